Context: an optimization exercise on an open-source flow, tuned for small area and a short achievable clock period. The choices shown serve that exercise and are no tape-out recipe.
Where RTL was checked, it was by simulation tests only, not by an equivalence proof against the original.
Order is by start time. A run may have started before the one above it ended, and the first run may already hold edits.
The series may have gaps, and a smaller design here may also do less where the tests do not look.
No functional check of the RTL was part of runs 2 to 10, 17 to 19, 21, 25 to 27, 29, 30, 33, 36 and 37.
Power figures rest on the tool's default switching activity, not on a simulated workload.

## flow/config.mk

```make
export PLATFORM = sky130hd
export DESIGN_NAME = systolictop
export DESIGN_NICKNAME = systolictop
export VERILOG_FILES = /design/flow/design.v
export SDC_FILE = /design/flow/constraint.sdc
export NUM_CORES = 4
export LEC_CHECK = 0
export CAP_MARGIN = 20
export CORE_MARGIN = 2
export CORE_UTILIZATION = 40
export SLEW_MARGIN = 20
```

## flow/constraint.sdc

```tcl
create_clock -name core_clock -period 6.6 [get_ports {clk}]
set_input_delay 1.3200 -clock core_clock [delete_from_list [all_inputs] [get_ports {clk}]]
set_output_delay 1.3200 -clock core_clock [all_outputs]
set_load 0.01 [all_outputs]
```

## flow/design.v

```verilog
module processelement
(
  input  wire clk,
  input  wire [8-1:0] MUL_A_in,
  input  wire [8-1:0] MUL_B_in,
  input  wire reset,
  input  wire clear,
  output reg [2*8-1:0] MUL_C_out,
  output reg [2*8-1:0] MUL_A_out,
  output reg [2*8-1:0] MUL_B_out
);
  wire [63:0] RESULT;
  wire [63:0] NEXT_RESULT;
  assign RESULT = MUL_A_in * MUL_B_in;
  assign NEXT_RESULT = clear ? RESULT : RESULT + MUL_C_out;
  always @( posedge clk ) begin
    if ( reset ) begin
      MUL_C_out <= 64'b0;
      MUL_A_out <= 64'b0;
      MUL_B_out <= 64'b0;
	 end
    else begin
      MUL_C_out <= NEXT_RESULT;
      MUL_A_out <= MUL_A_in;
      MUL_B_out <= MUL_B_in;
	 end
   end
endmodule
module systolicCU
(
 input wire clk,reset,
 input wire [8-1:0] a1,a2,b1,b2,
 output reg clear1,clear2,clear3,clear4
);
localparam
	s0 = 0,
	s1 = 1,
	s2 = 2,
	s3 = 3,
	s4 = 4,
	s5 = 5,
	s6 = 6,
	s7 = 7,
	s8 = 8,
	s9 = 9,
	s10= 10;
	reg [4:0] state_reg,state_next;
always @(posedge clk) begin
    if (reset) begin
        state_reg <= s0;
    end
    else begin
        state_reg <= state_next;
    end
end 
always @(state_reg or a1) begin 
    state_next = s0;
    case (state_reg)
        s0 : begin
            if ( a1 != 0) begin   
                state_next = s1; 
            end
            else begin  
                state_next = s0; 
            end
        end
        s1 : begin
                state_next = s2; 
            end
        s2 : begin
                state_next = s3; 
            end
        s3 : begin
                state_next = s4; 
            end
        s4 : begin
                state_next = s5; 
            end
        s5 : begin
                state_next = s6; 
            end
        s6 : begin
                state_next = s7; 
            end
		  s7 : begin
                state_next = s8; 
            end
		  s8 : begin
                state_next = s9; 
            end
		  s9 : begin
                state_next = s10; 
            end
		  s10 : begin
                state_next = s3; 
            end
    endcase
end 
always @(state_reg) begin
    case (state_reg)  
        s0 : begin
				clear1 = 0;
				clear2 = 0;
				clear3 = 0;
				clear4 = 0;
        end
        s3 : begin
				clear1 = 0;
				clear2 = 0;
				clear3 = 0;
				clear4 = 0;
        end
        s8 : begin
				clear1 = 1;
				clear2 = 0;
				clear3 = 0;
				clear4 = 0;
        end
		  s9 : begin
				clear1 = 0;
				clear2 = 1;
				clear3 = 1;
				clear4 = 0;
        end
		  s10 : begin
				clear1 = 0;
				clear2 = 0;
				clear3 = 0;
				clear4 = 1;
        end
		  default: begin
				clear1 = 0;
				clear2 = 0;
				clear3 = 0;
				clear4 = 0;
		   end
    endcase
end 
endmodule
module systolictop
(
 input wire clk,reset,
 input wire [8-1:0] a1,a2,b1,b2,
 input wire [3-1:0] i,j,
 output wire [2*8-1:0] c1,c2,c3,c4
);
 wire [8-1:0] a12,a34,b13,b24;
 wire clear1,clear2,clear3,clear4;
 systolicCU ctrl1(.clk(clk), .reset(reset), .clear1(clear1), .clear2(clear2), .clear3(clear3), .clear4(clear4), .a1(a1), .a2(a2), .b1(b1), .b2(b2));
 processelement pe1 (.clk(clk), .reset(reset), .MUL_A_in(a1),  .MUL_B_in(b1),  .MUL_A_out(a12), .MUL_B_out(b13), .MUL_C_out(c1), .clear(clear1));
 processelement pe2 (.clk(clk), .reset(reset), .MUL_A_in(a12), .MUL_B_in(b2),  .MUL_A_out(),    .MUL_B_out(b24), .MUL_C_out(c2), .clear(clear2));
 processelement pe3 (.clk(clk), .reset(reset), .MUL_A_in(a2),  .MUL_B_in(b13), .MUL_A_out(a34), .MUL_B_out(),    .MUL_C_out(c3), .clear(clear3));
 processelement pe4 (.clk(clk), .reset(reset), .MUL_A_in(a34), .MUL_B_in(b24), .MUL_A_out(),    .MUL_B_out(),    .MUL_C_out(c4), .clear(clear4));
endmodule
```

## flow/run.sh

```bash
#!/bin/bash
# synth_recipe.tcl (not shown) runs the flow's synth.tcl, then flattens the netlist and writes it again
# the make line also repeats each setting of config.mk as NAME=value (left out here)
make -C /OpenROAD-flow-scripts/flow DESIGN_CONFIG=/design/flow/config.mk WORK_HOME=/design/flow/orfs CLKGATE_MAP_FILE= SYNTH_SCRIPT=/design/flow/synth_recipe.tcl finish
```

==> impl_metrics.ini, run 1 <==
[status]
outcome = timing/DRC/antenna clean

[sta]
worstMarginPinSlew_ns = 0.832
setup_violations = 0
fin_setup_tns_ns = 0
hold_ws_ns = 0.596
fin_crit_sh_pct = 96.7
finalClockSkew_ns = 0.0143
period_needed_ns = 6.38
maxSlewViolCount = 0
max_freq_ghz = 0.157
hold_viol_final = 0
max_slew_margin_pct = 44.3

[power]
power_density_nw_per_um2 = 325
p_leak_nw = 9.01
ir_worst_vdd_v = 0.000459

[placement]
dpl_cell_area_um2 = 17200
place.detailed.hpwl_um = 29100
gp_congestion = 0.902
place_inst = 2396
numPortBuffers = 97

[final_layout]
syn2layout_area_growth_pct = 22.2
postLayoutCellArea_um2 = 17600
fin_util_pct = 49.6
nets = 2344
diodes = 0
multiInputGateArea_um2 = 11700
drive_gt1_share_pct = 12.5
seq_area_um2 = 2000
fillerInstances = 3481
fin_cells = 2414

[synth]
synthCells = 1692
synthArstFlopShare_pct = 0
yosysWarnings = 6
synth-seq-cells = 100
synth-main-ff-cell = dfxtp_1
synth.distinct_cells = 65
ys_seq_area_share_pct = 13.9
syn_area_per_cell_um2 = 8.53
synth_edf_count = 0
synthesis.area_um2 = 14400
synth_fp_nets = 2088

[clocking]
cts_sinks = 100
clk_pin_slew_worst_paths_ns = 0.07
cts_root_buf = clkbuf_16
htreeDepth = 3
cts_tree = yes
clock_path_buffers = 2
holdBufCountCts = 0
numCtsBuffers = 9
clkLatencyLatePin_ns = 0.38

[global_route]
antenna_found_initial = 0
grt_pass1_wl_um = 60400
grt_use_total_pct = 19.3
overflow = 0
grt_pass1_vias = 12600
grt_start_max_net_pins = 69

[route]
first_iter_violations = 401
post_drt_via_cell_ratio = 5.13
drtAntennaViolNets = 0
routed-via-count = 12400
firstDrtPassIters = 5
wl_per_cell_um = 14.6
routed_wl_um = 35400
drc = 0

[setup_path]
criticalPathCategory = in2reg
endpoint_kind = register
required_ns = 6.92
worstSetupStartpointType = input pin
cp_max_fo = 8
crit_arrival_ns = 6.70

[die]
fp.dieH_um = 194
coreArea_um2 = 35600
start_util_pct = 40.6
placementRows = 69
fp.dieArea_um2 = 37600
die_w_um = 194
num_io_pins = 104

[run]
cap_violations = 0

[worst_hold_path]
hold_path.class = reg2reg
==> layout by cell type, fill, tap and decap left out, types with 5 or more instances in the layout <==
cell type          n
and2_1           226
inv_1            214
ha_1             205
buf_4            174
fa_1             148
nand2_1          141
a21oi_1          108
dfxtp_1          100
nor2_1            72
clkdlybuf4s50_1   71
xnor2_1           46
o21ai_0           45
nor2b_1           41
xor2_1            30
a21o_1            29
a211oi_1          25
nand3_1           22
nor3_1            21
o21a_1            17
o21bai_1          15
dlymetal6s2s_1    14
clkbuf_16          9
nor4_1             8
nand4_1            7
clkbuf_2           7
or2_2              6
nand2b_1           6
o21ai_1            6
and3_1             6
a22o_1             6
a31oi_1            5
a21oi_2            5
o211ai_1           5
mux2i_1            5
==> area by class of cell <==
type / count / share of cell area, %
repair buffers: 272 / 13.0
clock buffers: 11 / 1.38
well taps: 461 / 3.27
inverters: 216 / 4.60
clock inverters: 5 / 0.425
multi-input cells: 1349 / 66.0
flip-flops and latches: 100 / 11.3
==> report_power, final <==
group | switching (W) | internal (W)
sequential | 0.000123 | 0.000756
combinational | 0.00204 | 0.00220
clock | 0.000265 | 0.000342
==> worst max-delay path: stages <==
cell and delay (ns):
clkdlybuf4s50_1 0.46, buf_4 0.17, nand2_1 0.09, fa_1 0.49
fa_1 0.50, inv_1 0.05, fa_1 0.47, inv_1 0.05
fa_1 0.47, inv_1 0.04, ha_1 0.33, nand2_1 0.11
o21ai_2 0.06, buf_4 0.14, o21a_1 0.15, nor2_1 0.11
xnor2_1 0.12, ha_1 0.36, o21ai_0 0.13, a21oi_2 0.17
a21oi_1 0.10, a311o_1 0.34, or4_1 0.41, nand3_1 0.08
==> layer usage <==
layer / part of all wire (%) / vias to the layer above / GRT usage [%]
met3: 2.9 / 39 / 2.52
li1: - / 6170 / -
met2: 49 / 174 / 33.7
met5: 0 / - / 0
met1: 47 / 5991 / 25.3
met4: 1.8 / 0 / 4.57
==> synthesized netlist by cell type (all sizes together) (7+ instances only) <==
| library cell | number | share of area [%] |
|---|---|---|
| and2 | 226 | 9.8 |
| inv | 216 | 5.6 |
| ha | 208 | 18 |
| fa | 148 | 21 |
| nand2 | 141 | 3.7 |
| a21oi | 113 | 3.9 |
| dfxtp | 100 | 14 |
| nor2 | 76 | 2.0 |
| o21ai | 54 | 1.9 |
| xnor2 | 48 | 2.9 |
| nor2b | 41 | 1.8 |
| a21o | 30 | 1.6 |
| xor2 | 30 | 1.8 |
| a211oi | 28 | 1.5 |
| clkbuf | 25 | 0.65 |
| nand3 | 22 | 0.76 |
| nor3 | 21 | 0.73 |
| o21a | 17 | 0.88 |
| o21bai | 15 | 0.78 |
| nor4 | 9 | 0.39 |
| nand4 | 7 | 0.30 |
==> metrics by stage <==
| step | total power (W) | setup slack (ns) |
|---|---|---|
| 3_5_place_dp | 0.00500 | -0.707 |
| 6_report | 0.00573 | 0.215 |
| 5_1_grt | 0.00631 | -0.00854 |
| 3_3_place_gp | 0.00494 | -0.707 |
| 4_1_cts | 0.00567 | -0.00170 |
| 2_1_floorplan | 0.00342 | 0.0180 |
==> repair_timing <==
action / CTS / global route
setup buffers: 0 / 2
gates resized for setup: 17 / 63
setup endpoints to repair: 6 / 13
pin swaps: 2 / 15
==> cells by family after synthesis <==
logic type / after synthesis / share of synthesized area, %
DFF: 100 / 13.9
adders and majority gates: 356 / 38.6
buffers and inverters: 243 / 6.32
muxes: 8 / 0.581
AOI/OAI and AO/OA: 321 / 14.4
xor gates and xnor gates: 78 / 4.73
and+or+nand+nor: 586 / 21.6
==> final timing paths <==
check	end	startpoint	depth (start not counted)	slack, ns
worst min-delay path	ctrl1.state_reg[3]	ctrl1.state_reg[1]	2	0.60
worst max-delay path	pe3.MUL_C_out[14]	a2[1]	24	0.22
worst min register to register	ctrl1.state_reg[3]	ctrl1.state_reg[1]	2	0.60
worst max register to register	pe4.MUL_C_out[15]	pe3.MUL_A_out[5]	21	0.88
==> inputs of run 2 (changes only) <==
--- a/flow/design.v
+++ b/flow/design.v
@@ -1,30 +1,17 @@
 module processelement
 (
-  input  wire clk,
-  input  wire [8-1:0] MUL_A_in,
-  input  wire [8-1:0] MUL_B_in,
-  input  wire reset,
-  input  wire clear,
-  output reg [2*8-1:0] MUL_C_out,
-  output reg [2*8-1:0] MUL_A_out,
-  output reg [2*8-1:0] MUL_B_out
+  input  wire        clk,
+  input  wire        reset,
+  input  wire        clear,
+  input  wire [7:0]  a,
+  input  wire [7:0]  b,
+  output reg  [15:0] c
 );
-  wire [63:0] RESULT;
-  wire [63:0] NEXT_RESULT;
-  assign RESULT = MUL_A_in * MUL_B_in;
-  assign NEXT_RESULT = clear ? RESULT : RESULT + MUL_C_out;
-  always @( posedge clk ) begin
-    if ( reset ) begin
-      MUL_C_out <= 64'b0;
-      MUL_A_out <= 64'b0;
-      MUL_B_out <= 64'b0;
-	 end
-    else begin
-      MUL_C_out <= NEXT_RESULT;
-      MUL_A_out <= MUL_A_in;
-      MUL_B_out <= MUL_B_in;
-	 end
-   end
+  wire [15:0] acc = clear ? 16'd0 : c;
+  always @(posedge clk) begin
+    if (reset) c <= 16'd0;
+    else       c <= acc + a * b;
+  end
 endmodule
 module systolicCU
 (
@@ -139,16 +126,24 @@
 endmodule
 module systolictop
 (
- input wire clk,reset,
- input wire [8-1:0] a1,a2,b1,b2,
- input wire [3-1:0] i,j,
- output wire [2*8-1:0] c1,c2,c3,c4
+ input  wire clk, reset,
+ input  wire [7:0] a1, a2, b1, b2,
+ input  wire [2:0] i, j,
+ output wire [15:0] c1, c2, c3, c4
 );
- wire [8-1:0] a12,a34,b13,b24;
- wire clear1,clear2,clear3,clear4;
- systolicCU ctrl1(.clk(clk), .reset(reset), .clear1(clear1), .clear2(clear2), .clear3(clear3), .clear4(clear4), .a1(a1), .a2(a2), .b1(b1), .b2(b2));
- processelement pe1 (.clk(clk), .reset(reset), .MUL_A_in(a1),  .MUL_B_in(b1),  .MUL_A_out(a12), .MUL_B_out(b13), .MUL_C_out(c1), .clear(clear1));
- processelement pe2 (.clk(clk), .reset(reset), .MUL_A_in(a12), .MUL_B_in(b2),  .MUL_A_out(),    .MUL_B_out(b24), .MUL_C_out(c2), .clear(clear2));
- processelement pe3 (.clk(clk), .reset(reset), .MUL_A_in(a2),  .MUL_B_in(b13), .MUL_A_out(a34), .MUL_B_out(),    .MUL_C_out(c3), .clear(clear3));
- processelement pe4 (.clk(clk), .reset(reset), .MUL_A_in(a34), .MUL_B_in(b24), .MUL_A_out(),    .MUL_B_out(),    .MUL_C_out(c4), .clear(clear4));
+  reg [7:0] a12, b13, a34, b24;
+  wire clear1, clear2, clear3, clear4;
+  always @(posedge clk) begin
+    if (reset) begin
+      a12 <= 8'd0; b13 <= 8'd0; a34 <= 8'd0; b24 <= 8'd0;
+    end else begin
+      a12 <= a1; b13 <= b1; a34 <= a2; b24 <= b2;
+    end
+  end
+  systolicCU ctrl1(.clk(clk), .reset(reset), .a1(a1), .a2(a2), .b1(b1), .b2(b2),
+                   .clear1(clear1), .clear2(clear2), .clear3(clear3), .clear4(clear4));
+  processelement pe1 (.clk(clk), .reset(reset), .clear(clear1), .a(a1),  .b(b1),  .c(c1));
+  processelement pe2 (.clk(clk), .reset(reset), .clear(clear2), .a(a12), .b(b2),  .c(c2));
+  processelement pe3 (.clk(clk), .reset(reset), .clear(clear3), .a(a2),  .b(b13), .c(c3));
+  processelement pe4 (.clk(clk), .reset(reset), .clear(clear4), .a(a34), .b(b24), .c(c4));
 endmodule
==> run 2 against run 1 <==
Effect of this change: routed wire length is 20% lower; critical path depth is 10 lower; cell area is 18% lower; count of clock-buffer cells in the layout is 2 higher; combinational power is about 20% lower; first-iteration DRC count is 18% lower; clock skew is 0.0031 ns lower; die area is 11% lower; via count is 24% lower; power is 16% lower; critical endpoint is now pe1.c[13]; highest routed layer unchanged.
==> impl_metrics.ini, run 2 <==
[global_route]
grt_start_max_net_pins = 67
grt_pass1_wl_um = 49400
grt_pass1_vias = 10100
grt_use_total_pct = 18.4
overflow = 0
antenna_found_initial = 0

[worst_hold_path]
hold_path.class = reg2reg
whs_path_depth = 1

[route]
drtAntennaViolNets = 0
drc = 0
routed-via-count = 9370
firstDrtPassIters = 5
first_iter_violations = 330
wl_per_cell_um = 14.5
routed_wl_um = 28200
post_drt_via_cell_ratio = 4.82

[synth]
synth-main-ff-cell = dfxtp_1
synthTopCellsByArea = fa_1, dfxtp_1, ha_1
synth.distinct_cells = 52
synth_area_leader_cell = fa_1
synth_fp_nets = 1838
synthCells = 1458
yosysTopAreaCellShare_pct = 31.1
synthAdderAreaFrac_pct = 44.7
synth_commonest_cells = inv_1, fa_1, and2_1
synth-simple-area-share_pct = 20.6
syn_area_per_cell_um2 = 8.82
synth_top_family_by_area = adder cells
synth-seq-cells = 100
synth_edf_count = 0
yosysWarnings = 3
synth_xor_area_share_pct = 2.52
ys_seq_area_share_pct = 15.6
synth_compound_area_share_pct = 5.89
synthArstFlopShare_pct = 0
synthesis.area_um2 = 12900
synth.most_common_cell = inv_1
synth.mux.area_fraction_pct = 0.175

[placement]
place_inst = 1928
place.detailed.hpwl_um = 23100
pre_cts_ws_ns = 0.556
gp_congestion = 0.860
numPortBuffers = 97

[final_layout]
final_common_cell = inv_1
diodes = 0
layout_common_cells = inv_1, fa_1, and2_1, nand2_1, ha_1
syn2layout_area_growth_pct = 12.8
nets = 1917
drive_gt1_share_pct = 1.69
fillerInstances = 3067
fin_cells = 1944

[setup_path]
cp_max_fo = 10
endpoint_kind = register
criticalPathCategory = in2reg
critPathMaxStageDelay_ns = 0.69
path_depth = 14
required_ns = 6.86
cp_top_family = adder cells
worstPathCellList = clkdlybuf4s50_1, and2_1, fa_1, fa_1, fa_1, inv_1, fa_1, inv_1, ha_1, a21o_1, a21oi_1, o21ai_1, a31oi_1, mux2_1
reg2reg_depth = 19
crit_path_top_delay_cell = clkdlybuf4s50_1
r2r_slack_ns = 1.35
crit_arrival_ns = 5.95
path_common_cell = fa_1
crit_buf_inv = 3
worstSetupStartpointType = input pin

[sta]
period_needed_ns = 5.69
setup_ws_ns = 0.911
worstMarginPinSlew_ns = 0.880
max_slew_margin_pct = 41.0
fin_setup_tns_ns = 0
fin_crit_sh_pct = 86.2
hold_ws_ns = 0.551
hold_viol_final = 0
finalClockSkew_ns = 0.0112
maxSlewViolCount = 0
setup_violations = 0
grt_setup_unrepaired = no
max_freq_ghz = 0.176

[die]
start_util_pct = 40.7
fp.dieH_um = 183
coreArea_um2 = 31600
die_w_um = 183
num_io_pins = 104
placementRows = 65
fp.dieArea_um2 = 33600

[clocking]
numCtsBuffers = 9
holdBufCountCts = 0
postCtsSetupRepairBufs = 0
htreeDepth = 3
cts_root_buf = clkbuf_16
cts_tree = yes
clkLatencyLatePin_ns = 0.37
clk_pin_slew_worst_paths_ns = 0.08
cts_resized = 0
clock_path_buffers = 2
cts_sinks = 100

[status]
outcome = timing/DRC/antenna clean

[run]
cap_violations = 0

[power]
power_density_nw_per_um2 = 331
p_leak_nw = 7.30
ir_worst_vdd_v = 0.000235
==> run 2: changes by cell type in the layout (fill, tap and decap cells not counted), sizes merged, moves of 22 or more <==
cell           delta
fa               +52
nor2             -22
clkdlybuf4s50    +25
buf             -172
ha               -68
a21oi            -86
xor2             -23
o21ai            -28
and2             -44
inv             +112
==> run 2: worst register-to-register path, cell delays in order, from the launching register on <==
cell	delay [ns]
dfxtp_1	0.36
nor3b_2	0.19
nand2_1	0.49
buf_4	0.36
nand2_1	0.14
fa_1	0.54
inv_1	0.04
ha_1	0.27
ha_1	0.28
inv_1	0.04
fa_1	0.49
inv_1	0.05
ha_1	0.22
fa_1	0.50
a211oi_1	0.34
nor2_1	0.12
o31ai_1	0.33
a31oi_1	0.16
xnor2_1	0.17
nor2_1	0.05
==> run 2: cell type report <==
cell class | instances | area, µm² | area share, %
Multi-Input combinational cell | 998 | 9510 | 65.5
Sequential cell | 100 | 2000 | 13.8
Inverter | 328 | 1230 | 8.49
Timing Repair Buffer | 100 | 991 | 6.83
Tap cell | 402 | 503 | 3.47
Clock buffer | 13 | 250 | 1.73
Clock inverter | 3 | 22.5 | 0.155
==> run 2: path summary, 6_finish.rpt <==
path / start / endpoint
max: a1[7] / pe1.c[13]
min: ctrl1.state_reg[3] / ctrl1.state_reg[2]
min reg2reg: ctrl1.state_reg[3] / ctrl1.state_reg[2]
max reg2reg: ctrl1.state_reg[3] / pe3.c[15]
==> run 2: per-layer routing <==
metal | track usage [%] | share of wire (%) | vias up
li1 | - | - | 4565
met4 | 5.15 | 1.3 | 0
met5 | 0 | 0 | -
met2 | 31.8 | 49 | 142
met3 | 1.85 | 3.0 | 18
met1 | 24.5 | 47 | 4645
==> run 2: kinds of logic after synthesis <==
| group | count (synthesis) |
|---|---|
| buffers and inverters | 360 |
| adders and majority gates | 340 |
| and+or+nand+nor | 505 |
| DFF | 100 |
| xor gates and xnor gates | 37 |
| muxes | 2 |
| AOI/OAI and AO/OA | 114 |
==> run 2: power breakdown <==
part / leakage [nW] / switching [W] / internal [W]
clock: 0.134 / 0.000260 / 0.000268
combinational: 6.34 / 0.00186 / 0.00155
sequential: 0.830 / 0.000103 / 0.000764
total: 7.30 / 0.00222 / 0.00259
==> run 2: metrics by stage <==
step | utilization, % | power, W | area (µm²)
after floorplan | - | 0.00341 | 12900
after global placement | 45.0 | 0.00423 | 14200
after detailed placement | 45.0 | 0.00428 | 14200
after CTS | 45.8 | 0.00486 | 14500
after global routing | 45.8 | 0.00541 | 14500
final | 45.8 | 0.00480 | 14500
==> inputs of run 3 (changes only) <==
--- a/flow/design.v
+++ b/flow/design.v
@@ -7,10 +7,132 @@
   input  wire [7:0]  b,
   output reg  [15:0] c
 );
+  wire [63:0] pp;
+  genvar gi, gj;
+  generate for (gi = 0; gi < 8; gi = gi + 1) begin : g_pp_a
+    for (gj = 0; gj < 8; gj = gj + 1) begin : g_pp_b
+      assign pp[gi*8+gj] = a[gi] & b[gj];
+    end
+  end endgenerate
   wire [15:0] acc = clear ? 16'd0 : c;
+  wire s1 = acc[1] ^ pp[1] ^ pp[8];
+  wire k2 = (acc[1] & pp[1]) | (acc[1] & pp[8]) | (pp[1] & pp[8]);
+  wire s3 = acc[2] ^ pp[2] ^ pp[9];
+  wire k4 = (acc[2] & pp[2]) | (acc[2] & pp[9]) | (pp[2] & pp[9]);
+  wire s5 = pp[16] ^ k2 ^ s3;
+  wire k6 = (pp[16] & k2) | (pp[16] & s3) | (k2 & s3);
+  wire s7 = acc[3] ^ pp[3] ^ pp[10];
+  wire k8 = (acc[3] & pp[3]) | (acc[3] & pp[10]) | (pp[3] & pp[10]);
+  wire s9 = pp[17] ^ pp[24] ^ k4;
+  wire k10 = (pp[17] & pp[24]) | (pp[17] & k4) | (pp[24] & k4);
+  wire s11 = s7 ^ k6 ^ s9;
+  wire k12 = (s7 & k6) | (s7 & s9) | (k6 & s9);
+  wire s13 = acc[4] ^ pp[4] ^ pp[11];
+  wire k14 = (acc[4] & pp[4]) | (acc[4] & pp[11]) | (pp[4] & pp[11]);
+  wire s15 = pp[18] ^ pp[25] ^ pp[32];
+  wire k16 = (pp[18] & pp[25]) | (pp[18] & pp[32]) | (pp[25] & pp[32]);
+  wire s17 = k8 ^ s13 ^ s15;
+  wire k18 = (k8 & s13) | (k8 & s15) | (s13 & s15);
+  wire s19 = k10 ^ s17 ^ k12;
+  wire k20 = (k10 & s17) | (k10 & k12) | (s17 & k12);
+  wire s21 = acc[5] ^ pp[5] ^ pp[12];
+  wire k22 = (acc[5] & pp[5]) | (acc[5] & pp[12]) | (pp[5] & pp[12]);
+  wire s23 = pp[19] ^ pp[26] ^ pp[33];
+  wire k24 = (pp[19] & pp[26]) | (pp[19] & pp[33]) | (pp[26] & pp[33]);
+  wire s25 = pp[40] ^ k14 ^ k16;
+  wire k26 = (pp[40] & k14) | (pp[40] & k16) | (k14 & k16);
+  wire s27 = s21 ^ s23 ^ k18;
+  wire k28 = (s21 & s23) | (s21 & k18) | (s23 & k18);
+  wire s29 = s25 ^ s27 ^ k20;
+  wire k30 = (s25 & s27) | (s25 & k20) | (s27 & k20);
+  wire s31 = acc[6] ^ pp[6] ^ pp[13];
+  wire k32 = (acc[6] & pp[6]) | (acc[6] & pp[13]) | (pp[6] & pp[13]);
+  wire s33 = pp[20] ^ pp[27] ^ pp[34];
+  wire k34 = (pp[20] & pp[27]) | (pp[20] & pp[34]) | (pp[27] & pp[34]);
+  wire s35 = pp[41] ^ pp[48] ^ k22;
+  wire k36 = (pp[41] & pp[48]) | (pp[41] & k22) | (pp[48] & k22);
+  wire s37 = k24 ^ s31 ^ s33;
+  wire k38 = (k24 & s31) | (k24 & s33) | (s31 & s33);
+  wire s39 = k26 ^ s35 ^ s37;
+  wire k40 = (k26 & s35) | (k26 & s37) | (s35 & s37);
+  wire s41 = k28 ^ s39 ^ k30;
+  wire k42 = (k28 & s39) | (k28 & k30) | (s39 & k30);
+  wire s43 = acc[7] ^ pp[7] ^ pp[14];
+  wire k44 = (acc[7] & pp[7]) | (acc[7] & pp[14]) | (pp[7] & pp[14]);
+  wire s45 = pp[21] ^ pp[28] ^ pp[35];
+  wire k46 = (pp[21] & pp[28]) | (pp[21] & pp[35]) | (pp[28] & pp[35]);
+  wire s47 = pp[42] ^ pp[49] ^ pp[56];
+  wire k48 = (pp[42] & pp[49]) | (pp[42] & pp[56]) | (pp[49] & pp[56]);
+  wire s49 = k32 ^ k34 ^ s43;
+  wire k50 = (k32 & k34) | (k32 & s43) | (k34 & s43);
+  wire s51 = s45 ^ s47 ^ k36;
+  wire k52 = (s45 & s47) | (s45 & k36) | (s47 & k36);
+  wire s53 = k38 ^ s49 ^ s51;
+  wire k54 = (k38 & s49) | (k38 & s51) | (s49 & s51);
+  wire s55 = k40 ^ s53 ^ k42;
+  wire k56 = (k40 & s53) | (k40 & k42) | (s53 & k42);
+  wire s57 = acc[8] ^ pp[15] ^ pp[22];
+  wire k58 = (acc[8] & pp[15]) | (acc[8] & pp[22]) | (pp[15] & pp[22]);
+  wire s59 = pp[29] ^ pp[36] ^ pp[43];
+  wire k60 = (pp[29] & pp[36]) | (pp[29] & pp[43]) | (pp[36] & pp[43]);
+  wire s61 = pp[50] ^ pp[57] ^ k44;
+  wire k62 = (pp[50] & pp[57]) | (pp[50] & k44) | (pp[57] & k44);
+  wire s63 = k46 ^ k48 ^ s57;
+  wire k64 = (k46 & k48) | (k46 & s57) | (k48 & s57);
+  wire s65 = s59 ^ k50 ^ s61;
+  wire k66 = (s59 & k50) | (s59 & s61) | (k50 & s61);
+  wire s67 = s63 ^ k52 ^ s65;
+  wire k68 = (s63 & k52) | (s63 & s65) | (k52 & s65);
+  wire s69 = k54 ^ s67 ^ k56;
+  wire k70 = (k54 & s67) | (k54 & k56) | (s67 & k56);
+  wire s71 = acc[9] ^ pp[23] ^ pp[30];
+  wire k72 = (acc[9] & pp[23]) | (acc[9] & pp[30]) | (pp[23] & pp[30]);
+  wire s73 = pp[37] ^ pp[44] ^ pp[51];
+  wire k74 = (pp[37] & pp[44]) | (pp[37] & pp[51]) | (pp[44] & pp[51]);
+  wire s75 = pp[58] ^ k58 ^ k60;
+  wire k76 = (pp[58] & k58) | (pp[58] & k60) | (k58 & k60);
+  wire s77 = s71 ^ s73 ^ k62;
+  wire k78 = (s71 & s73) | (s71 & k62) | (s73 & k62);
+  wire s79 = k64 ^ s75 ^ k66;
+  wire k80 = (k64 & s75) | (k64 & k66) | (s75 & k66);
+  wire s81 = s77 ^ k68 ^ s79;
+  wire k82 = (s77 & k68) | (s77 & s79) | (k68 & s79);
+  wire s83 = acc[10] ^ pp[31] ^ pp[38];
+  wire k84 = (acc[10] & pp[31]) | (acc[10] & pp[38]) | (pp[31] & pp[38]);
+  wire s85 = pp[45] ^ pp[52] ^ pp[59];
+  wire k86 = (pp[45] & pp[52]) | (pp[45] & pp[59]) | (pp[52] & pp[59]);
+  wire s87 = k72 ^ k74 ^ s83;
+  wire k88 = (k72 & k74) | (k72 & s83) | (k74 & s83);
+  wire s89 = s85 ^ k76 ^ s87;
+  wire k90 = (s85 & k76) | (s85 & s87) | (k76 & s87);
+  wire s91 = k78 ^ s89 ^ k80;
+  wire k92 = (k78 & s89) | (k78 & k80) | (s89 & k80);
+  wire s93 = acc[11] ^ pp[39] ^ pp[46];
+  wire k94 = (acc[11] & pp[39]) | (acc[11] & pp[46]) | (pp[39] & pp[46]);
+  wire s95 = pp[53] ^ pp[60] ^ k84;
+  wire k96 = (pp[53] & pp[60]) | (pp[53] & k84) | (pp[60] & k84);
+  wire s97 = k86 ^ s93 ^ k88;
+  wire k98 = (k86 & s93) | (k86 & k88) | (s93 & k88);
+  wire s99 = s95 ^ k90 ^ s97;
+  wire k100 = (s95 & k90) | (s95 & s97) | (k90 & s97);
+  wire s101 = acc[12] ^ pp[47] ^ pp[54];
+  wire k102 = (acc[12] & pp[47]) | (acc[12] & pp[54]) | (pp[47] & pp[54]);
+  wire s103 = pp[61] ^ k94 ^ s101;
+  wire k104 = (pp[61] & k94) | (pp[61] & s101) | (k94 & s101);
+  wire s105 = k96 ^ s103 ^ k98;
+  wire k106 = (k96 & s103) | (k96 & k98) | (s103 & k98);
+  wire s107 = acc[13] ^ pp[55] ^ pp[62];
+  wire k108 = (acc[13] & pp[55]) | (acc[13] & pp[62]) | (pp[55] & pp[62]);
+  wire s109 = k102 ^ s107 ^ k104;
+  wire k110 = (k102 & s107) | (k102 & k104) | (s107 & k104);
+  wire s111 = acc[14] ^ pp[63] ^ k108;
+  wire k112 = (acc[14] & pp[63]) | (acc[14] & k108) | (pp[63] & k108);
+  wire [15:0] r0 = {acc[15], s111, s109, k100, s99, s91, s81, s69, s55, s41, s29, s19, s11, s5, s1, acc[0]};
+  wire [15:0] r1 = {k112, k110, k106, s105, k92, k82, k70, 1'b0, 1'b0, 1'b0, 1'b0, 1'b0, 1'b0, 1'b0, 1'b0, pp[0]};
+  wire [15:0] sum = r0 + r1;
   always @(posedge clk) begin
     if (reset) c <= 16'd0;
-    else       c <= acc + a * b;
+    else       c <= sum;
   end
 endmodule
 module systolicCU
==> run 3 against run 2 <==
Effect of this change: flip-flop and latch count stayed put; critical path depth is 4 higher; clock skew is 0.0046 ns lower; count of clock-buffer cells in the layout is 1 lower; non-clock buffer count is 42 higher; global-route usage is 0.70 points higher; setup slack worse by 0.63 ns; sequential power hardly changed; register-to-register slack worse by 0.78 ns; die area is 12% lower; hold slack better by 0.016 ns.
==> impl_metrics.ini, run 3 <==
[die]
start_util_pct = 40.7
coreArea_um2 = 27800
die_w_um = 172
placementRows = 61
num_io_pins = 104
fp.dieArea_um2 = 29600
fp.dieH_um = 172

[synth]
synthAdderAreaFrac_pct = 43.2
yosysWarnings = 3
synth.distinct_cells = 52
synth_xor_area_share_pct = 3.87
synthCells = 1169
ys_seq_area_share_pct = 17.7
synth_fp_nets = 1465
synth_compound_area_share_pct = 3.63
synth_commonest_cells = and2_1, fa_1, inv_1
synthArstFlopShare_pct = 0
synth_edf_count = 0
yosysTopAreaCellShare_pct = 39.7
syn_area_per_cell_um2 = 9.67
synth.mux.area_fraction_pct = 0.387
synth.most_common_cell = and2_1
synthesis.area_um2 = 11300
synth_top_family_by_area = adder cells
synth_area_leader_cell = fa_1
synth-simple-area-share_pct = 24.9
synth-seq-cells = 100
synth-main-ff-cell = dfxtp_1
synthTopCellsByArea = fa_1, dfxtp_1, and2_1

[worst_hold_path]
min_from = ctrl1.state_reg[0]
hold_path.class = reg2reg

[final_layout]
seq_area_um2 = 2000
diodes = 0
fin_util_pct = 47.8
postLayoutCellArea_um2 = 13300
fillerInstances = 2733
nets = 1594
drive_gt1_share_pct = 5.22
layout_common_cells = and2_1, fa_1, inv_1, nand2_1, dfxtp_1
syn2layout_area_growth_pct = 17.3
final_common_cell = and2_1
multiInputGateArea_um2 = 8590

[placement]
place.detailed.hpwl_um = 21100
numPortBuffers = 97
dpl_cell_area_um2 = 13000
gp_congestion = 0.800

[setup_path]
required_ns = 6.85
r2r_slack_ns = 0.57
startpoint = a2[0]
worstSetupStartpointType = input pin
crit_path_top_delay_cell = fa_1
crit_buf_inv = 4
critPathMaxStageDelay_ns = 0.52
r2r-start = ctrl1.state_reg[2]
cp_top_family = adder cells
crit_arrival_ns = 6.57
worstPathCellList = clkdlybuf4s50_1, and2_1, fa_1, fa_1, fa_1, fa_1, inv_1, fa_1, inv_1, fa_1, fa_1, inv_1, fa_1, nand4b_1, o311ai_1, o211ai_1, mux2i_1, nand2_1
path_common_cell = fa_1
cp_max_fo = 4
endpoint_kind = register
criticalPathCategory = in2reg

[power]
power.switching_w = 0.00206
seqPwrFrac_pct = 18.2
p_sw_share_pct = 43.6
p_total_w = 0.00474
power_density_nw_per_um2 = 357
p_leak_nw = 5.97
p_comb_share_pct = 70.8
ir_worst_vdd_v = 0.000486
power.internal_w = 0.00267
clkPwrFrac_pct = 11.0

[clocking]
cts_resized = 0
postCtsSetupRepairBufs = 0
clock_path_buffers = 2
clkLatencyLatePin_ns = 0.36
cts_tree = yes
htreeDepth = 3
clk_pin_slew_worst_paths_ns = 0.07
cts_sinks = 100
numCtsBuffers = 9
cts_root_buf = clkbuf_16

[route]
routed-via-count = 7983
first_iter_violations = 363
routed_wl_um = 26200
firstDrtPassIters = 4
post_drt_via_cell_ratio = 4.75
drc = 0
drtAntennaViolNets = 0
wl_per_cell_um = 15.6

[global_route]
grt_pass1_wl_um = 43800
overflow = 0
antenna_found_initial = 0
grt_pass1_vias = 8316
grt_start_max_net_pins = 55
grt_use_total_pct = 19.1

[status]
outcome = timing/DRC/antenna clean

[sta]
grt_setup_unrepaired = yes
worstMarginPinSlew_ns = 0.643
period_needed_ns = 6.32
maxSlewViolCount = 0
setup_violations = 0
hold_viol_final = 0
max_slew_margin_pct = 57.1
max_freq_ghz = 0.158
fin_crit_sh_pct = 95.7
finalClockSkew_ns = 0.00655
fin_setup_tns_ns = 0

[run]
cap_violations = 0
[run 3: cell count changes in the layout (fill, tap and decap cells not counted), moves of 19 or more]
cell	previous run	this run
inv_1	328	165
ha_1	140	32
and2_1	182	228
buf_4	4	46
nand2_1	152	116
fa_1	200	224
xor2_1	7	26
[run 3: worst paths after layout]
kind | end | cells past startpoint
worst min register to register | ctrl1.state_reg[0] | 1
worst min-delay path | ctrl1.state_reg[0] | 1
worst max register to register | pe3.c[14] | 18
worst max-delay path | pe3.c[14] | 18
[run 3: power by group through the flow]
stage	Clock, W	Sequential, W	Combinational [W]
after global placement	0	0.000877	0.00333
after detailed placement	0	0.000876	0.00334
after global routing	0.000556	0.000884	0.00382
after CTS	0.000540	0.000866	0.00338
after floorplan	0	0.000906	0.00230
final	0.000519	0.000864	0.00335
[run 3: through the flow]
step,setup WS (ns),std cells,hold slack (ns)
final,0.283,1681,0.567
after global routing,-0.0169,1681,0.626
after CTS,0.299,1681,0.569
after detailed placement,-0.107,1665,0.559
after global placement,-0.0593,1665,0.542
after floorplan,0.483,1169,0.500
[run 3: final cells by class]
class | instances | area share (%)
multi-input cells | 880 | 64.8
inverters | 165 | 4.67
repair buffers | 142 | 9.85
flip-flops and latches | 100 | 15.1
well taps | 378 | 3.57
clock inverters | 4 | 0.189
clock buffers | 12 | 1.86
[run 3: cells by family (layout without fill, tap and decap cells)]
logic type	after synthesis	in the layout
flops	100	100
xor+xnor	50	50
compound gates	61	61
fa+ha+maj	256	256
simple gates	509	509
mux	4	4
buf+inv	189	323
[run 3: worst reg2reg max path, cell delays in order, from the launching register on]
cell and delay [ns]:
dfxtp_1 0.38, nand4bb_1 0.60, and2_1 0.40, fa_1 0.40
fa_1 0.52, fa_1 0.46, fa_1 0.42, inv_1 0.08
fa_1 0.17, inv_1 0.05, fa_1 0.45, fa_1 0.42
inv_1 0.08, fa_1 0.45, nand4b_1 0.29, o311ai_1 0.33
o211ai_1 0.19, mux2i_1 0.18, nand2_1 0.07
[run 3: what timing repair did]
item,CTS,global route
endpoints found under the hold margin,0,0
hold buffers,0,0
setup endpoints to repair,0,2
[run 3: routing by layer]
layer,wire (µm),vias to the layer above,share of wire (%),GRT usage (%)
li1,-,3815,-,-
met1,12500,4032,48,27.5
met2,12500,118,48,31.4
met3,854,18,3.3,1.79
met4,296,0,1.1,4.13
met5,0,-,0,0
==> inputs of run 4 (changes only) <==
==> flow/design.v (replaced) <==
module processelement
(
  input  wire        clk,
  input  wire        reset,
  input  wire        clear,
  input  wire [7:0]  a,
  input  wire [7:0]  b,
  output reg  [15:0] c
);
  wire [63:0] pp;
  genvar gi, gj;
  generate for (gi = 0; gi < 8; gi = gi + 1) begin : g_pp_a
    for (gj = 0; gj < 8; gj = gj + 1) begin : g_pp_b
      assign pp[gi*8+gj] = a[gi] & b[gj];
    end
  end endgenerate
  wire [15:0] acc = clear ? 16'd0 : c;
  wire s1 = acc[5] ^ pp[5];
  wire k2 = acc[5] & pp[5];
  wire s3 = acc[6] ^ pp[6] ^ pp[13];
  wire k4 = (acc[6] & pp[6]) | (acc[6] & pp[13]) | (pp[6] & pp[13]);
  wire s5 = pp[20] ^ pp[27];
  wire k6 = pp[20] & pp[27];
  wire s7 = acc[7] ^ pp[7] ^ pp[14];
  wire k8 = (acc[7] & pp[7]) | (acc[7] & pp[14]) | (pp[7] & pp[14]);
  wire s9 = pp[21] ^ pp[28] ^ pp[35];
  wire k10 = (pp[21] & pp[28]) | (pp[21] & pp[35]) | (pp[28] & pp[35]);
  wire s11 = pp[42] ^ pp[49];
  wire k12 = pp[42] & pp[49];
  wire s13 = acc[8] ^ pp[15] ^ pp[22];
  wire k14 = (acc[8] & pp[15]) | (acc[8] & pp[22]) | (pp[15] & pp[22]);
  wire s15 = pp[29] ^ pp[36] ^ pp[43];
  wire k16 = (pp[29] & pp[36]) | (pp[29] & pp[43]) | (pp[36] & pp[43]);
  wire s17 = pp[50] ^ pp[57];
  wire k18 = pp[50] & pp[57];
  wire s19 = acc[9] ^ pp[23] ^ pp[30];
  wire k20 = (acc[9] & pp[23]) | (acc[9] & pp[30]) | (pp[23] & pp[30]);
  wire s21 = pp[37] ^ pp[44] ^ pp[51];
  wire k22 = (pp[37] & pp[44]) | (pp[37] & pp[51]) | (pp[44] & pp[51]);
  wire s23 = acc[10] ^ pp[31] ^ pp[38];
  wire k24 = (acc[10] & pp[31]) | (acc[10] & pp[38]) | (pp[31] & pp[38]);
  wire s25 = acc[3] ^ pp[3];
  wire k26 = acc[3] & pp[3];
  wire s27 = acc[4] ^ pp[4] ^ pp[11];
  wire k28 = (acc[4] & pp[4]) | (acc[4] & pp[11]) | (pp[4] & pp[11]);
  wire s29 = pp[18] ^ pp[25];
  wire k30 = pp[18] & pp[25];
  wire s31 = pp[12] ^ pp[19] ^ pp[26];
  wire k32 = (pp[12] & pp[19]) | (pp[12] & pp[26]) | (pp[19] & pp[26]);
  wire s33 = pp[33] ^ pp[40] ^ s1;
  wire k34 = (pp[33] & pp[40]) | (pp[33] & s1) | (pp[40] & s1);
  wire s35 = pp[34] ^ pp[41] ^ pp[48];
  wire k36 = (pp[34] & pp[41]) | (pp[34] & pp[48]) | (pp[41] & pp[48]);
  wire s37 = k2 ^ s5 ^ s3;
  wire k38 = (k2 & s5) | (k2 & s3) | (s5 & s3);
  wire s39 = pp[56] ^ k6 ^ s11;
  wire k40 = (pp[56] & k6) | (pp[56] & s11) | (k6 & s11);
  wire s41 = k4 ^ s7 ^ s9;
  wire k42 = (k4 & s7) | (k4 & s9) | (s7 & s9);
  wire s43 = k12 ^ s17 ^ k8;
  wire k44 = (k12 & s17) | (k12 & k8) | (s17 & k8);
  wire s45 = k10 ^ s13 ^ s15;
  wire k46 = (k10 & s13) | (k10 & s15) | (s13 & s15);
  wire s47 = pp[58] ^ k18 ^ k14;
  wire k48 = (pp[58] & k18) | (pp[58] & k14) | (k18 & k14);
  wire s49 = k16 ^ s19 ^ s21;
  wire k50 = (k16 & s19) | (k16 & s21) | (s19 & s21);
  wire s51 = pp[45] ^ pp[52] ^ pp[59];
  wire k52 = (pp[45] & pp[52]) | (pp[45] & pp[59]) | (pp[52] & pp[59]);
  wire s53 = k20 ^ k22 ^ s23;
  wire k54 = (k20 & k22) | (k20 & s23) | (k22 & s23);
  wire s55 = acc[11] ^ pp[39] ^ pp[46];
  wire k56 = (acc[11] & pp[39]) | (acc[11] & pp[46]) | (pp[39] & pp[46]);
  wire s57 = pp[53] ^ pp[60] ^ k24;
  wire k58 = (pp[53] & pp[60]) | (pp[53] & k24) | (pp[60] & k24);
  wire s59 = acc[12] ^ pp[47] ^ pp[54];
  wire k60 = (acc[12] & pp[47]) | (acc[12] & pp[54]) | (pp[47] & pp[54]);
  wire s61 = acc[2] ^ pp[2];
  wire k62 = acc[2] & pp[2];
  wire s63 = pp[10] ^ pp[17] ^ pp[24];
  wire k64 = (pp[10] & pp[17]) | (pp[10] & pp[24]) | (pp[17] & pp[24]);
  wire s65 = pp[32] ^ k26 ^ s29;
  wire k66 = (pp[32] & k26) | (pp[32] & s29) | (k26 & s29);
  wire s67 = k30 ^ k28 ^ s31;
  wire k68 = (k30 & k28) | (k30 & s31) | (k28 & s31);
  wire s69 = k32 ^ s35 ^ k34;
  wire k70 = (k32 & s35) | (k32 & k34) | (s35 & k34);
  wire s71 = k36 ^ s39 ^ k38;
  wire k72 = (k36 & s39) | (k36 & k38) | (s39 & k38);
  wire s73 = k40 ^ k42 ^ s43;
  wire k74 = (k40 & k42) | (k40 & s43) | (k42 & s43);
  wire s75 = k44 ^ k46 ^ s47;
  wire k76 = (k44 & k46) | (k44 & s47) | (k46 & s47);
  wire s77 = s51 ^ k48 ^ k50;
  wire k78 = (s51 & k48) | (s51 & k50) | (k48 & k50);
  wire s79 = k52 ^ s55 ^ k54;
  wire k80 = (k52 & s55) | (k52 & k54) | (s55 & k54);
  wire s81 = pp[61] ^ k56 ^ s59;
  wire k82 = (pp[61] & k56) | (pp[61] & s59) | (k56 & s59);
  wire s83 = acc[13] ^ pp[55] ^ pp[62];
  wire k84 = (acc[13] & pp[55]) | (acc[13] & pp[62]) | (pp[55] & pp[62]);
  wire s85 = acc[1] ^ pp[1];
  wire k86 = acc[1] & pp[1];
  wire s87 = pp[9] ^ pp[16] ^ s61;
  wire k88 = (pp[9] & pp[16]) | (pp[9] & s61) | (pp[16] & s61);
  wire s89 = k62 ^ s25 ^ s63;
  wire k90 = (k62 & s25) | (k62 & s63) | (s25 & s63);
  wire s91 = k64 ^ s27 ^ s65;
  wire k92 = (k64 & s27) | (k64 & s65) | (s27 & s65);
  wire s93 = k66 ^ s33 ^ s67;
  wire k94 = (k66 & s33) | (k66 & s67) | (s33 & s67);
  wire s95 = k68 ^ s37 ^ s69;
  wire k96 = (k68 & s37) | (k68 & s69) | (s37 & s69);
  wire s97 = s41 ^ k70 ^ s71;
  wire k98 = (s41 & k70) | (s41 & s71) | (k70 & s71);
  wire s99 = s45 ^ k72 ^ s73;
  wire k100 = (s45 & k72) | (s45 & s73) | (k72 & s73);
  wire s101 = s49 ^ k74 ^ s75;
  wire k102 = (s49 & k74) | (s49 & s75) | (k74 & s75);
  wire s103 = s53 ^ k76 ^ s77;
  wire k104 = (s53 & k76) | (s53 & s77) | (k76 & s77);
  wire s105 = s57 ^ k78 ^ s79;
  wire k106 = (s57 & k78) | (s57 & s79) | (k78 & s79);
  wire s107 = k58 ^ s81 ^ k80;
  wire k108 = (k58 & s81) | (k58 & k80) | (s81 & k80);
  wire s109 = k60 ^ s83 ^ k82;
  wire k110 = (k60 & s83) | (k60 & k82) | (s83 & k82);
  wire s111 = acc[14] ^ pp[63] ^ k84;
  wire k112 = (acc[14] & pp[63]) | (acc[14] & k84) | (pp[63] & k84);
  wire [15:0] r0 = {acc[15], s111, s109, k106, k104, k102, k100, k98, k96, k94, k92, k90, k88, k86, pp[8], acc[0]};
  wire [15:0] r1 = {k112, k110, k108, s107, s105, s103, s101, s99, s97, s95, s93, s91, s89, s87, s85, pp[0]};
  wire [15:0] sum = r0 + r1;
  always @(posedge clk) begin
    if (reset) c <= 16'd0;
    else       c <= sum;
  end
endmodule
module systolicCU
(
 input wire clk,reset,
 input wire [8-1:0] a1,a2,b1,b2,
 output reg clear1,clear2,clear3,clear4
);
localparam
	s0 = 0,
	s1 = 1,
	s2 = 2,
	s3 = 3,
	s4 = 4,
	s5 = 5,
	s6 = 6,
	s7 = 7,
	s8 = 8,
	s9 = 9,
	s10= 10;
	reg [4:0] state_reg,state_next;
always @(posedge clk) begin
    if (reset) begin
        state_reg <= s0;
    end
    else begin
        state_reg <= state_next;
    end
end 
always @(state_reg or a1) begin 
    state_next = s0;
    case (state_reg)
        s0 : begin
            if ( a1 != 0) begin   
                state_next = s1; 
            end
            else begin  
                state_next = s0; 
            end
        end
        s1 : begin
                state_next = s2; 
            end
        s2 : begin
                state_next = s3; 
            end
        s3 : begin
                state_next = s4; 
            end
        s4 : begin
                state_next = s5; 
            end
        s5 : begin
                state_next = s6; 
            end
        s6 : begin
                state_next = s7; 
            end
		  s7 : begin
                state_next = s8; 
            end
		  s8 : begin
                state_next = s9; 
            end
		  s9 : begin
                state_next = s10; 
            end
		  s10 : begin
                state_next = s3; 
            end
    endcase
end 
always @(state_reg) begin
    case (state_reg)  
        s0 : begin
				clear1 = 0;
				clear2 = 0;
				clear3 = 0;
				clear4 = 0;
        end
        s3 : begin
				clear1 = 0;
				clear2 = 0;
				clear3 = 0;
				clear4 = 0;
        end
        s8 : begin
				clear1 = 1;
				clear2 = 0;
				clear3 = 0;
				clear4 = 0;
        end
		  s9 : begin
				clear1 = 0;
				clear2 = 1;
				clear3 = 1;
				clear4 = 0;
        end
		  s10 : begin
				clear1 = 0;
				clear2 = 0;
				clear3 = 0;
				clear4 = 1;
        end
		  default: begin
				clear1 = 0;
				clear2 = 0;
				clear3 = 0;
				clear4 = 0;
		   end
    endcase
end 
endmodule
module systolictop
(
 input  wire clk, reset,
 input  wire [7:0] a1, a2, b1, b2,
 input  wire [2:0] i, j,
 output wire [15:0] c1, c2, c3, c4
);
  reg [7:0] a12, b13, a34, b24;
  wire clear1, clear2, clear3, clear4;
  always @(posedge clk) begin
    if (reset) begin
      a12 <= 8'd0; b13 <= 8'd0; a34 <= 8'd0; b24 <= 8'd0;
    end else begin
      a12 <= a1; b13 <= b1; a34 <= a2; b24 <= b2;
    end
  end
  systolicCU ctrl1(.clk(clk), .reset(reset), .a1(a1), .a2(a2), .b1(b1), .b2(b2),
                   .clear1(clear1), .clear2(clear2), .clear3(clear3), .clear4(clear4));
  processelement pe1 (.clk(clk), .reset(reset), .clear(clear1), .a(a1),  .b(b1),  .c(c1));
  processelement pe2 (.clk(clk), .reset(reset), .clear(clear2), .a(a12), .b(b2),  .c(c2));
  processelement pe3 (.clk(clk), .reset(reset), .clear(clear3), .a(a2),  .b(b13), .c(c3));
  processelement pe4 (.clk(clk), .reset(reset), .clear(clear4), .a(a34), .b(b24), .c(c4));
endmodule
==> run 4 against run 3 <==
Effect of this change: register-to-register slack better by 0.42 ns; critical path depth down 4; routed wire length up 18%; critical path type unchanged; sequential power up 2.4%.
==> impl_metrics.ini, run 4 <==
[synth]
yosysTopAreaCellShare_pct = 31.1
synth.most_common_cell = inv_1
synthCells = 1428
syn_area_per_cell_um2 = 8.83
synth-main-ff-cell = dfxtp_1
synthesis.area_um2 = 12600
ys_seq_area_share_pct = 15.9
synth_commonest_cells = inv_1, and2_1, fa_1
synth_fp_nets = 1756
synth_edf_count = 0
synth-seq-cells = 100
synthTopCellsByArea = fa_1, dfxtp_1, and2_1
synthArstFlopShare_pct = 0
synth.distinct_cells = 68
synth_area_leader_cell = fa_1
yosysWarnings = 3

[setup_path]
endpoint_kind = register
worstPathCellList = clkdlybuf4s50_1, and2_1, fa_1, fa_1, fa_1, inv_1, fa_1, inv_1, ha_1, a21oi_1, o21ai_0, o211a_1, a311oi_1, mux2_2
cp_max_fo = 9
path_common_cell = fa_1
criticalPathCategory = in2reg
crit_path_top_delay_cell = clkdlybuf4s50_1
crit_arrival_ns = 6.08
r2r_slack_ns = 0.99
critPathMaxStageDelay_ns = 0.64
required_ns = 6.84
cp_top_family = adder cells
worstSetupStartpointType = input pin
crit_buf_inv = 3

[sta]
grt_setup_unrepaired = no
fin_setup_tns_ns = 0
finalClockSkew_ns = 0.00713
worstMarginPinSlew_ns = 0.914
max_freq_ghz = 0.171
setup_violations = 0
hold_viol_final = 0
max_slew_margin_pct = 38.7
maxSlewViolCount = 0
fin_crit_sh_pct = 88.4
period_needed_ns = 5.84

[die]
placementRows = 64
start_util_pct = 40.9
fp.dieArea_um2 = 32900
coreArea_um2 = 30800
fp.dieH_um = 182
num_io_pins = 104
die_w_um = 182

[clocking]
postCtsSetupRepairBufs = 0
cts_root_buf = clkbuf_16
numCtsBuffers = 9
clock_path_buffers = 2
cts_resized = 0
cts_tree = yes
cts_sinks = 100
holdBufCountCts = 0
htreeDepth = 3
clk_pin_slew_worst_paths_ns = 0.08
clkLatencyLatePin_ns = 0.36

[global_route]
grt_start_max_net_pins = 64
overflow = 0
grt_pass1_vias = 10300
grt_use_total_pct = 19.7
grt_pass1_wl_um = 52500
antenna_found_initial = 0

[final_layout]
syn2layout_area_growth_pct = 13.5
final_common_cell = inv_1
seq_area_um2 = 2000
nets = 1840
multiInputGateArea_um2 = 9520
fillerInstances = 2987
layout_common_cells = inv_1, and2_1, fa_1, nand2_1, dfxtp_1
drive_gt1_share_pct = 3.23
postLayoutCellArea_um2 = 14300

[route]
wl_per_cell_um = 16.1
first_iter_violations = 426
routed-via-count = 9725
drc = 0
firstDrtPassIters = 5
post_drt_via_cell_ratio = 5.08
routed_wl_um = 30800
drtAntennaViolNets = 0

[power]
ir_worst_vdd_v = 0.000282
p_sw_share_pct = 47.7
power.internal_w = 0.00267
p_comb_share_pct = 72.3
seqPwrFrac_pct = 17.4
clkPwrFrac_pct = 10.3
p_total_w = 0.00510
p_leak_nw = 6.77
power_density_nw_per_um2 = 356
power.switching_w = 0.00243

[placement]
place.detailed.hpwl_um = 24800
gp_congestion = 0.865
dpl_cell_area_um2 = 14000
numPortBuffers = 97

[worst_hold_path]
hold_path.class = reg2reg

[status]
outcome = timing/DRC/antenna clean

[run]
cap_violations = 0
[run 4: cell types whose count changed after synthesis, sizes merged, moves of 10 or more]
cell / delta
inv: +83
ha: +60
nand2: +44
and2: -30
fa: -28
a21oi: +27
a21o: +14
clkbuf: +13
nor3: +13
xor2: -10
[run 4: layout make-up]
type	count	area share, %
antenna	1	0.0175
sequential	100	14.0
tap	396	3.46
clock buffer	13	1.75
clock inverter	3	0.157
multi-input combinational	1041	66.5
timing repair buffer	112	7.56
inverter	248	6.51
[run 4: path summary, 6_finish.rpt]
| check | startpoint | endpoint | cells after the start |
|---|---|---|---|
| worst min register to register | ctrl1.state_reg[0] | ctrl1.state_reg[0] | 1 |
| worst max-delay path | a2[5] | pe3.c[13] | 14 |
| worst max register to register | ctrl1.state_reg[2] | pe4.c[14] | 14 |
| worst min-delay path | ctrl1.state_reg[0] | ctrl1.state_reg[0] | 1 |
[run 4: power groups by stage]
stage / registers (W) / logic (W) / clock network (W)
after global routing: 0.000904 / 0.00421 / 0.000568
after floorplan: 0.000920 / 0.00267 / 0
final: 0.000885 / 0.00369 / 0.000524
after global placement: 0.000898 / 0.00362 / 0
after CTS: 0.000887 / 0.00370 / 0.000546
after detailed placement: 0.000899 / 0.00367 / 0
[run 4: per-layer routing]
| metal | global-route usage (%) | up-vias | wire (µm) |
|---|---|---|---|
| met5 | 0 | - | 0 |
| met4 | 4.81 | 0 | 482 |
| met3 | 1.95 | 28 | 763 |
| met2 | 33.5 | 167 | 15000 |
| met1 | 27.2 | 4872 | 14600 |
| li1 | - | 4658 | - |
[run 4: cell families (layout without fill, tap and decap cells)]
family,after synthesis,after routing,share of synthesized area [%]
AOI/OAI and AO/OA,142,142,7.99
xor gates and xnor gates,32,32,2.28
adders and majority gates,288,288,40.3
buffers and inverters,287,376,8.63
DFF,100,100,15.9
muxes,12,12,1.02
other,0,1,0
and+or+nand+nor,567,567,23.9
[run 4: per-stage QoR]
step | std cells | hold WS, ns | worst slack (ns) | utilization, %
6_report | 1914 | 0.567 | 0.764 | 46.4
5_1_grt | 1913 | 0.606 | 0.547 | 46.4
4_1_cts | 1913 | 0.566 | 0.794 | 46.4
3_5_place_dp | 1897 | 0.556 | 0.405 | 45.5
3_3_place_gp | 1897 | 0.546 | 0.491 | 45.5
2_1_floorplan | 1428 | 0.500 | 1.26 | -
[run 4: worst reg2reg max path, cell delays in order, from the launching register on]
cell and delay [ns]:
dfxtp_1 0.39, nand4bb_1 0.83, and2_1 0.55, fa_1 0.42, fa_1 0.54, inv_1 0.05, fa_1 0.52, fa_1 0.55
inv_1 0.04, ha_1 0.37, a21o_1 0.24, a221oi_1 0.32, o21ai_0 0.16, o21ai_0 0.15, or3b_1 0.35
==> inputs of run 5 (changes only) <==
--- a/flow/config.mk
+++ b/flow/config.mk
@@ -8,4 +8,5 @@
 export CAP_MARGIN = 20
 export CORE_MARGIN = 2
 export CORE_UTILIZATION = 40
+export SETUP_SLACK_MARGIN = 1.5
 export SLEW_MARGIN = 20
==> run 5 against run 4 <==
Effect of this change: cell count up 0.16%; count of clock-buffer cells in the layout down 2; first-iteration DRC count down 4.5%; utilization up 0.59 points; clock power up 3%; non-clock buffer count up 4; combinational power up 9.8%; power up 7.3%; maximum frequency up 16%; sequential power down 0.7%; hold slack worse by 0.034 ns; critical endpoint unchanged; largest power group unchanged.
==> impl_metrics.ini, run 5 <==
[final_layout]
multiInputGateArea_um2 = 9750
layout_common_cells = inv_1, and2_1, fa_1, nand2_1, dfxtp_1
drive_gt1_share_pct = 7.76
final_common_cell = inv_1
diodes = 0
nets = 1844
seq_area_um2 = 2010
fillerInstances = 2999
syn2layout_area_growth_pct = 14.9
fin_cells = 1917

[sta]
setup_ws_ns = 1.58
fin_crit_sh_pct = 76.1
finalClockSkew_ns = 0.0109
hold_viol_final = 0
fin_setup_tns_ns = 0
max_freq_ghz = 0.199
max_slew_margin_pct = 48.9
worstMarginPinSlew_ns = 0.766
period_needed_ns = 5.02
maxSlewViolCount = 0
setup_violations = 0
grt_setup_unrepaired = no

[synth]
synthArstFlopShare_pct = 0
synthesis.area_um2 = 12600
syn_area_per_cell_um2 = 8.83
synth-seq-cells = 100
synthTopCellsByArea = fa_1, dfxtp_1, and2_1
synth_area_leader_cell = fa_1
ys_seq_area_share_pct = 15.9
synth.distinct_cells = 68
yosysWarnings = 3
yosysTopAreaCellShare_pct = 31.1
synth_edf_count = 0
synth-main-ff-cell = dfxtp_1
synth_commonest_cells = inv_1, and2_1, fa_1
synthCells = 1428
synth_fp_nets = 1756
synth.most_common_cell = inv_1

[die]
placementRows = 64
start_util_pct = 40.9
coreArea_um2 = 30800
fp.dieArea_um2 = 32900
die_w_um = 182
fp.dieH_um = 182
num_io_pins = 104

[route]
post_drt_via_cell_ratio = 5.05
first_iter_violations = 407
routed-via-count = 9688
routed_wl_um = 31000
wl_per_cell_um = 16.2
drtAntennaViolNets = 0
drc = 0
firstDrtPassIters = 5

[global_route]
grt_use_total_pct = 19.7
overflow = 0
grt_pass1_wl_um = 52200
grt_pass1_vias = 10100
antenna_found_initial = 0
grt_start_max_net_pins = 62

[clocking]
cts_root_buf = clkbuf_16
clkLatencyLatePin_ns = 0.36
htreeDepth = 3
cts_sinks = 100
numCtsBuffers = 9
cts_tree = yes
holdBufCountCts = 0
clk_pin_slew_worst_paths_ns = 0.08
clock_path_buffers = 2

[setup_path]
critPathMaxStageDelay_ns = 0.54
worstSetupStartpointType = input pin
r2r_slack_ns = 1.77
crit_arrival_ns = 5.26
reg2reg_depth = 15
required_ns = 6.84
path_depth = 16
crit_path_top_delay_cell = fa_1
worstPathCellList = dlygate4sd2_1, and2_1, ha_1, inv_1, fa_1, inv_1, fa_1, inv_1, fa_1, inv_1, ha_2, and4_4, nor2b_1, o211a_1, a311oi_2, mux2_2
crit_buf_inv = 5
path_common_cell = inv_1
endpoint_kind = register
cp_top_family = adder cells
criticalPathCategory = in2reg
cp_max_fo = 7

[placement]
place_inst = 1895
numPortBuffers = 97
place.detailed.hpwl_um = 24800
gp_congestion = 0.845
pre_cts_ws_ns = 0.551

[power]
power_density_nw_per_um2 = 378
ir_worst_vdd_v = 0.000302
p_leak_nw = 6.84

[worst_hold_path]
hold_path.class = reg2reg
whs_path_depth = 1

[run]
cap_violations = 0

[status]
outcome = timing/DRC/antenna clean
## run 5: cell counts after synthesis
No cell type changed its count.
## run 5: cells by family after synthesis
kind of cell | share of synthesized area [%]
flops | 15.9
buf+inv | 8.63
xor+xnor | 2.28
simple gates | 23.9
mux | 1.02
fa+ha+maj | 40.3
compound gates | 7.99
## run 5: report_power, final
group          total (W)  leakage (nW)  internal (W)  switching, W
sequential      0.000879         0.832      0.000772      0.000107
clock           0.000542         0.145      0.000278      0.000264
combinational    0.00405          5.86       0.00183       0.00222
total            0.00547          6.84       0.00288       0.00259
## run 5: path summary, 6_finish.rpt
check | end | startpoint
worst min register to register | ctrl1.state_reg[0] | ctrl1.state_reg[0]
worst min-delay path | ctrl1.state_reg[0] | ctrl1.state_reg[0]
worst max-delay path | pe3.c[13] | a2[7]
worst max register to register | pe4.c[14] | ctrl1.state_reg[0]
## run 5: layout make-up
| type | instances | share of cell area [%] |
|---|---|---|
| Clock buffer | 11 | 1.75 |
| Clock inverter | 5 | 0.251 |
| Inverter | 248 | 6.43 |
| Multi-Input combinational cell | 1041 | 67.3 |
| Sequential cell | 100 | 13.9 |
| Tap cell | 396 | 3.42 |
| Timing Repair Buffer | 116 | 6.95 |
## run 5: layer usage
layer	wire length (µm)	GRT usage [%]	vias to the layer above
li1	-	-	4664
met1	14700	27.4	4814
met2	15000	33.4	194
met3	1010	2.35	16
met4	294	3.54	0
met5	0	0	-
## run 5: stage by stage
stage	total power [W]	area, µm²	utilization, %	hold WS (ns)
finish	0.00547	14500	47.0	0.533
global route	0.00605	14500	47.0	0.557
CTS	0.00532	14400	46.7	0.604
detailed placement	0.00462	14000	45.5	0.564
global placement	0.00456	14000	45.5	0.546
floorplan	0.00363	12600	-	0.500
## run 5: repair_timing
action,CTS,global route
pin swaps,3,13
setup endpoints to repair,27,18
resized for setup,83,66
hold endpoints to repair,0,0
setup buffers,1,5
==> inputs of run 6 (changes only) <==
==> flow/design.v (replaced) <==
module processelement
(
  input  wire        clk,
  input  wire        reset,
  input  wire        clear,
  input  wire [7:0]  a,
  input  wire [7:0]  b,
  output reg  [15:0] c
);
  wire [63:0] pp;
  genvar gi, gj;
  generate for (gi = 0; gi < 8; gi = gi + 1) begin : g_pp_a
    for (gj = 0; gj < 8; gj = gj + 1) begin : g_pp_b
      assign pp[gi*8+gj] = a[gi] & b[gj];
    end
  end endgenerate
  wire [15:0] acc = clear ? 16'd0 : c;
  wire s1 = acc[5] ^ pp[5];
  wire k2 = acc[5] & pp[5];
  wire s3, k4;
  fa_cell u_s3 (.a(acc[6]), .b(pp[6]), .c(pp[13]), .s(s3), .co(k4));
  wire s5 = pp[20] ^ pp[27];
  wire k6 = pp[20] & pp[27];
  wire s7, k8;
  fa_cell u_s7 (.a(acc[7]), .b(pp[7]), .c(pp[14]), .s(s7), .co(k8));
  wire s9, k10;
  fa_cell u_s9 (.a(pp[21]), .b(pp[28]), .c(pp[35]), .s(s9), .co(k10));
  wire s11 = pp[42] ^ pp[49];
  wire k12 = pp[42] & pp[49];
  wire s13, k14;
  fa_cell u_s13 (.a(acc[8]), .b(pp[15]), .c(pp[22]), .s(s13), .co(k14));
  wire s15, k16;
  fa_cell u_s15 (.a(pp[29]), .b(pp[36]), .c(pp[43]), .s(s15), .co(k16));
  wire s17 = pp[50] ^ pp[57];
  wire k18 = pp[50] & pp[57];
  wire s19, k20;
  fa_cell u_s19 (.a(acc[9]), .b(pp[23]), .c(pp[30]), .s(s19), .co(k20));
  wire s21, k22;
  fa_cell u_s21 (.a(pp[37]), .b(pp[44]), .c(pp[51]), .s(s21), .co(k22));
  wire s23, k24;
  fa_cell u_s23 (.a(acc[10]), .b(pp[31]), .c(pp[38]), .s(s23), .co(k24));
  wire s25 = acc[3] ^ pp[3];
  wire k26 = acc[3] & pp[3];
  wire s27, k28;
  fa_cell u_s27 (.a(acc[4]), .b(pp[4]), .c(pp[11]), .s(s27), .co(k28));
  wire s29 = pp[18] ^ pp[25];
  wire k30 = pp[18] & pp[25];
  wire s31, k32;
  fa_cell u_s31 (.a(pp[12]), .b(pp[19]), .c(pp[26]), .s(s31), .co(k32));
  wire s33, k34;
  fa_cell u_s33 (.a(pp[33]), .b(pp[40]), .c(s1), .s(s33), .co(k34));
  wire s35, k36;
  fa_cell u_s35 (.a(pp[34]), .b(pp[41]), .c(pp[48]), .s(s35), .co(k36));
  wire s37, k38;
  fa_cell u_s37 (.a(k2), .b(s5), .c(s3), .s(s37), .co(k38));
  wire s39, k40;
  fa_cell u_s39 (.a(pp[56]), .b(k6), .c(s11), .s(s39), .co(k40));
  wire s41, k42;
  fa_cell u_s41 (.a(k4), .b(s7), .c(s9), .s(s41), .co(k42));
  wire s43, k44;
  fa_cell u_s43 (.a(k12), .b(s17), .c(k8), .s(s43), .co(k44));
  wire s45, k46;
  fa_cell u_s45 (.a(k10), .b(s13), .c(s15), .s(s45), .co(k46));
  wire s47, k48;
  fa_cell u_s47 (.a(pp[58]), .b(k18), .c(k14), .s(s47), .co(k48));
  wire s49, k50;
  fa_cell u_s49 (.a(k16), .b(s19), .c(s21), .s(s49), .co(k50));
  wire s51, k52;
  fa_cell u_s51 (.a(pp[45]), .b(pp[52]), .c(pp[59]), .s(s51), .co(k52));
  wire s53, k54;
  fa_cell u_s53 (.a(k20), .b(k22), .c(s23), .s(s53), .co(k54));
  wire s55, k56;
  fa_cell u_s55 (.a(acc[11]), .b(pp[39]), .c(pp[46]), .s(s55), .co(k56));
  wire s57, k58;
  fa_cell u_s57 (.a(pp[53]), .b(pp[60]), .c(k24), .s(s57), .co(k58));
  wire s59, k60;
  fa_cell u_s59 (.a(acc[12]), .b(pp[47]), .c(pp[54]), .s(s59), .co(k60));
  wire s61 = acc[2] ^ pp[2];
  wire k62 = acc[2] & pp[2];
  wire s63, k64;
  fa_cell u_s63 (.a(pp[10]), .b(pp[17]), .c(pp[24]), .s(s63), .co(k64));
  wire s65, k66;
  fa_cell u_s65 (.a(pp[32]), .b(k26), .c(s29), .s(s65), .co(k66));
  wire s67, k68;
  fa_cell u_s67 (.a(k30), .b(k28), .c(s31), .s(s67), .co(k68));
  wire s69, k70;
  fa_cell u_s69 (.a(k32), .b(s35), .c(k34), .s(s69), .co(k70));
  wire s71, k72;
  fa_cell u_s71 (.a(k36), .b(s39), .c(k38), .s(s71), .co(k72));
  wire s73, k74;
  fa_cell u_s73 (.a(k40), .b(k42), .c(s43), .s(s73), .co(k74));
  wire s75, k76;
  fa_cell u_s75 (.a(k44), .b(k46), .c(s47), .s(s75), .co(k76));
  wire s77, k78;
  fa_cell u_s77 (.a(s51), .b(k48), .c(k50), .s(s77), .co(k78));
  wire s79, k80;
  fa_cell u_s79 (.a(k52), .b(s55), .c(k54), .s(s79), .co(k80));
  wire s81, k82;
  fa_cell u_s81 (.a(pp[61]), .b(k56), .c(s59), .s(s81), .co(k82));
  wire s83, k84;
  fa_cell u_s83 (.a(acc[13]), .b(pp[55]), .c(pp[62]), .s(s83), .co(k84));
  wire s85 = acc[1] ^ pp[1];
  wire k86 = acc[1] & pp[1];
  wire s87, k88;
  fa_cell u_s87 (.a(pp[9]), .b(pp[16]), .c(s61), .s(s87), .co(k88));
  wire s89, k90;
  fa_cell u_s89 (.a(k62), .b(s25), .c(s63), .s(s89), .co(k90));
  wire s91, k92;
  fa_cell u_s91 (.a(k64), .b(s27), .c(s65), .s(s91), .co(k92));
  wire s93, k94;
  fa_cell u_s93 (.a(k66), .b(s33), .c(s67), .s(s93), .co(k94));
  wire s95, k96;
  fa_cell u_s95 (.a(k68), .b(s37), .c(s69), .s(s95), .co(k96));
  wire s97, k98;
  fa_cell u_s97 (.a(s41), .b(k70), .c(s71), .s(s97), .co(k98));
  wire s99, k100;
  fa_cell u_s99 (.a(s45), .b(k72), .c(s73), .s(s99), .co(k100));
  wire s101, k102;
  fa_cell u_s101 (.a(s49), .b(k74), .c(s75), .s(s101), .co(k102));
  wire s103, k104;
  fa_cell u_s103 (.a(s53), .b(k76), .c(s77), .s(s103), .co(k104));
  wire s105, k106;
  fa_cell u_s105 (.a(s57), .b(k78), .c(s79), .s(s105), .co(k106));
  wire s107, k108;
  fa_cell u_s107 (.a(k58), .b(s81), .c(k80), .s(s107), .co(k108));
  wire s109, k110;
  fa_cell u_s109 (.a(k60), .b(s83), .c(k82), .s(s109), .co(k110));
  wire s111, k112;
  fa_cell u_s111 (.a(acc[14]), .b(pp[63]), .c(k84), .s(s111), .co(k112));
  wire [15:0] r0 = {acc[15], s111, s109, k106, k104, k102, k100, k98, k96, k94, k92, k90, k88, k86, pp[8], acc[0]};
  wire [15:0] r1 = {k112, k110, k108, s107, s105, s103, s101, s99, s97, s95, s93, s91, s89, s87, s85, pp[0]};
  wire [15:0] sum = r0 + r1;
  always @(posedge clk) begin
    if (reset) c <= 16'd0;
    else       c <= sum;
  end
endmodule
module fa_cell (input wire a, input wire b, input wire c, output wire s, output wire co);
  assign s = a ^ b ^ c;
  assign co = (a & b) | (a & c) | (b & c);
endmodule
module systolicCU
(
 input wire clk,reset,
 input wire [8-1:0] a1,a2,b1,b2,
 output reg clear1,clear2,clear3,clear4
);
localparam
	s0 = 0,
	s1 = 1,
	s2 = 2,
	s3 = 3,
	s4 = 4,
	s5 = 5,
	s6 = 6,
	s7 = 7,
	s8 = 8,
	s9 = 9,
	s10= 10;
	reg [4:0] state_reg,state_next;
always @(posedge clk) begin
    if (reset) begin
        state_reg <= s0;
    end
    else begin
        state_reg <= state_next;
    end
end 
always @(state_reg or a1) begin 
    state_next = s0;
    case (state_reg)
        s0 : begin
            if ( a1 != 0) begin   
                state_next = s1; 
            end
            else begin  
                state_next = s0; 
            end
        end
        s1 : begin
                state_next = s2; 
            end
        s2 : begin
                state_next = s3; 
            end
        s3 : begin
                state_next = s4; 
            end
        s4 : begin
                state_next = s5; 
            end
        s5 : begin
                state_next = s6; 
            end
        s6 : begin
                state_next = s7; 
            end
		  s7 : begin
                state_next = s8; 
            end
		  s8 : begin
                state_next = s9; 
            end
		  s9 : begin
                state_next = s10; 
            end
		  s10 : begin
                state_next = s3; 
            end
    endcase
end 
always @(state_reg) begin
    case (state_reg)  
        s0 : begin
				clear1 = 0;
				clear2 = 0;
				clear3 = 0;
				clear4 = 0;
        end
        s3 : begin
				clear1 = 0;
				clear2 = 0;
				clear3 = 0;
				clear4 = 0;
        end
        s8 : begin
				clear1 = 1;
				clear2 = 0;
				clear3 = 0;
				clear4 = 0;
        end
		  s9 : begin
				clear1 = 0;
				clear2 = 1;
				clear3 = 1;
				clear4 = 0;
        end
		  s10 : begin
				clear1 = 0;
				clear2 = 0;
				clear3 = 0;
				clear4 = 1;
        end
		  default: begin
				clear1 = 0;
				clear2 = 0;
				clear3 = 0;
				clear4 = 0;
		   end
    endcase
end 
endmodule
module systolictop
(
 input  wire clk, reset,
 input  wire [7:0] a1, a2, b1, b2,
 input  wire [2:0] i, j,
 output wire [15:0] c1, c2, c3, c4
);
  reg [7:0] a12, b13, a34, b24;
  wire clear1, clear2, clear3, clear4;
  always @(posedge clk) begin
    if (reset) begin
      a12 <= 8'd0; b13 <= 8'd0; a34 <= 8'd0; b24 <= 8'd0;
    end else begin
      a12 <= a1; b13 <= b1; a34 <= a2; b24 <= b2;
    end
  end
  systolicCU ctrl1(.clk(clk), .reset(reset), .a1(a1), .a2(a2), .b1(b1), .b2(b2),
                   .clear1(clear1), .clear2(clear2), .clear3(clear3), .clear4(clear4));
  processelement pe1 (.clk(clk), .reset(reset), .clear(clear1), .a(a1),  .b(b1),  .c(c1));
  processelement pe2 (.clk(clk), .reset(reset), .clear(clear2), .a(a12), .b(b2),  .c(c2));
  processelement pe3 (.clk(clk), .reset(reset), .clear(clear3), .a(a2),  .b(b13), .c(c3));
  processelement pe4 (.clk(clk), .reset(reset), .clear(clear4), .a(a34), .b(b24), .c(c4));
endmodule
--- a/flow/config.mk
+++ b/flow/config.mk
@@ -8,5 +8,6 @@
 export CAP_MARGIN = 20
 export CORE_MARGIN = 2
 export CORE_UTILIZATION = 40
-export SETUP_SLACK_MARGIN = 1.5
 export SLEW_MARGIN = 20
+export SYNTH_HIERARCHICAL = 1
+export SYNTH_MINIMUM_KEEP_SIZE = 0
==> run 6 against run 5 <==
Effect of this change: sequential power down 1%; setup slack worse by 0.28 ns; utilization down 0.56 points; critical path type unchanged; critical endpoint is now pe2.c[14].
==> impl_metrics.ini, run 6 <==
[worst_hold_path]
min_from = ctrl1.state_reg[3]
whs_endpoint = ctrl1.state_reg[2]
whs_path_depth = 1
hold_path.class = reg2reg

[clocking]
numCtsBuffers = 9
clkLatencyLatePin_ns = 0.37
postCtsSetupRepairBufs = 0
clock_path_buffers = 2
holdBufCountCts = 0
htreeDepth = 3
cts_sinks = 100
cts_root_buf = clkbuf_16
clk_pin_slew_worst_paths_ns = 0.08
cts_resized = 0
cts_tree = yes

[synth]
synthArstFlopShare_pct = 0
synth_commonest_cells = and2_1, fa_1, nor2b_1
synth-seq-cells = 100
synth_fp_nets = 1534
synthCells = 1206
synth-main-ff-cell = dfxtp_1
yosysTopAreaCellShare_pct = 32.4
synth_area_leader_cell = fa_1
yosysWarnings = 9
synth.most_common_cell = and2_1
synth.distinct_cells = 47
synth_edf_count = 0
synthTopCellsByArea = fa_1, dfxtp_1, and2_1
ys_seq_area_share_pct = 16.5
syn_area_per_cell_um2 = 10.1
synthesis.area_um2 = 12100

[power]
power_density_nw_per_um2 = 365
p_leak_nw = 6.19
ir_worst_vdd_v = 0.000239
p_total_w = 0.00503

[sta]
fin_setup_tns_ns = 0
max_slew_margin_pct = 36.3
hold_viol_final = 0
fin_crit_sh_pct = 80.3
worstMarginPinSlew_ns = 0.951
finalClockSkew_ns = 0.0201
setup_violations = 0
max_freq_ghz = 0.189
period_needed_ns = 5.30
maxSlewViolCount = 0
grt_setup_unrepaired = no

[global_route]
grt_use_total_pct = 19.6
grt_util_met3_pct = 2.58
grt_pass1_wl_um = 49100
gr-usage-met1_pct = 26.7
grt_start_max_net_pins = 79
busiest_layer = met2
overflow = 0
grt_pass1_vias = 9456
antenna_found_initial = 0
grtUsageMet2_pct = 33.6

[route]
routed-via-count = 8808
drtAntennaViolNets = 0
firstDrtPassIters = 4
first_iter_violations = 343
wl_per_cell_um = 17.2
post_drt_via_cell_ratio = 5.21
drc = 0
routed_wl_um = 29100

[setup_path]
r2r-start = ctrl1.state_reg[3]
cp_max_fo = 9
criticalPathCategory = in2reg
endpoint_kind = register
r2r_slack_ns = 1.40
crit_arrival_ns = 5.56
reg2reg_depth = 14
r2r-end = pe3.c[14]
worstSetupStartpointType = input pin
required_ns = 6.86

[final_layout]
diodes = 0
layout_common_cells = and2_1, fa_1, nor2b_1, dfxtp_1, clkdlybuf4s50_1
syn2layout_area_growth_pct = 13.8
postLayoutCellArea_um2 = 13800
fin_util_pct = 46.4
nets = 1625
drive_gt1_share_pct = 3.46
final_common_cell = and2_1

[die]
coreArea_um2 = 29700
start_util_pct = 40.8
fp.dieArea_um2 = 31700
placementRows = 63
fp.dieH_um = 178
num_io_pins = 104
die_w_um = 178

[placement]
numPortBuffers = 97
place.detailed.hpwl_um = 22800
gp_congestion = 0.836
dpl_cell_area_um2 = 13500

[run]
cap_violations = 0

[status]
outcome = timing/DRC/antenna clean
run 6: cell types whose count changed after synthesis, sizes merged, moves of 9 or more:
cell | before | now
o21a | 3 | 12
nor2b | 51 | 124
nor2 | 53 | 63
and2 | 198 | 260
clkbuf | 31 | 8
nand2 | 160 | 44
nand4 | 10 | 0
inv | 248 | 5
o21ai | 15 | 24
a21oi | 42 | 61
run 6: final cells by class:
class	count	area [µm²]
multi-input combinational	1080	10000
sequential	100	2000
clock buffer	9	225
tap	390	488
inverter	5	18.8
timing repair buffer	101	998
clock inverter	5	53.8
fill	2818	15900
run 6: kinds of logic (layout without fill, tap and decap cells):
family,Yosys count,after routing,synth area share (%)
buf+inv,26,120,0.980
mux,16,16,1.44
simple gates,586,586,28.3
compound gates,161,161,8.78
fa+ha+maj,288,288,41.8
flops,100,100,16.5
xor+xnor,29,29,2.09
run 6: modules after synthesis (local to each module, per instance):
module          cells  flip-flops and latches  times used
fa_cell             1                       0         192
systolicCU         23                       4           1
systolictop        67                      32           1
processelement    231                      16           4
run 6: critical path, cell delays in order:
cell and delay [ns]:
clkdlybuf4s50_1 0.61, and2_1 0.27, fa_1 0.51, fa_1 0.40
fa_1 0.55, fa_1 0.42, ha_1 0.37, a21oi_1 0.14
o21ai_0 0.14, a31oi_1 0.20, a21boi_0 0.27, mux2_2 0.37
run 6: how the worst max path moves through the flow:
stage	startpoint	to	slack (ns)	depth (start not counted)
after floorplan	ctrl1.state_reg[3]	pe3.c[14]	1.75	15
after global placement	a1[3]	pe1.c[14]	0.93	12
after detailed placement	b2[5]	pe2.c[14]	0.92	12
after CTS	b2[5]	pe2.c[14]	1.32	12
after global routing	a1[3]	pe1.c[14]	1.06	12
final	b2[5]	pe2.c[14]	1.30	12
run 6: report_power, final:
part           internal, W  switching (W)
combinational      0.00167        0.00194
clock             0.000290       0.000260
sequential        0.000767       0.000102
run 6: per-stage QoR:
step / worst slack [ns] / hold WS, ns / std cells
global route: 1.06 / 0.589 / 1690
finish: 1.30 / 0.530 / 1690
floorplan: 1.75 / 0.457 / 1206
CTS: 1.32 / 0.533 / 1690
global placement: 0.934 / 0.501 / 1676
detailed placement: 0.917 / 0.517 / 1676
run 6: metal layers:
metal	part of all wire (%)	wire length, µm
met1	47	13600
met4	0.92	266
met2	49	14300
met5	0	0
met3	3.2	923
==> inputs of run 7 (changes only) <==
==> flow/design.v (replaced) <==
module processelement (
  input  wire [7:0]  a,
  input  wire [7:0]  b,
  input  wire        en,
  input  wire        keep,
  input  wire [15:0] c,
  output wire [15:0] d
);
  wire n1;
  g_nand3 u1 (.a(a[0]), .b(b[0]), .c(en), .y(n1));
  wire n2;
  g_nand3 u2 (.a(a[0]), .b(b[1]), .c(en), .y(n2));
  wire n3;
  g_nand3 u3 (.a(a[0]), .b(b[2]), .c(en), .y(n3));
  wire n4;
  g_nand3 u4 (.a(a[0]), .b(b[3]), .c(en), .y(n4));
  wire n5;
  g_nand3 u5 (.a(a[0]), .b(b[4]), .c(en), .y(n5));
  wire n6;
  g_nand3 u6 (.a(a[0]), .b(b[5]), .c(en), .y(n6));
  wire n7;
  g_nand3 u7 (.a(a[0]), .b(b[6]), .c(en), .y(n7));
  wire n8;
  g_nand3 u8 (.a(a[0]), .b(b[7]), .c(en), .y(n8));
  wire n9;
  g_nand3 u9 (.a(a[1]), .b(b[0]), .c(en), .y(n9));
  wire n10;
  g_nand3 u10 (.a(a[1]), .b(b[1]), .c(en), .y(n10));
  wire n11;
  g_nand3 u11 (.a(a[1]), .b(b[2]), .c(en), .y(n11));
  wire n12;
  g_nand3 u12 (.a(a[1]), .b(b[3]), .c(en), .y(n12));
  wire n13;
  g_nand3 u13 (.a(a[1]), .b(b[4]), .c(en), .y(n13));
  wire n14;
  g_nand3 u14 (.a(a[1]), .b(b[5]), .c(en), .y(n14));
  wire n15;
  g_nand3 u15 (.a(a[1]), .b(b[6]), .c(en), .y(n15));
  wire n16;
  g_nand3 u16 (.a(a[1]), .b(b[7]), .c(en), .y(n16));
  wire n17;
  g_nand3 u17 (.a(a[2]), .b(b[0]), .c(en), .y(n17));
  wire n18;
  g_nand3 u18 (.a(a[2]), .b(b[1]), .c(en), .y(n18));
  wire n19;
  g_nand3 u19 (.a(a[2]), .b(b[2]), .c(en), .y(n19));
  wire n20;
  g_nand3 u20 (.a(a[2]), .b(b[3]), .c(en), .y(n20));
  wire n21;
  g_nand3 u21 (.a(a[2]), .b(b[4]), .c(en), .y(n21));
  wire n22;
  g_nand3 u22 (.a(a[2]), .b(b[5]), .c(en), .y(n22));
  wire n23;
  g_nand3 u23 (.a(a[2]), .b(b[6]), .c(en), .y(n23));
  wire n24;
  g_nand3 u24 (.a(a[2]), .b(b[7]), .c(en), .y(n24));
  wire n25;
  g_nand3 u25 (.a(a[3]), .b(b[0]), .c(en), .y(n25));
  wire n26;
  g_nand3 u26 (.a(a[3]), .b(b[1]), .c(en), .y(n26));
  wire n27;
  g_nand3 u27 (.a(a[3]), .b(b[2]), .c(en), .y(n27));
  wire n28;
  g_nand3 u28 (.a(a[3]), .b(b[3]), .c(en), .y(n28));
  wire n29;
  g_nand3 u29 (.a(a[3]), .b(b[4]), .c(en), .y(n29));
  wire n30;
  g_nand3 u30 (.a(a[3]), .b(b[5]), .c(en), .y(n30));
  wire n31;
  g_nand3 u31 (.a(a[3]), .b(b[6]), .c(en), .y(n31));
  wire n32;
  g_nand3 u32 (.a(a[3]), .b(b[7]), .c(en), .y(n32));
  wire n33;
  g_nand3 u33 (.a(a[4]), .b(b[0]), .c(en), .y(n33));
  wire n34;
  g_nand3 u34 (.a(a[4]), .b(b[1]), .c(en), .y(n34));
  wire n35;
  g_nand3 u35 (.a(a[4]), .b(b[2]), .c(en), .y(n35));
  wire n36;
  g_nand3 u36 (.a(a[4]), .b(b[3]), .c(en), .y(n36));
  wire n37;
  g_nand3 u37 (.a(a[4]), .b(b[4]), .c(en), .y(n37));
  wire n38;
  g_nand3 u38 (.a(a[4]), .b(b[5]), .c(en), .y(n38));
  wire n39;
  g_nand3 u39 (.a(a[4]), .b(b[6]), .c(en), .y(n39));
  wire n40;
  g_nand3 u40 (.a(a[4]), .b(b[7]), .c(en), .y(n40));
  wire n41;
  g_nand3 u41 (.a(a[5]), .b(b[0]), .c(en), .y(n41));
  wire n42;
  g_nand3 u42 (.a(a[5]), .b(b[1]), .c(en), .y(n42));
  wire n43;
  g_nand3 u43 (.a(a[5]), .b(b[2]), .c(en), .y(n43));
  wire n44;
  g_nand3 u44 (.a(a[5]), .b(b[3]), .c(en), .y(n44));
  wire n45;
  g_nand3 u45 (.a(a[5]), .b(b[4]), .c(en), .y(n45));
  wire n46;
  g_nand3 u46 (.a(a[5]), .b(b[5]), .c(en), .y(n46));
  wire n47;
  g_nand3 u47 (.a(a[5]), .b(b[6]), .c(en), .y(n47));
  wire n48;
  g_nand3 u48 (.a(a[5]), .b(b[7]), .c(en), .y(n48));
  wire n49;
  g_nand3 u49 (.a(a[6]), .b(b[0]), .c(en), .y(n49));
  wire n50;
  g_nand3 u50 (.a(a[6]), .b(b[1]), .c(en), .y(n50));
  wire n51;
  g_nand3 u51 (.a(a[6]), .b(b[2]), .c(en), .y(n51));
  wire n52;
  g_nand3 u52 (.a(a[6]), .b(b[3]), .c(en), .y(n52));
  wire n53;
  g_nand3 u53 (.a(a[6]), .b(b[4]), .c(en), .y(n53));
  wire n54;
  g_nand3 u54 (.a(a[6]), .b(b[5]), .c(en), .y(n54));
  wire n55;
  g_nand3 u55 (.a(a[6]), .b(b[6]), .c(en), .y(n55));
  wire n56;
  g_nand3 u56 (.a(a[6]), .b(b[7]), .c(en), .y(n56));
  wire n57;
  g_nand3 u57 (.a(a[7]), .b(b[0]), .c(en), .y(n57));
  wire n58;
  g_nand3 u58 (.a(a[7]), .b(b[1]), .c(en), .y(n58));
  wire n59;
  g_nand3 u59 (.a(a[7]), .b(b[2]), .c(en), .y(n59));
  wire n60;
  g_nand3 u60 (.a(a[7]), .b(b[3]), .c(en), .y(n60));
  wire n61;
  g_nand3 u61 (.a(a[7]), .b(b[4]), .c(en), .y(n61));
  wire n62;
  g_nand3 u62 (.a(a[7]), .b(b[5]), .c(en), .y(n62));
  wire n63;
  g_nand3 u63 (.a(a[7]), .b(b[6]), .c(en), .y(n63));
  wire n64;
  g_nand3 u64 (.a(a[7]), .b(b[7]), .c(en), .y(n64));
  wire n65;
  g_nand2 u65 (.a(c[0]), .b(keep), .y(n65));
  wire n66;
  g_nand2 u66 (.a(c[1]), .b(keep), .y(n66));
  wire n67;
  g_nand2 u67 (.a(c[2]), .b(keep), .y(n67));
  wire n68;
  g_nand2 u68 (.a(c[3]), .b(keep), .y(n68));
  wire n69;
  g_nand2 u69 (.a(c[4]), .b(keep), .y(n69));
  wire n70;
  g_nand2 u70 (.a(c[5]), .b(keep), .y(n70));
  wire n71;
  g_nand2 u71 (.a(c[6]), .b(keep), .y(n71));
  wire n72;
  g_nand2 u72 (.a(c[7]), .b(keep), .y(n72));
  wire n73;
  g_nand2 u73 (.a(c[8]), .b(keep), .y(n73));
  wire n74;
  g_nand2 u74 (.a(c[9]), .b(keep), .y(n74));
  wire n75;
  g_nand2 u75 (.a(c[10]), .b(keep), .y(n75));
  wire n76;
  g_nand2 u76 (.a(c[11]), .b(keep), .y(n76));
  wire n77;
  g_nand2 u77 (.a(c[12]), .b(keep), .y(n77));
  wire n78;
  g_nand2 u78 (.a(c[13]), .b(keep), .y(n78));
  wire n79;
  g_nand2 u79 (.a(c[14]), .b(keep), .y(n79));
  wire n80;
  g_nand2 u80 (.a(c[15]), .b(keep), .y(n80));
  wire n81;
  g_xnor2 u81 (.a(n70), .b(n6), .y(n81));
  wire n82;
  g_or2 u82 (.a(n70), .b(n6), .y(n82));
  wire n83;
  wire n84;
  g_fa u84 (.a(n71), .b(n7), .c(n14), .s(n83), .co(n84));
  wire n85;
  g_xnor2 u85 (.a(n21), .b(n28), .y(n85));
  wire n86;
  g_or2 u86 (.a(n21), .b(n28), .y(n86));
  wire n87;
  wire n88;
  g_fa u88 (.a(n72), .b(n8), .c(n15), .s(n87), .co(n88));
  wire n89;
  wire n90;
  g_fa u90 (.a(n22), .b(n29), .c(n36), .s(n89), .co(n90));
  wire n91;
  g_xnor2 u91 (.a(n43), .b(n50), .y(n91));
  wire n92;
  g_or2 u92 (.a(n43), .b(n50), .y(n92));
  wire n93;
  wire n94;
  g_fa u94 (.a(n73), .b(n16), .c(n23), .s(n93), .co(n94));
  wire n95;
  wire n96;
  g_fa u96 (.a(n30), .b(n37), .c(n44), .s(n95), .co(n96));
  wire n97;
  g_xnor2 u97 (.a(n51), .b(n58), .y(n97));
  wire n98;
  g_or2 u98 (.a(n51), .b(n58), .y(n98));
  wire n99;
  wire n100;
  g_fa u100 (.a(n74), .b(n24), .c(n31), .s(n99), .co(n100));
  wire n101;
  wire n102;
  g_fa u102 (.a(n38), .b(n45), .c(n52), .s(n101), .co(n102));
  wire n103;
  wire n104;
  g_fa u104 (.a(n75), .b(n32), .c(n39), .s(n103), .co(n104));
  wire n105;
  g_xnor2 u105 (.a(n68), .b(n4), .y(n105));
  wire n106;
  g_or2 u106 (.a(n68), .b(n4), .y(n106));
  wire n107;
  wire n108;
  g_fa u108 (.a(n69), .b(n5), .c(n12), .s(n107), .co(n108));
  wire n109;
  g_xnor2 u109 (.a(n19), .b(n26), .y(n109));
  wire n110;
  g_or2 u110 (.a(n19), .b(n26), .y(n110));
  wire n111;
  wire n112;
  g_fa u112 (.a(n13), .b(n20), .c(n27), .s(n111), .co(n112));
  wire n113;
  wire n114;
  g_fa u114 (.a(n34), .b(n41), .c(n81), .s(n113), .co(n114));
  wire n115;
  wire n116;
  g_fa u116 (.a(n35), .b(n42), .c(n49), .s(n115), .co(n116));
  wire n117;
  wire n118;
  g_fa u118 (.a(n82), .b(n85), .c(n83), .s(n117), .co(n118));
  wire n119;
  wire n120;
  g_fa u120 (.a(n57), .b(n86), .c(n91), .s(n119), .co(n120));
  wire n121;
  wire n122;
  g_fa u122 (.a(n84), .b(n87), .c(n89), .s(n121), .co(n122));
  wire n123;
  wire n124;
  g_fa u124 (.a(n92), .b(n97), .c(n88), .s(n123), .co(n124));
  wire n125;
  wire n126;
  g_fa u126 (.a(n90), .b(n93), .c(n95), .s(n125), .co(n126));
  wire n127;
  wire n128;
  g_fa u128 (.a(n59), .b(n98), .c(n94), .s(n127), .co(n128));
  wire n129;
  wire n130;
  g_fa u130 (.a(n96), .b(n99), .c(n101), .s(n129), .co(n130));
  wire n131;
  wire n132;
  g_fa u132 (.a(n46), .b(n53), .c(n60), .s(n131), .co(n132));
  wire n133;
  wire n134;
  g_fa u134 (.a(n100), .b(n102), .c(n103), .s(n133), .co(n134));
  wire n135;
  wire n136;
  g_fa u136 (.a(n76), .b(n40), .c(n47), .s(n135), .co(n136));
  wire n137;
  wire n138;
  g_fa u138 (.a(n54), .b(n61), .c(n104), .s(n137), .co(n138));
  wire n139;
  wire n140;
  g_fa u140 (.a(n77), .b(n48), .c(n55), .s(n139), .co(n140));
  wire n141;
  g_xnor2 u141 (.a(n67), .b(n3), .y(n141));
  wire n142;
  g_or2 u142 (.a(n67), .b(n3), .y(n142));
  wire n143;
  wire n144;
  g_fa u144 (.a(n11), .b(n18), .c(n25), .s(n143), .co(n144));
  wire n145;
  wire n146;
  g_fa u146 (.a(n33), .b(n106), .c(n109), .s(n145), .co(n146));
  wire n147;
  wire n148;
  g_fa u148 (.a(n110), .b(n108), .c(n111), .s(n147), .co(n148));
  wire n149;
  wire n150;
  g_fa u150 (.a(n112), .b(n115), .c(n114), .s(n149), .co(n150));
  wire n151;
  wire n152;
  g_fa u152 (.a(n116), .b(n119), .c(n118), .s(n151), .co(n152));
  wire n153;
  wire n154;
  g_fa u154 (.a(n120), .b(n122), .c(n123), .s(n153), .co(n154));
  wire n155;
  wire n156;
  g_fa u156 (.a(n124), .b(n126), .c(n127), .s(n155), .co(n156));
  wire n157;
  wire n158;
  g_fa u158 (.a(n131), .b(n128), .c(n130), .s(n157), .co(n158));
  wire n159;
  wire n160;
  g_fa u160 (.a(n132), .b(n135), .c(n134), .s(n159), .co(n160));
  wire n161;
  wire n162;
  g_fa u162 (.a(n62), .b(n136), .c(n139), .s(n161), .co(n162));
  wire n163;
  wire n164;
  g_fa u164 (.a(n78), .b(n56), .c(n63), .s(n163), .co(n164));
  wire n165;
  g_xnor2 u165 (.a(n66), .b(n2), .y(n165));
  wire n166;
  g_or2 u166 (.a(n66), .b(n2), .y(n166));
  wire n167;
  wire n168;
  g_fa u168 (.a(n10), .b(n17), .c(n141), .s(n167), .co(n168));
  wire n169;
  wire n170;
  g_fa u170 (.a(n142), .b(n105), .c(n143), .s(n169), .co(n170));
  wire n171;
  wire n172;
  g_fa u172 (.a(n144), .b(n107), .c(n145), .s(n171), .co(n172));
  wire n173;
  wire n174;
  g_fa u174 (.a(n146), .b(n113), .c(n147), .s(n173), .co(n174));
  wire n175;
  wire n176;
  g_fa u176 (.a(n148), .b(n117), .c(n149), .s(n175), .co(n176));
  wire n177;
  wire n178;
  g_fa u178 (.a(n121), .b(n150), .c(n151), .s(n177), .co(n178));
  wire n179;
  wire n180;
  g_fa u180 (.a(n125), .b(n152), .c(n153), .s(n179), .co(n180));
  wire n181;
  wire n182;
  g_fa u182 (.a(n129), .b(n154), .c(n155), .s(n181), .co(n182));
  wire n183;
  wire n184;
  g_fa u184 (.a(n133), .b(n156), .c(n157), .s(n183), .co(n184));
  wire n185;
  wire n186;
  g_fa u186 (.a(n137), .b(n158), .c(n159), .s(n185), .co(n186));
  wire n187;
  wire n188;
  g_fa u188 (.a(n138), .b(n161), .c(n160), .s(n187), .co(n188));
  wire n189;
  wire n190;
  g_fa u190 (.a(n140), .b(n163), .c(n162), .s(n189), .co(n190));
  wire n191;
  wire n192;
  g_fa u192 (.a(n79), .b(n64), .c(n164), .s(n191), .co(n192));
  g_xor2 u193 (.a(n65), .b(n1), .y(d[0]));
  wire n194;
  g_nor2 u194 (.a(n65), .b(n1), .y(n194));
  wire n195;
  g_xor2 u195 (.a(n165), .b(n9), .y(n195));
  wire n196;
  g_nor2 u196 (.a(n165), .b(n9), .y(n196));
  wire n197;
  g_xor2 u197 (.a(n166), .b(n167), .y(n197));
  wire n198;
  g_nor2 u198 (.a(n166), .b(n167), .y(n198));
  wire n199;
  g_xor2 u199 (.a(n168), .b(n169), .y(n199));
  wire n200;
  g_nor2 u200 (.a(n168), .b(n169), .y(n200));
  wire n201;
  g_xor2 u201 (.a(n170), .b(n171), .y(n201));
  wire n202;
  g_nor2 u202 (.a(n170), .b(n171), .y(n202));
  wire n203;
  g_xor2 u203 (.a(n172), .b(n173), .y(n203));
  wire n204;
  g_nor2 u204 (.a(n172), .b(n173), .y(n204));
  wire n205;
  g_xor2 u205 (.a(n174), .b(n175), .y(n205));
  wire n206;
  g_nor2 u206 (.a(n174), .b(n175), .y(n206));
  wire n207;
  g_xor2 u207 (.a(n176), .b(n177), .y(n207));
  wire n208;
  g_nor2 u208 (.a(n176), .b(n177), .y(n208));
  wire n209;
  g_xor2 u209 (.a(n178), .b(n179), .y(n209));
  wire n210;
  g_nor2 u210 (.a(n178), .b(n179), .y(n210));
  wire n211;
  g_xor2 u211 (.a(n180), .b(n181), .y(n211));
  wire n212;
  g_nor2 u212 (.a(n180), .b(n181), .y(n212));
  wire n213;
  g_xor2 u213 (.a(n182), .b(n183), .y(n213));
  wire n214;
  g_nor2 u214 (.a(n182), .b(n183), .y(n214));
  wire n215;
  g_xor2 u215 (.a(n184), .b(n185), .y(n215));
  wire n216;
  g_nor2 u216 (.a(n184), .b(n185), .y(n216));
  wire n217;
  g_xor2 u217 (.a(n186), .b(n187), .y(n217));
  wire n218;
  g_nor2 u218 (.a(n186), .b(n187), .y(n218));
  wire n219;
  g_xor2 u219 (.a(n188), .b(n189), .y(n219));
  wire n220;
  g_nor2 u220 (.a(n188), .b(n189), .y(n220));
  wire n221;
  g_xor2 u221 (.a(n190), .b(n191), .y(n221));
  wire n222;
  g_nor2 u222 (.a(n190), .b(n191), .y(n222));
  wire n223;
  g_xor2 u223 (.a(n192), .b(n80), .y(n223));
  wire n224;
  g_nor2 u224 (.a(n192), .b(n80), .y(n224));
  wire n225;
  g_aoi21 u225 (.a1(n195), .a2(n194), .b1(n196), .y(n225));
  wire n226;
  g_inv u226 (.a(n225), .y(n226));
  wire n227;
  g_aoi21 u227 (.a1(n197), .a2(n226), .b1(n198), .y(n227));
  wire n228;
  g_inv u228 (.a(n227), .y(n228));
  wire n229;
  g_aoi21 u229 (.a1(n199), .a2(n228), .b1(n200), .y(n229));
  wire n230;
  g_inv u230 (.a(n229), .y(n230));
  wire n231;
  g_aoi21 u231 (.a1(n201), .a2(n230), .b1(n202), .y(n231));
  wire n232;
  g_inv u232 (.a(n231), .y(n232));
  wire n233;
  g_aoi21 u233 (.a1(n203), .a2(n232), .b1(n204), .y(n233));
  wire n234;
  g_inv u234 (.a(n233), .y(n234));
  wire n235;
  g_aoi21 u235 (.a1(n205), .a2(n234), .b1(n206), .y(n235));
  wire n236;
  g_inv u236 (.a(n235), .y(n236));
  wire n237;
  g_aoi21 u237 (.a1(n207), .a2(n236), .b1(n208), .y(n237));
  wire n238;
  g_inv u238 (.a(n237), .y(n238));
  wire n239;
  g_aoi21 u239 (.a1(n209), .a2(n238), .b1(n210), .y(n239));
  wire n240;
  g_inv u240 (.a(n239), .y(n240));
  wire n241;
  g_aoi21 u241 (.a1(n211), .a2(n240), .b1(n212), .y(n241));
  wire n242;
  g_inv u242 (.a(n241), .y(n242));
  wire n243;
  g_aoi21 u243 (.a1(n213), .a2(n242), .b1(n214), .y(n243));
  wire n244;
  g_inv u244 (.a(n243), .y(n244));
  wire n245;
  g_aoi21 u245 (.a1(n215), .a2(n244), .b1(n216), .y(n245));
  wire n246;
  g_inv u246 (.a(n245), .y(n246));
  wire n247;
  g_aoi21 u247 (.a1(n217), .a2(n246), .b1(n218), .y(n247));
  wire n248;
  g_inv u248 (.a(n247), .y(n248));
  wire n249;
  g_aoi21 u249 (.a1(n219), .a2(n248), .b1(n220), .y(n249));
  wire n250;
  g_inv u250 (.a(n249), .y(n250));
  wire n251;
  g_aoi21 u251 (.a1(n221), .a2(n250), .b1(n222), .y(n251));
  wire n252;
  g_inv u252 (.a(n251), .y(n252));
  wire n253;
  g_aoi21 u253 (.a1(n223), .a2(n252), .b1(n224), .y(n253));
  g_xor2 u254 (.a(n195), .b(n194), .y(d[1]));
  g_xnor2 u255 (.a(n197), .b(n225), .y(d[2]));
  g_xnor2 u256 (.a(n199), .b(n227), .y(d[3]));
  g_xnor2 u257 (.a(n201), .b(n229), .y(d[4]));
  g_xnor2 u258 (.a(n203), .b(n231), .y(d[5]));
  g_xnor2 u259 (.a(n205), .b(n233), .y(d[6]));
  g_xnor2 u260 (.a(n207), .b(n235), .y(d[7]));
  g_xnor2 u261 (.a(n209), .b(n237), .y(d[8]));
  g_xnor2 u262 (.a(n211), .b(n239), .y(d[9]));
  g_xnor2 u263 (.a(n213), .b(n241), .y(d[10]));
  g_xnor2 u264 (.a(n215), .b(n243), .y(d[11]));
  g_xnor2 u265 (.a(n217), .b(n245), .y(d[12]));
  g_xnor2 u266 (.a(n219), .b(n247), .y(d[13]));
  g_xnor2 u267 (.a(n221), .b(n249), .y(d[14]));
  g_xnor2 u268 (.a(n223), .b(n251), .y(d[15]));
endmodule
module g_aoi21 (input wire a1, a2, b1, output wire y);
  assign y = ~((a1 & a2) | b1);
endmodule
module g_fa (input wire a, b, c, output wire s, co);
  assign s = a ^ b ^ c;
  assign co = (a & b) | (a & c) | (b & c);
endmodule
module g_inv (input wire a, output wire y);
  assign y = ~a;
endmodule
module g_nand2 (input wire a, b, output wire y);
  assign y = ~(a & b);
endmodule
module g_nand3 (input wire a, b, c, output wire y);
  assign y = ~(a & b & c);
endmodule
module g_nor2 (input wire a, b, output wire y);
  assign y = ~(a | b);
endmodule
module g_or2 (input wire a, b, output wire y);
  assign y = a | b;
endmodule
module g_xnor2 (input wire a, b, output wire y);
  assign y = ~(a ^ b);
endmodule
module g_xor2 (input wire a, b, output wire y);
  assign y = a ^ b;
endmodule
module systolicCU
(
 input  wire clk, reset,
 input  wire [7:0] a1,
 output wire clear1, clear2, clear4
);
  localparam s0 = 4'd0, s1 = 4'd1, s2 = 4'd2, s3 = 4'd3, s4 = 4'd4, s5 = 4'd5,
             s6 = 4'd6, s7 = 4'd7, s8 = 4'd8, s9 = 4'd9, s10 = 4'd10;
  reg [3:0] state_reg;
  reg [3:0] state_next;
  always @(*) begin
    case (state_reg)
      s0:      state_next = (a1 != 8'd0) ? s1 : s0;
      s10:     state_next = s3;
      default: state_next = (state_reg > s10) ? s0 : state_reg + 4'd1;
    endcase
  end
  always @(posedge clk) begin
    if (reset) state_reg <= s0;
    else       state_reg <= state_next;
  end
  assign clear1 = (state_reg == s8);
  assign clear2 = (state_reg == s9);
  assign clear4 = (state_reg == s10);
endmodule
module systolictop
(
 input  wire clk, reset,
 input  wire [7:0] a1, a2, b1, b2,
 input  wire [2:0] i, j,
 output wire [15:0] c1, c2, c3, c4
);
  reg  [7:0]  a12, b13, a34, b24;
  reg  [15:0] acc1, acc2, acc3, acc4;
  wire [15:0] d1, d2, d3, d4;
  wire clear1, clear2, clear4;    
  wire en = ~reset;
  wire keep1 = ~(clear1 | reset);
  wire keep2 = ~(clear2 | reset);
  wire keep4 = ~(clear4 | reset);
  systolicCU ctrl1 (.clk(clk), .reset(reset), .a1(a1),
                    .clear1(clear1), .clear2(clear2), .clear4(clear4));
  always @(posedge clk) begin
    if (reset) begin
      a12 <= 8'd0; b13 <= 8'd0; a34 <= 8'd0; b24 <= 8'd0;
    end else begin
      a12 <= a1; b13 <= b1; a34 <= a2; b24 <= b2;
    end
  end
  processelement pe1 (.a(a1),  .b(b1),  .en(en), .keep(keep1), .c(acc1), .d(d1));
  processelement pe2 (.a(a12), .b(b2),  .en(en), .keep(keep2), .c(acc2), .d(d2));
  processelement pe3 (.a(a2),  .b(b13), .en(en), .keep(keep2), .c(acc3), .d(d3));
  processelement pe4 (.a(a34), .b(b24), .en(en), .keep(keep4), .c(acc4), .d(d4));
  always @(posedge clk) begin
    acc1 <= d1; acc2 <= d2; acc3 <= d3; acc4 <= d4;
  end
  assign c1 = acc1;
  assign c2 = acc2;
  assign c3 = acc3;
  assign c4 = acc4;
endmodule
==> run 7 against run 6 <==
Effect of this change: non-clock buffer count grew 72; largest power group unchanged; cell area shrank 8.6%; sequential power grew 4.8%; still clean on timing, DRC and antenna.
==> impl_metrics.ini, run 7 <==
[synth]
synth-main-ff-cell = dfxtp_1
synthTopCellsByArea = fa_1, dfxtp_1, nand3_1
yosysWarnings = 8
synth_fp_nets = 1271
synthCells = 1035
synth_area_leader_cell = fa_1
synth.most_common_cell = nand3_1
syn_area_per_cell_um2 = 9.97
synth-seq-cells = 100
synthArstFlopShare_pct = 0
ys_seq_area_share_pct = 19.4
synthesis.area_um2 = 10300
synth_edf_count = 0
synth_commonest_cells = nand3_1, fa_1, dfxtp_1
yosysTopAreaCellShare_pct = 37.3
synth.distinct_cells = 25

[clocking]
cts_sinks = 100
numCtsBuffers = 9
holdBufCountCts = 0
cts_tree = yes
clk_pin_slew_worst_paths_ns = 0.07
cts_resized = 0
clock_path_buffers = 2
cts_root_buf = clkbuf_16
postCtsSetupRepairBufs = 0
htreeDepth = 3
clkLatencyLatePin_ns = 0.35

[setup_path]
crit_path_top_delay_cell = clkdlybuf4s50_1
endpoint_kind = register
r2r-end = acc3[15]
reg2reg_depth = 32
startpoint = a1[1]
cp-endpoint = acc1[15]
worstSetupStartpointType = input pin
required_ns = 6.88
critPathMaxStageDelay_ns = 0.83
crit_arrival_ns = 6.25
criticalPathCategory = in2reg
path_common_cell = a21oi_2
path_depth = 26
cp_max_fo = 10
cp_top_family = adder cells
r2r-start = ctrl1.state_reg[1]
crit_buf_inv = 10
r2r_slack_ns = 1.38

[final_layout]
postLayoutCellArea_um2 = 12600
fin_cells = 1550
diodes = 0
layout_common_cells = nand3_1, fa_1, dfxtp_1, clkdlybuf4s50_1, xnor2_1
nets = 1452
drive_gt1_share_pct = 12.6
final_common_cell = nand3_1
syn2layout_area_growth_pct = 22.2

[sta]
max_slew_margin_pct = 61.7
max_freq_ghz = 0.168
finalClockSkew_ns = 0.00500
fin_crit_sh_pct = 90.4
setup_violations = 0
maxSlewViolCount = 0
hold_ws_ns = 0.515
hold_viol_final = 0
grt_setup_unrepaired = no
period_needed_ns = 5.97
worstMarginPinSlew_ns = 0.573

[power]
p_leak_nw = 3.91
power_density_nw_per_um2 = 256
ir_worst_vdd_v = 0.000142
p_total_w = 0.00323

[global_route]
antenna_found_initial = 0
overflow = 0
grt_pass1_vias = 8422
gr-usage-met1_pct = 27.2
grt_pass1_wl_um = 42300
grtUsageMet2_pct = 32.7
grt_use_total_pct = 19.7
grt_util_met3_pct = 2.66
busiest_layer = met2
grt_start_max_net_pins = 56

[die]
start_util_pct = 40.8
fp.dieH_um = 165
placementRows = 58
coreArea_um2 = 25300
num_io_pins = 104
die_w_um = 165
fp.dieArea_um2 = 27100

[route]
drc = 0
routed_wl_um = 25000
post_drt_via_cell_ratio = 5.14
drtAntennaViolNets = 0
wl_per_cell_um = 16.1
routed-via-count = 7960
first_iter_violations = 474
firstDrtPassIters = 5

[worst_hold_path]
hold_path.class = reg2reg

[placement]
dpl_cell_area_um2 = 12300
gp_congestion = 0.801
place.detailed.hpwl_um = 19400
numPortBuffers = 97
place_inst = 1535

[run]
cap_violations = 0

[status]
outcome = timing/DRC/antenna clean
[run 7: cell types whose count changed after synthesis, moves of 32 or more]
cell / delta
a21oi_1: -55
a21oi_2: +55
and2_1: -258
ha_1: -88
inv_1: +51
nand3_1: +238
nor2b_1: -94
or2_1: +32
xnor2_1: +73
xor2_1: +56
[run 7: cell type report]
cell class / instances / area, µm²
clock buffers: 13 / 250
multi-input cells: 876 / 8100
flip-flops and latches: 100 / 2000
repair buffers: 173 / 1590
inverters: 56 / 214
well taps: 330 / 413
fillers: 2379 / 12600
clock inverters: 2 / 35.0
[run 7: kinds of logic after synthesis]
kind of cell,Yosys count,synth area share [%]
adders and majority gates,196,37.7
DFF,100,19.4
buffers and inverters,59,2.37
and+or+nand+nor,461,21.8
AOI/OAI and AO/OA,61,5.24
xor gates and xnor gates,158,13.4
[run 7: power breakdown]
part / internal (W) / total (W) / switching, W
registers: 0.000780 / 0.000911 / 0.000131
logic: 0.000907 / 0.00178 / 0.000869
clock network: 0.000303 / 0.000544 / 0.000242
[run 7: tightest hold or removal path, cell delays in order (launching register included)]
cell and delay (ns):
dfxtp_1 0.31, nand2_1 0.09, xor2_1 0.07
[run 7: how the worst min path moves through the flow]
stage / slack [ns] / cells after the start / endpoint / start
2_1_floorplan: 0.53 / 2 / acc1[0] / acc1[0]
3_3_place_gp: 0.50 / 2 / acc2[0] / acc2[0]
3_5_place_dp: 0.49 / 2 / acc1[0] / acc1[0]
4_1_cts: 0.51 / 2 / acc2[0] / acc2[0]
5_1_grt: 0.55 / 2 / acc1[0] / acc1[0]
6_report: 0.51 / 2 / acc1[0] / acc1[0]
[run 7: per-module statistics from Yosys (local to each module, per instance), a selection]
module / copies in the design / area [µm²] / cells inside / flops+latches
g_fa: 192 / 20.0 / 1 / 0
g_or2: 32 / 6.26 / 1 / 0
g_xor2: 68 / 8.76 / 1 / 0
g_nor2: 60 / 3.75 / 1 / 0
systolicCU: 1 / 298 / 32 / 4
g_aoi21: 56 / 8.76 / 1 / 0
systolictop: 1 / 2170 / 135 / 96
g_nand2: 64 / 3.75 / 1 / 0
g_inv: 52 / 3.75 / 1 / 0
g_xnor2: 88 / 8.76 / 1 / 0
g_nand3: 256 / 5.00 / 1 / 0
[run 7: per-layer routing]
| metal | vias up | part of all wire [%] |
|---|---|---|
| met4 | 0 | 1.7 |
| li1 | 3753 | - |
| met2 | 213 | 48 |
| met5 | - | 0 |
| met1 | 3963 | 45 |
| met3 | 31 | 4.8 |
[run 7: metrics by stage]
stage	worst slack (ns)	util [%]	setup TNS [ns]
2_1_floorplan	-1.39	-	-22.12
3_3_place_gp	0.0475	48.8	0
3_5_place_dp	0.0337	48.8	0
4_1_cts	0.394	49.9	0
5_1_grt	0.141	49.9	0
6_report	0.633	49.9	0
==> inputs of run 8 (changes only) <==
--- a/flow/design.v
+++ b/flow/design.v
@@ -408,76 +408,138 @@
   wire n225;
   g_aoi21 u225 (.a1(n195), .a2(n194), .b1(n196), .y(n225));
   wire n226;
-  g_inv u226 (.a(n225), .y(n226));
+  g_aoi21 u226 (.a1(n199), .a2(n198), .b1(n200), .y(n226));
   wire n227;
-  g_aoi21 u227 (.a1(n197), .a2(n226), .b1(n198), .y(n227));
+  g_nand2 u227 (.a(n199), .b(n197), .y(n227));
   wire n228;
-  g_inv u228 (.a(n227), .y(n228));
+  g_aoi21 u228 (.a1(n203), .a2(n202), .b1(n204), .y(n228));
   wire n229;
-  g_aoi21 u229 (.a1(n199), .a2(n228), .b1(n200), .y(n229));
+  g_nand2 u229 (.a(n203), .b(n201), .y(n229));
   wire n230;
-  g_inv u230 (.a(n229), .y(n230));
+  g_aoi21 u230 (.a1(n207), .a2(n206), .b1(n208), .y(n230));
   wire n231;
-  g_aoi21 u231 (.a1(n201), .a2(n230), .b1(n202), .y(n231));
+  g_nand2 u231 (.a(n207), .b(n205), .y(n231));
   wire n232;
-  g_inv u232 (.a(n231), .y(n232));
+  g_aoi21 u232 (.a1(n211), .a2(n210), .b1(n212), .y(n232));
   wire n233;
-  g_aoi21 u233 (.a1(n203), .a2(n232), .b1(n204), .y(n233));
+  g_nand2 u233 (.a(n211), .b(n209), .y(n233));
   wire n234;
-  g_inv u234 (.a(n233), .y(n234));
+  g_aoi21 u234 (.a1(n215), .a2(n214), .b1(n216), .y(n234));
   wire n235;
-  g_aoi21 u235 (.a1(n205), .a2(n234), .b1(n206), .y(n235));
+  g_nand2 u235 (.a(n215), .b(n213), .y(n235));
   wire n236;
-  g_inv u236 (.a(n235), .y(n236));
+  g_aoi21 u236 (.a1(n219), .a2(n218), .b1(n220), .y(n236));
   wire n237;
-  g_aoi21 u237 (.a1(n207), .a2(n236), .b1(n208), .y(n237));
+  g_nand2 u237 (.a(n219), .b(n217), .y(n237));
   wire n238;
-  g_inv u238 (.a(n237), .y(n238));
+  g_aoi21 u238 (.a1(n223), .a2(n222), .b1(n224), .y(n238));
   wire n239;
-  g_aoi21 u239 (.a1(n209), .a2(n238), .b1(n210), .y(n239));
+  g_nand2 u239 (.a(n223), .b(n221), .y(n239));
   wire n240;
-  g_inv u240 (.a(n239), .y(n240));
+  g_inv u240 (.a(n225), .y(n240));
   wire n241;
-  g_aoi21 u241 (.a1(n211), .a2(n240), .b1(n212), .y(n241));
+  g_aoi21 u241 (.a1(n197), .a2(n240), .b1(n198), .y(n241));
   wire n242;
-  g_inv u242 (.a(n241), .y(n242));
+  g_oai21 u242 (.a1(n227), .a2(n225), .b1(n226), .y(n242));
   wire n243;
-  g_aoi21 u243 (.a1(n213), .a2(n242), .b1(n214), .y(n243));
+  g_inv u243 (.a(n228), .y(n243));
   wire n244;
-  g_inv u244 (.a(n243), .y(n244));
+  g_inv u244 (.a(n229), .y(n244));
   wire n245;
-  g_aoi21 u245 (.a1(n215), .a2(n244), .b1(n216), .y(n245));
+  g_aoi21 u245 (.a1(n205), .a2(n243), .b1(n206), .y(n245));
   wire n246;
-  g_inv u246 (.a(n245), .y(n246));
+  g_nand2 u246 (.a(n205), .b(n244), .y(n246));
   wire n247;
-  g_aoi21 u247 (.a1(n217), .a2(n246), .b1(n218), .y(n247));
+  g_oai21 u247 (.a1(n231), .a2(n228), .b1(n230), .y(n247));
   wire n248;
-  g_inv u248 (.a(n247), .y(n248));
+  g_nor2 u248 (.a(n231), .b(n229), .y(n248));
   wire n249;
-  g_aoi21 u249 (.a1(n219), .a2(n248), .b1(n220), .y(n249));
+  g_inv u249 (.a(n232), .y(n249));
   wire n250;
-  g_inv u250 (.a(n249), .y(n250));
+  g_inv u250 (.a(n233), .y(n250));
   wire n251;
-  g_aoi21 u251 (.a1(n221), .a2(n250), .b1(n222), .y(n251));
+  g_aoi21 u251 (.a1(n213), .a2(n249), .b1(n214), .y(n251));
   wire n252;
-  g_inv u252 (.a(n251), .y(n252));
+  g_nand2 u252 (.a(n213), .b(n250), .y(n252));
   wire n253;
-  g_aoi21 u253 (.a1(n223), .a2(n252), .b1(n224), .y(n253));
-  g_xor2 u254 (.a(n195), .b(n194), .y(d[1]));
-  g_xnor2 u255 (.a(n197), .b(n225), .y(d[2]));
-  g_xnor2 u256 (.a(n199), .b(n227), .y(d[3]));
-  g_xnor2 u257 (.a(n201), .b(n229), .y(d[4]));
-  g_xnor2 u258 (.a(n203), .b(n231), .y(d[5]));
-  g_xnor2 u259 (.a(n205), .b(n233), .y(d[6]));
-  g_xnor2 u260 (.a(n207), .b(n235), .y(d[7]));
-  g_xnor2 u261 (.a(n209), .b(n237), .y(d[8]));
-  g_xnor2 u262 (.a(n211), .b(n239), .y(d[9]));
-  g_xnor2 u263 (.a(n213), .b(n241), .y(d[10]));
-  g_xnor2 u264 (.a(n215), .b(n243), .y(d[11]));
-  g_xnor2 u265 (.a(n217), .b(n245), .y(d[12]));
-  g_xnor2 u266 (.a(n219), .b(n247), .y(d[13]));
-  g_xnor2 u267 (.a(n221), .b(n249), .y(d[14]));
-  g_xnor2 u268 (.a(n223), .b(n251), .y(d[15]));
+  g_oai21 u253 (.a1(n235), .a2(n232), .b1(n234), .y(n253));
+  wire n254;
+  g_nor2 u254 (.a(n235), .b(n233), .y(n254));
+  wire n255;
+  g_inv u255 (.a(n236), .y(n255));
+  wire n256;
+  g_inv u256 (.a(n237), .y(n256));
+  wire n257;
+  g_aoi21 u257 (.a1(n221), .a2(n255), .b1(n222), .y(n257));
+  wire n258;
+  g_nand2 u258 (.a(n221), .b(n256), .y(n258));
+  wire n259;
+  g_oai21 u259 (.a1(n239), .a2(n236), .b1(n238), .y(n259));
+  wire n260;
+  g_nor2 u260 (.a(n239), .b(n237), .y(n260));
+  wire n261;
+  g_aoi21 u261 (.a1(n201), .a2(n242), .b1(n202), .y(n261));
+  wire n262;
+  g_inv u262 (.a(n242), .y(n262));
+  wire n263;
+  g_oai21 u263 (.a1(n229), .a2(n262), .b1(n228), .y(n263));
+  wire n264;
+  g_oai21 u264 (.a1(n246), .a2(n262), .b1(n245), .y(n264));
+  wire n265;
+  g_aoi21 u265 (.a1(n248), .a2(n242), .b1(n247), .y(n265));
+  wire n266;
+  g_aoi21 u266 (.a1(n217), .a2(n253), .b1(n218), .y(n266));
+  wire n267;
+  g_nand2 u267 (.a(n217), .b(n254), .y(n267));
+  wire n268;
+  g_inv u268 (.a(n253), .y(n268));
+  wire n269;
+  g_inv u269 (.a(n254), .y(n269));
+  wire n270;
+  g_oai21 u270 (.a1(n237), .a2(n268), .b1(n236), .y(n270));
+  wire n271;
+  g_nor2 u271 (.a(n237), .b(n269), .y(n271));
+  wire n272;
+  g_oai21 u272 (.a1(n258), .a2(n268), .b1(n257), .y(n272));
+  wire n273;
+  g_nor2 u273 (.a(n258), .b(n269), .y(n273));
+  wire n274;
+  g_aoi21 u274 (.a1(n260), .a2(n253), .b1(n259), .y(n274));
+  wire n275;
+  g_nand2 u275 (.a(n260), .b(n254), .y(n275));
+  wire n276;
+  g_inv u276 (.a(n265), .y(n276));
+  wire n277;
+  g_aoi21 u277 (.a1(n209), .a2(n276), .b1(n210), .y(n277));
+  wire n278;
+  g_oai21 u278 (.a1(n233), .a2(n265), .b1(n232), .y(n278));
+  wire n279;
+  g_oai21 u279 (.a1(n252), .a2(n265), .b1(n251), .y(n279));
+  wire n280;
+  g_aoi21 u280 (.a1(n254), .a2(n276), .b1(n253), .y(n280));
+  wire n281;
+  g_oai21 u281 (.a1(n267), .a2(n265), .b1(n266), .y(n281));
+  wire n282;
+  g_aoi21 u282 (.a1(n271), .a2(n276), .b1(n270), .y(n282));
+  wire n283;
+  g_aoi21 u283 (.a1(n273), .a2(n276), .b1(n272), .y(n283));
+  wire n284;
+  g_oai21 u284 (.a1(n275), .a2(n265), .b1(n274), .y(n284));
+  g_xor2 u285 (.a(n195), .b(n194), .y(d[1]));
+  g_xnor2 u286 (.a(n197), .b(n225), .y(d[2]));
+  g_xnor2 u287 (.a(n199), .b(n241), .y(d[3]));
+  g_xor2 u288 (.a(n201), .b(n242), .y(d[4]));
+  g_xnor2 u289 (.a(n203), .b(n261), .y(d[5]));
+  g_xor2 u290 (.a(n205), .b(n263), .y(d[6]));
+  g_xor2 u291 (.a(n207), .b(n264), .y(d[7]));
+  g_xnor2 u292 (.a(n209), .b(n265), .y(d[8]));
+  g_xnor2 u293 (.a(n211), .b(n277), .y(d[9]));
+  g_xor2 u294 (.a(n213), .b(n278), .y(d[10]));
+  g_xor2 u295 (.a(n215), .b(n279), .y(d[11]));
+  g_xnor2 u296 (.a(n217), .b(n280), .y(d[12]));
+  g_xor2 u297 (.a(n219), .b(n281), .y(d[13]));
+  g_xnor2 u298 (.a(n221), .b(n282), .y(d[14]));
+  g_xnor2 u299 (.a(n223), .b(n283), .y(d[15]));
 endmodule
 module g_aoi21 (input wire a1, a2, b1, output wire y);
   assign y = ~((a1 & a2) | b1);
@@ -498,6 +560,9 @@
 module g_nor2 (input wire a, b, output wire y);
   assign y = ~(a | b);
 endmodule
+module g_oai21 (input wire a1, a2, b1, output wire y);
+  assign y = ~((a1 | a2) & b1);
+endmodule
 module g_or2 (input wire a, b, output wire y);
   assign y = a | b;
 endmodule
==> run 8 against run 7 <==
Effect of this change: flip-flop and latch count did not move; hold slack improved by 0.0042 ns; cell area rose by 1.2%; synthesized cell count rose by 10%; non-clock buffer count fell by 68; die area rose by 4.9%; setup slack improved by 0.50 ns; critical endpoint is now acc2[14].
==> impl_metrics.ini, run 8 <==
[setup_path]
path_common_cell = fa_1
criticalPathCategory = in2reg
crit_path_top_delay_cell = fa_1
worstSetupStartpointType = input pin
crit_arrival_ns = 5.71
endpoint_kind = register
required_ns = 6.85
critPathMaxStageDelay_ns = 0.55
cp_max_fo = 41
worstPathCellList = clkdlybuf4s50_1, buf_4, nor2_2, buf_4, nand2_1, fa_1, fa_1, fa_1, fa_1, xor2_2, nand2_1, o21ai_2, inv_1, o21ai_1, a21oi_2, xnor2_1

[die]
die_w_um = 169
fp.dieArea_um2 = 28400
num_io_pins = 104
fp.dieH_um = 169
placementRows = 60
start_util_pct = 40.4
coreArea_um2 = 26800

[sta]
fin_crit_sh_pct = 82.8
hold_viol_final = 0
grt_setup_unrepaired = no
worstMarginPinSlew_ns = 0.533
maxSlewViolCount = 0
finalClockSkew_ns = 0.0143
fin_setup_tns_ns = 0
period_needed_ns = 5.47
max_freq_ghz = 0.183
max_slew_margin_pct = 64.4
hold_ws_ns = 0.519
setup_violations = 0

[route]
drtAntennaViolNets = 0
first_iter_violations = 542
routed-via-count = 8433
drc = 0
firstDrtPassIters = 5
post_drt_via_cell_ratio = 5.28
routed_wl_um = 26000
wl_per_cell_um = 16.3

[global_route]
grt_pass1_vias = 8869
grt_pass1_wl_um = 44200
grt_start_max_net_pins = 119
antenna_found_initial = 0
overflow = 0
grt_use_total_pct = 19.3

[placement]
place_inst = 1582
place.detailed.hpwl_um = 19800
gp_congestion = 0.818
numPortBuffers = 97

[final_layout]
fin_cells = 1597
nets = 1488
seq_area_um2 = 2000
diodes = 0
multiInputGateArea_um2 = 8800
fillerInstances = 2547
layout_common_cells = nand3_1, fa_1, nand2_1, dfxtp_1, clkdlybuf4s50_1
final_common_cell = nand3_1
syn2layout_area_growth_pct = 17.7
drive_gt1_share_pct = 10.9

[synth]
synth-main-ff-cell = dfxtp_1
synth-seq-cells = 100
synth_fp_nets = 1375
ys_seq_area_share_pct = 18.5
synth.distinct_cells = 26
yosysTopAreaCellShare_pct = 35.5
synth_commonest_cells = nand3_1, fa_1, nand2_1
synthCells = 1139
synthesis.area_um2 = 10800
synth_area_leader_cell = fa_1
synthArstFlopShare_pct = 0
synth_edf_count = 0
synth.most_common_cell = nand3_1
syn_area_per_cell_um2 = 9.51
yosysWarnings = 8
synthTopCellsByArea = fa_1, dfxtp_1, nand3_1

[clocking]
numCtsBuffers = 9
postCtsSetupRepairBufs = 0
clk_pin_slew_worst_paths_ns = 0.08
cts_tree = yes
htreeDepth = 3
clkLatencyLatePin_ns = 0.36
clock_path_buffers = 2
holdBufCountCts = 0
cts_sinks = 100
cts_root_buf = clkbuf_16
cts_resized = 0

[power]
p_leak_nw = 3.62
ir_worst_vdd_v = 0.000164
power_density_nw_per_um2 = 261
p_total_w = 0.00333

[status]
outcome = timing/DRC/antenna clean

[worst_hold_path]
hold_path.class = reg2reg

[run]
cap_violations = 0
-- run 8: cell count changes in the layout (fill, tap and decap cells not counted), sizes merged --
cell,delta
dlymetal6s2s,-1
clkdlybuf4s50,+1
a21oi,+16
nor2,+16
o21ai,+40
buf,-68
inv,-8
nand2,+40
xor2,+24
xnor2,-24
-- run 8: power breakdown --
| group | internal (W) | leakage (nW) | switching, W |
|---|---|---|---|
| clock | 0.000303 | 0.140 | 0.000244 |
| sequential | 0.000780 | 0.833 | 0.000131 |
| combinational | 0.000848 | 2.65 | 0.00102 |
-- run 8: path summary, 6_finish.rpt --
check / startpoint / to / slack [ns] / depth (start not counted)
setup / recovery: reset / acc2[14] / 1.13 / 16
hold / removal: acc4[0] / acc4[0] / 0.52 / 2
setup reg to reg: ctrl1.state_reg[0] / acc4[15] / 2.04 / 17
hold reg to reg: acc4[0] / acc4[0] / 0.52 / 2
-- run 8: cells by family (layout without fill, tap and decap cells) --
logic type / after synthesis / after routing / share of synthesized area [%]
fa+ha+maj: 196 / 196 / 35.9
xor+xnor: 158 / 158 / 12.8
simple gates: 517 / 517 / 22.7
buf+inv: 51 / 168 / 1.97
compound gates: 117 / 117 / 8.13
flops: 100 / 100 / 18.5
-- run 8: cell type report --
type                            count  share of cell area (%)
Multi-Input combinational cell    988                    69.0
Sequential cell                   100                    15.7
Inverter                           48                    1.44
Tap cell                          341                    3.34
Clock inverter                      2                   0.275
Timing Repair Buffer              105                    8.28
Clock buffer                       13                    1.96
-- run 8: worst max-delay path, delay by kind of cell --
kind,cells,cell delay [ns]
AOI/OAI and AO/OA,3,0.43
buffers and inverters,4,1.23
xor gates and xnor gates,2,0.39
adders and majority gates,4,1.91
and+or+nand+nor,3,0.38
-- run 8: through the flow --
stage / setup slack [ns] / cell area [µm²] / utilization [%]
5_1_grt: 0.864 / 12800 / 47.6
3_5_place_dp: 0.741 / 12500 / 46.5
4_1_cts: 1.12 / 12800 / 47.6
2_1_floorplan: -0.575 / 11000 / -
6_report: 1.13 / 12800 / 47.6
3_3_place_gp: 0.801 / 12500 / 46.5
-- run 8: per-layer routing --
metal	track usage, %	wire, µm	up-vias
li1	-	-	3991
met1	26.3	11800	4240
met2	32.8	12800	184
met3	2.15	1060	18
met4	5.10	338	0
met5	0	0	-
-- run 8: Yosys stat by module (local to each module, per instance), excerpt --
module       cells  cell area, µm²  copies in the design
systolictop    135            2170                     1
systolicCU      32             298                     1
g_fa             1            20.0                   192
g_xnor2          1            8.76                    64
g_aoi21          1            8.76                    72
g_oai21          1            5.00                    40
g_nand3          1            5.00                   256
g_nand2          1            3.75                   104
g_nor2           1            3.75                    76
g_inv            1            3.75                    44
==> run 9: too many edits to list; what changed since run 8 <==
flow/design.v: 635 -> 629 lines; modules unchanged: 10
  processelement: edited, 543 -> 542 lines, not shown
  systolictop: edited, 36 -> 34 lines, not shown
  removed: g_nand3
==> run 9 against run 8 <==
Effect of this change: first-iteration DRC count decreased by 41%; critical path type unchanged; clock power fell by 6.6%; largest cell class unchanged; clock skew shrank 0.0044 ns; flip-flop and latch count up 1; critical path depth down 2; still clean; via count down 7.1%.
==> impl_metrics.ini, run 9 <==
[final_layout]
nets = 1495
final_common_cell = nand2_1
fin_cells = 1599
syn2layout_area_growth_pct = 15.9
fillerInstances = 2496
multiInputGateArea_um2 = 8450
layout_common_cells = nand2_1, fa_1, dfxtp_1, clkdlybuf4s50_1, xor2_1
drive_gt1_share_pct = 10.4
diodes = 0
seq_area_um2 = 2020

[clocking]
cts_tree = yes
postCtsSetupRepairBufs = 0
clk_pin_slew_worst_paths_ns = 0.07
htreeDepth = 3
clock_path_buffers = 2
clkLatencyLatePin_ns = 0.36
cts_root_buf = clkbuf_16
cts_resized = 0
holdBufCountCts = 0
cts_sinks = 101
numCtsBuffers = 9

[synth]
synthArstFlopShare_pct = 0
ys_seq_area_share_pct = 18.9
yosysWarnings = 8
syn_area_per_cell_um2 = 9.38
synth-seq-cells = 101
synthesis.area_um2 = 10700
synthTopCellsByArea = fa_1, dfxtp_1, nand2_1
synth.most_common_cell = nand2_1
synth_commonest_cells = nand2_1, fa_1, dfxtp_1
synthCells = 1142
synth_area_leader_cell = fa_1
synth_fp_nets = 1378
yosysTopAreaCellShare_pct = 35.9
synth-main-ff-cell = dfxtp_1
synth_edf_count = 0
synth.distinct_cells = 26

[setup_path]
path_common_cell = fa_1
critPathMaxStageDelay_ns = 0.72
crit_arrival_ns = 5.83
crit_path_top_delay_cell = nor3b_2
r2r-start = rst_q
criticalPathCategory = in2reg
required_ns = 6.84
worstPathCellList = buf_2, nor3b_2, nand2_1, fa_1, fa_1, fa_1, fa_1, xor2_1, nand2_1, o21ai_1, inv_1, o21ai_1, a21oi_2, xnor2_1
worstSetupStartpointType = input pin
r2r-end = acc4[14]
reg2reg_depth = 14
endpoint_kind = register
r2r_slack_ns = 1.78
cp_max_fo = 42

[status]
outcome = timing/DRC/antenna clean

[route]
drtAntennaViolNets = 0
routed-via-count = 7835
drc = 0
post_drt_via_cell_ratio = 4.90
firstDrtPassIters = 5
first_iter_violations = 322
wl_per_cell_um = 14.8
routed_wl_um = 23600

[sta]
setup_ws_ns = 1.01
max_slew_margin_pct = 34.2
finalClockSkew_ns = 0.00996
grt_setup_unrepaired = no
maxSlewViolCount = 0
fin_crit_sh_pct = 84.8
setup_violations = 0
fin_setup_tns_ns = 0
worstMarginPinSlew_ns = 0.986
hold_viol_final = 0
period_needed_ns = 5.59
max_freq_ghz = 0.179

[run]
cap_violations = 0

[die]
fp.dieArea_um2 = 28100
coreArea_um2 = 26200
placementRows = 59
start_util_pct = 40.9
num_io_pins = 104
fp.dieH_um = 168
die_w_um = 168

[power]
power_density_nw_per_um2 = 264
p_leak_nw = 3.72
ir_worst_vdd_v = 0.000184

[global_route]
grt_pass1_wl_um = 41500
antenna_found_initial = 0
grt_use_total_pct = 18.2
overflow = 0
grt_start_max_net_pins = 43
grt_pass1_vias = 8413

[worst_hold_path]
hold_path.class = reg2reg
whs_endpoint = acc4[0]
whs_path_depth = 2
min_from = acc4[0]

[placement]
place.detailed.hpwl_um = 19000
numPortBuffers = 97
place_inst = 1583
gp_congestion = 0.813
pre_cts_ws_ns = 0.652
==> run 9: routing by layer <==
layer / part of all wire (%) / vias up / wire, µm / track usage [%]
li1: - / 3791 / - / -
met1: 46 / 3878 / 10900 / 24.7
met2: 49 / 153 / 11500 / 31.0
met3: 4.0 / 13 / 940 / 2.86
met4: 1.2 / 0 / 274 / 4.01
met5: 0 / - / 0 / 0
==> run 9: how the worst max path moves through the flow <==
stage / to / cells after the start / from / slack (ns)
after CTS: acc4[14] / 14 / reset / 1.02
after detailed placement: acc4[14] / 14 / reset / 0.65
after global placement: acc4[14] / 14 / reset / 0.72
final: acc4[14] / 14 / reset / 1.01
after global routing: acc1[15] / 14 / reset / 0.68
after floorplan: acc2[14] / 15 / reset / 0.97
==> run 9: cell type report <==
type                            count  area share, %
Inverter                           47           1.42
Sequential cell                   101           16.3
Clock buffer                       10           1.84
Clock inverter                      6          0.323
Multi-Input combinational cell    988           68.1
Timing Repair Buffer              112           8.69
Tap cell                          335           3.38
==> run 9: per-module statistics from Yosys, one instance, submodules excluded, excerpt <==
module	cells	cell area, µm²	copies in the design
g_xor2	1	8.76	92
g_fa	1	20.0	192
systolicCU	32	298	1
g_nand2	1	3.75	360
systolictop	138	2370	1
g_or2	1	6.26	32
g_inv	1	3.75	44
g_oai21	1	5.00	40
g_aoi21	1	8.76	72
g_nor2	1	3.75	76
g_xnor2	1	8.76	64
==> run 9: worst max-delay path, delay by kind of cell <==
family | cells | cell delay, ns
compound gates | 3 | 0.52
buf+inv | 2 | 0.51
simple gates | 3 | 1.01
fa+ha+maj | 4 | 1.94
xor+xnor | 2 | 0.50
==> run 9: logic make-up after synthesis <==
group                    after synthesis  synth area share, %
AND/OR/NAND/NOR                      517                 21.4
adder cells (fa/ha/maj)              196                 36.4
XOR/XNOR                             158                 12.9
AO/OA/AOI/OAI                        117                 8.22
flip-flops                           101                 18.9
buffers and inverters                 53                 2.28
==> run 9: through the flow <==
step | hold WS [ns] | area, µm² | power (W) | util (%)
after floorplan | 0.530 | 10700 | 0.00217 | -
after global placement | 0.500 | 12100 | 0.00276 | 46.3
after detailed placement | 0.501 | 12100 | 0.00278 | 46.3
after CTS | 0.513 | 12400 | 0.00333 | 47.4
after global routing | 0.551 | 12400 | 0.00357 | 47.4
final | 0.512 | 12400 | 0.00328 | 47.4
==> run 9: where the power goes <==
part | internal [W] | switching, W | leakage, nW
logic | 0.000842 | 0.00102 | 2.74
registers | 0.000798 | 0.000110 | 0.846
clock network | 0.000256 | 0.000256 | 0.132
total | 0.00190 | 0.00138 | 3.72
==> inputs of run 10 (changes only) <==
--- a/flow/config.mk
+++ b/flow/config.mk
@@ -8,6 +8,7 @@
 export CAP_MARGIN = 20
 export CORE_MARGIN = 2
 export CORE_UTILIZATION = 40
+export SETUP_SLACK_MARGIN = 2.0
 export SLEW_MARGIN = 20
 export SYNTH_HIERARCHICAL = 1
 export SYNTH_MINIMUM_KEEP_SIZE = 0
==> run 10 against run 9 <==
Effect of this change: global-route usage grew 0.59 points; critical path depth grew 3; synthesized cell count is the same; die area is the same; largest power group unchanged; largest cell class unchanged.
==> impl_metrics.ini, run 10 <==
[status]
outcome = timing/DRC/antenna clean

[synth]
synth-seq-cells = 101
synth-main-ff-cell = dfxtp_1
ys_seq_area_share_pct = 18.9
synthCells = 1142
synth.most_common_cell = nand2_1
yosysTopAreaCellShare_pct = 35.9
yosysWarnings = 8
synthArstFlopShare_pct = 0
synth_fp_nets = 1378
synth_edf_count = 0
synth.distinct_cells = 26
synthTopCellsByArea = fa_1, dfxtp_1, nand2_1
synth_area_leader_cell = fa_1
syn_area_per_cell_um2 = 9.38
synthesis.area_um2 = 10700
synth_commonest_cells = nand2_1, fa_1, dfxtp_1

[final_layout]
postLayoutCellArea_um2 = 14700
syn2layout_area_growth_pct = 37.1
fillerInstances = 2251
diodes = 0
layout_common_cells = nand2_1, fa_1, buf_4, dfxtp_1, a21oi_2
final_common_cell = nand2_1
fin_cells = 1746
drive_gt1_share_pct = 32.5
nets = 1642

[sta]
max_slew_margin_pct = 54.2
grt_setup_unrepaired = yes
fin_crit_sh_pct = 71.6
period_needed_ns = 4.73
max_freq_ghz = 0.212
maxSlewViolCount = 0
worstMarginPinSlew_ns = 0.687
finalClockSkew_ns = 0.0104
setup_violations = 0
hold_viol_final = 0
fin_setup_tns_ns = 0

[route]
routed_wl_um = 26400
post_drt_via_cell_ratio = 4.88
routed-via-count = 8527
drtAntennaViolNets = 0
wl_per_cell_um = 15.1
drc = 0
first_iter_violations = 328
firstDrtPassIters = 6

[setup_path]
crit_path_top_delay_cell = fa_2
path_common_cell = fa_1
r2r-start = ctrl1.state_reg[0]
crit_arrival_ns = 4.97
worstPathCellList = buf_16, buf_12, nor3b_4, buf_6, buf_4, nand2_1, or2_1, fa_1, fa_1, fa_2, xor2_4, nand2_2, o21ai_2, a21oi_4, inv_4, a21oi_2, xnor2_1
cp_max_fo = 11
reg2reg_depth = 18
critPathMaxStageDelay_ns = 0.66
endpoint_kind = register
worstSetupStartpointType = input pin
criticalPathCategory = in2reg
r2r-end = acc1[14]
required_ns = 6.84
r2r_slack_ns = 2.40

[clocking]
numCtsBuffers = 9
cts_tree = yes
cts_sinks = 101
clock_path_buffers = 2
cts_root_buf = clkbuf_16
clkLatencyLatePin_ns = 0.36
clk_pin_slew_worst_paths_ns = 0.07
htreeDepth = 3

[placement]
dpl_cell_area_um2 = 12400
place.detailed.hpwl_um = 19400
place_inst = 1575
gp_congestion = 0.801
numPortBuffers = 97

[worst_hold_path]
whs_path_depth = 2
whs_endpoint = acc4[0]
min_from = acc4[0]
hold_path.class = reg2reg

[power]
p_leak_nw = 4.89
p_total_w = 0.00403
ir_worst_vdd_v = 0.000260
power_density_nw_per_um2 = 275

[die]
start_util_pct = 40.9
fp.dieH_um = 168
fp.dieArea_um2 = 28100
coreArea_um2 = 26200
num_io_pins = 104
placementRows = 59
die_w_um = 168

[global_route]
grt_use_total_pct = 18.8
antenna_found_initial = 0
grt_pass1_vias = 8971
grt_start_max_net_pins = 25
gr-usage-met1_pct = 24.9
grt_pass1_wl_um = 42800
overflow = 0
grt_util_met3_pct = 2.36
grtUsageMet2_pct = 32.3
busiest_layer = met2

[run]
cap_violations = 0
run 10: area by class of cell:
cell class | instances | area, µm² | area share [%]
clock inverters | 3 | 42.5 | 0.290
clock buffers | 13 | 270 | 1.84
inverters | 47 | 186 | 1.27
multi-input cells | 988 | 9390 | 64.0
flip-flops and latches | 101 | 2030 | 13.8
well taps | 335 | 419 | 2.85
repair buffers | 259 | 2340 | 16.0
run 10: cell families after synthesis:
logic type                 share of synthesized area [%]
DFF                                                 18.9
and+or+nand+nor                                     21.4
AOI/OAI and AO/OA                                   8.22
buffers and inverters                               2.28
xor gates and xnor gates                            12.9
adders and majority gates                           36.4
run 10: worst max-delay path by stage:
| stage | end | from | cells after the start | slack (ns) |
|---|---|---|---|---|
| after floorplan | acc4[14] | reset | 15 | 1.66 |
| after global placement | acc1[15] | b1[7] | 14 | 0.89 |
| after detailed placement | acc1[12] | reset | 15 | 0.88 |
| after CTS | acc3[14] | reset | 15 | 1.89 |
| after global routing | acc4[11] | reset | 16 | 1.74 |
| final | acc4[9] | reset | 17 | 1.87 |
run 10: per-layer routing:
metal  part of all wire (%)  routed length [µm]
met5                      0                   0
met4                    1.6                 427
met3                    3.4                 890
met2                     51               13500
met1                     44               11700
run 10: worst max-delay path: cells and delay by family:
kind            cells  cell delay (ns)
xor+xnor            2             0.32
fa+ha+maj           3             1.66
simple gates        4             0.65
compound gates      3             0.36
buf+inv             5             0.65
run 10: where the power goes:
part / internal (W) / switching (W)
logic: 0.00125 / 0.00128
registers: 0.000798 / 0.000116
clock network: 0.000326 / 0.000256
total: 0.00238 / 0.00166
run 10: per-module statistics from Yosys (local to each module, per instance), excerpt:
module	cells	cell area [µm²]	flip-flops and latches	copies in the design
systolictop	138	2370	97	1
systolicCU	32	298	4	1
g_fa	1	20.0	0	192
g_aoi21	1	8.76	0	72
g_xnor2	1	8.76	0	64
g_xor2	1	8.76	0	92
g_or2	1	6.26	0	32
g_oai21	1	5.00	0	40
g_inv	1	3.75	0	44
g_nand2	1	3.75	0	360
g_nor2	1	3.75	0	76
run 10: what timing repair did:
item / in CTS / in global routing
hold endpoints to repair: 0 / 0
buffers inserted: 94 / 58
setup endpoints to repair: 39 / 31
cloned: 3 / 0
gates resized for setup: 132 / 123
pin swaps: 101 / 119
hold buffers: 0 / 0
run 10: stage by stage:
stage               utilization [%]  hold WS, ns  setup WS, ns
floorplan                         -        0.529          1.66
global placement               47.4        0.501         0.894
detailed placement             47.4        0.507         0.883
CTS                            52.9        0.517          1.89
global route                   56.0        0.540          1.74
finish                         56.0        0.509          1.87
==> inputs of run 11 (changes only) <==
--- a/flow/design.v
+++ b/flow/design.v
@@ -605,25 +605,25 @@
   reg  [15:0] acc1, acc2, acc3, acc4;
   wire [15:0] d1, d2, d3, d4;
   wire clear1, clear2, clear4;    
-  wire z = ~(reset | rst_q);
-  wire keep1 = ~(clear1 | reset);
-  wire keep2 = ~(clear2 | reset);
-  wire keep4 = ~(clear4 | reset);
+  wire z = ~rst_q;
+  wire keep1 = ~(clear1 | rst_q);
+  wire keep2 = ~(clear2 | rst_q);
+  wire keep4 = ~(clear4 | rst_q);
   systolicCU ctrl1 (.clk(clk), .reset(reset), .a1(a1),
                     .clear1(clear1), .clear2(clear2), .clear4(clear4));
   always @(posedge clk) begin
     rst_q <= reset;
     a12 <= a1; b13 <= b1; a34 <= a2; b24 <= b2;
   end
-  processelement pe1 (.a(a1), .b(b1 & {8{~reset}}), .keep(keep1), .c(acc1), .d(d1));
-  processelement pe2 (.a(a12 & {8{z}}), .b(b2),  .keep(keep2), .c(acc2), .d(d2));
-  processelement pe3 (.a(a2),  .b(b13 & {8{z}}), .keep(keep2), .c(acc3), .d(d3));
+  processelement pe1 (.a(a1), .b(b1), .keep(keep1), .c(acc1), .d(d1));
+  processelement pe2 (.a(a12 & {8{z}}), .b(b2), .keep(keep2), .c(acc2), .d(d2));
+  processelement pe3 (.a(a2), .b(b13 & {8{z}}), .keep(keep2), .c(acc3), .d(d3));
   processelement pe4 (.a(a34 & {8{z}}), .b(b24), .keep(keep4), .c(acc4), .d(d4));
   always @(posedge clk) begin
     acc1 <= d1; acc2 <= d2; acc3 <= d3; acc4 <= d4;
   end
-  assign c1 = acc1;
-  assign c2 = acc2;
-  assign c3 = acc3;
-  assign c4 = acc4;
+  assign c1 = acc1 & {16{z}};
+  assign c2 = acc2 & {16{z}};
+  assign c3 = acc3 & {16{z}};
+  assign c4 = acc4 & {16{z}};
 endmodule
--- a/flow/config.mk
+++ b/flow/config.mk
@@ -8,7 +8,6 @@
 export CAP_MARGIN = 20
 export CORE_MARGIN = 2
 export CORE_UTILIZATION = 40
-export SETUP_SLACK_MARGIN = 2.0
 export SLEW_MARGIN = 20
 export SYNTH_HIERARCHICAL = 1
 export SYNTH_MINIMUM_KEEP_SIZE = 0
==> run 11 against run 10 <==
Effect of this change: still clean; synthesized cell count is 5.3% higher; first-iteration DRC count grew 19%; utilization down 9.2 points; setup slack got worse by 0.49 ns; critical path depth is 4 lower; global-route usage up 0.12 points; critical endpoint is now acc1[14].
==> impl_metrics.ini, run 11 <==
[status]
outcome = timing/DRC/antenna clean

[synth]
yosysWarnings = 8
synthesis.area_um2 = 10900
synth.distinct_cells = 26
ys_seq_area_share_pct = 18.6
yosysTopAreaCellShare_pct = 35.3
synth_fp_nets = 1438
synthTopCellsByArea = fa_1, dfxtp_1, nand2_1
synth_commonest_cells = nand2_1, fa_1, dfxtp_1
synth_area_leader_cell = fa_1
synthCells = 1202
synth-seq-cells = 101
synth_edf_count = 0
synth.most_common_cell = nand2_1
synth-main-ff-cell = dfxtp_1
syn_area_per_cell_um2 = 9.06
synthArstFlopShare_pct = 0

[setup_path]
critPathMaxStageDelay_ns = 0.78
r2r_slack_ns = 1.69
required_ns = 6.84
worstSetupStartpointType = input pin
crit_arrival_ns = 5.46
criticalPathCategory = in2reg
worstPathCellList = clkdlybuf4s50_1, nand2_1, fa_1, fa_1, fa_1, fa_1, xor2_1, nand2_1, o21ai_1, inv_1, o21ai_1, a21oi_2, xnor2_1
crit_buf_inv = 2
r2r-start = rst_q
cp_top_family = adder cells
crit_path_top_delay_cell = clkdlybuf4s50_1
r2r-end = acc2[14]
reg2reg_depth = 13
cp_max_fo = 10
path_common_cell = fa_1
endpoint_kind = register

[sta]
hold_ws_ns = 0.516
grt_setup_unrepaired = no
finalClockSkew_ns = 0.00857
fin_crit_sh_pct = 79.1
setup_violations = 0
worstMarginPinSlew_ns = 0.978
period_needed_ns = 5.22
fin_setup_tns_ns = 0
max_freq_ghz = 0.192
max_slew_margin_pct = 34.8
hold_viol_final = 0
maxSlewViolCount = 0

[die]
num_io_pins = 104
placementRows = 60
die_w_um = 169
fp.dieH_um = 169
fp.dieArea_um2 = 28600
coreArea_um2 = 26900
start_util_pct = 40.5

[clocking]
numCtsBuffers = 9
clk_pin_slew_worst_paths_ns = 0.07
htreeDepth = 3
cts_root_buf = clkbuf_16
cts_tree = yes
clock_path_buffers = 2
postCtsSetupRepairBufs = 0
cts_sinks = 101
clkLatencyLatePin_ns = 0.36
cts_resized = 0
holdBufCountCts = 0

[global_route]
grt_pass1_wl_um = 43300
grt_pass1_vias = 8923
grt_use_total_pct = 19.0
grt_start_max_net_pins = 92
overflow = 0
antenna_found_initial = 1

[final_layout]
postLayoutCellArea_um2 = 12600
nets = 1540
drive_gt1_share_pct = 7.49
layout_common_cells = nand2_1, fa_1, dfxtp_1, clkdlybuf4s50_1, xor2_1
diodes = 0
syn2layout_area_growth_pct = 15.4
final_common_cell = nand2_1

[power]
seqPwrFrac_pct = 22.2
p_total_w = 0.00440
clkPwrFrac_pct = 12.3
p_comb_share_pct = 65.5
p_sw_share_pct = 45.4
power.switching_w = 0.00200
power.internal_w = 0.00240
ir_worst_vdd_v = 0.000203
p_leak_nw = 4.18
power_density_nw_per_um2 = 350

[route]
firstDrtPassIters = 7
wl_per_cell_um = 15.3
post_drt_via_cell_ratio = 4.98
first_iter_violations = 389
drtAntennaViolNets = 0
drc = 0
routed-via-count = 8212
routed_wl_um = 25200

[worst_hold_path]
min_from = acc4[0]
whs_endpoint = acc4[0]
whs_path_depth = 2
hold_path.class = reg2reg

[placement]
numPortBuffers = 97
dpl_cell_area_um2 = 12300
gp_congestion = 0.853
place.detailed.hpwl_um = 19800

[run]
cap_violations = 0
run 11: logic make-up after synthesis:
kind of cell	synth area share, %
adder cells (fa/ha/maj)	35.7
AND/OR/NAND/NOR	22.8
flip-flops	18.6
XOR/XNOR	12.7
AO/OA/AOI/OAI	8.09
buffers and inverters	2.08
run 11: worst register-to-register path: cells and delay by family (launching register included):
family | cells | cell delay [ns]
AOI/OAI and AO/OA | 3 | 0.53
xor gates and xnor gates | 2 | 0.49
adders and majority gates | 4 | 1.99
buffers and inverters | 1 | 0.10
DFF | 1 | 0.64
and+or+nand+nor | 3 | 1.05
run 11: stage by stage:
stage          setup slack [ns]  std cells  util, %
2_1_floorplan              1.82       1202        -
3_3_place_gp               1.08       1634     45.7
3_5_place_dp               1.01       1634     45.7
4_1_cts                    1.39       1650     46.8
5_1_grt                    1.08       1650     46.8
6_report                   1.38       1650     46.8
run 11: Yosys stat by module (local to each module, per instance), excerpt:
module,cell area [µm²],copies in the design
g_xnor2,8.76,64
g_nor2,3.75,76
g_fa,20.0,192
systolicCU,298,1
g_nand2,3.75,360
g_oai21,5.00,40
g_or2,6.26,32
g_xor2,8.76,92
g_aoi21,8.76,72
g_inv,3.75,44
systolictop,2550,1
run 11: per-layer routing:
layer	part of all wire, %	vias to the layer above	GRT usage, %
met4	1.3	2	4.46
li1	-	3915	-
met3	4.6	27	3.13
met2	50	207	33.6
met1	44	4061	24.3
met5	0.051	-	0
run 11: layout make-up:
class                   instances  area, µm²
fillers                      2578      14300
well taps                     341        427
multi-input cells            1044       8650
clock buffers                  13        280
flip-flops and latches        101       2030
repair buffers                101       1000
clock inverters                 3       17.5
inverters                      47        176
run 11: worst max-delay path by stage:
stage / slack, ns / from / cells after the start / to
6_report: 1.38 / a1[2] / 13 / acc1[14]
5_1_grt: 1.08 / b2[7] / 13 / acc2[15]
4_1_cts: 1.39 / a1[3] / 13 / acc1[14]
3_5_place_dp: 1.01 / a1[4] / 13 / acc1[14]
3_3_place_gp: 1.08 / a1[3] / 13 / acc1[15]
2_1_floorplan: 1.82 / ctrl1.state_reg[1] / 16 / acc2[14]
run 11: power groups by stage:
| stage | clock network (W) | registers [W] | logic, W |
|---|---|---|---|
| final | 0.000542 | 0.000975 | 0.00288 |
| after global placement | 0 | 0.000992 | 0.00282 |
| after floorplan | 0 | 0.000929 | 0.00225 |
| after CTS | 0.000564 | 0.000981 | 0.00290 |
| after global routing | 0.000586 | 0.00101 | 0.00325 |
| after detailed placement | 0 | 0.000991 | 0.00287 |
## Run 12: large edit since run 11, in outline
flow/design.v: 629 -> 638 lines; modules unchanged: 9
  processelement: edited, 542 -> 542 lines, not shown
  g_and2: new, 3 lines
  systolicCU: edited, 25 -> 29 lines, not shown
  systolictop: edited, 34 -> 36 lines, not shown
==> module g_and2 as of run 12 <==
module g_and2 (input wire a, b, output wire y);
  assign y = a & b;
endmodule
removed: flow/run.sh
==> flow/flow/run.sh (new file) <==
#!/bin/bash
# Layout flow: the standard flow (standard.sh: ORFS synthesis to the final layout) with
#  - the port buffers made of buf_2 instead of the cell buffer_ports picks by default,
#  - clock tree synthesis without dummy load cells.
# ORFS writes each tool's log under orfs/logs; this script's own output goes to flow_run.log.
set -e
exec > flow_run.log 2>&1
export BUFFER_PORTS_ARGS="-buffer_cell sky130_fd_sc_hd__buf_2"
export CTS_ARGS="-sink_clustering_enable -repair_clock_nets -dont_use_dummy_load -buf_list {sky130_fd_sc_hd__clkbuf_4 sky130_fd_sc_hd__clkbuf_8}"
bash standard.sh
==> flow/standard.sh (new file) <==
#!/bin/bash
# synth_recipe.tcl (not shown) runs the flow's synth.tcl, then flattens the netlist and writes it again
# the make line also repeats each setting of config.mk as NAME=value (left out here)
make -C /OpenROAD-flow-scripts/flow DESIGN_CONFIG=/design/flow/config.mk WORK_HOME=/design/flow/orfs CLKGATE_MAP_FILE= SYNTH_SCRIPT=/design/flow/synth_recipe.tcl "${@:-finish}"
--- a/flow/config.mk
+++ b/flow/config.mk
@@ -8,6 +8,7 @@
 export CAP_MARGIN = 20
 export CORE_MARGIN = 2
 export CORE_UTILIZATION = 40
+export SETUP_SLACK_MARGIN = 2.8
 export SLEW_MARGIN = 20
 export SYNTH_HIERARCHICAL = 1
 export SYNTH_MINIMUM_KEEP_SIZE = 0
==> run 12 against run 11 <==
Effect of this change: critical path depth down 5; register-to-register slack better by 1.3 ns; count of clock-buffer cells in the layout is 4 higher; via count down 3.8%; routed wire length decreased by 0.63%; combinational power shrank 19%; cell count stayed put; utilization shrank 4.7 points.
==> impl_metrics.ini, run 12 <==
[status]
outcome = timing/DRC/antenna clean

[final_layout]
fillerInstances = 2927
syn2layout_area_growth_pct = 4.25
layout_common_cells = nand2_1, fa_1, dfxtp_1, buf_2, xor2_1
multiInputGateArea_um2 = 8370
final_common_cell = nand2_1
drive_gt1_share_pct = 13.9
nets = 1497
diodes = 0
seq_area_um2 = 2730

[sta]
maxSlewViolCount = 0
worstMarginPinSlew_ns = 0.741
fin_crit_sh_pct = 55.5
setup_violations = 0
period_needed_ns = 3.66
fin_setup_tns_ns = 0
hold_viol_final = 0
max_slew_margin_pct = 50.6
grt_setup_unrepaired = no
max_freq_ghz = 0.273
finalClockSkew_ns = 0.0191

[setup_path]
endpoint_kind = register
crit_arrival_ns = 4.03
criticalPathCategory = in2reg
r2r-start = ctrl1.keep2
r2r_slack_ns = 2.97
r2r-end = s3[7]
reg2reg_depth = 8
cp_max_fo = 10
worstSetupStartpointType = input pin
required_ns = 6.97

[global_route]
grt_pass1_wl_um = 42800
grt_pass1_vias = 8652
grt_use_total_pct = 17.3
overflow = 0
antenna_found_initial = 0
grt_start_max_net_pins = 65

[power]
ir_worst_vdd_v = 0.000215
power.internal_w = 0.00234
p_sw_share_pct = 43.5
power.switching_w = 0.00180
clkPwrFrac_pct = 12.3
seqPwrFrac_pct = 31.1
p_comb_share_pct = 56.6
power_density_nw_per_um2 = 333
p_total_w = 0.00413
p_leak_nw = 4.25

[route]
post_drt_via_cell_ratio = 4.79
drtAntennaViolNets = 0
routed-via-count = 7901
routed_wl_um = 25100
wl_per_cell_um = 15.2
drc = 0
firstDrtPassIters = 5
first_iter_violations = 271

[clocking]
clk_pin_slew_worst_paths_ns = 0.08
clkLatencyLatePin_ns = 0.43
cts_root_buf = clkbuf_8
clock_path_buffers = 2
numCtsBuffers = 17
cts_resized = 0
holdBufCountCts = 0
cts_sinks = 136
postCtsSetupRepairBufs = 0
htreeDepth = 4
cts_tree = yes

[placement]
numPortBuffers = 97
place.detailed.hpwl_um = 19400
gp_congestion = 0.817

[synth]
synthesis.area_um2 = 11900
yosysWarnings = 8
synth_fp_nets = 1479
synthCells = 1244
syn_area_per_cell_um2 = 9.57

[run]
cap_violations = 0

[worst_hold_path]
min_from = s1[0]
whs_path_depth = 2
whs_endpoint = s1[0]
hold_path.class = reg2reg

[die]
die_w_um = 177
coreArea_um2 = 29500
fp.dieH_um = 177
num_io_pins = 104
placementRows = 63
start_util_pct = 40.4
fp.dieArea_um2 = 31200
-- run 12: cell types whose count changed in the layout (fill, tap and decap cells not counted), sizes merged, moves of 12 or more --
cell           previous run  this run
clkdlybuf4s50            97         0
inv                      47        26
nor2b                    90        33
and2                      2        64
nand2                   360       336
a21oi                    73        53
dfxtp                   101       136
buf                       4        98
nor2                     81        56
or2                      32        44
o21ai                    41        29
-- run 12: layout make-up --
cell class	count	area share, %
inverter	26	0.786
timing repair buffer	98	3.97
sequential	136	22.0
clock buffer	17	1.89
multi-input combinational	983	67.5
tap	390	3.93
-- run 12: critical path, stage by stage --
cell	delay (ns)
buf_2	0.27
nand2_1	0.12
fa_1	0.48
fa_1	0.40
fa_1	0.46
fa_1	0.54
xor2_1	0.26
xor2_1	0.18
-- run 12: worst max-delay path by stage --
stage | start | end | slack (ns)
final | a1[0] | s1[7] | 2.94
after global placement | a1[1] | s1[7] | 2.47
after detailed placement | a1[1] | s1[7] | 2.51
after floorplan | a2[0] | s3[7] | 2.84
after global routing | s4[12] | c4[14] | 2.78
after CTS | s4[13] | c4[14] | 2.81
-- run 12: metrics by stage --
step	area (µm²)	hold WS [ns]	instances	setup WS, ns	util [%]
after floorplan	11900	0.582	1244	2.84	-
after global placement	12100	0.497	1633	2.47	41.2
after detailed placement	12100	0.500	1633	2.51	41.2
after CTS	12400	0.510	1650	2.81	42.0
after global routing	12400	0.552	1650	2.78	42.1
final	12400	0.509	1650	2.94	42.1
-- run 12: power groups by stage --
stage	sequential (W)	combinational (W)	clock [W]
finish	0.00129	0.00234	0.000508
global route	0.00132	0.00267	0.000564
CTS	0.00128	0.00235	0.000533
detailed placement	0.00130	0.00233	0
global placement	0.00130	0.00227	0
floorplan	0.00124	0.00241	0
-- run 12: metal layers --
metal  track usage, %  part of all wire [%]  up-vias
li1                 -                     -     3783
met1             22.2                    44     3942
met2             30.2                    50      152
met3             3.06                   4.0       24
met4             4.37                   1.3        0
met5                0                     0        -
==> inputs of run 13 (changes only) <==
--- a/flow/config.mk
+++ b/flow/config.mk
@@ -7,7 +7,8 @@
 export LEC_CHECK = 0
 export CAP_MARGIN = 20
 export CORE_MARGIN = 2
-export CORE_UTILIZATION = 40
+export CORE_UTILIZATION = 60
+export PLACE_DENSITY = 0.7
 export SETUP_SLACK_MARGIN = 2.8
 export SLEW_MARGIN = 20
 export SYNTH_HIERARCHICAL = 1
==> run 13 against run 12 <==
Effect of this change: still clean; clock skew up 0.0039 ns; clock power shrank 1%; critical path depth up 1; setup slack better by 0.021 ns; highest routed layer unchanged.
==> impl_metrics.ini, run 13 <==
[placement]
place_inst = 1508
dpl_cell_area_um2 = 12000
gp_congestion = 0.832
place.detailed.hpwl_um = 18200
numPortBuffers = 97

[power]
ir_worst_vdd_v = 0.000274
power.internal_w = 0.00233
power.switching_w = 0.00177
clkPwrFrac_pct = 12.2
power_density_nw_per_um2 = 335
p_comb_share_pct = 56.8
p_total_w = 0.00410
seqPwrFrac_pct = 31.0
p_leak_nw = 4.24
p_sw_share_pct = 43.1

[sta]
max_slew_margin_pct = 53.1
max_freq_ghz = 0.275
fin_setup_tns_ns = 0
period_needed_ns = 3.64
fin_crit_sh_pct = 55.2
grt_setup_unrepaired = yes
hold_viol_final = 0
worstMarginPinSlew_ns = 0.703
setup_violations = 0
finalClockSkew_ns = 0.0230
maxSlewViolCount = 0

[setup_path]
criticalPathCategory = in2reg
worstPathCellList = buf_2, nand2_1, fa_1, fa_1, fa_1, xor2_1, a21oi_2, o21ai_1, xor2_1
cp_top_family = adder cells
cp_max_fo = 10
critPathMaxStageDelay_ns = 0.56
endpoint_kind = register
crit_buf_inv = 1
required_ns = 6.97
crit_arrival_ns = 4.01
worstSetupStartpointType = input pin
r2r_slack_ns = 3.17
crit_path_top_delay_cell = fa_1
path_common_cell = fa_1

[die]
die_w_um = 145
fp.dieArea_um2 = 21000
placementRows = 51
fp.dieH_um = 145
start_util_pct = 61.2
num_io_pins = 104
coreArea_um2 = 19500

[clocking]
cts_root_buf = clkbuf_8
postCtsSetupRepairBufs = 0
numCtsBuffers = 17
clock_path_buffers = 2
cts_resized = 0
clk_pin_slew_worst_paths_ns = 0.07
htreeDepth = 4
cts_sinks = 136
clkLatencyLatePin_ns = 0.45
holdBufCountCts = 0
cts_tree = yes

[global_route]
grt_pass1_wl_um = 39900
grt_use_total_pct = 24.6
grt_start_max_net_pins = 65
grt_pass1_vias = 8420
antenna_found_initial = 0
overflow = 0

[final_layout]
fin_cells = 1525
fin_util_pct = 62.9
diodes = 0
syn2layout_area_growth_pct = 2.82
layout_common_cells = nand2_1, fa_1, dfxtp_1, buf_2, xor2_1
postLayoutCellArea_um2 = 12200
nets = 1497
final_common_cell = nand2_1
drive_gt1_share_pct = 13.8

[route]
drc = 0
routed_wl_um = 23700
firstDrtPassIters = 6
first_iter_violations = 327
post_drt_via_cell_ratio = 5.21
drtAntennaViolNets = 0
routed-via-count = 7950
wl_per_cell_um = 15.6

[synth]
synthesis.area_um2 = 11900
yosysWarnings = 8
synth_fp_nets = 1479
syn_area_per_cell_um2 = 9.57
synthCells = 1244

[status]
outcome = timing/DRC/antenna clean

[run]
cap_violations = 0

[worst_hold_path]
hold_path.class = reg2reg
run 13: cell count changes in the layout (fill, tap and decap cells not counted):
cell | before | now
xor2_1 | 90 | 92
dfxtp_2 | 0 | 1
dfxtp_1 | 135 | 134
xor2_2 | 2 | 0
run 13: final timing paths:
path,end,cells after the start,from
setup / recovery,s1[7],9,a1[1]
hold / removal,s3[0],2,s3[0]
setup reg to reg,s2[7],8,ctrl1.keep2
hold reg to reg,s3[0],2,s3[0]
run 13: final cells by class:
| cell class | count | area, µm² |
|---|---|---|
| Inverter | 26 | 97.6 |
| Clock buffer | 17 | 234 |
| Multi-Input combinational cell | 983 | 8360 |
| Tap cell | 265 | 332 |
| Sequential cell | 136 | 2730 |
| Fill cell | 1684 | 7220 |
| Timing Repair Buffer | 98 | 493 |
run 13: per-stage QoR:
| stage | hold slack [ns] | worst slack (ns) |
|---|---|---|
| 6_report | 0.508 | 2.96 |
| 5_1_grt | 0.536 | 2.72 |
| 4_1_cts | 0.507 | 2.85 |
| 3_5_place_dp | 0.497 | 2.53 |
| 3_3_place_gp | 0.493 | 2.52 |
| 2_1_floorplan | 0.582 | 2.84 |
run 13: power by group through the flow:
| stage | logic (W) | clock network [W] | registers (W) |
|---|---|---|---|
| after floorplan | 0.00241 | 0 | 0.00124 |
| after CTS | 0.00234 | 0.000515 | 0.00127 |
| after global placement | 0.00226 | 0 | 0.00127 |
| after global routing | 0.00265 | 0.000553 | 0.00130 |
| after detailed placement | 0.00232 | 0 | 0.00129 |
| final | 0.00233 | 0.000501 | 0.00127 |
run 13: worst reg2reg max path, delay by kind of cell, from the launching register on:
family	cells	cell delay, ns
flip-flops	1	0.59
adder cells (fa/ha/maj)	4	1.90
XOR/XNOR	2	0.45
buffers and inverters	1	0.31
AND/OR/NAND/NOR	1	0.11
run 13: routing by layer:
metal  GRT usage (%)  vias up  routed length [µm]
li1                -     3778                   -
met1            31.8     3955               10400
met2            42.3      195               12000
met3            4.38       22                1060
met4            7.41        0                 333
met5               0        -                   0
==> inputs of run 14 (changes only) <==
--- a/flow/config.mk
+++ b/flow/config.mk
@@ -7,9 +7,8 @@
 export LEC_CHECK = 0
 export CAP_MARGIN = 20
 export CORE_MARGIN = 2
-export CORE_UTILIZATION = 60
-export PLACE_DENSITY = 0.7
-export SETUP_SLACK_MARGIN = 2.8
+export CORE_UTILIZATION = 40
+export SETUP_SLACK_MARGIN = 3.0
 export SLEW_MARGIN = 20
 export SYNTH_HIERARCHICAL = 1
 export SYNTH_MINIMUM_KEEP_SIZE = 0
==> run 14 against run 13 <==
Effect of this change: non-clock buffer count grew 18; synthesized cell count is the same; first-iteration DRC count grew 3.7%; critical endpoint unchanged; cell area grew 4.3%; still clean; count of clock-buffer cells in the layout is the same; register-to-register slack gained 0.02 ns; maximum frequency grew 2.5%; setup slack gained 0.089 ns; via count grew 1.0%.
==> impl_metrics.ini, run 14 <==
[global_route]
antenna_found_initial = 0
grt_start_max_net_pins = 65
grt_use_total_pct = 17.4
grt_pass1_vias = 8640
grt_pass1_wl_um = 42900
overflow = 0

[setup_path]
worstPathCellList = clkbuf_4, nand2_1, fa_1, fa_2, fa_1, fa_1, xor2_2, xor2_1
endpoint_kind = register
crit_arrival_ns = 3.90
reg2reg_depth = 7
critPathMaxStageDelay_ns = 0.59
crit_path_top_delay_cell = fa_1
r2r_slack_ns = 3.19
cp_max_fo = 10
worstSetupStartpointType = input pin
r2r-end = s1[7]
r2r-start = ctrl1.keep1
criticalPathCategory = in2reg
path_common_cell = fa_1
required_ns = 6.95

[power]
p_total_w = 0.00434
power_density_nw_per_um2 = 340
ir_worst_vdd_v = 0.000229
p_leak_nw = 4.40

[worst_hold_path]
hold_path.class = reg2reg
whs_path_depth = 2
whs_endpoint = s1[0]
min_from = s1[0]

[synth]
synthCells = 1244
syn_area_per_cell_um2 = 9.57
synthesis.area_um2 = 11900
synth_fp_nets = 1479
yosysWarnings = 8

[route]
drtAntennaViolNets = 0
drc = 0
wl_per_cell_um = 15.3
first_iter_violations = 339
routed_wl_um = 25400
routed-via-count = 8032
post_drt_via_cell_ratio = 4.82
firstDrtPassIters = 5

[sta]
worstMarginPinSlew_ns = 0.740
finalClockSkew_ns = 0.0271
hold_viol_final = 0
grt_setup_unrepaired = yes
max_slew_margin_pct = 50.6
fin_setup_tns_ns = 0
period_needed_ns = 3.55
setup_violations = 0
hold_ws_ns = 0.512
max_freq_ghz = 0.281
fin_crit_sh_pct = 53.8
maxSlewViolCount = 0

[final_layout]
fin_util_pct = 43.3
diodes = 0
layout_common_cells = nand2_1, fa_1, dfxtp_1, buf_2, xor2_1
final_common_cell = nand2_1
nets = 1515
syn2layout_area_growth_pct = 7.27
drive_gt1_share_pct = 17.3
fin_cells = 1668

[die]
coreArea_um2 = 29500
start_util_pct = 40.4
placementRows = 63
fp.dieH_um = 177
fp.dieArea_um2 = 31200
num_io_pins = 104
die_w_um = 177

[clocking]
numCtsBuffers = 17
cts_sinks = 136
clkLatencyLatePin_ns = 0.44
cts_tree = yes
clk_pin_slew_worst_paths_ns = 0.06
htreeDepth = 4
clock_path_buffers = 2
cts_root_buf = clkbuf_8

[placement]
place_inst = 1633
place.detailed.hpwl_um = 19400
numPortBuffers = 97
gp_congestion = 0.808

[run]
cap_violations = 0

[status]
outcome = timing/DRC/antenna clean
## run 14: power breakdown
part / leakage, nW / internal, W / switching, W
Combinational: 3.15 / 0.00115 / 0.00138
Clock: 0.122 / 0.000227 / 0.000284
Sequential: 1.13 / 0.00109 / 0.000215
Total: 4.40 / 0.00247 / 0.00188
## run 14: layout make-up
class                           instances  area [µm²]
Clock buffer                           17         234
Fill cell                            2904       16700
Inverter                               26        97.6
Multi-Input combinational cell        983        8570
Sequential cell                       136        2730
Tap cell                              390         488
Timing Repair Buffer                  116         651
## run 14: worst max path at each step
stage / endpoint / slack (ns) / cells past startpoint / startpoint
floorplan: s3[7] / 2.90 / 8 / a2[0]
global placement: s1[7] / 2.58 / 9 / a1[1]
detailed placement: s1[7] / 2.55 / 8 / a1[0]
CTS: c3[13] / 3.00 / 8 / s3[11]
global route: c3[13] / 2.94 / 8 / s3[14]
finish: s1[7] / 3.05 / 8 / a1[1]
## run 14: repair_timing
item                       4_1_cts  5_1_grt
hold buffers                     0        0
resized for setup               14       18
pin swaps                        1       10
buffers inserted                 0       18
setup endpoints to repair       10       14
## run 14: stage by stage
stage | area (µm²) | setup slack, ns
2_1_floorplan | 12000 | 2.90
3_3_place_gp | 12200 | 2.58
3_5_place_dp | 12200 | 2.55
4_1_cts | 12500 | 3.00
5_1_grt | 12800 | 2.94
6_report | 12800 | 3.05
## run 14: worst max-delay path, delay by kind of cell
family / cells / cell delay (ns)
XOR/XNOR: 2 / 0.38
AND/OR/NAND/NOR: 1 / 0.10
adder cells (fa/ha/maj): 4 / 1.86
buffers and inverters: 1 / 0.22
## run 14: routing by layer
metal / vias to the layer above / GRT usage [%] / share of wire [%]
met5: - / 0 / 0
met2: 138 / 30.0 / 50
li1: 3795 / - / -
met3: 12 / 3.04 / 3.6
met4: 0 / 3.27 / 0.85
met1: 4087 / 23.0 / 45
==> inputs of run 15 (changes only) <==
--- a/flow/config.mk
+++ b/flow/config.mk
@@ -7,8 +7,9 @@
 export LEC_CHECK = 0
 export CAP_MARGIN = 20
 export CORE_MARGIN = 2
-export CORE_UTILIZATION = 40
-export SETUP_SLACK_MARGIN = 3.0
+export CORE_UTILIZATION = 70
+export PLACE_DENSITY = 0.8
+export SETUP_SLACK_MARGIN = 2.9
 export SLEW_MARGIN = 20
 export SYNTH_HIERARCHICAL = 1
 export SYNTH_MINIMUM_KEEP_SIZE = 0
==> run 15 against run 14 <==
Effect of this change: highest routed layer unchanged; count of clock-buffer cells in the layout unchanged; still clean; maximum frequency decreased by 1.7%; critical endpoint is now c1[13]; via count decreased by 0.14%.
==> impl_metrics.ini, run 15 <==
[die]
num_io_pins = 104
placementRows = 47
start_util_pct = 71.8
fp.dieArea_um2 = 18100
die_w_um = 134
coreArea_um2 = 16600
fp.dieH_um = 134

[route]
first_iter_violations = 442
routed-via-count = 8021
wl_per_cell_um = 15.8
drtAntennaViolNets = 0
firstDrtPassIters = 5
post_drt_via_cell_ratio = 5.42
drc = 0
routed_wl_um = 23400

[global_route]
antenna_found_initial = 0
grt_use_total_pct = 28.2
grt_pass1_wl_um = 40100
grt_pass1_vias = 8731
overflow = 0
grt_start_max_net_pins = 65

[synth]
yosysWarnings = 8
syn_area_per_cell_um2 = 9.57
synthesis.area_um2 = 11900
synthCells = 1244
synth_fp_nets = 1479

[clocking]
clk_pin_slew_worst_paths_ns = 0.07
cts_root_buf = clkbuf_8
clock_path_buffers = 2
holdBufCountCts = 0
cts_sinks = 136
postCtsSetupRepairBufs = 0
htreeDepth = 4
numCtsBuffers = 17
cts_tree = yes
clkLatencyLatePin_ns = 0.44

[setup_path]
worstSetupStartpointType = register
crit_path_top_delay_cell = dfxtp_1
worstPathCellList = xor2_2, nand2_1, o21ai_2, inv_1, o21ai_1, xor2_1, and2_1, buf_2
critPathMaxStageDelay_ns = 0.41
endpoint_kind = output pin
crit_arrival_ns = 2.29
criticalPathCategory = reg2out
required_ns = 5.28
cp_top_family = XOR/XNOR gates
crit_buf_inv = 2
cp_max_fo = 4

[final_layout]
final_common_cell = nand2_1
syn2layout_area_growth_pct = 3.52
fillerInstances = 1225
drive_gt1_share_pct = 15.3
diodes = 0
layout_common_cells = nand2_1, fa_1, dfxtp_1, buf_2, xor2_1
nets = 1497
fin_cells = 1480

[power]
ir_worst_vdd_v = 0.000291
power_density_nw_per_um2 = 341
p_leak_nw = 4.27

[sta]
finalClockSkew_ns = 0.0208
grt_setup_unrepaired = yes
maxSlewViolCount = 0
worstMarginPinSlew_ns = 1.03
fin_setup_tns_ns = 0
hold_viol_final = 0
setup_violations = 0
max_freq_ghz = 0.277
hold_ws_ns = 0.508
max_slew_margin_pct = 31.1
fin_crit_sh_pct = 54.7
period_needed_ns = 3.61

[placement]
gp_congestion = 0.864
place_inst = 1463
numPortBuffers = 97
place.detailed.hpwl_um = 18000

[run]
cap_violations = 0

[worst_hold_path]
hold_path.class = reg2reg

[status]
outcome = timing/DRC/antenna clean
-- run 15: tightest hold or removal path, stage by stage (launching register included) --
cell	delay, ns
dfxtp_1	0.31
nand2_1	0.09
xor2_1	0.06
-- run 15: repair_timing --
item,CTS,global route
endpoints found under the setup margin,7,11
gates resized for setup,4,14
pin swaps,0,0
-- run 15: final timing paths --
path | from | endpoint | slack (ns) | cells after the start
setup / recovery | s1[14] | c1[13] | 2.99 | 8
hold / removal | s3[0] | s3[0] | 0.51 | 2
setup reg to reg | ctrl1.keep4 | s4[7] | 3.20 | 7
hold reg to reg | s3[0] | s3[0] | 0.51 | 2
-- run 15: power by group --
part,total (W),internal (W),switching [W]
sequential,0.00128,0.00109,0.000187
combinational,0.00242,0.00105,0.00137
clock,0.000502,0.000227,0.000275
total,0.00420,0.00237,0.00183
-- run 15: per-stage QoR --
step | setup WS, ns | power (W) | cell area (µm²) | utilization (%)
2_1_floorplan | 2.88 | 0.00368 | 12000 | -
3_3_place_gp | 2.57 | 0.00354 | 12000 | 72.3
3_5_place_dp | 2.56 | 0.00365 | 12000 | 72.3
4_1_cts | 2.98 | 0.00417 | 12200 | 73.8
5_1_grt | 2.82 | 0.00458 | 12300 | 74.3
6_report | 2.99 | 0.00420 | 12300 | 74.3
-- run 15: cell type report --
type	count	area, µm²	share of cell area, %
clock buffers	17	234	1.90
inverters	26	97.6	0.792
multi-input cells	983	8500	69.0
flip-flops and latches	136	2730	22.1
well taps	220	275	2.23
repair buffers	98	493	4.00
-- run 15: routing by layer --
layer | part of all wire [%] | vias to the layer above | global-route usage, % | wire [µm]
li1 | - | 3763 | - | -
met1 | 42 | 3975 | 36.3 | 9940
met2 | 51 | 247 | 48.9 | 11900
met3 | 5.1 | 36 | 4.65 | 1190
met4 | 1.8 | 0 | 9.12 | 414
met5 | 0 | - | 0 | 0
==> inputs of run 16 (changes only) <==
--- a/flow/flow/run.sh
+++ b/flow/flow/run.sh
@@ -6,5 +6,5 @@
 set -e
 exec > flow_run.log 2>&1
 export BUFFER_PORTS_ARGS="-buffer_cell sky130_fd_sc_hd__buf_2"
-export CTS_ARGS="-sink_clustering_enable -repair_clock_nets -dont_use_dummy_load -buf_list {sky130_fd_sc_hd__clkbuf_4 sky130_fd_sc_hd__clkbuf_8}"
+export CTS_ARGS="-sink_clustering_enable -repair_clock_nets -dont_use_dummy_load -sink_clustering_size 30 -sink_clustering_max_diameter 80 -buf_list {sky130_fd_sc_hd__clkbuf_4 sky130_fd_sc_hd__clkbuf_8}"
 bash standard.sh
--- a/flow/config.mk
+++ b/flow/config.mk
@@ -7,9 +7,9 @@
 export LEC_CHECK = 0
 export CAP_MARGIN = 20
 export CORE_MARGIN = 2
-export CORE_UTILIZATION = 70
-export PLACE_DENSITY = 0.8
-export SETUP_SLACK_MARGIN = 2.9
+export CORE_UTILIZATION = 60
+export PLACE_DENSITY = 0.7
+export SETUP_SLACK_MARGIN = 2.8
 export SLEW_MARGIN = 20
 export SYNTH_HIERARCHICAL = 1
 export SYNTH_MINIMUM_KEEP_SIZE = 0
==> run 16 against run 15 <==
Effect of this change: first-iteration DRC count down 26%; via count down 0.89%; synthesized cell count unchanged; power down 2.5%; routed wire length up 1.3%; register-to-register slack worse by 0.03 ns; hold slack about the same; flip-flop and latch count unchanged; critical path type is now in2reg.
==> impl_metrics.ini, run 16 <==
[final_layout]
fin_util_pct = 62.9
seq_area_um2 = 2730
fin_cells = 1525
multiInputGateArea_um2 = 8360
drive_gt1_share_pct = 13.8
nets = 1497
syn2layout_area_growth_pct = 2.82
diodes = 0
fillerInstances = 1684
final_common_cell = nand2_1
layout_common_cells = nand2_1, fa_1, dfxtp_1, buf_2, xor2_1

[setup_path]
crit_arrival_ns = 4.01
r2r-end = s2[7]
path_common_cell = fa_1
reg2reg_depth = 8
r2r_slack_ns = 3.17
startpoint = a1[1]
cp-endpoint = s1[7]
crit_path_top_delay_cell = fa_1
path_depth = 9
r2r-start = ctrl1.keep2
cp_max_fo = 10
critPathMaxStageDelay_ns = 0.56
worstSetupStartpointType = input pin
worstPathCellList = buf_2, nand2_1, fa_1, fa_1, fa_1, xor2_1, a21oi_2, o21ai_1, xor2_1
crit_buf_inv = 1
required_ns = 6.97
endpoint_kind = register
cp_top_family = adder cells
criticalPathCategory = in2reg

[run]
cap_violations = 0

[placement]
place_inst = 1508
gp_congestion = 0.832
place.detailed.hpwl_um = 18200
numPortBuffers = 97

[route]
first_iter_violations = 327
routed.top_layer = met4
drc = 0
wl_met3_um = 1060
post_drt_via_cell_ratio = 5.21
firstDrtPassIters = 6
routed_wl_um = 23700
routed-via-count = 7950
met2_length_um = 12000
drtAntennaViolNets = 0
wl_per_cell_um = 15.6
m1WireLength_um = 10400

[status]
outcome = timing/DRC/antenna clean

[sta]
fin_crit_sh_pct = 55.2
hold_ws_ns = 0.508
finalClockSkew_ns = 0.0230
max_slew_margin_pct = 53.1
setup_violations = 0
period_needed_ns = 3.64
hold_viol_final = 0
fin_setup_tns_ns = 0
maxSlewViolCount = 0
max_freq_ghz = 0.275
worstMarginPinSlew_ns = 0.703
grt_setup_unrepaired = yes

[global_route]
grt_start_max_net_pins = 65
grt_use_total_pct = 24.6
overflow = 0
grt_pass1_wl_um = 39900
antenna_found_initial = 0
grt_pass1_vias = 8420

[clocking]
cts_sinks = 136
cts_root_buf = clkbuf_8
numCtsBuffers = 17
htreeDepth = 4
clk_pin_slew_worst_paths_ns = 0.07
cts_tree = yes
clkLatencyLatePin_ns = 0.45
clock_path_buffers = 2

[worst_hold_path]
hold_path.class = reg2reg
whs_path_depth = 2
min_from = s3[0]

[die]
start_util_pct = 61.2
placementRows = 51
fp.dieH_um = 145
fp.dieArea_um2 = 21000
num_io_pins = 104
coreArea_um2 = 19500
die_w_um = 145

[power]
ir_worst_vdd_v = 0.000274
power_density_nw_per_um2 = 335
p_leak_nw = 4.24
p_total_w = 0.00410

[synth]
synth_fp_nets = 1479
yosysWarnings = 8
syn_area_per_cell_um2 = 9.57
synthCells = 1244
synthesis.area_um2 = 11900
## run 16: cell type report
class	instances	share of cell area (%)
multi-input cells	983	68.3
clock buffers	17	1.91
well taps	265	2.71
inverters	26	0.797
flip-flops and latches	136	22.3
repair buffers	98	4.03
## run 16: layer usage
layer | up-vias | GRT usage [%]
met1 | 3955 | 31.8
met3 | 22 | 4.38
met4 | 0 | 7.41
met5 | - | 0
li1 | 3778 | -
met2 | 195 | 42.3
## run 16: worst min path at each step
stage                    endpoint  slack, ns
2_1_floorplan  ctrl1.state_reg[2]       0.58
5_1_grt                     s1[0]       0.54
3_5_place_dp                s3[0]       0.50
3_3_place_gp                s2[0]       0.49
4_1_cts                     s3[0]       0.51
6_report                    s3[0]       0.51
## run 16: where the power goes
part	internal [W]	leakage [nW]	switching, W	total (W)
Combinational	0.00101	2.99	0.00132	0.00233
Clock	0.000226	0.122	0.000275	0.000501
Sequential	0.00109	1.13	0.000176	0.00127
Total	0.00233	4.24	0.00177	0.00410
## run 16: through the flow
step,worst slack [ns],area (µm²)
2_1_floorplan,2.84,11900
3_3_place_gp,2.52,12000
3_5_place_dp,2.53,12000
4_1_cts,2.85,12200
5_1_grt,2.72,12200
6_report,2.96,12200
## run 16: worst register-to-register path, stage by stage (launching register included)
cell and delay [ns]:
dfxtp_2 0.59, buf_4 0.31, nand2_1 0.11, fa_1 0.51
fa_1 0.40, fa_1 0.45, fa_1 0.54, xor2_1 0.28
xor2_1 0.17
## run 16: repair_timing
| action | 4_1_cts | 5_1_grt |
|---|---|---|
| gates resized for setup | 0 | 5 |
| buffers inserted | 0 | 0 |
| endpoints found under the hold margin | 0 | 0 |
| setup endpoints to repair | 0 | 10 |
| hold buffers | 0 | 0 |
--- run 17: outline of the changes from run 16 ---
flow/design.v: 638 -> 654 lines; modules unchanged: 11
  processelement: edited, 542 -> 558 lines, shown in part
  systolictop: edited, 36 -> 36 lines, not shown
==> module processelement, changes in run 17, first 29 of 367 lines <==
@@ -5,8 +5,8 @@
   input  wire        clr,
   input  wire        rq,
   input  wire        rn,
-  input  wire [23:0] s,
-  output wire [23:0] ns,
+  input  wire [25:0] s,
+  output wire [25:0] ns,
   output wire [15:0] o
 );
   wire n1;
@@ -143,21 +143,21 @@
   g_or2 u66 (.a(fa5), .b(n6), .y(n66));
   wire n67;
   wire n68;
-  g_fa u68 (.a(fa6), .b(n7), .c(n14), .s(n67), .co(n68));
+  g_fa u68 (.a(n7), .b(n14), .c(n21), .s(n67), .co(n68));
   wire n69;
-  g_xnor2 u69 (.a(n21), .b(n28), .y(n69));
+  g_xnor2 u69 (.a(n28), .b(n35), .y(n69));
   wire n70;
-  g_or2 u70 (.a(n21), .b(n28), .y(n70));
+  g_or2 u70 (.a(n28), .b(n35), .y(n70));
   wire n71;
   wire n72;
-  g_fa u72 (.a(fa7), .b(n8), .c(n15), .s(n71), .co(n72));
+  g_fa u72 (.a(n8), .b(n15), .c(n22), .s(n71), .co(n72));
   wire n73;
   wire n74;
--- a/flow/flow/run.sh
+++ b/flow/flow/run.sh
@@ -6,5 +6,5 @@
 set -e
 exec > flow_run.log 2>&1
 export BUFFER_PORTS_ARGS="-buffer_cell sky130_fd_sc_hd__buf_2"
-export CTS_ARGS="-sink_clustering_enable -repair_clock_nets -dont_use_dummy_load -sink_clustering_size 30 -sink_clustering_max_diameter 80 -buf_list {sky130_fd_sc_hd__clkbuf_4 sky130_fd_sc_hd__clkbuf_8}"
+export CTS_ARGS="-sink_clustering_enable -repair_clock_nets -dont_use_dummy_load -buf_list {sky130_fd_sc_hd__clkbuf_4 sky130_fd_sc_hd__clkbuf_8}"
 bash standard.sh
==> run 17 against run 16 <==
Effect of this change: still clean on timing, DRC and antenna; first-iteration DRC count grew 16%; sequential share of layout area grew 0.84 points; register-to-register slack gained 0.37 ns; cell area grew 2.0%; maximum frequency grew 1.2%; setup slack gained 0.044 ns; largest cell class unchanged; highest routed layer unchanged.
==> impl_metrics.ini, run 17 <==
[sta]
grt_setup_unrepaired = no
fin_setup_tns_ns = 0
maxSlewViolCount = 0
max_slew_margin_pct = 49.6
fin_crit_sh_pct = 54.5
worstMarginPinSlew_ns = 0.755
setup_ws_ns = 3.00
hold_viol_final = 0
setup_violations = 0
max_freq_ghz = 0.278
finalClockSkew_ns = 0.0164
period_needed_ns = 3.60

[die]
fp.dieArea_um2 = 21500
fp.dieH_um = 146
die_w_um = 146
num_io_pins = 104
placementRows = 52
start_util_pct = 60.6
coreArea_um2 = 20100

[setup_path]
r2r-start = s2[7]
crit_path_top_delay_cell = dfxtp_1
path_common_cell = xor2_1
reg2reg_depth = 9
r2r_slack_ns = 3.54
worstSetupStartpointType = register
cp_max_fo = 4
criticalPathCategory = reg2out
r2r-end = s2[16]
worstPathCellList = xor2_1, nand2_1, o21ai_2, inv_1, o21ai_1, xor2_1, and2_1, buf_2
required_ns = 5.28
crit_arrival_ns = 2.28
endpoint_kind = output pin
critPathMaxStageDelay_ns = 0.34

[synth]
synth_fp_nets = 1507
yosysWarnings = 8
synthesis.area_um2 = 12200
syn_area_per_cell_um2 = 9.58
synthCells = 1272

[worst_hold_path]
min_from = s3[0]
whs_path_depth = 2
whs_endpoint = s3[0]
hold_path.class = reg2reg

[placement]
numPortBuffers = 97
place.detailed.hpwl_um = 18200
pre_cts_ws_ns = 2.86
gp_congestion = 0.840

[clocking]
htreeDepth = 4
clk_pin_slew_worst_paths_ns = 0.07
clkLatencyLatePin_ns = 0.45
clock_path_buffers = 2
cts_sinks = 144
cts_root_buf = clkbuf_8
cts_tree = yes
numCtsBuffers = 17
postCtsSetupRepairBufs = 0

[global_route]
grt_pass1_vias = 8474
grt_start_max_net_pins = 65
overflow = 0
antenna_found_initial = 0
grt_use_total_pct = 23.6
grt_pass1_wl_um = 40600

[route]
routed_wl_um = 23400
firstDrtPassIters = 5
first_iter_violations = 378
drc = 0
post_drt_via_cell_ratio = 5.21
wl_per_cell_um = 15.1
drtAntennaViolNets = 0
routed-via-count = 8083

[status]
outcome = timing/DRC/antenna clean

[power]
power_density_nw_per_um2 = 347
power.switching_w = 0.00188
clkPwrFrac_pct = 11.8
p_comb_share_pct = 57.1
p_sw_share_pct = 43.4
seqPwrFrac_pct = 31.2
ir_worst_vdd_v = 0.000244
power.internal_w = 0.00245
p_leak_nw = 4.38

[final_layout]
seq_area_um2 = 2890
nets = 1517
drive_gt1_share_pct = 14.0
fillerInstances = 1710
diodes = 0
final_common_cell = nand2_1
multiInputGateArea_um2 = 8420
layout_common_cells = nand2_1, fa_1, dfxtp_1, buf_2, xor2_1
syn2layout_area_growth_pct = 2.49
fin_util_pct = 62.1

[run]
cap_violations = 0
run 17: worst max-delay path by stage:
stage               startpoint     end  cells past startpoint
finish                  s4[12]  c4[11]                      8
detailed placement       a1[3]  s1[16]                      6
floorplan                a2[3]  s3[16]                      6
CTS                      s2[7]  c2[15]                      8
global placement         a1[3]  s1[16]                      6
global route            s4[11]  c4[15]                      8
run 17: per-stage QoR:
stage,total power [W],instance area (µm²),hold slack [ns],instances
2_1_floorplan,0.00384,12200,0.582,1272
5_1_grt,0.00477,12500,0.548,1550
3_5_place_dp,0.00384,12200,0.496,1533
6_report,0.00433,12500,0.513,1550
4_1_cts,0.00438,12400,0.509,1550
3_3_place_gp,0.00376,12200,0.490,1533
run 17: layer usage:
metal	up-vias	track usage (%)	share of wire, %
li1	3836	-	-
met1	4034	31.2	44
met2	184	40.4	50
met3	29	4.84	4.8
met4	0	5.73	1.3
met5	-	0	0
run 17: power by group through the flow:
stage          clock network [W]  logic (W)  registers [W]
3_3_place_gp                   0    0.00240        0.00136
3_5_place_dp                   0    0.00247        0.00137
2_1_floorplan                  0    0.00252        0.00132
4_1_cts                 0.000533    0.00250        0.00135
6_report                0.000510    0.00247        0.00135
5_1_grt                 0.000565    0.00283        0.00138
run 17: area by class of cell:
type,instances,share of cell area (%)
multi-input cells,991,67.4
well taps,270,2.71
inverters,30,0.902
repair buffers,98,3.95
flip-flops and latches,144,23.1
clock buffers,17,1.87
run 17: worst max-delay path, delay by kind of cell (launching register included):
family / cells / cell delay [ns]
AND/OR/NAND/NOR: 2 / 0.27
flip-flops: 1 / 0.34
buffers and inverters: 2 / 0.23
XOR/XNOR: 2 / 0.55
AO/OA/AOI/OAI: 2 / 0.45
run 17: repair_timing:
item	4_1_cts	5_1_grt
gates resized for setup	1	6
pin swaps	0	0
hold buffers	0	0
setup endpoints to repair	2	15
==> inputs of run 18 (changes only) <==
--- a/flow/design.v
+++ b/flow/design.v
@@ -5,8 +5,8 @@
   input  wire        clr,
   input  wire        rq,
   input  wire        rn,
-  input  wire [25:0] s,
-  output wire [25:0] ns,
+  input  wire [24:0] s,
+  output wire [24:0] ns,
   output wire [15:0] o
 );
   wire n1;
@@ -143,11 +143,11 @@
   g_or2 u66 (.a(fa5), .b(n6), .y(n66));
   wire n67;
   wire n68;
-  g_fa u68 (.a(n7), .b(n14), .c(n21), .s(n67), .co(n68));
+  g_fa u68 (.a(fa6), .b(n7), .c(n14), .s(n67), .co(n68));
   wire n69;
-  g_xnor2 u69 (.a(n28), .b(n35), .y(n69));
+  g_xnor2 u69 (.a(n21), .b(n28), .y(n69));
   wire n70;
-  g_or2 u70 (.a(n28), .b(n35), .y(n70));
+  g_or2 u70 (.a(n21), .b(n28), .y(n70));
   wire n71;
   wire n72;
   g_fa u72 (.a(n8), .b(n15), .c(n22), .s(n71), .co(n72));
@@ -196,10 +196,10 @@
   g_fa u98 (.a(n34), .b(n41), .c(n65), .s(n97), .co(n98));
   wire n99;
   wire n100;
-  g_fa u100 (.a(n42), .b(n49), .c(n66), .s(n99), .co(n100));
+  g_fa u100 (.a(n35), .b(n42), .c(n49), .s(n99), .co(n100));
   wire n101;
   wire n102;
-  g_fa u102 (.a(n69), .b(fa6), .c(n67), .s(n101), .co(n102));
+  g_fa u102 (.a(n66), .b(n69), .c(n67), .s(n101), .co(n102));
   wire n103;
   wire n104;
   g_fa u104 (.a(n70), .b(n75), .c(fa7), .s(n103), .co(n104));
@@ -248,7 +248,7 @@
   g_fa u132 (.a(n94), .b(n92), .c(n95), .s(n131), .co(n132));
   wire n133;
   wire n134;
-  g_fa u134 (.a(n96), .b(n98), .c(n99), .s(n133), .co(n134));
+  g_fa u134 (.a(n96), .b(n99), .c(n98), .s(n133), .co(n134));
   wire n135;
   wire n136;
   g_fa u136 (.a(n100), .b(n103), .c(n102), .s(n135), .co(n136));
@@ -358,203 +358,190 @@
   wire n198;
   g_aoi21 u198 (.a1(n195), .a2(n194), .b1(n196), .y(n198));
   wire n199;
-  g_xor2 u199 (.a(n176), .b(fa15), .y(n199));
+  g_xnor2 u199 (.a(n158), .b(n159), .y(n199));
   wire n200;
-  g_xor2 u200 (.a(s[7]), .b(s[8]), .y(n200));
+  g_or2 u200 (.a(n158), .b(n159), .y(n200));
   wire n201;
-  g_nor2 u201 (.a(s[7]), .b(s[8]), .y(n201));
+  g_xor2 u201 (.a(n199), .b(n198), .y(n201));
   wire n202;
-  g_xor2 u202 (.a(s[9]), .b(s[10]), .y(n202));
+  g_oai21 u202 (.a1(n199), .a2(n198), .b1(n200), .y(n202));
   wire n203;
-  g_nor2 u203 (.a(s[9]), .b(s[10]), .y(n203));
+  g_xor2 u203 (.a(n176), .b(fa15), .y(n203));
   wire n204;
-  g_xor2 u204 (.a(s[11]), .b(s[12]), .y(n204));
+  g_xor2 u204 (.a(s[8]), .b(s[9]), .y(n204));
   wire n205;
-  g_nor2 u205 (.a(s[11]), .b(s[12]), .y(n205));
+  g_nor2 u205 (.a(s[8]), .b(s[9]), .y(n205));
   wire n206;
-  g_xor2 u206 (.a(s[13]), .b(s[14]), .y(n206));
+  g_xor2 u206 (.a(s[10]), .b(s[11]), .y(n206));
   wire n207;
-  g_nor2 u207 (.a(s[13]), .b(s[14]), .y(n207));
+  g_nor2 u207 (.a(s[10]), .b(s[11]), .y(n207));
   wire n208;
-  g_xor2 u208 (.a(s[15]), .b(s[16]), .y(n208));
+  g_xor2 u208 (.a(s[12]), .b(s[13]), .y(n208));
   wire n209;
-  g_nor2 u209 (.a(s[15]), .b(s[16]), .y(n209));
+  g_nor2 u209 (.a(s[12]), .b(s[13]), .y(n209));
   wire n210;
-  g_xor2 u210 (.a(s[17]), .b(s[18]), .y(n210));
+  g_xor2 u210 (.a(s[14]), .b(s[15]), .y(n210));
   wire n211;
-  g_nor2 u211 (.a(s[17]), .b(s[18]), .y(n211));
+  g_nor2 u211 (.a(s[14]), .b(s[15]), .y(n211));
   wire n212;
-  g_xor2 u212 (.a(s[19]), .b(s[20]), .y(n212));
+  g_xor2 u212 (.a(s[16]), .b(s[17]), .y(n212));
   wire n213;
-  g_nor2 u213 (.a(s[19]), .b(s[20]), .y(n213));
+  g_nor2 u213 (.a(s[16]), .b(s[17]), .y(n213));
   wire n214;
-  g_xor2 u214 (.a(s[21]), .b(s[22]), .y(n214));
+  g_xor2 u214 (.a(s[18]), .b(s[19]), .y(n214));
   wire n215;
-  g_nor2 u215 (.a(s[21]), .b(s[22]), .y(n215));
+  g_nor2 u215 (.a(s[18]), .b(s[19]), .y(n215));
   wire n216;
-  g_xor2 u216 (.a(s[23]), .b(s[24]), .y(n216));
+  g_xor2 u216 (.a(s[20]), .b(s[21]), .y(n216));
   wire n217;
-  g_nor2 u217 (.a(s[23]), .b(s[24]), .y(n217));
+  g_nor2 u217 (.a(s[20]), .b(s[21]), .y(n217));
   wire n218;
-  g_inv u218 (.a(s[6]), .y(n218));
+  g_xor2 u218 (.a(s[22]), .b(s[23]), .y(n218));
   wire n219;
-  g_aoi21 u219 (.a1(n200), .a2(n218), .b1(n201), .y(n219));
+  g_nor2 u219 (.a(s[22]), .b(s[23]), .y(n219));
   wire n220;
-  g_aoi21 u220 (.a1(n204), .a2(n203), .b1(n205), .y(n220));
+  g_aoi21 u220 (.a1(n204), .a2(s[7]), .b1(n205), .y(n220));
   wire n221;
-  g_nand2 u221 (.a(n204), .b(n202), .y(n221));
+  g_aoi21 u221 (.a1(n208), .a2(n207), .b1(n209), .y(n221));
   wire n222;
-  g_aoi21 u222 (.a1(n208), .a2(n207), .b1(n209), .y(n222));
+  g_nand2 u222 (.a(n208), .b(n206), .y(n222));
   wire n223;
-  g_nand2 u223 (.a(n208), .b(n206), .y(n223));
+  g_aoi21 u223 (.a1(n212), .a2(n211), .b1(n213), .y(n223));
   wire n224;
-  g_aoi21 u224 (.a1(n212), .a2(n211), .b1(n213), .y(n224));
+  g_nand2 u224 (.a(n212), .b(n210), .y(n224));
   wire n225;
-  g_nand2 u225 (.a(n212), .b(n210), .y(n225));
+  g_aoi21 u225 (.a1(n216), .a2(n215), .b1(n217), .y(n225));
   wire n226;
-  g_aoi21 u226 (.a1(n216), .a2(n215), .b1(n217), .y(n226));
+  g_nand2 u226 (.a(n216), .b(n214), .y(n226));
   wire n227;
-  g_nand2 u227 (.a(n216), .b(n214), .y(n227));
+  g_nand2 u227 (.a(s[24]), .b(n219), .y(n227));
   wire n228;
-  g_inv u228 (.a(n219), .y(n228));
+  g_nand2 u228 (.a(s[24]), .b(n218), .y(n228));
   wire n229;
-  g_aoi21 u229 (.a1(n202), .a2(n228), .b1(n203), .y(n229));
+  g_inv u229 (.a(n220), .y(n229));
   wire n230;
-  g_oai21 u230 (.a1(n221), .a2(n219), .b1(n220), .y(n230));
+  g_aoi21 u230 (.a1(n206), .a2(n229), .b1(n207), .y(n230));
   wire n231;
-  g_inv u231 (.a(n222), .y(n231));
+  g_oai21 u231 (.a1(n222), .a2(n220), .b1(n221), .y(n231));
   wire n232;
-  g_aoi21 u232 (.a1(n210), .a2(n231), .b1(n211), .y(n232));
+  g_inv u232 (.a(n223), .y(n232));
   wire n233;
-  g_inv u233 (.a(n223), .y(n233));
+  g_aoi21 u233 (.a1(n214), .a2(n232), .b1(n215), .y(n233));
   wire n234;
-  g_nand2 u234 (.a(n210), .b(n233), .y(n234));
+  g_inv u234 (.a(n224), .y(n234));
   wire n235;
-  g_oai21 u235 (.a1(n225), .a2(n222), .b1(n224), .y(n235));
+  g_nand2 u235 (.a(n214), .b(n234), .y(n235));
   wire n236;
-  g_nor2 u236 (.a(n225), .b(n223), .y(n236));
+  g_oai21 u236 (.a1(n226), .a2(n223), .b1(n225), .y(n236));
   wire n237;
-  g_inv u237 (.a(s[25]), .y(n237));
+  g_nor2 u237 (.a(n226), .b(n224), .y(n237));
   wire n238;
-  g_nor2 u238 (.a(n237), .b(n226), .y(n238));
+  g_aoi21 u238 (.a1(n210), .a2(n231), .b1(n211), .y(n238));
   wire n239;
-  g_inv u239 (.a(n227), .y(n239));
+  g_inv u239 (.a(n231), .y(n239));
   wire n240;
-  g_nand2 u240 (.a(s[25]), .b(n239), .y(n240));
+  g_oai21 u240 (.a1(n224), .a2(n239), .b1(n223), .y(n240));
   wire n241;
-  g_aoi21 u241 (.a1(n206), .a2(n230), .b1(n207), .y(n241));
+  g_oai21 u241 (.a1(n235), .a2(n239), .b1(n233), .y(n241));
   wire n242;
-  g_inv u242 (.a(n230), .y(n242));
+  g_aoi21 u242 (.a1(n237), .a2(n231), .b1(n236), .y(n242));
   wire n243;
-  g_oai21 u243 (.a1(n223), .a2(n242), .b1(n222), .y(n243));
+  g_inv u243 (.a(n242), .y(n243));
   wire n244;
-  g_oai21 u244 (.a1(n234), .a2(n242), .b1(n232), .y(n244));
+  g_aoi21 u244 (.a1(n218), .a2(n243), .b1(n219), .y(n244));
   wire n245;
-  g_aoi21 u245 (.a1(n236), .a2(n230), .b1(n235), .y(n245));
+  g_oai21 u245 (.a1(n228), .a2(n242), .b1(n227), .y(n245));
   wire n246;
-  g_inv u246 (.a(n245), .y(n246));
+  g_xor2 u246 (.a(n204), .b(s[7]), .y(n246));
   wire n247;
-  g_aoi21 u247 (.a1(n214), .a2(n246), .b1(n215), .y(n247));
+  g_xnor2 u247 (.a(n206), .b(n220), .y(n247));
   wire n248;
-  g_oai21 u248 (.a1(n227), .a2(n245), .b1(n226), .y(n248));
+  g_xnor2 u248 (.a(n208), .b(n230), .y(n248));
   wire n249;
-  g_inv u249 (.a(n240), .y(n249));
+  g_xor2 u249 (.a(n210), .b(n231), .y(n249));
   wire n250;
-  g_aoi21 u250 (.a1(n249), .a2(n246), .b1(n238), .y(n250));
+  g_xnor2 u250 (.a(n212), .b(n238), .y(n250));
   wire n251;
-  g_xnor2 u251 (.a(n200), .b(s[6]), .y(n251));
+  g_xor2 u251 (.a(n214), .b(n240), .y(n251));
   wire n252;
-  g_xnor2 u252 (.a(n202), .b(n219), .y(n252));
+  g_xor2 u252 (.a(n216), .b(n241), .y(n252));
   wire n253;
-  g_xnor2 u253 (.a(n204), .b(n229), .y(n253));
+  g_xnor2 u253 (.a(n218), .b(n242), .y(n253));
   wire n254;
-  g_xor2 u254 (.a(n206), .b(n230), .y(n254));
-  wire n255;
-  g_xnor2 u255 (.a(n208), .b(n241), .y(n255));
-  wire n256;
-  g_xor2 u256 (.a(n210), .b(n243), .y(n256));
-  wire n257;
-  g_xor2 u257 (.a(n212), .b(n244), .y(n257));
-  wire n258;
-  g_xnor2 u258 (.a(n214), .b(n245), .y(n258));
-  wire n259;
-  g_xnor2 u259 (.a(n216), .b(n247), .y(n259));
-  wire n260;
-  g_xor2 u260 (.a(s[25]), .b(n248), .y(n260));
+  g_xnor2 u254 (.a(s[24]), .b(n244), .y(n254));
   wire fa0;
-  g_and2 u261 (.a(s[0]), .b(rn), .y(o[0]));
-  g_nand2 u262 (.a(s[0]), .b(keep), .y(fa0));
+  g_and2 u255 (.a(s[0]), .b(rn), .y(o[0]));
+  g_nand2 u256 (.a(s[0]), .b(keep), .y(fa0));
   wire fa1;
-  g_and2 u263 (.a(s[1]), .b(rn), .y(o[1]));
-  g_nand2 u264 (.a(s[1]), .b(keep), .y(fa1));
+  g_and2 u257 (.a(s[1]), .b(rn), .y(o[1]));
+  g_nand2 u258 (.a(s[1]), .b(keep), .y(fa1));
   wire fa2;
-  g_and2 u265 (.a(s[2]), .b(rn), .y(o[2]));
-  g_nand2 u266 (.a(s[2]), .b(keep), .y(fa2));
+  g_and2 u259 (.a(s[2]), .b(rn), .y(o[2]));
+  g_nand2 u260 (.a(s[2]), .b(keep), .y(fa2));
   wire fa3;
-  g_and2 u267 (.a(s[3]), .b(rn), .y(o[3]));
-  g_nand2 u268 (.a(s[3]), .b(keep), .y(fa3));
+  g_and2 u261 (.a(s[3]), .b(rn), .y(o[3]));
+  g_nand2 u262 (.a(s[3]), .b(keep), .y(fa3));
   wire fa4;
-  g_and2 u269 (.a(s[4]), .b(rn), .y(o[4]));
-  g_nand2 u270 (.a(s[4]), .b(keep), .y(fa4));
+  g_and2 u263 (.a(s[4]), .b(rn), .y(o[4]));
+  g_nand2 u264 (.a(s[4]), .b(keep), .y(fa4));
   wire fa5;
-  g_and2 u271 (.a(s[5]), .b(rn), .y(o[5]));
-  g_nand2 u272 (.a(s[5]), .b(keep), .y(fa5));
+  g_and2 u265 (.a(s[5]), .b(rn), .y(o[5]));
+  g_nand2 u266 (.a(s[5]), .b(keep), .y(fa5));
   wire fa6;
-  g_and2 u273 (.a(n251), .b(rn), .y(o[6]));
-  g_nand2 u274 (.a(n251), .b(keep), .y(fa6));
+  g_and2 u267 (.a(s[6]), .b(rn), .y(o[6]));
+  g_nand2 u268 (.a(s[6]), .b(keep), .y(fa6));
   wire fa7;
-  g_and2 u275 (.a(n252), .b(rn), .y(o[7]));
-  g_nand2 u276 (.a(n252), .b(keep), .y(fa7));
+  g_and2 u269 (.a(n246), .b(rn), .y(o[7]));
+  g_nand2 u270 (.a(n246), .b(keep), .y(fa7));
   wire fa8;
-  g_and2 u277 (.a(n253), .b(rn), .y(o[8]));
-  g_nand2 u278 (.a(n253), .b(keep), .y(fa8));
+  g_and2 u271 (.a(n247), .b(rn), .y(o[8]));
+  g_nand2 u272 (.a(n247), .b(keep), .y(fa8));
   wire fa9;
-  g_and2 u279 (.a(n254), .b(rn), .y(o[9]));
-  g_nand2 u280 (.a(n254), .b(keep), .y(fa9));
+  g_and2 u273 (.a(n248), .b(rn), .y(o[9]));
+  g_nand2 u274 (.a(n248), .b(keep), .y(fa9));
   wire fa10;
-  g_and2 u281 (.a(n255), .b(rn), .y(o[10]));
-  g_nand2 u282 (.a(n255), .b(keep), .y(fa10));
+  g_and2 u275 (.a(n249), .b(rn), .y(o[10]));
+  g_nand2 u276 (.a(n249), .b(keep), .y(fa10));
   wire fa11;
-  g_and2 u283 (.a(n256), .b(rn), .y(o[11]));
-  g_nand2 u284 (.a(n256), .b(keep), .y(fa11));
+  g_and2 u277 (.a(n250), .b(rn), .y(o[11]));
+  g_nand2 u278 (.a(n250), .b(keep), .y(fa11));
   wire fa12;
-  g_and2 u285 (.a(n257), .b(rn), .y(o[12]));
-  g_nand2 u286 (.a(n257), .b(keep), .y(fa12));
+  g_and2 u279 (.a(n251), .b(rn), .y(o[12]));
+  g_nand2 u280 (.a(n251), .b(keep), .y(fa12));
   wire fa13;
-  g_and2 u287 (.a(n258), .b(rn), .y(o[13]));
-  g_nand2 u288 (.a(n258), .b(keep), .y(fa13));
+  g_and2 u281 (.a(n252), .b(rn), .y(o[13]));
+  g_nand2 u282 (.a(n252), .b(keep), .y(fa13));
   wire fa14;
-  g_and2 u289 (.a(n259), .b(rn), .y(o[14]));
-  g_nand2 u290 (.a(n259), .b(keep), .y(fa14));
+  g_and2 u283 (.a(n253), .b(rn), .y(o[14]));
+  g_nand2 u284 (.a(n253), .b(keep), .y(fa14));
   wire fa15;
-  g_and2 u291 (.a(n260), .b(rn), .y(o[15]));
-  g_nand2 u292 (.a(n260), .b(keep), .y(fa15));
+  g_and2 u285 (.a(n254), .b(rn), .y(o[15]));
+  g_nand2 u286 (.a(n254), .b(keep), .y(fa15));
   assign ns[0] = n177;
   assign ns[1] = n181;
   assign ns[2] = n185;
   assign ns[3] = n189;
   assign ns[4] = n193;
   assign ns[5] = n197;
-  assign ns[6] = n198;
-  assign ns[7] = n158;
-  assign ns[8] = n159;
-  assign ns[9] = n160;
-  assign ns[10] = n161;
-  assign ns[11] = n162;
-  assign ns[12] = n163;
-  assign ns[13] = n164;
-  assign ns[14] = n165;
-  assign ns[15] = n166;
-  assign ns[16] = n167;
-  assign ns[17] = n168;
-  assign ns[18] = n169;
-  assign ns[19] = n170;
-  assign ns[20] = n171;
-  assign ns[21] = n172;
-  assign ns[22] = n173;
-  assign ns[23] = n174;
-  assign ns[24] = n175;
-  assign ns[25] = n199;
+  assign ns[6] = n201;
+  assign ns[7] = n202;
+  assign ns[8] = n160;
+  assign ns[9] = n161;
+  assign ns[10] = n162;
+  assign ns[11] = n163;
+  assign ns[12] = n164;
+  assign ns[13] = n165;
+  assign ns[14] = n166;
+  assign ns[15] = n167;
+  assign ns[16] = n168;
+  assign ns[17] = n169;
+  assign ns[18] = n170;
+  assign ns[19] = n171;
+  assign ns[20] = n172;
+  assign ns[21] = n173;
+  assign ns[22] = n174;
+  assign ns[23] = n175;
+  assign ns[24] = n203;
 endmodule
 module g_and2 (input wire a, b, output wire y);
   assign y = a & b;
@@ -626,8 +613,8 @@
   reg  [7:0]  a12, b13, a34, b24;
   reg         rst_q;       
   reg         rst_n;       
-  reg  [25:0] s1, s2, s3, s4;
-  wire [25:0] ns1, ns2, ns3, ns4;
+  reg  [24:0] s1, s2, s3, s4;
+  wire [24:0] ns1, ns2, ns3, ns4;
   wire clr1, clr2, clr4, keep1, keep2, keep4;    
   systolicCU ctrl1 (.clk(clk), .reset(reset), .a1(a1), .clr1(clr1), .clr2(clr2), .clr4(clr4),
                     .keep1(keep1), .keep2(keep2), .keep4(keep4));
==> run 18 against run 17 <==
Effect of this change: setup slack worse by 0.029 ns; count of clock-buffer cells in the layout stayed put; maximum frequency down 0.79%; cell area fell by 1.1%; synthesized area fell by 1.4%; cell count down 1.4%; routed wire length grew 2.0%; clock skew rose by 0.0023 ns; die area shrank 1.3%.
==> impl_metrics.ini, run 18 <==
[status]
outcome = timing/DRC/antenna clean

[sta]
grt_setup_unrepaired = yes
period_needed_ns = 3.63
finalClockSkew_ns = 0.0187
worstMarginPinSlew_ns = 0.711
maxSlewViolCount = 0
fin_crit_sh_pct = 54.9
max_slew_margin_pct = 52.6
max_freq_ghz = 0.276
setup_violations = 0
hold_viol_final = 0
fin_setup_tns_ns = 0

[global_route]
grt_pass1_wl_um = 41300
grt_use_total_pct = 24.2
grt_pass1_vias = 8616
overflow = 0
antenna_found_initial = 0
grt_start_max_net_pins = 65

[route]
first_iter_violations = 365
post_drt_via_cell_ratio = 5.24
wl_per_cell_um = 15.6
drtAntennaViolNets = 0
firstDrtPassIters = 5
routed_wl_um = 23900
drc = 0
routed-via-count = 8008

[setup_path]
endpoint_kind = output pin
cp_top_family = XOR/XNOR gates
worstSetupStartpointType = register
critPathMaxStageDelay_ns = 0.35
worstPathCellList = xor2_1, nand2_1, o21ai_2, inv_1, o21ai_1, xor2_1, and2_1, buf_2
path_depth = 8
required_ns = 5.28
crit_arrival_ns = 2.31
cp_max_fo = 4
path_common_cell = xor2_1
crit_buf_inv = 2
crit_path_top_delay_cell = dfxtp_1
criticalPathCategory = reg2out
reg2reg_depth = 8

[power]
p_leak_nw = 4.29
p_sw_share_pct = 43.6
ir_worst_vdd_v = 0.000288
power.internal_w = 0.00241
power_density_nw_per_um2 = 346
power.switching_w = 0.00186
clkPwrFrac_pct = 12.0
p_comb_share_pct = 57.1
seqPwrFrac_pct = 30.9

[die]
start_util_pct = 61.3
die_w_um = 146
coreArea_um2 = 19600
placementRows = 51
num_io_pins = 104
fp.dieArea_um2 = 21200
fp.dieH_um = 146

[final_layout]
final_common_cell = nand2_1
diodes = 0
layout_common_cells = nand2_1, fa_1, dfxtp_1, buf_2, xor2_1
drive_gt1_share_pct = 13.9
postLayoutCellArea_um2 = 12400
nets = 1501
syn2layout_area_growth_pct = 2.78

[synth]
syn_area_per_cell_um2 = 9.60
yosysWarnings = 8
synthesis.area_um2 = 12000
synth_fp_nets = 1487
synthCells = 1252

[clocking]
clkLatencyLatePin_ns = 0.45
clk_pin_slew_worst_paths_ns = 0.07
cts_sinks = 140
htreeDepth = 4
cts_root_buf = clkbuf_8
cts_tree = yes
clock_path_buffers = 2
numCtsBuffers = 17

[worst_hold_path]
hold_path.class = reg2reg
whs_path_depth = 2

[placement]
place.detailed.hpwl_um = 18500
gp_congestion = 0.837
numPortBuffers = 97
dpl_cell_area_um2 = 12100

[run]
cap_violations = 0
run 18: cell type report:
class | count | area [µm²]
Multi-Input combinational cell | 983 | 8390
Fill cell | 1668 | 7240
Sequential cell | 140 | 2810
Timing Repair Buffer | 98 | 493
Tap cell | 265 | 332
Clock buffer | 17 | 234
Inverter | 26 | 97.6
run 18: tightest hold or removal path, cell delays in order, from the launching register on:
cell and delay, ns:
dfxtp_1 0.31, nand2_1 0.09, xor2_1 0.06
run 18: metal layers:
metal / up-vias / GRT usage [%] / part of all wire (%)
li1: 3794 / - / -
met1: 3964 / 31.9 / 43
met2: 214 / 41.4 / 50
met3: 36 / 3.57 / 4.8
met4: 0 / 8.43 / 2.2
met5: - / 0 / 0
run 18: worst paths after layout:
check | from | endpoint | slack [ns]
worst min register to register | s3[0] | s3[0] | 0.50
worst max-delay path | s3[12] | c3[12] | 2.97
worst min-delay path | s3[0] | s3[0] | 0.50
worst max register to register | ctrl1.keep2 | s2[6] | 3.25
run 18: power by group through the flow:
stage / Sequential (W) / Clock [W] / Combinational [W]
after floorplan: 0.00128 / 0 / 0.00247
after global placement: 0.00132 / 0 / 0.00235
after detailed placement: 0.00133 / 0 / 0.00243
after CTS: 0.00132 / 0.000532 / 0.00246
after global routing: 0.00135 / 0.000563 / 0.00278
final: 0.00132 / 0.000512 / 0.00244
run 18: repair_timing:
| action | CTS | global route |
|---|---|---|
| endpoints found under the hold margin | 0 | 0 |
| setup buffers | 0 | 0 |
| setup endpoints to repair | 1 | 11 |
| gates resized for setup | 1 | 7 |
| hold buffers | 0 | 0 |
run 18: per-stage QoR:
| stage | total power (W) | hold slack (ns) | instances | utilization, % | worst slack (ns) |
|---|---|---|---|---|---|
| 2_1_floorplan | 0.00375 | 0.582 | 1252 | - | 3.01 |
| 4_1_cts | 0.00430 | 0.508 | 1529 | 62.8 | 2.82 |
| 5_1_grt | 0.00470 | 0.541 | 1529 | 63.0 | 2.78 |
| 6_report | 0.00428 | 0.504 | 1529 | 63.0 | 2.97 |
| 3_3_place_gp | 0.00367 | 0.491 | 1512 | 61.6 | 2.76 |
| 3_5_place_dp | 0.00376 | 0.496 | 1512 | 61.6 | 2.74 |
--- run 19: outline of the changes from run 18 ---
flow/design.v: 641 -> 677 lines; modules unchanged: 11
  processelement: edited, 545 -> 578 lines, shown in part
  g_mux2i: new, 3 lines
  systolictop: edited, 36 -> 36 lines, not shown
==> module processelement, changes in run 19, first 30 of 381 lines <==
@@ -5,8 +5,8 @@
   input  wire        clr,
   input  wire        rq,
   input  wire        rn,
-  input  wire [24:0] s,
-  output wire [24:0] ns,
+  input  wire [25:0] s,
+  output wire [25:0] ns,
   output wire [15:0] o
 );
   wire n1;
@@ -143,11 +143,11 @@
   g_or2 u66 (.a(fa5), .b(n6), .y(n66));
   wire n67;
   wire n68;
-  g_fa u68 (.a(fa6), .b(n7), .c(n14), .s(n67), .co(n68));
+  g_fa u68 (.a(n7), .b(n14), .c(n21), .s(n67), .co(n68));
   wire n69;
-  g_xnor2 u69 (.a(n21), .b(n28), .y(n69));
+  g_xnor2 u69 (.a(n28), .b(n35), .y(n69));
   wire n70;
-  g_or2 u70 (.a(n21), .b(n28), .y(n70));
+  g_or2 u70 (.a(n28), .b(n35), .y(n70));
   wire n71;
   wire n72;
   g_fa u72 (.a(n8), .b(n15), .c(n22), .s(n71), .co(n72));
@@ -196,10 +196,10 @@
   g_fa u98 (.a(n34), .b(n41), .c(n65), .s(n97), .co(n98));
   wire n99;
   wire n100;
==> module g_mux2i as of run 19 <==
module g_mux2i (input wire a0, a1, s, output wire y);
  assign y = ~(s ? a1 : a0);
endmodule
--- a/flow/config.mk
+++ b/flow/config.mk
@@ -9,7 +9,7 @@
 export CORE_MARGIN = 2
 export CORE_UTILIZATION = 60
 export PLACE_DENSITY = 0.7
-export SETUP_SLACK_MARGIN = 2.8
+export SETUP_SLACK_MARGIN = 2.9
 export SLEW_MARGIN = 20
 export SYNTH_HIERARCHICAL = 1
 export SYNTH_MINIMUM_KEEP_SIZE = 0
==> run 19 against run 18 <==
Effect of this change: non-clock buffer count is 3 higher; clock skew grew 0.0097 ns; power fell by 14%; cell count rose by 4.3%; combinational power fell by 23%; flip-flop and latch count grew 5; synthesized cell count up 4.9%; sequential share of layout area hardly changed; die area grew 3.1%; via count is 5.1% higher; critical path type unchanged.
==> impl_metrics.ini, run 19 <==
[sta]
hold_viol_final = 0
fin_crit_sh_pct = 54.6
setup_ws_ns = 3.00
max_freq_ghz = 0.278
fin_setup_tns_ns = 0
setup_violations = 0
max_slew_margin_pct = 51.6
finalClockSkew_ns = 0.0284
worstMarginPinSlew_ns = 0.725
maxSlewViolCount = 0
period_needed_ns = 3.60
grt_setup_unrepaired = yes

[route]
first_iter_violations = 451
drtAntennaViolNets = 0
firstDrtPassIters = 5
post_drt_via_cell_ratio = 5.28
routed_wl_um = 24900
routed-via-count = 8414
wl_per_cell_um = 15.6
drc = 0

[final_layout]
seq_area_um2 = 2900
layout_common_cells = nand2_1, fa_1, dfxtp_1, buf_2, or2_1
final_common_cell = nand2_1
diodes = 0
drive_gt1_share_pct = 14.0
syn2layout_area_growth_pct = 3.03
nets = 1561
fillerInstances = 1691
multiInputGateArea_um2 = 8670

[placement]
gp_congestion = 0.835
place.detailed.hpwl_um = 19100
pre_cts_ws_ns = 2.88
numPortBuffers = 97

[die]
placementRows = 52
coreArea_um2 = 20200
die_w_um = 148
fp.dieArea_um2 = 21800
start_util_pct = 61.3
num_io_pins = 104
fp.dieH_um = 148

[setup_path]
worstPathCellList = xor2_1, a21oi_2, o21ai_4, inv_1, o21ai_1, mux2i_1, buf_2
required_ns = 5.28
endpoint_kind = output pin
cp_max_fo = 4
cp_top_family = compound AO/OA/AOI/OAI gates
critPathMaxStageDelay_ns = 0.35
crit_path_top_delay_cell = dfxtp_1
crit_buf_inv = 2
crit_arrival_ns = 2.28
reg2reg_depth = 8
worstSetupStartpointType = register
criticalPathCategory = reg2out
path_depth = 7

[global_route]
grt_pass1_wl_um = 42700
gr-usage-met1_pct = 33.2
grt_start_max_net_pins = 44
antenna_found_initial = 0
busiest_layer = met2
grtUsageMet2_pct = 41.9
overflow = 0
grt_util_met3_pct = 3.67
grt_pass1_vias = 8873
grt_use_total_pct = 24.5

[power]
power_density_nw_per_um2 = 288
p_sw_share_pct = 42.2
p_leak_nw = 4.48
ir_worst_vdd_v = 0.000212
p_comb_share_pct = 50.8
power.switching_w = 0.00155
power.internal_w = 0.00213
clkPwrFrac_pct = 13.9
seqPwrFrac_pct = 35.3

[synth]
yosysWarnings = 8
syn_area_per_cell_um2 = 9.45
synthesis.area_um2 = 12400
synthCells = 1313
synth_fp_nets = 1548

[status]
outcome = timing/DRC/antenna clean

[clocking]
clkLatencyLatePin_ns = 0.45
cts_sinks = 145
cts_root_buf = clkbuf_8
clock_path_buffers = 2
htreeDepth = 4
holdBufCountCts = 0
clk_pin_slew_worst_paths_ns = 0.07
cts_tree = yes
numCtsBuffers = 17

[worst_hold_path]
whs_path_depth = 2
hold_path.class = reg2reg

[run]
cap_violations = 0
run 19: stage by stage:
step	util [%]	cell area [µm²]	power [W]	std cells	hold WS (ns)
global route	63.1	12800	0.00402	1594	0.532
detailed placement	61.5	12400	0.00314	1576	0.498
finish	63.1	12800	0.00368	1594	0.508
floorplan	-	12400	0.00306	1313	0.582
CTS	62.7	12700	0.00367	1593	0.513
global placement	61.5	12400	0.00307	1576	0.492
run 19: cell type report:
class / instances / area share (%)
multi-input combinational: 1031 / 67.9
tap: 270 / 2.64
inverter: 30 / 0.881
clock buffer: 17 / 1.83
timing repair buffer: 101 / 4.03
sequential: 145 / 22.7
run 19: layer usage:
metal | vias up | wire length [µm] | part of all wire [%]
met1 | 4208 | 11300 | 45
li1 | 4006 | - | -
met3 | 27 | 986 | 4.0
met2 | 173 | 12300 | 49
met5 | - | 0 | 0
met4 | 0 | 358 | 1.4
run 19: worst reg2reg max path, delay by kind of cell, from the launching register on:
kind	cells	cell delay (ns)
muxes	1	0.28
buffers and inverters	1	0.53
adders and majority gates	3	1.31
xor gates and xnor gates	1	0.20
and+or+nand+nor	2	0.26
DFF	1	0.59
run 19: repair_timing:
| action | in CTS | in global routing |
|---|---|---|
| setup endpoints to repair | 6 | 12 |
| setup buffers | 0 | 1 |
| resized for setup | 4 | 10 |
| pin swaps | 0 | 1 |
run 19: final timing paths:
check	startpoint	end	slack, ns
setup / recovery	s1[7]	c1[12]	3.00
hold / removal	s1[0]	s1[0]	0.51
setup reg to reg	rst_n	s1[14]	3.31
hold reg to reg	s1[0]	s1[0]	0.51
run 19: power groups by stage:
stage / Sequential (W) / Combinational, W / Clock, W
finish: 0.00130 / 0.00187 / 0.000511
global route: 0.00133 / 0.00213 / 0.000563
CTS: 0.00129 / 0.00185 / 0.000530
detailed placement: 0.00131 / 0.00184 / 0
global placement: 0.00130 / 0.00177 / 0
floorplan: 0.00126 / 0.00179 / 0
==> inputs of run 20 (changes only) <==
==> flow/design.v: back to that of run 12 <==
==> flow/flow/run.sh (replaced) <==
#!/bin/bash
# Layout flow: the standard flow (standard.sh: ORFS synthesis to the final layout) with
#  - the port buffers made of buf_2 instead of the cell buffer_ports picks by default,
#  - clock tree synthesis without dummy load cells,
#  - before floorplanning, combinational cells set to drive strength 1 (flow/downsize.tcl);
#    the flow's timing repair sizes up the ones that need it.
# ORFS writes each tool's log under orfs/logs; this script's own output goes to flow_run.log.
set -e
exec > flow_run.log 2>&1
export BUFFER_PORTS_ARGS="-buffer_cell sky130_fd_sc_hd__buf_2"
export CTS_ARGS="-sink_clustering_enable -repair_clock_nets -dont_use_dummy_load -buf_list {sky130_fd_sc_hd__clkbuf_4 sky130_fd_sc_hd__clkbuf_8}"
export PRE_FLOORPLAN_TCL="$(pwd)/flow/downsize.tcl"
bash standard.sh
==> flow/flow/downsize.tcl (new file) <==
# Before floorplanning: set the combinational cells that synthesis mapped at a drive strength
# above 1 back to strength 1. The timing repair steps of the flow size up the ones that need it.
set n 0
foreach inst [[ord::get_db_block] getInsts] {
  set m [[$inst getMaster] getName]
  if {[regexp {^sky130_fd_sc_hd__(a21oi|o21ai|nand2|nor2|xor2|xnor2|and2|or2|nor2b|nand3|inv|a21o|o21a|nand2b|and3|or3|nor3)_([2-9]|1[0-9])$} $m -> base sz]} {
    set target sky130_fd_sc_hd__${base}_1
    if {[get_lib_cells -quiet */$target] ne ""} {
      replace_cell [$inst getName] $target
      incr n
    }
  }
}
puts "downsize.tcl: $n cells set to drive strength 1"
--- a/flow/config.mk
+++ b/flow/config.mk
@@ -9,7 +9,7 @@
 export CORE_MARGIN = 2
 export CORE_UTILIZATION = 60
 export PLACE_DENSITY = 0.7
-export SETUP_SLACK_MARGIN = 2.9
+export SETUP_SLACK_MARGIN = 2.8
 export SLEW_MARGIN = 20
 export SYNTH_HIERARCHICAL = 1
 export SYNTH_MINIMUM_KEEP_SIZE = 0
==> run 20 against run 19 <==
Effect of this change: synthesized cell count fell by 5.3%; power rose by 8.7%; die area fell by 5.4%; via count fell by 5.8%; maximum frequency fell by 1.7%; clock power barely moved; count of clock-buffer cells in the layout did not move; hold slack got worse by 0.0021 ns; sequential power fell by 3%; flip-flop and latch count fell by 9; critical endpoint is now c3[13]; highest routed layer is now met5.
==> impl_metrics.ini, run 20 <==
[status]
outcome = timing/DRC/antenna clean

[setup_path]
crit_path_top_delay_cell = o21ai_1
crit_arrival_ns = 2.35
critPathMaxStageDelay_ns = 0.38
cp_max_fo = 4
worstSetupStartpointType = register
required_ns = 5.28
endpoint_kind = output pin
worstPathCellList = xor2_1, a21oi_1, o21ai_1, inv_1, o21ai_1, xor2_1, and2_1, buf_2
reg2reg_depth = 7
criticalPathCategory = reg2out

[sta]
fin_crit_sh_pct = 55.6
maxSlewViolCount = 0
finalClockSkew_ns = 0.0249
grt_setup_unrepaired = no
fin_setup_tns_ns = 0
max_slew_margin_pct = 31.3
hold_viol_final = 0
worstMarginPinSlew_ns = 1.03
period_needed_ns = 3.67
max_freq_ghz = 0.273
setup_ws_ns = 2.93
setup_violations = 0

[final_layout]
syn2layout_area_growth_pct = 2.88
fin_cells = 1527
nets = 1498
layout_common_cells = nand2_1, fa_1, dfxtp_1, buf_2, xor2_1
drive_gt1_share_pct = 9.67
fillerInstances = 1715
fin_util_pct = 62.4
final_common_cell = nand2_1

[clocking]
numCtsBuffers = 17
clock_path_buffers = 2
cts_root_buf = clkbuf_8
clk_pin_slew_worst_paths_ns = 0.07
cts_sinks = 136
clkLatencyLatePin_ns = 0.45
cts_tree = yes
htreeDepth = 4
holdBufCountCts = 0

[worst_hold_path]
hold_path.class = reg2reg
whs_path_depth = 2

[power]
power_density_nw_per_um2 = 332
p_leak_nw = 4.21
p_total_w = 0.00400
ir_worst_vdd_v = 0.000217

[die]
fp.dieArea_um2 = 20700
num_io_pins = 104
placementRows = 51
coreArea_um2 = 19300
start_util_pct = 60.6
die_w_um = 144
fp.dieH_um = 144

[run]
cap_violations = 0

[route]
drc = 0
firstDrtPassIters = 5
routed-via-count = 7924
drtAntennaViolNets = 0
first_iter_violations = 331
routed_wl_um = 23000
wl_per_cell_um = 15.1
post_drt_via_cell_ratio = 5.19

[global_route]
antenna_found_initial = 2
grt_pass1_vias = 8090
grt_pass1_wl_um = 38800
grt_start_max_net_pins = 65
grt_use_total_pct = 24.1
overflow = 0

[synth]
synthCells = 1244
yosysWarnings = 8
synthesis.area_um2 = 11700
syn_area_per_cell_um2 = 9.42
synth_fp_nets = 1479

[placement]
place_inst = 1509
pre_cts_ws_ns = 2.55
place.detailed.hpwl_um = 17700
gp_congestion = 0.840
numPortBuffers = 97
## run 20: cell types whose count changed in the layout (fill, tap and decap cells not counted), sizes merged, moves of 4 or more
cell | before | now
a21oi | 57 | 53
and2 | 24 | 64
dfxtp | 145 | 136
inv | 30 | 26
mux2i | 40 | 0
nand2 | 380 | 336
nor2 | 60 | 56
or2 | 80 | 44
xnor2 | 40 | 64
xor2 | 76 | 92
## run 20: critical path, delay by kind of cell, from the launching register on
| kind | cells | cell delay [ns] |
|---|---|---|
| AOI/OAI and AO/OA | 3 | 0.73 |
| xor gates and xnor gates | 2 | 0.43 |
| buffers and inverters | 2 | 0.26 |
| DFF | 1 | 0.34 |
| and+or+nand+nor | 1 | 0.15 |
## run 20: worst paths after layout
path         slack (ns)         from     end
max                2.93        s3[9]  c3[13]
min                0.51        s4[0]   s4[0]
max reg2reg        3.18  ctrl1.keep1   s1[7]
min reg2reg        0.51        s4[0]   s4[0]
## run 20: per-layer routing
metal / vias to the layer above / global-route usage [%] / wire (µm)
li1: 3781 / - / -
met1: 3936 / 32.7 / 10100
met2: 190 / 41.0 / 11600
met3: 15 / 3.80 / 1160
met4: 2 / 5.88 / 192
met5: - / 0 / 11
## run 20: area by class of cell
type,count,area (µm²),area share [%]
multi-input cells,983,8170,67.7
repair buffers,99,500,4.15
flip-flops and latches,136,2720,22.6
diodes,1,2.50,0.0208
clock buffers,17,234,1.94
well taps,265,332,2.75
inverters,26,97.6,0.809
## run 20: report_power, final
part	switching, W	leakage [nW]	internal, W
clock	0.000282	0.122	0.000226
sequential	0.000170	1.13	0.00109
combinational	0.00124	2.95	0.000989
total	0.00170	4.21	0.00231
## run 20: through the flow
step,instance area (µm²),hold slack [ns]
after floorplan,11700,0.570
after global placement,11800,0.493
after detailed placement,11800,0.496
after CTS,12000,0.508
after global routing,12100,0.528
final,12100,0.506
## run 20: repair_timing
item	4_1_cts	5_1_grt
endpoints found under the hold margin	0	0
setup endpoints to repair	0	6
buffers inserted	0	0
resized for setup	0	3
==> inputs of run 21 (changes only) <==
==> flow/design.v: back to that of run 18 <==
==> run 21 against run 20 <==
Effect of this change: register-to-register slack better by 0.09 ns; combinational power is 4% higher; largest power group unchanged; critical path type unchanged; highest routed layer is now met4; sequential share of layout area is 0.44 points higher; routed wire length is 0.86% higher; synthesized cell count is 0.64% higher; die area is 0.91% higher; cell count is 0.26% higher; hold slack worse by 0.0030 ns.
==> impl_metrics.ini, run 21 <==
[setup_path]
endpoint_kind = output pin
reg2reg_depth = 8
path_common_cell = a21oi_1
worstSetupStartpointType = register
critPathMaxStageDelay_ns = 0.32
criticalPathCategory = reg2out
crit_path_top_delay_cell = dfxtp_1
r2r-end = s2[6]
crit_arrival_ns = 2.34
worstPathCellList = xor2_1, a21oi_1, o21ai_2, a21oi_1, inv_1, a21oi_1, xnor2_1, and2_1, buf_2
startpoint = s4[9]
required_ns = 5.28
cp_max_fo = 4
r2r-start = ctrl1.keep2
r2r_slack_ns = 3.27

[route]
firstDrtPassIters = 4
wl_per_cell_um = 15.2
post_drt_via_cell_ratio = 5.16
drc = 0
routed-via-count = 7900
drtAntennaViolNets = 0
first_iter_violations = 387
routed_wl_um = 23200

[sta]
hold_viol_final = 0
fin_crit_sh_pct = 55.5
grt_setup_unrepaired = yes
worstMarginPinSlew_ns = 0.719
max_freq_ghz = 0.273
fin_setup_tns_ns = 0
finalClockSkew_ns = 0.0125
setup_violations = 0
maxSlewViolCount = 0
period_needed_ns = 3.66
max_slew_margin_pct = 52.0

[placement]
numPortBuffers = 97
gp_congestion = 0.861
place.detailed.hpwl_um = 17800

[die]
die_w_um = 144
fp.dieArea_um2 = 20900
start_util_pct = 61.0
placementRows = 51
coreArea_um2 = 19400
num_io_pins = 104
fp.dieH_um = 144

[clocking]
clock_path_buffers = 2
clk_pin_slew_worst_paths_ns = 0.07
clkLatencyLatePin_ns = 0.44
numCtsBuffers = 17
cts_sinks = 140
cts_tree = yes
htreeDepth = 4
cts_root_buf = clkbuf_8

[worst_hold_path]
min_from = s2[0]
whs_endpoint = s2[0]
hold_path.class = reg2reg
whs_path_depth = 2

[run]
cap_violations = 0

[global_route]
overflow = 0
busiest_layer = met2
grt_pass1_vias = 8326
grt_util_met3_pct = 3.91
grt_pass1_wl_um = 39300
grt_use_total_pct = 24.2
grtUsageMet2_pct = 40.6
gr-usage-met1_pct = 32.2
grt_start_max_net_pins = 65
antenna_found_initial = 1

[power]
p_sw_share_pct = 42.7
ir_worst_vdd_v = 0.000255
power.switching_w = 0.00177
seqPwrFrac_pct = 31.7
power.internal_w = 0.00238
p_leak_nw = 4.26
p_comb_share_pct = 56.0
p_total_w = 0.00415
power_density_nw_per_um2 = 341
clkPwrFrac_pct = 12.3

[final_layout]
drive_gt1_share_pct = 10.1
layout_common_cells = nand2_1, fa_1, dfxtp_1, buf_2, xor2_1
syn2layout_area_growth_pct = 2.93
nets = 1502
fillerInstances = 1713
final_common_cell = nand2_1

[synth]
syn_area_per_cell_um2 = 9.45
yosysWarnings = 8
synth_fp_nets = 1487
synthesis.area_um2 = 11800
synthCells = 1252

[status]
outcome = timing/DRC/antenna clean
run 21: repair_timing:
item	CTS	global route
endpoints found under the setup margin	2	12
gates resized for setup	2	7
buffers inserted	0	0
hold buffers	0	0
run 21: worst max path at each step:
stage                  end  slack (ns)
floorplan            s3[6]        3.02
global placement     s1[6]        2.78
detailed placement   s2[6]        2.75
CTS                 c4[15]        2.84
global route        c4[15]        2.72
finish              c4[15]        2.94
run 21: power by group through the flow:
stage	registers (W)	logic (W)	clock network [W]
after floorplan	0.00128	0.00238	0
after global placement	0.00132	0.00224	0
after detailed placement	0.00133	0.00230	0
after CTS	0.00131	0.00232	0.000535
after global routing	0.00135	0.00267	0.000562
final	0.00132	0.00232	0.000511
run 21: worst max-delay path, delay by kind of cell, from the launching register on:
family	cells	cell delay (ns)
simple gates	1	0.14
buf+inv	2	0.19
compound gates	4	0.92
xor+xnor	2	0.34
flops	1	0.32
run 21: per-layer routing:
layer	part of all wire, %	wire length (µm)
met1	45	10400
met4	2.5	580
met3	4.1	955
met2	49	11300
met5	0	0
run 21: cell type report:
cell class	count	area, µm²	area share [%]
inverters	26	97.6	0.802
diodes	1	2.50	0.0206
flip-flops and latches	140	2800	23.0
well taps	265	332	2.72
multi-input cells	983	8190	67.3
clock buffers	17	234	1.92
repair buffers	99	513	4.21
run 21: metrics by stage:
step	std cells	worst slack [ns]	hold slack [ns]	area [µm²]	utilization [%]
after global placement	1512	2.78	0.491	11900	61.2
after floorplan	1252	3.02	0.570	11800	-
after CTS	1529	2.84	0.507	12100	62.5
final	1531	2.94	0.503	12200	62.8
after global routing	1531	2.72	0.559	12200	62.8
after detailed placement	1512	2.75	0.496	11900	61.2
==> inputs of run 22 (changes only) <==
==> flow/design.v: back to that of run 12 <==
--- a/flow/config.mk
+++ b/flow/config.mk
@@ -9,7 +9,7 @@
 export CORE_MARGIN = 2
 export CORE_UTILIZATION = 60
 export PLACE_DENSITY = 0.7
-export SETUP_SLACK_MARGIN = 2.8
+export SETUP_SLACK_MARGIN = 3.0
 export SLEW_MARGIN = 20
 export SYNTH_HIERARCHICAL = 1
 export SYNTH_MINIMUM_KEEP_SIZE = 0
==> run 22 against run 21 <==
Effect of this change: global-route usage decreased by 0.51 points; cell count increased by 0.13%; non-clock buffer count increased by 7; critical endpoint is now s1[7].
==> impl_metrics.ini, run 22 <==
[route]
drtAntennaViolNets = 0
routed-via-count = 7980
drc = 0
post_drt_via_cell_ratio = 5.21
first_iter_violations = 381
routed_wl_um = 23200
firstDrtPassIters = 5
wl_per_cell_um = 15.1

[final_layout]
syn2layout_area_growth_pct = 5.06
multiInputGateArea_um2 = 8360
diodes = 0
layout_common_cells = nand2_1, fa_1, dfxtp_1, buf_2, xor2_1
drive_gt1_share_pct = 12.5
final_common_cell = nand2_1
fillerInstances = 1659
nets = 1505
seq_area_um2 = 2720

[global_route]
grt_use_total_pct = 23.7
grt_pass1_vias = 8004
grt_pass1_wl_um = 38200
overflow = 0
grt_start_max_net_pins = 65
antenna_found_initial = 1

[sta]
hold_ws_ns = 0.506
hold_viol_final = 0
max_slew_margin_pct = 33.6
grt_setup_unrepaired = no
maxSlewViolCount = 0
period_needed_ns = 3.55
worstMarginPinSlew_ns = 0.995
setup_ws_ns = 3.05
setup_violations = 0
max_freq_ghz = 0.282
fin_crit_sh_pct = 53.7
fin_setup_tns_ns = 0
finalClockSkew_ns = 0.0179

[setup_path]
r2r-start = ctrl1.keep1
crit_path_top_delay_cell = fa_1
critPathMaxStageDelay_ns = 0.59
path_common_cell = fa_1
cp_top_family = adder cells
endpoint_kind = register
worstSetupStartpointType = input pin
worstPathCellList = buf_2, nand2_4, fa_1, fa_2, fa_1, fa_1, xor2_2, xor2_1
criticalPathCategory = in2reg
r2r-end = s1[7]
startpoint = b1[6]
crit_arrival_ns = 3.91
path_depth = 8
required_ns = 6.96
cp-endpoint = s1[7]
cp_max_fo = 9
crit_buf_inv = 1
reg2reg_depth = 7
r2r_slack_ns = 3.21

[die]
num_io_pins = 104
fp.dieArea_um2 = 20700
start_util_pct = 60.6
placementRows = 51
die_w_um = 144
fp.dieH_um = 144
coreArea_um2 = 19300

[synth]
syn_area_per_cell_um2 = 9.42
synthesis.area_um2 = 11700
synth_fp_nets = 1479
synthCells = 1244
yosysWarnings = 8

[clocking]
cts_tree = yes
cts_root_buf = clkbuf_8
cts_sinks = 136
numCtsBuffers = 17
clkLatencyLatePin_ns = 0.44
htreeDepth = 4
holdBufCountCts = 0
clock_path_buffers = 2
clk_pin_slew_worst_paths_ns = 0.07

[power]
power_density_nw_per_um2 = 337
p_leak_nw = 4.30
ir_worst_vdd_v = 0.000231

[placement]
numPortBuffers = 97
gp_congestion = 0.843
place.detailed.hpwl_um = 17900
pre_cts_ws_ns = 2.58

[status]
outcome = timing/DRC/antenna clean

[run]
cap_violations = 0

[worst_hold_path]
min_from = s4[0]
hold_path.class = reg2reg
-- run 22: worst min-delay path by stage --
stage,to,cells after the start
after CTS,s4[0],2
after global placement,s4[0],2
after floorplan,ctrl1.state_reg[2],3
after global routing,s4[0],2
final,s4[0],2
after detailed placement,s4[0],2
-- run 22: area by class of cell --
cell class / count / area share, %
multi-input cells: 983 / 67.9
clock buffers: 17 / 1.90
inverters: 26 / 0.793
repair buffers: 106 / 4.57
flip-flops and latches: 136 / 22.1
well taps: 265 / 2.69
-- run 22: per-layer routing --
| metal | up-vias | track usage (%) | part of all wire, % |
|---|---|---|---|
| li1 | 3781 | - | - |
| met1 | 3977 | 31.7 | 44 |
| met2 | 190 | 40.1 | 50 |
| met3 | 30 | 4.00 | 4.7 |
| met4 | 2 | 6.81 | 1.4 |
| met5 | - | 0 | 0.048 |
-- run 22: what timing repair did --
item,CTS,global route
endpoints found under the setup margin,10,16
setup buffers,0,7
pin swaps,0,7
gates resized for setup,4,30
-- run 22: where the power goes --
part	leakage, nW	internal [W]	total [W]	switching (W)
clock network	0.122	0.000226	0.000500	0.000273
logic	3.05	0.00107	0.00236	0.00130
registers	1.13	0.00109	0.00129	0.000192
total	4.30	0.00238	0.00415	0.00176
-- run 22: worst min-delay path, cell delays in order, from the launching register on --
cell and delay, ns:
dfxtp_1 0.31, nand2_1 0.09, xor2_1 0.06
-- run 22: through the flow --
| step | util, % | cells | cell area [µm²] | total power, W |
|---|---|---|---|---|
| floorplan | - | 1244 | 11700 | 0.00356 |
| global placement | 61.2 | 1509 | 11800 | 0.00345 |
| detailed placement | 61.2 | 1509 | 11800 | 0.00352 |
| CTS | 62.5 | 1526 | 12100 | 0.00406 |
| global route | 63.7 | 1533 | 12300 | 0.00454 |
| finish | 63.7 | 1533 | 12300 | 0.00415 |
==> inputs of run 23 (changes only) <==
--- a/flow/design.v
+++ b/flow/design.v
@@ -314,7 +314,7 @@
   wire n176;
   g_fa u176 (.a(n64), .b(fa14), .c(n148), .s(n175), .co(n176));
   wire n177;
-  g_xor2 u177 (.a(fa0), .b(n1), .y(n177));
+  g_xnor2 u177 (.a(fa0), .b(n1), .y(n177));
   wire n178;
   g_nor2 u178 (.a(fa0), .b(n1), .y(n178));
   wire n179;
@@ -322,7 +322,7 @@
   wire n180;
   g_nor2 u180 (.a(n149), .b(n9), .y(n180));
   wire n181;
-  g_xor2 u181 (.a(n179), .b(n178), .y(n181));
+  g_xnor2 u181 (.a(n179), .b(n178), .y(n181));
   wire n182;
   g_aoi21 u182 (.a1(n179), .a2(n178), .b1(n180), .y(n182));
   wire n183;
@@ -330,7 +330,7 @@
   wire n184;
   g_or2 u184 (.a(n150), .b(n151), .y(n184));
   wire n185;
-  g_xor2 u185 (.a(n183), .b(n182), .y(n185));
+  g_xnor2 u185 (.a(n183), .b(n182), .y(n185));
   wire n186;
   g_oai21 u186 (.a1(n183), .a2(n182), .b1(n184), .y(n186));
   wire n187;
@@ -338,7 +338,7 @@
   wire n188;
   g_nor2 u188 (.a(n152), .b(n153), .y(n188));
   wire n189;
-  g_xor2 u189 (.a(n187), .b(n186), .y(n189));
+  g_xnor2 u189 (.a(n187), .b(n186), .y(n189));
   wire n190;
   g_aoi21 u190 (.a1(n187), .a2(n186), .b1(n188), .y(n190));
   wire n191;
@@ -346,7 +346,7 @@
   wire n192;
   g_or2 u192 (.a(n154), .b(n155), .y(n192));
   wire n193;
-  g_xor2 u193 (.a(n191), .b(n190), .y(n193));
+  g_xnor2 u193 (.a(n191), .b(n190), .y(n193));
   wire n194;
   g_oai21 u194 (.a1(n191), .a2(n190), .b1(n192), .y(n194));
   wire n195;
@@ -354,7 +354,7 @@
   wire n196;
   g_nor2 u196 (.a(n156), .b(n157), .y(n196));
   wire n197;
-  g_xor2 u197 (.a(n195), .b(n194), .y(n197));
+  g_xnor2 u197 (.a(n195), .b(n194), .y(n197));
   wire n198;
   g_aoi21 u198 (.a1(n195), .a2(n194), .b1(n196), .y(n198));
   wire n199;
@@ -362,7 +362,7 @@
   wire n200;
   g_or2 u200 (.a(n158), .b(n159), .y(n200));
   wire n201;
-  g_xor2 u201 (.a(n199), .b(n198), .y(n201));
+  g_xnor2 u201 (.a(n199), .b(n198), .y(n201));
   wire n202;
   g_oai21 u202 (.a1(n199), .a2(n198), .b1(n200), .y(n202));
   wire n203;
@@ -370,7 +370,7 @@
   wire n204;
   g_nor2 u204 (.a(n160), .b(n161), .y(n204));
   wire n205;
-  g_xor2 u205 (.a(n203), .b(n202), .y(n205));
+  g_xnor2 u205 (.a(n203), .b(n202), .y(n205));
   wire n206;
   g_aoi21 u206 (.a1(n203), .a2(n202), .b1(n204), .y(n206));
   wire n207;
@@ -452,69 +452,69 @@
   wire n245;
   g_nor2 u245 (.a(n244), .b(n243), .y(n245));
   wire n246;
-  g_xnor2 u246 (.a(n208), .b(s[8]), .y(n246));
+  g_xor2 u246 (.a(n208), .b(s[8]), .y(n246));
   wire n247;
-  g_xnor2 u247 (.a(n210), .b(n223), .y(n247));
+  g_xor2 u247 (.a(n210), .b(n223), .y(n247));
   wire n248;
-  g_xnor2 u248 (.a(n212), .b(n231), .y(n248));
+  g_xor2 u248 (.a(n212), .b(n231), .y(n248));
   wire n249;
-  g_xor2 u249 (.a(n214), .b(n232), .y(n249));
+  g_xnor2 u249 (.a(n214), .b(n232), .y(n249));
   wire n250;
-  g_xnor2 u250 (.a(n216), .b(n239), .y(n250));
+  g_xor2 u250 (.a(n216), .b(n239), .y(n250));
   wire n251;
-  g_xor2 u251 (.a(n218), .b(n241), .y(n251));
+  g_xnor2 u251 (.a(n218), .b(n241), .y(n251));
   wire n252;
-  g_xor2 u252 (.a(n220), .b(n242), .y(n252));
+  g_xnor2 u252 (.a(n220), .b(n242), .y(n252));
   wire n253;
-  g_xnor2 u253 (.a(s[23]), .b(n243), .y(n253));
+  g_xor2 u253 (.a(s[23]), .b(n243), .y(n253));
   wire fa0;
-  g_and2 u254 (.a(s[0]), .b(rn), .y(o[0]));
-  g_nand2 u255 (.a(s[0]), .b(keep), .y(fa0));
+  g_nor2 u254 (.a(s[0]), .b(rq), .y(o[0]));
+  g_nand2 u255 (.a(o[0]), .b(keep), .y(fa0));
   wire fa1;
-  g_and2 u256 (.a(s[1]), .b(rn), .y(o[1]));
-  g_nand2 u257 (.a(s[1]), .b(keep), .y(fa1));
+  g_nor2 u256 (.a(s[1]), .b(rq), .y(o[1]));
+  g_nand2 u257 (.a(o[1]), .b(keep), .y(fa1));
   wire fa2;
-  g_and2 u258 (.a(s[2]), .b(rn), .y(o[2]));
-  g_nand2 u259 (.a(s[2]), .b(keep), .y(fa2));
+  g_nor2 u258 (.a(s[2]), .b(rq), .y(o[2]));
+  g_nand2 u259 (.a(o[2]), .b(keep), .y(fa2));
   wire fa3;
-  g_and2 u260 (.a(s[3]), .b(rn), .y(o[3]));
-  g_nand2 u261 (.a(s[3]), .b(keep), .y(fa3));
+  g_nor2 u260 (.a(s[3]), .b(rq), .y(o[3]));
+  g_nand2 u261 (.a(o[3]), .b(keep), .y(fa3));
   wire fa4;
-  g_and2 u262 (.a(s[4]), .b(rn), .y(o[4]));
-  g_nand2 u263 (.a(s[4]), .b(keep), .y(fa4));
+  g_nor2 u262 (.a(s[4]), .b(rq), .y(o[4]));
+  g_nand2 u263 (.a(o[4]), .b(keep), .y(fa4));
   wire fa5;
-  g_and2 u264 (.a(s[5]), .b(rn), .y(o[5]));
-  g_nand2 u265 (.a(s[5]), .b(keep), .y(fa5));
+  g_nor2 u264 (.a(s[5]), .b(rq), .y(o[5]));
+  g_nand2 u265 (.a(o[5]), .b(keep), .y(fa5));
   wire fa6;
-  g_and2 u266 (.a(s[6]), .b(rn), .y(o[6]));
-  g_nand2 u267 (.a(s[6]), .b(keep), .y(fa6));
+  g_nor2 u266 (.a(s[6]), .b(rq), .y(o[6]));
+  g_nand2 u267 (.a(o[6]), .b(keep), .y(fa6));
   wire fa7;
-  g_and2 u268 (.a(s[7]), .b(rn), .y(o[7]));
-  g_nand2 u269 (.a(s[7]), .b(keep), .y(fa7));
+  g_nor2 u268 (.a(s[7]), .b(rq), .y(o[7]));
+  g_nand2 u269 (.a(o[7]), .b(keep), .y(fa7));
   wire fa8;
-  g_and2 u270 (.a(n246), .b(rn), .y(o[8]));
-  g_nand2 u271 (.a(n246), .b(keep), .y(fa8));
+  g_nor2 u270 (.a(n246), .b(rq), .y(o[8]));
+  g_nand2 u271 (.a(o[8]), .b(keep), .y(fa8));
   wire fa9;
-  g_and2 u272 (.a(n247), .b(rn), .y(o[9]));
-  g_nand2 u273 (.a(n247), .b(keep), .y(fa9));
+  g_nor2 u272 (.a(n247), .b(rq), .y(o[9]));
+  g_nand2 u273 (.a(o[9]), .b(keep), .y(fa9));
   wire fa10;
-  g_and2 u274 (.a(n248), .b(rn), .y(o[10]));
-  g_nand2 u275 (.a(n248), .b(keep), .y(fa10));
+  g_nor2 u274 (.a(n248), .b(rq), .y(o[10]));
+  g_nand2 u275 (.a(o[10]), .b(keep), .y(fa10));
   wire fa11;
-  g_and2 u276 (.a(n249), .b(rn), .y(o[11]));
-  g_nand2 u277 (.a(n249), .b(keep), .y(fa11));
+  g_nor2 u276 (.a(n249), .b(rq), .y(o[11]));
+  g_nand2 u277 (.a(o[11]), .b(keep), .y(fa11));
   wire fa12;
-  g_and2 u278 (.a(n250), .b(rn), .y(o[12]));
-  g_nand2 u279 (.a(n250), .b(keep), .y(fa12));
+  g_nor2 u278 (.a(n250), .b(rq), .y(o[12]));
+  g_nand2 u279 (.a(o[12]), .b(keep), .y(fa12));
   wire fa13;
-  g_and2 u280 (.a(n251), .b(rn), .y(o[13]));
-  g_nand2 u281 (.a(n251), .b(keep), .y(fa13));
+  g_nor2 u280 (.a(n251), .b(rq), .y(o[13]));
+  g_nand2 u281 (.a(o[13]), .b(keep), .y(fa13));
   wire fa14;
-  g_and2 u282 (.a(n252), .b(rn), .y(o[14]));
-  g_nand2 u283 (.a(n252), .b(keep), .y(fa14));
+  g_nor2 u282 (.a(n252), .b(rq), .y(o[14]));
+  g_nand2 u283 (.a(o[14]), .b(keep), .y(fa14));
   wire fa15;
-  g_and2 u284 (.a(n253), .b(rn), .y(o[15]));
-  g_nand2 u285 (.a(n253), .b(keep), .y(fa15));
+  g_nor2 u284 (.a(n253), .b(rq), .y(o[15]));
+  g_nand2 u285 (.a(o[15]), .b(keep), .y(fa15));
   assign ns[0] = n177;
   assign ns[1] = n181;
   assign ns[2] = n185;
@@ -540,9 +540,6 @@
   assign ns[22] = n175;
   assign ns[23] = n207;
 endmodule
-module g_and2 (input wire a, b, output wire y);
-  assign y = a & b;
-endmodule
 module g_aoi21 (input wire a1, a2, b1, output wire y);
   assign y = ~((a1 & a2) | b1);
 endmodule
--- a/flow/config.mk
+++ b/flow/config.mk
@@ -9,7 +9,7 @@
 export CORE_MARGIN = 2
 export CORE_UTILIZATION = 60
 export PLACE_DENSITY = 0.7
-export SETUP_SLACK_MARGIN = 3.0
+export SETUP_SLACK_MARGIN = 3.2
 export SLEW_MARGIN = 20
 export SYNTH_HIERARCHICAL = 1
 export SYNTH_MINIMUM_KEEP_SIZE = 0
==> run 23 against run 22 <==
Effect of this change: flip-flop and latch count unchanged; synthesized cell count about the same; power down 15%; combinational power down 22%; utilization up 3.2 points; sequential share of layout area down 0.20 points; cell area up 2.3%; via count up 0.94%; clock power up 1%; clock skew down 0.0048 ns; cell count about the same; global-route usage up 1.5 points; critical endpoint unchanged; largest cell class unchanged; largest power group unchanged; highest routed layer is now met4.
==> impl_metrics.ini, run 23 <==
[global_route]
antenna_found_initial = 1
grt_start_max_net_pins = 41
grt_pass1_vias = 8425
overflow = 0
grt_use_total_pct = 25.2
grt_pass1_wl_um = 40200

[sta]
max_freq_ghz = 0.295
fin_crit_sh_pct = 51.4
maxSlewViolCount = 0
max_slew_margin_pct = 54.9
hold_ws_ns = 0.540
hold_viol_final = 0
period_needed_ns = 3.39
grt_setup_unrepaired = yes
worstMarginPinSlew_ns = 0.677
fin_setup_tns_ns = 0
finalClockSkew_ns = 0.0131
setup_violations = 0

[power]
p_leak_nw = 4.14
ir_worst_vdd_v = 0.000259
power_density_nw_per_um2 = 281

[route]
post_drt_via_cell_ratio = 5.25
first_iter_violations = 407
firstDrtPassIters = 7
drc = 0
drtAntennaViolNets = 0
wl_per_cell_um = 15.8
routed-via-count = 8055
routed_wl_um = 24300

[die]
coreArea_um2 = 18800
placementRows = 50
die_w_um = 143
num_io_pins = 104
fp.dieArea_um2 = 20400
fp.dieH_um = 143
start_util_pct = 61.4

[synth]
synthesis.area_um2 = 11600
synthCells = 1243
yosysWarnings = 8
syn_area_per_cell_um2 = 9.30
synth_fp_nets = 1478

[setup_path]
cp_max_fo = 10
worstPathCellList = buf_2, nand2_1, fa_1, fa_1, fa_1, xnor2_1, o21ai_2, xnor2_1
crit_path_top_delay_cell = fa_1
worstSetupStartpointType = input pin
required_ns = 6.92
crit_arrival_ns = 3.71
path_common_cell = fa_1
endpoint_kind = register
criticalPathCategory = in2reg
cp_top_family = adder cells
crit_buf_inv = 1
critPathMaxStageDelay_ns = 0.60

[clocking]
htreeDepth = 4
numCtsBuffers = 17
clk_pin_slew_worst_paths_ns = 0.07
cts_root_buf = clkbuf_8
cts_sinks = 136
clock_path_buffers = 2
cts_tree = yes
clkLatencyLatePin_ns = 0.44

[final_layout]
final_common_cell = nand2_1
layout_common_cells = nand2_1, fa_1, nor2_1, dfxtp_1, xnor2_1
fin_cells = 1534
drive_gt1_share_pct = 18.7
nets = 1510
syn2layout_area_growth_pct = 9.01
multiInputGateArea_um2 = 8470
seq_area_um2 = 2760
fillerInstances = 1562

[placement]
gp_congestion = 0.834
place.detailed.hpwl_um = 18100
place_inst = 1502
numPortBuffers = 97

[status]
outcome = timing/DRC/antenna clean

[run]
cap_violations = 0

[worst_hold_path]
hold_path.class = reg2reg
run 23: routing by layer:
metal	share of wire, %	routed length (µm)	track usage, %
met5	0	0	0
met3	5.0	1200	4.93
met4	2.3	548	8.39
met2	50	12100	42.3
met1	43	10400	33.2
run 23: report_power, final:
part / switching (W) / internal, W
clock network: 0.000278 / 0.000227
registers: 0.000159 / 0.00105
logic: 0.00101 / 0.000819
run 23: cell type report:
type                    count  share of cell area [%]
inverters                  25                   0.745
clock buffers              17                    1.86
diodes                      1                  0.0199
multi-input cells         983                    67.3
repair buffers            112                    5.59
flip-flops and latches    136                    21.9
well taps                 260                    2.58
run 23: tightest hold or removal path, stage by stage, from the launching register on:
cell,delay (ns)
dfxtp_1,0.31
nor2_1,0.04
nand2_1,0.09
xnor2_1,0.06
run 23: per-stage QoR:
step | cell area, µm² | utilization, % | power (W) | worst slack, ns
after floorplan | 11700 | - | 0.00277 | 2.95
after global placement | 11800 | 62.7 | 0.00277 | 2.66
after detailed placement | 11800 | 62.7 | 0.00282 | 2.64
after CTS | 12200 | 64.7 | 0.00341 | 3.20
after global routing | 12600 | 66.9 | 0.00384 | 3.12
final | 12600 | 66.9 | 0.00354 | 3.21
run 23: repair_timing:
item	4_1_cts	5_1_grt
hold endpoints to repair	0	0
endpoints found under the setup margin	22	25
hold buffers	0	0
buffers inserted	4	10
gates cloned	0	0
gates resized for setup	30	82
pin swaps	6	24
run 23: worst paths after layout:
path          startpoint    end  slack (ns)  cells after the start
min reg2reg        s1[0]  s1[0]        0.54                      3
max                a1[4]  s1[7]        3.21                      8
max reg2reg  ctrl1.keep2  s2[7]        3.44                      8
min                s1[0]  s1[0]        0.54                      3
==> inputs of run 24 (changes only) <==
--- a/flow/config.mk
+++ b/flow/config.mk
@@ -9,7 +9,7 @@
 export CORE_MARGIN = 2
 export CORE_UTILIZATION = 60
 export PLACE_DENSITY = 0.7
-export SETUP_SLACK_MARGIN = 3.2
+export SETUP_SLACK_MARGIN = 3.0
 export SLEW_MARGIN = 20
 export SYNTH_HIERARCHICAL = 1
 export SYNTH_MINIMUM_KEEP_SIZE = 0
==> run 24 against run 23 <==
Effect of this change: setup slack worse by 0.11 ns; first-iteration DRC count is 9.8% lower; sequential power is essentially flat; sequential share of layout area rose by 0.71 points; register-to-register slack got worse by 0.18 ns; flip-flop and latch count unchanged; still clean on timing, DRC and antenna; combinational power fell by 9%; critical path depth unchanged; clock power about the same; synthesized area is the same; via count fell by 1.1%; utilization is 2.9 points lower.
==> impl_metrics.ini, run 24 <==
[sta]
fin_crit_sh_pct = 53.0
grt_setup_unrepaired = yes
worstMarginPinSlew_ns = 0.714
setup_violations = 0
period_needed_ns = 3.50
max_freq_ghz = 0.286
max_slew_margin_pct = 52.3
fin_setup_tns_ns = 0
maxSlewViolCount = 0
finalClockSkew_ns = 0.0281
hold_viol_final = 0

[route]
wl_per_cell_um = 15.4
routed_wl_um = 23400
drc = 0
post_drt_via_cell_ratio = 5.23
first_iter_violations = 367
firstDrtPassIters = 5
drtAntennaViolNets = 0
routed-via-count = 7964

[clocking]
cts_tree = yes
holdBufCountCts = 0
cts_root_buf = clkbuf_8
clk_pin_slew_worst_paths_ns = 0.07
numCtsBuffers = 17
clkLatencyLatePin_ns = 0.44
clock_path_buffers = 2
cts_sinks = 136
htreeDepth = 4

[worst_hold_path]
hold_path.class = reg2reg
whs_path_depth = 3

[die]
die_w_um = 143
placementRows = 50
fp.dieArea_um2 = 20400
coreArea_um2 = 18800
fp.dieH_um = 143
start_util_pct = 61.4
num_io_pins = 104

[synth]
synthCells = 1243
synth_fp_nets = 1478
yosysWarnings = 8
synthesis.area_um2 = 11600
syn_area_per_cell_um2 = 9.30

[placement]
gp_congestion = 0.827
place_inst = 1503
place.detailed.hpwl_um = 18000
numPortBuffers = 97

[global_route]
grt_pass1_wl_um = 39400
antenna_found_initial = 2
grt_use_total_pct = 24.7
grt_start_max_net_pins = 41
overflow = 0
grt_pass1_vias = 8255

[final_layout]
drive_gt1_share_pct = 11.6
fillerInstances = 1624
final_common_cell = nand2_1
syn2layout_area_growth_pct = 4.31
nets = 1501
diodes = 0
layout_common_cells = nand2_1, fa_1, dfxtp_1, nor2_1, buf_2
fin_cells = 1524

[power]
p_total_w = 0.00335
power_density_nw_per_um2 = 278
ir_worst_vdd_v = 0.000241
p_leak_nw = 3.96

[setup_path]
required_ns = 6.92
cp_max_fo = 10
reg2reg_depth = 9
criticalPathCategory = in2reg
worstSetupStartpointType = input pin
crit_arrival_ns = 3.82
endpoint_kind = register

[status]
outcome = timing/DRC/antenna clean

[run]
cap_violations = 0
run 24: critical path, cell delays in order:
cell,delay [ns]
buf_2,0.23
nand2_1,0.12
or2_1,0.26
fa_1,0.50
fa_1,0.52
fa_1,0.54
xor2_1,0.22
xnor2_1,0.10
run 24: path summary, 6_finish.rpt:
kind              start     to  slack (ns)
hold reg to reg   s3[0]  s3[0]        0.54
setup / recovery  a1[3]  s1[7]        3.10
hold / removal    s3[0]  s3[0]        0.54
setup reg to reg  rst_q  s2[7]        3.26
run 24: power by group:
part | total (W) | internal [W] | switching, W
sequential | 0.00118 | 0.00104 | 0.000142
combinational | 0.00167 | 0.000730 | 0.000939
clock | 0.000505 | 0.000227 | 0.000279
total | 0.00335 | 0.00199 | 0.00136
run 24: layer usage:
layer	up-vias	routed length (µm)	track usage, %
met1	3951	10400	33.2
met2	204	11500	40.6
li1	3783	-	-
met5	-	11	0
met4	2	341	6.67
met3	24	1210	5.84
run 24: area by class of cell:
cell class | instances | area (µm²) | share of cell area [%]
tap | 260 | 325 | 2.70
sequential | 136 | 2730 | 22.6
multi-input combinational | 983 | 8130 | 67.5
clock buffer | 17 | 234 | 1.94
inverter | 25 | 93.8 | 0.779
timing repair buffer | 103 | 542 | 4.49
run 24: metrics by stage:
stage                     util, %  cell area, µm²  hold slack, ns  worst slack, ns
after floorplan                 -           11600           0.570             2.95
after global placement       62.1           11700           0.528             2.68
after detailed placement     62.1           11700           0.533             2.67
after CTS                    63.4           11900           0.545             3.02
after global routing         64.0           12100           0.609             2.97
final                        64.0           12100           0.540             3.10
run 24: timing repair:
action | 4_1_cts | 5_1_grt
cloned | 0 | 0
gates resized for setup | 3 | 12
buffers inserted | 0 | 4
setup endpoints to repair | 3 | 16
hold endpoints to repair | 0 | 0
pin swaps | 0 | 4
==> inputs of run 25 (changes only) <==
--- a/flow/design.v
+++ b/flow/design.v
@@ -5,8 +5,8 @@
   input  wire        clr,
   input  wire        rq,
   input  wire        rn,
-  input  wire [23:0] s,
-  output wire [23:0] ns,
+  input  wire [24:0] s,
+  output wire [24:0] ns,
   output wire [15:0] o
 );
   wire n1;
@@ -150,14 +150,14 @@
   g_or2 u70 (.a(n21), .b(n28), .y(n70));
   wire n71;
   wire n72;
-  g_fa u72 (.a(fa7), .b(n8), .c(n15), .s(n71), .co(n72));
+  g_fa u72 (.a(n8), .b(n15), .c(n22), .s(n71), .co(n72));
   wire n73;
   wire n74;
-  g_fa u74 (.a(n22), .b(n29), .c(n36), .s(n73), .co(n74));
+  g_fa u74 (.a(n29), .b(n36), .c(n43), .s(n73), .co(n74));
   wire n75;
-  g_xnor2 u75 (.a(n43), .b(n50), .y(n75));
+  g_xnor2 u75 (.a(n50), .b(n57), .y(n75));
   wire n76;
-  g_or2 u76 (.a(n43), .b(n50), .y(n76));
+  g_or2 u76 (.a(n50), .b(n57), .y(n76));
   wire n77;
   wire n78;
   g_fa u78 (.a(n16), .b(n23), .c(n30), .s(n77), .co(n78));
@@ -202,7 +202,7 @@
   g_fa u102 (.a(n66), .b(n69), .c(n67), .s(n101), .co(n102));
   wire n103;
   wire n104;
-  g_fa u104 (.a(n57), .b(n70), .c(n75), .s(n103), .co(n104));
+  g_fa u104 (.a(n70), .b(n75), .c(fa7), .s(n103), .co(n104));
   wire n105;
   wire n106;
   g_fa u106 (.a(n68), .b(n71), .c(n73), .s(n105), .co(n106));
@@ -366,155 +366,157 @@
   wire n202;
   g_oai21 u202 (.a1(n199), .a2(n198), .b1(n200), .y(n202));
   wire n203;
-  g_xor2 u203 (.a(n160), .b(n161), .y(n203));
+  g_xor2 u203 (.a(n176), .b(fa15), .y(n203));
   wire n204;
-  g_nor2 u204 (.a(n160), .b(n161), .y(n204));
+  g_xor2 u204 (.a(s[8]), .b(s[9]), .y(n204));
   wire n205;
-  g_xnor2 u205 (.a(n203), .b(n202), .y(n205));
+  g_nor2 u205 (.a(s[8]), .b(s[9]), .y(n205));
   wire n206;
-  g_aoi21 u206 (.a1(n203), .a2(n202), .b1(n204), .y(n206));
+  g_xor2 u206 (.a(s[10]), .b(s[11]), .y(n206));
   wire n207;
-  g_xor2 u207 (.a(n176), .b(fa15), .y(n207));
+  g_nor2 u207 (.a(s[10]), .b(s[11]), .y(n207));
   wire n208;
-  g_xor2 u208 (.a(s[9]), .b(s[10]), .y(n208));
+  g_xor2 u208 (.a(s[12]), .b(s[13]), .y(n208));
   wire n209;
-  g_nor2 u209 (.a(s[9]), .b(s[10]), .y(n209));
+  g_nor2 u209 (.a(s[12]), .b(s[13]), .y(n209));
   wire n210;
-  g_xor2 u210 (.a(s[11]), .b(s[12]), .y(n210));
+  g_xor2 u210 (.a(s[14]), .b(s[15]), .y(n210));
   wire n211;
-  g_nor2 u211 (.a(s[11]), .b(s[12]), .y(n211));
+  g_nor2 u211 (.a(s[14]), .b(s[15]), .y(n211));
   wire n212;
-  g_xor2 u212 (.a(s[13]), .b(s[14]), .y(n212));
+  g_xor2 u212 (.a(s[16]), .b(s[17]), .y(n212));
   wire n213;
-  g_nor2 u213 (.a(s[13]), .b(s[14]), .y(n213));
+  g_nor2 u213 (.a(s[16]), .b(s[17]), .y(n213));
   wire n214;
-  g_xor2 u214 (.a(s[15]), .b(s[16]), .y(n214));
+  g_xor2 u214 (.a(s[18]), .b(s[19]), .y(n214));
   wire n215;
-  g_nor2 u215 (.a(s[15]), .b(s[16]), .y(n215));
+  g_nor2 u215 (.a(s[18]), .b(s[19]), .y(n215));
   wire n216;
-  g_xor2 u216 (.a(s[17]), .b(s[18]), .y(n216));
+  g_xor2 u216 (.a(s[20]), .b(s[21]), .y(n216));
   wire n217;
-  g_nor2 u217 (.a(s[17]), .b(s[18]), .y(n217));
+  g_nor2 u217 (.a(s[20]), .b(s[21]), .y(n217));
   wire n218;
-  g_xor2 u218 (.a(s[19]), .b(s[20]), .y(n218));
+  g_xor2 u218 (.a(s[22]), .b(s[23]), .y(n218));
   wire n219;
-  g_nor2 u219 (.a(s[19]), .b(s[20]), .y(n219));
+  g_nor2 u219 (.a(s[22]), .b(s[23]), .y(n219));
   wire n220;
-  g_xor2 u220 (.a(s[21]), .b(s[22]), .y(n220));
+  g_aoi21 u220 (.a1(n204), .a2(s[7]), .b1(n205), .y(n220));
   wire n221;
-  g_nor2 u221 (.a(s[21]), .b(s[22]), .y(n221));
+  g_aoi21 u221 (.a1(n208), .a2(n207), .b1(n209), .y(n221));
   wire n222;
-  g_inv u222 (.a(s[8]), .y(n222));
+  g_nand2 u222 (.a(n208), .b(n206), .y(n222));
   wire n223;
-  g_aoi21 u223 (.a1(n208), .a2(n222), .b1(n209), .y(n223));
+  g_aoi21 u223 (.a1(n212), .a2(n211), .b1(n213), .y(n223));
   wire n224;
-  g_aoi21 u224 (.a1(n212), .a2(n211), .b1(n213), .y(n224));
+  g_nand2 u224 (.a(n212), .b(n210), .y(n224));
   wire n225;
-  g_nand2 u225 (.a(n212), .b(n210), .y(n225));
+  g_aoi21 u225 (.a1(n216), .a2(n215), .b1(n217), .y(n225));
   wire n226;
-  g_aoi21 u226 (.a1(n216), .a2(n215), .b1(n217), .y(n226));
+  g_nand2 u226 (.a(n216), .b(n214), .y(n226));
   wire n227;
-  g_nand2 u227 (.a(n216), .b(n214), .y(n227));
+  g_nand2 u227 (.a(s[24]), .b(n219), .y(n227));
   wire n228;
-  g_aoi21 u228 (.a1(n220), .a2(n219), .b1(n221), .y(n228));
+  g_nand2 u228 (.a(s[24]), .b(n218), .y(n228));
   wire n229;
-  g_nand2 u229 (.a(n220), .b(n218), .y(n229));
+  g_inv u229 (.a(n220), .y(n229));
   wire n230;
-  g_inv u230 (.a(n223), .y(n230));
+  g_aoi21 u230 (.a1(n206), .a2(n229), .b1(n207), .y(n230));
   wire n231;
-  g_aoi21 u231 (.a1(n210), .a2(n230), .b1(n211), .y(n231));
+  g_oai21 u231 (.a1(n222), .a2(n220), .b1(n221), .y(n231));
   wire n232;
-  g_oai21 u232 (.a1(n225), .a2(n223), .b1(n224), .y(n232));
+  g_inv u232 (.a(n223), .y(n232));
   wire n233;
-  g_inv u233 (.a(n226), .y(n233));
+  g_aoi21 u233 (.a1(n214), .a2(n232), .b1(n215), .y(n233));
   wire n234;
-  g_aoi21 u234 (.a1(n218), .a2(n233), .b1(n219), .y(n234));
+  g_inv u234 (.a(n224), .y(n234));
   wire n235;
-  g_inv u235 (.a(n227), .y(n235));
+  g_nand2 u235 (.a(n214), .b(n234), .y(n235));
   wire n236;
-  g_nand2 u236 (.a(n218), .b(n235), .y(n236));
+  g_oai21 u236 (.a1(n226), .a2(n223), .b1(n225), .y(n236));
   wire n237;
-  g_oai21 u237 (.a1(n229), .a2(n226), .b1(n228), .y(n237));
+  g_nor2 u237 (.a(n226), .b(n224), .y(n237));
   wire n238;
-  g_nor2 u238 (.a(n229), .b(n227), .y(n238));
+  g_aoi21 u238 (.a1(n210), .a2(n231), .b1(n211), .y(n238));
   wire n239;
-  g_aoi21 u239 (.a1(n214), .a2(n232), .b1(n215), .y(n239));
+  g_inv u239 (.a(n231), .y(n239));
   wire n240;
-  g_inv u240 (.a(n232), .y(n240));
+  g_oai21 u240 (.a1(n224), .a2(n239), .b1(n223), .y(n240));
   wire n241;
-  g_oai21 u241 (.a1(n227), .a2(n240), .b1(n226), .y(n241));
+  g_oai21 u241 (.a1(n235), .a2(n239), .b1(n233), .y(n241));
   wire n242;
-  g_oai21 u242 (.a1(n236), .a2(n240), .b1(n234), .y(n242));
+  g_aoi21 u242 (.a1(n237), .a2(n231), .b1(n236), .y(n242));
   wire n243;
-  g_aoi21 u243 (.a1(n238), .a2(n232), .b1(n237), .y(n243));
+  g_inv u243 (.a(n242), .y(n243));
   wire n244;
-  g_inv u244 (.a(s[23]), .y(n244));
+  g_aoi21 u244 (.a1(n218), .a2(n243), .b1(n219), .y(n244));
   wire n245;
-  g_nor2 u245 (.a(n244), .b(n243), .y(n245));
+  g_oai21 u245 (.a1(n228), .a2(n242), .b1(n227), .y(n245));
   wire n246;
-  g_xor2 u246 (.a(n208), .b(s[8]), .y(n246));
+  g_xnor2 u246 (.a(n204), .b(s[7]), .y(n246));
   wire n247;
-  g_xor2 u247 (.a(n210), .b(n223), .y(n247));
+  g_xor2 u247 (.a(n206), .b(n220), .y(n247));
   wire n248;
-  g_xor2 u248 (.a(n212), .b(n231), .y(n248));
+  g_xor2 u248 (.a(n208), .b(n230), .y(n248));
   wire n249;
-  g_xnor2 u249 (.a(n214), .b(n232), .y(n249));
+  g_xnor2 u249 (.a(n210), .b(n231), .y(n249));
   wire n250;
-  g_xor2 u250 (.a(n216), .b(n239), .y(n250));
+  g_xor2 u250 (.a(n212), .b(n238), .y(n250));
   wire n251;
-  g_xnor2 u251 (.a(n218), .b(n241), .y(n251));
+  g_xnor2 u251 (.a(n214), .b(n240), .y(n251));
   wire n252;
-  g_xnor2 u252 (.a(n220), .b(n242), .y(n252));
+  g_xnor2 u252 (.a(n216), .b(n241), .y(n252));
   wire n253;
-  g_xor2 u253 (.a(s[23]), .b(n243), .y(n253));
+  g_xor2 u253 (.a(n218), .b(n242), .y(n253));
+  wire n254;
+  g_xor2 u254 (.a(s[24]), .b(n244), .y(n254));
   wire fa0;
-  g_nor2 u254 (.a(s[0]), .b(rq), .y(o[0]));
-  g_nand2 u255 (.a(o[0]), .b(keep), .y(fa0));
+  g_nor2 u255 (.a(s[0]), .b(rq), .y(o[0]));
+  g_nand2 u256 (.a(o[0]), .b(keep), .y(fa0));
   wire fa1;
-  g_nor2 u256 (.a(s[1]), .b(rq), .y(o[1]));
-  g_nand2 u257 (.a(o[1]), .b(keep), .y(fa1));
+  g_nor2 u257 (.a(s[1]), .b(rq), .y(o[1]));
+  g_nand2 u258 (.a(o[1]), .b(keep), .y(fa1));
   wire fa2;
-  g_nor2 u258 (.a(s[2]), .b(rq), .y(o[2]));
-  g_nand2 u259 (.a(o[2]), .b(keep), .y(fa2));
+  g_nor2 u259 (.a(s[2]), .b(rq), .y(o[2]));
+  g_nand2 u260 (.a(o[2]), .b(keep), .y(fa2));
   wire fa3;
-  g_nor2 u260 (.a(s[3]), .b(rq), .y(o[3]));
-  g_nand2 u261 (.a(o[3]), .b(keep), .y(fa3));
+  g_nor2 u261 (.a(s[3]), .b(rq), .y(o[3]));
+  g_nand2 u262 (.a(o[3]), .b(keep), .y(fa3));
   wire fa4;
-  g_nor2 u262 (.a(s[4]), .b(rq), .y(o[4]));
-  g_nand2 u263 (.a(o[4]), .b(keep), .y(fa4));
+  g_nor2 u263 (.a(s[4]), .b(rq), .y(o[4]));
+  g_nand2 u264 (.a(o[4]), .b(keep), .y(fa4));
   wire fa5;
-  g_nor2 u264 (.a(s[5]), .b(rq), .y(o[5]));
-  g_nand2 u265 (.a(o[5]), .b(keep), .y(fa5));
+  g_nor2 u265 (.a(s[5]), .b(rq), .y(o[5]));
+  g_nand2 u266 (.a(o[5]), .b(keep), .y(fa5));
   wire fa6;
-  g_nor2 u266 (.a(s[6]), .b(rq), .y(o[6]));
-  g_nand2 u267 (.a(o[6]), .b(keep), .y(fa6));
+  g_nor2 u267 (.a(s[6]), .b(rq), .y(o[6]));
+  g_nand2 u268 (.a(o[6]), .b(keep), .y(fa6));
   wire fa7;
-  g_nor2 u268 (.a(s[7]), .b(rq), .y(o[7]));
-  g_nand2 u269 (.a(o[7]), .b(keep), .y(fa7));
+  g_nor2 u269 (.a(n246), .b(rq), .y(o[7]));
+  g_nand2 u270 (.a(o[7]), .b(keep), .y(fa7));
   wire fa8;
-  g_nor2 u270 (.a(n246), .b(rq), .y(o[8]));
-  g_nand2 u271 (.a(o[8]), .b(keep), .y(fa8));
+  g_nor2 u271 (.a(n247), .b(rq), .y(o[8]));
+  g_nand2 u272 (.a(o[8]), .b(keep), .y(fa8));
   wire fa9;
-  g_nor2 u272 (.a(n247), .b(rq), .y(o[9]));
-  g_nand2 u273 (.a(o[9]), .b(keep), .y(fa9));
+  g_nor2 u273 (.a(n248), .b(rq), .y(o[9]));
+  g_nand2 u274 (.a(o[9]), .b(keep), .y(fa9));
   wire fa10;
-  g_nor2 u274 (.a(n248), .b(rq), .y(o[10]));
-  g_nand2 u275 (.a(o[10]), .b(keep), .y(fa10));
+  g_nor2 u275 (.a(n249), .b(rq), .y(o[10]));
+  g_nand2 u276 (.a(o[10]), .b(keep), .y(fa10));
   wire fa11;
-  g_nor2 u276 (.a(n249), .b(rq), .y(o[11]));
-  g_nand2 u277 (.a(o[11]), .b(keep), .y(fa11));
+  g_nor2 u277 (.a(n250), .b(rq), .y(o[11]));
+  g_nand2 u278 (.a(o[11]), .b(keep), .y(fa11));
   wire fa12;
-  g_nor2 u278 (.a(n250), .b(rq), .y(o[12]));
-  g_nand2 u279 (.a(o[12]), .b(keep), .y(fa12));
+  g_nor2 u279 (.a(n251), .b(rq), .y(o[12]));
+  g_nand2 u280 (.a(o[12]), .b(keep), .y(fa12));
   wire fa13;
-  g_nor2 u280 (.a(n251), .b(rq), .y(o[13]));
-  g_nand2 u281 (.a(o[13]), .b(keep), .y(fa13));
+  g_nor2 u281 (.a(n252), .b(rq), .y(o[13]));
+  g_nand2 u282 (.a(o[13]), .b(keep), .y(fa13));
   wire fa14;
-  g_nor2 u282 (.a(n252), .b(rq), .y(o[14]));
-  g_nand2 u283 (.a(o[14]), .b(keep), .y(fa14));
+  g_nor2 u283 (.a(n253), .b(rq), .y(o[14]));
+  g_nand2 u284 (.a(o[14]), .b(keep), .y(fa14));
   wire fa15;
-  g_nor2 u284 (.a(n253), .b(rq), .y(o[15]));
-  g_nand2 u285 (.a(o[15]), .b(keep), .y(fa15));
+  g_nor2 u285 (.a(n254), .b(rq), .y(o[15]));
+  g_nand2 u286 (.a(o[15]), .b(keep), .y(fa15));
   assign ns[0] = n177;
   assign ns[1] = n181;
   assign ns[2] = n185;
@@ -522,23 +524,24 @@
   assign ns[4] = n193;
   assign ns[5] = n197;
   assign ns[6] = n201;
-  assign ns[7] = n205;
-  assign ns[8] = n206;
-  assign ns[9] = n162;
-  assign ns[10] = n163;
-  assign ns[11] = n164;
-  assign ns[12] = n165;
-  assign ns[13] = n166;
-  assign ns[14] = n167;
-  assign ns[15] = n168;
-  assign ns[16] = n169;
-  assign ns[17] = n170;
-  assign ns[18] = n171;
-  assign ns[19] = n172;
-  assign ns[20] = n173;
-  assign ns[21] = n174;
-  assign ns[22] = n175;
-  assign ns[23] = n207;
+  assign ns[7] = n202;
+  assign ns[8] = n160;
+  assign ns[9] = n161;
+  assign ns[10] = n162;
+  assign ns[11] = n163;
+  assign ns[12] = n164;
+  assign ns[13] = n165;
+  assign ns[14] = n166;
+  assign ns[15] = n167;
+  assign ns[16] = n168;
+  assign ns[17] = n169;
+  assign ns[18] = n170;
+  assign ns[19] = n171;
+  assign ns[20] = n172;
+  assign ns[21] = n173;
+  assign ns[22] = n174;
+  assign ns[23] = n175;
+  assign ns[24] = n203;
 endmodule
 module g_aoi21 (input wire a1, a2, b1, output wire y);
   assign y = ~((a1 & a2) | b1);
@@ -607,8 +610,8 @@
   reg  [7:0]  a12, b13, a34, b24;
   reg         rst_q;       
   reg         rst_n;       
-  reg  [23:0] s1, s2, s3, s4;
-  wire [23:0] ns1, ns2, ns3, ns4;
+  reg  [24:0] s1, s2, s3, s4;
+  wire [24:0] ns1, ns2, ns3, ns4;
   wire clr1, clr2, clr4, keep1, keep2, keep4;    
   systolicCU ctrl1 (.clk(clk), .reset(reset), .a1(a1), .clr1(clr1), .clr2(clr2), .clr4(clr4),
                     .keep1(keep1), .keep2(keep2), .keep4(keep4));
==> run 25 against run 24 <==
Effect of this change: power grew 1.9%; critical path type is now reg2out; hold slack better by 0.0050 ns; critical endpoint is now c2[15]; register-to-register slack worse by 0.03 ns; count of clock-buffer cells in the layout unchanged.
==> impl_metrics.ini, run 25 <==
[global_route]
grt_start_max_net_pins = 41
grt_pass1_wl_um = 39700
grt_use_total_pct = 24.7
grt_pass1_vias = 8326
antenna_found_initial = 0
overflow = 0

[synth]
synth_fp_nets = 1486
yosysWarnings = 8
syn_area_per_cell_um2 = 9.32
synthCells = 1251
synthesis.area_um2 = 11700

[sta]
hold_viol_final = 0
finalClockSkew_ns = 0.0208
period_needed_ns = 3.51
fin_crit_sh_pct = 53.1
maxSlewViolCount = 0
grt_setup_unrepaired = yes
worstMarginPinSlew_ns = 0.758
setup_violations = 0
fin_setup_tns_ns = 0
max_slew_margin_pct = 49.4
max_freq_ghz = 0.285

[die]
die_w_um = 143
fp.dieArea_um2 = 20600
coreArea_um2 = 18900
num_io_pins = 104
placementRows = 50
fp.dieH_um = 143
start_util_pct = 61.7

[clocking]
clock_path_buffers = 2
numCtsBuffers = 17
cts_tree = yes
cts_sinks = 140
clk_pin_slew_worst_paths_ns = 0.07
cts_root_buf = clkbuf_8
htreeDepth = 4
clkLatencyLatePin_ns = 0.44

[power]
power_density_nw_per_um2 = 282
ir_worst_vdd_v = 0.000234
p_leak_nw = 3.98

[setup_path]
endpoint_kind = output pin
worstSetupStartpointType = register
required_ns = 5.28
crit_arrival_ns = 2.19
criticalPathCategory = reg2out
cp_max_fo = 4

[final_layout]
drive_gt1_share_pct = 11.4
diodes = 0
fin_cells = 1527
nets = 1504
syn2layout_area_growth_pct = 3.78
final_common_cell = nand2_1
layout_common_cells = nand2_1, fa_1, dfxtp_1, nor2_1, buf_2

[placement]
gp_congestion = 0.836
numPortBuffers = 97
place_inst = 1507
place.detailed.hpwl_um = 18000

[status]
outcome = timing/DRC/antenna clean

[route]
routed_wl_um = 23600
drc = 0
routed-via-count = 7984
first_iter_violations = 458
drtAntennaViolNets = 0
firstDrtPassIters = 5
wl_per_cell_um = 15.5
post_drt_via_cell_ratio = 5.23

[worst_hold_path]
hold_path.class = reg2reg

[run]
cap_violations = 0
[run 25: power by group]
group	switching [W]	internal, W	leakage [nW]
sequential	0.000150	0.00107	1.17
combinational	0.000966	0.000724	2.69
clock	0.000287	0.000227	0.122
total	0.00140	0.00202	3.98
[run 25: critical path: stages (launching register included)]
cell and delay (ns):
dfxtp_1 0.34, xor2_2 0.19, a21oi_2 0.27, o21ai_4 0.12, a21oi_2 0.20, inv_1 0.06, a21oi_1 0.17, xor2_1 0.16
nor2_1 0.07, buf_2 0.17
[run 25: path summary, 6_finish.rpt]
check,start,to,slack [ns],cells after the start
max,s2[9],c2[15],3.09,9
min,s2[0],s2[0],0.55,3
max reg2reg,ctrl1.keep2,s3[7],3.23,8
min reg2reg,s2[0],s2[0],0.55,3
[run 25: cell type report]
cell class,count,area (µm²)
Fill cell,1629,6790
Clock buffer,17,234
Inverter,25,93.8
Multi-Input combinational cell,983,8120
Sequential cell,140,2810
Timing Repair Buffer,102,523
Tap cell,260,325
[run 25: timing repair]
action | 4_1_cts | 5_1_grt
pin swaps | 0 | 7
gates resized for setup | 9 | 18
setup endpoints to repair | 5 | 26
endpoints found under the hold margin | 0 | 0
setup buffers | 0 | 3
hold buffers | 0 | 0
cloned | 0 | 0
[run 25: stage by stage]
| step | cell area, µm² | hold slack, ns | utilization, % | setup WS [ns] | total power, W |
|---|---|---|---|---|---|
| global route | 12100 | 0.595 | 64.1 | 2.90 | 0.00373 |
| CTS | 12000 | 0.547 | 63.4 | 2.95 | 0.00339 |
| global placement | 11700 | 0.528 | 62.0 | 2.82 | 0.00280 |
| detailed placement | 11700 | 0.535 | 62.0 | 2.78 | 0.00285 |
| floorplan | 11700 | 0.570 | - | 3.05 | 0.00278 |
| finish | 12100 | 0.545 | 64.1 | 3.09 | 0.00342 |
[run 25: routing by layer]
metal	up-vias	share of wire, %	track usage [%]
met5	-	0	0
met4	0	1.2	6.35
met3	24	4.6	4.50
met2	214	49	41.4
met1	3953	45	33.4
li1	3793	-	-
==> inputs of run 26 (changes only) <==
--- a/flow/design.v
+++ b/flow/design.v
@@ -5,8 +5,8 @@
   input  wire        clr,
   input  wire        rq,
   input  wire        rn,
-  input  wire [24:0] s,
-  output wire [24:0] ns,
+  input  wire [22:0] s,
+  output wire [22:0] ns,
   output wire [15:0] o
 );
   wire n1;
@@ -150,24 +150,24 @@
   g_or2 u70 (.a(n21), .b(n28), .y(n70));
   wire n71;
   wire n72;
-  g_fa u72 (.a(n8), .b(n15), .c(n22), .s(n71), .co(n72));
+  g_fa u72 (.a(fa7), .b(n8), .c(n15), .s(n71), .co(n72));
   wire n73;
   wire n74;
-  g_fa u74 (.a(n29), .b(n36), .c(n43), .s(n73), .co(n74));
+  g_fa u74 (.a(n22), .b(n29), .c(n36), .s(n73), .co(n74));
   wire n75;
-  g_xnor2 u75 (.a(n50), .b(n57), .y(n75));
+  g_xnor2 u75 (.a(n43), .b(n50), .y(n75));
   wire n76;
-  g_or2 u76 (.a(n50), .b(n57), .y(n76));
+  g_or2 u76 (.a(n43), .b(n50), .y(n76));
   wire n77;
   wire n78;
-  g_fa u78 (.a(n16), .b(n23), .c(n30), .s(n77), .co(n78));
+  g_fa u78 (.a(fa8), .b(n16), .c(n23), .s(n77), .co(n78));
   wire n79;
   wire n80;
-  g_fa u80 (.a(n37), .b(n44), .c(n51), .s(n79), .co(n80));
+  g_fa u80 (.a(n30), .b(n37), .c(n44), .s(n79), .co(n80));
   wire n81;
-  g_xnor2 u81 (.a(n58), .b(fa8), .y(n81));
+  g_xnor2 u81 (.a(n51), .b(n58), .y(n81));
   wire n82;
-  g_or2 u82 (.a(n58), .b(fa8), .y(n82));
+  g_or2 u82 (.a(n51), .b(n58), .y(n82));
   wire n83;
   wire n84;
   g_fa u84 (.a(n24), .b(n31), .c(n38), .s(n83), .co(n84));
@@ -202,22 +202,22 @@
   g_fa u102 (.a(n66), .b(n69), .c(n67), .s(n101), .co(n102));
   wire n103;
   wire n104;
-  g_fa u104 (.a(n70), .b(n75), .c(fa7), .s(n103), .co(n104));
+  g_fa u104 (.a(n57), .b(n70), .c(n75), .s(n103), .co(n104));
   wire n105;
   wire n106;
   g_fa u106 (.a(n68), .b(n71), .c(n73), .s(n105), .co(n106));
   wire n107;
   wire n108;
-  g_fa u108 (.a(n76), .b(n72), .c(n74), .s(n107), .co(n108));
+  g_fa u108 (.a(n76), .b(n81), .c(n72), .s(n107), .co(n108));
   wire n109;
   wire n110;
-  g_fa u110 (.a(n77), .b(n79), .c(n81), .s(n109), .co(n110));
+  g_fa u110 (.a(n74), .b(n77), .c(n79), .s(n109), .co(n110));
   wire n111;
   wire n112;
-  g_fa u112 (.a(fa9), .b(n78), .c(n80), .s(n111), .co(n112));
+  g_fa u112 (.a(n82), .b(fa9), .c(n78), .s(n111), .co(n112));
   wire n113;
   wire n114;
-  g_fa u114 (.a(n83), .b(n85), .c(n82), .s(n113), .co(n114));
+  g_fa u114 (.a(n80), .b(n83), .c(n85), .s(n113), .co(n114));
   wire n115;
   wire n116;
   g_fa u116 (.a(n53), .b(n60), .c(fa10), .s(n115), .co(n116));
@@ -257,10 +257,10 @@
   g_fa u138 (.a(n104), .b(n106), .c(n107), .s(n137), .co(n138));
   wire n139;
   wire n140;
-  g_fa u140 (.a(n108), .b(n111), .c(n110), .s(n139), .co(n140));
+  g_fa u140 (.a(n108), .b(n110), .c(n111), .s(n139), .co(n140));
   wire n141;
   wire n142;
-  g_fa u142 (.a(n112), .b(n115), .c(n117), .s(n141), .co(n142));
+  g_fa u142 (.a(n112), .b(n115), .c(n114), .s(n141), .co(n142));
   wire n143;
   wire n144;
   g_fa u144 (.a(n119), .b(n116), .c(n118), .s(n143), .co(n144));
@@ -300,7 +300,7 @@
   g_fa u166 (.a(n113), .b(n138), .c(n139), .s(n165), .co(n166));
   wire n167;
   wire n168;
-  g_fa u168 (.a(n114), .b(n140), .c(n141), .s(n167), .co(n168));
+  g_fa u168 (.a(n117), .b(n140), .c(n141), .s(n167), .co(n168));
   wire n169;
   wire n170;
   g_fa u170 (.a(n121), .b(n142), .c(n143), .s(n169), .co(n170));
@@ -366,157 +366,151 @@
   wire n202;
   g_oai21 u202 (.a1(n199), .a2(n198), .b1(n200), .y(n202));
   wire n203;
-  g_xor2 u203 (.a(n176), .b(fa15), .y(n203));
+  g_xor2 u203 (.a(n160), .b(n161), .y(n203));
   wire n204;
-  g_xor2 u204 (.a(s[8]), .b(s[9]), .y(n204));
+  g_nor2 u204 (.a(n160), .b(n161), .y(n204));
   wire n205;
-  g_nor2 u205 (.a(s[8]), .b(s[9]), .y(n205));
+  g_xnor2 u205 (.a(n203), .b(n202), .y(n205));
   wire n206;
-  g_xor2 u206 (.a(s[10]), .b(s[11]), .y(n206));
+  g_aoi21 u206 (.a1(n203), .a2(n202), .b1(n204), .y(n206));
   wire n207;
-  g_nor2 u207 (.a(s[10]), .b(s[11]), .y(n207));
+  g_xnor2 u207 (.a(n162), .b(n163), .y(n207));
   wire n208;
-  g_xor2 u208 (.a(s[12]), .b(s[13]), .y(n208));
+  g_or2 u208 (.a(n162), .b(n163), .y(n208));
   wire n209;
-  g_nor2 u209 (.a(s[12]), .b(s[13]), .y(n209));
+  g_xnor2 u209 (.a(n207), .b(n206), .y(n209));
   wire n210;
-  g_xor2 u210 (.a(s[14]), .b(s[15]), .y(n210));
+  g_oai21 u210 (.a1(n207), .a2(n206), .b1(n208), .y(n210));
   wire n211;
-  g_nor2 u211 (.a(s[14]), .b(s[15]), .y(n211));
+  g_xor2 u211 (.a(n176), .b(fa15), .y(n211));
   wire n212;
-  g_xor2 u212 (.a(s[16]), .b(s[17]), .y(n212));
+  g_xor2 u212 (.a(s[10]), .b(s[11]), .y(n212));
   wire n213;
-  g_nor2 u213 (.a(s[16]), .b(s[17]), .y(n213));
+  g_nor2 u213 (.a(s[10]), .b(s[11]), .y(n213));
   wire n214;
-  g_xor2 u214 (.a(s[18]), .b(s[19]), .y(n214));
+  g_xor2 u214 (.a(s[12]), .b(s[13]), .y(n214));
   wire n215;
-  g_nor2 u215 (.a(s[18]), .b(s[19]), .y(n215));
+  g_nor2 u215 (.a(s[12]), .b(s[13]), .y(n215));
   wire n216;
-  g_xor2 u216 (.a(s[20]), .b(s[21]), .y(n216));
+  g_xor2 u216 (.a(s[14]), .b(s[15]), .y(n216));
   wire n217;
-  g_nor2 u217 (.a(s[20]), .b(s[21]), .y(n217));
+  g_nor2 u217 (.a(s[14]), .b(s[15]), .y(n217));
   wire n218;
-  g_xor2 u218 (.a(s[22]), .b(s[23]), .y(n218));
+  g_xor2 u218 (.a(s[16]), .b(s[17]), .y(n218));
   wire n219;
-  g_nor2 u219 (.a(s[22]), .b(s[23]), .y(n219));
+  g_nor2 u219 (.a(s[16]), .b(s[17]), .y(n219));
   wire n220;
-  g_aoi21 u220 (.a1(n204), .a2(s[7]), .b1(n205), .y(n220));
+  g_xor2 u220 (.a(s[18]), .b(s[19]), .y(n220));
   wire n221;
-  g_aoi21 u221 (.a1(n208), .a2(n207), .b1(n209), .y(n221));
+  g_nor2 u221 (.a(s[18]), .b(s[19]), .y(n221));
   wire n222;
-  g_nand2 u222 (.a(n208), .b(n206), .y(n222));
+  g_xor2 u222 (.a(s[20]), .b(s[21]), .y(n222));
   wire n223;
-  g_aoi21 u223 (.a1(n212), .a2(n211), .b1(n213), .y(n223));
+  g_nor2 u223 (.a(s[20]), .b(s[21]), .y(n223));
   wire n224;
-  g_nand2 u224 (.a(n212), .b(n210), .y(n224));
+  g_aoi21 u224 (.a1(n212), .a2(s[9]), .b1(n213), .y(n224));
   wire n225;
   g_aoi21 u225 (.a1(n216), .a2(n215), .b1(n217), .y(n225));
   wire n226;
   g_nand2 u226 (.a(n216), .b(n214), .y(n226));
   wire n227;
-  g_nand2 u227 (.a(s[24]), .b(n219), .y(n227));
+  g_aoi21 u227 (.a1(n220), .a2(n219), .b1(n221), .y(n227));
   wire n228;
-  g_nand2 u228 (.a(s[24]), .b(n218), .y(n228));
+  g_nand2 u228 (.a(n220), .b(n218), .y(n228));
   wire n229;
-  g_inv u229 (.a(n220), .y(n229));
+  g_nand2 u229 (.a(s[22]), .b(n223), .y(n229));
   wire n230;
-  g_aoi21 u230 (.a1(n206), .a2(n229), .b1(n207), .y(n230));
+  g_nand2 u230 (.a(s[22]), .b(n222), .y(n230));
   wire n231;
-  g_oai21 u231 (.a1(n222), .a2(n220), .b1(n221), .y(n231));
+  g_inv u231 (.a(n224), .y(n231));
   wire n232;
-  g_inv u232 (.a(n223), .y(n232));
+  g_aoi21 u232 (.a1(n214), .a2(n231), .b1(n215), .y(n232));
   wire n233;
-  g_aoi21 u233 (.a1(n214), .a2(n232), .b1(n215), .y(n233));
+  g_oai21 u233 (.a1(n226), .a2(n224), .b1(n225), .y(n233));
   wire n234;
-  g_inv u234 (.a(n224), .y(n234));
+  g_inv u234 (.a(n227), .y(n234));
   wire n235;
-  g_nand2 u235 (.a(n214), .b(n234), .y(n235));
+  g_aoi21 u235 (.a1(n222), .a2(n234), .b1(n223), .y(n235));
   wire n236;
-  g_oai21 u236 (.a1(n226), .a2(n223), .b1(n225), .y(n236));
+  g_inv u236 (.a(n228), .y(n236));
   wire n237;
-  g_nor2 u237 (.a(n226), .b(n224), .y(n237));
+  g_nand2 u237 (.a(n222), .b(n236), .y(n237));
   wire n238;
-  g_aoi21 u238 (.a1(n210), .a2(n231), .b1(n211), .y(n238));
+  g_oai21 u238 (.a1(n230), .a2(n227), .b1(n229), .y(n238));
   wire n239;
-  g_inv u239 (.a(n231), .y(n239));
+  g_nor2 u239 (.a(n230), .b(n228), .y(n239));
   wire n240;
-  g_oai21 u240 (.a1(n224), .a2(n239), .b1(n223), .y(n240));
+  g_aoi21 u240 (.a1(n218), .a2(n233), .b1(n219), .y(n240));
   wire n241;
-  g_oai21 u241 (.a1(n235), .a2(n239), .b1(n233), .y(n241));
+  g_inv u241 (.a(n233), .y(n241));
   wire n242;
-  g_aoi21 u242 (.a1(n237), .a2(n231), .b1(n236), .y(n242));
+  g_oai21 u242 (.a1(n228), .a2(n241), .b1(n227), .y(n242));
   wire n243;
-  g_inv u243 (.a(n242), .y(n243));
+  g_oai21 u243 (.a1(n237), .a2(n241), .b1(n235), .y(n243));
   wire n244;
-  g_aoi21 u244 (.a1(n218), .a2(n243), .b1(n219), .y(n244));
+  g_aoi21 u244 (.a1(n239), .a2(n233), .b1(n238), .y(n244));
   wire n245;
-  g_oai21 u245 (.a1(n228), .a2(n242), .b1(n227), .y(n245));
+  g_xnor2 u245 (.a(n212), .b(s[9]), .y(n245));
   wire n246;
-  g_xnor2 u246 (.a(n204), .b(s[7]), .y(n246));
+  g_xor2 u246 (.a(n214), .b(n224), .y(n246));
   wire n247;
-  g_xor2 u247 (.a(n206), .b(n220), .y(n247));
+  g_xor2 u247 (.a(n216), .b(n232), .y(n247));
   wire n248;
-  g_xor2 u248 (.a(n208), .b(n230), .y(n248));
+  g_xnor2 u248 (.a(n218), .b(n233), .y(n248));
   wire n249;
-  g_xnor2 u249 (.a(n210), .b(n231), .y(n249));
+  g_xor2 u249 (.a(n220), .b(n240), .y(n249));
   wire n250;
-  g_xor2 u250 (.a(n212), .b(n238), .y(n250));
+  g_xnor2 u250 (.a(n222), .b(n242), .y(n250));
   wire n251;
-  g_xnor2 u251 (.a(n214), .b(n240), .y(n251));
-  wire n252;
-  g_xnor2 u252 (.a(n216), .b(n241), .y(n252));
-  wire n253;
-  g_xor2 u253 (.a(n218), .b(n242), .y(n253));
-  wire n254;
-  g_xor2 u254 (.a(s[24]), .b(n244), .y(n254));
+  g_xnor2 u251 (.a(s[22]), .b(n243), .y(n251));
   wire fa0;
-  g_nor2 u255 (.a(s[0]), .b(rq), .y(o[0]));
-  g_nand2 u256 (.a(o[0]), .b(keep), .y(fa0));
+  g_nor2 u252 (.a(s[0]), .b(rq), .y(o[0]));
+  g_nand2 u253 (.a(o[0]), .b(keep), .y(fa0));
   wire fa1;
-  g_nor2 u257 (.a(s[1]), .b(rq), .y(o[1]));
-  g_nand2 u258 (.a(o[1]), .b(keep), .y(fa1));
+  g_nor2 u254 (.a(s[1]), .b(rq), .y(o[1]));
+  g_nand2 u255 (.a(o[1]), .b(keep), .y(fa1));
   wire fa2;
-  g_nor2 u259 (.a(s[2]), .b(rq), .y(o[2]));
-  g_nand2 u260 (.a(o[2]), .b(keep), .y(fa2));
+  g_nor2 u256 (.a(s[2]), .b(rq), .y(o[2]));
+  g_nand2 u257 (.a(o[2]), .b(keep), .y(fa2));
   wire fa3;
-  g_nor2 u261 (.a(s[3]), .b(rq), .y(o[3]));
-  g_nand2 u262 (.a(o[3]), .b(keep), .y(fa3));
+  g_nor2 u258 (.a(s[3]), .b(rq), .y(o[3]));
+  g_nand2 u259 (.a(o[3]), .b(keep), .y(fa3));
   wire fa4;
-  g_nor2 u263 (.a(s[4]), .b(rq), .y(o[4]));
-  g_nand2 u264 (.a(o[4]), .b(keep), .y(fa4));
+  g_nor2 u260 (.a(s[4]), .b(rq), .y(o[4]));
+  g_nand2 u261 (.a(o[4]), .b(keep), .y(fa4));
   wire fa5;
-  g_nor2 u265 (.a(s[5]), .b(rq), .y(o[5]));
-  g_nand2 u266 (.a(o[5]), .b(keep), .y(fa5));
+  g_nor2 u262 (.a(s[5]), .b(rq), .y(o[5]));
+  g_nand2 u263 (.a(o[5]), .b(keep), .y(fa5));
   wire fa6;
-  g_nor2 u267 (.a(s[6]), .b(rq), .y(o[6]));
-  g_nand2 u268 (.a(o[6]), .b(keep), .y(fa6));
+  g_nor2 u264 (.a(s[6]), .b(rq), .y(o[6]));
+  g_nand2 u265 (.a(o[6]), .b(keep), .y(fa6));
   wire fa7;
-  g_nor2 u269 (.a(n246), .b(rq), .y(o[7]));
-  g_nand2 u270 (.a(o[7]), .b(keep), .y(fa7));
+  g_nor2 u266 (.a(s[7]), .b(rq), .y(o[7]));
+  g_nand2 u267 (.a(o[7]), .b(keep), .y(fa7));
   wire fa8;
-  g_nor2 u271 (.a(n247), .b(rq), .y(o[8]));
-  g_nand2 u272 (.a(o[8]), .b(keep), .y(fa8));
+  g_nor2 u268 (.a(s[8]), .b(rq), .y(o[8]));
+  g_nand2 u269 (.a(o[8]), .b(keep), .y(fa8));
   wire fa9;
-  g_nor2 u273 (.a(n248), .b(rq), .y(o[9]));
-  g_nand2 u274 (.a(o[9]), .b(keep), .y(fa9));
+  g_nor2 u270 (.a(n245), .b(rq), .y(o[9]));
+  g_nand2 u271 (.a(o[9]), .b(keep), .y(fa9));
   wire fa10;
-  g_nor2 u275 (.a(n249), .b(rq), .y(o[10]));
-  g_nand2 u276 (.a(o[10]), .b(keep), .y(fa10));
+  g_nor2 u272 (.a(n246), .b(rq), .y(o[10]));
+  g_nand2 u273 (.a(o[10]), .b(keep), .y(fa10));
   wire fa11;
-  g_nor2 u277 (.a(n250), .b(rq), .y(o[11]));
-  g_nand2 u278 (.a(o[11]), .b(keep), .y(fa11));
+  g_nor2 u274 (.a(n247), .b(rq), .y(o[11]));
+  g_nand2 u275 (.a(o[11]), .b(keep), .y(fa11));
   wire fa12;
-  g_nor2 u279 (.a(n251), .b(rq), .y(o[12]));
-  g_nand2 u280 (.a(o[12]), .b(keep), .y(fa12));
+  g_nor2 u276 (.a(n248), .b(rq), .y(o[12]));
+  g_nand2 u277 (.a(o[12]), .b(keep), .y(fa12));
   wire fa13;
-  g_nor2 u281 (.a(n252), .b(rq), .y(o[13]));
-  g_nand2 u282 (.a(o[13]), .b(keep), .y(fa13));
+  g_nor2 u278 (.a(n249), .b(rq), .y(o[13]));
+  g_nand2 u279 (.a(o[13]), .b(keep), .y(fa13));
   wire fa14;
-  g_nor2 u283 (.a(n253), .b(rq), .y(o[14]));
-  g_nand2 u284 (.a(o[14]), .b(keep), .y(fa14));
+  g_nor2 u280 (.a(n250), .b(rq), .y(o[14]));
+  g_nand2 u281 (.a(o[14]), .b(keep), .y(fa14));
   wire fa15;
-  g_nor2 u285 (.a(n254), .b(rq), .y(o[15]));
-  g_nand2 u286 (.a(o[15]), .b(keep), .y(fa15));
+  g_nor2 u282 (.a(n251), .b(rq), .y(o[15]));
+  g_nand2 u283 (.a(o[15]), .b(keep), .y(fa15));
   assign ns[0] = n177;
   assign ns[1] = n181;
   assign ns[2] = n185;
@@ -524,24 +518,22 @@
   assign ns[4] = n193;
   assign ns[5] = n197;
   assign ns[6] = n201;
-  assign ns[7] = n202;
-  assign ns[8] = n160;
-  assign ns[9] = n161;
-  assign ns[10] = n162;
-  assign ns[11] = n163;
-  assign ns[12] = n164;
-  assign ns[13] = n165;
-  assign ns[14] = n166;
-  assign ns[15] = n167;
-  assign ns[16] = n168;
-  assign ns[17] = n169;
-  assign ns[18] = n170;
-  assign ns[19] = n171;
-  assign ns[20] = n172;
-  assign ns[21] = n173;
-  assign ns[22] = n174;
-  assign ns[23] = n175;
-  assign ns[24] = n203;
+  assign ns[7] = n205;
+  assign ns[8] = n209;
+  assign ns[9] = n210;
+  assign ns[10] = n164;
+  assign ns[11] = n165;
+  assign ns[12] = n166;
+  assign ns[13] = n167;
+  assign ns[14] = n168;
+  assign ns[15] = n169;
+  assign ns[16] = n170;
+  assign ns[17] = n171;
+  assign ns[18] = n172;
+  assign ns[19] = n173;
+  assign ns[20] = n174;
+  assign ns[21] = n175;
+  assign ns[22] = n211;
 endmodule
 module g_aoi21 (input wire a1, a2, b1, output wire y);
   assign y = ~((a1 & a2) | b1);
@@ -610,8 +602,8 @@
   reg  [7:0]  a12, b13, a34, b24;
   reg         rst_q;       
   reg         rst_n;       
-  reg  [24:0] s1, s2, s3, s4;
-  wire [24:0] ns1, ns2, ns3, ns4;
+  reg  [22:0] s1, s2, s3, s4;
+  wire [22:0] ns1, ns2, ns3, ns4;
   wire clr1, clr2, clr4, keep1, keep2, keep4;    
   systolicCU ctrl1 (.clk(clk), .reset(reset), .a1(a1), .clr1(clr1), .clr2(clr2), .clr4(clr4),
                     .keep1(keep1), .keep2(keep2), .keep4(keep4));
==> run 26 against run 25 <==
Effect of this change: still clean; cell count is 3.3% lower; routed wire length is 0.55% higher; synthesized area is 2.5% lower; critical path depth stayed put; sequential share of layout area is 1.3 points lower; global-route usage is 0.57 points higher; maximum frequency is 2.5% lower; combinational power hardly changed; via count is 1.8% lower; critical endpoint is now s1[8]; largest cell class unchanged; highest routed layer unchanged.
==> impl_metrics.ini, run 26 <==
[setup_path]
required_ns = 6.92
r2r_slack_ns = 3.13
cp_max_fo = 8
criticalPathCategory = in2reg
r2r-start = rst_q
reg2reg_depth = 9
r2r-end = s1[8]
endpoint_kind = register
crit_arrival_ns = 3.91
worstSetupStartpointType = input pin

[die]
num_io_pins = 104
die_w_um = 142
start_util_pct = 61.0
placementRows = 50
fp.dieArea_um2 = 20100
fp.dieH_um = 142
coreArea_um2 = 18600

[placement]
gp_congestion = 0.841
place_inst = 1452
pre_cts_ws_ns = 2.48
numPortBuffers = 97
place.detailed.hpwl_um = 17600
dpl_cell_area_um2 = 11600

[worst_hold_path]
min_from = s3[0]
whs_endpoint = s3[0]
hold_path.class = reg2reg
whs_path_depth = 3

[global_route]
grt_start_max_net_pins = 41
grt_use_total_pct = 25.2
grt_pass1_wl_um = 39600
antenna_found_initial = 1
grt_pass1_vias = 8254
overflow = 0

[sta]
setup_violations = 0
worstMarginPinSlew_ns = 0.679
fin_setup_tns_ns = 0
maxSlewViolCount = 0
period_needed_ns = 3.60
fin_crit_sh_pct = 54.5
finalClockSkew_ns = 0.0158
max_freq_ghz = 0.278
hold_viol_final = 0
setup_ws_ns = 3.00
grt_setup_unrepaired = yes
max_slew_margin_pct = 54.7

[power]
p_total_w = 0.00335
power_density_nw_per_um2 = 277
p_leak_nw = 3.99
ir_worst_vdd_v = 0.000293

[route]
routed_wl_um = 23800
drtAntennaViolNets = 0
post_drt_via_cell_ratio = 5.31
wl_per_cell_um = 16.1
drc = 0
first_iter_violations = 526
firstDrtPassIters = 5
routed-via-count = 7842

[synth]
synth_fp_nets = 1450
yosysWarnings = 8
synthCells = 1215
syn_area_per_cell_um2 = 9.36
synthesis.area_um2 = 11400

[run]
cap_violations = 0

[final_layout]
nets = 1480
diodes = 0
layout_common_cells = nand2_1, fa_1, dfxtp_1, nor2_1, xnor2_1
postLayoutCellArea_um2 = 12100
syn2layout_area_growth_pct = 6.47
fin_cells = 1477
final_common_cell = nand2_1
drive_gt1_share_pct = 14.3

[clocking]
cts_tree = yes
cts_root_buf = clkbuf_8
clkLatencyLatePin_ns = 0.43
clock_path_buffers = 2
clk_pin_slew_worst_paths_ns = 0.07
htreeDepth = 4
cts_sinks = 132
numCtsBuffers = 17

[status]
outcome = timing/DRC/antenna clean
==> run 26: layer usage <==
layer	up-vias	routed length (µm)	share of wire (%)	GRT usage, %
met5	-	0	0	0
met2	197	11900	50	42.3
met3	21	1160	4.9	5.26
met1	3907	10300	43	33.7
met4	0	390	1.6	6.89
li1	3717	-	-	-
==> run 26: area by class of cell <==
cell class	count	area, µm²
flip-flops and latches	132	2650
repair buffers	106	676
fillers	1555	6540
multi-input cells	967	8170
inverters	21	78.8
clock buffers	17	234
well taps	234	293
==> run 26: worst max path at each step <==
stage	cells past startpoint	slack, ns	to	start
global placement	9	2.53	s1[8]	a1[0]
detailed placement	9	2.48	s1[8]	a1[1]
CTS	10	3.01	s2[8]	b2[4]
global route	10	2.94	s1[8]	b1[2]
floorplan	9	2.79	s3[8]	a2[0]
finish	9	3.00	s1[8]	a1[1]
==> run 26: worst max-delay path: stages <==
cell and delay, ns:
buf_12 0.10, nand2_4 0.05, fa_1 0.49, fa_2 0.42, fa_1 0.51, fa_2 0.59
xor2_2 0.20, a21oi_2 0.10, xnor2_1 0.13
==> run 26: repair_timing <==
| item | in CTS | in global routing |
|---|---|---|
| endpoints found under the setup margin | 5 | 20 |
| hold buffers | 0 | 0 |
| resized for setup | 6 | 69 |
| buffers inserted | 1 | 7 |
| pin swaps | 0 | 23 |
==> run 26: metrics by stage <==
stage	utilization, %	hold slack, ns
after floorplan	-	0.570
after global placement	62.0	0.529
after detailed placement	62.0	0.539
after CTS	63.4	0.552
after global routing	64.9	0.600
final	64.9	0.548
==> run 26: report_power, final <==
group	switching (W)	total (W)	leakage, nW	internal (W)
clock	0.000278	0.000505	0.122	0.000227
combinational	0.000933	0.00171	2.76	0.000775
sequential	0.000131	0.00114	1.10	0.00101
total	0.00134	0.00335	3.99	0.00201
==> run 27: too many edits to list; what changed since run 26 <==
flow/design.v: 630 -> 672 lines; modules unchanged: 10
  processelement: edited, 537 -> 579 lines, shown in part
  systolictop: edited, 36 -> 36 lines
==> module processelement, changes in run 27, first 30 of 406 lines <==
@@ -5,8 +5,8 @@
   input  wire        clr,
   input  wire        rq,
   input  wire        rn,
-  input  wire [22:0] s,
-  output wire [22:0] ns,
+  input  wire [24:0] s,
+  output wire [24:0] ns,
   output wire [15:0] o
 );
   wire n1;
@@ -150,24 +150,24 @@
   g_or2 u70 (.a(n21), .b(n28), .y(n70));
   wire n71;
   wire n72;
-  g_fa u72 (.a(fa7), .b(n8), .c(n15), .s(n71), .co(n72));
+  g_fa u72 (.a(n8), .b(n15), .c(n22), .s(n71), .co(n72));
   wire n73;
   wire n74;
-  g_fa u74 (.a(n22), .b(n29), .c(n36), .s(n73), .co(n74));
+  g_fa u74 (.a(n29), .b(n36), .c(n43), .s(n73), .co(n74));
   wire n75;
-  g_xnor2 u75 (.a(n43), .b(n50), .y(n75));
+  g_xnor2 u75 (.a(n50), .b(n57), .y(n75));
   wire n76;
-  g_or2 u76 (.a(n43), .b(n50), .y(n76));
+  g_or2 u76 (.a(n50), .b(n57), .y(n76));
   wire n77;
   wire n78;
-  g_fa u78 (.a(fa8), .b(n16), .c(n23), .s(n77), .co(n78));
==> module systolictop, changes in run 27 <==
@@ -8,8 +8,8 @@
   reg  [7:0]  a12, b13, a34, b24;
   reg         rst_q;       
   reg         rst_n;       
-  reg  [22:0] s1, s2, s3, s4;
-  wire [22:0] ns1, ns2, ns3, ns4;
+  reg  [24:0] s1, s2, s3, s4;
+  wire [24:0] ns1, ns2, ns3, ns4;
   wire clr1, clr2, clr4, keep1, keep2, keep4;    
   systolicCU ctrl1 (.clk(clk), .reset(reset), .a1(a1), .clr1(clr1), .clr2(clr2), .clr4(clr4),
                     .keep1(keep1), .keep2(keep2), .keep4(keep4));
==> run 27 against run 26 <==
Effect of this change: synthesized cell count rose by 7.2%; cell count grew 7.0%; first-iteration DRC count fell by 11%; routed wire length up 1.6%; still clean; critical path depth is 2 lower; sequential power is 7% higher; clock power barely moved; highest routed layer unchanged.
==> impl_metrics.ini, run 27 <==
[die]
start_util_pct = 61.1
die_w_um = 145
fp.dieArea_um2 = 21000
fp.dieH_um = 145
coreArea_um2 = 19500
placementRows = 51
num_io_pins = 104

[worst_hold_path]
min_from = s3[0]
hold_path.class = reg2reg
whs_endpoint = s3[0]
whs_path_depth = 3

[sta]
max_freq_ghz = 0.289
maxSlewViolCount = 0
setup_violations = 0
hold_ws_ns = 0.545
hold_viol_final = 0
grt_setup_unrepaired = no
fin_crit_sh_pct = 52.5
max_slew_margin_pct = 51.4
period_needed_ns = 3.46
worstMarginPinSlew_ns = 0.727
finalClockSkew_ns = 0.0209
fin_setup_tns_ns = 0

[route]
routed-via-count = 8367
routed_wl_um = 24100
wl_met3_um = 1280
m1WireLength_um = 10800
first_iter_violations = 467
post_drt_via_cell_ratio = 5.29
met2_length_um = 11700
drtAntennaViolNets = 0
firstDrtPassIters = 5
wl_per_cell_um = 15.3
routed.top_layer = met4
drc = 0

[power]
ir_worst_vdd_v = 0.000220
p_leak_nw = 3.90
power_density_nw_per_um2 = 284

[final_layout]
final_common_cell = nand2_1
seq_area_um2 = 2810
syn2layout_area_growth_pct = 2.74
diodes = 0
nets = 1553
fin_util_pct = 62.8
layout_common_cells = nand2_1, fa_1, dfxtp_1, nor2_1, buf_2
drive_gt1_share_pct = 9.35
multiInputGateArea_um2 = 8310
fillerInstances = 1671

[clocking]
clk_pin_slew_worst_paths_ns = 0.07
htreeDepth = 4
numCtsBuffers = 17
cts_tree = yes
postCtsSetupRepairBufs = 0
cts_sinks = 140
clkLatencyLatePin_ns = 0.45
holdBufCountCts = 0
cts_root_buf = clkbuf_8
clock_path_buffers = 2

[setup_path]
crit_arrival_ns = 2.14
endpoint_kind = output pin
crit_path_top_delay_cell = dfxtp_1
startpoint = s1[11]
r2r_slack_ns = 3.24
critPathMaxStageDelay_ns = 0.34
r2r-start = ctrl1.keep2
cp_max_fo = 4
path_common_cell = xor2_1
r2r-end = s2[7]
worstPathCellList = xor2_1, nand2_1, o21ai_1, a21oi_1, xor2_1, nor2_1, buf_2
worstSetupStartpointType = register
required_ns = 5.28
criticalPathCategory = reg2out
reg2reg_depth = 8

[global_route]
antenna_found_initial = 0
grt_pass1_wl_um = 40300
grt_use_total_pct = 24.7
grt_pass1_vias = 8597
overflow = 0
grt_start_max_net_pins = 41

[synth]
yosysWarnings = 8
syn_area_per_cell_um2 = 9.13
synthesis.area_um2 = 11900
synthCells = 1303
synth_fp_nets = 1538

[placement]
gp_congestion = 0.857
numPortBuffers = 97
place.detailed.hpwl_um = 19000

[status]
outcome = timing/DRC/antenna clean

[run]
cap_violations = 0
run 27: worst max-delay path by stage:
stage / cells past startpoint / end
CTS: 7 / c1[13]
detailed placement: 8 / s1[6]
finish: 7 / c1[13]
global route: 8 / c3[15]
floorplan: 8 / s3[6]
global placement: 8 / s3[7]
run 27: through the flow:
stage               instances  worst slack [ns]  total power [W]  cell area, µm²
finish                   1581              3.14          0.00347           12200
global route             1581              3.00          0.00379           12200
CTS                      1581              3.14          0.00349           12200
detailed placement       1564              2.80          0.00297           12000
global placement         1564              2.82          0.00292           12000
floorplan                1303              3.05          0.00287           11900
run 27: report_power, final:
| group | total [W] | leakage, nW | switching, W | internal [W] |
|---|---|---|---|---|
| sequential | 0.00122 | 1.17 | 0.000151 | 0.00107 |
| combinational | 0.00175 | 2.61 | 0.00103 | 0.000724 |
| clock | 0.000503 | 0.122 | 0.000276 | 0.000226 |
run 27: repair_timing:
| action | in CTS | in global routing |
|---|---|---|
| endpoints found under the hold margin | 0 | 0 |
| setup endpoints to repair | 0 | 7 |
| resized for setup | 0 | 5 |
run 27: cell type report:
type                       instances  area share, %
multi-input combinational       1047           67.9
clock buffer                      17           1.91
sequential                       140           23.0
tap                              265           2.71
inverter                          13          0.399
timing repair buffer              99           4.09
run 27: worst max-delay path: cells and delay by family (launching register included):
kind | cells | cell delay [ns]
AOI/OAI and AO/OA | 2 | 0.40
xor gates and xnor gates | 2 | 0.50
buffers and inverters | 1 | 0.16
DFF | 1 | 0.34
and+or+nand+nor | 2 | 0.30
run 27: routing by layer:
| metal | vias up | global-route usage [%] |
|---|---|---|
| met4 | 0 | 6.59 |
| met2 | 242 | 41.7 |
| li1 | 3990 | - |
| met5 | - | 0 |
| met1 | 4100 | 33.6 |
| met3 | 35 | 3.75 |
==> inputs of run 28 (changes only) <==
==> flow/design.v: back to that of run 23 <==
--- a/flow/config.mk
+++ b/flow/config.mk
@@ -9,7 +9,7 @@
 export CORE_MARGIN = 2
 export CORE_UTILIZATION = 60
 export PLACE_DENSITY = 0.7
-export SETUP_SLACK_MARGIN = 3.0
+export SETUP_SLACK_MARGIN = 3.1
 export SLEW_MARGIN = 20
 export SYNTH_HIERARCHICAL = 1
 export SYNTH_MINIMUM_KEEP_SIZE = 0
==> run 28 against run 27 <==
Effect of this change: critical path depth rose by 1; non-clock buffer count rose by 7; utilization rose by 2.1 points; sequential share of layout area fell by 0.59 points; highest routed layer unchanged; synthesized cell count fell by 4.6%; synthesized area fell by 2.9%; power fell by 1.3%; cell count fell by 3.4%; flip-flop and latch count fell by 4; hold slack got worse by 0.0032 ns.
==> impl_metrics.ini, run 28 <==
[die]
start_util_pct = 61.4
coreArea_um2 = 18800
die_w_um = 143
fp.dieArea_um2 = 20400
num_io_pins = 104
placementRows = 50
fp.dieH_um = 143

[final_layout]
final_common_cell = nand2_1
syn2layout_area_growth_pct = 5.75
postLayoutCellArea_um2 = 12200
diodes = 0
nets = 1504
drive_gt1_share_pct = 13.7
fin_util_pct = 64.9
fillerInstances = 1593
layout_common_cells = nand2_1, fa_1, dfxtp_1, nor2_1, buf_2

[status]
outcome = timing/DRC/antenna clean

[clocking]
numCtsBuffers = 17
htreeDepth = 4
clkLatencyLatePin_ns = 0.45
cts_root_buf = clkbuf_8
holdBufCountCts = 0
clk_pin_slew_worst_paths_ns = 0.06
cts_sinks = 136
cts_tree = yes
clock_path_buffers = 2

[global_route]
grt_pass1_vias = 8140
grt_pass1_wl_um = 39200
grt_start_max_net_pins = 41
grt_use_total_pct = 24.6
overflow = 0
antenna_found_initial = 1

[setup_path]
startpoint = a2[0]
r2r-start = rst_q
crit_buf_inv = 1
crit_arrival_ns = 3.75
crit_path_top_delay_cell = fa_1
cp_top_family = adder cells
required_ns = 6.92
cp_max_fo = 9
critPathMaxStageDelay_ns = 0.53
path_common_cell = fa_1
worstPathCellList = buf_2, nand2_4, fa_1, fa_2, fa_1, fa_1, xor2_1, a21oi_1
criticalPathCategory = in2reg
worstSetupStartpointType = input pin
endpoint_kind = register

[synth]
synthesis.area_um2 = 11600
synthCells = 1243
yosysWarnings = 8
syn_area_per_cell_um2 = 9.30
synth_fp_nets = 1478

[sta]
hold_viol_final = 0
max_slew_margin_pct = 54.2
grt_setup_unrepaired = yes
setup_violations = 0
maxSlewViolCount = 0
fin_crit_sh_pct = 51.9
finalClockSkew_ns = 0.0175
worstMarginPinSlew_ns = 0.687
max_freq_ghz = 0.292
fin_setup_tns_ns = 0
period_needed_ns = 3.43

[route]
firstDrtPassIters = 5
wl_per_cell_um = 15.3
drtAntennaViolNets = 0
routed-via-count = 8042
post_drt_via_cell_ratio = 5.27
first_iter_violations = 330
drc = 0
routed_wl_um = 23400

[power]
power_density_nw_per_um2 = 281
ir_worst_vdd_v = 0.000224
p_total_w = 0.00343
p_leak_nw = 4.02

[placement]
gp_congestion = 0.829
place.detailed.hpwl_um = 17800
dpl_cell_area_um2 = 11700
numPortBuffers = 97

[worst_hold_path]
hold_path.class = reg2reg
min_from = s3[0]

[run]
cap_violations = 0
-- run 28: layer usage --
layer	global-route usage, %	wire length (µm)	up-vias
met5	0	0	-
met4	8.18	491	0
met3	4.39	1120	40
met2	39.6	11400	207
met1	34.2	10400	4013
li1	-	-	3782
-- run 28: what timing repair did --
action                     CTS  global route
buffers inserted             0             7
pin swaps                    0            10
resized for setup            6            49
setup endpoints to repair   15            23
-- run 28: worst paths after layout --
kind / endpoint / slack [ns] / depth (start not counted)
setup reg to reg: s2[8] / 3.27 / 9
hold reg to reg: s3[0] / 0.54 / 3
setup / recovery: s3[8] / 3.17 / 8
hold / removal: s3[0] / 0.54 / 3
-- run 28: worst register-to-register path, stage by stage, from the launching register on --
cell and delay (ns):
dfxtp_4 0.45, buf_6 0.23, nor2_1 0.24, nand2_1 0.12
fa_1 0.50, fa_2 0.35, fa_1 0.46, fa_1 0.53
xor2_1 0.22, a21oi_1 0.11
-- run 28: metrics by stage --
step           hold slack, ns  setup WS, ns  cells
2_1_floorplan           0.570          2.95   1243
3_3_place_gp            0.529          2.67   1503
3_5_place_dp            0.533          2.65   1503
4_1_cts                 0.545          3.02   1520
5_1_grt                 0.608          3.08   1527
6_report                0.542          3.17   1527
-- run 28: area by class of cell --
class,instances,area [µm²],share of cell area (%)
Sequential cell,136,2730,22.4
Tap cell,260,325,2.66
Timing Repair Buffer,106,591,4.83
Inverter,25,93.8,0.768
Clock buffer,17,234,1.91
Multi-Input combinational cell,983,8240,67.5
-- run 28: power by group --
part / internal, W / switching, W
Clock: 0.000227 / 0.000281
Combinational: 0.000765 / 0.000968
Sequential: 0.00104 / 0.000150
Total: 0.00203 / 0.00140
==> run 29: too many edits to list; what changed since run 28 <==
flow/design.v: 635 -> 778 lines; modules unchanged: 10
  processelement: edited, 542 -> 686 lines, not shown
  g_maj3: new, 3 lines
  removed: g_fa
==> module g_maj3 as of run 29 <==
module g_maj3 (input wire a, b, c, output wire y);
  assign y = (a & b) | (a & c) | (b & c);
endmodule
--- a/flow/config.mk
+++ b/flow/config.mk
@@ -9,7 +9,7 @@
 export CORE_MARGIN = 2
 export CORE_UTILIZATION = 60
 export PLACE_DENSITY = 0.7
-export SETUP_SLACK_MARGIN = 3.1
+export SETUP_SLACK_MARGIN = 3.2
 export SLEW_MARGIN = 20
 export SYNTH_HIERARCHICAL = 1
 export SYNTH_MINIMUM_KEEP_SIZE = 0
==> run 29 against run 28 <==
Effect of this change: sequential share of layout area shrank 2.7 points; clock skew is 0.013 ns higher; sequential power about the same; count of clock-buffer cells in the layout unchanged; critical path type is now reg2out; critical endpoint is now c3[13].
==> impl_metrics.ini, run 29 <==
[setup_path]
crit_buf_inv = 2
required_ns = 5.28
critPathMaxStageDelay_ns = 0.37
r2r-start = rst_q
cp_top_family = flip-flops
crit_path_top_delay_cell = dfxtp_1
crit_arrival_ns = 2.01
criticalPathCategory = reg2out
startpoint = s3[14]
cp_max_fo = 4
endpoint_kind = output pin
worstSetupStartpointType = register
worstPathCellList = xor2_2, nand2_1, o21ai_4, inv_1, o21ai_2, xnor2_1, nor2_1, buf_2

[route]
drc = 0
wl_per_cell_um = 14.0
firstDrtPassIters = 5
routed_wl_um = 27100
first_iter_violations = 347
drtAntennaViolNets = 0
post_drt_via_cell_ratio = 5.24
routed-via-count = 10200

[die]
fp.dieArea_um2 = 23300
start_util_pct = 60.8
coreArea_um2 = 21800
fp.dieH_um = 153
die_w_um = 153
placementRows = 54
num_io_pins = 104

[global_route]
grt_pass1_vias = 10400
grt_pass1_wl_um = 46400
grt_start_max_net_pins = 54
overflow = 0
antenna_found_initial = 0
grt_use_total_pct = 23.5

[placement]
numPortBuffers = 97
place.detailed.hpwl_um = 20800
gp_congestion = 0.858
place_inst = 1907

[sta]
fin_crit_sh_pct = 50.4
maxSlewViolCount = 0
finalClockSkew_ns = 0.0304
max_freq_ghz = 0.301
period_needed_ns = 3.33
grt_setup_unrepaired = yes
hold_viol_final = 0
worstMarginPinSlew_ns = 0.774
fin_setup_tns_ns = 0
setup_violations = 0
max_slew_margin_pct = 48.4

[run]
cap_violations = 0

[clocking]
cts_root_buf = clkbuf_8
cts_tree = yes
htreeDepth = 4
clock_path_buffers = 2
clk_pin_slew_worst_paths_ns = 0.08
clkLatencyLatePin_ns = 0.44
numCtsBuffers = 17
cts_sinks = 136

[power]
ir_worst_vdd_v = 0.000192
power_density_nw_per_um2 = 283
p_total_w = 0.00396
p_leak_nw = 4.60

[final_layout]
nets = 1708
layout_common_cells = xnor2_1, nand2_1, maj3_2, nor2_1, dfxtp_1
fin_cells = 1943
drive_gt1_share_pct = 23.0
fillerInstances = 1932
diodes = 0
syn2layout_area_growth_pct = 5.59
final_common_cell = xnor2_1

[synth]
yosysWarnings = 8
synth_fp_nets = 1670
synthCells = 1627
syn_area_per_cell_um2 = 8.14
synthesis.area_um2 = 13200

[status]
outcome = timing/DRC/antenna clean

[worst_hold_path]
min_from = s2[0]
hold_path.class = reg2reg
[run 29: cell count changes in the layout (fill, tap and decap cells not counted), moves of 4 or more]
cell / before / now
buf_2: 88 / 97
xnor2_1: 86 / 472
fa_1: 187 / 0
clkbuf_4: 4 / 0
fa_2: 5 / 0
buf_4: 11 / 20
maj3_2: 0 / 192
dfxtp_2: 5 / 19
dfxtp_1: 130 / 116
[run 29: report_power, final]
part	total [W]	internal [W]	leakage [nW]	switching, W
sequential	0.00121	0.00105	1.13	0.000156
clock	0.000506	0.000227	0.122	0.000279
combinational	0.00225	0.00107	3.35	0.00118
[run 29: routing by layer]
| layer | global-route usage, % | share of wire [%] | up-vias |
|---|---|---|---|
| met5 | 0 | 0 | - |
| met4 | 7.32 | 1.5 | 0 |
| met3 | 3.27 | 3.3 | 22 |
| met2 | 42.9 | 49 | 148 |
| met1 | 28.6 | 46 | 4816 |
| li1 | - | - | 5200 |
[run 29: stage by stage]
stage / utilization (%) / hold WS, ns / cell area [µm²] / worst slack [ns]
finish: 64.2 / 0.551 / 14000 / 3.27
detailed placement: 61.3 / 0.541 / 13300 / 3.08
global placement: 61.3 / 0.529 / 13300 / 3.13
global route: 64.2 / 0.598 / 14000 / 3.09
CTS: 62.9 / 0.551 / 13700 / 3.18
floorplan: - / 0.570 / 13200 / 3.22
[run 29: layout make-up]
type / count / area (µm²) / area share [%]
Multi-Input combinational cell: 1367 / 9900 / 70.8
Sequential cell: 136 / 2750 / 19.7
Timing Repair Buffer: 118 / 647 / 4.63
Tap cell: 280 / 350 / 2.51
Clock buffer: 17 / 234 / 1.67
Inverter: 25 / 93.8 / 0.671
[run 29: worst min-delay path, cell delays in order (launching register included)]
cell and delay [ns]:
dfxtp_1 0.32, nor2_1 0.04, nand2_1 0.08, xnor2_1 0.06
[run 29: worst paths after layout]
check,endpoint,slack (ns),cells past startpoint
worst max register to register,s4[7],3.56,12
worst max-delay path,c3[13],3.27,8
worst min-delay path,s2[0],0.55,3
worst min register to register,s2[0],0.55,3
[run 29: repair_timing]
item / CTS / global route
endpoints found under the setup margin: 16 / 25
cloned: 0 / 0
gates resized for setup: 17 / 43
hold buffers: 0 / 0
setup buffers: 2 / 17
pin swaps: 4 / 24
==> inputs of run 30 (changes only) <==
--- a/flow/config.mk
+++ b/flow/config.mk
@@ -9,7 +9,7 @@
 export CORE_MARGIN = 2
 export CORE_UTILIZATION = 60
 export PLACE_DENSITY = 0.7
-export SETUP_SLACK_MARGIN = 3.2
+export SETUP_SLACK_MARGIN = 3.5
 export SLEW_MARGIN = 20
 export SYNTH_HIERARCHICAL = 1
 export SYNTH_MINIMUM_KEEP_SIZE = 0
==> run 30 against run 29 <==
Effect of this change: maximum frequency rose by 0.44%; flip-flop and latch count unchanged; via count increased by 3.6%; sequential power grew 4%; setup slack gained 0.015 ns; cell area increased by 6.9%; synthesized cell count unchanged; global-route usage rose by 0.48 points; routed wire length is 4.7% higher; synthesized area unchanged; hold slack lost 0.0012 ns; critical path type unchanged; power grew 12%; critical endpoint is now c2[12].
==> impl_metrics.ini, run 30 <==
[power]
p_sw_share_pct = 40.7
power.switching_w = 0.00180
p_comb_share_pct = 60.2
seqPwrFrac_pct = 28.5
clkPwrFrac_pct = 11.3
power.internal_w = 0.00262
power_density_nw_per_um2 = 296
p_leak_nw = 5.04
ir_worst_vdd_v = 0.000207

[setup_path]
r2r_slack_ns = 3.46
r2r-end = s2[23]
endpoint_kind = output pin
crit_arrival_ns = 1.99
cp_max_fo = 4
worstSetupStartpointType = register
required_ns = 5.28
reg2reg_depth = 22
criticalPathCategory = reg2out
r2r-start = s2[14]

[die]
placementRows = 54
num_io_pins = 104
start_util_pct = 60.8
die_w_um = 153
fp.dieArea_um2 = 23300
fp.dieH_um = 153
coreArea_um2 = 21800

[sta]
finalClockSkew_ns = 0.0273
maxSlewViolCount = 0
period_needed_ns = 3.31
max_freq_ghz = 0.302
hold_viol_final = 0
grt_setup_unrepaired = yes
fin_crit_sh_pct = 50.2
setup_violations = 0
worstMarginPinSlew_ns = 0.715
fin_setup_tns_ns = 0
max_slew_margin_pct = 52.4
setup_ws_ns = 3.29

[final_layout]
syn2layout_area_growth_pct = 12.8
nets = 1761
fillerInstances = 1766
postLayoutCellArea_um2 = 14900
final_common_cell = xnor2_1
drive_gt1_share_pct = 30.1
diodes = 0
fin_util_pct = 68.7
layout_common_cells = xnor2_1, nand2_1, maj3_2, nor2_1, dfxtp_1
fin_cells = 1996

[placement]
dpl_cell_area_um2 = 13400
place_inst = 1907
place.detailed.hpwl_um = 20200
gp_congestion = 0.847
numPortBuffers = 97
pre_cts_ws_ns = 3.11

[route]
firstDrtPassIters = 4
first_iter_violations = 378
routed-via-count = 10600
wl_per_cell_um = 14.2
drc = 0
routed_wl_um = 28400
drtAntennaViolNets = 0
post_drt_via_cell_ratio = 5.29

[synth]
synthesis.area_um2 = 13200
syn_area_per_cell_um2 = 8.14
synthCells = 1627
synth_fp_nets = 1670
yosysWarnings = 8

[clocking]
clock_path_buffers = 2
numCtsBuffers = 17
cts_sinks = 136
htreeDepth = 4
cts_tree = yes
clk_pin_slew_worst_paths_ns = 0.06
cts_root_buf = clkbuf_8
clkLatencyLatePin_ns = 0.44
holdBufCountCts = 0

[worst_hold_path]
min_from = s4[0]
hold_path.class = reg2reg
whs_endpoint = s4[0]
whs_path_depth = 3

[global_route]
grt_start_max_net_pins = 49
grt_pass1_vias = 10400
grt_use_total_pct = 24.0
antenna_found_initial = 0
grt_pass1_wl_um = 47300
overflow = 0

[status]
outcome = timing/DRC/antenna clean

[run]
cap_violations = 0
run 30: area by class of cell:
| type | count | area, µm² | share of cell area [%] |
|---|---|---|---|
| multi-input combinational | 1367 | 10300 | 69.2 |
| sequential | 136 | 2800 | 18.7 |
| timing repair buffer | 171 | 1130 | 7.54 |
| tap | 280 | 350 | 2.35 |
| clock buffer | 17 | 234 | 1.57 |
| inverter | 25 | 93.8 | 0.628 |
run 30: power by group through the flow:
stage / Combinational (W) / Clock (W) / Sequential, W
6_report: 0.00266 / 0.000500 / 0.00126
4_1_cts: 0.00239 / 0.000517 / 0.00121
5_1_grt: 0.00289 / 0.000553 / 0.00128
3_5_place_dp: 0.00205 / 0 / 0.00119
3_3_place_gp: 0.00200 / 0 / 0.00118
2_1_floorplan: 0.00203 / 0 / 0.00116
run 30: critical path: stages (launching register included):
cell	delay [ns]
dfxtp_2	0.33
xor2_2	0.18
buf_4	0.15
a21oi_4	0.13
o21ai_4	0.09
buf_6	0.13
a21oi_4	0.14
xor2_1	0.08
nor2_1	0.16
buf_2	0.16
run 30: worst max path at each step:
stage / startpoint / end / slack [ns] / cells after the start
after global placement: b1[2] / s1[8] / 3.15 / 11
after detailed placement: b1[2] / s1[8] / 3.11 / 11
after global routing: s3[14] / c3[14] / 3.15 / 8
after floorplan: a1[0] / s1[7] / 3.50 / 10
after CTS: s3[17] / c3[14] / 3.33 / 8
final: s2[14] / c2[12] / 3.29 / 9
run 30: repair_timing:
item                                    CTS  global route
gates resized for setup                  84            95
buffers inserted                         49            23
endpoints found under the hold margin     0             0
gates cloned                              0             0
pin swaps                                54            61
endpoints found under the setup margin   53            39
run 30: routing by layer:
layer  vias up  wire length (µm)  GRT usage, %
li1       5293                 -             -
met1      5062             12600          29.7
met2       172             14400          43.9
met3        24               952          2.99
met4         0               363          6.48
met5         -                 0             0
run 30: through the flow:
step,hold slack [ns],total power [W]
after floorplan,0.570,0.00319
after global placement,0.531,0.00318
after detailed placement,0.538,0.00324
after CTS,0.552,0.00411
after global routing,0.591,0.00473
final,0.549,0.00442
==> inputs of run 31 (changes only) <==
==> flow/design.v: back to that of run 23 <==
--- a/flow/config.mk
+++ b/flow/config.mk
@@ -8,8 +8,9 @@
 export CAP_MARGIN = 20
 export CORE_MARGIN = 2
 export CORE_UTILIZATION = 60
+export GPL_ROUTABILITY_DRIVEN = 0
 export PLACE_DENSITY = 0.7
-export SETUP_SLACK_MARGIN = 3.5
+export SETUP_SLACK_MARGIN = 3.1
 export SLEW_MARGIN = 20
 export SYNTH_HIERARCHICAL = 1
 export SYNTH_MINIMUM_KEEP_SIZE = 0
==> run 31 against run 30 <==
Effect of this change: still clean; synthesized cell count decreased by 24%; largest power group unchanged; via count is 24% lower; combinational power decreased by 35%.
==> impl_metrics.ini, run 31 <==
[synth]
yosysWarnings = 8
syn_area_per_cell_um2 = 9.30
synthCells = 1243
synth_fp_nets = 1478
synthesis.area_um2 = 11600

[setup_path]
r2r-end = s2[8]
critPathMaxStageDelay_ns = 0.53
r2r-start = rst_q
cp_max_fo = 9
r2r_slack_ns = 3.27
path_common_cell = fa_1
startpoint = a2[0]
endpoint_kind = register
reg2reg_depth = 9
crit_arrival_ns = 3.75
worstSetupStartpointType = input pin
cp_top_family = adder cells
required_ns = 6.92
crit_path_top_delay_cell = fa_1
path_depth = 8
criticalPathCategory = in2reg
crit_buf_inv = 1
worstPathCellList = buf_2, nand2_4, fa_1, fa_2, fa_1, fa_1, xor2_1, a21oi_1

[route]
post_drt_via_cell_ratio = 5.27
routed_wl_um = 23400
first_iter_violations = 330
drtAntennaViolNets = 0
routed-via-count = 8042
firstDrtPassIters = 5
wl_per_cell_um = 15.3
drc = 0

[final_layout]
fillerInstances = 1593
fin_cells = 1527
nets = 1504
final_common_cell = nand2_1
syn2layout_area_growth_pct = 5.75
diodes = 0
postLayoutCellArea_um2 = 12200
layout_common_cells = nand2_1, fa_1, dfxtp_1, nor2_1, buf_2
drive_gt1_share_pct = 13.7

[global_route]
grt_pass1_vias = 8140
antenna_found_initial = 1
overflow = 0
grt_start_max_net_pins = 41
grt_use_total_pct = 24.6
grt_pass1_wl_um = 39200

[sta]
maxSlewViolCount = 0
period_needed_ns = 3.43
setup_violations = 0
fin_setup_tns_ns = 0
fin_crit_sh_pct = 51.9
hold_ws_ns = 0.542
max_freq_ghz = 0.292
max_slew_margin_pct = 54.2
hold_viol_final = 0
worstMarginPinSlew_ns = 0.687
finalClockSkew_ns = 0.0175
grt_setup_unrepaired = yes

[placement]
place.detailed.hpwl_um = 17800
numPortBuffers = 97
place_inst = 1503
dpl_cell_area_um2 = 11700

[clocking]
numCtsBuffers = 17
cts_root_buf = clkbuf_8
cts_sinks = 136
clkLatencyLatePin_ns = 0.45
htreeDepth = 4
cts_tree = yes
clk_pin_slew_worst_paths_ns = 0.06
clock_path_buffers = 2

[worst_hold_path]
whs_endpoint = s3[0]
hold_path.class = reg2reg
whs_path_depth = 3
min_from = s3[0]

[die]
num_io_pins = 104
start_util_pct = 61.4
fp.dieH_um = 143
fp.dieArea_um2 = 20400
coreArea_um2 = 18800
die_w_um = 143
placementRows = 50

[power]
p_leak_nw = 4.02
power_density_nw_per_um2 = 281
ir_worst_vdd_v = 0.000224

[run]
cap_violations = 0

[status]
outcome = timing/DRC/antenna clean
## run 31: repair_timing
action / in CTS / in global routing
endpoints found under the setup margin: 15 / 23
hold buffers: 0 / 0
buffers inserted: 0 / 7
pin swaps: 0 / 10
gates resized for setup: 6 / 49
## run 31: where the power goes
group	internal (W)	total [W]	leakage [nW]	switching (W)
sequential	0.00104	0.00119	1.13	0.000150
clock	0.000227	0.000507	0.122	0.000281
combinational	0.000765	0.00173	2.77	0.000968
total	0.00203	0.00343	4.02	0.00140
## run 31: metrics by stage
stage	util, %	setup WS, ns	total power, W
after floorplan	-	2.95	0.00275
after global placement	62.1	2.67	0.00276
after detailed placement	62.1	2.65	0.00281
after CTS	63.5	3.02	0.00334
after global routing	64.9	3.08	0.00373
final	64.9	3.17	0.00343
## run 31: tightest hold or removal path: stages, from the launching register on
cell and delay (ns):
dfxtp_1 0.31, nor2_1 0.04, nand2_1 0.09, xnor2_1 0.06
## run 31: cell type report
type / instances / area (µm²) / share of cell area [%]
inverters: 25 / 93.8 / 0.768
multi-input cells: 983 / 8240 / 67.5
clock buffers: 17 / 234 / 1.91
flip-flops and latches: 136 / 2730 / 22.4
repair buffers: 106 / 591 / 4.83
well taps: 260 / 325 / 2.66
## run 31: worst max-delay path by stage
stage                     endpoint  slack (ns)
final                        s3[8]        3.17
after global routing        c3[13]        3.08
after CTS                    s2[8]        3.02
after detailed placement     s1[8]        2.65
after global placement       s1[8]        2.67
after floorplan              s3[8]        2.95
## run 31: per-layer routing
| layer | up-vias | track usage (%) | routed length, µm |
|---|---|---|---|
| met2 | 207 | 39.6 | 11400 |
| met3 | 40 | 4.39 | 1120 |
| met4 | 0 | 8.18 | 491 |
| li1 | 3782 | - | - |
| met1 | 4013 | 34.2 | 10400 |
| met5 | - | 0 | 0 |
==> inputs of run 32 (changes only) <==
--- a/flow/config.mk
+++ b/flow/config.mk
@@ -7,9 +7,8 @@
 export LEC_CHECK = 0
 export CAP_MARGIN = 20
 export CORE_MARGIN = 2
-export CORE_UTILIZATION = 60
-export GPL_ROUTABILITY_DRIVEN = 0
-export PLACE_DENSITY = 0.7
+export CORE_UTILIZATION = 50
+export PLACE_DENSITY = 0.6
 export SETUP_SLACK_MARGIN = 3.1
 export SLEW_MARGIN = 20
 export SYNTH_HIERARCHICAL = 1
==> run 32 against run 31 <==
Effect of this change: clock skew rose by 0.0015 ns; synthesized area did not move; sequential power barely moved; via count fell by 1.3%; count of clock-buffer cells in the layout unchanged; combinational power about the same; power increased by 0.36%; non-clock buffer count is 1 higher; clock power is essentially flat; setup slack got worse by 0.015 ns; largest cell class unchanged; flip-flop and latch count is the same; critical path type unchanged; hold slack better by 0.0049 ns.
==> impl_metrics.ini, run 32 <==
[die]
fp.dieH_um = 156
start_util_pct = 51.0
fp.dieArea_um2 = 24300
coreArea_um2 = 22600
placementRows = 55
die_w_um = 156
num_io_pins = 104

[setup_path]
r2r_slack_ns = 3.29
r2r-end = s2[7]
r2r-start = rst_q
reg2reg_depth = 9
worstSetupStartpointType = input pin
cp_max_fo = 9
crit_path_top_delay_cell = fa_1
worstPathCellList = clkbuf_4, nand2_1, fa_1, fa_2, fa_1, fa_1, xor2_2, xnor2_1
endpoint_kind = register
crit_arrival_ns = 3.77
critPathMaxStageDelay_ns = 0.51
startpoint = b1[5]
criticalPathCategory = in2reg
required_ns = 6.93
path_common_cell = fa_1

[global_route]
overflow = 0
grt_pass1_wl_um = 40800
busiest_layer = met2
grt_use_total_pct = 21.2
grt_util_met3_pct = 3.36
antenna_found_initial = 0
grt_pass1_vias = 8460
grt_start_max_net_pins = 41
grtUsageMet2_pct = 36.8
gr-usage-met1_pct = 27.7

[sta]
worstMarginPinSlew_ns = 0.690
fin_setup_tns_ns = 0
hold_viol_final = 0
grt_setup_unrepaired = yes
period_needed_ns = 3.44
max_freq_ghz = 0.291
maxSlewViolCount = 0
hold_ws_ns = 0.547
setup_violations = 0
finalClockSkew_ns = 0.0190
fin_crit_sh_pct = 52.1
max_slew_margin_pct = 54.0

[clocking]
clk_pin_slew_worst_paths_ns = 0.08
numCtsBuffers = 17
cts_tree = yes
cts_sinks = 136
clock_path_buffers = 2
htreeDepth = 4
clkLatencyLatePin_ns = 0.44
cts_root_buf = clkbuf_8

[power]
clkPwrFrac_pct = 14.8
power.switching_w = 0.00141
p_leak_nw = 4.06
p_total_w = 0.00344
p_sw_share_pct = 41.0
power.internal_w = 0.00203
seqPwrFrac_pct = 34.6
p_comb_share_pct = 50.7
power_density_nw_per_um2 = 280
ir_worst_vdd_v = 0.000185

[placement]
gp_congestion = 0.810
place.detailed.hpwl_um = 18400
dpl_cell_area_um2 = 11700
place_inst = 1528
numPortBuffers = 97

[synth]
yosysWarnings = 8
synth_fp_nets = 1478
synthCells = 1243
synthesis.area_um2 = 11600
syn_area_per_cell_um2 = 9.30

[worst_hold_path]
whs_endpoint = s1[0]
min_from = s1[0]
whs_path_depth = 3
hold_path.class = reg2reg

[final_layout]
fillerInstances = 2121
nets = 1505
postLayoutCellArea_um2 = 12300
final_common_cell = nand2_1
drive_gt1_share_pct = 13.7
syn2layout_area_growth_pct = 6.46
fin_cells = 1553
diodes = 0
layout_common_cells = nand2_1, fa_1, dfxtp_1, nor2_1

[route]
routed-via-count = 7935
post_drt_via_cell_ratio = 5.11
drtAntennaViolNets = 0
firstDrtPassIters = 5
first_iter_violations = 282
wl_per_cell_um = 15.7
routed_wl_um = 24300
drc = 0

[status]
outcome = timing/DRC/antenna clean

[run]
cap_violations = 0
run 32: repair_timing:
item,CTS,global route
buffers inserted,0,8
gates resized for setup,10,53
hold buffers,0,0
pin swaps,1,12
setup endpoints to repair,19,23
run 32: worst max-delay path, delay by kind of cell:
| kind | cells | cell delay (ns) |
|---|---|---|
| buf+inv | 1 | 0.18 |
| simple gates | 1 | 0.09 |
| xor+xnor | 2 | 0.34 |
| fa+ha+maj | 4 | 1.83 |
run 32: power groups by stage:
stage,Sequential (W),Combinational (W),Clock (W)
final,0.00119,0.00174,0.000508
after global routing,0.00121,0.00198,0.000557
after CTS,0.00117,0.00165,0.000527
after detailed placement,0.00119,0.00163,0
after global placement,0.00119,0.00159,0
after floorplan,0.00116,0.00159,0
run 32: how the worst max path moves through the flow:
stage	end	slack [ns]	cells past startpoint
6_report	s1[7]	3.16	8
2_1_floorplan	s3[8]	2.95	9
4_1_cts	c4[14]	3.10	8
5_1_grt	c3[13]	3.06	8
3_5_place_dp	s1[7]	2.61	8
3_3_place_gp	s1[7]	2.66	9
run 32: per-layer routing:
| layer | up-vias | wire (µm) |
|---|---|---|
| met5 | - | 0 |
| met4 | 0 | 234 |
| met3 | 20 | 1030 |
| met2 | 159 | 12300 |
| li1 | 3781 | - |
| met1 | 3975 | 10800 |
run 32: metrics by stage:
step | worst slack [ns] | util (%)
finish | 3.16 | 54.3
global route | 3.06 | 54.3
floorplan | 2.95 | -
global placement | 2.66 | 51.8
detailed placement | 2.61 | 51.8
CTS | 3.10 | 53.0
run 32: cell type report:
class,count,area (µm²),share of cell area (%)
tap,285,357,2.90
sequential,136,2730,22.2
inverter,25,93.8,0.763
clock buffer,17,234,1.90
timing repair buffer,107,626,5.09
multi-input combinational,983,8260,67.2
==> inputs of run 33 (changes only) <==
--- a/flow/design.v
+++ b/flow/design.v
@@ -408,113 +408,137 @@
   wire n223;
   g_aoi21 u223 (.a1(n208), .a2(n222), .b1(n209), .y(n223));
   wire n224;
-  g_aoi21 u224 (.a1(n212), .a2(n211), .b1(n213), .y(n224));
+  g_aoi21 u224 (.a1(n210), .a2(n209), .b1(n211), .y(n224));
   wire n225;
-  g_nand2 u225 (.a(n212), .b(n210), .y(n225));
+  g_nand2 u225 (.a(n210), .b(n208), .y(n225));
   wire n226;
-  g_aoi21 u226 (.a1(n216), .a2(n215), .b1(n217), .y(n226));
+  g_aoi21 u226 (.a1(n212), .a2(n211), .b1(n213), .y(n226));
   wire n227;
-  g_nand2 u227 (.a(n216), .b(n214), .y(n227));
+  g_nand2 u227 (.a(n212), .b(n210), .y(n227));
   wire n228;
-  g_aoi21 u228 (.a1(n220), .a2(n219), .b1(n221), .y(n228));
+  g_aoi21 u228 (.a1(n214), .a2(n213), .b1(n215), .y(n228));
   wire n229;
-  g_nand2 u229 (.a(n220), .b(n218), .y(n229));
+  g_nand2 u229 (.a(n214), .b(n212), .y(n229));
   wire n230;
-  g_inv u230 (.a(n223), .y(n230));
+  g_aoi21 u230 (.a1(n216), .a2(n215), .b1(n217), .y(n230));
   wire n231;
-  g_aoi21 u231 (.a1(n210), .a2(n230), .b1(n211), .y(n231));
+  g_nand2 u231 (.a(n216), .b(n214), .y(n231));
   wire n232;
-  g_oai21 u232 (.a1(n225), .a2(n223), .b1(n224), .y(n232));
+  g_aoi21 u232 (.a1(n218), .a2(n217), .b1(n219), .y(n232));
   wire n233;
-  g_inv u233 (.a(n226), .y(n233));
+  g_nand2 u233 (.a(n218), .b(n216), .y(n233));
   wire n234;
-  g_aoi21 u234 (.a1(n218), .a2(n233), .b1(n219), .y(n234));
+  g_aoi21 u234 (.a1(n220), .a2(n219), .b1(n221), .y(n234));
   wire n235;
-  g_inv u235 (.a(n227), .y(n235));
+  g_nand2 u235 (.a(n220), .b(n218), .y(n235));
   wire n236;
-  g_nand2 u236 (.a(n218), .b(n235), .y(n236));
+  g_nand2 u236 (.a(s[23]), .b(n221), .y(n236));
   wire n237;
-  g_oai21 u237 (.a1(n229), .a2(n226), .b1(n228), .y(n237));
+  g_nand2 u237 (.a(s[23]), .b(n220), .y(n237));
   wire n238;
-  g_nor2 u238 (.a(n229), .b(n227), .y(n238));
+  g_oai21 u238 (.a1(n225), .a2(s[8]), .b1(n224), .y(n238));
   wire n239;
-  g_aoi21 u239 (.a1(n214), .a2(n232), .b1(n215), .y(n239));
+  g_oai21 u239 (.a1(n227), .a2(n223), .b1(n226), .y(n239));
   wire n240;
-  g_inv u240 (.a(n232), .y(n240));
+  g_oai21 u240 (.a1(n229), .a2(n224), .b1(n228), .y(n240));
   wire n241;
-  g_oai21 u241 (.a1(n227), .a2(n240), .b1(n226), .y(n241));
+  g_nor2 u241 (.a(n229), .b(n225), .y(n241));
   wire n242;
-  g_oai21 u242 (.a1(n236), .a2(n240), .b1(n234), .y(n242));
+  g_oai21 u242 (.a1(n231), .a2(n226), .b1(n230), .y(n242));
   wire n243;
-  g_aoi21 u243 (.a1(n238), .a2(n232), .b1(n237), .y(n243));
+  g_nor2 u243 (.a(n231), .b(n227), .y(n243));
   wire n244;
-  g_inv u244 (.a(s[23]), .y(n244));
+  g_oai21 u244 (.a1(n233), .a2(n228), .b1(n232), .y(n244));
   wire n245;
-  g_nor2 u245 (.a(n244), .b(n243), .y(n245));
+  g_nor2 u245 (.a(n233), .b(n229), .y(n245));
   wire n246;
-  g_xor2 u246 (.a(n208), .b(s[8]), .y(n246));
+  g_oai21 u246 (.a1(n235), .a2(n230), .b1(n234), .y(n246));
   wire n247;
-  g_xor2 u247 (.a(n210), .b(n223), .y(n247));
+  g_nor2 u247 (.a(n235), .b(n231), .y(n247));
   wire n248;
-  g_xor2 u248 (.a(n212), .b(n231), .y(n248));
+  g_oai21 u248 (.a1(n237), .a2(n232), .b1(n236), .y(n248));
   wire n249;
-  g_xnor2 u249 (.a(n214), .b(n232), .y(n249));
+  g_nor2 u249 (.a(n237), .b(n233), .y(n249));
   wire n250;
-  g_xor2 u250 (.a(n216), .b(n239), .y(n250));
+  g_aoi21 u250 (.a1(n241), .a2(n222), .b1(n240), .y(n250));
   wire n251;
-  g_xnor2 u251 (.a(n218), .b(n241), .y(n251));
+  g_inv u251 (.a(n223), .y(n251));
   wire n252;
-  g_xnor2 u252 (.a(n220), .b(n242), .y(n252));
+  g_aoi21 u252 (.a1(n243), .a2(n251), .b1(n242), .y(n252));
   wire n253;
-  g_xor2 u253 (.a(s[23]), .b(n243), .y(n253));
+  g_aoi21 u253 (.a1(n245), .a2(n238), .b1(n244), .y(n253));
+  wire n254;
+  g_aoi21 u254 (.a1(n247), .a2(n239), .b1(n246), .y(n254));
+  wire n255;
+  g_aoi21 u255 (.a1(n249), .a2(n240), .b1(n248), .y(n255));
+  wire n256;
+  g_nand2 u256 (.a(n249), .b(n241), .y(n256));
+  wire n257;
+  g_oai21 u257 (.a1(n256), .a2(s[8]), .b1(n255), .y(n257));
+  wire n258;
+  g_xor2 u258 (.a(n208), .b(s[8]), .y(n258));
+  wire n259;
+  g_xor2 u259 (.a(n210), .b(n223), .y(n259));
+  wire n260;
+  g_xnor2 u260 (.a(n212), .b(n238), .y(n260));
+  wire n261;
+  g_xnor2 u261 (.a(n214), .b(n239), .y(n261));
+  wire n262;
+  g_xor2 u262 (.a(n216), .b(n250), .y(n262));
+  wire n263;
+  g_xor2 u263 (.a(n218), .b(n252), .y(n263));
+  wire n264;
+  g_xor2 u264 (.a(n220), .b(n253), .y(n264));
+  wire n265;
+  g_xor2 u265 (.a(s[23]), .b(n254), .y(n265));
   wire fa0;
-  g_nor2 u254 (.a(s[0]), .b(rq), .y(o[0]));
-  g_nand2 u255 (.a(o[0]), .b(keep), .y(fa0));
+  g_nor2 u266 (.a(s[0]), .b(rq), .y(o[0]));
+  g_nand2 u267 (.a(o[0]), .b(keep), .y(fa0));
   wire fa1;
-  g_nor2 u256 (.a(s[1]), .b(rq), .y(o[1]));
-  g_nand2 u257 (.a(o[1]), .b(keep), .y(fa1));
+  g_nor2 u268 (.a(s[1]), .b(rq), .y(o[1]));
+  g_nand2 u269 (.a(o[1]), .b(keep), .y(fa1));
   wire fa2;
-  g_nor2 u258 (.a(s[2]), .b(rq), .y(o[2]));
-  g_nand2 u259 (.a(o[2]), .b(keep), .y(fa2));
+  g_nor2 u270 (.a(s[2]), .b(rq), .y(o[2]));
+  g_nand2 u271 (.a(o[2]), .b(keep), .y(fa2));
   wire fa3;
-  g_nor2 u260 (.a(s[3]), .b(rq), .y(o[3]));
-  g_nand2 u261 (.a(o[3]), .b(keep), .y(fa3));
+  g_nor2 u272 (.a(s[3]), .b(rq), .y(o[3]));
+  g_nand2 u273 (.a(o[3]), .b(keep), .y(fa3));
   wire fa4;
-  g_nor2 u262 (.a(s[4]), .b(rq), .y(o[4]));
-  g_nand2 u263 (.a(o[4]), .b(keep), .y(fa4));
+  g_nor2 u274 (.a(s[4]), .b(rq), .y(o[4]));
+  g_nand2 u275 (.a(o[4]), .b(keep), .y(fa4));
   wire fa5;
-  g_nor2 u264 (.a(s[5]), .b(rq), .y(o[5]));
-  g_nand2 u265 (.a(o[5]), .b(keep), .y(fa5));
+  g_nor2 u276 (.a(s[5]), .b(rq), .y(o[5]));
+  g_nand2 u277 (.a(o[5]), .b(keep), .y(fa5));
   wire fa6;
-  g_nor2 u266 (.a(s[6]), .b(rq), .y(o[6]));
-  g_nand2 u267 (.a(o[6]), .b(keep), .y(fa6));
+  g_nor2 u278 (.a(s[6]), .b(rq), .y(o[6]));
+  g_nand2 u279 (.a(o[6]), .b(keep), .y(fa6));
   wire fa7;
-  g_nor2 u268 (.a(s[7]), .b(rq), .y(o[7]));
-  g_nand2 u269 (.a(o[7]), .b(keep), .y(fa7));
+  g_nor2 u280 (.a(s[7]), .b(rq), .y(o[7]));
+  g_nand2 u281 (.a(o[7]), .b(keep), .y(fa7));
   wire fa8;
-  g_nor2 u270 (.a(n246), .b(rq), .y(o[8]));
-  g_nand2 u271 (.a(o[8]), .b(keep), .y(fa8));
+  g_nor2 u282 (.a(n258), .b(rq), .y(o[8]));
+  g_nand2 u283 (.a(o[8]), .b(keep), .y(fa8));
   wire fa9;
-  g_nor2 u272 (.a(n247), .b(rq), .y(o[9]));
-  g_nand2 u273 (.a(o[9]), .b(keep), .y(fa9));
+  g_nor2 u284 (.a(n259), .b(rq), .y(o[9]));
+  g_nand2 u285 (.a(o[9]), .b(keep), .y(fa9));
   wire fa10;
-  g_nor2 u274 (.a(n248), .b(rq), .y(o[10]));
-  g_nand2 u275 (.a(o[10]), .b(keep), .y(fa10));
+  g_nor2 u286 (.a(n260), .b(rq), .y(o[10]));
+  g_nand2 u287 (.a(o[10]), .b(keep), .y(fa10));
   wire fa11;
-  g_nor2 u276 (.a(n249), .b(rq), .y(o[11]));
-  g_nand2 u277 (.a(o[11]), .b(keep), .y(fa11));
+  g_nor2 u288 (.a(n261), .b(rq), .y(o[11]));
+  g_nand2 u289 (.a(o[11]), .b(keep), .y(fa11));
   wire fa12;
-  g_nor2 u278 (.a(n250), .b(rq), .y(o[12]));
-  g_nand2 u279 (.a(o[12]), .b(keep), .y(fa12));
+  g_nor2 u290 (.a(n262), .b(rq), .y(o[12]));
+  g_nand2 u291 (.a(o[12]), .b(keep), .y(fa12));
   wire fa13;
-  g_nor2 u280 (.a(n251), .b(rq), .y(o[13]));
-  g_nand2 u281 (.a(o[13]), .b(keep), .y(fa13));
+  g_nor2 u292 (.a(n263), .b(rq), .y(o[13]));
+  g_nand2 u293 (.a(o[13]), .b(keep), .y(fa13));
   wire fa14;
-  g_nor2 u282 (.a(n252), .b(rq), .y(o[14]));
-  g_nand2 u283 (.a(o[14]), .b(keep), .y(fa14));
+  g_nor2 u294 (.a(n264), .b(rq), .y(o[14]));
+  g_nand2 u295 (.a(o[14]), .b(keep), .y(fa14));
   wire fa15;
-  g_nor2 u284 (.a(n253), .b(rq), .y(o[15]));
-  g_nand2 u285 (.a(o[15]), .b(keep), .y(fa15));
+  g_nor2 u296 (.a(n265), .b(rq), .y(o[15]));
+  g_nand2 u297 (.a(o[15]), .b(keep), .y(fa15));
   assign ns[0] = n177;
   assign ns[1] = n181;
   assign ns[2] = n185;
--- a/flow/config.mk
+++ b/flow/config.mk
@@ -7,8 +7,8 @@
 export LEC_CHECK = 0
 export CAP_MARGIN = 20
 export CORE_MARGIN = 2
-export CORE_UTILIZATION = 50
-export PLACE_DENSITY = 0.6
+export CORE_UTILIZATION = 60
+export PLACE_DENSITY = 0.7
 export SETUP_SLACK_MARGIN = 3.1
 export SLEW_MARGIN = 20
 export SYNTH_HIERARCHICAL = 1
==> run 33 against run 32 <==
Effect of this change: still clean on timing, DRC and antenna; cell area up 1.4%; flip-flop and latch count unchanged; clock skew down 0.00057 ns; routed wire length up 0.49%; synthesized cell count up 2.3%; sequential share of layout area down 0.30 points; cell count up 0.58%; critical path type unchanged; highest routed layer unchanged.
==> impl_metrics.ini, run 33 <==
[setup_path]
crit_arrival_ns = 3.86
worstPathCellList = buf_12, nand2_4, fa_1, fa_1, fa_2, xor2_2, a21oi_2, o21ai_2, xnor2_2
r2r-start = ctrl1.keep1
required_ns = 6.95
r2r-end = s1[7]
crit_buf_inv = 1
critPathMaxStageDelay_ns = 0.65
path_common_cell = fa_1
endpoint_kind = register
reg2reg_depth = 8
r2r_slack_ns = 3.21
worstSetupStartpointType = input pin
startpoint = a1[3]
cp_max_fo = 8
cp_top_family = adder cells
criticalPathCategory = in2reg
crit_path_top_delay_cell = fa_2

[global_route]
grt_pass1_vias = 8330
gr-usage-met1_pct = 34.5
grt_start_max_net_pins = 41
grt_util_met3_pct = 3.97
overflow = 0
grtUsageMet2_pct = 42.2
antenna_found_initial = 0
grt_pass1_wl_um = 40100
grt_use_total_pct = 25.0
busiest_layer = met2

[clocking]
cts_sinks = 136
cts_root_buf = clkbuf_8
clk_pin_slew_worst_paths_ns = 0.07
clkLatencyLatePin_ns = 0.43
clock_path_buffers = 2
holdBufCountCts = 0
htreeDepth = 4
numCtsBuffers = 17
cts_tree = yes

[sta]
setup_violations = 0
worstMarginPinSlew_ns = 0.745
grt_setup_unrepaired = yes
hold_viol_final = 0
max_freq_ghz = 0.284
fin_crit_sh_pct = 53.3
maxSlewViolCount = 0
fin_setup_tns_ns = 0
finalClockSkew_ns = 0.0184
period_needed_ns = 3.52
setup_ws_ns = 3.08
max_slew_margin_pct = 50.3

[synth]
synthesis.area_um2 = 11700
yosysWarnings = 8
synthCells = 1271
syn_area_per_cell_um2 = 9.19
synth_fp_nets = 1506

[die]
start_util_pct = 60.6
coreArea_um2 = 19300
die_w_um = 144
num_io_pins = 104
fp.dieH_um = 144
fp.dieArea_um2 = 20600
placementRows = 51

[route]
wl_per_cell_um = 15.6
drc = 0
firstDrtPassIters = 8
routed-via-count = 8271
routed_wl_um = 24400
post_drt_via_cell_ratio = 5.30
drtAntennaViolNets = 0
first_iter_violations = 462

[final_layout]
postLayoutCellArea_um2 = 12500
nets = 1534
fillerInstances = 1679
fin_util_pct = 64.7
drive_gt1_share_pct = 13.5
layout_common_cells = nand2_1, fa_1, dfxtp_1, nor2_1, xnor2_1
diodes = 0
syn2layout_area_growth_pct = 6.77
final_common_cell = nand2_1

[power]
power_density_nw_per_um2 = 280
ir_worst_vdd_v = 0.000164
p_leak_nw = 4.06

[placement]
numPortBuffers = 97
dpl_cell_area_um2 = 11800
pre_cts_ws_ns = 2.60
place.detailed.hpwl_um = 18400
gp_congestion = 0.849

[worst_hold_path]
hold_path.class = reg2reg
min_from = s3[0]
whs_path_depth = 3
whs_endpoint = s3[0]

[status]
outcome = timing/DRC/antenna clean

[run]
cap_violations = 0
-- run 33: per-stage QoR --
step | hold WS (ns) | instances | power, W
global placement | 0.529 | 1536 | 0.00284
detailed placement | 0.537 | 1536 | 0.00288
CTS | 0.549 | 1553 | 0.00340
finish | 0.546 | 1562 | 0.00349
global route | 0.596 | 1562 | 0.00380
floorplan | 0.570 | 1271 | 0.00282
-- run 33: how the worst max path moves through the flow --
stage | end | depth (start not counted)
2_1_floorplan | s3[8] | 9
3_3_place_gp | s1[7] | 9
3_5_place_dp | s1[7] | 9
4_1_cts | s1[7] | 9
5_1_grt | s1[7] | 9
6_report | s1[7] | 9
-- run 33: layout make-up --
class / count / area [µm²] / share of cell area (%)
Sequential cell: 136 / 2730 / 21.9
Clock buffer: 17 / 234 / 1.88
Tap cell: 265 / 332 / 2.66
Inverter: 13 / 48.8 / 0.391
Timing Repair Buffer: 108 / 701 / 5.62
Multi-Input combinational cell: 1023 / 8430 / 67.6
-- run 33: tightest hold or removal path: stages, from the launching register on --
cell and delay, ns:
dfxtp_1 0.31, nor2_1 0.04, nand2_1 0.09, xnor2_1 0.06
-- run 33: repair_timing --
| action | in CTS | in global routing |
|---|---|---|
| setup endpoints to repair | 9 | 14 |
| endpoints found under the hold margin | 0 | 0 |
| setup buffers | 0 | 9 |
| pin swaps | 0 | 10 |
| resized for setup | 11 | 66 |
-- run 33: per-layer routing --
layer | vias to the layer above | part of all wire (%)
met5 | - | 0
met4 | 0 | 1.1
met3 | 21 | 4.3
met2 | 222 | 50
met1 | 4122 | 45
li1 | 3906 | -
-- run 33: where the power goes --
| part | switching [W] | total, W | internal, W |
|---|---|---|---|
| logic | 0.00103 | 0.00180 | 0.000775 |
| registers | 0.000153 | 0.00119 | 0.00104 |
| clock network | 0.000269 | 0.000496 | 0.000226 |
==> inputs of run 34 (changes only) <==
==> flow/design.v: back to that of run 23 <==
==> flow/flow/run.sh (replaced) <==
#!/bin/bash
# Layout flow: the standard flow (standard.sh: ORFS synthesis to the final layout) with
#  - the port buffers made of buf_1 instead of the cell buffer_ports picks by default,
#  - clock tree synthesis without dummy load cells,
#  - before floorplanning, combinational cells set to drive strength 1 (flow/downsize.tcl);
#    the flow's timing repair sizes up the ones that need it.
# ORFS writes each tool's log under orfs/logs; this script's own output goes to flow_run.log.
set -e
exec > flow_run.log 2>&1
export BUFFER_PORTS_ARGS="-buffer_cell sky130_fd_sc_hd__buf_1"
export CTS_ARGS="-sink_clustering_enable -repair_clock_nets -dont_use_dummy_load -buf_list {sky130_fd_sc_hd__clkbuf_4 sky130_fd_sc_hd__clkbuf_8}"
export PRE_FLOORPLAN_TCL="$(pwd)/flow/downsize.tcl"
bash standard.sh
==> run 34 against run 33 <==
Effect of this change: largest cell class unchanged; critical path depth is 1 lower; cell area is 2.7% lower; critical endpoint unchanged; highest routed layer unchanged; global-route usage hardly changed; critical path type unchanged; still clean on timing, DRC and antenna; count of clock-buffer cells in the layout stayed put; synthesized area is 1.1% lower.
==> impl_metrics.ini, run 34 <==
[setup_path]
crit_path_top_delay_cell = fa_2
criticalPathCategory = in2reg
critPathMaxStageDelay_ns = 0.59
crit_arrival_ns = 3.81
endpoint_kind = register
cp_max_fo = 10
reg2reg_depth = 8
worstSetupStartpointType = input pin
required_ns = 6.97
worstPathCellList = clkbuf_4, nand2_4, fa_1, fa_2, fa_1, fa_2, xor2_2, xnor2_1

[sta]
fin_setup_tns_ns = 0
max_slew_margin_pct = 44.5
period_needed_ns = 3.45
finalClockSkew_ns = 0.0176
hold_viol_final = 0
worstMarginPinSlew_ns = 0.832
grt_setup_unrepaired = yes
max_freq_ghz = 0.290
setup_violations = 0
fin_crit_sh_pct = 52.2
maxSlewViolCount = 0

[final_layout]
diodes = 0
drive_gt1_share_pct = 8.85
fillerInstances = 1640
syn2layout_area_growth_pct = 5.09
nets = 1503
fin_util_pct = 64.5
final_common_cell = nand2_1
layout_common_cells = nand2_1, fa_1, dfxtp_1, nor2_1, xnor2_1
postLayoutCellArea_um2 = 12100

[route]
drtAntennaViolNets = 0
routed_wl_um = 23700
wl_per_cell_um = 15.6
post_drt_via_cell_ratio = 5.25
drc = 0
routed-via-count = 8019
firstDrtPassIters = 5
first_iter_violations = 422

[power]
p_leak_nw = 3.79
ir_worst_vdd_v = 0.000240
power_density_nw_per_um2 = 280

[placement]
dpl_cell_area_um2 = 11600
gp_congestion = 0.824
place.detailed.hpwl_um = 18200
numPortBuffers = 97

[clocking]
cts_tree = yes
numCtsBuffers = 17
htreeDepth = 4
cts_sinks = 136
clkLatencyLatePin_ns = 0.44
holdBufCountCts = 0
clk_pin_slew_worst_paths_ns = 0.07
clock_path_buffers = 2
cts_root_buf = clkbuf_8

[global_route]
grt_pass1_vias = 8432
grtUsageMet2_pct = 41.8
grt_use_total_pct = 25.0
gr-usage-met1_pct = 33.4
grt_pass1_wl_um = 39800
overflow = 0
antenna_found_initial = 0
grt_start_max_net_pins = 41
busiest_layer = met2
grt_util_met3_pct = 4.49

[status]
outcome = timing/DRC/antenna clean

[die]
coreArea_um2 = 18800
start_util_pct = 61.4
placementRows = 50
die_w_um = 143
fp.dieH_um = 143
fp.dieArea_um2 = 20400
num_io_pins = 104

[worst_hold_path]
whs_path_depth = 3
hold_path.class = reg2reg

[synth]
synth_fp_nets = 1478
synthCells = 1243
synthesis.area_um2 = 11600
syn_area_per_cell_um2 = 9.30
yosysWarnings = 8

[run]
cap_violations = 0
-- run 34: routing by layer --
metal  part of all wire (%)  up-vias
met2                     49      234
met5                      0        -
met4                    1.6        0
met1                     44     3975
li1                       -     3776
met3                    5.3       34
-- run 34: final cells by class --
class,instances,area [µm²],area share (%)
clock buffer,17,234,1.93
timing repair buffer,105,513,4.22
sequential,136,2730,22.5
tap,260,325,2.68
multi-input combinational,983,8250,67.9
inverter,25,93.8,0.773
-- run 34: repair_timing --
item | in CTS | in global routing
endpoints found under the setup margin | 27 | 26
resized for setup | 27 | 64
setup buffers | 0 | 6
pin swaps | 1 | 14
-- run 34: final timing paths --
kind	from	end	slack [ns]
worst max register to register	ctrl1.keep2	s2[8]	3.25
worst max-delay path	a1[0]	s1[7]	3.15
worst min-delay path	s1[0]	s1[0]	0.55
worst min register to register	s1[0]	s1[0]	0.55
-- run 34: stage by stage --
stage / setup WS, ns / instances / hold WS [ns] / power [W]
after floorplan: 2.95 / 1243 / 0.570 / 0.00275
after global placement: 2.43 / 1503 / 0.531 / 0.00272
after detailed placement: 2.39 / 1503 / 0.540 / 0.00278
after CTS: 3.03 / 1520 / 0.554 / 0.00332
after global routing: 3.03 / 1526 / 0.621 / 0.00371
final: 3.15 / 1526 / 0.551 / 0.00340
-- run 34: worst max-delay path, delay by kind of cell --
family	cells	cell delay, ns
simple gates	1	0.06
buf+inv	1	0.20
xor+xnor	2	0.32
fa+ha+maj	4	1.91
-- run 34: power breakdown --
group | internal [W] | switching (W)
Sequential | 0.00104 | 0.000150
Clock | 0.000227 | 0.000281
Combinational | 0.000726 | 0.000973
==> inputs of run 35 (changes only) <==
--- a/flow/flow/run.sh
+++ b/flow/flow/run.sh
@@ -10,4 +10,5 @@
 export BUFFER_PORTS_ARGS="-buffer_cell sky130_fd_sc_hd__buf_1"
 export CTS_ARGS="-sink_clustering_enable -repair_clock_nets -dont_use_dummy_load -buf_list {sky130_fd_sc_hd__clkbuf_4 sky130_fd_sc_hd__clkbuf_8}"
 export PRE_FLOORPLAN_TCL="$(pwd)/flow/downsize.tcl"
+export SETUP_MOVE_SEQUENCE="unbuffer,sizeup,swap"
 bash standard.sh
==> run 35 against run 34 <==
Effect of this change: still clean on timing, DRC and antenna; cell area hardly changed; count of clock-buffer cells in the layout stayed put; sequential power barely moved; flip-flop and latch count stayed put; die area unchanged; synthesized area is the same; setup slack improved by 0.0052 ns; via count is essentially flat; power is essentially flat; largest power group unchanged.
==> impl_metrics.ini, run 35 <==
[power]
p_leak_nw = 3.76
ir_worst_vdd_v = 0.000240
power_density_nw_per_um2 = 280

[final_layout]
seq_area_um2 = 2740
syn2layout_area_growth_pct = 5.00
fillerInstances = 1630
diodes = 0
layout_common_cells = nand2_1, fa_1, dfxtp_1, nor2_1, xnor2_1
multiInputGateArea_um2 = 8270
drive_gt1_share_pct = 9.05
nets = 1497
final_common_cell = nand2_1

[route]
firstDrtPassIters = 5
wl_per_cell_um = 15.5
wl_met3_um = 1380
routed-via-count = 8012
routed_wl_um = 23600
m1WireLength_um = 10100
first_iter_violations = 400
post_drt_via_cell_ratio = 5.27
drc = 0
drtAntennaViolNets = 0
met2_length_um = 11600
routed.top_layer = met4

[global_route]
grt_pass1_vias = 8432
overflow = 0
grt_use_total_pct = 25.0
antenna_found_initial = 0
grt_start_max_net_pins = 41
grt_pass1_wl_um = 39800

[synth]
synth_fp_nets = 1478
yosysWarnings = 8
synthesis.area_um2 = 11600
synthCells = 1243
syn_area_per_cell_um2 = 9.30

[clocking]
clkLatencyLatePin_ns = 0.44
clk_pin_slew_worst_paths_ns = 0.07
htreeDepth = 4
clock_path_buffers = 2
postCtsSetupRepairBufs = 0
cts_sinks = 136
cts_tree = yes
cts_root_buf = clkbuf_8
numCtsBuffers = 17

[placement]
pre_cts_ws_ns = 2.39
place.detailed.hpwl_um = 18200
gp_congestion = 0.824
numPortBuffers = 97

[sta]
max_freq_ghz = 0.291
finalClockSkew_ns = 0.0178
period_needed_ns = 3.44
setup_violations = 0
fin_crit_sh_pct = 52.2
maxSlewViolCount = 0
setup_ws_ns = 3.16
fin_setup_tns_ns = 0
grt_setup_unrepaired = yes
max_slew_margin_pct = 46.4
hold_viol_final = 0
worstMarginPinSlew_ns = 0.804

[die]
num_io_pins = 104
placementRows = 50
start_util_pct = 61.4
die_w_um = 143
fp.dieArea_um2 = 20400
coreArea_um2 = 18800
fp.dieH_um = 143

[setup_path]
worstSetupStartpointType = input pin
criticalPathCategory = in2reg
critPathMaxStageDelay_ns = 0.59
crit_arrival_ns = 3.81
required_ns = 6.97
worstPathCellList = clkbuf_4, nand2_4, fa_1, fa_2, fa_1, fa_2, xor2_2, xnor2_1
cp_max_fo = 10
endpoint_kind = register
crit_path_top_delay_cell = fa_2

[worst_hold_path]
hold_path.class = reg2reg

[status]
outcome = timing/DRC/antenna clean

[run]
cap_violations = 0
[run 35: metal layers]
| layer | GRT usage (%) | vias up |
|---|---|---|
| li1 | - | 3759 |
| met1 | 33.4 | 3972 |
| met2 | 41.8 | 247 |
| met3 | 4.49 | 34 |
| met4 | 7.82 | 0 |
| met5 | 0 | - |
[run 35: power by group]
group	total, W	switching [W]	internal [W]
logic	0.00169	0.000974	0.000715
clock network	0.000510	0.000283	0.000227
registers	0.00120	0.000153	0.00104
total	0.00339	0.00141	0.00198
[run 35: per-stage QoR]
step	power [W]	utilization (%)	cells	hold WS (ns)	cell area, µm²
CTS	0.00332	63.0	1520	0.554	11900
global placement	0.00272	61.5	1503	0.531	11600
floorplan	0.00275	-	1243	0.570	11600
detailed placement	0.00278	61.5	1503	0.540	11600
finish	0.00339	64.4	1520	0.549	12100
global route	0.00371	64.4	1520	0.621	12100
[run 35: worst paths after layout]
check,to,slack (ns),start,cells past startpoint
min reg2reg,s1[0],0.55,s1[0],3
min,s1[0],0.55,s1[0],3
max reg2reg,s2[8],3.25,ctrl1.keep2,8
max,s1[7],3.16,a1[0],8
[run 35: timing repair]
| action | 4_1_cts | 5_1_grt |
|---|---|---|
| hold buffers | 0 | 0 |
| cloned | 0 | 0 |
| setup endpoints to repair | 27 | 26 |
| gates resized for setup | 27 | 76 |
| pin swaps | 1 | 15 |
[run 35: cell type report]
cell class	instances	area share, %
Multi-Input combinational cell	983	68.2
Inverter	25	0.773
Timing Repair Buffer	99	3.88
Sequential cell	136	22.6
Tap cell	260	2.68
Clock buffer	17	1.93
[run 35: critical path: cells and delay by family]
family	cells	cell delay, ns
AND/OR/NAND/NOR	1	0.06
XOR/XNOR	2	0.31
adder cells (fa/ha/maj)	4	1.91
buffers and inverters	1	0.20
==> inputs of run 36 (changes only) <==
--- a/flow/design.v
+++ b/flow/design.v
@@ -214,22 +214,22 @@
   g_fa u110 (.a(n77), .b(n79), .c(n81), .s(n109), .co(n110));
   wire n111;
   wire n112;
-  g_fa u112 (.a(fa9), .b(n78), .c(n80), .s(n111), .co(n112));
+  g_fa u112 (.a(n78), .b(n80), .c(n83), .s(n111), .co(n112));
   wire n113;
   wire n114;
-  g_fa u114 (.a(n83), .b(n85), .c(n82), .s(n113), .co(n114));
+  g_fa u114 (.a(n85), .b(fa9), .c(n82), .s(n113), .co(n114));
   wire n115;
   wire n116;
-  g_fa u116 (.a(n53), .b(n60), .c(fa10), .s(n115), .co(n116));
+  g_fa u116 (.a(n53), .b(n60), .c(n84), .s(n115), .co(n116));
   wire n117;
   wire n118;
-  g_fa u118 (.a(n84), .b(n86), .c(n87), .s(n117), .co(n118));
+  g_fa u118 (.a(n86), .b(n87), .c(fa10), .s(n117), .co(n118));
   wire n119;
   wire n120;
   g_fa u120 (.a(n40), .b(n47), .c(n54), .s(n119), .co(n120));
   wire n121;
   wire n122;
-  g_fa u122 (.a(n61), .b(fa11), .c(n88), .s(n121), .co(n122));
+  g_fa u122 (.a(n61), .b(n88), .c(fa11), .s(n121), .co(n122));
   wire n123;
   wire n124;
   g_fa u124 (.a(n48), .b(n55), .c(n62), .s(n123), .co(n124));
@@ -266,10 +266,10 @@
   g_fa u144 (.a(n119), .b(n116), .c(n118), .s(n143), .co(n144));
   wire n145;
   wire n146;
-  g_fa u146 (.a(fa12), .b(n120), .c(n123), .s(n145), .co(n146));
+  g_fa u146 (.a(n120), .b(n123), .c(fa12), .s(n145), .co(n146));
   wire n147;
   wire n148;
-  g_fa u148 (.a(n56), .b(n63), .c(fa13), .s(n147), .co(n148));
+  g_fa u148 (.a(n56), .b(n63), .c(n124), .s(n147), .co(n148));
   wire n149;
   g_xnor2 u149 (.a(fa1), .b(n2), .y(n149));
   wire n150;
@@ -294,13 +294,13 @@
   g_fa u162 (.a(n105), .b(n134), .c(n135), .s(n161), .co(n162));
   wire n163;
   wire n164;
-  g_fa u164 (.a(n109), .b(n136), .c(n137), .s(n163), .co(n164));
+  g_fa u164 (.a(n136), .b(n137), .c(n109), .s(n163), .co(n164));
   wire n165;
   wire n166;
-  g_fa u166 (.a(n113), .b(n138), .c(n139), .s(n165), .co(n166));
+  g_fa u166 (.a(n138), .b(n113), .c(n139), .s(n165), .co(n166));
   wire n167;
   wire n168;
-  g_fa u168 (.a(n114), .b(n140), .c(n141), .s(n167), .co(n168));
+  g_fa u168 (.a(n114), .b(n141), .c(n140), .s(n167), .co(n168));
   wire n169;
   wire n170;
   g_fa u170 (.a(n121), .b(n142), .c(n143), .s(n169), .co(n170));
@@ -309,10 +309,10 @@
   g_fa u172 (.a(n122), .b(n145), .c(n144), .s(n171), .co(n172));
   wire n173;
   wire n174;
-  g_fa u174 (.a(n124), .b(n147), .c(n146), .s(n173), .co(n174));
+  g_fa u174 (.a(n147), .b(fa13), .c(n146), .s(n173), .co(n174));
   wire n175;
   wire n176;
-  g_fa u176 (.a(n64), .b(fa14), .c(n148), .s(n175), .co(n176));
+  g_fa u176 (.a(n64), .b(n148), .c(fa14), .s(n175), .co(n176));
   wire n177;
   g_xnor2 u177 (.a(fa0), .b(n1), .y(n177));
   wire n178;
--- a/flow/flow/run.sh
+++ b/flow/flow/run.sh
@@ -10,5 +10,4 @@
 export BUFFER_PORTS_ARGS="-buffer_cell sky130_fd_sc_hd__buf_1"
 export CTS_ARGS="-sink_clustering_enable -repair_clock_nets -dont_use_dummy_load -buf_list {sky130_fd_sc_hd__clkbuf_4 sky130_fd_sc_hd__clkbuf_8}"
 export PRE_FLOORPLAN_TCL="$(pwd)/flow/downsize.tcl"
-export SETUP_MOVE_SEQUENCE="unbuffer,sizeup,swap"
 bash standard.sh
==> run 36 against run 35 <==
Effect of this change: routed wire length is 0.25% lower; clock skew decreased by 0.00055 ns; synthesized cell count stayed put; die area is the same; utilization increased by 0.33 points; hold slack worse by 0.0013 ns; setup slack got worse by 0.044 ns; sequential share of layout area decreased by 0.19 points; maximum frequency down 1.3%; flip-flop and latch count is the same; cell area grew 0.51%; critical path type unchanged; critical endpoint unchanged; largest cell class unchanged; largest power group unchanged; highest routed layer unchanged.
==> impl_metrics.ini, run 36 <==
[status]
outcome = timing/DRC/antenna clean

[die]
num_io_pins = 104
fp.dieArea_um2 = 20400
placementRows = 50
coreArea_um2 = 18800
fp.dieH_um = 143
start_util_pct = 61.4
die_w_um = 143

[route]
routed_wl_um = 23500
post_drt_via_cell_ratio = 5.28
drtAntennaViolNets = 0
first_iter_violations = 367
firstDrtPassIters = 5
wl_per_cell_um = 15.4
drc = 0
routed-via-count = 8051

[setup_path]
endpoint_kind = register
crit_arrival_ns = 3.82
r2r_slack_ns = 3.22
cp_max_fo = 9
criticalPathCategory = in2reg
required_ns = 6.94
worstSetupStartpointType = input pin

[sta]
finalClockSkew_ns = 0.0173
max_slew_margin_pct = 48.8
grt_setup_unrepaired = yes
period_needed_ns = 3.49
maxSlewViolCount = 0
fin_setup_tns_ns = 0
worstMarginPinSlew_ns = 0.768
setup_violations = 0
fin_crit_sh_pct = 52.8
max_freq_ghz = 0.287
hold_viol_final = 0

[power]
p_leak_nw = 3.82
power_density_nw_per_um2 = 279
p_comb_share_pct = 50.0
power.internal_w = 0.00200
clkPwrFrac_pct = 14.9
p_sw_share_pct = 41.4
p_total_w = 0.00341
power.switching_w = 0.00141
seqPwrFrac_pct = 35.1
ir_worst_vdd_v = 0.000228

[clocking]
numCtsBuffers = 17
cts_tree = yes
holdBufCountCts = 0
clk_pin_slew_worst_paths_ns = 0.07
clock_path_buffers = 2
clkLatencyLatePin_ns = 0.45
cts_sinks = 136
cts_root_buf = clkbuf_8
htreeDepth = 4

[placement]
place.detailed.hpwl_um = 18000
numPortBuffers = 97
gp_congestion = 0.852

[worst_hold_path]
hold_path.class = reg2reg

[global_route]
grt_use_total_pct = 24.6
grt_start_max_net_pins = 41
antenna_found_initial = 0
gr-usage-met1_pct = 32.2
grtUsageMet2_pct = 41.1
grt_pass1_wl_um = 39200
grt_pass1_vias = 8363
busiest_layer = met2
grt_util_met3_pct = 4.76
overflow = 0

[run]
cap_violations = 0

[final_layout]
diodes = 0
nets = 1503
syn2layout_area_growth_pct = 5.53
fillerInstances = 1561
drive_gt1_share_pct = 9.08
final_common_cell = nand2_1
layout_common_cells = nand2_1, fa_1, dfxtp_1, nor2_1, xnor2_1

[synth]
synthCells = 1243
synthesis.area_um2 = 11600
syn_area_per_cell_um2 = 9.30
synth_fp_nets = 1478
yosysWarnings = 8
==> run 36: cell type report <==
class | count | area [µm²] | share of cell area [%]
flip-flops and latches | 136 | 2730 | 22.4
clock buffers | 17 | 234 | 1.92
well taps | 260 | 325 | 2.67
repair buffers | 105 | 514 | 4.22
multi-input cells | 983 | 8300 | 68.1
inverters | 25 | 93.8 | 0.770
==> run 36: worst paths after layout <==
check,startpoint,endpoint,depth (start not counted)
setup reg to reg,ctrl1.keep1,s1[7],7
setup / recovery,b1[6],s1[7],8
hold reg to reg,s1[0],s1[0],3
hold / removal,s1[0],s1[0],3
==> run 36: worst max-delay path, stage by stage <==
cell and delay, ns:
buf_2 0.24, nand2_4 0.07, fa_1 0.48, fa_2 0.35, fa_1 0.52, fa_1 0.48
xor2_2 0.22, xnor2_1 0.14
==> run 36: routing by layer <==
layer	wire length (µm)	vias to the layer above	part of all wire (%)
li1	-	3778	-
met1	10100	3981	43
met2	11500	247	49
met3	1440	45	6.1
met4	501	0	2.1
met5	0	-	0
==> run 36: power by group through the flow <==
| stage | sequential [W] | combinational (W) | clock, W |
|---|---|---|---|
| 2_1_floorplan | 0.00116 | 0.00160 | 0 |
| 3_3_place_gp | 0.00119 | 0.00154 | 0 |
| 3_5_place_dp | 0.00119 | 0.00158 | 0 |
| 4_1_cts | 0.00118 | 0.00162 | 0.000527 |
| 5_1_grt | 0.00122 | 0.00193 | 0.000562 |
| 6_report | 0.00120 | 0.00170 | 0.000507 |
==> run 36: timing repair <==
action	4_1_cts	5_1_grt
setup buffers	1	5
hold endpoints to repair	0	0
gates resized for setup	31	51
pin swaps	1	7
setup endpoints to repair	28	28
==> run 36: stage by stage <==
step	utilization [%]	cell area, µm²	instances	worst slack, ns	hold WS (ns)
floorplan	-	11700	1243	2.95	0.570
global placement	61.7	11600	1503	2.38	0.532
detailed placement	61.7	11600	1503	2.35	0.543
CTS	63.4	11900	1521	3.10	0.555
global route	64.8	12200	1526	3.06	0.608
finish	64.8	12200	1526	3.11	0.548
==> inputs of run 37 (changes only) <==
--- a/flow/design.v
+++ b/flow/design.v
@@ -5,8 +5,8 @@
   input  wire        clr,
   input  wire        rq,
   input  wire        rn,
-  input  wire [23:0] s,
-  output wire [23:0] ns,
+  input  wire [22:0] s,
+  output wire [22:0] ns,
   output wire [15:0] o
 );
   wire n1;
@@ -214,22 +214,22 @@
   g_fa u110 (.a(n77), .b(n79), .c(n81), .s(n109), .co(n110));
   wire n111;
   wire n112;
-  g_fa u112 (.a(n78), .b(n80), .c(n83), .s(n111), .co(n112));
+  g_fa u112 (.a(fa9), .b(n78), .c(n80), .s(n111), .co(n112));
   wire n113;
   wire n114;
-  g_fa u114 (.a(n85), .b(fa9), .c(n82), .s(n113), .co(n114));
+  g_fa u114 (.a(n83), .b(n85), .c(n82), .s(n113), .co(n114));
   wire n115;
   wire n116;
-  g_fa u116 (.a(n53), .b(n60), .c(n84), .s(n115), .co(n116));
+  g_fa u116 (.a(n53), .b(n60), .c(fa10), .s(n115), .co(n116));
   wire n117;
   wire n118;
-  g_fa u118 (.a(n86), .b(n87), .c(fa10), .s(n117), .co(n118));
+  g_fa u118 (.a(n84), .b(n86), .c(n87), .s(n117), .co(n118));
   wire n119;
   wire n120;
   g_fa u120 (.a(n40), .b(n47), .c(n54), .s(n119), .co(n120));
   wire n121;
   wire n122;
-  g_fa u122 (.a(n61), .b(n88), .c(fa11), .s(n121), .co(n122));
+  g_fa u122 (.a(n61), .b(fa11), .c(n88), .s(n121), .co(n122));
   wire n123;
   wire n124;
   g_fa u124 (.a(n48), .b(n55), .c(n62), .s(n123), .co(n124));
@@ -266,10 +266,10 @@
   g_fa u144 (.a(n119), .b(n116), .c(n118), .s(n143), .co(n144));
   wire n145;
   wire n146;
-  g_fa u146 (.a(n120), .b(n123), .c(fa12), .s(n145), .co(n146));
+  g_fa u146 (.a(fa12), .b(n120), .c(n123), .s(n145), .co(n146));
   wire n147;
   wire n148;
-  g_fa u148 (.a(n56), .b(n63), .c(n124), .s(n147), .co(n148));
+  g_fa u148 (.a(n56), .b(n63), .c(fa13), .s(n147), .co(n148));
   wire n149;
   g_xnor2 u149 (.a(fa1), .b(n2), .y(n149));
   wire n150;
@@ -294,13 +294,13 @@
   g_fa u162 (.a(n105), .b(n134), .c(n135), .s(n161), .co(n162));
   wire n163;
   wire n164;
-  g_fa u164 (.a(n136), .b(n137), .c(n109), .s(n163), .co(n164));
+  g_fa u164 (.a(n109), .b(n136), .c(n137), .s(n163), .co(n164));
   wire n165;
   wire n166;
-  g_fa u166 (.a(n138), .b(n113), .c(n139), .s(n165), .co(n166));
+  g_fa u166 (.a(n113), .b(n138), .c(n139), .s(n165), .co(n166));
   wire n167;
   wire n168;
-  g_fa u168 (.a(n114), .b(n141), .c(n140), .s(n167), .co(n168));
+  g_fa u168 (.a(n114), .b(n140), .c(n141), .s(n167), .co(n168));
   wire n169;
   wire n170;
   g_fa u170 (.a(n121), .b(n142), .c(n143), .s(n169), .co(n170));
@@ -309,10 +309,10 @@
   g_fa u172 (.a(n122), .b(n145), .c(n144), .s(n171), .co(n172));
   wire n173;
   wire n174;
-  g_fa u174 (.a(n147), .b(fa13), .c(n146), .s(n173), .co(n174));
+  g_fa u174 (.a(n124), .b(n147), .c(n146), .s(n173), .co(n174));
   wire n175;
   wire n176;
-  g_fa u176 (.a(n64), .b(n148), .c(fa14), .s(n175), .co(n176));
+  g_fa u176 (.a(n64), .b(fa14), .c(n148), .s(n175), .co(n176));
   wire n177;
   g_xnor2 u177 (.a(fa0), .b(n1), .y(n177));
   wire n178;
@@ -374,147 +374,149 @@
   wire n206;
   g_aoi21 u206 (.a1(n203), .a2(n202), .b1(n204), .y(n206));
   wire n207;
-  g_xor2 u207 (.a(n176), .b(fa15), .y(n207));
+  g_xor2 u207 (.a(n174), .b(n175), .y(n207));
   wire n208;
-  g_xor2 u208 (.a(s[9]), .b(s[10]), .y(n208));
+  g_nor2 u208 (.a(n174), .b(n175), .y(n208));
   wire n209;
-  g_nor2 u209 (.a(s[9]), .b(s[10]), .y(n209));
+  g_xor2 u209 (.a(n176), .b(fa15), .y(n209));
   wire n210;
-  g_xor2 u210 (.a(s[11]), .b(s[12]), .y(n210));
+  g_xor2 u210 (.a(n209), .b(n208), .y(n210));
   wire n211;
-  g_nor2 u211 (.a(s[11]), .b(s[12]), .y(n211));
+  g_xor2 u211 (.a(s[9]), .b(s[10]), .y(n211));
   wire n212;
-  g_xor2 u212 (.a(s[13]), .b(s[14]), .y(n212));
+  g_nor2 u212 (.a(s[9]), .b(s[10]), .y(n212));
   wire n213;
-  g_nor2 u213 (.a(s[13]), .b(s[14]), .y(n213));
+  g_xor2 u213 (.a(s[11]), .b(s[12]), .y(n213));
   wire n214;
-  g_xor2 u214 (.a(s[15]), .b(s[16]), .y(n214));
+  g_nor2 u214 (.a(s[11]), .b(s[12]), .y(n214));
   wire n215;
-  g_nor2 u215 (.a(s[15]), .b(s[16]), .y(n215));
+  g_xor2 u215 (.a(s[13]), .b(s[14]), .y(n215));
   wire n216;
-  g_xor2 u216 (.a(s[17]), .b(s[18]), .y(n216));
+  g_nor2 u216 (.a(s[13]), .b(s[14]), .y(n216));
   wire n217;
-  g_nor2 u217 (.a(s[17]), .b(s[18]), .y(n217));
+  g_xor2 u217 (.a(s[15]), .b(s[16]), .y(n217));
   wire n218;
-  g_xor2 u218 (.a(s[19]), .b(s[20]), .y(n218));
+  g_nor2 u218 (.a(s[15]), .b(s[16]), .y(n218));
   wire n219;
-  g_nor2 u219 (.a(s[19]), .b(s[20]), .y(n219));
+  g_xor2 u219 (.a(s[17]), .b(s[18]), .y(n219));
   wire n220;
-  g_xor2 u220 (.a(s[21]), .b(s[22]), .y(n220));
+  g_nor2 u220 (.a(s[17]), .b(s[18]), .y(n220));
   wire n221;
-  g_nor2 u221 (.a(s[21]), .b(s[22]), .y(n221));
+  g_xor2 u221 (.a(s[19]), .b(s[20]), .y(n221));
   wire n222;
-  g_inv u222 (.a(s[8]), .y(n222));
+  g_nor2 u222 (.a(s[19]), .b(s[20]), .y(n222));
   wire n223;
-  g_aoi21 u223 (.a1(n208), .a2(n222), .b1(n209), .y(n223));
+  g_inv u223 (.a(s[8]), .y(n223));
   wire n224;
-  g_aoi21 u224 (.a1(n212), .a2(n211), .b1(n213), .y(n224));
+  g_aoi21 u224 (.a1(n211), .a2(n223), .b1(n212), .y(n224));
   wire n225;
-  g_nand2 u225 (.a(n212), .b(n210), .y(n225));
+  g_aoi21 u225 (.a1(n215), .a2(n214), .b1(n216), .y(n225));
   wire n226;
-  g_aoi21 u226 (.a1(n216), .a2(n215), .b1(n217), .y(n226));
+  g_nand2 u226 (.a(n215), .b(n213), .y(n226));
   wire n227;
-  g_nand2 u227 (.a(n216), .b(n214), .y(n227));
+  g_aoi21 u227 (.a1(n219), .a2(n218), .b1(n220), .y(n227));
   wire n228;
-  g_aoi21 u228 (.a1(n220), .a2(n219), .b1(n221), .y(n228));
+  g_nand2 u228 (.a(n219), .b(n217), .y(n228));
   wire n229;
-  g_nand2 u229 (.a(n220), .b(n218), .y(n229));
+  g_nand2 u229 (.a(s[21]), .b(n222), .y(n229));
   wire n230;
-  g_inv u230 (.a(n223), .y(n230));
+  g_nand2 u230 (.a(s[21]), .b(n221), .y(n230));
   wire n231;
-  g_aoi21 u231 (.a1(n210), .a2(n230), .b1(n211), .y(n231));
+  g_inv u231 (.a(n224), .y(n231));
   wire n232;
-  g_oai21 u232 (.a1(n225), .a2(n223), .b1(n224), .y(n232));
+  g_aoi21 u232 (.a1(n213), .a2(n231), .b1(n214), .y(n232));
   wire n233;
-  g_inv u233 (.a(n226), .y(n233));
+  g_oai21 u233 (.a1(n226), .a2(n224), .b1(n225), .y(n233));
   wire n234;
-  g_aoi21 u234 (.a1(n218), .a2(n233), .b1(n219), .y(n234));
+  g_inv u234 (.a(n227), .y(n234));
   wire n235;
-  g_inv u235 (.a(n227), .y(n235));
+  g_aoi21 u235 (.a1(n221), .a2(n234), .b1(n222), .y(n235));
   wire n236;
-  g_nand2 u236 (.a(n218), .b(n235), .y(n236));
+  g_inv u236 (.a(n228), .y(n236));
   wire n237;
-  g_oai21 u237 (.a1(n229), .a2(n226), .b1(n228), .y(n237));
+  g_nand2 u237 (.a(n221), .b(n236), .y(n237));
   wire n238;
-  g_nor2 u238 (.a(n229), .b(n227), .y(n238));
+  g_oai21 u238 (.a1(n230), .a2(n227), .b1(n229), .y(n238));
   wire n239;
-  g_aoi21 u239 (.a1(n214), .a2(n232), .b1(n215), .y(n239));
+  g_nor2 u239 (.a(n230), .b(n228), .y(n239));
   wire n240;
-  g_inv u240 (.a(n232), .y(n240));
+  g_aoi21 u240 (.a1(n217), .a2(n233), .b1(n218), .y(n240));
   wire n241;
-  g_oai21 u241 (.a1(n227), .a2(n240), .b1(n226), .y(n241));
+  g_inv u241 (.a(n233), .y(n241));
   wire n242;
-  g_oai21 u242 (.a1(n236), .a2(n240), .b1(n234), .y(n242));
+  g_oai21 u242 (.a1(n228), .a2(n241), .b1(n227), .y(n242));
   wire n243;
-  g_aoi21 u243 (.a1(n238), .a2(n232), .b1(n237), .y(n243));
+  g_oai21 u243 (.a1(n237), .a2(n241), .b1(n235), .y(n243));
   wire n244;
-  g_inv u244 (.a(s[23]), .y(n244));
+  g_aoi21 u244 (.a1(n239), .a2(n233), .b1(n238), .y(n244));
   wire n245;
-  g_nor2 u245 (.a(n244), .b(n243), .y(n245));
+  g_inv u245 (.a(s[22]), .y(n245));
   wire n246;
-  g_xor2 u246 (.a(n208), .b(s[8]), .y(n246));
+  g_nor2 u246 (.a(n245), .b(n244), .y(n246));
   wire n247;
-  g_xor2 u247 (.a(n210), .b(n223), .y(n247));
+  g_xor2 u247 (.a(n211), .b(s[8]), .y(n247));
   wire n248;
-  g_xor2 u248 (.a(n212), .b(n231), .y(n248));
+  g_xor2 u248 (.a(n213), .b(n224), .y(n248));
   wire n249;
-  g_xnor2 u249 (.a(n214), .b(n232), .y(n249));
+  g_xor2 u249 (.a(n215), .b(n232), .y(n249));
   wire n250;
-  g_xor2 u250 (.a(n216), .b(n239), .y(n250));
+  g_xnor2 u250 (.a(n217), .b(n233), .y(n250));
   wire n251;
-  g_xnor2 u251 (.a(n218), .b(n241), .y(n251));
+  g_xor2 u251 (.a(n219), .b(n240), .y(n251));
   wire n252;
-  g_xnor2 u252 (.a(n220), .b(n242), .y(n252));
+  g_xnor2 u252 (.a(n221), .b(n242), .y(n252));
   wire n253;
-  g_xor2 u253 (.a(s[23]), .b(n243), .y(n253));
+  g_xnor2 u253 (.a(s[21]), .b(n243), .y(n253));
+  wire n254;
+  g_xor2 u254 (.a(s[22]), .b(n244), .y(n254));
   wire fa0;
-  g_nor2 u254 (.a(s[0]), .b(rq), .y(o[0]));
-  g_nand2 u255 (.a(o[0]), .b(keep), .y(fa0));
+  g_nor2 u255 (.a(s[0]), .b(rq), .y(o[0]));
+  g_nand2 u256 (.a(o[0]), .b(keep), .y(fa0));
   wire fa1;
-  g_nor2 u256 (.a(s[1]), .b(rq), .y(o[1]));
-  g_nand2 u257 (.a(o[1]), .b(keep), .y(fa1));
+  g_nor2 u257 (.a(s[1]), .b(rq), .y(o[1]));
+  g_nand2 u258 (.a(o[1]), .b(keep), .y(fa1));
   wire fa2;
-  g_nor2 u258 (.a(s[2]), .b(rq), .y(o[2]));
-  g_nand2 u259 (.a(o[2]), .b(keep), .y(fa2));
+  g_nor2 u259 (.a(s[2]), .b(rq), .y(o[2]));
+  g_nand2 u260 (.a(o[2]), .b(keep), .y(fa2));
   wire fa3;
-  g_nor2 u260 (.a(s[3]), .b(rq), .y(o[3]));
-  g_nand2 u261 (.a(o[3]), .b(keep), .y(fa3));
+  g_nor2 u261 (.a(s[3]), .b(rq), .y(o[3]));
+  g_nand2 u262 (.a(o[3]), .b(keep), .y(fa3));
   wire fa4;
-  g_nor2 u262 (.a(s[4]), .b(rq), .y(o[4]));
-  g_nand2 u263 (.a(o[4]), .b(keep), .y(fa4));
+  g_nor2 u263 (.a(s[4]), .b(rq), .y(o[4]));
+  g_nand2 u264 (.a(o[4]), .b(keep), .y(fa4));
   wire fa5;
-  g_nor2 u264 (.a(s[5]), .b(rq), .y(o[5]));
-  g_nand2 u265 (.a(o[5]), .b(keep), .y(fa5));
+  g_nor2 u265 (.a(s[5]), .b(rq), .y(o[5]));
+  g_nand2 u266 (.a(o[5]), .b(keep), .y(fa5));
   wire fa6;
-  g_nor2 u266 (.a(s[6]), .b(rq), .y(o[6]));
-  g_nand2 u267 (.a(o[6]), .b(keep), .y(fa6));
+  g_nor2 u267 (.a(s[6]), .b(rq), .y(o[6]));
+  g_nand2 u268 (.a(o[6]), .b(keep), .y(fa6));
   wire fa7;
-  g_nor2 u268 (.a(s[7]), .b(rq), .y(o[7]));
-  g_nand2 u269 (.a(o[7]), .b(keep), .y(fa7));
+  g_nor2 u269 (.a(s[7]), .b(rq), .y(o[7]));
+  g_nand2 u270 (.a(o[7]), .b(keep), .y(fa7));
   wire fa8;
-  g_nor2 u270 (.a(n246), .b(rq), .y(o[8]));
-  g_nand2 u271 (.a(o[8]), .b(keep), .y(fa8));
+  g_nor2 u271 (.a(n247), .b(rq), .y(o[8]));
+  g_nand2 u272 (.a(o[8]), .b(keep), .y(fa8));
   wire fa9;
-  g_nor2 u272 (.a(n247), .b(rq), .y(o[9]));
-  g_nand2 u273 (.a(o[9]), .b(keep), .y(fa9));
+  g_nor2 u273 (.a(n248), .b(rq), .y(o[9]));
+  g_nand2 u274 (.a(o[9]), .b(keep), .y(fa9));
   wire fa10;
-  g_nor2 u274 (.a(n248), .b(rq), .y(o[10]));
-  g_nand2 u275 (.a(o[10]), .b(keep), .y(fa10));
+  g_nor2 u275 (.a(n249), .b(rq), .y(o[10]));
+  g_nand2 u276 (.a(o[10]), .b(keep), .y(fa10));
   wire fa11;
-  g_nor2 u276 (.a(n249), .b(rq), .y(o[11]));
-  g_nand2 u277 (.a(o[11]), .b(keep), .y(fa11));
+  g_nor2 u277 (.a(n250), .b(rq), .y(o[11]));
+  g_nand2 u278 (.a(o[11]), .b(keep), .y(fa11));
   wire fa12;
-  g_nor2 u278 (.a(n250), .b(rq), .y(o[12]));
-  g_nand2 u279 (.a(o[12]), .b(keep), .y(fa12));
+  g_nor2 u279 (.a(n251), .b(rq), .y(o[12]));
+  g_nand2 u280 (.a(o[12]), .b(keep), .y(fa12));
   wire fa13;
-  g_nor2 u280 (.a(n251), .b(rq), .y(o[13]));
-  g_nand2 u281 (.a(o[13]), .b(keep), .y(fa13));
+  g_nor2 u281 (.a(n252), .b(rq), .y(o[13]));
+  g_nand2 u282 (.a(o[13]), .b(keep), .y(fa13));
   wire fa14;
-  g_nor2 u282 (.a(n252), .b(rq), .y(o[14]));
-  g_nand2 u283 (.a(o[14]), .b(keep), .y(fa14));
+  g_nor2 u283 (.a(n253), .b(rq), .y(o[14]));
+  g_nand2 u284 (.a(o[14]), .b(keep), .y(fa14));
   wire fa15;
-  g_nor2 u284 (.a(n253), .b(rq), .y(o[15]));
-  g_nand2 u285 (.a(o[15]), .b(keep), .y(fa15));
+  g_nor2 u285 (.a(n254), .b(rq), .y(o[15]));
+  g_nand2 u286 (.a(o[15]), .b(keep), .y(fa15));
   assign ns[0] = n177;
   assign ns[1] = n181;
   assign ns[2] = n185;
@@ -536,9 +538,8 @@
   assign ns[18] = n171;
   assign ns[19] = n172;
   assign ns[20] = n173;
-  assign ns[21] = n174;
-  assign ns[22] = n175;
-  assign ns[23] = n207;
+  assign ns[21] = n207;
+  assign ns[22] = n210;
 endmodule
 module g_aoi21 (input wire a1, a2, b1, output wire y);
   assign y = ~((a1 & a2) | b1);
@@ -607,8 +608,8 @@
   reg  [7:0]  a12, b13, a34, b24;
   reg         rst_q;       
   reg         rst_n;       
-  reg  [23:0] s1, s2, s3, s4;
-  wire [23:0] ns1, ns2, ns3, ns4;
+  reg  [22:0] s1, s2, s3, s4;
+  wire [22:0] ns1, ns2, ns3, ns4;
   wire clr1, clr2, clr4, keep1, keep2, keep4;    
   systolicCU ctrl1 (.clk(clk), .reset(reset), .a1(a1), .clr1(clr1), .clr2(clr2), .clr4(clr4),
                     .keep1(keep1), .keep2(keep2), .keep4(keep4));
==> run 37 against run 36 <==
Effect of this change: still clean; power is essentially flat; register-to-register slack improved by 0.05 ns; sequential power hardly changed; critical path type unchanged; largest power group unchanged; highest routed layer is now met5.
==> impl_metrics.ini, run 37 <==
[status]
outcome = timing/DRC/antenna clean

[global_route]
grt_pass1_wl_um = 39800
grt_start_max_net_pins = 45
grt_pass1_vias = 8478
overflow = 0
grt_use_total_pct = 25.1
antenna_found_initial = 1

[setup_path]
cp_top_family = adder cells
path_common_cell = fa_1
worstSetupStartpointType = input pin
r2r-start = rst_q
crit_path_top_delay_cell = fa_1
required_ns = 6.93
critPathMaxStageDelay_ns = 0.51
r2r-end = s1[7]
endpoint_kind = register
criticalPathCategory = in2reg
crit_buf_inv = 1
reg2reg_depth = 9
r2r_slack_ns = 3.27
worstPathCellList = buf_2, nand2_4, fa_1, fa_2, fa_1, fa_1, xor2_2, xnor2_1
crit_arrival_ns = 3.80
cp_max_fo = 9

[clocking]
cts_tree = yes
holdBufCountCts = 0
clock_path_buffers = 2
clk_pin_slew_worst_paths_ns = 0.07
htreeDepth = 4
clkLatencyLatePin_ns = 0.46
cts_root_buf = clkbuf_8
numCtsBuffers = 17
cts_sinks = 132

[die]
num_io_pins = 104
placementRows = 50
coreArea_um2 = 18700
die_w_um = 142
start_util_pct = 61.3
fp.dieH_um = 142
fp.dieArea_um2 = 20200

[route]
drtAntennaViolNets = 0
routed_wl_um = 23800
routed-via-count = 8060
wl_per_cell_um = 15.8
drc = 0
firstDrtPassIters = 5
post_drt_via_cell_ratio = 5.36
first_iter_violations = 409

[worst_hold_path]
min_from = s3[0]
whs_endpoint = s3[0]
hold_path.class = reg2reg
whs_path_depth = 3

[placement]
gp_congestion = 0.829
numPortBuffers = 97
place.detailed.hpwl_um = 18200
place_inst = 1477

[final_layout]
fin_cells = 1505
drive_gt1_share_pct = 9.05
final_common_cell = nand2_1
diodes = 0
syn2layout_area_growth_pct = 5.36
nets = 1508
fillerInstances = 1599
multiInputGateArea_um2 = 8300
seq_area_um2 = 2650
layout_common_cells = nand2_1, fa_1, dfxtp_1, nor2_1, xnor2_1

[sta]
fin_crit_sh_pct = 52.5
setup_violations = 0
maxSlewViolCount = 0
max_slew_margin_pct = 47.6
worstMarginPinSlew_ns = 0.785
finalClockSkew_ns = 0.0257
fin_setup_tns_ns = 0
hold_viol_final = 0
period_needed_ns = 3.47
grt_setup_unrepaired = no
max_freq_ghz = 0.288

[run]
cap_violations = 0

[synth]
yosysWarnings = 8
synthCells = 1239
synth_fp_nets = 1474
synthesis.area_um2 = 11500
syn_area_per_cell_um2 = 9.26

[power]
p_leak_nw = 3.81
power_density_nw_per_um2 = 282
ir_worst_vdd_v = 0.000243
## run 37: metrics by stage
step	instance area, µm²	setup slack (ns)	utilization [%]	power (W)	hold slack, ns
floorplan	11500	2.95	-	0.00272	0.570
global placement	11500	2.47	61.5	0.00269	0.532
detailed placement	11500	2.42	61.5	0.00275	0.538
CTS	11800	3.10	63.1	0.00329	0.550
global route	12100	3.07	64.6	0.00371	0.616
finish	12100	3.13	64.6	0.00341	0.545
## run 37: cell type report
class                   instances  share of cell area [%]
flip-flops and latches        132                    21.9
well taps                     234                    2.42
repair buffers                110                    4.29
inverters                      25                   0.776
clock buffers                  17                    1.94
multi-input cells             987                    68.6
## run 37: repair_timing
action,in CTS,in global routing
endpoints found under the setup margin,23,28
setup buffers,0,11
resized for setup,32,47
pin swaps,2,13
## run 37: routing by layer
layer,global-route usage [%],wire length [µm],vias to the layer above
li1,-,-,3792
met1,32.6,10300,4023
met2,43.4,12000,218
met3,4.58,1250,25
met4,7.35,257,2
met5,0,13,-
## run 37: worst reg2reg max path, stage by stage (launching register included)
cell and delay, ns:
dfxtp_4 0.42, buf_8 0.24, nor2_1 0.22, nand2_1 0.11, fa_1 0.56, fa_2 0.36
fa_1 0.50, fa_1 0.47, xor2_2 0.21, xnor2_1 0.12
## run 37: how the worst max path moves through the flow
stage	start	end	slack [ns]	depth (start not counted)
3_3_place_gp	a1[1]	s1[8]	2.47	9
5_1_grt	s2[12]	c2[14]	3.07	8
3_5_place_dp	b2[4]	s2[8]	2.42	9
4_1_cts	b1[0]	s1[8]	3.10	10
2_1_floorplan	a2[1]	s3[8]	2.95	9
6_report	a2[0]	s3[7]	3.13	8
## run 37: report_power, final
group          internal (W)  switching, W
logic              0.000751      0.000989
clock network      0.000226      0.000273
registers           0.00101      0.000154

==> port drivers added, routing unchanged <==
No port has a modelled driver above. Below, the same layouts with a new extraction and two added sets of constraints. Step 1 (the two cells are an assumption about what drives the block):
set clk [get_ports {clk}]
set_driving_cell -lib_cell sky130_fd_sc_hd__clkbuf_16 $clk
set_driving_cell -lib_cell sky130_fd_sc_hd__buf_2 [delete_from_list [all_inputs] $clk]
Step 2 moves the port delays by t, midway between the first and last clock arrival at a register: inputs arrive t later, outputs are due t later. That takes back most of the time a late clock gives input paths. Three values: no drivers, after step 1, after step 2; two values: the first two.
| run | t (ns) | setup slack, ns | latest minus earliest clock arrival (ns) | slew at the worst register clock pin (ns) | worst slew at a driven data input, ns |
|---|---|---|---|---|---|
| run 1 | 0.417 | 0.215 / 0.233 / -0.185 | 0.015 / 0.015 | 0.08 / 0.08 | 0.05 |
| run 2 | 0.417 | 0.911 / 0.939 / 0.522 | 0.011 / 0.012 | 0.08 / 0.08 | 0.07 |
| run 3 | 0.400 | 0.283 / 0.307 / -0.093 | 0.007 / 0.008 | 0.08 / 0.08 | 0.07 |
| run 4 | 0.401 | 0.764 / 0.789 / 0.388 | 0.008 / 0.008 | 0.08 / 0.08 | 0.04 |
| run 5 | 0.399 | 1.579 / 1.607 / 1.208 | 0.012 / 0.012 | 0.08 / 0.08 | 0.04 |
| run 6 | 0.408 | 1.299 / 1.327 / 0.918 | 0.020 / 0.021 | 0.08 / 0.08 | 0.04 |
| run 7 | 0.396 | 0.633 / 0.654 / 0.258 | 0.005 / 0.005 | 0.07 / 0.07 | 0.04 |
| run 8 | 0.402 | 1.134 / 1.159 / 0.757 | 0.014 / 0.014 | 0.08 / 0.08 | 0.03 |
| run 9 | 0.405 | 1.005 / 1.023 / 0.618 | 0.010 / 0.010 | 0.08 / 0.08 | 0.05 |
| run 10 | 0.398 | 1.873 / 1.782 / 1.384 | 0.010 / 0.010 | 0.08 / 0.08 | 0.22 |
| run 11 | 0.403 | 1.379 / 1.403 / 1.000 | 0.009 / 0.009 | 0.07 / 0.07 | 0.07 |
| run 12 | 0.468 | 2.938 / 2.931 / 2.487 | 0.025 / 0.024 | 0.08 / 0.08 | 0.05 |
| run 13 | 0.479 | 2.959 / 2.961 / 2.501 | 0.029 / 0.030 | 0.08 / 0.08 | 0.04 |
| run 14 | 0.465 | 3.048 / 3.061 / 2.597 | 0.027 / 0.027 | 0.08 / 0.08 | 0.05 |
| run 15 | 0.477 | 2.987 / 2.943 / 2.530 | 0.021 / 0.021 | 0.08 / 0.08 | 0.05 |
| run 16 | 0.479 | 2.959 / 2.961 / 2.501 | 0.029 / 0.030 | 0.08 / 0.08 | 0.04 |
| run 17 | 0.482 | 3.002 / 2.961 / 2.848 | 0.017 / 0.016 | 0.07 / 0.07 | 0.05 |
| run 18 | 0.485 | 2.974 / 2.930 / 2.704 | 0.019 / 0.019 | 0.08 / 0.08 | 0.04 |
| run 19 | 0.483 | 2.997 / 2.953 / 2.863 | 0.030 / 0.030 | 0.08 / 0.08 | 0.06 |
| run 20 | 0.481 | 2.933 / 2.891 / 2.525 | 0.026 / 0.026 | 0.08 / 0.08 | 0.06 |
| run 21 | 0.480 | 2.937 / 2.895 / 2.715 | 0.017 / 0.017 | 0.08 / 0.08 | 0.05 |
| run 22 | 0.479 | 3.055 / 3.079 / 2.600 | 0.020 / 0.020 | 0.08 / 0.08 | 0.05 |
| run 23 | 0.471 | 3.210 / 3.213 / 2.743 | 0.013 / 0.013 | 0.07 / 0.07 | 0.06 |
| run 24 | 0.469 | 3.103 / 3.116 / 2.647 | 0.032 / 0.032 | 0.08 / 0.08 | 0.05 |
| run 25 | 0.469 | 3.094 / 3.056 / 2.775 | 0.023 / 0.023 | 0.08 / 0.08 | 0.05 |
| run 26 | 0.468 | 3.005 / 2.983 / 2.515 | 0.016 / 0.016 | 0.08 / 0.08 | 0.06 |
| run 27 | 0.482 | 3.138 / 3.097 / 2.766 | 0.021 / 0.020 | 0.08 / 0.08 | 0.04 |
| run 28 | 0.477 | 3.174 / 3.187 / 2.711 | 0.019 / 0.019 | 0.08 / 0.08 | 0.05 |
| run 29 | 0.471 | 3.275 / 3.228 / 3.057 | 0.032 / 0.032 | 0.08 / 0.08 | 0.03 |
| run 30 | 0.479 | 3.289 / 3.242 / 3.124 | 0.032 / 0.032 | 0.09 / 0.09 | 0.04 |
| run 31 | 0.477 | 3.174 / 3.187 / 2.711 | 0.019 / 0.019 | 0.08 / 0.08 | 0.05 |
| run 32 | 0.470 | 3.159 / 3.171 / 2.702 | 0.024 / 0.023 | 0.08 / 0.08 | 0.05 |
| run 33 | 0.468 | 3.083 / 3.063 / 2.595 | 0.025 / 0.026 | 0.08 / 0.08 | 0.07 |
| run 34 | 0.473 | 3.153 / 3.146 / 2.705 | 0.019 / 0.019 | 0.07 / 0.07 | 0.07 |
| run 35 | 0.476 | 3.158 / 3.152 / 2.701 | 0.020 / 0.020 | 0.08 / 0.08 | 0.07 |
| run 36 | 0.483 | 3.114 / 3.136 / 2.653 | 0.018 / 0.018 | 0.07 / 0.07 | 0.06 |
| run 37 | 0.486 | 3.133 / 3.152 / 2.666 | 0.026 / 0.026 | 0.08 / 0.08 | 0.05 |
With both steps, setup timing fails in run 1 and run 3, where it was met with ideal ports. The setup slack of run 26, which loses most, moves by -0.022 ns with the drivers and by -0.490 ns with both steps.
